From an optimization exercise on the open Yosys and OpenROAD flow, aimed at small area and a short achievable clock period; shortcuts taken in it are not production practice. RTL that was checked went through simulation tests only; none was proved equivalent to the original. The runs stand in the order in which they began. Some may have run side by side, so a run need not build on the results above it, and the first need not be the original design. Not every run is shown, and edits may drop behaviour that the tests do not exercise. For runs 3, 5, 6, 12, 14, 16 to 19, 22 to 24, 30 and 31, only the layout was checked, not whether the RTL still works.

<file path="config.mk">
export PLATFORM = sky130hd
export DESIGN_NAME = smul_q31
export DESIGN_NICKNAME = smul_q31
export VERILOG_FILES = /design/flow/design.v
export SDC_FILE = /design/flow/constraint.sdc
export NUM_CORES = 4
export LEC_CHECK = 0
export CAP_MARGIN = 20
export CORE_MARGIN = 2
export CORE_UTILIZATION = 45
export SETUP_SLACK_MARGIN = 2.5
export SLEW_MARGIN = 20
</file>
<file path="constraint.sdc">
create_clock -name core_clock -period 8.0 [get_ports {clk}]
set_input_delay 1.6000 -clock core_clock [delete_from_list [all_inputs] [get_ports {clk}]]
set_output_delay 1.6000 -clock core_clock [all_outputs]
set_load 0.01 [all_outputs]
</file>
<file path="design.v">
/*verilator lint_off MULTITOP*/
module num_rpad #(
    parameter int IN_WIDTH  = 32,
    parameter int OUT_WIDTH = 32
) (
    input  logic [ IN_WIDTH-1:0] in,
    output logic [OUT_WIDTH-1:0] out
);
  localparam int EXTEND = OUT_WIDTH - IN_WIDTH;
  assign out = {in, {EXTEND{1'b0}}};
endmodule
module num_sneg #(
    parameter int WIDTH = 32
) (
    input  logic signed [WIDTH-1:0] in,
    output logic signed [WIDTH-1:0] out
);
  assign out = -in;
endmodule
module num_sabs #(
    parameter int WIDTH = 32
) (
    input  logic signed [WIDTH-1:0] in,
    output logic signed [WIDTH-1:0] out
);
  assign out = in[WIDTH-1] ? -in : in;
endmodule
module num_min #(
    parameter int WIDTH = 32
) (
    input  logic [WIDTH-1:0] left,
    input  logic [WIDTH-1:0] right,
    output logic [WIDTH-1:0] out
);
  assign out = (left < right) ? left : right;
endmodule
module num_max #(
    parameter int WIDTH = 32
) (
    input  logic [WIDTH-1:0] left,
    input  logic [WIDTH-1:0] right,
    output logic [WIDTH-1:0] out
);
  assign out = (left > right) ? left : right;
endmodule
module num_smin #(
    parameter int WIDTH = 32
) (
    input  logic signed [WIDTH-1:0] left,
    input  logic signed [WIDTH-1:0] right,
    output logic signed [WIDTH-1:0] out
);
  assign out = (left < right) ? left : right;
endmodule
module num_smax #(
    parameter int WIDTH = 32
) (
    input  logic signed [WIDTH-1:0] left,
    input  logic signed [WIDTH-1:0] right,
    output logic signed [WIDTH-1:0] out
);
  assign out = (left > right) ? left : right;
endmodule
module num_ssignbit #(
    parameter int WIDTH = 32
) (
    input logic signed [WIDTH-1:0] in,
    output logic out
);
  assign out = in[WIDTH-1];
endmodule
module num_sadd #(
    parameter int LEFT_WIDTH = 32,
    parameter int LEFT_LSB = 0,
    parameter int RIGHT_WIDTH = 32,
    parameter int RIGHT_LSB = 0,
    parameter int OUT_WIDTH = 33
) (
    input  logic signed [ LEFT_WIDTH-1:0] left,
    input  logic signed [RIGHT_WIDTH-1:0] right,
    output logic signed [  OUT_WIDTH-1:0] out
);
  logic signed [  LEFT_LSB+LEFT_WIDTH-1:0] left_aligned;
  logic signed [RIGHT_LSB+RIGHT_WIDTH-1:0] right_aligned;
  assign left_aligned = {left, {LEFT_LSB{1'b0}}};
  assign right_aligned = {right, {RIGHT_LSB{1'b0}}};
  assign out = left_aligned + right_aligned;
endmodule
module num_smul #(
    parameter int LEFT_WIDTH = 32,
    parameter int RIGHT_WIDTH = 32,
    parameter int OUT_WIDTH = 64,
    parameter int OUT_LSB = 0
) (
    input  logic signed [ LEFT_WIDTH-1:0] left,
    input  logic signed [RIGHT_WIDTH-1:0] right,
    input  logic                          go,
    input  logic                          reset,
    input  logic                          clk,
    output logic signed [  OUT_WIDTH-1:0] out,
    output logic                          done
);
  logic [1:0] done_buffer;
  assign done = done_buffer[1];
  logic signed [       LEFT_WIDTH-1:0] left_tmp;
  logic signed [      RIGHT_WIDTH-1:0] right_tmp;
  logic signed [OUT_LSB+OUT_WIDTH-1:0] out_tmp;
  assign out = out_tmp[OUT_LSB+OUT_WIDTH-1:OUT_LSB];
  always_ff @(posedge clk) begin
    if (go) begin
      done_buffer[0] <= 1;
      done_buffer[1] <= done_buffer[0];
    end else begin
      done_buffer <= 0;
    end
  end
  always_ff @(posedge clk) begin
    if (!reset && go) begin
      left_tmp  <= left;
      right_tmp <= right;
    end else begin
      left_tmp  <= 0;
      right_tmp <= 0;
    end
  end
  always_ff @(posedge clk) begin
    if (reset) begin
      out_tmp <= 0;
    end else if (go) begin
      out_tmp <= left_tmp * right_tmp;
    end else begin
      out_tmp <= out_tmp;
    end
  end
endmodule
module smul_q31 (
    input  logic        clk,
    input  logic        reset,
    input  logic        go,
    input  logic [31:0] left,
    input  logic [31:0] right,
    output logic [31:0] out,
    output logic        done
);
  num_smul #(
      .LEFT_WIDTH (32),
      .RIGHT_WIDTH(32),
      .OUT_WIDTH  (32),
      .OUT_LSB    (31)
  ) mul (
      .left (left),
      .right(right),
      .go   (go),
      .reset(reset),
      .clk  (clk),
      .out  (out),
      .done (done)
  );
endmodule
</file>
<file path="run.sh">
#!/bin/bash
# synth_recipe.tcl (not shown) runs the flow's synth.tcl, then flattens the netlist and writes it again
# the make line also repeats each setting of config.mk as NAME=value (left out here)
make -C /OpenROAD-flow-scripts/flow DESIGN_CONFIG=/design/flow/config.mk WORK_HOME=/design/flow/orfs CLKGATE_MAP_FILE= SYNTH_SCRIPT=/design/flow/synth_recipe.tcl finish
</file>
==> flow_summary.toml, run 1 <==
[placed_design]
hpwl_um = 85700
routabilityCongestion = 0.8639
post-place-ws_ns = 0.06120
io_buffers = 99

[timing]
slew_viol_final = 0
tns_ns = 0
fmax_mhz = 131.5
worst_pin_slew_ns = 0.6503
period_minus_slack_ns = 7.603
rsz0062_at_grt = "true"
timing.final.ws_setup_ns = 0.3974
hold_violations = 0
finalSetupViolCount = 0
relSlewSlack_pct = 56.57
finClkSkew_ns = 0.02667
fin_crit_sh_pct = 95.03

[clocking]
clock_path_buffers = 2
cts_root_buf = "clkbuf_16"
cts.clk_slew.worst_paths_ns = 0.10
cts_sinks = 98
clock_latency_ns = 0.43
cts.htree.levels = 3
cts_buffers = 9
tritoncts = "yes"

[cells_and_area]
syn2layout_area_growth_pct = 16.86
drive_gt1_share_pct = 14.26
fin_nets = 5528

[grt]
grt_pass1_wl_um = 172300
grtUsageTotal_pct = 26.28
grt_pass1_vias = 30110
antenna_found_initial = 8
grt_max_degree = 51
grt_overflow_total = 0

[setup_path]
worstSetupPathType = "flip-flop to flip-flop"
worstSetupEndpointType = "flip-flop"
cp.required_ns = 8.30
cp.arrival_ns = 7.90
crit_path_top_delay_cell = "fa_1"
cpMostUsedCell = "fa_1"
cp_max_fo = 32
crit_path_max_incr_delay_ns = 0.62
cp-start-kind = "flip-flop"

[floorplanning]
start_util_pct = 45.29
die_h_um = 296.3
ios = 100
core-area_um2 = 84880
fp.dieW_um = 296.3
rows = 107
die_area_um2 = 87790

[routing]
viasPerCell = 5.092
wl_per_cell_um = 20.52
initialDrtViolationCount = 1474
drc = 0
first_pass_iters = 5
routed_wl_um = 110100
antenna_left = 0
vias = 27310

[synthesis]
ys_ff_latch = 98
synthTopCellsByArea = "fa_1 (56%), and2_1 (9.6%), inv_1 (9.5%)"
synth.most_common_cell = "fa_1"
synth_edf_count = 0
synth_area_um2 = 38450
synthCells = 4030
synth_top_area_share_pct = 55.82
synth_area_per_cell_um2 = 9.540
synth_ff_type = "dfxtp_1"
yosysWarnings = 1
async_flop_share_pct = 0
synth_common_cells = "fa_1 (1072), inv_1 (969), and2_1 (590), nand2_1 (513), clkbuf_1 (210)"
seq_area_frac_synth_pct = 5.103
synth_top_area_cell = "fa_1"
synth_cell_types = 68

[min_path]
min_path_type = "flip-flop to flip-flop"

[job]
maxCapViolCount = 0

[outcome]
status = "no timing/DRC/antenna violations"
[critical path, delay by kind of cell, from the launching register on]
| kind | cells | cell delay, ns |
|---|---|---|
| flip-flops | 1 | 0.34 |
| buffers and inverters | 9 | 0.84 |
| AO/OA/AOI/OAI | 4 | 0.58 |
| AND/OR/NAND/NOR | 4 | 1.18 |
| adder cells (fa/ha/maj) | 9 | 4.49 |
[flip-flops by register name (all words and copies together), names as in the netlist]
name	count
mul.done_buffer	2
mul.left_tmp	32
mul.out_tmp	32
mul.right_tmp	32
[path summary, 6_finish.rpt]
path                               start                       endpoint  slack, ns  depth (start not counted)
max          mul.right_tmp[5]$_SDFF_PN0_   mul.out_tmp[60]$_SDFFE_PP0P_       0.40                         26
min           mul.done_buffer[0]$_DFF_P_  mul.done_buffer[1]$_SDFF_PN0_       0.44                          1
max reg2reg  mul.right_tmp[5]$_SDFF_PN0_   mul.out_tmp[60]$_SDFFE_PP0P_       0.40                         26
min reg2reg   mul.done_buffer[0]$_DFF_P_  mul.done_buffer[1]$_SDFF_PN0_       0.44                          1
[kinds of logic (layout without fill, tap and decap cells)]
logic type | Yosys count | in the layout | synth area share [%]
XOR/XNOR | 40 | 40 | 0.9113
AO/OA/AOI/OAI | 181 | 181 | 3.372
flip-flops | 98 | 98 | 5.103
multiplexers | 17 | 17 | 0.4426
other | 0 | 3 | 0
AND/OR/NAND/NOR | 1261 | 1261 | 17.00
adder cells (fa/ha/maj) | 1250 | 1250 | 61.61
buffers and inverters | 1183 | 1369 | 11.55
[layer usage]
layer / routed length (um) / track usage (%)
met5: 12 / 0
met4: 4790 / 10.48
met3: 4020 / 2.637
met2: 58570 / 47.59
met1: 42680 / 32.14
[through the flow]
stage          hold WS (ns)  util [%]  std cells  instance area, um^2
3_5_place_dp         0.4232     49.63       5206                42130
2_1_floorplan        0.4119         -       4030                39660
3_3_place_gp         0.4218     49.63       5206                42130
4_1_cts              0.4434     51.88       5307                44040
5_1_grt              0.4555     52.93       5362                44930
6_report             0.4409     52.93       5363                44930
[cell usage in the layout, fill, tap and decap left out, types with 24 or more instances in the layout]
cell                n
ha_4               28
ha_1              150
fa_1             1014
and2_4             35
buf_12             44
xnor2_1            24
nor2b_1            27
dfxtp_1            47
buf_6              44
inv_1             947
clkdlybuf4s50_1    97
nor2_1             33
nand2_1           499
and2_1            555
a21oi_1            33
a21o_1             24
dfxtp_4            44
fa_2               58
buf_4             174
[final cells by class]
type	count	area, um^2
repair buffers	384	4192
clock inverters	7	71.32
multi-input cells	2749	33220
fillers	7841	39950
well taps	1144	1431
diodes	3	7.507
inverters	969	3645
clock buffers	9	225.2
flip-flops and latches	98	2136
[timing repair]
item	4_1_cts	5_1_grt
gates cloned	10	4
gates resized for setup	194	104
endpoints found under the setup margin	32	32
pin swaps	91	97
hold buffers	0	0
buffers inserted	75	49
endpoints found under the hold margin	0	0
Power of run 1 is not shown: the default activity estimate is doubtful for this run.
==> run 2: changes to the inputs <==
--- a/design.v
+++ b/design.v
@@ -142,18 +142,853 @@
     output logic [31:0] out,
     output logic        done
 );
-  num_smul #(
-      .LEFT_WIDTH (32),
-      .RIGHT_WIDTH(32),
-      .OUT_WIDTH  (32),
-      .OUT_LSB    (31)
-  ) mul (
-      .left (left),
-      .right(right),
-      .go   (go),
-      .reset(reset),
-      .clk  (clk),
-      .out  (out),
-      .done (done)
-  );
+  logic d0, d1;        
+  logic zero;          
+  logic [31:0] p1, p2;  
+  logic pc;            
+  logic [31:0] a1, a2;  
+  logic ac;            
+  wire phase = d0;
+  wire load = d0 & ~d1;
+  assign done = d1;
+  wire [16:0] bs = phase ? right[31:15] : {right[15:0], 1'b0};
+  wire [31:0] psum = p1 + p2 + {31'd0, pc} - 32'd1431633920;
+  wire [46:0] rsum = {{15{psum[31]}}, psum} - 47'd93823560581120;
+  wire [46:0] rrow = phase ? rsum : 47'd0;
+  wire neg0 = bs[2];
+  wire one0 = bs[1] ^ bs[0];
+  wire two0 = (bs[2] & ~bs[1] & ~bs[0]) | (~bs[2] & bs[1] & bs[0]);
+  wire neg1 = bs[4];
+  wire one1 = bs[3] ^ bs[2];
+  wire two1 = (bs[4] & ~bs[3] & ~bs[2]) | (~bs[4] & bs[3] & bs[2]);
+  wire neg2 = bs[6];
+  wire one2 = bs[5] ^ bs[4];
+  wire two2 = (bs[6] & ~bs[5] & ~bs[4]) | (~bs[6] & bs[5] & bs[4]);
+  wire neg3 = bs[8];
+  wire one3 = bs[7] ^ bs[6];
+  wire two3 = (bs[8] & ~bs[7] & ~bs[6]) | (~bs[8] & bs[7] & bs[6]);
+  wire neg4 = bs[10];
+  wire one4 = bs[9] ^ bs[8];
+  wire two4 = (bs[10] & ~bs[9] & ~bs[8]) | (~bs[10] & bs[9] & bs[8]);
+  wire neg5 = bs[12];
+  wire one5 = bs[11] ^ bs[10];
+  wire two5 = (bs[12] & ~bs[11] & ~bs[10]) | (~bs[12] & bs[11] & bs[10]);
+  wire neg6 = bs[14];
+  wire one6 = bs[13] ^ bs[12];
+  wire two6 = (bs[14] & ~bs[13] & ~bs[12]) | (~bs[14] & bs[13] & bs[12]);
+  wire neg7 = bs[16];
+  wire one7 = bs[15] ^ bs[14];
+  wire two7 = (bs[16] & ~bs[15] & ~bs[14]) | (~bs[16] & bs[15] & bs[14]);
+  wire pp0_0 = (one0 & left[0]) ^ neg0;
+  wire pp0_1 = ((one0 & left[1]) | (two0 & left[0])) ^ neg0;
+  wire pp0_2 = ((one0 & left[2]) | (two0 & left[1])) ^ neg0;
+  wire pp0_3 = ((one0 & left[3]) | (two0 & left[2])) ^ neg0;
+  wire pp0_4 = ((one0 & left[4]) | (two0 & left[3])) ^ neg0;
+  wire pp0_5 = ((one0 & left[5]) | (two0 & left[4])) ^ neg0;
+  wire pp0_6 = ((one0 & left[6]) | (two0 & left[5])) ^ neg0;
+  wire pp0_7 = ((one0 & left[7]) | (two0 & left[6])) ^ neg0;
+  wire pp0_8 = ((one0 & left[8]) | (two0 & left[7])) ^ neg0;
+  wire pp0_9 = ((one0 & left[9]) | (two0 & left[8])) ^ neg0;
+  wire pp0_10 = ((one0 & left[10]) | (two0 & left[9])) ^ neg0;
+  wire pp0_11 = ((one0 & left[11]) | (two0 & left[10])) ^ neg0;
+  wire pp0_12 = ((one0 & left[12]) | (two0 & left[11])) ^ neg0;
+  wire pp0_13 = ((one0 & left[13]) | (two0 & left[12])) ^ neg0;
+  wire pp0_14 = ((one0 & left[14]) | (two0 & left[13])) ^ neg0;
+  wire pp0_15 = ((one0 & left[15]) | (two0 & left[14])) ^ neg0;
+  wire pp0_16 = ((one0 & left[16]) | (two0 & left[15])) ^ neg0;
+  wire pp0_17 = ((one0 & left[17]) | (two0 & left[16])) ^ neg0;
+  wire pp0_18 = ((one0 & left[18]) | (two0 & left[17])) ^ neg0;
+  wire pp0_19 = ((one0 & left[19]) | (two0 & left[18])) ^ neg0;
+  wire pp0_20 = ((one0 & left[20]) | (two0 & left[19])) ^ neg0;
+  wire pp0_21 = ((one0 & left[21]) | (two0 & left[20])) ^ neg0;
+  wire pp0_22 = ((one0 & left[22]) | (two0 & left[21])) ^ neg0;
+  wire pp0_23 = ((one0 & left[23]) | (two0 & left[22])) ^ neg0;
+  wire pp0_24 = ((one0 & left[24]) | (two0 & left[23])) ^ neg0;
+  wire pp0_25 = ((one0 & left[25]) | (two0 & left[24])) ^ neg0;
+  wire pp0_26 = ((one0 & left[26]) | (two0 & left[25])) ^ neg0;
+  wire pp0_27 = ((one0 & left[27]) | (two0 & left[26])) ^ neg0;
+  wire pp0_28 = ((one0 & left[28]) | (two0 & left[27])) ^ neg0;
+  wire pp0_29 = ((one0 & left[29]) | (two0 & left[28])) ^ neg0;
+  wire pp0_30 = ((one0 & left[30]) | (two0 & left[29])) ^ neg0;
+  wire pp0_31 = ((one0 & left[31]) | (two0 & left[30])) ^ neg0;
+  wire pp0_32 = ~((((one0 & left[31]) | (two0 & left[31])) ^ neg0));
+  wire pp1_0 = (one1 & left[0]) ^ neg1;
+  wire pp1_1 = ((one1 & left[1]) | (two1 & left[0])) ^ neg1;
+  wire pp1_2 = ((one1 & left[2]) | (two1 & left[1])) ^ neg1;
+  wire pp1_3 = ((one1 & left[3]) | (two1 & left[2])) ^ neg1;
+  wire pp1_4 = ((one1 & left[4]) | (two1 & left[3])) ^ neg1;
+  wire pp1_5 = ((one1 & left[5]) | (two1 & left[4])) ^ neg1;
+  wire pp1_6 = ((one1 & left[6]) | (two1 & left[5])) ^ neg1;
+  wire pp1_7 = ((one1 & left[7]) | (two1 & left[6])) ^ neg1;
+  wire pp1_8 = ((one1 & left[8]) | (two1 & left[7])) ^ neg1;
+  wire pp1_9 = ((one1 & left[9]) | (two1 & left[8])) ^ neg1;
+  wire pp1_10 = ((one1 & left[10]) | (two1 & left[9])) ^ neg1;
+  wire pp1_11 = ((one1 & left[11]) | (two1 & left[10])) ^ neg1;
+  wire pp1_12 = ((one1 & left[12]) | (two1 & left[11])) ^ neg1;
+  wire pp1_13 = ((one1 & left[13]) | (two1 & left[12])) ^ neg1;
+  wire pp1_14 = ((one1 & left[14]) | (two1 & left[13])) ^ neg1;
+  wire pp1_15 = ((one1 & left[15]) | (two1 & left[14])) ^ neg1;
+  wire pp1_16 = ((one1 & left[16]) | (two1 & left[15])) ^ neg1;
+  wire pp1_17 = ((one1 & left[17]) | (two1 & left[16])) ^ neg1;
+  wire pp1_18 = ((one1 & left[18]) | (two1 & left[17])) ^ neg1;
+  wire pp1_19 = ((one1 & left[19]) | (two1 & left[18])) ^ neg1;
+  wire pp1_20 = ((one1 & left[20]) | (two1 & left[19])) ^ neg1;
+  wire pp1_21 = ((one1 & left[21]) | (two1 & left[20])) ^ neg1;
+  wire pp1_22 = ((one1 & left[22]) | (two1 & left[21])) ^ neg1;
+  wire pp1_23 = ((one1 & left[23]) | (two1 & left[22])) ^ neg1;
+  wire pp1_24 = ((one1 & left[24]) | (two1 & left[23])) ^ neg1;
+  wire pp1_25 = ((one1 & left[25]) | (two1 & left[24])) ^ neg1;
+  wire pp1_26 = ((one1 & left[26]) | (two1 & left[25])) ^ neg1;
+  wire pp1_27 = ((one1 & left[27]) | (two1 & left[26])) ^ neg1;
+  wire pp1_28 = ((one1 & left[28]) | (two1 & left[27])) ^ neg1;
+  wire pp1_29 = ((one1 & left[29]) | (two1 & left[28])) ^ neg1;
+  wire pp1_30 = ((one1 & left[30]) | (two1 & left[29])) ^ neg1;
+  wire pp1_31 = ((one1 & left[31]) | (two1 & left[30])) ^ neg1;
+  wire pp1_32 = ~((((one1 & left[31]) | (two1 & left[31])) ^ neg1));
+  wire pp2_0 = (one2 & left[0]) ^ neg2;
+  wire pp2_1 = ((one2 & left[1]) | (two2 & left[0])) ^ neg2;
+  wire pp2_2 = ((one2 & left[2]) | (two2 & left[1])) ^ neg2;
+  wire pp2_3 = ((one2 & left[3]) | (two2 & left[2])) ^ neg2;
+  wire pp2_4 = ((one2 & left[4]) | (two2 & left[3])) ^ neg2;
+  wire pp2_5 = ((one2 & left[5]) | (two2 & left[4])) ^ neg2;
+  wire pp2_6 = ((one2 & left[6]) | (two2 & left[5])) ^ neg2;
+  wire pp2_7 = ((one2 & left[7]) | (two2 & left[6])) ^ neg2;
+  wire pp2_8 = ((one2 & left[8]) | (two2 & left[7])) ^ neg2;
+  wire pp2_9 = ((one2 & left[9]) | (two2 & left[8])) ^ neg2;
+  wire pp2_10 = ((one2 & left[10]) | (two2 & left[9])) ^ neg2;
+  wire pp2_11 = ((one2 & left[11]) | (two2 & left[10])) ^ neg2;
+  wire pp2_12 = ((one2 & left[12]) | (two2 & left[11])) ^ neg2;
+  wire pp2_13 = ((one2 & left[13]) | (two2 & left[12])) ^ neg2;
+  wire pp2_14 = ((one2 & left[14]) | (two2 & left[13])) ^ neg2;
+  wire pp2_15 = ((one2 & left[15]) | (two2 & left[14])) ^ neg2;
+  wire pp2_16 = ((one2 & left[16]) | (two2 & left[15])) ^ neg2;
+  wire pp2_17 = ((one2 & left[17]) | (two2 & left[16])) ^ neg2;
+  wire pp2_18 = ((one2 & left[18]) | (two2 & left[17])) ^ neg2;
+  wire pp2_19 = ((one2 & left[19]) | (two2 & left[18])) ^ neg2;
+  wire pp2_20 = ((one2 & left[20]) | (two2 & left[19])) ^ neg2;
+  wire pp2_21 = ((one2 & left[21]) | (two2 & left[20])) ^ neg2;
+  wire pp2_22 = ((one2 & left[22]) | (two2 & left[21])) ^ neg2;
+  wire pp2_23 = ((one2 & left[23]) | (two2 & left[22])) ^ neg2;
+  wire pp2_24 = ((one2 & left[24]) | (two2 & left[23])) ^ neg2;
+  wire pp2_25 = ((one2 & left[25]) | (two2 & left[24])) ^ neg2;
+  wire pp2_26 = ((one2 & left[26]) | (two2 & left[25])) ^ neg2;
+  wire pp2_27 = ((one2 & left[27]) | (two2 & left[26])) ^ neg2;
+  wire pp2_28 = ((one2 & left[28]) | (two2 & left[27])) ^ neg2;
+  wire pp2_29 = ((one2 & left[29]) | (two2 & left[28])) ^ neg2;
+  wire pp2_30 = ((one2 & left[30]) | (two2 & left[29])) ^ neg2;
+  wire pp2_31 = ((one2 & left[31]) | (two2 & left[30])) ^ neg2;
+  wire pp2_32 = ~((((one2 & left[31]) | (two2 & left[31])) ^ neg2));
+  wire pp3_0 = (one3 & left[0]) ^ neg3;
+  wire pp3_1 = ((one3 & left[1]) | (two3 & left[0])) ^ neg3;
+  wire pp3_2 = ((one3 & left[2]) | (two3 & left[1])) ^ neg3;
+  wire pp3_3 = ((one3 & left[3]) | (two3 & left[2])) ^ neg3;
+  wire pp3_4 = ((one3 & left[4]) | (two3 & left[3])) ^ neg3;
+  wire pp3_5 = ((one3 & left[5]) | (two3 & left[4])) ^ neg3;
+  wire pp3_6 = ((one3 & left[6]) | (two3 & left[5])) ^ neg3;
+  wire pp3_7 = ((one3 & left[7]) | (two3 & left[6])) ^ neg3;
+  wire pp3_8 = ((one3 & left[8]) | (two3 & left[7])) ^ neg3;
+  wire pp3_9 = ((one3 & left[9]) | (two3 & left[8])) ^ neg3;
+  wire pp3_10 = ((one3 & left[10]) | (two3 & left[9])) ^ neg3;
+  wire pp3_11 = ((one3 & left[11]) | (two3 & left[10])) ^ neg3;
+  wire pp3_12 = ((one3 & left[12]) | (two3 & left[11])) ^ neg3;
+  wire pp3_13 = ((one3 & left[13]) | (two3 & left[12])) ^ neg3;
+  wire pp3_14 = ((one3 & left[14]) | (two3 & left[13])) ^ neg3;
+  wire pp3_15 = ((one3 & left[15]) | (two3 & left[14])) ^ neg3;
+  wire pp3_16 = ((one3 & left[16]) | (two3 & left[15])) ^ neg3;
+  wire pp3_17 = ((one3 & left[17]) | (two3 & left[16])) ^ neg3;
+  wire pp3_18 = ((one3 & left[18]) | (two3 & left[17])) ^ neg3;
+  wire pp3_19 = ((one3 & left[19]) | (two3 & left[18])) ^ neg3;
+  wire pp3_20 = ((one3 & left[20]) | (two3 & left[19])) ^ neg3;
+  wire pp3_21 = ((one3 & left[21]) | (two3 & left[20])) ^ neg3;
+  wire pp3_22 = ((one3 & left[22]) | (two3 & left[21])) ^ neg3;
+  wire pp3_23 = ((one3 & left[23]) | (two3 & left[22])) ^ neg3;
+  wire pp3_24 = ((one3 & left[24]) | (two3 & left[23])) ^ neg3;
+  wire pp3_25 = ((one3 & left[25]) | (two3 & left[24])) ^ neg3;
+  wire pp3_26 = ((one3 & left[26]) | (two3 & left[25])) ^ neg3;
+  wire pp3_27 = ((one3 & left[27]) | (two3 & left[26])) ^ neg3;
+  wire pp3_28 = ((one3 & left[28]) | (two3 & left[27])) ^ neg3;
+  wire pp3_29 = ((one3 & left[29]) | (two3 & left[28])) ^ neg3;
+  wire pp3_30 = ((one3 & left[30]) | (two3 & left[29])) ^ neg3;
+  wire pp3_31 = ((one3 & left[31]) | (two3 & left[30])) ^ neg3;
+  wire pp3_32 = ~((((one3 & left[31]) | (two3 & left[31])) ^ neg3));
+  wire pp4_0 = (one4 & left[0]) ^ neg4;
+  wire pp4_1 = ((one4 & left[1]) | (two4 & left[0])) ^ neg4;
+  wire pp4_2 = ((one4 & left[2]) | (two4 & left[1])) ^ neg4;
+  wire pp4_3 = ((one4 & left[3]) | (two4 & left[2])) ^ neg4;
+  wire pp4_4 = ((one4 & left[4]) | (two4 & left[3])) ^ neg4;
+  wire pp4_5 = ((one4 & left[5]) | (two4 & left[4])) ^ neg4;
+  wire pp4_6 = ((one4 & left[6]) | (two4 & left[5])) ^ neg4;
+  wire pp4_7 = ((one4 & left[7]) | (two4 & left[6])) ^ neg4;
+  wire pp4_8 = ((one4 & left[8]) | (two4 & left[7])) ^ neg4;
+  wire pp4_9 = ((one4 & left[9]) | (two4 & left[8])) ^ neg4;
+  wire pp4_10 = ((one4 & left[10]) | (two4 & left[9])) ^ neg4;
+  wire pp4_11 = ((one4 & left[11]) | (two4 & left[10])) ^ neg4;
+  wire pp4_12 = ((one4 & left[12]) | (two4 & left[11])) ^ neg4;
+  wire pp4_13 = ((one4 & left[13]) | (two4 & left[12])) ^ neg4;
+  wire pp4_14 = ((one4 & left[14]) | (two4 & left[13])) ^ neg4;
+  wire pp4_15 = ((one4 & left[15]) | (two4 & left[14])) ^ neg4;
+  wire pp4_16 = ((one4 & left[16]) | (two4 & left[15])) ^ neg4;
+  wire pp4_17 = ((one4 & left[17]) | (two4 & left[16])) ^ neg4;
+  wire pp4_18 = ((one4 & left[18]) | (two4 & left[17])) ^ neg4;
+  wire pp4_19 = ((one4 & left[19]) | (two4 & left[18])) ^ neg4;
+  wire pp4_20 = ((one4 & left[20]) | (two4 & left[19])) ^ neg4;
+  wire pp4_21 = ((one4 & left[21]) | (two4 & left[20])) ^ neg4;
+  wire pp4_22 = ((one4 & left[22]) | (two4 & left[21])) ^ neg4;
+  wire pp4_23 = ((one4 & left[23]) | (two4 & left[22])) ^ neg4;
+  wire pp4_24 = ((one4 & left[24]) | (two4 & left[23])) ^ neg4;
+  wire pp4_25 = ((one4 & left[25]) | (two4 & left[24])) ^ neg4;
+  wire pp4_26 = ((one4 & left[26]) | (two4 & left[25])) ^ neg4;
+  wire pp4_27 = ((one4 & left[27]) | (two4 & left[26])) ^ neg4;
+  wire pp4_28 = ((one4 & left[28]) | (two4 & left[27])) ^ neg4;
+  wire pp4_29 = ((one4 & left[29]) | (two4 & left[28])) ^ neg4;
+  wire pp4_30 = ((one4 & left[30]) | (two4 & left[29])) ^ neg4;
+  wire pp4_31 = ((one4 & left[31]) | (two4 & left[30])) ^ neg4;
+  wire pp4_32 = ~((((one4 & left[31]) | (two4 & left[31])) ^ neg4));
+  wire pp5_0 = (one5 & left[0]) ^ neg5;
+  wire pp5_1 = ((one5 & left[1]) | (two5 & left[0])) ^ neg5;
+  wire pp5_2 = ((one5 & left[2]) | (two5 & left[1])) ^ neg5;
+  wire pp5_3 = ((one5 & left[3]) | (two5 & left[2])) ^ neg5;
+  wire pp5_4 = ((one5 & left[4]) | (two5 & left[3])) ^ neg5;
+  wire pp5_5 = ((one5 & left[5]) | (two5 & left[4])) ^ neg5;
+  wire pp5_6 = ((one5 & left[6]) | (two5 & left[5])) ^ neg5;
+  wire pp5_7 = ((one5 & left[7]) | (two5 & left[6])) ^ neg5;
+  wire pp5_8 = ((one5 & left[8]) | (two5 & left[7])) ^ neg5;
+  wire pp5_9 = ((one5 & left[9]) | (two5 & left[8])) ^ neg5;
+  wire pp5_10 = ((one5 & left[10]) | (two5 & left[9])) ^ neg5;
+  wire pp5_11 = ((one5 & left[11]) | (two5 & left[10])) ^ neg5;
+  wire pp5_12 = ((one5 & left[12]) | (two5 & left[11])) ^ neg5;
+  wire pp5_13 = ((one5 & left[13]) | (two5 & left[12])) ^ neg5;
+  wire pp5_14 = ((one5 & left[14]) | (two5 & left[13])) ^ neg5;
+  wire pp5_15 = ((one5 & left[15]) | (two5 & left[14])) ^ neg5;
+  wire pp5_16 = ((one5 & left[16]) | (two5 & left[15])) ^ neg5;
+  wire pp5_17 = ((one5 & left[17]) | (two5 & left[16])) ^ neg5;
+  wire pp5_18 = ((one5 & left[18]) | (two5 & left[17])) ^ neg5;
+  wire pp5_19 = ((one5 & left[19]) | (two5 & left[18])) ^ neg5;
+  wire pp5_20 = ((one5 & left[20]) | (two5 & left[19])) ^ neg5;
+  wire pp5_21 = ((one5 & left[21]) | (two5 & left[20])) ^ neg5;
+  wire pp5_22 = ((one5 & left[22]) | (two5 & left[21])) ^ neg5;
+  wire pp5_23 = ((one5 & left[23]) | (two5 & left[22])) ^ neg5;
+  wire pp5_24 = ((one5 & left[24]) | (two5 & left[23])) ^ neg5;
+  wire pp5_25 = ((one5 & left[25]) | (two5 & left[24])) ^ neg5;
+  wire pp5_26 = ((one5 & left[26]) | (two5 & left[25])) ^ neg5;
+  wire pp5_27 = ((one5 & left[27]) | (two5 & left[26])) ^ neg5;
+  wire pp5_28 = ((one5 & left[28]) | (two5 & left[27])) ^ neg5;
+  wire pp5_29 = ((one5 & left[29]) | (two5 & left[28])) ^ neg5;
+  wire pp5_30 = ((one5 & left[30]) | (two5 & left[29])) ^ neg5;
+  wire pp5_31 = ((one5 & left[31]) | (two5 & left[30])) ^ neg5;
+  wire pp5_32 = ~((((one5 & left[31]) | (two5 & left[31])) ^ neg5));
+  wire pp6_0 = (one6 & left[0]) ^ neg6;
+  wire pp6_1 = ((one6 & left[1]) | (two6 & left[0])) ^ neg6;
+  wire pp6_2 = ((one6 & left[2]) | (two6 & left[1])) ^ neg6;
+  wire pp6_3 = ((one6 & left[3]) | (two6 & left[2])) ^ neg6;
+  wire pp6_4 = ((one6 & left[4]) | (two6 & left[3])) ^ neg6;
+  wire pp6_5 = ((one6 & left[5]) | (two6 & left[4])) ^ neg6;
+  wire pp6_6 = ((one6 & left[6]) | (two6 & left[5])) ^ neg6;
+  wire pp6_7 = ((one6 & left[7]) | (two6 & left[6])) ^ neg6;
+  wire pp6_8 = ((one6 & left[8]) | (two6 & left[7])) ^ neg6;
+  wire pp6_9 = ((one6 & left[9]) | (two6 & left[8])) ^ neg6;
+  wire pp6_10 = ((one6 & left[10]) | (two6 & left[9])) ^ neg6;
+  wire pp6_11 = ((one6 & left[11]) | (two6 & left[10])) ^ neg6;
+  wire pp6_12 = ((one6 & left[12]) | (two6 & left[11])) ^ neg6;
+  wire pp6_13 = ((one6 & left[13]) | (two6 & left[12])) ^ neg6;
+  wire pp6_14 = ((one6 & left[14]) | (two6 & left[13])) ^ neg6;
+  wire pp6_15 = ((one6 & left[15]) | (two6 & left[14])) ^ neg6;
+  wire pp6_16 = ((one6 & left[16]) | (two6 & left[15])) ^ neg6;
+  wire pp6_17 = ((one6 & left[17]) | (two6 & left[16])) ^ neg6;
+  wire pp6_18 = ((one6 & left[18]) | (two6 & left[17])) ^ neg6;
+  wire pp6_19 = ((one6 & left[19]) | (two6 & left[18])) ^ neg6;
+  wire pp6_20 = ((one6 & left[20]) | (two6 & left[19])) ^ neg6;
+  wire pp6_21 = ((one6 & left[21]) | (two6 & left[20])) ^ neg6;
+  wire pp6_22 = ((one6 & left[22]) | (two6 & left[21])) ^ neg6;
+  wire pp6_23 = ((one6 & left[23]) | (two6 & left[22])) ^ neg6;
+  wire pp6_24 = ((one6 & left[24]) | (two6 & left[23])) ^ neg6;
+  wire pp6_25 = ((one6 & left[25]) | (two6 & left[24])) ^ neg6;
+  wire pp6_26 = ((one6 & left[26]) | (two6 & left[25])) ^ neg6;
+  wire pp6_27 = ((one6 & left[27]) | (two6 & left[26])) ^ neg6;
+  wire pp6_28 = ((one6 & left[28]) | (two6 & left[27])) ^ neg6;
+  wire pp6_29 = ((one6 & left[29]) | (two6 & left[28])) ^ neg6;
+  wire pp6_30 = ((one6 & left[30]) | (two6 & left[29])) ^ neg6;
+  wire pp6_31 = ((one6 & left[31]) | (two6 & left[30])) ^ neg6;
+  wire pp6_32 = ~((((one6 & left[31]) | (two6 & left[31])) ^ neg6));
+  wire pp7_0 = (one7 & left[0]) ^ neg7;
+  wire pp7_1 = ((one7 & left[1]) | (two7 & left[0])) ^ neg7;
+  wire pp7_2 = ((one7 & left[2]) | (two7 & left[1])) ^ neg7;
+  wire pp7_3 = ((one7 & left[3]) | (two7 & left[2])) ^ neg7;
+  wire pp7_4 = ((one7 & left[4]) | (two7 & left[3])) ^ neg7;
+  wire pp7_5 = ((one7 & left[5]) | (two7 & left[4])) ^ neg7;
+  wire pp7_6 = ((one7 & left[6]) | (two7 & left[5])) ^ neg7;
+  wire pp7_7 = ((one7 & left[7]) | (two7 & left[6])) ^ neg7;
+  wire pp7_8 = ((one7 & left[8]) | (two7 & left[7])) ^ neg7;
+  wire pp7_9 = ((one7 & left[9]) | (two7 & left[8])) ^ neg7;
+  wire pp7_10 = ((one7 & left[10]) | (two7 & left[9])) ^ neg7;
+  wire pp7_11 = ((one7 & left[11]) | (two7 & left[10])) ^ neg7;
+  wire pp7_12 = ((one7 & left[12]) | (two7 & left[11])) ^ neg7;
+  wire pp7_13 = ((one7 & left[13]) | (two7 & left[12])) ^ neg7;
+  wire pp7_14 = ((one7 & left[14]) | (two7 & left[13])) ^ neg7;
+  wire pp7_15 = ((one7 & left[15]) | (two7 & left[14])) ^ neg7;
+  wire pp7_16 = ((one7 & left[16]) | (two7 & left[15])) ^ neg7;
+  wire pp7_17 = ((one7 & left[17]) | (two7 & left[16])) ^ neg7;
+  wire pp7_18 = ((one7 & left[18]) | (two7 & left[17])) ^ neg7;
+  wire pp7_19 = ((one7 & left[19]) | (two7 & left[18])) ^ neg7;
+  wire pp7_20 = ((one7 & left[20]) | (two7 & left[19])) ^ neg7;
+  wire pp7_21 = ((one7 & left[21]) | (two7 & left[20])) ^ neg7;
+  wire pp7_22 = ((one7 & left[22]) | (two7 & left[21])) ^ neg7;
+  wire pp7_23 = ((one7 & left[23]) | (two7 & left[22])) ^ neg7;
+  wire pp7_24 = ((one7 & left[24]) | (two7 & left[23])) ^ neg7;
+  wire pp7_25 = ((one7 & left[25]) | (two7 & left[24])) ^ neg7;
+  wire pp7_26 = ((one7 & left[26]) | (two7 & left[25])) ^ neg7;
+  wire pp7_27 = ((one7 & left[27]) | (two7 & left[26])) ^ neg7;
+  wire pp7_28 = ((one7 & left[28]) | (two7 & left[27])) ^ neg7;
+  wire pp7_29 = ((one7 & left[29]) | (two7 & left[28])) ^ neg7;
+  wire pp7_30 = ((one7 & left[30]) | (two7 & left[29])) ^ neg7;
+  wire pp7_31 = ((one7 & left[31]) | (two7 & left[30])) ^ neg7;
+  wire pp7_32 = ~((((one7 & left[31]) | (two7 & left[31])) ^ neg7));
+  wire s1 = rrow[0] ^ neg0;
+  wire c2 = rrow[0] & neg0;
+  wire s3 = rrow[1] ^ c2;
+  wire c4 = rrow[1] & c2;
+  wire s5 = rrow[2] ^ neg1 ^ pp0_2;
+  wire c6 = (rrow[2] & neg1) | (rrow[2] & pp0_2) | (neg1 & pp0_2);
+  wire s7 = pp1_0 ^ c4;
+  wire c8 = pp1_0 & c4;
+  wire s9 = rrow[3] ^ pp0_3 ^ pp1_1;
+  wire c10 = (rrow[3] & pp0_3) | (rrow[3] & pp1_1) | (pp0_3 & pp1_1);
+  wire s11 = c6 ^ c8;
+  wire c12 = c6 & c8;
+  wire s13 = rrow[4] ^ neg2 ^ pp0_4;
+  wire c14 = (rrow[4] & neg2) | (rrow[4] & pp0_4) | (neg2 & pp0_4);
+  wire s15 = pp1_2 ^ pp2_0 ^ c10;
+  wire c16 = (pp1_2 & pp2_0) | (pp1_2 & c10) | (pp2_0 & c10);
+  wire s17 = s13 ^ c12;
+  wire c18 = s13 & c12;
+  wire s19 = rrow[5] ^ pp0_5 ^ pp1_3;
+  wire c20 = (rrow[5] & pp0_5) | (rrow[5] & pp1_3) | (pp0_5 & pp1_3);
+  wire s21 = pp2_1 ^ c14 ^ s19;
+  wire c22 = (pp2_1 & c14) | (pp2_1 & s19) | (c14 & s19);
+  wire s23 = c16 ^ c18;
+  wire c24 = c16 & c18;
+  wire s25 = rrow[6] ^ neg3 ^ pp0_6;
+  wire c26 = (rrow[6] & neg3) | (rrow[6] & pp0_6) | (neg3 & pp0_6);
+  wire s27 = pp1_4 ^ pp2_2 ^ pp3_0;
+  wire c28 = (pp1_4 & pp2_2) | (pp1_4 & pp3_0) | (pp2_2 & pp3_0);
+  wire s29 = c20 ^ s25 ^ s27;
+  wire c30 = (c20 & s25) | (c20 & s27) | (s25 & s27);
+  wire s31 = c22 ^ s29;
+  wire c32 = c22 & s29;
+  wire s33 = rrow[7] ^ pp0_7 ^ pp1_5;
+  wire c34 = (rrow[7] & pp0_7) | (rrow[7] & pp1_5) | (pp0_7 & pp1_5);
+  wire s35 = pp2_3 ^ pp3_1 ^ c26;
+  wire c36 = (pp2_3 & pp3_1) | (pp2_3 & c26) | (pp3_1 & c26);
+  wire s37 = c28 ^ s33 ^ c30;
+  wire c38 = (c28 & s33) | (c28 & c30) | (s33 & c30);
+  wire s39 = s35 ^ c32;
+  wire c40 = s35 & c32;
+  wire s41 = rrow[8] ^ neg4 ^ pp0_8;
+  wire c42 = (rrow[8] & neg4) | (rrow[8] & pp0_8) | (neg4 & pp0_8);
+  wire s43 = pp1_6 ^ pp2_4 ^ pp3_2;
+  wire c44 = (pp1_6 & pp2_4) | (pp1_6 & pp3_2) | (pp2_4 & pp3_2);
+  wire s45 = pp4_0 ^ c34 ^ s41;
+  wire c46 = (pp4_0 & c34) | (pp4_0 & s41) | (c34 & s41);
+  wire s47 = s43 ^ c36 ^ s45;
+  wire c48 = (s43 & c36) | (s43 & s45) | (c36 & s45);
+  wire s49 = c38 ^ s47;
+  wire c50 = c38 & s47;
+  wire s51 = rrow[9] ^ pp0_9 ^ pp1_7;
+  wire c52 = (rrow[9] & pp0_9) | (rrow[9] & pp1_7) | (pp0_9 & pp1_7);
+  wire s53 = pp2_5 ^ pp3_3 ^ pp4_1;
+  wire c54 = (pp2_5 & pp3_3) | (pp2_5 & pp4_1) | (pp3_3 & pp4_1);
+  wire s55 = c42 ^ c44 ^ s51;
+  wire c56 = (c42 & c44) | (c42 & s51) | (c44 & s51);
+  wire s57 = s53 ^ c46 ^ s55;
+  wire c58 = (s53 & c46) | (s53 & s55) | (c46 & s55);
+  wire s59 = c48 ^ s57;
+  wire c60 = c48 & s57;
+  wire s61 = rrow[10] ^ neg5 ^ pp0_10;
+  wire c62 = (rrow[10] & neg5) | (rrow[10] & pp0_10) | (neg5 & pp0_10);
+  wire s63 = pp1_8 ^ pp2_6 ^ pp3_4;
+  wire c64 = (pp1_8 & pp2_6) | (pp1_8 & pp3_4) | (pp2_6 & pp3_4);
+  wire s65 = pp4_2 ^ pp5_0 ^ c52;
+  wire c66 = (pp4_2 & pp5_0) | (pp4_2 & c52) | (pp5_0 & c52);
+  wire s67 = c54 ^ s61 ^ s63;
+  wire c68 = (c54 & s61) | (c54 & s63) | (s61 & s63);
+  wire s69 = c56 ^ s65 ^ s67;
+  wire c70 = (c56 & s65) | (c56 & s67) | (s65 & s67);
+  wire s71 = c58 ^ s69;
+  wire c72 = c58 & s69;
+  wire s73 = rrow[11] ^ pp0_11 ^ pp1_9;
+  wire c74 = (rrow[11] & pp0_11) | (rrow[11] & pp1_9) | (pp0_11 & pp1_9);
+  wire s75 = pp2_7 ^ pp3_5 ^ pp4_3;
+  wire c76 = (pp2_7 & pp3_5) | (pp2_7 & pp4_3) | (pp3_5 & pp4_3);
+  wire s77 = pp5_1 ^ c62 ^ c64;
+  wire c78 = (pp5_1 & c62) | (pp5_1 & c64) | (c62 & c64);
+  wire s79 = s73 ^ s75 ^ c66;
+  wire c80 = (s73 & s75) | (s73 & c66) | (s75 & c66);
+  wire s81 = c68 ^ s77 ^ s79;
+  wire c82 = (c68 & s77) | (c68 & s79) | (s77 & s79);
+  wire s83 = c70 ^ c72;
+  wire c84 = c70 & c72;
+  wire s85 = rrow[12] ^ neg6 ^ pp0_12;
+  wire c86 = (rrow[12] & neg6) | (rrow[12] & pp0_12) | (neg6 & pp0_12);
+  wire s87 = pp1_10 ^ pp2_8 ^ pp3_6;
+  wire c88 = (pp1_10 & pp2_8) | (pp1_10 & pp3_6) | (pp2_8 & pp3_6);
+  wire s89 = pp4_4 ^ pp5_2 ^ pp6_0;
+  wire c90 = (pp4_4 & pp5_2) | (pp4_4 & pp6_0) | (pp5_2 & pp6_0);
+  wire s91 = c74 ^ c76 ^ s85;
+  wire c92 = (c74 & c76) | (c74 & s85) | (c76 & s85);
+  wire s93 = s87 ^ s89 ^ c78;
+  wire c94 = (s87 & s89) | (s87 & c78) | (s89 & c78);
+  wire s95 = s91 ^ c80 ^ s93;
+  wire c96 = (s91 & c80) | (s91 & s93) | (c80 & s93);
+  wire s97 = c82 ^ s95;
+  wire c98 = c82 & s95;
+  wire s99 = rrow[13] ^ pp0_13 ^ pp1_11;
+  wire c100 = (rrow[13] & pp0_13) | (rrow[13] & pp1_11) | (pp0_13 & pp1_11);
+  wire s101 = pp2_9 ^ pp3_7 ^ pp4_5;
+  wire c102 = (pp2_9 & pp3_7) | (pp2_9 & pp4_5) | (pp3_7 & pp4_5);
+  wire s103 = pp5_3 ^ pp6_1 ^ c86;
+  wire c104 = (pp5_3 & pp6_1) | (pp5_3 & c86) | (pp6_1 & c86);
+  wire s105 = c88 ^ c90 ^ s101;
+  wire c106 = (c88 & c90) | (c88 & s101) | (c90 & s101);
+  wire s107 = s99 ^ c92 ^ s103;
+  wire c108 = (s99 & c92) | (s99 & s103) | (c92 & s103);
+  wire s109 = s105 ^ c94 ^ s107;
+  wire c110 = (s105 & c94) | (s105 & s107) | (c94 & s107);
+  wire s111 = c96 ^ s109;
+  wire c112 = c96 & s109;
+  wire s113 = rrow[14] ^ neg7 ^ pp0_14;
+  wire c114 = (rrow[14] & neg7) | (rrow[14] & pp0_14) | (neg7 & pp0_14);
+  wire s115 = pp1_12 ^ pp2_10 ^ pp3_8;
+  wire c116 = (pp1_12 & pp2_10) | (pp1_12 & pp3_8) | (pp2_10 & pp3_8);
+  wire s117 = pp4_6 ^ pp5_4 ^ pp6_2;
+  wire c118 = (pp4_6 & pp5_4) | (pp4_6 & pp6_2) | (pp5_4 & pp6_2);
+  wire s119 = pp7_0 ^ c100 ^ c102;
+  wire c120 = (pp7_0 & c100) | (pp7_0 & c102) | (c100 & c102);
+  wire s121 = s113 ^ s115 ^ s117;
+  wire c122 = (s113 & s115) | (s113 & s117) | (s115 & s117);
+  wire s123 = c104 ^ c106 ^ s119;
+  wire c124 = (c104 & c106) | (c104 & s119) | (c106 & s119);
+  wire s125 = s121 ^ c108 ^ s123;
+  wire c126 = (s121 & c108) | (s121 & s123) | (c108 & s123);
+  wire s127 = c110 ^ s125;
+  wire c128 = c110 & s125;
+  wire s129 = rrow[15] ^ pp0_15 ^ pp1_13;
+  wire c130 = (rrow[15] & pp0_15) | (rrow[15] & pp1_13) | (pp0_15 & pp1_13);
+  wire s131 = pp2_11 ^ pp3_9 ^ pp4_7;
+  wire c132 = (pp2_11 & pp3_9) | (pp2_11 & pp4_7) | (pp3_9 & pp4_7);
+  wire s133 = pp5_5 ^ pp6_3 ^ pp7_1;
+  wire c134 = (pp5_5 & pp6_3) | (pp5_5 & pp7_1) | (pp6_3 & pp7_1);
+  wire s135 = c114 ^ c116 ^ c118;
+  wire c136 = (c114 & c116) | (c114 & c118) | (c116 & c118);
+  wire s137 = s129 ^ s131 ^ s133;
+  wire c138 = (s129 & s131) | (s129 & s133) | (s131 & s133);
+  wire s139 = c120 ^ c122 ^ s135;
+  wire c140 = (c120 & c122) | (c120 & s135) | (c122 & s135);
+  wire s141 = s137 ^ c124 ^ s139;
+  wire c142 = (s137 & c124) | (s137 & s139) | (c124 & s139);
+  wire s143 = c126 ^ s141;
+  wire c144 = c126 & s141;
+  wire s145 = rrow[16] ^ pp0_16 ^ pp1_14;
+  wire c146 = (rrow[16] & pp0_16) | (rrow[16] & pp1_14) | (pp0_16 & pp1_14);
+  wire s147 = pp2_12 ^ pp3_10 ^ pp4_8;
+  wire c148 = (pp2_12 & pp3_10) | (pp2_12 & pp4_8) | (pp3_10 & pp4_8);
+  wire s149 = pp5_6 ^ pp6_4 ^ pp7_2;
+  wire c150 = (pp5_6 & pp6_4) | (pp5_6 & pp7_2) | (pp6_4 & pp7_2);
+  wire s151 = c130 ^ c132 ^ c134;
+  wire c152 = (c130 & c132) | (c130 & c134) | (c132 & c134);
+  wire s153 = s145 ^ s147 ^ s149;
+  wire c154 = (s145 & s147) | (s145 & s149) | (s147 & s149);
+  wire s155 = c136 ^ c138 ^ s151;
+  wire c156 = (c136 & c138) | (c136 & s151) | (c138 & s151);
+  wire s157 = s153 ^ c140 ^ s155;
+  wire c158 = (s153 & c140) | (s153 & s155) | (c140 & s155);
+  wire s159 = c142 ^ s157;
+  wire c160 = c142 & s157;
+  wire s161 = rrow[17] ^ pp0_17 ^ pp1_15;
+  wire c162 = (rrow[17] & pp0_17) | (rrow[17] & pp1_15) | (pp0_17 & pp1_15);
+  wire s163 = pp2_13 ^ pp3_11 ^ pp4_9;
+  wire c164 = (pp2_13 & pp3_11) | (pp2_13 & pp4_9) | (pp3_11 & pp4_9);
+  wire s165 = pp5_7 ^ pp6_5 ^ pp7_3;
+  wire c166 = (pp5_7 & pp6_5) | (pp5_7 & pp7_3) | (pp6_5 & pp7_3);
+  wire s167 = c146 ^ c148 ^ c150;
+  wire c168 = (c146 & c148) | (c146 & c150) | (c148 & c150);
+  wire s169 = s161 ^ s163 ^ s165;
+  wire c170 = (s161 & s163) | (s161 & s165) | (s163 & s165);
+  wire s171 = c152 ^ c154 ^ s167;
+  wire c172 = (c152 & c154) | (c152 & s167) | (c154 & s167);
+  wire s173 = s169 ^ c156 ^ s171;
+  wire c174 = (s169 & c156) | (s169 & s171) | (c156 & s171);
+  wire s175 = c158 ^ s173;
+  wire c176 = c158 & s173;
+  wire s177 = rrow[18] ^ pp0_18 ^ pp1_16;
+  wire c178 = (rrow[18] & pp0_18) | (rrow[18] & pp1_16) | (pp0_18 & pp1_16);
+  wire s179 = pp2_14 ^ pp3_12 ^ pp4_10;
+  wire c180 = (pp2_14 & pp3_12) | (pp2_14 & pp4_10) | (pp3_12 & pp4_10);
+  wire s181 = pp5_8 ^ pp6_6 ^ pp7_4;
+  wire c182 = (pp5_8 & pp6_6) | (pp5_8 & pp7_4) | (pp6_6 & pp7_4);
+  wire s183 = c162 ^ c164 ^ c166;
+  wire c184 = (c162 & c164) | (c162 & c166) | (c164 & c166);
+  wire s185 = s177 ^ s179 ^ s181;
+  wire c186 = (s177 & s179) | (s177 & s181) | (s179 & s181);
+  wire s187 = c168 ^ c170 ^ s183;
+  wire c188 = (c168 & c170) | (c168 & s183) | (c170 & s183);
+  wire s189 = s185 ^ c172 ^ s187;
+  wire c190 = (s185 & c172) | (s185 & s187) | (c172 & s187);
+  wire s191 = c174 ^ s189;
+  wire c192 = c174 & s189;
+  wire s193 = rrow[19] ^ pp0_19 ^ pp1_17;
+  wire c194 = (rrow[19] & pp0_19) | (rrow[19] & pp1_17) | (pp0_19 & pp1_17);
+  wire s195 = pp2_15 ^ pp3_13 ^ pp4_11;
+  wire c196 = (pp2_15 & pp3_13) | (pp2_15 & pp4_11) | (pp3_13 & pp4_11);
+  wire s197 = pp5_9 ^ pp6_7 ^ pp7_5;
+  wire c198 = (pp5_9 & pp6_7) | (pp5_9 & pp7_5) | (pp6_7 & pp7_5);
+  wire s199 = c178 ^ c180 ^ c182;
+  wire c200 = (c178 & c180) | (c178 & c182) | (c180 & c182);
+  wire s201 = s193 ^ s195 ^ s197;
+  wire c202 = (s193 & s195) | (s193 & s197) | (s195 & s197);
+  wire s203 = c184 ^ c186 ^ s199;
+  wire c204 = (c184 & c186) | (c184 & s199) | (c186 & s199);
+  wire s205 = s201 ^ c188 ^ s203;
+  wire c206 = (s201 & c188) | (s201 & s203) | (c188 & s203);
+  wire s207 = c190 ^ s205;
+  wire c208 = c190 & s205;
+  wire s209 = rrow[20] ^ pp0_20 ^ pp1_18;
+  wire c210 = (rrow[20] & pp0_20) | (rrow[20] & pp1_18) | (pp0_20 & pp1_18);
+  wire s211 = pp2_16 ^ pp3_14 ^ pp4_12;
+  wire c212 = (pp2_16 & pp3_14) | (pp2_16 & pp4_12) | (pp3_14 & pp4_12);
+  wire s213 = pp5_10 ^ pp6_8 ^ pp7_6;
+  wire c214 = (pp5_10 & pp6_8) | (pp5_10 & pp7_6) | (pp6_8 & pp7_6);
+  wire s215 = c194 ^ c196 ^ c198;
+  wire c216 = (c194 & c196) | (c194 & c198) | (c196 & c198);
+  wire s217 = s209 ^ s211 ^ s213;
+  wire c218 = (s209 & s211) | (s209 & s213) | (s211 & s213);
+  wire s219 = c200 ^ c202 ^ s215;
+  wire c220 = (c200 & c202) | (c200 & s215) | (c202 & s215);
+  wire s221 = s217 ^ c204 ^ s219;
+  wire c222 = (s217 & c204) | (s217 & s219) | (c204 & s219);
+  wire s223 = c206 ^ s221;
+  wire c224 = c206 & s221;
+  wire s225 = rrow[21] ^ pp0_21 ^ pp1_19;
+  wire c226 = (rrow[21] & pp0_21) | (rrow[21] & pp1_19) | (pp0_21 & pp1_19);
+  wire s227 = pp2_17 ^ pp3_15 ^ pp4_13;
+  wire c228 = (pp2_17 & pp3_15) | (pp2_17 & pp4_13) | (pp3_15 & pp4_13);
+  wire s229 = pp5_11 ^ pp6_9 ^ pp7_7;
+  wire c230 = (pp5_11 & pp6_9) | (pp5_11 & pp7_7) | (pp6_9 & pp7_7);
+  wire s231 = c210 ^ c212 ^ c214;
+  wire c232 = (c210 & c212) | (c210 & c214) | (c212 & c214);
+  wire s233 = s225 ^ s227 ^ s229;
+  wire c234 = (s225 & s227) | (s225 & s229) | (s227 & s229);
+  wire s235 = c216 ^ c218 ^ s231;
+  wire c236 = (c216 & c218) | (c216 & s231) | (c218 & s231);
+  wire s237 = s233 ^ c220 ^ s235;
+  wire c238 = (s233 & c220) | (s233 & s235) | (c220 & s235);
+  wire s239 = c222 ^ s237;
+  wire c240 = c222 & s237;
+  wire s241 = rrow[22] ^ pp0_22 ^ pp1_20;
+  wire c242 = (rrow[22] & pp0_22) | (rrow[22] & pp1_20) | (pp0_22 & pp1_20);
+  wire s243 = pp2_18 ^ pp3_16 ^ pp4_14;
+  wire c244 = (pp2_18 & pp3_16) | (pp2_18 & pp4_14) | (pp3_16 & pp4_14);
+  wire s245 = pp5_12 ^ pp6_10 ^ pp7_8;
+  wire c246 = (pp5_12 & pp6_10) | (pp5_12 & pp7_8) | (pp6_10 & pp7_8);
+  wire s247 = c226 ^ c228 ^ c230;
+  wire c248 = (c226 & c228) | (c226 & c230) | (c228 & c230);
+  wire s249 = s241 ^ s243 ^ s245;
+  wire c250 = (s241 & s243) | (s241 & s245) | (s243 & s245);
+  wire s251 = c232 ^ c234 ^ s247;
+  wire c252 = (c232 & c234) | (c232 & s247) | (c234 & s247);
+  wire s253 = s249 ^ c236 ^ s251;
+  wire c254 = (s249 & c236) | (s249 & s251) | (c236 & s251);
+  wire s255 = c238 ^ s253;
+  wire c256 = c238 & s253;
+  wire s257 = rrow[23] ^ pp0_23 ^ pp1_21;
+  wire c258 = (rrow[23] & pp0_23) | (rrow[23] & pp1_21) | (pp0_23 & pp1_21);
+  wire s259 = pp2_19 ^ pp3_17 ^ pp4_15;
+  wire c260 = (pp2_19 & pp3_17) | (pp2_19 & pp4_15) | (pp3_17 & pp4_15);
+  wire s261 = pp5_13 ^ pp6_11 ^ pp7_9;
+  wire c262 = (pp5_13 & pp6_11) | (pp5_13 & pp7_9) | (pp6_11 & pp7_9);
+  wire s263 = c242 ^ c244 ^ c246;
+  wire c264 = (c242 & c244) | (c242 & c246) | (c244 & c246);
+  wire s265 = s257 ^ s259 ^ s261;
+  wire c266 = (s257 & s259) | (s257 & s261) | (s259 & s261);
+  wire s267 = c248 ^ c250 ^ s263;
+  wire c268 = (c248 & c250) | (c248 & s263) | (c250 & s263);
+  wire s269 = s265 ^ c252 ^ s267;
+  wire c270 = (s265 & c252) | (s265 & s267) | (c252 & s267);
+  wire s271 = c254 ^ s269;
+  wire c272 = c254 & s269;
+  wire s273 = rrow[24] ^ pp0_24 ^ pp1_22;
+  wire c274 = (rrow[24] & pp0_24) | (rrow[24] & pp1_22) | (pp0_24 & pp1_22);
+  wire s275 = pp2_20 ^ pp3_18 ^ pp4_16;
+  wire c276 = (pp2_20 & pp3_18) | (pp2_20 & pp4_16) | (pp3_18 & pp4_16);
+  wire s277 = pp5_14 ^ pp6_12 ^ pp7_10;
+  wire c278 = (pp5_14 & pp6_12) | (pp5_14 & pp7_10) | (pp6_12 & pp7_10);
+  wire s279 = c258 ^ c260 ^ c262;
+  wire c280 = (c258 & c260) | (c258 & c262) | (c260 & c262);
+  wire s281 = s273 ^ s275 ^ s277;
+  wire c282 = (s273 & s275) | (s273 & s277) | (s275 & s277);
+  wire s283 = c264 ^ c266 ^ s279;
+  wire c284 = (c264 & c266) | (c264 & s279) | (c266 & s279);
+  wire s285 = s281 ^ c268 ^ s283;
+  wire c286 = (s281 & c268) | (s281 & s283) | (c268 & s283);
+  wire s287 = c270 ^ s285;
+  wire c288 = c270 & s285;
+  wire s289 = rrow[25] ^ pp0_25 ^ pp1_23;
+  wire c290 = (rrow[25] & pp0_25) | (rrow[25] & pp1_23) | (pp0_25 & pp1_23);
+  wire s291 = pp2_21 ^ pp3_19 ^ pp4_17;
+  wire c292 = (pp2_21 & pp3_19) | (pp2_21 & pp4_17) | (pp3_19 & pp4_17);
+  wire s293 = pp5_15 ^ pp6_13 ^ pp7_11;
+  wire c294 = (pp5_15 & pp6_13) | (pp5_15 & pp7_11) | (pp6_13 & pp7_11);
+  wire s295 = c274 ^ c276 ^ c278;
+  wire c296 = (c274 & c276) | (c274 & c278) | (c276 & c278);
+  wire s297 = s289 ^ s291 ^ s293;
+  wire c298 = (s289 & s291) | (s289 & s293) | (s291 & s293);
+  wire s299 = c280 ^ c282 ^ s295;
+  wire c300 = (c280 & c282) | (c280 & s295) | (c282 & s295);
+  wire s301 = s297 ^ c284 ^ s299;
+  wire c302 = (s297 & c284) | (s297 & s299) | (c284 & s299);
+  wire s303 = c286 ^ s301;
+  wire c304 = c286 & s301;
+  wire s305 = rrow[26] ^ pp0_26 ^ pp1_24;
+  wire c306 = (rrow[26] & pp0_26) | (rrow[26] & pp1_24) | (pp0_26 & pp1_24);
+  wire s307 = pp2_22 ^ pp3_20 ^ pp4_18;
+  wire c308 = (pp2_22 & pp3_20) | (pp2_22 & pp4_18) | (pp3_20 & pp4_18);
+  wire s309 = pp5_16 ^ pp6_14 ^ pp7_12;
+  wire c310 = (pp5_16 & pp6_14) | (pp5_16 & pp7_12) | (pp6_14 & pp7_12);
+  wire s311 = c290 ^ c292 ^ c294;
+  wire c312 = (c290 & c292) | (c290 & c294) | (c292 & c294);
+  wire s313 = s305 ^ s307 ^ s309;
+  wire c314 = (s305 & s307) | (s305 & s309) | (s307 & s309);
+  wire s315 = c296 ^ c298 ^ s311;
+  wire c316 = (c296 & c298) | (c296 & s311) | (c298 & s311);
+  wire s317 = s313 ^ c300 ^ s315;
+  wire c318 = (s313 & c300) | (s313 & s315) | (c300 & s315);
+  wire s319 = c302 ^ s317;
+  wire c320 = c302 & s317;
+  wire s321 = rrow[27] ^ pp0_27 ^ pp1_25;
+  wire c322 = (rrow[27] & pp0_27) | (rrow[27] & pp1_25) | (pp0_27 & pp1_25);
+  wire s323 = pp2_23 ^ pp3_21 ^ pp4_19;
+  wire c324 = (pp2_23 & pp3_21) | (pp2_23 & pp4_19) | (pp3_21 & pp4_19);
+  wire s325 = pp5_17 ^ pp6_15 ^ pp7_13;
+  wire c326 = (pp5_17 & pp6_15) | (pp5_17 & pp7_13) | (pp6_15 & pp7_13);
+  wire s327 = c306 ^ c308 ^ c310;
+  wire c328 = (c306 & c308) | (c306 & c310) | (c308 & c310);
+  wire s329 = s321 ^ s323 ^ s325;
+  wire c330 = (s321 & s323) | (s321 & s325) | (s323 & s325);
+  wire s331 = c312 ^ c314 ^ s327;
+  wire c332 = (c312 & c314) | (c312 & s327) | (c314 & s327);
+  wire s333 = s329 ^ c316 ^ s331;
+  wire c334 = (s329 & c316) | (s329 & s331) | (c316 & s331);
+  wire s335 = c318 ^ s333;
+  wire c336 = c318 & s333;
+  wire s337 = rrow[28] ^ pp0_28 ^ pp1_26;
+  wire c338 = (rrow[28] & pp0_28) | (rrow[28] & pp1_26) | (pp0_28 & pp1_26);
+  wire s339 = pp2_24 ^ pp3_22 ^ pp4_20;
+  wire c340 = (pp2_24 & pp3_22) | (pp2_24 & pp4_20) | (pp3_22 & pp4_20);
+  wire s341 = pp5_18 ^ pp6_16 ^ pp7_14;
+  wire c342 = (pp5_18 & pp6_16) | (pp5_18 & pp7_14) | (pp6_16 & pp7_14);
+  wire s343 = c322 ^ c324 ^ c326;
+  wire c344 = (c322 & c324) | (c322 & c326) | (c324 & c326);
+  wire s345 = s337 ^ s339 ^ s341;
+  wire c346 = (s337 & s339) | (s337 & s341) | (s339 & s341);
+  wire s347 = c328 ^ c330 ^ s343;
+  wire c348 = (c328 & c330) | (c328 & s343) | (c330 & s343);
+  wire s349 = s345 ^ c332 ^ s347;
+  wire c350 = (s345 & c332) | (s345 & s347) | (c332 & s347);
+  wire s351 = c334 ^ s349;
+  wire c352 = c334 & s349;
+  wire s353 = rrow[29] ^ pp0_29 ^ pp1_27;
+  wire c354 = (rrow[29] & pp0_29) | (rrow[29] & pp1_27) | (pp0_29 & pp1_27);
+  wire s355 = pp2_25 ^ pp3_23 ^ pp4_21;
+  wire c356 = (pp2_25 & pp3_23) | (pp2_25 & pp4_21) | (pp3_23 & pp4_21);
+  wire s357 = pp5_19 ^ pp6_17 ^ pp7_15;
+  wire c358 = (pp5_19 & pp6_17) | (pp5_19 & pp7_15) | (pp6_17 & pp7_15);
+  wire s359 = c338 ^ c340 ^ c342;
+  wire c360 = (c338 & c340) | (c338 & c342) | (c340 & c342);
+  wire s361 = s353 ^ s355 ^ s357;
+  wire c362 = (s353 & s355) | (s353 & s357) | (s355 & s357);
+  wire s363 = c344 ^ c346 ^ s359;
+  wire c364 = (c344 & c346) | (c344 & s359) | (c346 & s359);
+  wire s365 = s361 ^ c348 ^ s363;
+  wire c366 = (s361 & c348) | (s361 & s363) | (c348 & s363);
+  wire s367 = c350 ^ s365;
+  wire c368 = c350 & s365;
+  wire s369 = rrow[30] ^ pp0_30 ^ pp1_28;
+  wire c370 = (rrow[30] & pp0_30) | (rrow[30] & pp1_28) | (pp0_30 & pp1_28);
+  wire s371 = pp2_26 ^ pp3_24 ^ pp4_22;
+  wire c372 = (pp2_26 & pp3_24) | (pp2_26 & pp4_22) | (pp3_24 & pp4_22);
+  wire s373 = pp5_20 ^ pp6_18 ^ pp7_16;
+  wire c374 = (pp5_20 & pp6_18) | (pp5_20 & pp7_16) | (pp6_18 & pp7_16);
+  wire s375 = c354 ^ c356 ^ c358;
+  wire c376 = (c354 & c356) | (c354 & c358) | (c356 & c358);
+  wire s377 = s369 ^ s371 ^ s373;
+  wire c378 = (s369 & s371) | (s369 & s373) | (s371 & s373);
+  wire s379 = c360 ^ c362 ^ s375;
+  wire c380 = (c360 & c362) | (c360 & s375) | (c362 & s375);
+  wire s381 = s377 ^ c364 ^ s379;
+  wire c382 = (s377 & c364) | (s377 & s379) | (c364 & s379);
+  wire s383 = c366 ^ s381;
+  wire c384 = c366 & s381;
+  wire s385 = rrow[31] ^ pp0_31 ^ pp1_29;
+  wire c386 = (rrow[31] & pp0_31) | (rrow[31] & pp1_29) | (pp0_31 & pp1_29);
+  wire s387 = pp2_27 ^ pp3_25 ^ pp4_23;
+  wire c388 = (pp2_27 & pp3_25) | (pp2_27 & pp4_23) | (pp3_25 & pp4_23);
+  wire s389 = pp5_21 ^ pp6_19 ^ pp7_17;
+  wire c390 = (pp5_21 & pp6_19) | (pp5_21 & pp7_17) | (pp6_19 & pp7_17);
+  wire s391 = c370 ^ c372 ^ c374;
+  wire c392 = (c370 & c372) | (c370 & c374) | (c372 & c374);
+  wire s393 = s385 ^ s387 ^ s389;
+  wire c394 = (s385 & s387) | (s385 & s389) | (s387 & s389);
+  wire s395 = c376 ^ c378 ^ s391;
+  wire c396 = (c376 & c378) | (c376 & s391) | (c378 & s391);
+  wire s397 = s393 ^ c380 ^ s395;
+  wire c398 = (s393 & c380) | (s393 & s395) | (c380 & s395);
+  wire s399 = c382 ^ s397;
+  wire c400 = c382 & s397;
+  wire s401 = rrow[32] ^ pp0_32 ^ pp1_30;
+  wire c402 = (rrow[32] & pp0_32) | (rrow[32] & pp1_30) | (pp0_32 & pp1_30);
+  wire s403 = pp2_28 ^ pp3_26 ^ pp4_24;
+  wire c404 = (pp2_28 & pp3_26) | (pp2_28 & pp4_24) | (pp3_26 & pp4_24);
+  wire s405 = pp5_22 ^ pp6_20 ^ pp7_18;
+  wire c406 = (pp5_22 & pp6_20) | (pp5_22 & pp7_18) | (pp6_20 & pp7_18);
+  wire s407 = c386 ^ c388 ^ c390;
+  wire c408 = (c386 & c388) | (c386 & c390) | (c388 & c390);
+  wire s409 = s401 ^ s403 ^ s405;
+  wire c410 = (s401 & s403) | (s401 & s405) | (s403 & s405);
+  wire s411 = c392 ^ c394 ^ s407;
+  wire c412 = (c392 & c394) | (c392 & s407) | (c394 & s407);
+  wire s413 = s409 ^ c396 ^ s411;
+  wire c414 = (s409 & c396) | (s409 & s411) | (c396 & s411);
+  wire s415 = c398 ^ s413;
+  wire c416 = c398 & s413;
+  wire s417 = rrow[33] ^ pp1_31 ^ pp2_29;
+  wire c418 = (rrow[33] & pp1_31) | (rrow[33] & pp2_29) | (pp1_31 & pp2_29);
+  wire s419 = pp3_27 ^ pp4_25 ^ pp5_23;
+  wire c420 = (pp3_27 & pp4_25) | (pp3_27 & pp5_23) | (pp4_25 & pp5_23);
+  wire s421 = pp6_21 ^ pp7_19 ^ c402;
+  wire c422 = (pp6_21 & pp7_19) | (pp6_21 & c402) | (pp7_19 & c402);
+  wire s423 = c404 ^ c406 ^ s417;
+  wire c424 = (c404 & c406) | (c404 & s417) | (c406 & s417);
+  wire s425 = s419 ^ c408 ^ c410;
+  wire c426 = (s419 & c408) | (s419 & c410) | (c408 & c410);
+  wire s427 = s421 ^ s423 ^ c412;
+  wire c428 = (s421 & s423) | (s421 & c412) | (s423 & c412);
+  wire s429 = s425 ^ s427 ^ c414;
+  wire c430 = (s425 & s427) | (s425 & c414) | (s427 & c414);
+  wire s431 = rrow[34] ^ pp1_32 ^ pp2_30;
+  wire c432 = (rrow[34] & pp1_32) | (rrow[34] & pp2_30) | (pp1_32 & pp2_30);
+  wire s433 = pp3_28 ^ pp4_26 ^ pp5_24;
+  wire c434 = (pp3_28 & pp4_26) | (pp3_28 & pp5_24) | (pp4_26 & pp5_24);
+  wire s435 = pp6_22 ^ pp7_20 ^ c418;
+  wire c436 = (pp6_22 & pp7_20) | (pp6_22 & c418) | (pp7_20 & c418);
+  wire s437 = c420 ^ s431 ^ s433;
+  wire c438 = (c420 & s431) | (c420 & s433) | (s431 & s433);
+  wire s439 = c422 ^ c424 ^ s435;
+  wire c440 = (c422 & c424) | (c422 & s435) | (c424 & s435);
+  wire s441 = s437 ^ c426 ^ s439;
+  wire c442 = (s437 & c426) | (s437 & s439) | (c426 & s439);
+  wire s443 = c428 ^ s441;
+  wire c444 = c428 & s441;
+  wire s445 = rrow[35] ^ pp2_31 ^ pp3_29;
+  wire c446 = (rrow[35] & pp2_31) | (rrow[35] & pp3_29) | (pp2_31 & pp3_29);
+  wire s447 = pp4_27 ^ pp5_25 ^ pp6_23;
+  wire c448 = (pp4_27 & pp5_25) | (pp4_27 & pp6_23) | (pp5_25 & pp6_23);
+  wire s449 = pp7_21 ^ c432 ^ c434;
+  wire c450 = (pp7_21 & c432) | (pp7_21 & c434) | (c432 & c434);
+  wire s451 = s445 ^ s447 ^ c436;
+  wire c452 = (s445 & s447) | (s445 & c436) | (s447 & c436);
+  wire s453 = c438 ^ s449 ^ c440;
+  wire c454 = (c438 & s449) | (c438 & c440) | (s449 & c440);
+  wire s455 = s451 ^ s453 ^ c442;
+  wire c456 = (s451 & s453) | (s451 & c442) | (s453 & c442);
+  wire s457 = rrow[36] ^ pp2_32 ^ pp3_30;
+  wire c458 = (rrow[36] & pp2_32) | (rrow[36] & pp3_30) | (pp2_32 & pp3_30);
+  wire s459 = pp4_28 ^ pp5_26 ^ pp6_24;
+  wire c460 = (pp4_28 & pp5_26) | (pp4_28 & pp6_24) | (pp5_26 & pp6_24);
+  wire s461 = pp7_22 ^ c446 ^ c448;
+  wire c462 = (pp7_22 & c446) | (pp7_22 & c448) | (c446 & c448);
+  wire s463 = s457 ^ s459 ^ c450;
+  wire c464 = (s457 & s459) | (s457 & c450) | (s459 & c450);
+  wire s465 = s461 ^ c452 ^ s463;
+  wire c466 = (s461 & c452) | (s461 & s463) | (c452 & s463);
+  wire s467 = c454 ^ s465;
+  wire c468 = c454 & s465;
+  wire s469 = rrow[37] ^ pp3_31 ^ pp4_29;
+  wire c470 = (rrow[37] & pp3_31) | (rrow[37] & pp4_29) | (pp3_31 & pp4_29);
+  wire s471 = pp5_27 ^ pp6_25 ^ pp7_23;
+  wire c472 = (pp5_27 & pp6_25) | (pp5_27 & pp7_23) | (pp6_25 & pp7_23);
+  wire s473 = c458 ^ c460 ^ s469;
+  wire c474 = (c458 & c460) | (c458 & s469) | (c460 & s469);
+  wire s475 = s471 ^ c462 ^ s473;
+  wire c476 = (s471 & c462) | (s471 & s473) | (c462 & s473);
+  wire s477 = c464 ^ s475 ^ c466;
+  wire c478 = (c464 & s475) | (c464 & c466) | (s475 & c466);
+  wire s479 = rrow[38] ^ pp3_32 ^ pp4_30;
+  wire c480 = (rrow[38] & pp3_32) | (rrow[38] & pp4_30) | (pp3_32 & pp4_30);
+  wire s481 = pp5_28 ^ pp6_26 ^ pp7_24;
+  wire c482 = (pp5_28 & pp6_26) | (pp5_28 & pp7_24) | (pp6_26 & pp7_24);
+  wire s483 = c470 ^ c472 ^ s479;
+  wire c484 = (c470 & c472) | (c470 & s479) | (c472 & s479);
+  wire s485 = s481 ^ c474 ^ s483;
+  wire c486 = (s481 & c474) | (s481 & s483) | (c474 & s483);
+  wire s487 = c476 ^ s485;
+  wire c488 = c476 & s485;
+  wire s489 = rrow[39] ^ pp4_31 ^ pp5_29;
+  wire c490 = (rrow[39] & pp4_31) | (rrow[39] & pp5_29) | (pp4_31 & pp5_29);
+  wire s491 = pp6_27 ^ pp7_25 ^ c480;
+  wire c492 = (pp6_27 & pp7_25) | (pp6_27 & c480) | (pp7_25 & c480);
+  wire s493 = c482 ^ s489 ^ c484;
+  wire c494 = (c482 & s489) | (c482 & c484) | (s489 & c484);
+  wire s495 = s491 ^ c486 ^ s493;
+  wire c496 = (s491 & c486) | (s491 & s493) | (c486 & s493);
+  wire s497 = rrow[40] ^ pp4_32 ^ pp5_30;
+  wire c498 = (rrow[40] & pp4_32) | (rrow[40] & pp5_30) | (pp4_32 & pp5_30);
+  wire s499 = pp6_28 ^ pp7_26 ^ c490;
+  wire c500 = (pp6_28 & pp7_26) | (pp6_28 & c490) | (pp7_26 & c490);
+  wire s501 = s497 ^ c492 ^ s499;
+  wire c502 = (s497 & c492) | (s497 & s499) | (c492 & s499);
+  wire s503 = c494 ^ s501;
+  wire c504 = c494 & s501;
+  wire s505 = rrow[41] ^ pp5_31 ^ pp6_29;
+  wire c506 = (rrow[41] & pp5_31) | (rrow[41] & pp6_29) | (pp5_31 & pp6_29);
+  wire s507 = pp7_27 ^ c498 ^ s505;
+  wire c508 = (pp7_27 & c498) | (pp7_27 & s505) | (c498 & s505);
+  wire s509 = c500 ^ s507 ^ c502;
+  wire c510 = (c500 & s507) | (c500 & c502) | (s507 & c502);
+  wire s511 = rrow[42] ^ pp5_32 ^ pp6_30;
+  wire c512 = (rrow[42] & pp5_32) | (rrow[42] & pp6_30) | (pp5_32 & pp6_30);
+  wire s513 = pp7_28 ^ c506 ^ s511;
+  wire c514 = (pp7_28 & c506) | (pp7_28 & s511) | (c506 & s511);
+  wire s515 = c508 ^ s513;
+  wire c516 = c508 & s513;
+  wire s517 = rrow[43] ^ pp6_31 ^ pp7_29;
+  wire c518 = (rrow[43] & pp6_31) | (rrow[43] & pp7_29) | (pp6_31 & pp7_29);
+  wire s519 = c512 ^ s517 ^ c514;
+  wire c520 = (c512 & s517) | (c512 & c514) | (s517 & c514);
+  wire s521 = rrow[44] ^ pp6_32 ^ pp7_30;
+  wire c522 = (rrow[44] & pp6_32) | (rrow[44] & pp7_30) | (pp6_32 & pp7_30);
+  wire s523 = c518 ^ s521;
+  wire c524 = c518 & s521;
+  wire s525 = rrow[45] ^ pp7_31 ^ c522;
+  wire c526 = (rrow[45] & pp7_31) | (rrow[45] & c522) | (pp7_31 & c522);
+  wire s527 = rrow[46] ^ pp7_32;
+  wire c528 = rrow[46] & pp7_32;
+  wire [47:0] v1 = {c528, s527, c524, s523, c516, s515, c504, s503, c488, s487, c468, s467, c444, s443, c416, c400, c384, c368, c352, c336, c320, c304, c288, c272, c256, c240, c224, c208, c192, c176, c160, c144, c128, c112, c98, c84, s81, c60, c50, c40, s37, c24, s21, s15, s9, s5, pp0_1, s1};
+  wire [47:0] v2 = {1'b0, c526, s525, c520, s519, c510, s509, c496, s495, c478, s477, c456, s455, c430, s429, s415, s399, s383, s367, s351, s335, s319, s303, s287, s271, s255, s239, s223, s207, s191, s175, s159, s143, s127, s111, s97, s83, s71, s59, s49, s39, s31, s23, s17, s11, s7, s3, pp0_0};
+  wire [16:0] lo16 = {1'b0, v1[15:0]} + {1'b0, v2[15:0]};
+  wire [15:0] lo15 = {1'b0, v1[14:0]} + {1'b0, v2[14:0]};
+  always_ff @(posedge clk) begin
+    d0 <= go;
+    d1 <= go & d0;
+    p1 <= v1[47:16];
+    p2 <= v2[47:16];
+    pc <= lo16[16];
+    if (reset) zero <= 1'b1;
+    else if (load) zero <= 1'b0;
+    if (load) begin
+      a1 <= v1[46:15];
+      a2 <= v2[46:15];
+      ac <= lo15[15];
+    end
+  end
+  wire [31:0] res = a1 + a2 + {31'd0, ac};
+  assign out = zero ? 32'd0 : res;
 endmodule
==> run 2 against run 1 <==
Still clean on timing, DRC and antenna; worst setup slack improved by 2.0 ns; cell count fell by 37%; sequential share of layout area rose by 7.8 points; hold slack improved by 0.30 ns; clock-buffer cell count rose by 8; core utilization rose by 4.6 points; register-to-register slack improved by 2.0 ns; area after synthesis fell by 46%; routed wire length fell by 32%; die area fell by 45%; fmax rose by 35%; clock skew fell by 0.014 ns.
==> flow_summary.toml, run 2 <==
[floorplanning]
rows = 78
core-area_um2 = 45580
fp.dieW_um = 219.4
die_h_um = 219.4
start_util_pct = 45.80
ios = 100
die_area_um2 = 48120

[synthesis]
async_flop_share_pct = 0
yosysWarnings = 1
synthTopCellsByArea = "fa_1 (21%), edfxtp_1 (9.4%), ha_1 (9.0%)"
synth.most_common_cell = "nand2_1"
synth_common_cells = "nand2_1 (372), nor2_1 (286), clkbuf_1 (234), fa_1 (222), inv_1 (214)"
synth_top_area_share_pct = 21.29
synth_edf_count = 65
synth_cell_types = 77
synth_area_per_cell_um2 = 7.748
synth_top_area_cell = "fa_1"
synthCells = 2694
ys_ff_latch = 131
synth_area_um2 = 20870
synth_ff_type = "dfxtp_1"
seq_area_frac_synth_pct = 15.68

[timing]
relSlewSlack_pct = 34.99
tns_ns = 0
worst_pin_slew_ns = 0.9563
slew_viol_final = 0
finalSetupViolCount = 0
finClkSkew_ns = 0.01291
period_minus_slack_ns = 5.643
fin_crit_sh_pct = 70.54
rsz0062_at_grt = "true"
fmax_mhz = 177.2
hold_violations = 0

[cells_and_area]
fin_nets = 3198
reg_top3 = "a1 (32), a2 (32)"
syn2layout_area_growth_pct = 25.55
mostFrequentLayoutCells = "nand2_1 (364), nor2_1 (265), a21oi_1 (190)"
multi_input_area_um2 = 17490
fill_cells = 4086
final_area_um2 = 26210
antenna_cells = 0
regArea_um2 = 3278
final_common_cell = "nand2_1"
drive_gt1_share_pct = 21.25

[setup_path]
reg2regPathDepth = 20
crit_path_max_incr_delay_ns = 0.57
worstSetupPathType = "input port to flip-flop"
cp.required_ns = 8.37
path_delay_family = "adder cells"
cp-start-kind = "input port"
path_cells = "dlygate4sd2_1, mux2_4, clkinv_8, or2_4, nand2_1, a21oi_2, o21ai_1, fa_2, fa_2, inv_2, fa_1, fa_1, ha_4, ha_4, nand4_1, or3_1, o221ai_2, a21o_1, a21o_1"
cp_num_cells = 19
cp_num_buf_inv = 3
crit_path_top_delay_cell = "fa_1"
cp.arrival_ns = 6.02
cp_max_fo = 8
worstSetupEndpointType = "flip-flop"

[routing]
antenna_left = 0
routed_wl_um = 74940
vias = 20520
first_pass_iters = 7
drc = 0
wl_per_cell_um = 22.22
viasPerCell = 6.084
initialDrtViolationCount = 2462

[min_path]
hold_depth = 1
min_path_type = "flip-flop to flip-flop"

[clocking]
cts.htree.levels = 4
tritoncts = "yes"
clock_latency_ns = 0.43
cts_root_buf = "clkbuf_16"
cts.clk_slew.worst_paths_ns = 0.06
cts_buffers = 17
cts_sinks = 131
clock_path_buffers = 2
ctsHoldBuffers = 0

[grt]
grt_max_degree = 55
grt_pass1_wl_um = 114200
grtUsageTotal_pct = 30.74
grt_overflow_total = 0
antenna_found_initial = 0
grt_pass1_vias = 19370

[placed_design]
placed_area_um2 = 22380
routabilityCongestion = 0.9388
hpwl_um = 52990
io_buffers = 99

[outcome]
status = "no timing/DRC/antenna violations"

[job]
maxCapViolCount = 0
## run 2: timing repair
| action | CTS | global route |
|---|---|---|
| gates cloned | 13 | 4 |
| resized for setup | 369 | 181 |
| buffers inserted | 78 | 44 |
| setup endpoints to repair | 115 | 74 |
| pin swaps | 152 | 150 |
## run 2: final cells by class
class,count,area share (%)
sequential,131,12.51
tap,600,2.865
clock inverter,15,0.5109
timing repair inverter,1,0.02865
multi-input combinational,2083,66.74
timing repair buffer,307,12.48
clock buffer,17,1.623
inverter,218,3.242
## run 2: cell families (layout without fill, tap and decap cells)
family,after synthesis,after routing,share of synthesized area (%)
XOR/XNOR,87,87,3.651
multiplexers,27,28,1.373
adder cells (fa/ha/maj),372,372,30.28
AO/OA/AOI/OAI,756,756,23.40
flip-flops,131,131,15.68
buffers and inverters,486,558,8.866
AND/OR/NAND/NOR,835,840,16.74
## run 2: layer usage
| layer | GRT usage (%) | vias to the layer above | wire (um) |
|---|---|---|---|
| met4 | 8.288 | 0 | 2245 |
| li1 | - | 9342 | - |
| met3 | 7.152 | 138 | 8180 |
| met5 | 0 | - | 0 |
| met2 | 47.26 | 1109 | 33160 |
| met1 | 43.27 | 9926 | 31360 |
## run 2: path summary, 6_finish.rpt
check	from	to	slack, ns
min	d0$_DFF_P_	d1$_DFF_P_	0.74
min reg2reg	d0$_DFF_P_	d1$_DFF_P_	0.74
max reg2reg	pc$_DFF_P_	a2[9]$_DFFE_PP_	2.44
max	right[21]	pc$_DFF_P_	2.36
## run 2: metrics by stage
| step | hold WS [ns] | utilization (%) | setup slack [ns] | std cells |
|---|---|---|---|---|
| floorplan | 0.6937 | - | 2.230 | 2694 |
| global placement | 0.7578 | 49.11 | 0.9825 | 3201 |
| detailed placement | 0.7851 | 49.11 | 0.8871 | 3201 |
| CTS | 0.7987 | 55.09 | 2.306 | 3324 |
| global route | 0.7649 | 57.50 | 2.235 | 3372 |
| finish | 0.7361 | 57.50 | 2.357 | 3372 |
Power of run 2 is not shown: the default activity estimate is doubtful for this run.
--- run 3: outline of the changes from run 2 ---
design.v: 994 -> 1092 lines; modules unchanged: 10
  smul_q31: edited, 859 -> 957 lines, shown in part
==> module smul_q31 as of run 3, first 33 of 957 lines <==
module smul_q31 (
    input  logic        clk,
    input  logic        reset,
    input  logic        go,
    input  logic [31:0] left,
    input  logic [31:0] right,
    output logic [31:0] out,
    output logic        done
);
  logic d0, d1;        
  logic zero;          
  logic [31:0] p1, p2;  
  logic pc;            
  logic [31:0] a1, a2;  
  logic ac;            
  wire phase = d0;
  wire load = d0 & ~d1;
  assign done = d1;
  wire [16:0] bs = phase ? right[31:15] : {right[15:0], 1'b0};
  wire [31:0] g1 = phase ? p1 : 32'd0;
  wire [31:0] g2 = phase ? p2 : 32'd0;
  wire gc = phase & pc;
  wire neg0 = bs[2];
  wire one0 = bs[1] ^ bs[0];
  wire two0 = (bs[2] & ~bs[1] & ~bs[0]) | (~bs[2] & bs[1] & bs[0]);
  wire neg1 = bs[4];
  wire one1 = bs[3] ^ bs[2];
  wire two1 = (bs[4] & ~bs[3] & ~bs[2]) | (~bs[4] & bs[3] & bs[2]);
  wire neg2 = bs[6];
  wire one2 = bs[5] ^ bs[4];
  wire two2 = (bs[6] & ~bs[5] & ~bs[4]) | (~bs[6] & bs[5] & bs[4]);
  wire neg3 = bs[8];
  wire one3 = bs[7] ^ bs[6];
==> run 3 against run 2 <==
Flip-flop and latch count unchanged; non-clock buffer count up 24; largest cell class unchanged; clock-buffer cell count up 11; global-route usage up 1.5 points; first-iteration DRC count up 8.8%; clock skew up 0.0043 ns.
==> flow_summary.toml, run 3 <==
[setup_path]
cp-start-kind = "input port"
worstSetupPathType = "input port to flip-flop"
crit_path_top_delay_cell = "fa_2"
path_cells = "clkdlybuf4s50_1, mux2_4, clkinvlp_4, fa_2, fa_1, fa_2, inv_1, fa_1, ha_4, o22ai_1, nor2_2, o221ai_1, o21ai_1, a41o_1, maj3_2"
cp.required_ns = 8.30
cp.arrival_ns = 6.21
worstSetupEndpointType = "flip-flop"
crit_path_max_incr_delay_ns = 0.69
cp_max_fo = 14
critPathLaunch = "right[31]"
reg2reg_from = "d0$_DFF_P_"

[synthesis]
ys_ff_latch = 131
synthCells = 2530
synth_area_per_cell_um2 = 7.711
synthTopCellsByArea = "fa_1 (26%), edfxtp_1 (10%), dfxtp_1 (6.8%)"
seq_area_frac_synth_pct = 16.78
synth_cell_types = 65
synth_common_cells = "nor2_1 (352), nand2_1 (317), inv_1 (265), fa_1 (251), clkbuf_1 (226)"
synth_area_um2 = 19510
synth_top_area_share_pct = 25.76
async_flop_share_pct = 0
yosysWarnings = 1
synth_top_area_cell = "fa_1"
synth.most_common_cell = "nor2_1"
synth_ff_type = "dfxtp_1"
synth_edf_count = 65

[floorplanning]
fp.dieW_um = 212.2
ios = 100
die_h_um = 212.2
die_area_um2 = 45040
rows = 76
start_util_pct = 45.39
core-area_um2 = 42980

[cells_and_area]
reg_top3 = "a1 (32), a2 (32)"
syn2layout_area_growth_pct = 27.17
final_common_cell = "nor2_1"
regArea_um2 = 3277
fin_util_pct = 57.73
multi_input_area_um2 = 15580
mostFrequentLayoutCells = "nor2_1 (336), nand2_1 (308), inv_1 (236)"
fin_nets = 3010
fill_cells = 3827
drive_gt1_share_pct = 22.13

[outcome]
status = "no timing/DRC/antenna violations"

[grt]
grt_overflow_total = 0
grtUsageTotal_pct = 32.22
grt_max_degree = 67
antenna_found_initial = 2
grt_pass1_vias = 17720
grt_pass1_wl_um = 109800

[routing]
wl_per_cell_um = 23.05
routed_wl_um = 74470
first_pass_iters = 7
antenna_left = 0
viasPerCell = 6.075
vias = 19620
initialDrtViolationCount = 2679
drc = 0

[job]
maxCapViolCount = 0

[clocking]
cts.htree.levels = 4
cts_sinks = 131
tritoncts = "yes"
clock_latency_ns = 0.41
cts_buffers = 17
cts_root_buf = "clkbuf_16"
cts.clk_slew.worst_paths_ns = 0.06
clock_path_buffers = 2

[placed_design]
io_buffers = 99
hpwl_um = 51150
routabilityCongestion = 0.9408

[timing]
slew_viol_final = 0
period_minus_slack_ns = 5.911
fmax_mhz = 169.2
worst_pin_slew_ns = 1.011
fin_crit_sh_pct = 73.89
rsz0062_at_grt = "true"
finClkSkew_ns = 0.01725
tns_ns = 0
hold_violations = 0
relSlewSlack_pct = 32.62
finalSetupViolCount = 0

[min_path]
min_path_type = "flip-flop to flip-flop"
hold_start = "zero$_SDFFE_PP1P_"
-- run 3: cell families (layout without fill, tap and decap cells) --
family	after synthesis	after routing	share of synthesized area, %
mux	18	18	1.020
compound gates	686	686	22.60
buf+inv	528	634	10.33
xor+xnor	72	72	3.232
fa+ha+maj	315	315	29.83
simple gates	780	788	16.21
flops	131	131	16.78
other cells	0	1	0
-- run 3: critical path, delay by kind of cell --
kind	cells	cell delay (ns)
adder cells (fa/ha/maj)	6	2.84
AND/OR/NAND/NOR	1	0.06
multiplexers	1	0.29
AO/OA/AOI/OAI	4	0.63
buffers and inverters	3	0.77
-- run 3: what timing repair did --
| action | CTS | global route |
|---|---|---|
| hold buffers | 0 | 0 |
| cloned | 18 | 6 |
| buffers inserted | 99 | 39 |
| endpoints found under the setup margin | 98 | 66 |
| resized for setup | 356 | 203 |
| pin swaps | 98 | 102 |
-- run 3: cell type report --
| type | instances | share of cell area [%] |
|---|---|---|
| multi-input cells | 1879 | 62.80 |
| repair buffers | 331 | 14.51 |
| flip-flops and latches | 131 | 13.21 |
| inverters | 271 | 4.236 |
| well taps | 585 | 2.950 |
| clock buffers | 28 | 2.088 |
| clock inverters | 4 | 0.1967 |
| diodes | 1 | 0.01009 |
-- run 3: final timing paths --
path / to / slack (ns) / cells after the start
max: pc$_DFF_P_ / 2.09 / 15
min: zero$_SDFFE_PP1P_ / 0.83 / 3
max reg2reg: pc$_DFF_P_ / 2.43 / 16
min reg2reg: zero$_SDFFE_PP1P_ / 0.83 / 3
-- run 3: metrics by stage --
stage               hold slack [ns]  cells  cell area (um^2)  worst slack [ns]
floorplan                    0.6610   2530             19790             2.015
global placement             0.8101   3035             21040            0.7639
detailed placement           0.8282   3035             21040            0.6349
CTS                          0.8388   3184             23780             2.079
global route                 0.8933   3230             24810             2.001
finish                       0.8325   3230             24810             2.089
-- run 3: per-layer routing --
layer | global-route usage (%) | share of wire [%]
met5 | 0 | 0.017
met3 | 8.877 | 13
met4 | 9.646 | 4.3
met2 | 47.09 | 42
met1 | 46.41 | 41
Power of run 3 is not shown: the default activity estimate is doubtful for this run.
## Run 4: large edit since run 3, in outline
design.v: 1092 -> 836 lines; modules unchanged: 10
  smul_q31: edited, 957 -> 662 lines, shown in part
  sq_benc: new, 10 lines, not shown
  sq_bpp: new, 10 lines, not shown
  sq_fa: new, 10 lines
  sq_ha: new, 9 lines
==> module smul_q31, changes in run 4, first 12 of 1594 lines <==
@@ -7,951 +7,656 @@
     output logic [31:0] out,
     output logic        done
 );
-  logic d0, d1;        
-  logic zero;          
-  logic [31:0] p1, p2;  
-  logic pc;            
-  logic [31:0] a1, a2;  
-  logic ac;            
-  wire phase = d0;
-  wire load = d0 & ~d1;
==> module sq_fa as of run 4 <==
module sq_fa (
    input  logic a,
    input  logic b,
    input  logic c,
    output logic s,
    output logic co
);
  assign s = a ^ b ^ c;
  assign co = (a & b) | (a & c) | (b & c);
endmodule
==> module sq_ha as of run 4 <==
module sq_ha (
    input  logic a,
    input  logic b,
    output logic s,
    output logic co
);
  assign s = a ^ b;
  assign co = a & b;
endmodule
--- a/config.mk
+++ b/config.mk
@@ -8,5 +8,7 @@
 export CAP_MARGIN = 20
 export CORE_MARGIN = 2
 export CORE_UTILIZATION = 45
-export SETUP_SLACK_MARGIN = 2.5
+export SETUP_SLACK_MARGIN = 4.0
 export SLEW_MARGIN = 20
+export SYNTH_HIERARCHICAL = 1
+export SYNTH_MINIMUM_KEEP_SIZE = 0
==> run 4 against run 3 <==
Core utilization is 6.9 points higher; hold slack worse by 0.20 ns; cell count is 25% lower; sequential share of layout area is 2.4 points higher; global-route usage is 0.066 points lower; routed wire length is 6.7% lower; area after synthesis is 2.6% lower; critical path type unchanged.
==> flow_summary.toml, run 4 <==
[outcome]
status = "no timing/DRC/antenna violations"

[setup_path]
worstSetupPathType = "input port to flip-flop"
cp.required_ns = 8.15
cpMostUsedCell = "fa_2"
cp_max_fo = 5
r2r_end = "a2[27]$_DFFE_PP_"
cp-start-kind = "input port"
cp.arrival_ns = 5.27
worstSetupEndpointType = "flip-flop"
reg2regPathDepth = 13
path_cells = "buf_6, mux2_4, buf_12, xor2_4, buf_12, buf_12, a22oi_2, xnor2_2, fa_2, fa_2, fa_2, fa_1, fa_2"
crit_path_top_delay_cell = "fa_1"
critPathLaunch = "right[2]"
r2r_setup_slack_ns = 3.07
crit_path_max_incr_delay_ns = 0.54
reg2reg_from = "d0$_DFF_P_"

[synthesis]
synthTopCellsByArea = "fa_1 (27%), a22oi_2 (17%), edfxtp_1 (13%)"
yosysWarnings = 7
synth-adder-area-share_pct = 32.89
synth_common_cells = "xnor2_1 (280), a22oi_2 (264), fa_1 (259), dfxtp_1 (86), ha_1 (85)"
synth_mux_area_share_pct = 1.205
synth_edf_count = 83
yosys.area_share.xor_xnor_pct = 13.74
synthCells = 1503
synth_ff_type = "dfxtp_1"
synth_area_per_cell_um2 = 12.64
synth.most_common_cell = "xnor2_1"
async_flop_share_pct = 0
seq_area_frac_synth_pct = 22.18
synth_top_area_cell = "fa_1"
synth_top_family_by_area = "adder cells"
synth_compound_area_share_pct = 23.28
synth_simple_gate_area_share_pct = 5.605
synth_top_area_share_pct = 27.29
ys_ff_latch = 169
synth_area_um2 = 19000
synth_cell_types = 61

[cells_and_area]
syn2layout_area_growth_pct = 42.42
antenna_cells = 0
final_common_cell = "a22oi_2"
drive_gt1_share_pct = 57.17
fin_nets = 2275
fill_cells = 3084
mostFrequentLayoutCells = "a22oi_2 (265), xnor2_1 (173), fa_2 (169)"

[timing]
worst_pin_slew_ns = 1.102
period_minus_slack_ns = 5.122
tns_ns = 0
relSlewSlack_pct = 26.53
rsz0062_at_grt = "true"
finClkSkew_ns = 0.01487
slew_viol_final = 0
fmax_mhz = 195.2
timing.final.ws_setup_ns = 2.878
hold_violations = 0
fin_crit_sh_pct = 64.02
finalSetupViolCount = 0

[clocking]
cts_root_buf = "clkbuf_16"
cts_sinks = 169
cts.clk_slew.worst_paths_ns = 0.07
cts_buffers = 17
ctsHoldBuffers = 0
clock_latency_ns = 0.43
clock_path_buffers = 2
tritoncts = "yes"
cts.htree.levels = 4

[floorplanning]
fp.dieW_um = 209.5
die_h_um = 209.5
rows = 75
start_util_pct = 45.39
ios = 100
die_area_um2 = 43880
core-area_um2 = 41850

[grt]
grt_pass1_wl_um = 103200
grt_pass1_vias = 15400
grtUsageTotal_pct = 32.15
grt_max_degree = 77
antenna_found_initial = 0
grt_overflow_total = 0

[placed_design]
io_buffers = 99
hpwl_um = 41540
routabilityCongestion = 0.8727
post-place-ws_ns = 1.107

[routing]
initialDrtViolationCount = 1286
vias = 14690
viasPerCell = 6.082
routed_wl_um = 69490
wl_per_cell_um = 28.76
drc = 0
antenna_left = 0
first_pass_iters = 6

[min_path]
min_path_type = "flip-flop to flip-flop"
hold_start = "d1$_DFF_P_"
hold_depth = 1
min_to = "a1[38]$_DFFE_PP_"

[job]
maxCapViolCount = 0
-- run 4: worst max-delay path, delay by kind of cell --
kind / cells / cell delay, ns
compound gates: 1 / 0.25
fa+ha+maj: 5 / 2.29
mux: 1 / 0.29
buf+inv: 4 / 0.52
xor+xnor: 2 / 0.32
-- run 4: kinds of logic after synthesis --
logic type	count (synthesis)
buffers and inverters	45
and+or+nand+nor	211
xor gates and xnor gates	298
other	1
AOI/OAI and AO/OA	415
DFF	169
muxes	20
adders and majority gates	344
-- run 4: metrics by stage --
step                instance area [um^2]  cells  util (%)  hold slack, ns
finish                             27060   2416     64.65          0.6336
floorplan                          19960   1512         -          0.8161
global route                       27060   2416     64.65          0.6453
detailed placement                 21760   2154     51.98          0.6255
CTS                                26480   2398     63.26          0.6389
global placement                   21760   2154     51.98          0.6186
-- run 4: layout make-up --
type                            count  area, um^2  area share, %
Sequential cell                   169        4219          15.59
Multi-Input combinational cell   1317       17460          64.54
Clock buffer                       19       452.9          1.674
Clock inverter                     13       117.6         0.4347
Tap cell                          539       674.4          2.493
Inverter                           16       60.06         0.2220
Timing Repair Buffer              343        4070          15.04
-- run 4: Yosys stat by module (local to each module, per instance) --
module / cell area, um^2 / flip-flops and latches
smul_q31: 7511 / 169
sq_benc: 38.79 / 0
sq_bpp: 21.27 / 0
sq_fa: 20.02 / 0
sq_ha: 12.51 / 0
-- run 4: repair_timing --
item | in CTS | in global routing
resized for setup | 706 | 89
setup buffers | 176 | 17
cloned | 36 | 1
pin swaps | 231 | 111
setup endpoints to repair | 198 | 189
-- run 4: worst max path at each step --
stage,slack [ns],depth (start not counted),end
global placement,1.19,12,a2[10]$_DFFE_PP_
finish,2.88,13,a2[15]$_DFFE_PP_
detailed placement,1.11,12,a2[28]$_DFFE_PP_
floorplan,2.25,9,a2[10]$_DFFE_PP_
global route,2.84,13,a2[10]$_DFFE_PP_
CTS,2.93,13,a2[10]$_DFFE_PP_
-- run 4: layer usage --
| layer | up-vias | track usage [%] | part of all wire (%) |
|---|---|---|---|
| li1 | 6223 | - | - |
| met1 | 7430 | 43.76 | 41 |
| met2 | 784 | 48.31 | 43 |
| met3 | 257 | 7.931 | 9.1 |
| met4 | 0 | 15.53 | 6.5 |
| met5 | - | 0 | 0 |
Power of run 4 is not shown: the default activity estimate is doubtful for this run.
==> run 5: too many edits to list; what changed since run 4 <==
design.v: 836 -> 798 lines; modules unchanged: 14
  smul_q31: edited, 662 -> 615 lines, shown in part
  sq_fa1: new, 9 lines
==> module smul_q31, changes in run 5, first 14 of 911 lines <==
@@ -11,16 +11,55 @@
   logic zero;                 
   logic [41:0] p1, p2;       
   logic pl;                   
+  logic pn;                   
   logic [40:0] a1, a2;       
   logic al;                   
+  logic an;                   
   wire phase = d0;            
   wire load = d0 & ~d1;       
   assign done = d1;
   wire [16:0] bs = phase ? right[31:15] : {right[15:0], 1'b0};
-  wire [10:0] plo = {1'b0, p1[9:0]} + {1'b0, p2[9:0]} + {10'd0, pl};
-  wire [31:0] g1 = phase ? p1[41:10] : 32'd0;
==> module sq_fa1 as of run 5 <==
module sq_fa1 (
    input  logic a,
    input  logic b,
    output logic s,
    output logic co
);
  assign s = ~(a ^ b);
  assign co = a | b;
endmodule
--- a/config.mk
+++ b/config.mk
@@ -8,7 +8,7 @@
 export CAP_MARGIN = 20
 export CORE_MARGIN = 2
 export CORE_UTILIZATION = 45
-export SETUP_SLACK_MARGIN = 4.0
+export SETUP_SLACK_MARGIN = 2.5
 export SLEW_MARGIN = 20
 export SYNTH_HIERARCHICAL = 1
 export SYNTH_MINIMUM_KEEP_SIZE = 0
==> run 5 against run 4 <==
Still clean; worst setup slack worse by 1.4 ns; area after synthesis is 9.1% higher; die area is 8.9% higher; first-iteration DRC count is 3.4% lower; via count is 2.8% higher; clock-buffer cell count is 1 lower; sequential share of layout area is 1.4 points higher; non-clock buffer count is 132 lower; largest cell class unchanged.
==> flow_summary.toml, run 5 <==
[synthesis]
synthTopCellsByArea = "fa_1 (22%), a22oi_2 (16%), ha_1 (13%)"
synth_area_um2 = 20720
synth.most_common_cell = "xnor2_1"
yosysWarnings = 7
seq_area_frac_synth_pct = 20.68
async_flop_share_pct = 0
synthCells = 1737
synth_common_cells = "xnor2_1 (284), a22oi_2 (264), fa_1 (227), ha_1 (216), dfxtp_1 (88)"
synth_area_per_cell_um2 = 11.93
synth_cell_types = 67
synth_top_area_share_pct = 21.93
synth_ff_type = "dfxtp_1"
synth_top_area_cell = "fa_1"
ys_ff_latch = 172
synth_edf_count = 84

[job]
maxCapViolCount = 0

[cells_and_area]
largest_register_ffs = 42
fin_nets = 2475
multi_input_area_um2 = 17270
final_common_cell = "xnor2_1"
regArea_um2 = 4288
top_register = "p2"
instances_no_fill = 2578
mostFrequentLayoutCells = "xnor2_1 (280), a22oi_2 (264), ha_1 (202)"
fill_cells = 3890
antenna_cells = 0
fin_util_pct = 55.44
drive_gt1_share_pct = 33.57
syn2layout_area_growth_pct = 21.44

[routing]
antenna_left = 0
first_pass_iters = 5
initialDrtViolationCount = 1242
drc = 0
routed_wl_um = 60440
vias = 15110
viasPerCell = 5.860
wl_per_cell_um = 23.44

[min_path]
min_path_type = "flip-flop to flip-flop"

[placed_design]
post-place-ws_ns = 0.9490
io_buffers = 99
hpwl_um = 44770
dp_cells = 2475
routabilityCongestion = 0.8879

[setup_path]
worstSetupEndpointType = "flip-flop"
cp.required_ns = 8.15
cp_max_fo = 2
worstSetupPathType = "flip-flop to flip-flop"
cp-start-kind = "flip-flop"
cp.arrival_ns = 6.69

[floorplanning]
rows = 78
start_util_pct = 45.65
ios = 100
fp.dieW_um = 218.6
die_h_um = 218.6
core-area_um2 = 45380
die_area_um2 = 47770

[clocking]
ctsHoldBuffers = 0
cts_sinks = 172
cts_root_buf = "clkbuf_16"
clock_path_buffers = 2
cts.htree.levels = 4
tritoncts = "yes"
clock_latency_ns = 0.45
cts_buffers = 17
cts.clk_slew.worst_paths_ns = 0.07

[timing]
fmax_mhz = 153.0
finClkSkew_ns = 0.02547
worst_pin_slew_ns = 1.180
slew_viol_final = 0
timing.final.ws_setup_ns = 1.462
period_minus_slack_ns = 6.538
tns_ns = 0
finalSetupViolCount = 0
hold_violations = 0
fin_crit_sh_pct = 81.72
rsz0062_at_grt = "true"
relSlewSlack_pct = 21.09

[outcome]
status = "no timing/DRC/antenna violations"

[grt]
grt_max_degree = 69
grt_overflow_total = 0
grtUsageTotal_pct = 25.85
grt_pass1_vias = 15420
antenna_found_initial = 2
grt_pass1_wl_um = 92890
## run 5: per-layer routing
layer / vias up / routed length [um] / track usage (%)
li1: 6822 / - / -
met1: 7729 / 29190 / 38.56
met2: 510 / 25990 / 38.53
met3: 47 / 4451 / 5.414
met4: 0 / 814 / 5.125
met5: - / 0 / 0
## run 5: logic make-up (layout without fill, tap and decap cells)
| logic type | Yosys count | after routing | synth area share, % |
|---|---|---|---|
| adders and majority gates | 443 | 443 | 34.98 |
| other | 1 | 15 | 0.01810 |
| AOI/OAI and AO/OA | 473 | 476 | 22.97 |
| DFF | 172 | 172 | 20.68 |
| buffers and inverters | 98 | 320 | 1.926 |
| xor gates and xnor gates | 306 | 308 | 12.94 |
| and+or+nand+nor | 218 | 218 | 5.115 |
| muxes | 26 | 26 | 1.383 |
## run 5: layout make-up
type,instances,area share [%]
multi-input cells,1486,68.65
flip-flops and latches,172,17.04
repair buffers,211,7.937
well taps,600,2.984
clock buffers,18,1.706
inverters,77,1.149
clock inverters,14,0.5321
## run 5: modules after synthesis (local to each module, per instance)
| module | times used | cell area [um^2] | flops+latches | cells |
|---|---|---|---|---|
| sq_bpp | 264 | 21.27 | 0 | 2 |
| sq_ha | 45 | 12.51 | 0 | 1 |
| smul_q31 | 1 | 9518 | 172 | 856 |
| sq_benc | 8 | 38.79 | 0 | 5 |
| sq_fa1 | 9 | 27.53 | 0 | 5 |
| sq_fa | 223 | 20.02 | 0 | 1 |
## run 5: path summary, 6_finish.rpt
check / start / end / slack [ns] / depth (start not counted)
worst max register to register: p2[3]$_DFF_P_ / a2[20]$_DFFE_PP_ / 1.46 / 26
worst min register to register: d1$_DFF_P_ / zero$_SDFFE_PP1P_ / 0.66 / 2
worst max-delay path: p2[3]$_DFF_P_ / a2[20]$_DFFE_PP_ / 1.46 / 26
worst min-delay path: d1$_DFF_P_ / zero$_SDFFE_PP1P_ / 0.66 / 2
## run 5: what timing repair did
action                                  in CTS  in global routing
setup buffers                               40                 24
endpoints found under the setup margin     157                142
resized for setup                          119                 67
gates cloned                                 5                  1
pin swaps                                  104                 58
## run 5: worst max-delay path, cell delays in order, from the launching register on
cell and delay [ns]:
dfxtp_1 0.31, ha_1 0.29, ha_1 0.29, a21o_1 0.18
a21o_1 0.16, a21oi_2 0.13, o21ai_2 0.08, a211o_1 0.26
o211ai_1 0.10, fa_1 0.46, inv_2 0.08, ha_4 0.13
inv_2 0.03, fa_2 0.36, nor2b_4 0.12, o31a_1 0.15
o211ai_1 0.15, a21oi_2 0.29, buf_4 0.18, o31a_1 0.13
buf_4 0.11, nor2_2 0.04, nor3b_4 0.30, fa_2 0.51
fa_2 0.35, fa_2 0.54, fa_2 0.50
## run 5: metrics by stage
stage               hold WS [ns]  cell area [um^2]
floorplan                 0.6636             21210
global placement          0.6368             23180
detailed placement        0.6487             23240
CTS                       0.6699             24610
global route              0.7167             25160
finish                    0.6610             25160
Power of run 5 is left out: the tool's default activity adds up to more than one toggle a clock period on the data nets, which glitch-free logic cannot reach.
==> run 6: changes to the inputs <==
--- a/design.v
+++ b/design.v
@@ -146,7 +146,6 @@
   logic zero;                 
   logic [41:0] p1, p2;       
   logic pl;                   
-  logic pn;                   
   logic [40:0] a1, a2;       
   logic al;                   
   logic an;                   
@@ -154,7 +153,7 @@
   wire load = d0 & ~d1;       
   assign done = d1;
   wire [16:0] bs = phase ? right[31:15] : {right[15:0], 1'b0};
-  wire [11:0] plo = {2'b0, p1[9:0]} + {2'b0, p2[9:0]} + {11'd0, pl} + ({11'd0, pn} << 8);
+  wire [10:0] plo = {1'b0, p1[9:0]} + {1'b0, p2[9:0]} + {10'd0, pl};
   wire [31:0] ph1 = p1[41:10];
   wire [31:0] ph2 = p2[41:10];
   wire [31:0] ks0, kc0;
@@ -191,10 +190,9 @@
   sq_ha k30 (.a(ph1[30]), .b(ph2[30]), .s(ks0[30]), .co(kc0[30]));
   sq_fa1 k31 (.a(ph1[31]), .b(ph2[31]), .s(ks0[31]), .co(kc0[31]));
   wire [46:0] ks = {15'd10922, ks0};
-  wire [46:0] kc = {14'd0, kc0, 1'b0};
-  wire [46:0] rsum = ks + kc + {45'd0, plo[11:10]};
-  wire [46:0] rg = phase ? rsum : 47'd0;
-  wire [46:0] rr = rg;
+  wire [46:0] kc = {14'd0, kc0, plo[10]};
+  wire [46:0] rsum = ks + kc;
+  wire [46:0] rr = phase ? rsum : {32'd0, neg7, 14'd0};
   wire neg0, one0, two0;
   sq_benc e0 (.b(bs[2:0]), .neg(neg0), .one(one0), .two(two0));
   wire neg1, one1, two1;
@@ -735,7 +733,6 @@
     p1 <= v1[47:6];
     p2 <= v2[47:6];
     pl <= c1lo[6];
-    pn <= neg7;
     if (reset) zero <= 1'b1;
     else if (load) zero <= 1'b0;
     if (load) begin
==> run 6 against run 5 <==
Sequential share of layout area is 0.16 points higher; critical path depth stayed put; routed wire length is 4.6% higher; flip-flop and latch count is 1 lower; largest cell class unchanged.
==> flow_summary.toml, run 6 <==
[synthesis]
ys_ff_latch = 171
synth.most_common_cell = "xnor2_1"
synth_ff_type = "dfxtp_1"
synth_area_um2 = 20590
synth_edf_count = 84
seq_area_frac_synth_pct = 20.71
synth_top_area_share_pct = 21.88
synth_area_per_cell_um2 = 11.73
async_flop_share_pct = 0
synth_top_area_cell = "fa_1"
synth_cell_types = 69
synth_common_cells = "xnor2_1 (288), a22oi_2 (264), fa_1 (225), ha_1 (178), dfxtp_1 (87)"
yosysWarnings = 7
synthTopCellsByArea = "fa_1 (22%), a22oi_2 (16%), edfxtp_1 (12%)"
synthCells = 1756

[setup_path]
worstSetupEndpointType = "flip-flop"
cp_num_cells = 26
cp_max_fo = 3
cp.required_ns = 8.17
cp_num_buf_inv = 3
path_delay_family = "adder cells"
reg2regPathDepth = 26
cp-start-kind = "flip-flop"
crit_path_top_delay_cell = "fa_2"
crit_path_max_incr_delay_ns = 0.54
cpMostUsedCell = "fa_2"
cp.arrival_ns = 6.44
worstSetupPathType = "flip-flop to flip-flop"

[grt]
grt_overflow_total = 0
antenna_found_initial = 0
grt_pass1_wl_um = 96390
grtUsageTotal_pct = 26.73
grt_max_degree = 63
grt_pass1_vias = 15710

[floorplanning]
start_util_pct = 45.47
rows = 78
die_h_um = 217.9
core-area_um2 = 45280
die_area_um2 = 47480
ios = 100
fp.dieW_um = 217.9

[cells_and_area]
mostFrequentLayoutCells = "xnor2_1 (285), a22oi_2 (264), ha_1 (174)"
fin_nets = 2445
top_register = "p2"
final_area_um2 = 24810
syn2layout_area_growth_pct = 20.48
largest_register_ffs = 42
drive_gt1_share_pct = 31.24
final_common_cell = "xnor2_1"

[timing]
worst_pin_slew_ns = 1.213
tns_ns = 0
fmax_mhz = 159.3
rsz0062_at_grt = "true"
fin_crit_sh_pct = 78.45
finalSetupViolCount = 0
relSlewSlack_pct = 18.88
finClkSkew_ns = 0.009001
hold_violations = 0
slew_viol_final = 0
period_minus_slack_ns = 6.276

[routing]
wl_per_cell_um = 24.42
initialDrtViolationCount = 1384
first_pass_iters = 5
vias = 15390
antenna_left = 0
routed_wl_um = 63230
viasPerCell = 5.945
drc = 0

[placed_design]
placed_area_um2 = 22860
hpwl_um = 45190
routabilityCongestion = 0.8786
io_buffers = 99

[clocking]
clock_path_buffers = 2
cts_root_buf = "clkbuf_16"
tritoncts = "yes"
cts.clk_slew.worst_paths_ns = 0.07
cts_sinks = 171
cts.htree.levels = 4
cts_buffers = 17
clock_latency_ns = 0.44

[min_path]
hold_depth = 1
min_path_type = "flip-flop to flip-flop"

[outcome]
status = "no timing/DRC/antenna violations"

[job]
maxCapViolCount = 0
[run 6: changes by cell type after synthesis, moves of 5 or more]
| cell | delta |
|---|---|
| a21oi_1 | +10 |
| xor2_1 | +6 |
| clkbuf_1 | +7 |
| a21o_1 | +12 |
| and3_1 | +9 |
| a31oi_1 | +5 |
| nor3b_1 | -5 |
| nor3_1 | +7 |
| inv_1 | -9 |
| ha_1 | -38 |
| nand3_1 | +8 |
[run 6: cell families (layout without fill, tap and decap cells)]
group | after synthesis | count (layout) | share of synthesized area (%)
AO/OA/AOI/OAI | 506 | 510 | 24.35
XOR/XNOR | 316 | 320 | 13.44
adder cells (fa/ha/maj) | 403 | 403 | 32.69
buffers and inverters | 97 | 307 | 1.926
flip-flops | 171 | 171 | 20.71
multiplexers | 23 | 23 | 1.234
other | 1 | 16 | 0.01821
AND/OR/NAND/NOR | 239 | 239 | 5.633
[run 6: layout make-up]
cell class,instances,area (um^2)
diodes,1,2.502
clock buffers,17,425.4
clock inverters,15,166.4
fillers,3879,20480
inverters,68,255.2
multi-input cells,1510,17040
flip-flops and latches,171,4267
well taps,600,750.7
repair buffers,207,1899
[run 6: metal layers]
metal | wire length [um] | global-route usage, %
met1 | 28780 | 39.01
met2 | 28240 | 40.72
met3 | 4504 | 4.379
met4 | 1713 | 7.778
met5 | 0 | 0
[run 6: timing repair]
action | in CTS | in global routing
cloned | 6 | 2
pin swaps | 76 | 85
buffers inserted | 29 | 40
resized for setup | 114 | 82
hold buffers | 0 | 0
endpoints found under the setup margin | 141 | 138
[run 6: path summary, 6_finish.rpt]
check                start               end  slack, ns
max          p1[0]$_DFF_P_  a2[27]$_DFFE_PP_       1.72
min reg2reg     d1$_DFF_P_  a2[40]$_DFFE_PP_       0.79
min             d1$_DFF_P_  a2[40]$_DFFE_PP_       0.79
max reg2reg  p1[0]$_DFF_P_  a2[27]$_DFFE_PP_       1.72
[run 6: Yosys stat by module, one instance, submodules excluded]
module / copies in the design / flops+latches / cells / area (um^2)
sq_ha: 45 / 0 / 1 / 12.51
sq_benc: 8 / 0 / 5 / 38.79
sq_bpp: 264 / 0 / 2 / 21.27
sq_fa: 223 / 0 / 1 / 20.02
sq_fa1: 9 / 0 / 5 / 27.53
smul_q31: 1 / 171 / 875 / 9390
[run 6: metrics by stage]
| stage | utilization, % | hold WS, ns | setup slack [ns] | cells |
|---|---|---|---|---|
| floorplan | - | 0.5862 | 2.313 | 1770 |
| global placement | 50.48 | 0.7955 | 1.483 | 2479 |
| detailed placement | 50.48 | 0.7928 | 1.437 | 2479 |
| CTS | 53.25 | 0.8109 | 1.801 | 2546 |
| global route | 54.78 | 0.8407 | 1.536 | 2588 |
| finish | 54.78 | 0.7852 | 1.724 | 2589 |
Power of run 6 is left out for the same reason.
==> run 7: changes to the inputs <==
==> design.v: back to that of run 4 <==
==> run 7 against run 6 <==
Final area shrank 5.0%; die area shrank 7.6%; non-clock buffer count is the same; register-to-register slack gained 1.3 ns; critical path depth shrank 13.
==> flow_summary.toml, run 7 <==
[grt]
grt_pass1_wl_um = 91500
grt_max_degree = 77
grtUsageTotal_pct = 28.12
grt_pass1_vias = 13970
antenna_found_initial = 0
grt_overflow_total = 0

[floorplanning]
fp.dieW_um = 209.5
core-area_um2 = 41850
die_h_um = 209.5
rows = 75
die_area_um2 = 43880
start_util_pct = 45.39
ios = 100

[clocking]
cts_buffers = 17
ctsHoldBuffers = 0
clock_path_buffers = 2
tritoncts = "yes"
clock_latency_ns = 0.43
cts_root_buf = "clkbuf_16"
cts_sinks = 169
cts.clk_slew.worst_paths_ns = 0.06
cts.htree.levels = 4

[synthesis]
synthTopCellsByArea = "fa_1 (27%), a22oi_2 (17%), edfxtp_1 (13%)"
synth_area_per_cell_um2 = 12.64
synth_common_cells = "xnor2_1 (280), a22oi_2 (264), fa_1 (259), dfxtp_1 (86), ha_1 (85)"
synth_edf_count = 83
seq_area_frac_synth_pct = 22.18
synth_cell_types = 61
synth_top_area_share_pct = 27.29
async_flop_share_pct = 0
synthCells = 1503
yosysWarnings = 7
synth_top_area_cell = "fa_1"
synth_ff_type = "dfxtp_1"
synth.most_common_cell = "xnor2_1"
synth_area_um2 = 19000
ys_ff_latch = 169

[outcome]
status = "no timing/DRC/antenna violations"

[setup_path]
cpMostUsedCell = "fa_1"
crit_path_top_delay_cell = "fa_1"
path_cells = "dlygate4sd2_1, mux2_8, nand2b_4, o22ai_4, buf_12, buf_12, a22oi_2, xnor2_1, fa_1, fa_1, fa_2, fa_1, fa_2"
worstSetupPathType = "input port to flip-flop"
crit_path_max_incr_delay_ns = 0.55
cp.arrival_ns = 5.67
cp_max_fo = 17
cp.required_ns = 8.17
worstSetupEndpointType = "flip-flop"
cp-start-kind = "input port"

[timing]
period_minus_slack_ns = 5.497
tns_ns = 0
fmax_mhz = 181.9
rsz0062_at_grt = "true"
slew_viol_final = 0
relSlewSlack_pct = 21.17
worst_pin_slew_ns = 1.179
fin_crit_sh_pct = 68.72
finalSetupViolCount = 0
hold_violations = 0
finClkSkew_ns = 0.008999

[job]
maxCapViolCount = 0

[routing]
wl_per_cell_um = 26.77
antenna_left = 0
initialDrtViolationCount = 1191
first_pass_iters = 7
routed_wl_um = 61120
drc = 0
viasPerCell = 5.898
vias = 13470

[cells_and_area]
drive_gt1_share_pct = 34.69
syn2layout_area_growth_pct = 24.10
mostFrequentLayoutCells = "a22oi_2 (264), xnor2_1 (248), fa_1 (185)"
final_common_cell = "a22oi_2"
final_area_um2 = 23580
antenna_cells = 0
fill_cells = 3470
fin_nets = 2142
fin_util_pct = 56.33

[placed_design]
hpwl_um = 40690
placed_area_um2 = 21340
routabilityCongestion = 0.8672
io_buffers = 99

[min_path]
min_path_type = "flip-flop to flip-flop"
[run 7: cell count changes in the layout (fill, tap and decap cells not counted), sizes merged, moves of 11 or more]
cell / before / now
a21oi: 63 / 48
a31oi: 15 / 4
and2: 12 / 66
and3: 13 / 2
fa: 225 / 259
ha: 178 / 85
inv: 77 / 19
mux2: 19 / 34
nand3: 19 / 4
nor2: 73 / 50
nor3: 25 / 6
o21a: 16 / 4
o21ai: 32 / 21
[run 7: logic make-up after synthesis]
group | Yosys count | synth area share (%)
muxes | 20 | 1.205
other | 1 | 0.01974
and+or+nand+nor | 211 | 5.605
xor gates and xnor gates | 298 | 13.74
AOI/OAI and AO/OA | 415 | 23.28
buffers and inverters | 45 | 1.080
adders and majority gates | 344 | 32.89
DFF | 169 | 22.18
[run 7: final timing paths]
kind	start	depth (start not counted)	end	slack, ns
hold reg to reg	d1$_DFF_P_	1	a1[40]$_DFFE_PP_	0.64
setup reg to reg	d0$_DFF_P_	9	a2[19]$_DFFE_PP_	3.04
hold / removal	d1$_DFF_P_	1	a1[40]$_DFFE_PP_	0.64
setup / recovery	right[29]	13	a2[21]$_DFFE_PP_	2.50
[run 7: per-layer routing]
| layer | GRT usage (%) | wire length (um) | share of wire, % |
|---|---|---|---|
| met1 | 40.83 | 27240 | 45 |
| met2 | 43.13 | 27020 | 44 |
| met3 | 5.985 | 5021 | 8.2 |
| met4 | 6.872 | 1831 | 3.0 |
| met5 | 0 | 0 | 0 |
[run 7: layout make-up]
| class | instances | area, um^2 | share of cell area, % |
|---|---|---|---|
| Multi-Input combinational cell | 1320 | 15880 | 67.36 |
| Sequential cell | 169 | 4219 | 17.90 |
| Timing Repair Buffer | 207 | 2152 | 9.129 |
| Tap cell | 539 | 674.4 | 2.861 |
| Clock buffer | 21 | 481.7 | 2.043 |
| Clock inverter | 11 | 107.6 | 0.4564 |
| Inverter | 16 | 60.06 | 0.2548 |
[run 7: critical path, delay by kind of cell]
family                     cells  cell delay, ns
AOI/OAI and AO/OA              2            0.27
and+or+nand+nor                1            0.07
muxes                          1            0.36
buffers and inverters          3            0.79
adders and majority gates      5            2.36
xor gates and xnor gates       1            0.20
[run 7: repair_timing]
action                                  in CTS  in global routing
cloned                                      22                  4
pin swaps                                   18                 14
gates resized for setup                     57                 50
buffers inserted                            45                 22
endpoints found under the setup margin     146                 45
[run 7: stage by stage]
| stage | instances | setup slack (ns) | hold WS (ns) |
|---|---|---|---|
| global route | 2283 | 2.479 | 0.6785 |
| floorplan | 1512 | 2.247 | 0.8138 |
| global placement | 2158 | 1.123 | 0.6235 |
| detailed placement | 2158 | 1.022 | 0.6296 |
| CTS | 2257 | 2.491 | 0.6438 |
| finish | 2283 | 2.503 | 0.6406 |
[run 7: Yosys stat by module, one instance, submodules excluded]
module	times used	cell area (um^2)	flops+latches	cells
sq_fa	259	20.02	0	1
sq_benc	8	38.79	0	5
sq_ha	30	12.51	0	1
sq_bpp	264	21.27	0	2
smul_q31	1	7511	169	646
Power of run 7 is not shown: the default activity estimate is doubtful for this run.
## Run 8: large edit since run 7, in outline
design.v: 836 -> 988 lines; modules unchanged: 14
  smul_q31: edited, 662 -> 814 lines, shown in part
==> module smul_q31, changes in run 8, first 27 of 1087 lines <==
@@ -9,18 +9,114 @@
 );
   logic d0, d1;               
   logic zero;                 
-  logic [41:0] p1, p2;       
-  logic pl;                   
-  logic [40:0] a1, a2;       
-  logic al;                   
-  wire phase = d0;            
-  wire load = d0 & ~d1;       
+  logic [41:0] sa, sb;        
+  logic sl;                   
+  wire cyc1 = go & ~d0;       
+  wire cyc2 = d0 & ~d1;       
+  wire hold = ~go | d1;       
+  wire kboth = cyc2 | hold;
   assign done = d1;
-  wire [16:0] bs = phase ? right[31:15] : {right[15:0], 1'b0};
-  wire [10:0] plo = {1'b0, p1[9:0]} + {1'b0, p2[9:0]} + {10'd0, pl};
-  wire [31:0] g1 = phase ? p1[41:10] : 32'd0;
-  wire [31:0] g2 = phase ? p2[41:10] : 32'd0;
-  wire gc = phase & plo[10];
+  wire [16:0] bs = ({17{cyc2}} & right[31:15]) | ({17{cyc1}} & {right[15:0], 1'b0});
+  wire [10:0] qlo = {1'b0, sa[9:0]} + {1'b0, sb[9:0]} + {10'd0, sl};
+  wire [47:0] ea, eb;
+  assign ea[0] = (cyc2 & sa[10]);
+  assign eb[0] = (cyc2 & sb[10]);
==> run 8 against run 7 <==
Still clean on timing, DRC and antenna; global-route usage is 2.6 points higher; flip-flop and latch count shrank 81; non-clock buffer count is 14 higher; via count about the same; sequential share of layout area down 9.5 points; cell count is 4.2% lower; core utilization is 0.41 points lower; clock skew is 0.0042 ns higher; routed wire length shrank 0.41%; critical path depth rose by 1; final area fell by 11%; critical path type unchanged; highest routed layer unchanged.
==> flow_summary.toml, run 8 <==
[outcome]
status = "no timing/DRC/antenna violations"

[synthesis]
ys_ff_latch = 88
synth.most_common_cell = "fa_1"
synth_cell_types = 58
synthTopCellsByArea = "fa_1 (34%), a22oi_2 (19%), xnor2_1 (14%)"
seq_area_frac_synth_pct = 10.22
synth_area_um2 = 17240
yosysWarnings = 7
synth_area_per_cell_um2 = 11.73
synth_simple_gate_area_share_pct = 5.320
synth_top_family_by_area = "adder cells"
synth_ff_type = "dfxtp_1"
synth_common_cells = "fa_1 (290), xnor2_1 (283), a22oi_2 (264), dfxtp_1 (88), ha_1 (75)"
synth-adder-area-share_pct = 39.12
synthCells = 1470
synth_edf_count = 0
async_flop_share_pct = 0
yosys.area_share.xor_xnor_pct = 15.24
synth_top_area_cell = "fa_1"
synth_compound_area_share_pct = 28.47
synth_mux_area_share_pct = 0.06532
synth_top_area_share_pct = 33.68

[clocking]
cts.htree.levels = 3
clock_path_buffers = 2
ctsHoldBuffers = 0
clock_latency_ns = 0.36
cts_root_buf = "clkbuf_16"
cts.clk_slew.worst_paths_ns = 0.07
tritoncts = "yes"
cts_buffers = 9
cts_sinks = 88

[cells_and_area]
drive_gt1_share_pct = 30.39
instances_no_fill = 2186
fin_nets = 2102
mostFrequentLayoutCells = "xnor2_1 (273), fa_1 (265), a22oi_2 (264)"
final_common_cell = "xnor2_1"
final_area_um2 = 21060
syn2layout_area_growth_pct = 22.19
reg_top3 = "sa (42), sb (42)"
antenna_cells = 0

[timing]
relSlewSlack_pct = 21.31
finalSetupViolCount = 0
worst_pin_slew_ns = 1.177
tns_ns = 0
fin_crit_sh_pct = 68.90
rsz0062_at_grt = "true"
finClkSkew_ns = 0.01317
fmax_mhz = 181.4
timing.final.ws_setup_ns = 2.488
slew_viol_final = 0
hold_violations = 0
period_minus_slack_ns = 5.512

[placed_design]
io_buffers = 99
hpwl_um = 43140
dp_cells = 2104
post-place-ws_ns = 0.8199
routabilityCongestion = 0.9038
placed_area_um2 = 19500

[grt]
grtUsageTotal_pct = 30.68
grt_pass1_wl_um = 89770
grt_max_degree = 76
grt_overflow_total = 0
grt_pass1_vias = 13780
antenna_found_initial = 0

[setup_path]
cp.required_ns = 8.23
cp-start-kind = "input port"
r2r_setup_slack_ns = 3.06
cp_max_fo = 19
cp.arrival_ns = 5.74
worstSetupPathType = "input port to flip-flop"
worstSetupEndpointType = "flip-flop"

[min_path]
min_path_type = "flip-flop to flip-flop"

[routing]
antenna_left = 0
first_pass_iters = 5
routed_wl_um = 60870
initialDrtViolationCount = 1196
viasPerCell = 6.165
wl_per_cell_um = 27.84
drc = 0
vias = 13480

[floorplanning]
start_util_pct = 45.77
die_h_um = 199.7
rows = 71
core-area_um2 = 37670
fp.dieW_um = 199.7
die_area_um2 = 39890
ios = 100

[job]
maxCapViolCount = 0
==> run 8: final timing paths <==
| path | from | to | cells past startpoint |
|---|---|---|---|
| setup / recovery | right[19] | sb[26]$_DFF_P_ | 14 |
| hold / removal | d0$_DFF_P_ | d1$_DFF_P_ | 1 |
| setup reg to reg | d0$_DFF_P_ | sb[24]$_DFF_P_ | 8 |
| hold reg to reg | d0$_DFF_P_ | d1$_DFF_P_ | 1 |
==> run 8: area by class of cell <==
| class | count | area, um^2 |
|---|---|---|
| clock buffer | 10 | 229.0 |
| inverter | 19 | 71.32 |
| fill | 3275 | 16600 |
| sequential | 88 | 1763 |
| timing repair buffer | 221 | 2484 |
| clock inverter | 6 | 43.79 |
| tap | 511 | 639.4 |
| multi-input combinational | 1331 | 15830 |
==> run 8: critical path, stage by stage <==
cell	delay, ns
clkdlybuf4s50_1	0.47
a22o_4	0.32
buf_12	0.18
o22ai_4	0.25
buf_12	0.15
buf_12	0.10
buf_16	0.13
a22oi_2	0.08
xnor2_2	0.16
fa_1	0.55
fa_1	0.44
fa_2	0.35
fa_1	0.51
fa_2	0.43
==> run 8: layer usage <==
layer	track usage (%)	part of all wire, %	vias up
li1	-	-	5760
met1	44.06	42	7004
met2	47.25	45	601
met3	5.283	8.6	112
met4	9.630	3.7	0
met5	0	0	-
==> run 8: kinds of logic (layout without fill, tap and decap cells) <==
| kind of cell | Yosys count | count (layout) |
|---|---|---|
| buffers and inverters | 62 | 256 |
| other | 1 | 8 |
| AND/OR/NAND/NOR | 178 | 178 |
| XOR/XNOR | 300 | 301 |
| flip-flops | 88 | 88 |
| AO/OA/AOI/OAI | 475 | 478 |
| multiplexers | 1 | 1 |
| adder cells (fa/ha/maj) | 365 | 365 |
==> run 8: metrics by stage <==
step | hold WS (ns) | util, %
after floorplan | 0.4603 | -
after global placement | 0.5990 | 51.79
after detailed placement | 0.5987 | 51.77
after CTS | 0.6415 | 54.83
after global routing | 0.6544 | 55.92
final | 0.6451 | 55.92
==> run 8: what timing repair did <==
action / CTS / global route
gates resized for setup: 57 / 30
setup endpoints to repair: 82 / 39
pin swaps: 18 / 19
setup buffers: 37 / 15
cloned: 9 / 5
==> run 8: per-module statistics from Yosys, one instance, submodules excluded <==
module	times used	cell area (um^2)	cells inside	flops+latches
sq_fa	290	20.02	1	0
smul_q31	1	5132	582	88
sq_bpp	264	21.27	2	0
sq_ha	30	12.51	1	0
sq_benc	8	38.79	5	0
Power of run 8 is not shown: the default activity estimate is doubtful for this run.
==> run 9: changes to the inputs <==
--- a/config.mk
+++ b/config.mk
@@ -8,7 +8,7 @@
 export CAP_MARGIN = 20
 export CORE_MARGIN = 2
 export CORE_UTILIZATION = 45
-export SETUP_SLACK_MARGIN = 2.5
+export SETUP_SLACK_MARGIN = 3.0
 export SLEW_MARGIN = 20
 export SYNTH_HIERARCHICAL = 1
 export SYNTH_MINIMUM_KEEP_SIZE = 0
==> run 9 against run 8 <==
Still clean on timing, DRC and antenna; cell count up 3.9%; die area unchanged; via count grew 3.5%; clock skew fell by 0.0070 ns; sequential share of layout area is 0.51 points lower; critical path depth rose by 2; register-to-register slack lost 0.05 ns; flip-flop and latch count unchanged; first-iteration DRC count fell by 6.2%; fmax up 3.2%; non-clock buffer count grew 87; critical path type unchanged.
==> flow_summary.toml, run 9 <==
[floorplanning]
fp.dieW_um = 199.7
start_util_pct = 45.77
core-area_um2 = 37670
rows = 71
ios = 100
die_area_um2 = 39890
die_h_um = 199.7

[clocking]
tritoncts = "yes"
cts_root_buf = "clkbuf_16"
ctsHoldBuffers = 0
clock_path_buffers = 2
cts_buffers = 9
clock_latency_ns = 0.36
cts_sinks = 88
cts.htree.levels = 3
cts.clk_slew.worst_paths_ns = 0.07

[synthesis]
synth_cell_types = 58
synth_ff_type = "dfxtp_1"
seq_area_frac_synth_pct = 10.22
synthTopCellsByArea = "fa_1 (34%), a22oi_2 (19%), xnor2_1 (14%)"
async_flop_share_pct = 0
synth_area_per_cell_um2 = 11.73
synthCells = 1470
synth_top_area_share_pct = 33.68
synth_top_area_cell = "fa_1"
ys_ff_latch = 88
synth.most_common_cell = "fa_1"
synth_edf_count = 0
synth_area_um2 = 17240
yosysWarnings = 7
synth_common_cells = "fa_1 (290), xnor2_1 (283), a22oi_2 (264), dfxtp_1 (88), ha_1 (75)"

[setup_path]
cp_num_cells = 16
r2r_end = "sb[19]$_DFF_P_"
cp.arrival_ns = 5.59
crit_path_top_delay_cell = "fa_1"
reg2regPathDepth = 8
worstSetupPathType = "input port to flip-flop"
reg2reg_from = "d0$_DFF_P_"
path_cells = "buf_8, nor2b_4, buf_6, a22o_4, buf_12, xor2_4, buf_12, buf_8, buf_4, a22oi_2, xnor2_2, fa_1, fa_2, fa_2, fa_1, fa_2"
cpMostUsedCell = "fa_2"
cp_max_fo = 6
cp_num_buf_inv = 6
crit_path_max_incr_delay_ns = 0.59
cp.required_ns = 8.24
r2r_setup_slack_ns = 3.01
worstSetupEndpointType = "flip-flop"
path_delay_family = "adder cells"
cp-start-kind = "input port"

[grt]
antenna_found_initial = 2
grt_pass1_vias = 14390
grt_max_degree = 76
grt_pass1_wl_um = 90720
grt_overflow_total = 0
grtUsageTotal_pct = 31.23

[routing]
routed_wl_um = 62340
antenna_left = 0
viasPerCell = 6.141
initialDrtViolationCount = 1122
vias = 13950
wl_per_cell_um = 27.44
first_pass_iters = 5
drc = 0

[timing]
rsz0062_at_grt = "true"
slew_viol_final = 0
period_minus_slack_ns = 5.342
fmax_mhz = 187.2
finClkSkew_ns = 0.006189
tns_ns = 0
worst_pin_slew_ns = 1.181
finalSetupViolCount = 0
relSlewSlack_pct = 21.30
timing.final.ws_setup_ns = 2.658
hold_violations = 0
fin_crit_sh_pct = 66.77

[placed_design]
routabilityCongestion = 0.8993
io_buffers = 99
post-place-ws_ns = 1.190
hpwl_um = 43130

[min_path]
min_path_type = "flip-flop to flip-flop"
min_to = "d1$_DFF_P_"
hold_depth = 1
hold_start = "d0$_DFF_P_"

[cells_and_area]
final_common_cell = "a22oi_2"
fill_cells = 3061
fin_nets = 2187
drive_gt1_share_pct = 42.56
reg_top3 = "sa (42), sb (42)"
syn2layout_area_growth_pct = 30.50
mostFrequentLayoutCells = "a22oi_2 (264), xnor2_1 (236), fa_1 (178)"

[outcome]
status = "no timing/DRC/antenna violations"

[job]
maxCapViolCount = 0
-- run 9: changes by cell type in the layout (fill, tap and decap cells not counted), sizes merged, moves of 2 or more --
cell	before	now
buf	118	211
clkdlybuf4s50	94	66
dlygate4sd2	0	16
dlymetal6s2s	0	6
clkbuf	16	21
o22ai	13	10
bufbuf	3	1
clkinv	4	2
-- run 9: kinds of logic after synthesis --
group	Yosys count	share of synthesized area [%]
AO/OA/AOI/OAI	475	28.47
XOR/XNOR	300	15.24
adder cells (fa/ha/maj)	365	39.12
buffers and inverters	62	1.539
flip-flops	88	10.22
multiplexers	1	0.06532
other	1	0.02175
AND/OR/NAND/NOR	178	5.320
-- run 9: metal layers --
layer / routed length (um) / vias to the layer above / share of wire [%] / GRT usage [%]
met5: 0 / - / 0 / 0
met4: 2801 / 0 / 4.5 / 13.09
met3: 5652 / 139 / 9.1 / 8.405
met2: 27730 / 684 / 44 / 46.69
met1: 26160 / 7205 / 42 / 42.79
li1: - / 5924 / - / -
-- run 9: how the worst max path moves through the flow --
stage,from,endpoint,slack (ns)
detailed placement,go,sb[22]$_DFF_P_,1.19
CTS,go,sb[26]$_DFF_P_,2.70
finish,go,sb[27]$_DFF_P_,2.66
floorplan,go,sb[27]$_DFF_P_,2.25
global placement,go,sb[22]$_DFF_P_,1.27
global route,go,sb[27]$_DFF_P_,2.61
-- run 9: Yosys stat by module, one instance, submodules excluded --
module	copies in the design	cell area, um^2	cells inside
smul_q31	1	5132	582
sq_fa	290	20.02	1
sq_bpp	264	21.27	2
sq_ha	30	12.51	1
sq_benc	8	38.79	5
-- run 9: layout make-up --
type / count / area (um^2) / area share [%]
repair buffers: 308 / 3246 / 14.43
flip-flops and latches: 88 / 1769 / 7.864
well taps: 511 / 639.4 / 2.842
clock buffers: 13 / 260.3 / 1.157
clock inverters: 3 / 40.04 / 0.1780
diodes: 1 / 2.502 / 0.01112
multi-input cells: 1329 / 16470 / 73.20
inverters: 19 / 71.32 / 0.3170
-- run 9: stage by stage --
| stage | cell area (um^2) | util [%] | cells | hold slack [ns] |
|---|---|---|---|---|
| 3_3_place_gp | 19560 | 51.93 | 2106 | 0.5876 |
| 4_1_cts | 21620 | 57.39 | 2229 | 0.6305 |
| 5_1_grt | 22490 | 59.72 | 2271 | 0.6383 |
| 2_1_floorplan | 17660 | - | 1477 | 0.4603 |
| 6_report | 22500 | 59.73 | 2272 | 0.6426 |
| 3_5_place_dp | 19570 | 51.96 | 2107 | 0.5933 |
-- run 9: worst register-to-register path: cells and delay by family (launching register included) --
kind / cells / cell delay (ns)
adder cells (fa/ha/maj): 5 / 2.55
buffers and inverters: 1 / 0.78
AND/OR/NAND/NOR: 1 / 0.67
flip-flops: 1 / 0.52
AO/OA/AOI/OAI: 1 / 0.34
-- run 9: what timing repair did --
action	CTS	global route
gates resized for setup	215	115
setup endpoints to repair	100	79
cloned	6	5
pin swaps	88	108
buffers inserted	100	37
endpoints found under the hold margin	0	0
Power of run 9 is not shown: the default activity estimate is doubtful for this run.
==> run 10: changes to the inputs <==
==> flow/run.sh (new file) <==
#!/bin/bash
# The standard synthesis and layout, except that the input and output
# ports are buffered with buf_2 cells rather than the flow's default choice.
set -euo pipefail
bash standard.sh synth > synth.log 2>&1
export BUFFER_PORTS_ARGS="-buffer_cell sky130_fd_sc_hd__buf_2"
bash standard.sh > layout.log 2>&1
==> standard.sh (new file) <==
#!/bin/bash
# synth_recipe.tcl (not shown) runs the flow's synth.tcl, then flattens the netlist and writes it again
# the make line also repeats each setting of config.mk as NAME=value (left out here)
make -C /OpenROAD-flow-scripts/flow DESIGN_CONFIG=/design/flow/config.mk WORK_HOME=/design/flow/orfs CLKGATE_MAP_FILE= SYNTH_SCRIPT=/design/flow/synth_recipe.tcl "${@:-finish}"
--- a/config.mk
+++ b/config.mk
@@ -8,7 +8,7 @@
 export CAP_MARGIN = 20
 export CORE_MARGIN = 2
 export CORE_UTILIZATION = 45
-export SETUP_SLACK_MARGIN = 3.0
+export SETUP_SLACK_MARGIN = 2.5
 export SLEW_MARGIN = 20
 export SYNTH_HIERARCHICAL = 1
 export SYNTH_MINIMUM_KEEP_SIZE = 0
removed: run.sh
==> run 10 against run 9 <==
Still clean; non-clock buffer count down 142; worst setup slack worse by 0.060 ns; synthesized cell count unchanged; critical path depth unchanged; global-route usage down 1.1 points; clock-buffer cell count down 2; critical endpoint is now sb[14]$_DFF_P_; largest cell class unchanged.
==> flow_summary.toml, run 10 <==
[synthesis]
synthTopCellsByArea = "fa_1 (34%), a22oi_2 (19%), xnor2_1 (14%)"
yosys.area_share.xor_xnor_pct = 15.24
synth.most_common_cell = "fa_1"
synth-adder-area-share_pct = 39.12
yosysWarnings = 7
ys_ff_latch = 88
synth_compound_area_share_pct = 28.47
synth_area_um2 = 17240
synth_top_area_share_pct = 33.68
synth_area_per_cell_um2 = 11.73
synth_simple_gate_area_share_pct = 5.320
synth_top_area_cell = "fa_1"
synth_mux_area_share_pct = 0.06532
synth_ff_type = "dfxtp_1"
synth_top_family_by_area = "adder cells"
async_flop_share_pct = 0
synthCells = 1470
synth_edf_count = 0
seq_area_frac_synth_pct = 10.22
synth_common_cells = "fa_1 (290), xnor2_1 (283), a22oi_2 (264), dfxtp_1 (88), ha_1 (75)"
synth_cell_types = 58

[placed_design]
dp_cells = 2071
hpwl_um = 42840
io_buffers = 99
routabilityCongestion = 0.9272

[floorplanning]
fp.dieW_um = 199.7
ios = 100
die_area_um2 = 39890
core-area_um2 = 37670
die_h_um = 199.7
start_util_pct = 45.77
rows = 71

[cells_and_area]
syn2layout_area_growth_pct = 14.51
final_common_cell = "xnor2_1"
fin_nets = 2049
drive_gt1_share_pct = 33.23
mostFrequentLayoutCells = "xnor2_1 (278), fa_1 (266), a22oi_2 (264)"
fill_cells = 3357
instances_no_fill = 2133
antenna_cells = 0
reg_top3 = "sa (42), sb (42)"

[setup_path]
cp_num_buf_inv = 5
path_cells = "buf_2, nor2b_4, buf_6, a22o_4, buf_16, nand2b_4, o22ai_4, buf_4, clkbuf_16, a22oi_2, xnor2_2, fa_1, fa_1, fa_2, fa_1, fa_2"
worstSetupPathType = "input port to flip-flop"
crit_path_top_delay_cell = "fa_1"
cp_num_cells = 16
cp-start-kind = "input port"
crit_path_max_incr_delay_ns = 0.53
reg2regPathDepth = 13
cpMostUsedCell = "fa_1"
path_delay_family = "adder cells"
reg2reg_from = "d0$_DFF_P_"
cp.arrival_ns = 5.64
r2r_end = "sb[28]$_DFF_P_"
worstSetupEndpointType = "flip-flop"
cp.required_ns = 8.24
r2r_setup_slack_ns = 2.83
cp_max_fo = 18

[grt]
antenna_found_initial = 1
grt_pass1_wl_um = 87750
grt_max_degree = 76
grt_pass1_vias = 13330
grt_overflow_total = 0
grtUsageTotal_pct = 30.16

[clocking]
cts_buffers = 9
cts.htree.levels = 3
ctsHoldBuffers = 0
cts.clk_slew.worst_paths_ns = 0.07
cts_sinks = 88
cts_root_buf = "clkbuf_16"
clock_path_buffers = 2
tritoncts = "yes"
clock_latency_ns = 0.36

[timing]
rsz0062_at_grt = "false"
worst_pin_slew_ns = 0.8828
slew_viol_final = 0
relSlewSlack_pct = 41.15
fin_crit_sh_pct = 67.52
period_minus_slack_ns = 5.402
hold_violations = 0
finClkSkew_ns = 0.01120
tns_ns = 0
fmax_mhz = 185.1
finalSetupViolCount = 0

[min_path]
hold_start = "sa[41]$_DFF_P_"
min_path_type = "flip-flop to flip-flop"
hold_depth = 2
min_to = "sa[41]$_DFF_P_"

[job]
maxCapViolCount = 0

[routing]
wl_per_cell_um = 27.52
initialDrtViolationCount = 1067
routed_wl_um = 58710
antenna_left = 0
drc = 0
vias = 13170
first_pass_iters = 5
viasPerCell = 6.176

[outcome]
status = "no timing/DRC/antenna violations"
## run 10: worst max-delay path by stage
stage / end / startpoint
6_report: sb[14]$_DFF_P_ / go
5_1_grt: sb[19]$_DFF_P_ / go
2_1_floorplan: sb[27]$_DFF_P_ / go
4_1_cts: sb[28]$_DFF_P_ / go
3_5_place_dp: sb[28]$_DFF_P_ / go
3_3_place_gp: sb[28]$_DFF_P_ / go
## run 10: worst register-to-register path: stages (launching register included)
cell     delay [ns]
dfxtp_1        0.58
nor2b_4        0.71
and2_1         0.47
nand2_1        0.16
o22ai_4        0.19
buf_6          0.25
a22oi_2        0.09
xnor2_1        0.22
inv_1          0.10
fa_1           0.50
fa_1           0.41
fa_1           0.43
fa_1           0.53
fa_1           0.41
## run 10: per-module statistics from Yosys (local to each module, per instance)
module,cells inside,area (um^2),flops+latches
smul_q31,582,5132,88
sq_bpp,2,21.27,0
sq_benc,5,38.79,0
sq_ha,1,12.51,0
sq_fa,1,20.02,0
## run 10: repair_timing
| item | in CTS | in global routing |
|---|---|---|
| cloned | 7 | 3 |
| buffers inserted | 23 | 13 |
| resized for setup | 27 | 16 |
| setup endpoints to repair | 72 | 41 |
| pin swaps | 12 | 8 |
## run 10: stage by stage
stage	instance area (um^2)	worst slack, ns	utilization, %	hold WS, ns
final	19740	2.598	52.41	0.6727
after global routing	19740	2.481	52.41	0.6706
after CTS	19500	2.511	51.77	0.6260
after detailed placement	18770	1.242	49.82	0.6152
after global placement	18770	1.313	49.82	0.6034
after floorplan	17620	2.247	-	0.4603
## run 10: area by class of cell
class | count | area (um^2) | area share, %
clock buffer | 11 | 242.7 | 1.230
clock inverter | 5 | 32.53 | 0.1648
inverter | 19 | 71.32 | 0.3613
multi-input combinational | 1333 | 15760 | 79.84
sequential | 88 | 1762 | 8.924
tap | 511 | 639.4 | 3.239
timing repair buffer | 166 | 1232 | 6.243
## run 10: layer usage
metal	vias up	global-route usage (%)	part of all wire (%)
met5	-	0	0
met4	0	10.43	3.3
li1	5656	-	-
met1	6831	42.56	44
met2	601	45.52	44
met3	86	6.937	8.5
## run 10: logic make-up (layout without fill, tap and decap cells)
kind of cell / after synthesis / in the layout
muxes: 1 / 1
and+or+nand+nor: 178 / 178
AOI/OAI and AO/OA: 475 / 480
DFF: 88 / 88
other: 1 / 8
xor gates and xnor gates: 300 / 301
adders and majority gates: 365 / 365
buffers and inverters: 62 / 201
Power of run 10 is not shown: the default activity estimate is doubtful for this run.
==> run 11: changes to the inputs <==
==> run.sh (new file) <==
#!/bin/bash
# synth_recipe.tcl (not shown) runs the flow's synth.tcl, then flattens the netlist and writes it again
# the make line also repeats each setting of config.mk as NAME=value (left out here)
make -C /OpenROAD-flow-scripts/flow DESIGN_CONFIG=/design/flow/config.mk WORK_HOME=/design/flow/orfs CLKGATE_MAP_FILE= SYNTH_SCRIPT=/design/flow/synth_recipe.tcl finish
--- a/config.mk
+++ b/config.mk
@@ -8,7 +8,7 @@
 export CAP_MARGIN = 20
 export CORE_MARGIN = 2
 export CORE_UTILIZATION = 45
-export SETUP_SLACK_MARGIN = 2.5
+export SETUP_SLACK_MARGIN = 2.0
 export SLEW_MARGIN = 20
 export SYNTH_HIERARCHICAL = 1
 export SYNTH_MINIMUM_KEEP_SIZE = 0
removed: flow/run.sh
removed: standard.sh
==> run 11 against run 10 <==
Still clean; first-iteration DRC count increased by 11%; register-to-register slack improved by 0.23 ns; non-clock buffer count up 7; die area did not move; core utilization grew 1.2 points; clock skew up 0.0046 ns; cell count increased by 0.33%; synthesized cell count did not move; routed wire length shrank 1.4%; clock-buffer cell count down 2; fmax down 8.8%; flip-flop and latch count unchanged.
==> flow_summary.toml, run 11 <==
[outcome]
status = "no timing/DRC/antenna violations"

[synthesis]
synth_top_area_share_pct = 33.68
synth_common_cells = "fa_1 (290), xnor2_1 (283), a22oi_2 (264), dfxtp_1 (88), ha_1 (75)"
ys_ff_latch = 88
synth_top_area_cell = "fa_1"
seq_area_frac_synth_pct = 10.22
synthTopCellsByArea = "fa_1 (34%), a22oi_2 (19%), xnor2_1 (14%)"
async_flop_share_pct = 0
synth_area_um2 = 17240
synth_area_per_cell_um2 = 11.73
synthCells = 1470
synth_edf_count = 0
synth_ff_type = "dfxtp_1"
synth.most_common_cell = "fa_1"
yosysWarnings = 7
synth_cell_types = 58

[cells_and_area]
mostFrequentLayoutCells = "fa_1 (290), xnor2_1 (282), a22oi_2 (264)"
antenna_cells = 0
final_area_um2 = 20190
reg_top3 = "sa (42), sb (42)"
drive_gt1_share_pct = 25.54
fin_nets = 2056
instances_no_fill = 2140
syn2layout_area_growth_pct = 17.12
final_common_cell = "fa_1"

[timing]
finClkSkew_ns = 0.01582
worst_pin_slew_ns = 1.160
hold_violations = 0
relSlewSlack_pct = 22.42
timing.hold.ws_ns = 0.6098
slew_viol_final = 0
rsz0062_at_grt = "false"
fmax_mhz = 168.8
tns_ns = 0
finalSetupViolCount = 0
fin_crit_sh_pct = 74.05
period_minus_slack_ns = 5.924

[routing]
antenna_left = 0
viasPerCell = 6.062
drc = 0
wl_per_cell_um = 27.06
initialDrtViolationCount = 1184
routed_wl_um = 57910
first_pass_iters = 5
vias = 12970

[min_path]
min_path_type = "flip-flop to flip-flop"
min_to = "d1$_DFF_P_"
hold_start = "d0$_DFF_P_"
hold_depth = 1

[job]
maxCapViolCount = 0

[placed_design]
routabilityCongestion = 0.9091
placed_area_um2 = 19320
dp_cells = 2090
hpwl_um = 42710
io_buffers = 99

[clocking]
cts_buffers = 9
clock_latency_ns = 0.37
cts_sinks = 88
clock_path_buffers = 2
tritoncts = "yes"
cts.htree.levels = 3
cts.clk_slew.worst_paths_ns = 0.08
cts_root_buf = "clkbuf_16"

[floorplanning]
die_area_um2 = 39890
ios = 100
core-area_um2 = 37670
rows = 71
die_h_um = 199.7
start_util_pct = 45.77
fp.dieW_um = 199.7

[setup_path]
worstSetupEndpointType = "flip-flop"
worstSetupPathType = "input port to flip-flop"
r2r_setup_slack_ns = 3.06
cp-start-kind = "input port"
r2r_end = "sb[18]$_DFF_P_"
cp.required_ns = 8.26
reg2reg_from = "d0$_DFF_P_"
cp_max_fo = 16
reg2regPathDepth = 12
cp.arrival_ns = 6.18

[grt]
grt_overflow_total = 0
antenna_found_initial = 0
grt_pass1_vias = 13380
grtUsageTotal_pct = 30.30
grt_max_degree = 76
grt_pass1_wl_um = 88670
[run 11: cell counts after synthesis]
Identical to the previous run, type by type.
[run 11: cell families after synthesis]
kind of cell             count (synthesis)  share of synthesized area [%]
other                                    1                        0.02175
multiplexers                             1                        0.06532
XOR/XNOR                               300                          15.24
adder cells (fa/ha/maj)                365                          39.12
AND/OR/NAND/NOR                        178                          5.320
AO/OA/AOI/OAI                          475                          28.47
flip-flops                              88                          10.22
buffers and inverters                   62                          1.539
[run 11: per-stage QoR]
step,setup slack [ns],utilization [%]
final,2.076,53.60
after global placement,1.225,51.21
after detailed placement,1.144,51.29
after global routing,2.020,53.60
after CTS,2.004,53.17
after floorplan,2.005,-
[run 11: what timing repair did]
item	CTS	global route
pin swaps	10	5
resized for setup	21	10
buffers inserted	16	12
hold buffers	0	0
setup endpoints to repair	65	54
cloned	6	0
[run 11: worst max-delay path, stage by stage]
cell and delay [ns]:
clkdlybuf4s50_1 0.48, nor2b_1 0.18, buf_6 0.18, a22o_4 0.30
nand2b_2 0.30, o22ai_4 0.26, buf_12 0.20, a22oi_2 0.07
xnor2_1 0.31, fa_1 0.49, fa_1 0.47, fa_1 0.39
fa_1 0.52, fa_1 0.41
[run 11: worst max path at each step]
stage | startpoint | end | slack (ns) | depth (start not counted)
2_1_floorplan | go | sb[27]$_DFF_P_ | 2.00 | 13
3_3_place_gp | go | sb[14]$_DFF_P_ | 1.22 | 14
3_5_place_dp | go | sb[16]$_DFF_P_ | 1.14 | 14
4_1_cts | go | sb[16]$_DFF_P_ | 2.00 | 12
5_1_grt | go | sb[16]$_DFF_P_ | 2.02 | 14
6_report | go | sb[18]$_DFF_P_ | 2.08 | 14
[run 11: final cells by class]
cell class / count / area [um^2]
timing repair buffer: 173 / 1729
tap: 511 / 639.4
fill: 3334 / 17480
sequential: 88 / 1762
inverter: 19 / 71.32
clock inverter: 7 / 87.58
clock buffer: 9 / 225.2
multi-input combinational: 1333 / 15680
[run 11: modules after synthesis, one instance, submodules excluded]
module / area [um^2] / flops+latches / times used
smul_q31: 5132 / 88 / 1
sq_benc: 38.79 / 0 / 8
sq_bpp: 21.27 / 0 / 264
sq_fa: 20.02 / 0 / 290
sq_ha: 12.51 / 0 / 30
[run 11: layer usage]
| layer | track usage, % | part of all wire [%] |
|---|---|---|
| met1 | 44.67 | 46 |
| met2 | 45.79 | 44 |
| met3 | 5.249 | 7.3 |
| met5 | 0 | 0 |
| met4 | 8.340 | 2.9 |
Power of run 11 is not shown: the default activity estimate is doubtful for this run.
==> run 12: changes to the inputs <==
--- a/design.v
+++ b/design.v
@@ -144,7 +144,7 @@
 );
   logic d0, d1;               
   logic zero;                 
-  logic [41:0] sa, sb;        
+  logic [39:0] sa, sb;        
   logic sl;                   
   wire cyc1 = go & ~d0;       
   wire cyc2 = d0 & ~d1;       
@@ -152,152 +152,152 @@
   wire kboth = cyc2 | hold;
   assign done = d1;
   wire [16:0] bs = ({17{cyc2}} & right[31:15]) | ({17{cyc1}} & {right[15:0], 1'b0});
-  wire [10:0] qlo = {1'b0, sa[9:0]} + {1'b0, sb[9:0]} + {10'd0, sl};
+  wire [8:0] qlo = {1'b0, sa[7:0]} + {1'b0, sb[7:0]} + {8'd0, sl};
   wire [47:0] ea, eb;
-  assign ea[0] = (cyc2 & sa[10]);
-  assign eb[0] = (cyc2 & sb[10]);
-  assign ea[1] = (cyc2 & sa[11]);
-  assign eb[1] = (cyc2 & sb[11]);
-  assign ea[2] = (cyc2 & sa[12]);
-  assign eb[2] = (cyc2 & sb[12]);
-  assign ea[3] = (cyc2 & sa[13]);
-  assign eb[3] = (cyc2 & sb[13]);
-  assign ea[4] = (cyc2 & sa[14]);
-  assign eb[4] = (cyc2 & sb[14]);
-  assign ea[5] = (cyc2 & sa[15]);
-  assign eb[5] = (cyc2 & sb[15]);
-  assign ea[6] = (cyc2 & sa[16]) | (hold & sa[0]);
-  assign eb[6] = (cyc2 & sb[16]) | (hold & sb[0]);
-  assign ea[7] = (cyc2 & sa[17]) | (hold & sa[1]);
-  assign eb[7] = (cyc2 & sb[17]) | (hold & sb[1]);
-  assign ea[8] = (cyc2 & sa[18]) | (hold & sa[2]);
-  assign eb[8] = (cyc2 & sb[18]) | (hold & sb[2]);
-  assign ea[9] = (cyc2 & sa[19]) | (hold & sa[3]);
-  assign eb[9] = (cyc2 & sb[19]) | (hold & sb[3]);
-  assign ea[10] = (cyc2 & sa[20]) | (hold & sa[4]);
-  assign eb[10] = (cyc2 & sb[20]) | (hold & sb[4]);
-  assign ea[11] = (cyc2 & sa[21]) | (hold & sa[5]);
-  assign eb[11] = (cyc2 & sb[21]) | (hold & sb[5]);
-  assign ea[12] = (cyc2 & sa[22]) | (hold & sa[6]);
-  assign eb[12] = (cyc2 & sb[22]) | (hold & sb[6]);
-  assign ea[13] = (cyc2 & sa[23]) | (hold & sa[7]);
-  assign eb[13] = (cyc2 & sb[23]) | (hold & sb[7]);
-  assign ea[14] = (cyc2 & sa[24]) | (hold & sa[8]);
-  assign eb[14] = (cyc2 & sb[24]) | (hold & sb[8]);
-  assign ea[15] = (cyc2 & sa[25]) | (hold & sa[9]);
-  assign eb[15] = (cyc2 & sb[25]) | (hold & sb[9]);
-  assign ea[16] = (cyc2 & sa[26]) | (hold & sa[10]);
-  assign eb[16] = (cyc2 & sb[26]) | (hold & sb[10]);
-  assign ea[17] = (cyc2 & sa[27]) | (hold & sa[11]);
-  assign eb[17] = (cyc2 & sb[27]) | (hold & sb[11]);
-  assign ea[18] = (cyc2 & sa[28]) | (hold & sa[12]);
-  assign eb[18] = (cyc2 & sb[28]) | (hold & sb[12]);
-  assign ea[19] = (cyc2 & sa[29]) | (hold & sa[13]);
-  assign eb[19] = (cyc2 & sb[29]) | (hold & sb[13]);
-  assign ea[20] = (cyc2 & sa[30]) | (hold & sa[14]);
-  assign eb[20] = (cyc2 & sb[30]) | (hold & sb[14]);
-  assign ea[21] = (cyc2 & sa[31]) | (hold & sa[15]);
-  assign eb[21] = (cyc2 & sb[31]) | (hold & sb[15]);
-  assign ea[22] = (cyc2 & sa[32]) | (hold & sa[16]);
-  assign eb[22] = (cyc2 & sb[32]) | (hold & sb[16]);
-  assign ea[23] = (cyc2 & sa[33]) | (hold & sa[17]);
-  assign eb[23] = (cyc2 & sb[33]) | (hold & sb[17]);
-  assign ea[24] = (cyc2 & sa[34]) | (hold & sa[18]);
-  assign eb[24] = (cyc2 & sb[34]) | (hold & sb[18]);
-  assign ea[25] = (cyc2 & sa[35]) | (hold & sa[19]);
-  assign eb[25] = (cyc2 & sb[35]) | (hold & sb[19]);
-  assign ea[26] = (cyc2 & sa[36]) | (hold & sa[20]);
-  assign eb[26] = (cyc2 & sb[36]) | (hold & sb[20]);
-  assign ea[27] = (cyc2 & sa[37]) | (hold & sa[21]);
-  assign eb[27] = (cyc2 & sb[37]) | (hold & sb[21]);
-  assign ea[28] = (cyc2 & sa[38]) | (hold & sa[22]);
-  assign eb[28] = (cyc2 & sb[38]) | (hold & sb[22]);
-  assign ea[29] = (cyc2 & sa[39]) | (hold & sa[23]);
-  assign eb[29] = (cyc2 & sb[39]) | (hold & sb[23]);
-  assign ea[30] = (cyc2 & sa[40]) | (hold & sa[24]);
-  assign eb[30] = (cyc2 & sb[40]) | (hold & sb[24]);
-  assign ea[31] = (cyc2 & sa[41]) | (hold & sa[25]);
-  assign eb[31] = (cyc2 & sb[41]) | (hold & sb[25]);
-  assign ea[32] = (hold & sa[26]);
-  assign eb[32] = (hold & sb[26]);
-  assign ea[33] = (hold & sa[27]);
-  assign eb[33] = (hold & sb[27]);
-  assign ea[34] = (hold & sa[28]);
-  assign eb[34] = (hold & sb[28]);
-  assign ea[35] = (hold & sa[29]);
-  assign eb[35] = (hold & sb[29]);
-  assign ea[36] = (hold & sa[30]);
-  assign eb[36] = (hold & sb[30]);
-  assign ea[37] = (hold & sa[31]);
-  assign eb[37] = (hold & sb[31]);
-  assign ea[38] = (hold & sa[32]);
-  assign eb[38] = (hold & sb[32]);
-  assign ea[39] = (hold & sa[33]);
-  assign eb[39] = (hold & sb[33]);
-  assign ea[40] = (hold & sa[34]);
-  assign eb[40] = (hold & sb[34]);
-  assign ea[41] = (hold & sa[35]);
-  assign eb[41] = (hold & sb[35]);
-  assign ea[42] = (hold & sa[36]);
-  assign eb[42] = (hold & sb[36]);
-  assign ea[43] = (hold & sa[37]);
-  assign eb[43] = (hold & sb[37]);
-  assign ea[44] = (hold & sa[38]);
-  assign eb[44] = (hold & sb[38]);
-  assign ea[45] = (hold & sa[39]);
-  assign eb[45] = (hold & sb[39]);
-  assign ea[46] = (hold & sa[40]);
-  assign eb[46] = (hold & sb[40]);
-  assign ea[47] = (hold & sa[41]);
-  assign eb[47] = (hold & sb[41]);
-  wire ec = cyc2 & qlo[10];
+  assign ea[0] = (cyc2 & sa[8]);
+  assign eb[0] = (cyc2 & sb[8]);
+  assign ea[1] = (cyc2 & sa[9]);
+  assign eb[1] = (cyc2 & sb[9]);
+  assign ea[2] = (cyc2 & sa[10]);
+  assign eb[2] = (cyc2 & sb[10]);
+  assign ea[3] = (cyc2 & sa[11]);
+  assign eb[3] = (cyc2 & sb[11]);
+  assign ea[4] = (cyc2 & sa[12]);
+  assign eb[4] = (cyc2 & sb[12]);
+  assign ea[5] = (cyc2 & sa[13]);
+  assign eb[5] = (cyc2 & sb[13]);
+  assign ea[6] = (cyc2 & sa[14]);
+  assign eb[6] = (cyc2 & sb[14]);
+  assign ea[7] = (cyc2 & sa[15]);
+  assign eb[7] = (cyc2 & sb[15]);
+  assign ea[8] = (cyc2 & sa[16]) | (hold & sa[0]);
+  assign eb[8] = (cyc2 & sb[16]) | (hold & sb[0]);
+  assign ea[9] = (cyc2 & sa[17]) | (hold & sa[1]);
+  assign eb[9] = (cyc2 & sb[17]) | (hold & sb[1]);
+  assign ea[10] = (cyc2 & sa[18]) | (hold & sa[2]);
+  assign eb[10] = (cyc2 & sb[18]) | (hold & sb[2]);
+  assign ea[11] = (cyc2 & sa[19]) | (hold & sa[3]);
+  assign eb[11] = (cyc2 & sb[19]) | (hold & sb[3]);
+  assign ea[12] = (cyc2 & sa[20]) | (hold & sa[4]);
+  assign eb[12] = (cyc2 & sb[20]) | (hold & sb[4]);
+  assign ea[13] = (cyc2 & sa[21]) | (hold & sa[5]);
+  assign eb[13] = (cyc2 & sb[21]) | (hold & sb[5]);
+  assign ea[14] = (cyc2 & sa[22]) | (hold & sa[6]);
+  assign eb[14] = (cyc2 & sb[22]) | (hold & sb[6]);
+  assign ea[15] = (cyc2 & sa[23]) | (hold & sa[7]);
+  assign eb[15] = (cyc2 & sb[23]) | (hold & sb[7]);
+  assign ea[16] = (cyc2 & sa[24]) | (hold & sa[8]);
+  assign eb[16] = (cyc2 & sb[24]) | (hold & sb[8]);
+  assign ea[17] = (cyc2 & sa[25]) | (hold & sa[9]);
+  assign eb[17] = (cyc2 & sb[25]) | (hold & sb[9]);
+  assign ea[18] = (cyc2 & sa[26]) | (hold & sa[10]);
+  assign eb[18] = (cyc2 & sb[26]) | (hold & sb[10]);
+  assign ea[19] = (cyc2 & sa[27]) | (hold & sa[11]);
+  assign eb[19] = (cyc2 & sb[27]) | (hold & sb[11]);
+  assign ea[20] = (cyc2 & sa[28]) | (hold & sa[12]);
+  assign eb[20] = (cyc2 & sb[28]) | (hold & sb[12]);
+  assign ea[21] = (cyc2 & sa[29]) | (hold & sa[13]);
+  assign eb[21] = (cyc2 & sb[29]) | (hold & sb[13]);
+  assign ea[22] = (cyc2 & sa[30]) | (hold & sa[14]);
+  assign eb[22] = (cyc2 & sb[30]) | (hold & sb[14]);
+  assign ea[23] = (cyc2 & sa[31]) | (hold & sa[15]);
+  assign eb[23] = (cyc2 & sb[31]) | (hold & sb[15]);
+  assign ea[24] = (cyc2 & sa[32]) | (hold & sa[16]);
+  assign eb[24] = (cyc2 & sb[32]) | (hold & sb[16]);
+  assign ea[25] = (cyc2 & sa[33]) | (hold & sa[17]);
+  assign eb[25] = (cyc2 & sb[33]) | (hold & sb[17]);
+  assign ea[26] = (cyc2 & sa[34]) | (hold & sa[18]);
+  assign eb[26] = (cyc2 & sb[34]) | (hold & sb[18]);
+  assign ea[27] = (cyc2 & sa[35]) | (hold & sa[19]);
+  assign eb[27] = (cyc2 & sb[35]) | (hold & sb[19]);
+  assign ea[28] = (cyc2 & sa[36]) | (hold & sa[20]);
+  assign eb[28] = (cyc2 & sb[36]) | (hold & sb[20]);
+  assign ea[29] = (cyc2 & sa[37]) | (hold & sa[21]);
+  assign eb[29] = (cyc2 & sb[37]) | (hold & sb[21]);
+  assign ea[30] = (cyc2 & sa[38]) | (hold & sa[22]);
+  assign eb[30] = (cyc2 & sb[38]) | (hold & sb[22]);
+  assign ea[31] = (cyc2 & sa[39]) | (hold & sa[23]);
+  assign eb[31] = (cyc2 & sb[39]) | (hold & sb[23]);
+  assign ea[32] = (hold & sa[24]);
+  assign eb[32] = (hold & sb[24]);
+  assign ea[33] = (hold & sa[25]);
+  assign eb[33] = (hold & sb[25]);
+  assign ea[34] = (hold & sa[26]);
+  assign eb[34] = (hold & sb[26]);
+  assign ea[35] = (hold & sa[27]);
+  assign eb[35] = (hold & sb[27]);
+  assign ea[36] = (hold & sa[28]);
+  assign eb[36] = (hold & sb[28]);
+  assign ea[37] = (hold & sa[29]);
+  assign eb[37] = (hold & sb[29]);
+  assign ea[38] = (hold & sa[30]);
+  assign eb[38] = (hold & sb[30]);
+  assign ea[39] = (hold & sa[31]);
+  assign eb[39] = (hold & sb[31]);
+  assign ea[40] = (hold & sa[32]);
+  assign eb[40] = (hold & sb[32]);
+  assign ea[41] = (hold & sa[33]);
+  assign eb[41] = (hold & sb[33]);
+  assign ea[42] = (hold & sa[34]);
+  assign eb[42] = (hold & sb[34]);
+  assign ea[43] = (hold & sa[35]);
+  assign eb[43] = (hold & sb[35]);
+  assign ea[44] = (hold & sa[36]);
+  assign eb[44] = (hold & sb[36]);
+  assign ea[45] = (hold & sa[37]);
+  assign eb[45] = (hold & sb[37]);
+  assign ea[46] = (hold & sa[38]);
+  assign eb[46] = (hold & sb[38]);
+  assign ea[47] = (hold & sa[39]);
+  assign eb[47] = (hold & sb[39]);
+  wire ec = cyc2 & qlo[8];
   wire eh = hold & sl;
-  wire neg0, one0, two0;
-  sq_benc e0 (.b(bs[2:0]), .neg(neg0), .one(one0), .two(two0));
-  wire neg1, one1, two1;
-  sq_benc e1 (.b(bs[4:2]), .neg(neg1), .one(one1), .two(two1));
-  wire neg2, one2, two2;
-  sq_benc e2 (.b(bs[6:4]), .neg(neg2), .one(one2), .two(two2));
-  wire neg3, one3, two3;
-  sq_benc e3 (.b(bs[8:6]), .neg(neg3), .one(one3), .two(two3));
-  wire neg4, one4, two4;
-  sq_benc e4 (.b(bs[10:8]), .neg(neg4), .one(one4), .two(two4));
-  wire neg5, one5, two5;
-  sq_benc e5 (.b(bs[12:10]), .neg(neg5), .one(one5), .two(two5));
-  wire neg6, one6, two6;
-  sq_benc e6 (.b(bs[14:12]), .neg(neg6), .one(one6), .two(two6));
-  wire neg7, one7, two7;
-  sq_benc e7 (.b(bs[16:14]), .neg(neg7), .one(one7), .two(two7));
+  wire [1:0] neg0, one0, two0;
+  sq_benc e0[1:0] (.b(bs[2:0]), .neg(neg0), .one(one0), .two(two0));
+  wire [1:0] neg1, one1, two1;
+  sq_benc e1[1:0] (.b(bs[4:2]), .neg(neg1), .one(one1), .two(two1));
+  wire [1:0] neg2, one2, two2;
+  sq_benc e2[1:0] (.b(bs[6:4]), .neg(neg2), .one(one2), .two(two2));
+  wire [1:0] neg3, one3, two3;
+  sq_benc e3[1:0] (.b(bs[8:6]), .neg(neg3), .one(one3), .two(two3));
+  wire [1:0] neg4, one4, two4;
+  sq_benc e4[1:0] (.b(bs[10:8]), .neg(neg4), .one(one4), .two(two4));
+  wire [1:0] neg5, one5, two5;
+  sq_benc e5[1:0] (.b(bs[12:10]), .neg(neg5), .one(one5), .two(two5));
+  wire [1:0] neg6, one6, two6;
+  sq_benc e6[1:0] (.b(bs[14:12]), .neg(neg6), .one(one6), .two(two6));
+  wire [1:0] neg7, one7, two7;
+  sq_benc e7[1:0] (.b(bs[16:14]), .neg(neg7), .one(one7), .two(two7));
   wire [32:0] pp0, q0;
-  sq_bpp b0[32:0] (.x0({left[31], left}), .x1({left, 1'b0}), .neg(neg0), .one(one0), .two(two0), .p(q0));
+  sq_bpp b0[32:0] (.x0({left[31], left}), .x1({left, 1'b0}), .neg({{17{neg0[1]}}, {16{neg0[0]}}}), .one({{17{one0[1]}}, {16{one0[0]}}}), .two({{17{two0[1]}}, {16{two0[0]}}}), .p(q0));
   assign pp0 = {~q0[32], q0[31:0]};
   wire [32:0] pp1, q1;
-  sq_bpp b1[32:0] (.x0({left[31], left}), .x1({left, 1'b0}), .neg(neg1), .one(one1), .two(two1), .p(q1));
+  sq_bpp b1[32:0] (.x0({left[31], left}), .x1({left, 1'b0}), .neg({{17{neg1[1]}}, {16{neg1[0]}}}), .one({{17{one1[1]}}, {16{one1[0]}}}), .two({{17{two1[1]}}, {16{two1[0]}}}), .p(q1));
   assign pp1 = {~q1[32], q1[31:0]};
   wire [32:0] pp2, q2;
-  sq_bpp b2[32:0] (.x0({left[31], left}), .x1({left, 1'b0}), .neg(neg2), .one(one2), .two(two2), .p(q2));
+  sq_bpp b2[32:0] (.x0({left[31], left}), .x1({left, 1'b0}), .neg({{17{neg2[1]}}, {16{neg2[0]}}}), .one({{17{one2[1]}}, {16{one2[0]}}}), .two({{17{two2[1]}}, {16{two2[0]}}}), .p(q2));
   assign pp2 = {~q2[32], q2[31:0]};
   wire [32:0] pp3, q3;
-  sq_bpp b3[32:0] (.x0({left[31], left}), .x1({left, 1'b0}), .neg(neg3), .one(one3), .two(two3), .p(q3));
+  sq_bpp b3[32:0] (.x0({left[31], left}), .x1({left, 1'b0}), .neg({{17{neg3[1]}}, {16{neg3[0]}}}), .one({{17{one3[1]}}, {16{one3[0]}}}), .two({{17{two3[1]}}, {16{two3[0]}}}), .p(q3));
   assign pp3 = {~q3[32], q3[31:0]};
   wire [32:0] pp4, q4;
-  sq_bpp b4[32:0] (.x0({left[31], left}), .x1({left, 1'b0}), .neg(neg4), .one(one4), .two(two4), .p(q4));
+  sq_bpp b4[32:0] (.x0({left[31], left}), .x1({left, 1'b0}), .neg({{17{neg4[1]}}, {16{neg4[0]}}}), .one({{17{one4[1]}}, {16{one4[0]}}}), .two({{17{two4[1]}}, {16{two4[0]}}}), .p(q4));
   assign pp4 = {~q4[32], q4[31:0]};
   wire [32:0] pp5, q5;
-  sq_bpp b5[32:0] (.x0({left[31], left}), .x1({left, 1'b0}), .neg(neg5), .one(one5), .two(two5), .p(q5));
+  sq_bpp b5[32:0] (.x0({left[31], left}), .x1({left, 1'b0}), .neg({{17{neg5[1]}}, {16{neg5[0]}}}), .one({{17{one5[1]}}, {16{one5[0]}}}), .two({{17{two5[1]}}, {16{two5[0]}}}), .p(q5));
   assign pp5 = {~q5[32], q5[31:0]};
   wire [32:0] pp6, q6;
-  sq_bpp b6[32:0] (.x0({left[31], left}), .x1({left, 1'b0}), .neg(neg6), .one(one6), .two(two6), .p(q6));
+  sq_bpp b6[32:0] (.x0({left[31], left}), .x1({left, 1'b0}), .neg({{17{neg6[1]}}, {16{neg6[0]}}}), .one({{17{one6[1]}}, {16{one6[0]}}}), .two({{17{two6[1]}}, {16{two6[0]}}}), .p(q6));
   assign pp6 = {~q6[32], q6[31:0]};
   wire [32:0] pp7, q7;
-  sq_bpp b7[32:0] (.x0({left[31], left}), .x1({left, 1'b0}), .neg(neg7), .one(one7), .two(two7), .p(q7));
+  sq_bpp b7[32:0] (.x0({left[31], left}), .x1({left, 1'b0}), .neg({{17{neg7[1]}}, {16{neg7[0]}}}), .one({{17{one7[1]}}, {16{one7[0]}}}), .two({{17{two7[1]}}, {16{two7[0]}}}), .p(q7));
   assign pp7 = {~q7[32], q7[31:0]};
   wire s1, c2;
   sq_ha h2 (.a(ea[12]), .b(eb[12]), .s(s1), .co(c2));
   wire s3, c4;
   sq_ha h4 (.a(ea[13]), .b(eb[13]), .s(s3), .co(c4));
   wire s5, c6;
-  sq_fa f6 (.a(ea[14]), .b(eb[14]), .c(neg7), .s(s5), .co(c6));
+  sq_fa f6 (.a(ea[14]), .b(eb[14]), .c(neg7[0]), .s(s5), .co(c6));
   wire s7, c8;
   sq_ha h8 (.a(pp0[14]), .b(pp1[12]), .s(s7), .co(c8));
   wire s9, c10;
@@ -381,19 +381,19 @@
   wire s87, c88;
   sq_ha h88 (.a(kboth), .b(ea[35]), .s(s87), .co(c88));
   wire s89, c90;
-  sq_fa f90 (.a(ea[6]), .b(eb[6]), .c(eh), .s(s89), .co(c90));
+  sq_ha h90 (.a(ea[6]), .b(eb[6]), .s(s89), .co(c90));
   wire s91, c92;
   sq_ha h92 (.a(ea[7]), .b(eb[7]), .s(s91), .co(c92));
   wire s93, c94;
-  sq_fa f94 (.a(ea[8]), .b(eb[8]), .c(neg4), .s(s93), .co(c94));
+  sq_fa f94 (.a(ea[8]), .b(eb[8]), .c(eh), .s(s93), .co(c94));
   wire s95, c96;
-  sq_ha h96 (.a(pp0[8]), .b(pp1[6]), .s(s95), .co(c96));
+  sq_fa f96 (.a(neg4[0]), .b(pp0[8]), .c(pp1[6]), .s(s95), .co(c96));
   wire s97, c98;
   sq_fa f98 (.a(ea[9]), .b(eb[9]), .c(pp0[9]), .s(s97), .co(c98));
   wire s99, c100;
   sq_ha h100 (.a(pp1[7]), .b(pp2[5]), .s(s99), .co(c100));
   wire s101, c102;
-  sq_fa f102 (.a(ea[10]), .b(eb[10]), .c(neg5), .s(s101), .co(c102));
+  sq_fa f102 (.a(ea[10]), .b(eb[10]), .c(neg5[0]), .s(s101), .co(c102));
   wire s103, c104;
   sq_fa f104 (.a(pp0[10]), .b(pp1[8]), .c(pp2[6]), .s(s103), .co(c104));
   wire s105, c106;
@@ -405,7 +405,7 @@
   wire s111, c112;
   sq_ha h112 (.a(pp4[3]), .b(pp5[1]), .s(s111), .co(c112));
   wire s113, c114;
-  sq_fa f114 (.a(s1), .b(neg6), .c(pp0[12]), .s(s113), .co(c114));
+  sq_fa f114 (.a(s1), .b(neg6[0]), .c(pp0[12]), .s(s113), .co(c114));
   wire s115, c116;
   sq_fa f116 (.a(pp1[10]), .b(pp2[8]), .c(pp3[6]), .s(s115), .co(c116));
   wire s117, c118;
@@ -579,7 +579,7 @@
   wire s285, c286;
   sq_ha h286 (.a(ea[3]), .b(eb[3]), .s(s285), .co(c286));
   wire s287, c288;
-  sq_fa f288 (.a(ea[4]), .b(eb[4]), .c(neg2), .s(s287), .co(c288));
+  sq_fa f288 (.a(ea[4]), .b(eb[4]), .c(neg2[0]), .s(s287), .co(c288));
   wire s289, c290;
   sq_ha h290 (.a(pp0[4]), .b(pp1[2]), .s(s289), .co(c290));
   wire s291, c292;
@@ -587,21 +587,21 @@
   wire s293, c294;
   sq_ha h294 (.a(pp1[3]), .b(pp2[1]), .s(s293), .co(c294));
   wire s295, c296;
-  sq_fa f296 (.a(s89), .b(neg3), .c(pp0[6]), .s(s295), .co(c296));
+  sq_fa f296 (.a(s89), .b(neg3[0]), .c(pp0[6]), .s(s295), .co(c296));
   wire s297, c298;
   sq_fa f298 (.a(pp1[4]), .b(pp2[2]), .c(pp3[0]), .s(s297), .co(c298));
   wire s299, c300;
-  sq_fa f300 (.a(s91), .b(c90), .c(pp0[7]), .s(s299), .co(c300));
+  sq_fa f300 (.a(c90), .b(s91), .c(pp0[7]), .s(s299), .co(c300));
   wire s301, c302;
   sq_fa f302 (.a(pp1[5]), .b(pp2[3]), .c(pp3[1]), .s(s301), .co(c302));
   wire s303, c304;
-  sq_fa f304 (.a(c92), .b(pp2[4]), .c(pp3[2]), .s(s303), .co(c304));
+  sq_fa f304 (.a(c92), .b(s93), .c(pp2[4]), .s(s303), .co(c304));
   wire s305, c306;
-  sq_fa f306 (.a(pp4[0]), .b(s93), .c(s95), .s(s305), .co(c306));
+  sq_fa f306 (.a(pp3[2]), .b(pp4[0]), .c(s95), .s(s305), .co(c306));
   wire s307, c308;
-  sq_fa f308 (.a(pp3[3]), .b(pp4[1]), .c(c94), .s(s307), .co(c308));
+  sq_fa f308 (.a(c94), .b(pp3[3]), .c(pp4[1]), .s(s307), .co(c308));
   wire s309, c310;
-  sq_fa f310 (.a(c96), .b(s99), .c(s97), .s(s309), .co(c310));
+  sq_fa f310 (.a(s99), .b(c96), .c(s97), .s(s309), .co(c310));
   wire s311, c312;
   sq_fa f312 (.a(pp5[0]), .b(s101), .c(c100), .s(s311), .co(c312));
   wire s313, c314;
@@ -747,7 +747,7 @@
   wire s453, c454;
   sq_fa f454 (.a(ea[1]), .b(eb[1]), .c(c282), .s(s453), .co(c454));
   wire s455, c456;
-  sq_fa f456 (.a(s283), .b(neg1), .c(pp0[2]), .s(s455), .co(c456));
+  sq_fa f456 (.a(s283), .b(neg1[0]), .c(pp0[2]), .s(s455), .co(c456));
   wire s457, c458;
   sq_fa f458 (.a(c284), .b(s285), .c(pp0[3]), .s(s457), .co(c458));
   wire s459, c460;
@@ -837,7 +837,7 @@
   wire s543, c544;
   sq_fa f544 (.a(ea[46]), .b(eb[46]), .c(c450), .s(s543), .co(c544));
   wire s545, c546;
-  sq_ha h546 (.a(neg0), .b(s451), .s(s545), .co(c546));
+  sq_ha h546 (.a(neg0[0]), .b(s451), .s(s545), .co(c546));
   wire s547, c548;
   sq_fa f548 (.a(c452), .b(s453), .c(pp0[1]), .s(s547), .co(c548));
   wire s549, c550;
@@ -853,7 +853,7 @@
   wire s559, c560;
   sq_fa f560 (.a(s301), .b(c464), .c(s465), .s(s559), .co(c560));
   wire s561, c562;
-  sq_fa f562 (.a(s305), .b(c466), .c(s467), .s(s561), .co(c562));
+  sq_fa f562 (.a(c466), .b(s305), .c(s467), .s(s561), .co(c562));
   wire s563, c564;
   sq_fa f564 (.a(c468), .b(s309), .c(s469), .s(s563), .co(c564));
   wire s565, c566;
@@ -934,18 +934,18 @@
   sq_fa f640 (.a(ea[47]), .b(eb[47]), .c(c544), .s(s639), .co(c640));
   wire [47:0] v1 = {s639, s637, c634, s633, s631, s629, c626, s625, c622, s621, c618, c616, c614, c612, c610, c608, c606, c604, c602, c600, c598, c596, c594, c592, c590, c588, c586, c584, c582, c580, c578, c576, c574, c572, c570, c568, c566, c564, c562, c560, c558, c556, c554, c552, c550, c548, c546, pp0[0]};
   wire [47:0] v2 = {c638, c636, s635, c632, c630, c628, s627, c624, s623, c620, s619, s617, s615, s613, s611, s609, s607, s605, s603, s601, s599, s597, s595, s593, s591, s589, s587, s585, s583, s581, s579, s577, s575, s573, s571, s569, s567, s565, s563, s561, s559, s557, s555, s553, s551, s549, s547, s545};
-  wire [6:0] vlo = {1'b0, v1[5:0]} + {1'b0, v2[5:0]};
+  wire [8:0] vlo = {1'b0, v1[7:0]} + {1'b0, v2[7:0]};
   always_ff @(posedge clk) begin
     d0 <= go;
     d1 <= go & d0;
-    sa <= v1[47:6];
-    sb <= v2[47:6];
-    sl <= vlo[6];
+    sa <= v1[47:8];
+    sb <= v2[47:8];
+    sl <= vlo[8];
     if (reset) zero <= 1'b1;
     else if (cyc2) zero <= 1'b0;
   end
-  wire [40:0] res = sa[40:0] + sb[40:0] + {40'd0, sl};
-  assign out = zero ? 32'd0 : res[40:9];
+  wire [38:0] res = sa[38:0] + sb[38:0] + {38'd0, sl};
+  assign out = zero ? 32'd0 : res[38:7];
 endmodule
 module sq_benc (
     input  logic [2:0] b,
==> flow/run.sh (new file) <==
#!/bin/bash
# The standard synthesis and layout, with two changes to how the layout
# is made:
#  - after synthesis, the Booth selector gates (a22oi) are set to their
#    smallest drive strength (the placement's repair steps resize them again
#    where timing needs it);
#  - the input and output ports are buffered with buf_2 cells rather than
#    the flow's default choice.
set -euo pipefail
bash standard.sh synth > synth.log 2>&1
R=orfs/results/sky130hd/smul_q31/base
cat > downsize.tcl <<TCL
read_db $R/1_synth.odb
set db [ord::get_db]
set m1 [\$db findMaster sky130_fd_sc_hd__a22oi_1]
set n 0
foreach inst [[ord::get_db_block] getInsts] {
  if {[[\$inst getMaster] getName] eq "sky130_fd_sc_hd__a22oi_2"} {
    \$inst swapMaster \$m1
    incr n
  }
}
puts "downsized \$n a22oi_2 to a22oi_1"
write_db $R/1_synth.odb
TCL
openroad -no_init -exit downsize.tcl > downsize.log 2>&1
export BUFFER_PORTS_ARGS="-buffer_cell sky130_fd_sc_hd__buf_2"
bash standard.sh > layout.log 2>&1
==> standard.sh (new file) <==
#!/bin/bash
# synth_recipe.tcl (not shown) runs the flow's synth.tcl, then flattens the netlist and writes it again
# the make line also repeats each setting of config.mk as NAME=value (left out here)
make -C /OpenROAD-flow-scripts/flow DESIGN_CONFIG=/design/flow/config.mk WORK_HOME=/design/flow/orfs CLKGATE_MAP_FILE= SYNTH_SCRIPT=/design/flow/synth_recipe.tcl "${@:-finish}"
--- a/config.mk
+++ b/config.mk
@@ -8,7 +8,7 @@
 export CAP_MARGIN = 20
 export CORE_MARGIN = 2
 export CORE_UTILIZATION = 45
-export SETUP_SLACK_MARGIN = 2.0
+export SETUP_SLACK_MARGIN = 2.5
 export SLEW_MARGIN = 20
 export SYNTH_HIERARCHICAL = 1
 export SYNTH_MINIMUM_KEEP_SIZE = 0
removed: run.sh
==> run 12 against run 11 <==
First-iteration DRC count up 45%; die area down 5.4%; non-clock buffer count up 12; final area down 5.6%; synthesized cell count up 3.5%; area after synthesis down 5.5%; core utilization about the same; fmax up 8.4%; clock skew down 0.0058 ns.
==> flow_summary.toml, run 12 <==
[timing]
worst_pin_slew_ns = 0.8878
slew_viol_final = 0
finalSetupViolCount = 0
fin_crit_sh_pct = 68.30
hold_violations = 0
rsz0062_at_grt = "true"
fmax_mhz = 183.0
tns_ns = 0
finClkSkew_ns = 0.009992
period_minus_slack_ns = 5.464
relSlewSlack_pct = 40.69

[setup_path]
r2r_setup_slack_ns = 2.86
reg2reg_from = "d0$_DFF_P_"
r2r_end = "sb[17]$_DFF_P_"
path_delay_family = "adder cells"
cp_num_buf_inv = 5
cp_max_fo = 13
crit_path_max_incr_delay_ns = 0.58
cp.required_ns = 8.22
path_cells = "buf_2, nor2b_4, buf_8, a22o_4, buf_12, buf_4, xor2_4, buf_12, a22oi_1, xnor2_1, fa_1, fa_2, fa_1, fa_1, fa_1"
worstSetupEndpointType = "flip-flop"
crit_path_top_delay_cell = "fa_1"
cp-start-kind = "input port"
cpMostUsedCell = "fa_1"
reg2regPathDepth = 12
critPathLaunch = "go"
worstSetupPathType = "input port to flip-flop"
cp.arrival_ns = 5.69

[placed_design]
routabilityCongestion = 0.9245
hpwl_um = 41030
io_buffers = 99

[min_path]
min_to = "zero$_SDFFE_PP1P_"
hold_depth = 2
min_path_type = "flip-flop to flip-flop"
hold_start = "zero$_SDFFE_PP1P_"

[outcome]
status = "no timing/DRC/antenna violations"

[routing]
vias = 13590
drc = 0
viasPerCell = 6.341
initialDrtViolationCount = 1718
wl_per_cell_um = 26.48
first_pass_iters = 6
routed_wl_um = 56740
antenna_left = 0

[grt]
grt_overflow_total = 0
antenna_found_initial = 1
grt_pass1_wl_um = 85410
grtUsageTotal_pct = 29.76
grt_max_degree = 76
grt_pass1_vias = 13570

[floorplanning]
die_h_um = 194.3
core-area_um2 = 35570
rows = 69
die_area_um2 = 37740
fp.dieW_um = 194.3
ios = 100
start_util_pct = 45.80

[cells_and_area]
drive_gt1_share_pct = 16.53
syn2layout_area_growth_pct = 17.03
fill_cells = 3246
fin_nets = 2109
fin_util_pct = 53.60
reg_top3 = "sa (40), sb (40)"
antenna_cells = 0
mostFrequentLayoutCells = "fa_1 (288), xnor2_1 (276), a22oi_1 (261)"
final_common_cell = "fa_1"

[clocking]
cts_root_buf = "clkbuf_16"
cts.clk_slew.worst_paths_ns = 0.07
tritoncts = "yes"
cts_buffers = 9
cts.htree.levels = 3
clock_latency_ns = 0.35
clock_path_buffers = 2
ctsHoldBuffers = 0
cts_sinks = 84

[synthesis]
synthCells = 1521
synth_area_per_cell_um2 = 10.71
yosysWarnings = 7
synth_area_um2 = 16290

[job]
maxCapViolCount = 0
-- run 12: changes by cell type in the layout (fill, tap and decap cells not counted), sizes merged, moves of 8 or more --
cell / delta
inv: -8
a21o: -9
clkdlybuf4s50: -98
a21oi: -10
buf: +108
xor2: +10
nand2b: +8
nand2: +11
-- run 12: metal layers --
layer / GRT usage (%) / wire length [um] / vias up / share of wire (%)
met4: 8.081 / 1826 / 0 / 3.2
met2: 47.56 / 26670 / 713 / 47
met3: 3.392 / 4667 / 106 / 8.2
met5: 0 / 0 / - / 0
li1: - / - / 5848 / -
met1: 42.91 / 23570 / 6921 / 42
-- run 12: worst max path at each step --
stage / end / slack, ns / depth (start not counted)
global placement: sb[11]$_DFF_P_ / 1.66 / 13
global route: sb[20]$_DFF_P_ / 2.47 / 14
floorplan: sb[27]$_DFF_P_ / 2.51 / 13
detailed placement: sb[11]$_DFF_P_ / 1.60 / 13
finish: sb[20]$_DFF_P_ / 2.54 / 15
CTS: sb[11]$_DFF_P_ / 2.47 / 15
-- run 12: layout make-up --
type / instances / area, um^2 / area share, %
inverters: 13 / 48.80 / 0.2559
repair buffers: 185 / 1545 / 8.105
multi-input cells: 1384 / 14880 / 78.04
well taps: 461 / 576.8 / 3.025
clock buffers: 10 / 239.0 / 1.253
clock inverters: 6 / 95.09 / 0.4988
flip-flops and latches: 84 / 1682 / 8.820
-- run 12: what timing repair did --
| action | in CTS | in global routing |
|---|---|---|
| setup endpoints to repair | 65 | 60 |
| pin swaps | 15 | 18 |
| gates resized for setup | 44 | 21 |
| cloned | 5 | 2 |
| buffers inserted | 30 | 39 |
-- run 12: metrics by stage --
step                instances  worst slack, ns  instance area (um^2)  hold WS (ns)
floorplan                1528            2.515                 16480        0.4603
CTS                      2102            2.472                 18510        0.4818
global placement         2051            1.664                 17400        0.4594
detailed placement       2051            1.605                 17400        0.4710
finish                   2143            2.536                 19070        0.4784
global route             2143            2.467                 19070        0.5118
-- run 12: tightest hold or removal path, stage by stage, from the launching register on --
cell and delay (ns):
dfxtp_1 0.31, inv_1 0.06, o21bai_1 0.07
Power of run 12 is not shown: the default activity estimate is doubtful for this run.
==> run 13: changes to the inputs <==
==> design.v: back to that of run 8 <==
--- a/flow/run.sh
+++ b/flow/run.sh
@@ -5,7 +5,9 @@
 #    smallest drive strength (the placement's repair steps resize them again
 #    where timing needs it);
 #  - the input and output ports are buffered with buf_2 cells rather than
-#    the flow's default choice.
+#    the flow's default choice;
+#  - after global routing, gates off the critical paths are downsized
+#    (ORFS's RECOVER_POWER step).
 set -euo pipefail
 bash standard.sh synth > synth.log 2>&1
 R=orfs/results/sky130hd/smul_q31/base
@@ -25,4 +27,5 @@
 TCL
 openroad -no_init -exit downsize.tcl > downsize.log 2>&1
 export BUFFER_PORTS_ARGS="-buffer_cell sky130_fd_sc_hd__buf_2"
+export RECOVER_POWER=100
 bash standard.sh > layout.log 2>&1
==> run 13 against run 12 <==
Die area decreased by 2.3%; final area decreased by 3.5%; via count decreased by 0.18%; fmax decreased by 17%; routed wire length increased by 7.1%; critical endpoint is now sb[28]$_DFF_P_; flip-flop and latch count increased by 4; cell count decreased by 3.0%; synthesized cell count decreased by 3.4%; sequential share of layout area increased by 0.76 points; worst setup slack got worse by 1.1 ns; hold slack improved by 0.14 ns; non-clock buffer count decreased by 23; highest routed layer unchanged.
==> flow_summary.toml, run 13 <==
[grt]
met1_usage_pct = 43.93
antenna_found_initial = 0
grt_util_met3_pct = 9.117
grt_busiest_layer = "met2"
grt_pass1_wl_um = 90060
grt_overflow_total = 0
grt_max_degree = 76
grtUsageTotal_pct = 33.69
grt_pass1_vias = 13860
grt_use_met2_pct = 51.46

[cells_and_area]
drive_gt1_share_pct = 13.31
antenna_cells = 0
fill_cells = 3113
mostFrequentLayoutCells = "fa_1 (289), xnor2_1 (283), a22oi_1 (254)"
syn2layout_area_growth_pct = 15.57
final_common_cell = "fa_1"
fin_nets = 2053
reg_top3 = "sa (42), sb (42)"

[outcome]
status = "no timing/DRC/antenna violations"

[synthesis]
synthCells = 1470
synth_area_um2 = 15920
yosysWarnings = 7
synth_area_per_cell_um2 = 10.83

[timing]
fin_crit_sh_pct = 82.65
period_minus_slack_ns = 6.612
worst_pin_slew_ns = 1.078
rsz0062_at_grt = "false"
slew_viol_final = 0
fmax_mhz = 151.2
finClkSkew_ns = 0.01651
hold_violations = 0
finalSetupViolCount = 0
relSlewSlack_pct = 28.11
tns_ns = 0

[floorplanning]
die_h_um = 192.1
rows = 68
start_util_pct = 45.85
core-area_um2 = 34710
die_area_um2 = 36890
ios = 100
fp.dieW_um = 192.1

[routing]
antenna_left = 0
routed_wl_um = 60740
first_pass_iters = 7
drc = 0
initialDrtViolationCount = 1359
vias = 13560
viasPerCell = 6.527
wl_per_cell_um = 29.23

[clocking]
cts.clk_slew.worst_paths_ns = 0.06
tritoncts = "yes"
cts_sinks = 88
cts_root_buf = "clkbuf_16"
cts.htree.levels = 3
cts_buffers = 9
clock_latency_ns = 0.37
clock_path_buffers = 2

[setup_path]
cp.arrival_ns = 6.85
worstSetupEndpointType = "flip-flop"
worstSetupPathType = "input port to flip-flop"
cp-start-kind = "input port"
cp_max_fo = 10
cp.required_ns = 8.24

[placed_design]
routabilityCongestion = 0.9332
hpwl_um = 39670
io_buffers = 99

[job]
maxCapViolCount = 0

[min_path]
min_path_type = "flip-flop to flip-flop"
-- run 13: critical path, cell delays in order --
cell and delay [ns]:
clkbuf_1 0.14, nor2b_1 0.24, clkbuf_1 0.52, a22o_1 0.60, nand2_1 0.30, o22ai_1 0.90, a22oi_1 0.22, xnor2_1 0.19
ha_1 0.32, fa_1 0.48, fa_1 0.39, fa_1 0.51, fa_1 0.41
-- run 13: final timing paths --
check,startpoint,end,slack (ns),cells past startpoint
setup reg to reg,d0$_DFF_P_,sb[28]$_DFF_P_,2.31,11
setup / recovery,go,sb[28]$_DFF_P_,1.39,13
hold reg to reg,d0$_DFF_P_,d1$_DFF_P_,0.61,1
hold / removal,d0$_DFF_P_,d1$_DFF_P_,0.61,1
-- run 13: layout make-up --
| class | count | area [um^2] | area share, % |
|---|---|---|---|
| clock buffers | 12 | 246.5 | 1.340 |
| clock inverters | 1 | 30.03 | 0.1632 |
| inverters | 19 | 71.32 | 0.3877 |
| multi-input cells | 1341 | 14460 | 78.59 |
| flip-flops and latches | 88 | 1762 | 9.576 |
| well taps | 455 | 569.3 | 3.095 |
| repair buffers | 162 | 1260 | 6.849 |
-- run 13: timing repair --
item / in CTS / in global routing
pin swaps: 19 / 6
hold buffers: 0 / 0
cloned: 14 / 2
endpoints found under the setup margin: 69 / 45
setup buffers: 35 / 10
resized for setup: 37 / 12
-- run 13: routing by layer --
| metal | vias up | routed length [um] |
|---|---|---|
| met3 | 202 | 6443 |
| met1 | 6930 | 23520 |
| met4 | 0 | 3560 |
| met2 | 774 | 27220 |
| met5 | - | 0 |
| li1 | 5658 | - |
-- run 13: through the flow --
| stage | util, % | hold slack [ns] | setup slack (ns) | cell area (um^2) | std cells |
|---|---|---|---|---|---|
| floorplan | - | 0.4603 | 2.471 | 16240 | 1477 |
| global placement | 49.64 | 0.5914 | 1.383 | 17230 | 2003 |
| detailed placement | 49.72 | 0.5853 | 1.305 | 17260 | 2004 |
| CTS | 52.97 | 0.5939 | 2.482 | 18390 | 2066 |
| global route | 53.00 | 0.6423 | 1.268 | 18400 | 2078 |
| finish | 53.00 | 0.6140 | 1.388 | 18400 | 2078 |
Power of run 13 is not shown: the default activity estimate is doubtful for this run.
==> run 14: changes to the inputs <==
--- a/design.v
+++ b/design.v
@@ -144,160 +144,161 @@
 );
   logic d0, d1;               
   logic zero;                 
-  logic [41:0] sa, sb;        
+  logic [39:0] sa, sb;        
   logic sl;                   
-  wire cyc1 = go & ~d0;       
+  wire xen = go & ~d1;        
   wire cyc2 = d0 & ~d1;       
   wire hold = ~go | d1;       
   wire kboth = cyc2 | hold;
   assign done = d1;
-  wire [16:0] bs = ({17{cyc2}} & right[31:15]) | ({17{cyc1}} & {right[15:0], 1'b0});
-  wire [10:0] qlo = {1'b0, sa[9:0]} + {1'b0, sb[9:0]} + {10'd0, sl};
+  wire [16:0] bs = cyc2 ? right[31:15] : {right[15:0], 1'b0};
+  wire [31:0] x = left & {32{xen}};
+  wire [8:0] qlo = {1'b0, sa[7:0]} + {1'b0, sb[7:0]} + {8'd0, sl};
   wire [47:0] ea, eb;
-  assign ea[0] = (cyc2 & sa[10]);
-  assign eb[0] = (cyc2 & sb[10]);
-  assign ea[1] = (cyc2 & sa[11]);
-  assign eb[1] = (cyc2 & sb[11]);
-  assign ea[2] = (cyc2 & sa[12]);
-  assign eb[2] = (cyc2 & sb[12]);
-  assign ea[3] = (cyc2 & sa[13]);
-  assign eb[3] = (cyc2 & sb[13]);
-  assign ea[4] = (cyc2 & sa[14]);
-  assign eb[4] = (cyc2 & sb[14]);
-  assign ea[5] = (cyc2 & sa[15]);
-  assign eb[5] = (cyc2 & sb[15]);
-  assign ea[6] = (cyc2 & sa[16]) | (hold & sa[0]);
-  assign eb[6] = (cyc2 & sb[16]) | (hold & sb[0]);
-  assign ea[7] = (cyc2 & sa[17]) | (hold & sa[1]);
-  assign eb[7] = (cyc2 & sb[17]) | (hold & sb[1]);
-  assign ea[8] = (cyc2 & sa[18]) | (hold & sa[2]);
-  assign eb[8] = (cyc2 & sb[18]) | (hold & sb[2]);
-  assign ea[9] = (cyc2 & sa[19]) | (hold & sa[3]);
-  assign eb[9] = (cyc2 & sb[19]) | (hold & sb[3]);
-  assign ea[10] = (cyc2 & sa[20]) | (hold & sa[4]);
-  assign eb[10] = (cyc2 & sb[20]) | (hold & sb[4]);
-  assign ea[11] = (cyc2 & sa[21]) | (hold & sa[5]);
-  assign eb[11] = (cyc2 & sb[21]) | (hold & sb[5]);
-  assign ea[12] = (cyc2 & sa[22]) | (hold & sa[6]);
-  assign eb[12] = (cyc2 & sb[22]) | (hold & sb[6]);
-  assign ea[13] = (cyc2 & sa[23]) | (hold & sa[7]);
-  assign eb[13] = (cyc2 & sb[23]) | (hold & sb[7]);
-  assign ea[14] = (cyc2 & sa[24]) | (hold & sa[8]);
-  assign eb[14] = (cyc2 & sb[24]) | (hold & sb[8]);
-  assign ea[15] = (cyc2 & sa[25]) | (hold & sa[9]);
-  assign eb[15] = (cyc2 & sb[25]) | (hold & sb[9]);
-  assign ea[16] = (cyc2 & sa[26]) | (hold & sa[10]);
-  assign eb[16] = (cyc2 & sb[26]) | (hold & sb[10]);
-  assign ea[17] = (cyc2 & sa[27]) | (hold & sa[11]);
-  assign eb[17] = (cyc2 & sb[27]) | (hold & sb[11]);
-  assign ea[18] = (cyc2 & sa[28]) | (hold & sa[12]);
-  assign eb[18] = (cyc2 & sb[28]) | (hold & sb[12]);
-  assign ea[19] = (cyc2 & sa[29]) | (hold & sa[13]);
-  assign eb[19] = (cyc2 & sb[29]) | (hold & sb[13]);
-  assign ea[20] = (cyc2 & sa[30]) | (hold & sa[14]);
-  assign eb[20] = (cyc2 & sb[30]) | (hold & sb[14]);
-  assign ea[21] = (cyc2 & sa[31]) | (hold & sa[15]);
-  assign eb[21] = (cyc2 & sb[31]) | (hold & sb[15]);
-  assign ea[22] = (cyc2 & sa[32]) | (hold & sa[16]);
-  assign eb[22] = (cyc2 & sb[32]) | (hold & sb[16]);
-  assign ea[23] = (cyc2 & sa[33]) | (hold & sa[17]);
-  assign eb[23] = (cyc2 & sb[33]) | (hold & sb[17]);
-  assign ea[24] = (cyc2 & sa[34]) | (hold & sa[18]);
-  assign eb[24] = (cyc2 & sb[34]) | (hold & sb[18]);
-  assign ea[25] = (cyc2 & sa[35]) | (hold & sa[19]);
-  assign eb[25] = (cyc2 & sb[35]) | (hold & sb[19]);
-  assign ea[26] = (cyc2 & sa[36]) | (hold & sa[20]);
-  assign eb[26] = (cyc2 & sb[36]) | (hold & sb[20]);
-  assign ea[27] = (cyc2 & sa[37]) | (hold & sa[21]);
-  assign eb[27] = (cyc2 & sb[37]) | (hold & sb[21]);
-  assign ea[28] = (cyc2 & sa[38]) | (hold & sa[22]);
-  assign eb[28] = (cyc2 & sb[38]) | (hold & sb[22]);
-  assign ea[29] = (cyc2 & sa[39]) | (hold & sa[23]);
-  assign eb[29] = (cyc2 & sb[39]) | (hold & sb[23]);
-  assign ea[30] = (cyc2 & sa[40]) | (hold & sa[24]);
-  assign eb[30] = (cyc2 & sb[40]) | (hold & sb[24]);
-  assign ea[31] = (cyc2 & sa[41]) | (hold & sa[25]);
-  assign eb[31] = (cyc2 & sb[41]) | (hold & sb[25]);
-  assign ea[32] = (hold & sa[26]);
-  assign eb[32] = (hold & sb[26]);
-  assign ea[33] = (hold & sa[27]);
-  assign eb[33] = (hold & sb[27]);
-  assign ea[34] = (hold & sa[28]);
-  assign eb[34] = (hold & sb[28]);
-  assign ea[35] = (hold & sa[29]);
-  assign eb[35] = (hold & sb[29]);
-  assign ea[36] = (hold & sa[30]);
-  assign eb[36] = (hold & sb[30]);
-  assign ea[37] = (hold & sa[31]);
-  assign eb[37] = (hold & sb[31]);
-  assign ea[38] = (hold & sa[32]);
-  assign eb[38] = (hold & sb[32]);
-  assign ea[39] = (hold & sa[33]);
-  assign eb[39] = (hold & sb[33]);
-  assign ea[40] = (hold & sa[34]);
-  assign eb[40] = (hold & sb[34]);
-  assign ea[41] = (hold & sa[35]);
-  assign eb[41] = (hold & sb[35]);
-  assign ea[42] = (hold & sa[36]);
-  assign eb[42] = (hold & sb[36]);
-  assign ea[43] = (hold & sa[37]);
-  assign eb[43] = (hold & sb[37]);
-  assign ea[44] = (hold & sa[38]);
-  assign eb[44] = (hold & sb[38]);
-  assign ea[45] = (hold & sa[39]);
-  assign eb[45] = (hold & sb[39]);
-  assign ea[46] = (hold & sa[40]);
-  assign eb[46] = (hold & sb[40]);
-  assign ea[47] = (hold & sa[41]);
-  assign eb[47] = (hold & sb[41]);
-  wire ec = cyc2 & qlo[10];
+  assign ea[0] = (cyc2 & sa[8]);
+  assign eb[0] = (cyc2 & sb[8]);
+  assign ea[1] = (cyc2 & sa[9]);
+  assign eb[1] = (cyc2 & sb[9]);
+  assign ea[2] = (cyc2 & sa[10]);
+  assign eb[2] = (cyc2 & sb[10]);
+  assign ea[3] = (cyc2 & sa[11]);
+  assign eb[3] = (cyc2 & sb[11]);
+  assign ea[4] = (cyc2 & sa[12]);
+  assign eb[4] = (cyc2 & sb[12]);
+  assign ea[5] = (cyc2 & sa[13]);
+  assign eb[5] = (cyc2 & sb[13]);
+  assign ea[6] = (cyc2 & sa[14]);
+  assign eb[6] = (cyc2 & sb[14]);
+  assign ea[7] = (cyc2 & sa[15]);
+  assign eb[7] = (cyc2 & sb[15]);
+  assign ea[8] = (cyc2 & sa[16]) | (hold & sa[0]);
+  assign eb[8] = (cyc2 & sb[16]) | (hold & sb[0]);
+  assign ea[9] = (cyc2 & sa[17]) | (hold & sa[1]);
+  assign eb[9] = (cyc2 & sb[17]) | (hold & sb[1]);
+  assign ea[10] = (cyc2 & sa[18]) | (hold & sa[2]);
+  assign eb[10] = (cyc2 & sb[18]) | (hold & sb[2]);
+  assign ea[11] = (cyc2 & sa[19]) | (hold & sa[3]);
+  assign eb[11] = (cyc2 & sb[19]) | (hold & sb[3]);
+  assign ea[12] = (cyc2 & sa[20]) | (hold & sa[4]);
+  assign eb[12] = (cyc2 & sb[20]) | (hold & sb[4]);
+  assign ea[13] = (cyc2 & sa[21]) | (hold & sa[5]);
+  assign eb[13] = (cyc2 & sb[21]) | (hold & sb[5]);
+  assign ea[14] = (cyc2 & sa[22]) | (hold & sa[6]);
+  assign eb[14] = (cyc2 & sb[22]) | (hold & sb[6]);
+  assign ea[15] = (cyc2 & sa[23]) | (hold & sa[7]);
+  assign eb[15] = (cyc2 & sb[23]) | (hold & sb[7]);
+  assign ea[16] = (cyc2 & sa[24]) | (hold & sa[8]);
+  assign eb[16] = (cyc2 & sb[24]) | (hold & sb[8]);
+  assign ea[17] = (cyc2 & sa[25]) | (hold & sa[9]);
+  assign eb[17] = (cyc2 & sb[25]) | (hold & sb[9]);
+  assign ea[18] = (cyc2 & sa[26]) | (hold & sa[10]);
+  assign eb[18] = (cyc2 & sb[26]) | (hold & sb[10]);
+  assign ea[19] = (cyc2 & sa[27]) | (hold & sa[11]);
+  assign eb[19] = (cyc2 & sb[27]) | (hold & sb[11]);
+  assign ea[20] = (cyc2 & sa[28]) | (hold & sa[12]);
+  assign eb[20] = (cyc2 & sb[28]) | (hold & sb[12]);
+  assign ea[21] = (cyc2 & sa[29]) | (hold & sa[13]);
+  assign eb[21] = (cyc2 & sb[29]) | (hold & sb[13]);
+  assign ea[22] = (cyc2 & sa[30]) | (hold & sa[14]);
+  assign eb[22] = (cyc2 & sb[30]) | (hold & sb[14]);
+  assign ea[23] = (cyc2 & sa[31]) | (hold & sa[15]);
+  assign eb[23] = (cyc2 & sb[31]) | (hold & sb[15]);
+  assign ea[24] = (cyc2 & sa[32]) | (hold & sa[16]);
+  assign eb[24] = (cyc2 & sb[32]) | (hold & sb[16]);
+  assign ea[25] = (cyc2 & sa[33]) | (hold & sa[17]);
+  assign eb[25] = (cyc2 & sb[33]) | (hold & sb[17]);
+  assign ea[26] = (cyc2 & sa[34]) | (hold & sa[18]);
+  assign eb[26] = (cyc2 & sb[34]) | (hold & sb[18]);
+  assign ea[27] = (cyc2 & sa[35]) | (hold & sa[19]);
+  assign eb[27] = (cyc2 & sb[35]) | (hold & sb[19]);
+  assign ea[28] = (cyc2 & sa[36]) | (hold & sa[20]);
+  assign eb[28] = (cyc2 & sb[36]) | (hold & sb[20]);
+  assign ea[29] = (cyc2 & sa[37]) | (hold & sa[21]);
+  assign eb[29] = (cyc2 & sb[37]) | (hold & sb[21]);
+  assign ea[30] = (cyc2 & sa[38]) | (hold & sa[22]);
+  assign eb[30] = (cyc2 & sb[38]) | (hold & sb[22]);
+  assign ea[31] = (cyc2 & sa[39]) | (hold & sa[23]);
+  assign eb[31] = (cyc2 & sb[39]) | (hold & sb[23]);
+  assign ea[32] = (hold & sa[24]);
+  assign eb[32] = (hold & sb[24]);
+  assign ea[33] = (hold & sa[25]);
+  assign eb[33] = (hold & sb[25]);
+  assign ea[34] = (hold & sa[26]);
+  assign eb[34] = (hold & sb[26]);
+  assign ea[35] = (hold & sa[27]);
+  assign eb[35] = (hold & sb[27]);
+  assign ea[36] = (hold & sa[28]);
+  assign eb[36] = (hold & sb[28]);
+  assign ea[37] = (hold & sa[29]);
+  assign eb[37] = (hold & sb[29]);
+  assign ea[38] = (hold & sa[30]);
+  assign eb[38] = (hold & sb[30]);
+  assign ea[39] = (hold & sa[31]);
+  assign eb[39] = (hold & sb[31]);
+  assign ea[40] = (hold & sa[32]);
+  assign eb[40] = (hold & sb[32]);
+  assign ea[41] = (hold & sa[33]);
+  assign eb[41] = (hold & sb[33]);
+  assign ea[42] = (hold & sa[34]);
+  assign eb[42] = (hold & sb[34]);
+  assign ea[43] = (hold & sa[35]);
+  assign eb[43] = (hold & sb[35]);
+  assign ea[44] = (hold & sa[36]);
+  assign eb[44] = (hold & sb[36]);
+  assign ea[45] = (hold & sa[37]);
+  assign eb[45] = (hold & sb[37]);
+  assign ea[46] = (hold & sa[38]);
+  assign eb[46] = (hold & sb[38]);
+  assign ea[47] = (hold & sa[39]);
+  assign eb[47] = (hold & sb[39]);
+  wire ec = cyc2 & qlo[8];
   wire eh = hold & sl;
-  wire neg0, one0, two0;
+  wire [0:0] neg0, one0, two0;
   sq_benc e0 (.b(bs[2:0]), .neg(neg0), .one(one0), .two(two0));
-  wire neg1, one1, two1;
+  wire [0:0] neg1, one1, two1;
   sq_benc e1 (.b(bs[4:2]), .neg(neg1), .one(one1), .two(two1));
-  wire neg2, one2, two2;
+  wire [0:0] neg2, one2, two2;
   sq_benc e2 (.b(bs[6:4]), .neg(neg2), .one(one2), .two(two2));
-  wire neg3, one3, two3;
+  wire [0:0] neg3, one3, two3;
   sq_benc e3 (.b(bs[8:6]), .neg(neg3), .one(one3), .two(two3));
-  wire neg4, one4, two4;
+  wire [0:0] neg4, one4, two4;
   sq_benc e4 (.b(bs[10:8]), .neg(neg4), .one(one4), .two(two4));
-  wire neg5, one5, two5;
+  wire [0:0] neg5, one5, two5;
   sq_benc e5 (.b(bs[12:10]), .neg(neg5), .one(one5), .two(two5));
-  wire neg6, one6, two6;
+  wire [0:0] neg6, one6, two6;
   sq_benc e6 (.b(bs[14:12]), .neg(neg6), .one(one6), .two(two6));
-  wire neg7, one7, two7;
+  wire [0:0] neg7, one7, two7;
   sq_benc e7 (.b(bs[16:14]), .neg(neg7), .one(one7), .two(two7));
   wire [32:0] pp0, q0;
-  sq_bpp b0[32:0] (.x0({left[31], left}), .x1({left, 1'b0}), .neg(neg0), .one(one0), .two(two0), .p(q0));
+  sq_bpp b0[32:0] (.x0({x[31], x}), .x1({x, 1'b0}), .neg({{17{neg0[0]}}, {16{neg0[0]}}}), .one({{17{one0[0]}}, {16{one0[0]}}}), .two({{17{two0[0]}}, {16{two0[0]}}}), .p(q0));
   assign pp0 = {~q0[32], q0[31:0]};
   wire [32:0] pp1, q1;
-  sq_bpp b1[32:0] (.x0({left[31], left}), .x1({left, 1'b0}), .neg(neg1), .one(one1), .two(two1), .p(q1));
+  sq_bpp b1[32:0] (.x0({x[31], x}), .x1({x, 1'b0}), .neg({{17{neg1[0]}}, {16{neg1[0]}}}), .one({{17{one1[0]}}, {16{one1[0]}}}), .two({{17{two1[0]}}, {16{two1[0]}}}), .p(q1));
   assign pp1 = {~q1[32], q1[31:0]};
   wire [32:0] pp2, q2;
-  sq_bpp b2[32:0] (.x0({left[31], left}), .x1({left, 1'b0}), .neg(neg2), .one(one2), .two(two2), .p(q2));
+  sq_bpp b2[32:0] (.x0({x[31], x}), .x1({x, 1'b0}), .neg({{17{neg2[0]}}, {16{neg2[0]}}}), .one({{17{one2[0]}}, {16{one2[0]}}}), .two({{17{two2[0]}}, {16{two2[0]}}}), .p(q2));
   assign pp2 = {~q2[32], q2[31:0]};
   wire [32:0] pp3, q3;
-  sq_bpp b3[32:0] (.x0({left[31], left}), .x1({left, 1'b0}), .neg(neg3), .one(one3), .two(two3), .p(q3));
+  sq_bpp b3[32:0] (.x0({x[31], x}), .x1({x, 1'b0}), .neg({{17{neg3[0]}}, {16{neg3[0]}}}), .one({{17{one3[0]}}, {16{one3[0]}}}), .two({{17{two3[0]}}, {16{two3[0]}}}), .p(q3));
   assign pp3 = {~q3[32], q3[31:0]};
   wire [32:0] pp4, q4;
-  sq_bpp b4[32:0] (.x0({left[31], left}), .x1({left, 1'b0}), .neg(neg4), .one(one4), .two(two4), .p(q4));
+  sq_bpp b4[32:0] (.x0({x[31], x}), .x1({x, 1'b0}), .neg({{17{neg4[0]}}, {16{neg4[0]}}}), .one({{17{one4[0]}}, {16{one4[0]}}}), .two({{17{two4[0]}}, {16{two4[0]}}}), .p(q4));
   assign pp4 = {~q4[32], q4[31:0]};
   wire [32:0] pp5, q5;
-  sq_bpp b5[32:0] (.x0({left[31], left}), .x1({left, 1'b0}), .neg(neg5), .one(one5), .two(two5), .p(q5));
+  sq_bpp b5[32:0] (.x0({x[31], x}), .x1({x, 1'b0}), .neg({{17{neg5[0]}}, {16{neg5[0]}}}), .one({{17{one5[0]}}, {16{one5[0]}}}), .two({{17{two5[0]}}, {16{two5[0]}}}), .p(q5));
   assign pp5 = {~q5[32], q5[31:0]};
   wire [32:0] pp6, q6;
-  sq_bpp b6[32:0] (.x0({left[31], left}), .x1({left, 1'b0}), .neg(neg6), .one(one6), .two(two6), .p(q6));
+  sq_bpp b6[32:0] (.x0({x[31], x}), .x1({x, 1'b0}), .neg({{17{neg6[0]}}, {16{neg6[0]}}}), .one({{17{one6[0]}}, {16{one6[0]}}}), .two({{17{two6[0]}}, {16{two6[0]}}}), .p(q6));
   assign pp6 = {~q6[32], q6[31:0]};
   wire [32:0] pp7, q7;
-  sq_bpp b7[32:0] (.x0({left[31], left}), .x1({left, 1'b0}), .neg(neg7), .one(one7), .two(two7), .p(q7));
+  sq_bpp b7[32:0] (.x0({x[31], x}), .x1({x, 1'b0}), .neg({{17{neg7[0]}}, {16{neg7[0]}}}), .one({{17{one7[0]}}, {16{one7[0]}}}), .two({{17{two7[0]}}, {16{two7[0]}}}), .p(q7));
   assign pp7 = {~q7[32], q7[31:0]};
   wire s1, c2;
   sq_ha h2 (.a(ea[12]), .b(eb[12]), .s(s1), .co(c2));
   wire s3, c4;
   sq_ha h4 (.a(ea[13]), .b(eb[13]), .s(s3), .co(c4));
   wire s5, c6;
-  sq_fa f6 (.a(ea[14]), .b(eb[14]), .c(neg7), .s(s5), .co(c6));
+  sq_fa f6 (.a(ea[14]), .b(eb[14]), .c(neg7[0]), .s(s5), .co(c6));
   wire s7, c8;
   sq_ha h8 (.a(pp0[14]), .b(pp1[12]), .s(s7), .co(c8));
   wire s9, c10;
@@ -381,19 +382,19 @@
   wire s87, c88;
   sq_ha h88 (.a(kboth), .b(ea[35]), .s(s87), .co(c88));
   wire s89, c90;
-  sq_fa f90 (.a(ea[6]), .b(eb[6]), .c(eh), .s(s89), .co(c90));
+  sq_ha h90 (.a(ea[6]), .b(eb[6]), .s(s89), .co(c90));
   wire s91, c92;
   sq_ha h92 (.a(ea[7]), .b(eb[7]), .s(s91), .co(c92));
   wire s93, c94;
-  sq_fa f94 (.a(ea[8]), .b(eb[8]), .c(neg4), .s(s93), .co(c94));
+  sq_fa f94 (.a(ea[8]), .b(eb[8]), .c(eh), .s(s93), .co(c94));
   wire s95, c96;
-  sq_ha h96 (.a(pp0[8]), .b(pp1[6]), .s(s95), .co(c96));
+  sq_fa f96 (.a(neg4[0]), .b(pp0[8]), .c(pp1[6]), .s(s95), .co(c96));
   wire s97, c98;
   sq_fa f98 (.a(ea[9]), .b(eb[9]), .c(pp0[9]), .s(s97), .co(c98));
   wire s99, c100;
   sq_ha h100 (.a(pp1[7]), .b(pp2[5]), .s(s99), .co(c100));
   wire s101, c102;
-  sq_fa f102 (.a(ea[10]), .b(eb[10]), .c(neg5), .s(s101), .co(c102));
+  sq_fa f102 (.a(ea[10]), .b(eb[10]), .c(neg5[0]), .s(s101), .co(c102));
   wire s103, c104;
   sq_fa f104 (.a(pp0[10]), .b(pp1[8]), .c(pp2[6]), .s(s103), .co(c104));
   wire s105, c106;
@@ -405,7 +406,7 @@
   wire s111, c112;
   sq_ha h112 (.a(pp4[3]), .b(pp5[1]), .s(s111), .co(c112));
   wire s113, c114;
-  sq_fa f114 (.a(s1), .b(neg6), .c(pp0[12]), .s(s113), .co(c114));
+  sq_fa f114 (.a(s1), .b(neg6[0]), .c(pp0[12]), .s(s113), .co(c114));
   wire s115, c116;
   sq_fa f116 (.a(pp1[10]), .b(pp2[8]), .c(pp3[6]), .s(s115), .co(c116));
   wire s117, c118;
@@ -579,7 +580,7 @@
   wire s285, c286;
   sq_ha h286 (.a(ea[3]), .b(eb[3]), .s(s285), .co(c286));
   wire s287, c288;
-  sq_fa f288 (.a(ea[4]), .b(eb[4]), .c(neg2), .s(s287), .co(c288));
+  sq_fa f288 (.a(ea[4]), .b(eb[4]), .c(neg2[0]), .s(s287), .co(c288));
   wire s289, c290;
   sq_ha h290 (.a(pp0[4]), .b(pp1[2]), .s(s289), .co(c290));
   wire s291, c292;
@@ -587,21 +588,21 @@
   wire s293, c294;
   sq_ha h294 (.a(pp1[3]), .b(pp2[1]), .s(s293), .co(c294));
   wire s295, c296;
-  sq_fa f296 (.a(s89), .b(neg3), .c(pp0[6]), .s(s295), .co(c296));
+  sq_fa f296 (.a(s89), .b(neg3[0]), .c(pp0[6]), .s(s295), .co(c296));
   wire s297, c298;
   sq_fa f298 (.a(pp1[4]), .b(pp2[2]), .c(pp3[0]), .s(s297), .co(c298));
   wire s299, c300;
-  sq_fa f300 (.a(s91), .b(c90), .c(pp0[7]), .s(s299), .co(c300));
+  sq_fa f300 (.a(c90), .b(s91), .c(pp0[7]), .s(s299), .co(c300));
   wire s301, c302;
   sq_fa f302 (.a(pp1[5]), .b(pp2[3]), .c(pp3[1]), .s(s301), .co(c302));
   wire s303, c304;
-  sq_fa f304 (.a(c92), .b(pp2[4]), .c(pp3[2]), .s(s303), .co(c304));
+  sq_fa f304 (.a(c92), .b(s93), .c(pp2[4]), .s(s303), .co(c304));
   wire s305, c306;
-  sq_fa f306 (.a(pp4[0]), .b(s93), .c(s95), .s(s305), .co(c306));
+  sq_fa f306 (.a(pp3[2]), .b(pp4[0]), .c(s95), .s(s305), .co(c306));
   wire s307, c308;
-  sq_fa f308 (.a(pp3[3]), .b(pp4[1]), .c(c94), .s(s307), .co(c308));
+  sq_fa f308 (.a(c94), .b(pp3[3]), .c(pp4[1]), .s(s307), .co(c308));
   wire s309, c310;
-  sq_fa f310 (.a(c96), .b(s99), .c(s97), .s(s309), .co(c310));
+  sq_fa f310 (.a(s99), .b(c96), .c(s97), .s(s309), .co(c310));
   wire s311, c312;
   sq_fa f312 (.a(pp5[0]), .b(s101), .c(c100), .s(s311), .co(c312));
   wire s313, c314;
@@ -747,7 +748,7 @@
   wire s453, c454;
   sq_fa f454 (.a(ea[1]), .b(eb[1]), .c(c282), .s(s453), .co(c454));
   wire s455, c456;
-  sq_fa f456 (.a(s283), .b(neg1), .c(pp0[2]), .s(s455), .co(c456));
+  sq_fa f456 (.a(s283), .b(neg1[0]), .c(pp0[2]), .s(s455), .co(c456));
   wire s457, c458;
   sq_fa f458 (.a(c284), .b(s285), .c(pp0[3]), .s(s457), .co(c458));
   wire s459, c460;
@@ -837,7 +838,7 @@
   wire s543, c544;
   sq_fa f544 (.a(ea[46]), .b(eb[46]), .c(c450), .s(s543), .co(c544));
   wire s545, c546;
-  sq_ha h546 (.a(neg0), .b(s451), .s(s545), .co(c546));
+  sq_ha h546 (.a(neg0[0]), .b(s451), .s(s545), .co(c546));
   wire s547, c548;
   sq_fa f548 (.a(c452), .b(s453), .c(pp0[1]), .s(s547), .co(c548));
   wire s549, c550;
@@ -853,7 +854,7 @@
   wire s559, c560;
   sq_fa f560 (.a(s301), .b(c464), .c(s465), .s(s559), .co(c560));
   wire s561, c562;
-  sq_fa f562 (.a(s305), .b(c466), .c(s467), .s(s561), .co(c562));
+  sq_fa f562 (.a(c466), .b(s305), .c(s467), .s(s561), .co(c562));
   wire s563, c564;
   sq_fa f564 (.a(c468), .b(s309), .c(s469), .s(s563), .co(c564));
   wire s565, c566;
@@ -934,18 +935,18 @@
   sq_fa f640 (.a(ea[47]), .b(eb[47]), .c(c544), .s(s639), .co(c640));
   wire [47:0] v1 = {s639, s637, c634, s633, s631, s629, c626, s625, c622, s621, c618, c616, c614, c612, c610, c608, c606, c604, c602, c600, c598, c596, c594, c592, c590, c588, c586, c584, c582, c580, c578, c576, c574, c572, c570, c568, c566, c564, c562, c560, c558, c556, c554, c552, c550, c548, c546, pp0[0]};
   wire [47:0] v2 = {c638, c636, s635, c632, c630, c628, s627, c624, s623, c620, s619, s617, s615, s613, s611, s609, s607, s605, s603, s601, s599, s597, s595, s593, s591, s589, s587, s585, s583, s581, s579, s577, s575, s573, s571, s569, s567, s565, s563, s561, s559, s557, s555, s553, s551, s549, s547, s545};
-  wire [6:0] vlo = {1'b0, v1[5:0]} + {1'b0, v2[5:0]};
+  wire [8:0] vlo = {1'b0, v1[7:0]} + {1'b0, v2[7:0]};
   always_ff @(posedge clk) begin
     d0 <= go;
     d1 <= go & d0;
-    sa <= v1[47:6];
-    sb <= v2[47:6];
-    sl <= vlo[6];
+    sa <= v1[47:8];
+    sb <= v2[47:8];
+    sl <= vlo[8];
     if (reset) zero <= 1'b1;
     else if (cyc2) zero <= 1'b0;
   end
-  wire [40:0] res = sa[40:0] + sb[40:0] + {40'd0, sl};
-  assign out = zero ? 32'd0 : res[40:9];
+  wire [38:0] res = sa[38:0] + sb[38:0] + {38'd0, sl};
+  assign out = zero ? 32'd0 : res[38:7];
 endmodule
 module sq_benc (
     input  logic [2:0] b,
--- a/flow/run.sh
+++ b/flow/run.sh
@@ -5,9 +5,7 @@
 #    smallest drive strength (the placement's repair steps resize them again
 #    where timing needs it);
 #  - the input and output ports are buffered with buf_2 cells rather than
-#    the flow's default choice;
-#  - after global routing, gates off the critical paths are downsized
-#    (ORFS's RECOVER_POWER step).
+#    the flow's default choice.
 set -euo pipefail
 bash standard.sh synth > synth.log 2>&1
 R=orfs/results/sky130hd/smul_q31/base
@@ -27,5 +25,4 @@
 TCL
 openroad -no_init -exit downsize.tcl > downsize.log 2>&1
 export BUFFER_PORTS_ARGS="-buffer_cell sky130_fd_sc_hd__buf_2"
-export RECOVER_POWER=100
 bash standard.sh > layout.log 2>&1
==> run 14 against run 13 <==
Sequential share of layout area fell by 0.37 points; critical path depth fell by 1; core utilization down 1.7 points; area after synthesis grew 1.9%; register-to-register slack better by 0.54 ns; first-iteration DRC count rose by 0.22%; worst setup slack better by 1.2 ns; largest cell class unchanged; highest routed layer unchanged.
==> flow_summary.toml, run 14 <==
[routing]
initialDrtViolationCount = 1362
first_pass_iters = 6
wl_per_cell_um = 26.95
vias = 13460
antenna_left = 0
routed_wl_um = 56720
drc = 0
viasPerCell = 6.395

[cells_and_area]
regArea_um2 = 1682
fin_util_pct = 51.34
syn2layout_area_growth_pct = 12.59
drive_gt1_share_pct = 14.23
final_common_cell = "fa_1"
fin_nets = 2071
fill_cells = 3312
antenna_cells = 0
multi_input_area_um2 = 14570
reg_top3 = "sa (40), sb (40)"
mostFrequentLayoutCells = "fa_1 (290), xnor2_1 (276), a22oi_1 (264)"

[synthesis]
yosysWarnings = 7
synth_area_per_cell_um2 = 10.72
synth_area_um2 = 16220
synthCells = 1513

[floorplanning]
ios = 100
die_area_um2 = 37580
die_h_um = 193.9
rows = 69
fp.dieW_um = 193.9
start_util_pct = 45.60
core-area_um2 = 35570

[job]
maxCapViolCount = 0

[min_path]
min_path_type = "flip-flop to flip-flop"

[outcome]
status = "no timing/DRC/antenna violations"

[clocking]
cts_buffers = 9
cts_root_buf = "clkbuf_16"
cts.clk_slew.worst_paths_ns = 0.07
cts_sinks = 84
tritoncts = "yes"
clock_path_buffers = 2
cts.htree.levels = 3
clock_latency_ns = 0.36

[grt]
grt_pass1_vias = 13980
grt_overflow_total = 0
grtUsageTotal_pct = 30.03
grt_max_degree = 76
grt_pass1_wl_um = 85950
antenna_found_initial = 1

[timing]
finClkSkew_ns = 0.009759
rsz0062_at_grt = "false"
worst_pin_slew_ns = 1.086
tns_ns = 0
relSlewSlack_pct = 27.61
finalSetupViolCount = 0
hold_violations = 0
fmax_mhz = 186.4
period_minus_slack_ns = 5.365
fin_crit_sh_pct = 67.07
slew_viol_final = 0
timing.hold.ws_ns = 0.5039

[setup_path]
cp-start-kind = "input port"
cpMostUsedCell = "fa_1"
crit_path_top_delay_cell = "fa_1"
path_cells = "buf_2, mux2_2, buf_6, nand2b_1, o22ai_4, buf_4, a22oi_1, xnor2_1, fa_1, fa_1, fa_1, fa_1"
worstSetupPathType = "input port to flip-flop"
path_delay_family = "adder cells"
r2r_setup_slack_ns = 2.85
cp_num_buf_inv = 3
crit_path_max_incr_delay_ns = 0.60
cp.required_ns = 8.21
cp.arrival_ns = 5.57
worstSetupEndpointType = "flip-flop"
cp_max_fo = 37

[placed_design]
io_buffers = 99
routabilityCongestion = 0.9268
hpwl_um = 40880
run 14: repair_timing:
item,4_1_cts,5_1_grt
setup endpoints to repair,71,51
hold endpoints to repair,0,0
cloned,2,2
resized for setup,25,7
hold buffers,0,0
buffers inserted,3,6
pin swaps,2,3
run 14: worst paths after layout:
| check | to | start | cells after the start |
|---|---|---|---|
| max | sa[17]$_DFF_P_ | right[25] | 12 |
| min | d1$_DFF_P_ | d0$_DFF_P_ | 1 |
| max reg2reg | sb[19]$_DFF_P_ | d1$_DFF_P_ | 11 |
| min reg2reg | d1$_DFF_P_ | d0$_DFF_P_ | 1 |
run 14: cell type report:
cell class | instances | area share (%)
sequential | 84 | 9.209
inverter | 14 | 0.3015
clock inverter | 6 | 0.3974
clock buffer | 10 | 1.309
timing repair buffer | 149 | 5.858
multi-input combinational | 1381 | 79.77
tap | 461 | 3.159
run 14: routing by layer:
metal | wire, um | up-vias | GRT usage [%]
met5 | 0 | - | 0
met2 | 25680 | 777 | 45.69
li1 | - | 5725 | -
met1 | 23550 | 6844 | 42.92
met4 | 1786 | 0 | 9.540
met3 | 5707 | 115 | 6.401
run 14: through the flow:
stage	cells	setup slack, ns	area [um^2]
floorplan	1520	2.501	16310
global placement	2069	1.529	17480
detailed placement	2075	1.379	17650
CTS	2096	2.496	18120
global route	2105	2.535	18260
finish	2105	2.635	18260
run 14: worst register-to-register path, stage by stage, from the launching register on:
cell and delay [ns]:
dfxtp_1 0.43, nor2b_4 0.53, mux2_2 0.47, nand2b_1 0.17, o22ai_2 0.85, buf_4 0.38
a22oi_1 0.12, xnor2_1 0.18, fa_1 0.47, fa_1 0.51, fa_1 0.54, fa_1 0.41
Power of run 14 is not shown: the default activity estimate is doubtful for this run.
==> run 15: changes to the inputs <==
==> design.v: back to that of run 8 <==
==> run 15 against run 14 <==
Global-route usage rose by 3.7 points; die area is 1.8% lower; fmax down 1.8%; worst setup slack got worse by 0.097 ns; register-to-register slack improved by 0.08 ns; sequential share of layout area grew 0.28 points; synthesized cell count fell by 2.8%; via count increased by 0.82%; routed wire length rose by 7.2%; hold slack improved by 0.12 ns.
==> flow_summary.toml, run 15 <==
[cells_and_area]
antenna_cells = 0
instances_no_fill = 2078
final_area_um2 = 18560
fin_nets = 2053
syn2layout_area_growth_pct = 16.61
reg_top3 = "sa (42), sb (42)"
drive_gt1_share_pct = 15.83
final_common_cell = "fa_1"
mostFrequentLayoutCells = "fa_1 (289), xnor2_1 (283), a22oi_1 (254)"

[outcome]
status = "no timing/DRC/antenna violations"

[synthesis]
synth_area_per_cell_um2 = 10.83
synth_area_um2 = 15920
synthCells = 1470
yosysWarnings = 7

[placed_design]
io_buffers = 99
hpwl_um = 39670
routabilityCongestion = 0.9332
placed_area_um2 = 17260
post-place-ws_ns = 1.305
dp_cells = 2004

[clocking]
cts_root_buf = "clkbuf_16"
ctsHoldBuffers = 0
cts_sinks = 88
cts.htree.levels = 3
cts.clk_slew.worst_paths_ns = 0.06
tritoncts = "yes"
clock_latency_ns = 0.37
cts_buffers = 9
clock_path_buffers = 2

[timing]
timing.final.ws_setup_ns = 2.538
fin_crit_sh_pct = 68.28
period_minus_slack_ns = 5.462
hold_violations = 0
slew_viol_final = 0
rsz0062_at_grt = "false"
finClkSkew_ns = 0.01603
relSlewSlack_pct = 36.84
worst_pin_slew_ns = 0.9459
finalSetupViolCount = 0
tns_ns = 0
fmax_mhz = 183.1

[setup_path]
setup.worst_path.end = "sb[22]$_DFF_P_"
cp-start-kind = "input port"
worstSetupEndpointType = "flip-flop"
cp.required_ns = 8.23
critPathLaunch = "go"
r2r_setup_slack_ns = 2.93
cp.arrival_ns = 5.70
r2r_end = "sb[22]$_DFF_P_"
worstSetupPathType = "input port to flip-flop"
reg2reg_from = "d0$_DFF_P_"
cp_max_fo = 13
reg2regPathDepth = 8

[routing]
wl_per_cell_um = 29.26
antenna_left = 0
viasPerCell = 6.531
drc = 0
first_pass_iters = 6
initialDrtViolationCount = 1416
vias = 13570
routed_wl_um = 60810

[floorplanning]
start_util_pct = 45.85
ios = 100
rows = 68
core-area_um2 = 34710
die_area_um2 = 36890
die_h_um = 192.1
fp.dieW_um = 192.1

[grt]
antenna_found_initial = 0
grt_max_degree = 76
grt_pass1_wl_um = 90060
grt_pass1_vias = 13860
grtUsageTotal_pct = 33.69
grt_overflow_total = 0

[min_path]
min_path_type = "flip-flop to flip-flop"

[job]
maxCapViolCount = 0
run 15: cell count changes in the layout (fill, tap and decap cells not counted), sizes merged, moves of 5 or more:
cell,change
and2,-37
a22o,+24
mux2,-18
buf,+13
a21oi,+10
a21o,+9
and3,-7
nand4,+7
nor3,-7
xnor2,+7
a41oi,-5
o21a,-5
run 15: worst max-delay path: stages:
cell	delay (ns)
buf_2	0.12
nor2b_2	0.17
buf_4	0.22
a22o_4	0.31
nand2b_1	0.19
o22ai_4	0.20
buf_6	0.20
a22oi_1	0.11
xnor2_1	0.27
fa_1	0.47
fa_1	0.49
fa_1	0.41
fa_1	0.51
fa_1	0.41
run 15: per-stage QoR:
stage	hold WS [ns]	utilization, %
6_report	0.6286	53.47
5_1_grt	0.6516	53.47
4_1_cts	0.5939	52.97
3_5_place_dp	0.5853	49.72
3_3_place_gp	0.5914	49.64
2_1_floorplan	0.4603	-
run 15: timing repair:
item	in CTS	in global routing
setup endpoints to repair	69	45
gates cloned	14	2
resized for setup	37	12
setup buffers	35	10
endpoints found under the hold margin	0	0
pin swaps	19	6
run 15: worst min-delay path by stage:
| stage | cells past startpoint | end | start | slack, ns |
|---|---|---|---|---|
| after floorplan | 1 | d1$_DFF_P_ | d0$_DFF_P_ | 0.46 |
| after global placement | 1 | d1$_DFF_P_ | d0$_DFF_P_ | 0.59 |
| after detailed placement | 1 | d1$_DFF_P_ | d0$_DFF_P_ | 0.59 |
| after CTS | 1 | d1$_DFF_P_ | d0$_DFF_P_ | 0.59 |
| after global routing | 1 | d1$_DFF_P_ | d0$_DFF_P_ | 0.65 |
| final | 1 | d1$_DFF_P_ | d0$_DFF_P_ | 0.63 |
run 15: cell type report:
cell class	instances	area (um^2)
sequential	88	1762
inverter	19	71.32
clock inverter	1	30.03
multi-input combinational	1341	14580
tap	455	569.3
fill	3083	16150
timing repair buffer	162	1305
clock buffer	12	246.5
run 15: metal layers:
metal / global-route usage [%] / vias up / part of all wire [%]
met5: 0 / - / 0
met4: 17.29 / 0 / 5.6
met3: 9.117 / 196 / 10
met2: 51.46 / 798 / 45
met1: 43.93 / 6912 / 39
li1: - / 5665 / -
Power of run 15 is not shown: the default activity estimate is doubtful for this run.
==> run 16: changes to the inputs <==
==> design.v: back to that of run 14 <==
--- a/config.mk
+++ b/config.mk
@@ -8,7 +8,7 @@
 export CAP_MARGIN = 20
 export CORE_MARGIN = 2
 export CORE_UTILIZATION = 45
-export SETUP_SLACK_MARGIN = 2.5
+export SETUP_SLACK_MARGIN = 2.8
 export SLEW_MARGIN = 20
 export SYNTH_HIERARCHICAL = 1
 export SYNTH_MINIMUM_KEEP_SIZE = 0
==> run 16 against run 15 <==
Still clean; worst setup slack improved by 0.29 ns; largest cell class unchanged; fmax increased by 5.6%; flip-flop and latch count decreased by 4.
==> flow_summary.toml, run 16 <==
[outcome]
status = "no timing/DRC/antenna violations"

[routing]
antenna_left = 0
wl_per_cell_um = 27.72
routed_wl_um = 58860
first_pass_iters = 6
dr_wl_met3_um = 6400
viasPerCell = 6.438
routedLengthMet1_um = 24110
initialDrtViolationCount = 1558
drc = 0
top_layer = "met5"
dr_wl_met2_um = 25940
vias = 13670

[grt]
grt_max_degree = 77
grtUsageTotal_pct = 31.25
antenna_found_initial = 2
grt_overflow_total = 0
grt_pass1_vias = 14100
grt_pass1_wl_um = 89040

[floorplanning]
die_area_um2 = 37580
ios = 100
die_h_um = 193.9
core-area_um2 = 35570
rows = 69
start_util_pct = 45.60
fp.dieW_um = 193.9

[synthesis]
synth_area_per_cell_um2 = 10.72
synthCells = 1513
yosysWarnings = 7
synth_area_um2 = 16220

[clocking]
cts_sinks = 84
cts.htree.levels = 3
clock_latency_ns = 0.36
ctsHoldBuffers = 0
cts_buffers = 9
tritoncts = "yes"
cts_root_buf = "clkbuf_16"
clock_path_buffers = 2
cts.clk_slew.worst_paths_ns = 0.07

[setup_path]
cp_num_cells = 10
cpMostUsedCell = "fa_1"
reg2regPathDepth = 12
path_cells = "buf_2, mux2_8, xor2_2, a22oi_1, xnor2_1, ha_1, fa_1, fa_1, fa_1, fa_1"
cp-start-kind = "input port"
path_delay_family = "adder cells"
cp_max_fo = 11
cp.required_ns = 8.24
cp.arrival_ns = 5.41
worstSetupPathType = "input port to flip-flop"
worstSetupEndpointType = "flip-flop"
cp_num_buf_inv = 1
crit_path_max_incr_delay_ns = 0.61
crit_path_top_delay_cell = "xor2_2"

[timing]
fmax_mhz = 193.3
worst_pin_slew_ns = 0.8835
relSlewSlack_pct = 41.01
slew_viol_final = 0
finClkSkew_ns = 0.007197
rsz0062_at_grt = "true"
hold_violations = 0
fin_crit_sh_pct = 64.65
tns_ns = 0
period_minus_slack_ns = 5.172
finalSetupViolCount = 0

[placed_design]
dp_cells = 2072
routabilityCongestion = 0.9076
io_buffers = 99
hpwl_um = 41040

[cells_and_area]
syn2layout_area_growth_pct = 15.34
final_common_cell = "fa_1"
multi_input_area_um2 = 14920
instances_no_fill = 2123
fill_cells = 3266
drive_gt1_share_pct = 17.54
reg_top3 = "sa (40), sb (40)"
mostFrequentLayoutCells = "fa_1 (277), xnor2_1 (274), a22oi_1 (244)"
regArea_um2 = 1683
fin_util_pct = 52.59
fin_nets = 2086

[min_path]
hold_depth = 1
min_path_type = "flip-flop to flip-flop"

[job]
maxCapViolCount = 0
run 16: cell count changes in the layout (fill, tap and decap cells not counted), moves of 12 or more:
| cell | previous run | this run |
|---|---|---|
| and2_1 | 49 | 70 |
| and2_2 | 0 | 12 |
| buf_12 | 18 | 6 |
| fa_1 | 289 | 277 |
| fa_2 | 1 | 13 |
run 16: cell type report:
type,instances,area share [%]
tap,461,3.083
multi-input combinational,1387,79.74
sequential,84,8.996
antenna,3,0.04013
timing repair buffer,158,5.852
clock inverter,7,0.7759
clock buffer,9,1.204
inverter,14,0.3077
run 16: path summary, 6_finish.rpt:
path | slack, ns | endpoint | startpoint
max | 2.83 | sb[11]$_DFF_P_ | right[3]
min | 0.51 | d1$_DFF_P_ | d0$_DFF_P_
max reg2reg | 3.04 | sb[13]$_DFF_P_ | d0$_DFF_P_
min reg2reg | 0.51 | d1$_DFF_P_ | d0$_DFF_P_
run 16: layer usage:
layer	track usage, %	up-vias
li1	-	5764
met1	44.66	6865
met2	46.97	865
met3	6.958	172
met4	10.63	2
met5	0	-
run 16: repair_timing:
action,CTS,global route
gates resized for setup,27,22
pin swaps,7,2
endpoints found under the setup margin,71,46
buffers inserted,18,5
gates cloned,7,2
hold endpoints to repair,0,0
run 16: stage by stage:
stage / hold slack [ns] / setup WS [ns] / cell area [um^2]
floorplan: 0.4403 / 2.688 / 16540
global placement: 0.5038 / 1.858 / 17720
detailed placement: 0.5078 / 1.811 / 17780
CTS: 0.5246 / 2.801 / 18510
global route: 0.5525 / 2.786 / 18700
finish: 0.5131 / 2.828 / 18710
Power of run 16 is not shown: the default activity estimate is doubtful for this run.
==> run 17: changes to the inputs <==
--- a/config.mk
+++ b/config.mk
@@ -8,7 +8,7 @@
 export CAP_MARGIN = 20
 export CORE_MARGIN = 2
 export CORE_UTILIZATION = 45
-export SETUP_SLACK_MARGIN = 2.8
+export SETUP_SLACK_MARGIN = 3.1
 export SLEW_MARGIN = 20
 export SYNTH_HIERARCHICAL = 1
 export SYNTH_MINIMUM_KEEP_SIZE = 0
==> run 17 against run 16 <==
Register-to-register slack improved by 0.08 ns; clock skew up 0.0042 ns; die area stayed put; clock-buffer cell count is 3 higher; synthesized cell count is the same; non-clock buffer count grew 41; via count rose by 3.7%; critical endpoint is now sb[15]$_DFF_P_; routed wire length increased by 9.2%; flip-flop and latch count unchanged.
==> flow_summary.toml, run 17 <==
[clocking]
cts_sinks = 84
tritoncts = "yes"
cts_buffers = 9
cts_root_buf = "clkbuf_16"
cts.clk_slew.worst_paths_ns = 0.07
clock_latency_ns = 0.36
cts.htree.levels = 3
clock_path_buffers = 2

[grt]
grt_pass1_vias = 14560
grt_overflow_total = 0
grt_max_degree = 76
antenna_found_initial = 1
grt_pass1_wl_um = 94340
grtUsageTotal_pct = 33.54

[cells_and_area]
regArea_um2 = 1687
mostFrequentLayoutCells = "xnor2_1 (266), fa_1 (245), a22oi_1 (233)"
antenna_cells = 0
reg_top3 = "sa (40), sb (40)"
syn2layout_area_growth_pct = 21.92
fin_nets = 2131
final_common_cell = "xnor2_1"
fill_cells = 3124
final_area_um2 = 19770
drive_gt1_share_pct = 23.83
multi_input_area_um2 = 15320

[timing]
worst_pin_slew_ns = 0.8647
finClkSkew_ns = 0.01141
rsz0062_at_grt = "true"
period_minus_slack_ns = 5.046
fmax_mhz = 198.2
hold_violations = 0
slew_viol_final = 0
finalSetupViolCount = 0
fin_crit_sh_pct = 63.07
relSlewSlack_pct = 42.36
tns_ns = 0

[setup_path]
cp.required_ns = 8.25
worstSetupPathType = "input port to flip-flop"
cp_num_buf_inv = 3
cp-start-kind = "input port"
path_delay_family = "adder cells"
crit_path_max_incr_delay_ns = 0.61
cp_max_fo = 6
crit_path_top_delay_cell = "fa_1"
cp.arrival_ns = 5.29
path_cells = "buf_6, mux2_8, nand2b_4, o22ai_4, buf_12, buf_8, a22oi_2, xnor2_2, fa_1, fa_2, fa_2, fa_2, fa_1"
cpMostUsedCell = "fa_2"
worstSetupEndpointType = "flip-flop"

[floorplanning]
rows = 69
start_util_pct = 45.60
ios = 100
core-area_um2 = 35570
die_area_um2 = 37580
fp.dieW_um = 193.9
die_h_um = 193.9

[synthesis]
synth_area_per_cell_um2 = 10.72
synthCells = 1513
synth_area_um2 = 16220
yosysWarnings = 7

[routing]
antenna_left = 0
viasPerCell = 6.545
routed_wl_um = 64280
vias = 14170
drc = 0
initialDrtViolationCount = 1475
first_pass_iters = 7
wl_per_cell_um = 29.69

[job]
maxCapViolCount = 0

[placed_design]
io_buffers = 99
routabilityCongestion = 0.9347
hpwl_um = 41210
placed_area_um2 = 17780

[outcome]
status = "no timing/DRC/antenna violations"

[min_path]
min_path_type = "flip-flop to flip-flop"
==> run 17: layout make-up <==
class | count | share of cell area, %
Clock buffer | 12 | 1.196
Clock inverter | 4 | 0.4935
Inverter | 14 | 0.3037
Multi-Input combinational cell | 1391 | 77.49
Sequential cell | 84 | 8.529
Tap cell | 461 | 2.917
Timing Repair Buffer | 199 | 9.074
==> run 17: worst paths after layout <==
| check | start | to | cells after the start | slack, ns |
|---|---|---|---|---|
| max | right[1] | sb[15]$_DFF_P_ | 13 | 2.95 |
| min reg2reg | d0$_DFF_P_ | d1$_DFF_P_ | 1 | 0.64 |
| min | d0$_DFF_P_ | d1$_DFF_P_ | 1 | 0.64 |
| max reg2reg | d0$_DFF_P_ | sb[15]$_DFF_P_ | 13 | 3.12 |
==> run 17: what timing repair did <==
item,in CTS,in global routing
hold buffers,0,0
endpoints found under the setup margin,75,58
cloned,14,5
setup buffers,47,14
pin swaps,23,35
gates resized for setup,94,85
==> run 17: per-stage QoR <==
step / cells / worst slack [ns] / util (%) / hold WS [ns]
floorplan: 1520 / 2.688 / - / 0.4403
finish: 2165 / 2.954 / 55.59 / 0.6445
detailed placement: 2069 / 1.808 / 50.00 / 0.4880
CTS: 2146 / 3.040 / 54.00 / 0.4950
global route: 2165 / 2.927 / 55.59 / 0.6476
global placement: 2068 / 1.838 / 49.92 / 0.4711
==> run 17: worst register-to-register path: cells and delay by family, from the launching register on <==
kind | cells | cell delay, ns
adders and majority gates | 5 | 2.42
DFF | 1 | 0.50
muxes | 1 | 0.51
AOI/OAI and AO/OA | 2 | 0.26
buffers and inverters | 2 | 0.30
and+or+nand+nor | 2 | 0.66
xor gates and xnor gates | 1 | 0.12
==> run 17: per-layer routing <==
| metal | track usage, % | part of all wire, % | vias up |
|---|---|---|---|
| met2 | 49.10 | 43 | 983 |
| met1 | 45.48 | 39 | 7099 |
| li1 | - | - | 5882 |
| met4 | 15.97 | 5.5 | 0 |
| met5 | 0 | 0 | - |
| met3 | 10.16 | 12 | 205 |
Power of run 17 is not shown: the default activity estimate is doubtful for this run.
==> run 18: changes to the inputs <==
--- a/design.v
+++ b/design.v
@@ -253,45 +253,45 @@
   assign eb[47] = (hold & sb[39]);
   wire ec = cyc2 & qlo[8];
   wire eh = hold & sl;
-  wire [0:0] neg0, one0, two0;
-  sq_benc e0 (.b(bs[2:0]), .neg(neg0), .one(one0), .two(two0));
-  wire [0:0] neg1, one1, two1;
-  sq_benc e1 (.b(bs[4:2]), .neg(neg1), .one(one1), .two(two1));
-  wire [0:0] neg2, one2, two2;
-  sq_benc e2 (.b(bs[6:4]), .neg(neg2), .one(one2), .two(two2));
-  wire [0:0] neg3, one3, two3;
-  sq_benc e3 (.b(bs[8:6]), .neg(neg3), .one(one3), .two(two3));
-  wire [0:0] neg4, one4, two4;
-  sq_benc e4 (.b(bs[10:8]), .neg(neg4), .one(one4), .two(two4));
-  wire [0:0] neg5, one5, two5;
-  sq_benc e5 (.b(bs[12:10]), .neg(neg5), .one(one5), .two(two5));
-  wire [0:0] neg6, one6, two6;
-  sq_benc e6 (.b(bs[14:12]), .neg(neg6), .one(one6), .two(two6));
-  wire [0:0] neg7, one7, two7;
-  sq_benc e7 (.b(bs[16:14]), .neg(neg7), .one(one7), .two(two7));
+  wire [1:0] neg0, one0, two0;
+  sq_benc e0[1:0] (.b(bs[2:0]), .neg(neg0), .one(one0), .two(two0));
+  wire [1:0] neg1, one1, two1;
+  sq_benc e1[1:0] (.b(bs[4:2]), .neg(neg1), .one(one1), .two(two1));
+  wire [1:0] neg2, one2, two2;
+  sq_benc e2[1:0] (.b(bs[6:4]), .neg(neg2), .one(one2), .two(two2));
+  wire [1:0] neg3, one3, two3;
+  sq_benc e3[1:0] (.b(bs[8:6]), .neg(neg3), .one(one3), .two(two3));
+  wire [1:0] neg4, one4, two4;
+  sq_benc e4[1:0] (.b(bs[10:8]), .neg(neg4), .one(one4), .two(two4));
+  wire [1:0] neg5, one5, two5;
+  sq_benc e5[1:0] (.b(bs[12:10]), .neg(neg5), .one(one5), .two(two5));
+  wire [1:0] neg6, one6, two6;
+  sq_benc e6[1:0] (.b(bs[14:12]), .neg(neg6), .one(one6), .two(two6));
+  wire [1:0] neg7, one7, two7;
+  sq_benc e7[1:0] (.b(bs[16:14]), .neg(neg7), .one(one7), .two(two7));
   wire [32:0] pp0, q0;
-  sq_bpp b0[32:0] (.x0({x[31], x}), .x1({x, 1'b0}), .neg({{17{neg0[0]}}, {16{neg0[0]}}}), .one({{17{one0[0]}}, {16{one0[0]}}}), .two({{17{two0[0]}}, {16{two0[0]}}}), .p(q0));
+  sq_bpp b0[32:0] (.x0({x[31], x}), .x1({x, 1'b0}), .neg({{17{neg0[1]}}, {16{neg0[0]}}}), .one({{17{one0[1]}}, {16{one0[0]}}}), .two({{17{two0[1]}}, {16{two0[0]}}}), .p(q0));
   assign pp0 = {~q0[32], q0[31:0]};
   wire [32:0] pp1, q1;
-  sq_bpp b1[32:0] (.x0({x[31], x}), .x1({x, 1'b0}), .neg({{17{neg1[0]}}, {16{neg1[0]}}}), .one({{17{one1[0]}}, {16{one1[0]}}}), .two({{17{two1[0]}}, {16{two1[0]}}}), .p(q1));
+  sq_bpp b1[32:0] (.x0({x[31], x}), .x1({x, 1'b0}), .neg({{17{neg1[1]}}, {16{neg1[0]}}}), .one({{17{one1[1]}}, {16{one1[0]}}}), .two({{17{two1[1]}}, {16{two1[0]}}}), .p(q1));
   assign pp1 = {~q1[32], q1[31:0]};
   wire [32:0] pp2, q2;
-  sq_bpp b2[32:0] (.x0({x[31], x}), .x1({x, 1'b0}), .neg({{17{neg2[0]}}, {16{neg2[0]}}}), .one({{17{one2[0]}}, {16{one2[0]}}}), .two({{17{two2[0]}}, {16{two2[0]}}}), .p(q2));
+  sq_bpp b2[32:0] (.x0({x[31], x}), .x1({x, 1'b0}), .neg({{17{neg2[1]}}, {16{neg2[0]}}}), .one({{17{one2[1]}}, {16{one2[0]}}}), .two({{17{two2[1]}}, {16{two2[0]}}}), .p(q2));
   assign pp2 = {~q2[32], q2[31:0]};
   wire [32:0] pp3, q3;
-  sq_bpp b3[32:0] (.x0({x[31], x}), .x1({x, 1'b0}), .neg({{17{neg3[0]}}, {16{neg3[0]}}}), .one({{17{one3[0]}}, {16{one3[0]}}}), .two({{17{two3[0]}}, {16{two3[0]}}}), .p(q3));
+  sq_bpp b3[32:0] (.x0({x[31], x}), .x1({x, 1'b0}), .neg({{17{neg3[1]}}, {16{neg3[0]}}}), .one({{17{one3[1]}}, {16{one3[0]}}}), .two({{17{two3[1]}}, {16{two3[0]}}}), .p(q3));
   assign pp3 = {~q3[32], q3[31:0]};
   wire [32:0] pp4, q4;
-  sq_bpp b4[32:0] (.x0({x[31], x}), .x1({x, 1'b0}), .neg({{17{neg4[0]}}, {16{neg4[0]}}}), .one({{17{one4[0]}}, {16{one4[0]}}}), .two({{17{two4[0]}}, {16{two4[0]}}}), .p(q4));
+  sq_bpp b4[32:0] (.x0({x[31], x}), .x1({x, 1'b0}), .neg({{17{neg4[1]}}, {16{neg4[0]}}}), .one({{17{one4[1]}}, {16{one4[0]}}}), .two({{17{two4[1]}}, {16{two4[0]}}}), .p(q4));
   assign pp4 = {~q4[32], q4[31:0]};
   wire [32:0] pp5, q5;
-  sq_bpp b5[32:0] (.x0({x[31], x}), .x1({x, 1'b0}), .neg({{17{neg5[0]}}, {16{neg5[0]}}}), .one({{17{one5[0]}}, {16{one5[0]}}}), .two({{17{two5[0]}}, {16{two5[0]}}}), .p(q5));
+  sq_bpp b5[32:0] (.x0({x[31], x}), .x1({x, 1'b0}), .neg({{17{neg5[1]}}, {16{neg5[0]}}}), .one({{17{one5[1]}}, {16{one5[0]}}}), .two({{17{two5[1]}}, {16{two5[0]}}}), .p(q5));
   assign pp5 = {~q5[32], q5[31:0]};
   wire [32:0] pp6, q6;
-  sq_bpp b6[32:0] (.x0({x[31], x}), .x1({x, 1'b0}), .neg({{17{neg6[0]}}, {16{neg6[0]}}}), .one({{17{one6[0]}}, {16{one6[0]}}}), .two({{17{two6[0]}}, {16{two6[0]}}}), .p(q6));
+  sq_bpp b6[32:0] (.x0({x[31], x}), .x1({x, 1'b0}), .neg({{17{neg6[1]}}, {16{neg6[0]}}}), .one({{17{one6[1]}}, {16{one6[0]}}}), .two({{17{two6[1]}}, {16{two6[0]}}}), .p(q6));
   assign pp6 = {~q6[32], q6[31:0]};
   wire [32:0] pp7, q7;
-  sq_bpp b7[32:0] (.x0({x[31], x}), .x1({x, 1'b0}), .neg({{17{neg7[0]}}, {16{neg7[0]}}}), .one({{17{one7[0]}}, {16{one7[0]}}}), .two({{17{two7[0]}}, {16{two7[0]}}}), .p(q7));
+  sq_bpp b7[32:0] (.x0({x[31], x}), .x1({x, 1'b0}), .neg({{17{neg7[1]}}, {16{neg7[0]}}}), .one({{17{one7[1]}}, {16{one7[0]}}}), .two({{17{two7[1]}}, {16{two7[0]}}}), .p(q7));
   assign pp7 = {~q7[32], q7[31:0]};
   wire s1, c2;
   sq_ha h2 (.a(ea[12]), .b(eb[12]), .s(s1), .co(c2));
--- a/config.mk
+++ b/config.mk
@@ -8,7 +8,7 @@
 export CAP_MARGIN = 20
 export CORE_MARGIN = 2
 export CORE_UTILIZATION = 45
-export SETUP_SLACK_MARGIN = 3.1
+export SETUP_SLACK_MARGIN = 2.8
 export SLEW_MARGIN = 20
 export SYNTH_HIERARCHICAL = 1
 export SYNTH_MINIMUM_KEEP_SIZE = 0
==> run 18 against run 17 <==
Clock-buffer cell count is 1 lower; routed wire length is 12% lower; final area is 2.9% lower; first-iteration DRC count stayed put; fmax is 2.3% lower; still clean on timing, DRC and antenna; area after synthesis is 1.9% higher; non-clock buffer count is 3 higher; worst setup slack worse by 0.12 ns; die area is 1.9% higher; core utilization is 2.8 points lower; via count is 3.2% lower.
==> flow_summary.toml, run 18 <==
[placed_design]
hpwl_um = 41930
io_buffers = 99
dp_cells = 2095
routabilityCongestion = 0.9248

[grt]
grt_pass1_wl_um = 87020
grt_pass1_vias = 13970
antenna_found_initial = 0
grtUsageTotal_pct = 29.90
grt_overflow_total = 0
grt_max_degree = 76

[floorplanning]
core-area_um2 = 36350
die_h_um = 195.7
ios = 100
fp.dieW_um = 195.7
start_util_pct = 45.48
die_area_um2 = 38280
rows = 70

[routing]
antenna_left = 0
wl_per_cell_um = 25.73
first_pass_iters = 6
viasPerCell = 6.253
routed_wl_um = 56440
drc = 0
vias = 13720
initialDrtViolationCount = 1475

[timing]
finalSetupViolCount = 0
finClkSkew_ns = 0.01295
slew_viol_final = 0
relSlewSlack_pct = 44.43
fmax_mhz = 193.6
worst_pin_slew_ns = 0.8336
period_minus_slack_ns = 5.164
fin_crit_sh_pct = 64.56
rsz0062_at_grt = "true"
timing.hold.ws_ns = 0.4801
tns_ns = 0
hold_violations = 0

[min_path]
min_path_type = "flip-flop to flip-flop"

[setup_path]
worstSetupPathType = "input port to flip-flop"
cp.required_ns = 8.22
path_cells = "buf_2, mux2_4, nand2b_1, o22ai_4, buf_4, a22oi_1, xnor2_2, fa_1, fa_1, fa_1, fa_1, fa_1"
cp_max_fo = 7
crit_path_max_incr_delay_ns = 0.52
cp-start-kind = "input port"
setup.worst_path.end = "sb[22]$_DFF_P_"
r2r_setup_slack_ns = 3.02
reg2regPathDepth = 12
reg2reg_from = "d1$_DFF_P_"
critPathLaunch = "right[2]"
cp.arrival_ns = 5.38
worstSetupEndpointType = "flip-flop"
cpMostUsedCell = "fa_1"
r2r_end = "sb[22]$_DFF_P_"
crit_path_top_delay_cell = "fa_1"

[outcome]
status = "no timing/DRC/antenna violations"

[cells_and_area]
drive_gt1_share_pct = 17.79
reg_top3 = "sa (40), sb (40)"
mostFrequentLayoutCells = "fa_1 (288), xnor2_1 (274), a22oi_1 (264)"
antenna_cells = 0
syn2layout_area_growth_pct = 16.15
fin_nets = 2154
fill_cells = 3233
final_common_cell = "fa_1"
instances_no_fill = 2194

[clocking]
tritoncts = "yes"
cts_root_buf = "clkbuf_16"
clock_latency_ns = 0.35
ctsHoldBuffers = 0
cts.htree.levels = 3
clock_path_buffers = 2
cts.clk_slew.worst_paths_ns = 0.07
cts_buffers = 9
cts_sinks = 84

[synthesis]
synthCells = 1553
yosysWarnings = 7
synth_area_um2 = 16530
synth_area_per_cell_um2 = 10.64

[job]
maxCapViolCount = 0
## run 18: changes by cell type in the layout (fill, tap and decap cells not counted), moves of 6 or more
cell      previous run  this run
buf_2               93        99
buf_12              23        17
nand2_1             33        45
a22oi_2             31         0
fa_1               245       288
xnor2_2             10         2
buf_4               55        77
nand2b_4             6         0
a22oi_1            233       264
and2_2              12         5
xnor2_1            266       274
nand2b_1             5        20
fa_2                45         2
buf_6               16         7
## run 18: worst min-delay path by stage
stage	depth (start not counted)	endpoint	from	slack (ns)
after floorplan	1	d1$_DFF_P_	d0$_DFF_P_	0.44
after global placement	1	d1$_DFF_P_	d0$_DFF_P_	0.47
after detailed placement	1	d1$_DFF_P_	d0$_DFF_P_	0.48
after CTS	1	d1$_DFF_P_	d0$_DFF_P_	0.48
after global routing	1	d1$_DFF_P_	d0$_DFF_P_	0.54
final	1	d1$_DFF_P_	d0$_DFF_P_	0.48
## run 18: metrics by stage
stage	utilization, %	area, um^2	worst slack [ns]
global route	52.82	19200	2.780
detailed placement	48.48	17620	1.602
finish	52.82	19200	2.836
global placement	48.46	17610	1.548
floorplan	-	16620	2.768
CTS	51.54	18730	2.774
## run 18: critical path: cells and delay by family
| kind | cells | cell delay (ns) |
|---|---|---|
| AO/OA/AOI/OAI | 2 | 0.42 |
| multiplexers | 1 | 0.33 |
| XOR/XNOR | 1 | 0.27 |
| AND/OR/NAND/NOR | 1 | 0.20 |
| adder cells (fa/ha/maj) | 5 | 2.28 |
| buffers and inverters | 2 | 0.27 |
## run 18: metal layers
metal	up-vias	wire (um)	GRT usage (%)
met5	-	0	0
li1	5935	-	-
met4	0	2152	10.30
met2	677	25900	47.04
met1	7004	24180	42.96
met3	104	4201	3.559
## run 18: layout make-up
type	count	area, um^2	area share (%)
well taps	468	585.6	3.050
clock inverters	4	57.56	0.2998
clock buffers	11	252.7	1.316
inverters	14	57.56	0.2998
flip-flops and latches	84	1682	8.759
multi-input cells	1411	15040	78.34
repair buffers	202	1523	7.931
## run 18: what timing repair did
item / CTS / global route
gates cloned: 0 / 1
setup endpoints to repair: 70 / 50
gates resized for setup: 60 / 32
buffers inserted: 48 / 35
pin swaps: 14 / 18
Power of run 18 is not shown: the default activity estimate is doubtful for this run.
==> run 19: changes to the inputs <==
==> design.v: back to that of run 14 <==
--- a/config.mk
+++ b/config.mk
@@ -7,7 +7,7 @@
 export LEC_CHECK = 0
 export CAP_MARGIN = 20
 export CORE_MARGIN = 2
-export CORE_UTILIZATION = 45
+export CORE_UTILIZATION = 60
 export SETUP_SLACK_MARGIN = 2.8
 export SLEW_MARGIN = 20
 export SYNTH_HIERARCHICAL = 1
==> run 19 against run 18 <==
Worst setup slack gained 0.015 ns; register-to-register slack lost 0.10 ns; routed wire length is essentially flat; via count grew 1.2%; synthesized cell count shrank 2.6%; fmax grew 0.29%; critical path type unchanged; critical endpoint is now sb[19]$_DFF_P_; highest routed layer unchanged.
==> flow_summary.toml, run 19 <==
[clocking]
clock_path_buffers = 2
cts_sinks = 84
cts.htree.levels = 3
cts_buffers = 9
ctsHoldBuffers = 0
tritoncts = "yes"
clock_latency_ns = 0.36
cts_root_buf = "clkbuf_16"
cts.clk_slew.worst_paths_ns = 0.07

[setup_path]
setup.worst_path.end = "sb[19]$_DFF_P_"
crit_path_top_delay_cell = "fa_1"
cp-start-kind = "input port"
r2r_end = "sb[10]$_DFF_P_"
critPathLaunch = "go"
crit_path_max_incr_delay_ns = 0.50
r2r_setup_slack_ns = 2.92
reg2reg_from = "d0$_DFF_P_"
worstSetupEndpointType = "flip-flop"
cp.arrival_ns = 5.39
path_cells = "buf_2, nor2b_4, buf_4, and2_2, a22oi_1, xnor2_1, fa_1, fa_1, fa_1, fa_1, fa_1"
cp_max_fo = 16
cpMostUsedCell = "fa_1"
reg2regPathDepth = 12
worstSetupPathType = "input port to flip-flop"
cp.required_ns = 8.24

[timing]
worst_pin_slew_ns = 0.8765
period_minus_slack_ns = 5.150
finClkSkew_ns = 0.01136
fmax_mhz = 194.2
timing.hold.ws_ns = 0.6037
slew_viol_final = 0
rsz0062_at_grt = "true"
relSlewSlack_pct = 41.56
hold_violations = 0
fin_crit_sh_pct = 64.37
tns_ns = 0
finalSetupViolCount = 0

[routing]
drc = 0
viasPerCell = 6.949
routed_wl_um = 56470
first_pass_iters = 6
initialDrtViolationCount = 1711
vias = 13880
antenna_left = 0
wl_per_cell_um = 28.28

[grt]
grt_pass1_vias = 14280
grt_overflow_total = 0
grt_pass1_wl_um = 85430
grtUsageTotal_pct = 40.25
antenna_found_initial = 0
grt_max_degree = 76

[cells_and_area]
syn2layout_area_growth_pct = 14.22
mostFrequentLayoutCells = "fa_1 (277), xnor2_1 (276), a22oi_1 (244)"
fill_cells = 2107
regArea_um2 = 1683
drive_gt1_share_pct = 17.41
final_common_cell = "fa_1"
multi_input_area_um2 = 14970
reg_top3 = "sa (40), sb (40)"
fin_nets = 2082

[synthesis]
synth_area_per_cell_um2 = 10.72
synthCells = 1513
synth_area_um2 = 16220
yosysWarnings = 7

[min_path]
min_path_type = "flip-flop to flip-flop"

[floorplanning]
fp.dieW_um = 168.4
start_util_pct = 60.69
ios = 100
core-area_um2 = 26730
die_area_um2 = 28360
rows = 60
die_h_um = 168.4

[outcome]
status = "no timing/DRC/antenna violations"

[placed_design]
hpwl_um = 37900
routabilityCongestion = 0.9341
io_buffers = 99

[job]
maxCapViolCount = 0
[run 19: critical path: cells and delay by family]
kind	cells	cell delay [ns]
buffers and inverters	2	0.36
AND/OR/NAND/NOR	2	0.70
adder cells (fa/ha/maj)	5	2.25
AO/OA/AOI/OAI	1	0.19
XOR/XNOR	1	0.26
[run 19: repair_timing]
action,in CTS,in global routing
hold endpoints to repair,0,0
pin swaps,9,3
endpoints found under the setup margin,70,51
gates cloned,9,4
buffers inserted,17,8
resized for setup,30,20
[run 19: final cells by class]
class,instances,area share (%)
multi-input combinational,1391,80.82
tap,341,2.303
timing repair buffer,150,5.639
antenna,2,0.02701
inverter,14,0.2972
sequential,84,9.084
clock inverter,6,0.6146
clock buffer,9,1.216
[run 19: routing by layer]
layer / vias up / global-route usage [%] / wire, um
met1: 6857 / 53.85 / 21220
met4: 0 / 17.50 / 3025
li1: 5768 / - / -
met2: 1033 / 59.40 / 24190
met5: - / 0 / 0
met3: 220 / 14.22 / 8032
[run 19: how the worst min path moves through the flow]
| stage | from | to | slack, ns | cells past startpoint |
|---|---|---|---|---|
| final | d0$_DFF_P_ | d1$_DFF_P_ | 0.60 | 1 |
| after global routing | d0$_DFF_P_ | d1$_DFF_P_ | 0.60 | 1 |
| after CTS | d0$_DFF_P_ | d1$_DFF_P_ | 0.51 | 1 |
| after detailed placement | d0$_DFF_P_ | d1$_DFF_P_ | 0.49 | 1 |
| after global placement | d0$_DFF_P_ | d1$_DFF_P_ | 0.47 | 1 |
| after floorplan | d0$_DFF_P_ | d1$_DFF_P_ | 0.44 | 1 |
[run 19: stage by stage]
| step | setup WS, ns | instance area, um^2 | utilization, % | instances |
|---|---|---|---|---|
| 2_1_floorplan | 2.688 | 16540 | - | 1520 |
| 3_3_place_gp | 1.719 | 17460 | 65.33 | 1939 |
| 3_5_place_dp | 1.504 | 17550 | 65.68 | 1942 |
| 4_1_cts | 2.806 | 18330 | 68.58 | 1983 |
| 5_1_grt | 2.784 | 18520 | 69.30 | 1995 |
| 6_report | 2.850 | 18530 | 69.32 | 1997 |
Power of run 19 is not shown: the default activity estimate is doubtful for this run.
==> run 20: changes to the inputs <==
--- a/design.v
+++ b/design.v
@@ -143,116 +143,117 @@
     output logic        done
 );
   logic d0, d1;               
-  logic zero;                 
   logic [39:0] sa, sb;        
   logic sl;                   
   wire xen = go & ~d1;        
   wire cyc2 = d0 & ~d1;       
   wire hold = ~go | d1;       
-  wire kboth = cyc2 | hold;
+  wire keep = hold & ~reset;
+  wire add2 = cyc2 & ~reset;  
+  wire kboth = add2 | hold;
   assign done = d1;
   wire [16:0] bs = cyc2 ? right[31:15] : {right[15:0], 1'b0};
   wire [31:0] x = left & {32{xen}};
   wire [8:0] qlo = {1'b0, sa[7:0]} + {1'b0, sb[7:0]} + {8'd0, sl};
   wire [47:0] ea, eb;
-  assign ea[0] = (cyc2 & sa[8]);
-  assign eb[0] = (cyc2 & sb[8]);
-  assign ea[1] = (cyc2 & sa[9]);
-  assign eb[1] = (cyc2 & sb[9]);
-  assign ea[2] = (cyc2 & sa[10]);
-  assign eb[2] = (cyc2 & sb[10]);
-  assign ea[3] = (cyc2 & sa[11]);
-  assign eb[3] = (cyc2 & sb[11]);
-  assign ea[4] = (cyc2 & sa[12]);
-  assign eb[4] = (cyc2 & sb[12]);
-  assign ea[5] = (cyc2 & sa[13]);
-  assign eb[5] = (cyc2 & sb[13]);
-  assign ea[6] = (cyc2 & sa[14]);
-  assign eb[6] = (cyc2 & sb[14]);
-  assign ea[7] = (cyc2 & sa[15]);
-  assign eb[7] = (cyc2 & sb[15]);
-  assign ea[8] = (cyc2 & sa[16]) | (hold & sa[0]);
-  assign eb[8] = (cyc2 & sb[16]) | (hold & sb[0]);
-  assign ea[9] = (cyc2 & sa[17]) | (hold & sa[1]);
-  assign eb[9] = (cyc2 & sb[17]) | (hold & sb[1]);
-  assign ea[10] = (cyc2 & sa[18]) | (hold & sa[2]);
-  assign eb[10] = (cyc2 & sb[18]) | (hold & sb[2]);
-  assign ea[11] = (cyc2 & sa[19]) | (hold & sa[3]);
-  assign eb[11] = (cyc2 & sb[19]) | (hold & sb[3]);
-  assign ea[12] = (cyc2 & sa[20]) | (hold & sa[4]);
-  assign eb[12] = (cyc2 & sb[20]) | (hold & sb[4]);
-  assign ea[13] = (cyc2 & sa[21]) | (hold & sa[5]);
-  assign eb[13] = (cyc2 & sb[21]) | (hold & sb[5]);
-  assign ea[14] = (cyc2 & sa[22]) | (hold & sa[6]);
-  assign eb[14] = (cyc2 & sb[22]) | (hold & sb[6]);
-  assign ea[15] = (cyc2 & sa[23]) | (hold & sa[7]);
-  assign eb[15] = (cyc2 & sb[23]) | (hold & sb[7]);
-  assign ea[16] = (cyc2 & sa[24]) | (hold & sa[8]);
-  assign eb[16] = (cyc2 & sb[24]) | (hold & sb[8]);
-  assign ea[17] = (cyc2 & sa[25]) | (hold & sa[9]);
-  assign eb[17] = (cyc2 & sb[25]) | (hold & sb[9]);
-  assign ea[18] = (cyc2 & sa[26]) | (hold & sa[10]);
-  assign eb[18] = (cyc2 & sb[26]) | (hold & sb[10]);
-  assign ea[19] = (cyc2 & sa[27]) | (hold & sa[11]);
-  assign eb[19] = (cyc2 & sb[27]) | (hold & sb[11]);
-  assign ea[20] = (cyc2 & sa[28]) | (hold & sa[12]);
-  assign eb[20] = (cyc2 & sb[28]) | (hold & sb[12]);
-  assign ea[21] = (cyc2 & sa[29]) | (hold & sa[13]);
-  assign eb[21] = (cyc2 & sb[29]) | (hold & sb[13]);
-  assign ea[22] = (cyc2 & sa[30]) | (hold & sa[14]);
-  assign eb[22] = (cyc2 & sb[30]) | (hold & sb[14]);
-  assign ea[23] = (cyc2 & sa[31]) | (hold & sa[15]);
-  assign eb[23] = (cyc2 & sb[31]) | (hold & sb[15]);
-  assign ea[24] = (cyc2 & sa[32]) | (hold & sa[16]);
-  assign eb[24] = (cyc2 & sb[32]) | (hold & sb[16]);
-  assign ea[25] = (cyc2 & sa[33]) | (hold & sa[17]);
-  assign eb[25] = (cyc2 & sb[33]) | (hold & sb[17]);
-  assign ea[26] = (cyc2 & sa[34]) | (hold & sa[18]);
-  assign eb[26] = (cyc2 & sb[34]) | (hold & sb[18]);
-  assign ea[27] = (cyc2 & sa[35]) | (hold & sa[19]);
-  assign eb[27] = (cyc2 & sb[35]) | (hold & sb[19]);
-  assign ea[28] = (cyc2 & sa[36]) | (hold & sa[20]);
-  assign eb[28] = (cyc2 & sb[36]) | (hold & sb[20]);
-  assign ea[29] = (cyc2 & sa[37]) | (hold & sa[21]);
-  assign eb[29] = (cyc2 & sb[37]) | (hold & sb[21]);
-  assign ea[30] = (cyc2 & sa[38]) | (hold & sa[22]);
-  assign eb[30] = (cyc2 & sb[38]) | (hold & sb[22]);
-  assign ea[31] = (cyc2 & sa[39]) | (hold & sa[23]);
-  assign eb[31] = (cyc2 & sb[39]) | (hold & sb[23]);
-  assign ea[32] = (hold & sa[24]);
-  assign eb[32] = (hold & sb[24]);
-  assign ea[33] = (hold & sa[25]);
-  assign eb[33] = (hold & sb[25]);
-  assign ea[34] = (hold & sa[26]);
-  assign eb[34] = (hold & sb[26]);
-  assign ea[35] = (hold & sa[27]);
-  assign eb[35] = (hold & sb[27]);
-  assign ea[36] = (hold & sa[28]);
-  assign eb[36] = (hold & sb[28]);
-  assign ea[37] = (hold & sa[29]);
-  assign eb[37] = (hold & sb[29]);
-  assign ea[38] = (hold & sa[30]);
-  assign eb[38] = (hold & sb[30]);
-  assign ea[39] = (hold & sa[31]);
-  assign eb[39] = (hold & sb[31]);
-  assign ea[40] = (hold & sa[32]);
-  assign eb[40] = (hold & sb[32]);
-  assign ea[41] = (hold & sa[33]);
-  assign eb[41] = (hold & sb[33]);
-  assign ea[42] = (hold & sa[34]);
-  assign eb[42] = (hold & sb[34]);
-  assign ea[43] = (hold & sa[35]);
-  assign eb[43] = (hold & sb[35]);
-  assign ea[44] = (hold & sa[36]);
-  assign eb[44] = (hold & sb[36]);
-  assign ea[45] = (hold & sa[37]);
-  assign eb[45] = (hold & sb[37]);
-  assign ea[46] = (hold & sa[38]);
-  assign eb[46] = (hold & sb[38]);
-  assign ea[47] = (hold & sa[39]);
-  assign eb[47] = (hold & sb[39]);
-  wire ec = cyc2 & qlo[8];
-  wire eh = hold & sl;
+  assign ea[0] = (add2 & sa[8]);
+  assign eb[0] = (add2 & sb[8]);
+  assign ea[1] = (add2 & sa[9]);
+  assign eb[1] = (add2 & sb[9]);
+  assign ea[2] = (add2 & sa[10]);
+  assign eb[2] = (add2 & sb[10]);
+  assign ea[3] = (add2 & sa[11]);
+  assign eb[3] = (add2 & sb[11]);
+  assign ea[4] = (add2 & sa[12]);
+  assign eb[4] = (add2 & sb[12]);
+  assign ea[5] = (add2 & sa[13]);
+  assign eb[5] = (add2 & sb[13]);
+  assign ea[6] = (add2 & sa[14]);
+  assign eb[6] = (add2 & sb[14]);
+  assign ea[7] = (add2 & sa[15]);
+  assign eb[7] = (add2 & sb[15]);
+  assign ea[8] = (add2 & sa[16]) | (keep & sa[0]);
+  assign eb[8] = (add2 & sb[16]) | (keep & sb[0]);
+  assign ea[9] = (add2 & sa[17]) | (keep & sa[1]);
+  assign eb[9] = (add2 & sb[17]) | (keep & sb[1]);
+  assign ea[10] = (add2 & sa[18]) | (keep & sa[2]);
+  assign eb[10] = (add2 & sb[18]) | (keep & sb[2]);
+  assign ea[11] = (add2 & sa[19]) | (keep & sa[3]);
+  assign eb[11] = (add2 & sb[19]) | (keep & sb[3]);
+  assign ea[12] = (add2 & sa[20]) | (keep & sa[4]);
+  assign eb[12] = (add2 & sb[20]) | (keep & sb[4]);
+  assign ea[13] = (add2 & sa[21]) | (keep & sa[5]);
+  assign eb[13] = (add2 & sb[21]) | (keep & sb[5]);
+  assign ea[14] = (add2 & sa[22]) | (keep & sa[6]);
+  assign eb[14] = (add2 & sb[22]) | (keep & sb[6]);
+  assign ea[15] = (add2 & sa[23]) | (keep & sa[7]);
+  assign eb[15] = (add2 & sb[23]) | (keep & sb[7]);
+  assign ea[16] = (add2 & sa[24]) | (keep & sa[8]);
+  assign eb[16] = (add2 & sb[24]) | (keep & sb[8]);
+  assign ea[17] = (add2 & sa[25]) | (keep & sa[9]);
+  assign eb[17] = (add2 & sb[25]) | (keep & sb[9]);
+  assign ea[18] = (add2 & sa[26]) | (keep & sa[10]);
+  assign eb[18] = (add2 & sb[26]) | (keep & sb[10]);
+  assign ea[19] = (add2 & sa[27]) | (keep & sa[11]);
+  assign eb[19] = (add2 & sb[27]) | (keep & sb[11]);
+  assign ea[20] = (add2 & sa[28]) | (keep & sa[12]);
+  assign eb[20] = (add2 & sb[28]) | (keep & sb[12]);
+  assign ea[21] = (add2 & sa[29]) | (keep & sa[13]);
+  assign eb[21] = (add2 & sb[29]) | (keep & sb[13]);
+  assign ea[22] = (add2 & sa[30]) | (keep & sa[14]);
+  assign eb[22] = (add2 & sb[30]) | (keep & sb[14]);
+  assign ea[23] = (add2 & sa[31]) | (keep & sa[15]);
+  assign eb[23] = (add2 & sb[31]) | (keep & sb[15]);
+  assign ea[24] = (add2 & sa[32]) | (keep & sa[16]);
+  assign eb[24] = (add2 & sb[32]) | (keep & sb[16]);
+  assign ea[25] = (add2 & sa[33]) | (keep & sa[17]);
+  assign eb[25] = (add2 & sb[33]) | (keep & sb[17]);
+  assign ea[26] = (add2 & sa[34]) | (keep & sa[18]);
+  assign eb[26] = (add2 & sb[34]) | (keep & sb[18]);
+  assign ea[27] = (add2 & sa[35]) | (keep & sa[19]);
+  assign eb[27] = (add2 & sb[35]) | (keep & sb[19]);
+  assign ea[28] = (add2 & sa[36]) | (keep & sa[20]);
+  assign eb[28] = (add2 & sb[36]) | (keep & sb[20]);
+  assign ea[29] = (add2 & sa[37]) | (keep & sa[21]);
+  assign eb[29] = (add2 & sb[37]) | (keep & sb[21]);
+  assign ea[30] = (add2 & sa[38]) | (keep & sa[22]);
+  assign eb[30] = (add2 & sb[38]) | (keep & sb[22]);
+  assign ea[31] = (add2 & sa[39]) | (keep & sa[23]);
+  assign eb[31] = (add2 & sb[39]) | (keep & sb[23]);
+  assign ea[32] = (keep & sa[24]);
+  assign eb[32] = (keep & sb[24]);
+  assign ea[33] = (keep & sa[25]);
+  assign eb[33] = (keep & sb[25]);
+  assign ea[34] = (keep & sa[26]);
+  assign eb[34] = (keep & sb[26]);
+  assign ea[35] = (keep & sa[27]);
+  assign eb[35] = (keep & sb[27]);
+  assign ea[36] = (keep & sa[28]);
+  assign eb[36] = (keep & sb[28]);
+  assign ea[37] = (keep & sa[29]);
+  assign eb[37] = (keep & sb[29]);
+  assign ea[38] = (keep & sa[30]);
+  assign eb[38] = (keep & sb[30]);
+  assign ea[39] = (keep & sa[31]);
+  assign eb[39] = (keep & sb[31]);
+  assign ea[40] = (keep & sa[32]);
+  assign eb[40] = (keep & sb[32]);
+  assign ea[41] = (keep & sa[33]);
+  assign eb[41] = (keep & sb[33]);
+  assign ea[42] = (keep & sa[34]);
+  assign eb[42] = (keep & sb[34]);
+  assign ea[43] = (keep & sa[35]);
+  assign eb[43] = (keep & sb[35]);
+  assign ea[44] = (keep & sa[36]);
+  assign eb[44] = (keep & sb[36]);
+  assign ea[45] = (keep & sa[37]);
+  assign eb[45] = (keep & sb[37]);
+  assign ea[46] = (keep & sa[38]);
+  assign eb[46] = (keep & sb[38]);
+  assign ea[47] = (keep & sa[39]);
+  assign eb[47] = (keep & sb[39]);
+  wire ec = add2 & qlo[8];
+  wire eh = keep & sl;
   wire [0:0] neg0, one0, two0;
   sq_benc e0 (.b(bs[2:0]), .neg(neg0), .one(one0), .two(two0));
   wire [0:0] neg1, one1, two1;
@@ -306,11 +307,11 @@
   wire s11, c12;
   sq_ha h12 (.a(pp1[13]), .b(pp2[11]), .s(s11), .co(c12));
   wire s13, c14;
-  sq_fa f14 (.a(cyc2), .b(ea[16]), .c(eb[16]), .s(s13), .co(c14));
+  sq_fa f14 (.a(add2), .b(ea[16]), .c(eb[16]), .s(s13), .co(c14));
   wire s15, c16;
   sq_fa f16 (.a(pp0[16]), .b(pp1[14]), .c(pp2[12]), .s(s15), .co(c16));
   wire s17, c18;
-  sq_fa f18 (.a(cyc2), .b(ea[17]), .c(eb[17]), .s(s17), .co(c18));
+  sq_fa f18 (.a(add2), .b(ea[17]), .c(eb[17]), .s(s17), .co(c18));
   wire s19, c20;
   sq_fa f20 (.a(pp0[17]), .b(pp1[15]), .c(pp2[13]), .s(s19), .co(c20));
   wire s21, c22;
@@ -318,7 +319,7 @@
   wire s23, c24;
   sq_ha h24 (.a(pp1[16]), .b(pp2[14]), .s(s23), .co(c24));
   wire s25, c26;
-  sq_fa f26 (.a(cyc2), .b(ea[19]), .c(eb[19]), .s(s25), .co(c26));
+  sq_fa f26 (.a(add2), .b(ea[19]), .c(eb[19]), .s(s25), .co(c26));
   wire s27, c28;
   sq_fa f28 (.a(pp0[19]), .b(pp1[17]), .c(pp2[15]), .s(s27), .co(c28));
   wire s29, c30;
@@ -326,7 +327,7 @@
   wire s31, c32;
   sq_ha h32 (.a(pp1[18]), .b(pp2[16]), .s(s31), .co(c32));
   wire s33, c34;
-  sq_fa f34 (.a(cyc2), .b(ea[21]), .c(eb[21]), .s(s33), .co(c34));
+  sq_fa f34 (.a(add2), .b(ea[21]), .c(eb[21]), .s(s33), .co(c34));
   wire s35, c36;
   sq_fa f36 (.a(pp0[21]), .b(pp1[19]), .c(pp2[17]), .s(s35), .co(c36));
   wire s37, c38;
@@ -334,7 +335,7 @@
   wire s39, c40;
   sq_ha h40 (.a(pp1[20]), .b(pp2[18]), .s(s39), .co(c40));
   wire s41, c42;
-  sq_fa f42 (.a(cyc2), .b(ea[23]), .c(eb[23]), .s(s41), .co(c42));
+  sq_fa f42 (.a(add2), .b(ea[23]), .c(eb[23]), .s(s41), .co(c42));
   wire s43, c44;
   sq_fa f44 (.a(pp0[23]), .b(pp1[21]), .c(pp2[19]), .s(s43), .co(c44));
   wire s45, c46;
@@ -342,7 +343,7 @@
   wire s47, c48;
   sq_ha h48 (.a(pp1[22]), .b(pp2[20]), .s(s47), .co(c48));
   wire s49, c50;
-  sq_fa f50 (.a(cyc2), .b(ea[25]), .c(eb[25]), .s(s49), .co(c50));
+  sq_fa f50 (.a(add2), .b(ea[25]), .c(eb[25]), .s(s49), .co(c50));
   wire s51, c52;
   sq_fa f52 (.a(pp0[25]), .b(pp1[23]), .c(pp2[21]), .s(s51), .co(c52));
   wire s53, c54;
@@ -350,7 +351,7 @@
   wire s55, c56;
   sq_ha h56 (.a(pp1[24]), .b(pp2[22]), .s(s55), .co(c56));
   wire s57, c58;
-  sq_fa f58 (.a(cyc2), .b(ea[27]), .c(eb[27]), .s(s57), .co(c58));
+  sq_fa f58 (.a(add2), .b(ea[27]), .c(eb[27]), .s(s57), .co(c58));
   wire s59, c60;
   sq_fa f60 (.a(pp0[27]), .b(pp1[25]), .c(pp2[23]), .s(s59), .co(c60));
   wire s61, c62;
@@ -358,7 +359,7 @@
   wire s63, c64;
   sq_ha h64 (.a(pp1[26]), .b(pp2[24]), .s(s63), .co(c64));
   wire s65, c66;
-  sq_fa f66 (.a(cyc2), .b(ea[29]), .c(eb[29]), .s(s65), .co(c66));
+  sq_fa f66 (.a(add2), .b(ea[29]), .c(eb[29]), .s(s65), .co(c66));
   wire s67, c68;
   sq_fa f68 (.a(pp0[29]), .b(pp1[27]), .c(pp2[25]), .s(s67), .co(c68));
   wire s69, c70;
@@ -366,7 +367,7 @@
   wire s71, c72;
   sq_ha h72 (.a(pp1[28]), .b(pp2[26]), .s(s71), .co(c72));
   wire s73, c74;
-  sq_fa f74 (.a(cyc2), .b(ea[31]), .c(eb[31]), .s(s73), .co(c74));
+  sq_fa f74 (.a(add2), .b(ea[31]), .c(eb[31]), .s(s73), .co(c74));
   wire s75, c76;
   sq_fa f76 (.a(pp0[31]), .b(pp1[29]), .c(pp2[27]), .s(s75), .co(c76));
   wire s77, c78;
@@ -942,11 +943,9 @@
     sa <= v1[47:8];
     sb <= v2[47:8];
     sl <= vlo[8];
-    if (reset) zero <= 1'b1;
-    else if (cyc2) zero <= 1'b0;
   end
   wire [38:0] res = sa[38:0] + sb[38:0] + {38'd0, sl};
-  assign out = zero ? 32'd0 : res[38:7];
+  assign out = res[38:7];
 endmodule
 module sq_benc (
     input  logic [2:0] b,
--- a/config.mk
+++ b/config.mk
@@ -7,7 +7,7 @@
 export LEC_CHECK = 0
 export CAP_MARGIN = 20
 export CORE_MARGIN = 2
-export CORE_UTILIZATION = 60
+export CORE_UTILIZATION = 45
 export SETUP_SLACK_MARGIN = 2.8
 export SLEW_MARGIN = 20
 export SYNTH_HIERARCHICAL = 1
==> run 20 against run 19 <==
Still clean; synthesized cell count shrank 4.0%; cell count rose by 3.0%; clock skew barely moved; final area is 1.0% lower; core utilization shrank 16 points; area after synthesis decreased by 2.6%; routed wire length rose by 0.83%; die area grew 29%; hold slack got worse by 0.14 ns; first-iteration DRC count shrank 21%.
==> flow_summary.toml, run 20 <==
[timing]
slew_viol_final = 0
hold_violations = 0
relSlewSlack_pct = 41.96
fmax_mhz = 194.0
tns_ns = 0
finalSetupViolCount = 0
period_minus_slack_ns = 5.155
worst_pin_slew_ns = 0.8706
rsz0062_at_grt = "true"
timing.hold.ws_ns = 0.4675
finClkSkew_ns = 0.01131
fin_crit_sh_pct = 64.44

[setup_path]
worstSetupEndpointType = "flip-flop"
setup.worst_path.end = "sb[21]$_DFF_P_"
reg2reg_from = "d1$_DFF_P_"
worstSetupPathType = "input port to flip-flop"
critPathLaunch = "right[20]"
cp_max_fo = 10
cp.arrival_ns = 5.39
reg2regPathDepth = 12
cp.required_ns = 8.23
cp-start-kind = "input port"
r2r_end = "sb[17]$_DFF_P_"
r2r_setup_slack_ns = 2.90

[floorplanning]
core-area_um2 = 34540
die_area_um2 = 36630
start_util_pct = 45.74
rows = 68
fp.dieW_um = 191.4
ios = 100
die_h_um = 191.4

[clocking]
ctsHoldBuffers = 0
cts_buffers = 9
clock_latency_ns = 0.36
cts.htree.levels = 3
clock_path_buffers = 2
tritoncts = "yes"
cts_sinks = 83
cts_root_buf = "clkbuf_16"
cts.clk_slew.worst_paths_ns = 0.07

[routing]
viasPerCell = 6.384
wl_per_cell_um = 27.68
first_pass_iters = 6
antenna_left = 0
vias = 13130
initialDrtViolationCount = 1347
drc = 0
routed_wl_um = 56930

[cells_and_area]
drive_gt1_share_pct = 17.98
fin_util_pct = 53.08
final_common_cell = "xnor2_1"
mostFrequentLayoutCells = "xnor2_1 (283), fa_1 (278), a22oi_1 (247)"
antenna_cells = 0
syn2layout_area_growth_pct = 16.04
fin_nets = 2029
final_area_um2 = 18340
reg_top3 = "sa (40), sb (40)"
fill_cells = 3173

[placed_design]
io_buffers = 99
hpwl_um = 40290
placed_area_um2 = 17310
routabilityCongestion = 0.9015

[grt]
antenna_found_initial = 1
grt_max_degree = 52
grt_pass1_wl_um = 85590
grt_overflow_total = 0
grtUsageTotal_pct = 31.83
grt_pass1_vias = 13190

[outcome]
status = "no timing/DRC/antenna violations"

[synthesis]
yosysWarnings = 7
synthCells = 1452
synth_area_per_cell_um2 = 10.88
synth_area_um2 = 15800

[min_path]
min_path_type = "flip-flop to flip-flop"

[job]
maxCapViolCount = 0
==> run 20: final cells by class <==
type / count / area, um^2 / area share (%)
flip-flops and latches: 83 / 1662 / 9.062
repair buffers: 156 / 1150 / 6.271
clock inverters: 6 / 88.84 / 0.4845
inverters: 17 / 63.81 / 0.3480
well taps: 455 / 569.3 / 3.105
clock buffers: 10 / 229.0 / 1.249
multi-input cells: 1330 / 14570 / 79.48
==> run 20: what timing repair did <==
item,CTS,global route
buffers inserted,19,8
pin swaps,13,4
setup endpoints to repair,72,41
gates cloned,11,2
gates resized for setup,35,34
==> run 20: how the worst min path moves through the flow <==
stage | from | endpoint | slack, ns | cells past startpoint
finish | d0$_DFF_P_ | d1$_DFF_P_ | 0.47 | 1
global route | d0$_DFF_P_ | d1$_DFF_P_ | 0.48 | 1
CTS | d0$_DFF_P_ | d1$_DFF_P_ | 0.47 | 1
detailed placement | d0$_DFF_P_ | d1$_DFF_P_ | 0.46 | 1
global placement | d0$_DFF_P_ | d1$_DFF_P_ | 0.44 | 1
floorplan | d0$_DFF_P_ | d1$_DFF_P_ | 0.44 | 1
==> run 20: metrics by stage <==
stage | worst slack [ns] | cells
finish | 2.845 | 2057
global route | 2.766 | 2057
CTS | 2.757 | 2047
detailed placement | 1.467 | 2001
global placement | 1.503 | 1998
floorplan | 2.712 | 1459
==> run 20: worst max-delay path: stages <==
cell	delay [ns]
buf_2	0.09
mux2_4	0.34
nand2b_4	0.21
o22ai_2	0.54
a22oi_1	0.17
xnor2_1	0.29
ha_1	0.31
fa_1	0.51
fa_1	0.40
fa_1	0.51
fa_1	0.41
==> run 20: per-layer routing <==
layer  track usage, %  part of all wire [%]  vias to the layer above
met3            8.317                    11                       94
met5                0                     0                        -
li1                 -                     -                     5555
met1            46.21                    42                     6671
met4            9.438                   3.1                        0
met2            46.50                    44                      812
Power of run 20 is not shown: the default activity estimate is doubtful for this run.
==> run 21: changes to the inputs <==
--- a/design.v
+++ b/design.v
@@ -953,7 +953,7 @@
     output logic       one,
     output logic       two
 );
-  assign neg = b[2];
+  assign neg = b[2] & ~(b[1] & b[0]);    
   assign one = b[1] ^ b[0];
   assign two = (b[2] & ~b[1] & ~b[0]) | (~b[2] & b[1] & b[0]);
 endmodule
==> run 21 against run 20 <==
Still clean; cell count rose by 0.97%; fmax shrank 1.3%; register-to-register slack improved by 0.03 ns; synthesized cell count unchanged; flip-flop and latch count unchanged; critical path depth grew 1.
==> flow_summary.toml, run 21 <==
[outcome]
status = "no timing/DRC/antenna violations"

[grt]
antenna_found_initial = 1
grt_pass1_wl_um = 85730
grt_max_degree = 82
grt_util_met3_pct = 8.151
grt_use_met2_pct = 47.28
grt_pass1_vias = 13490
grt_overflow_total = 0
grtUsageTotal_pct = 31.72
grt_busiest_layer = "met2"
met1_usage_pct = 44.93

[routing]
vias = 13270
initialDrtViolationCount = 1315
drc = 0
wl_per_cell_um = 27.59
routed_wl_um = 57300
antenna_left = 0
viasPerCell = 6.390
first_pass_iters = 6

[synthesis]
synth_area_per_cell_um2 = 10.90
yosysWarnings = 7
synthCells = 1452
synth_area_um2 = 15820

[setup_path]
path_cells = "buf_2, nor2b_4, buf_12, buf_4, and2_2, a22oi_1, xnor2_1, fa_1, fa_1, fa_1, fa_1, fa_1"
cpMostUsedCell = "fa_1"
cp.arrival_ns = 5.46
crit_path_top_delay_cell = "fa_1"
worstSetupEndpointType = "flip-flop"
crit_path_max_incr_delay_ns = 0.57
cp.required_ns = 8.24
cp_max_fo = 16
cp-start-kind = "input port"
worstSetupPathType = "input port to flip-flop"

[floorplanning]
start_util_pct = 45.80
die_area_um2 = 36670
die_h_um = 191.5
ios = 100
fp.dieW_um = 191.5
rows = 68
core-area_um2 = 34540

[clocking]
cts_root_buf = "clkbuf_16"
tritoncts = "yes"
cts_sinks = 83
cts.clk_slew.worst_paths_ns = 0.07
cts_buffers = 9
clock_latency_ns = 0.37
clock_path_buffers = 2
cts.htree.levels = 3
ctsHoldBuffers = 0

[timing]
tns_ns = 0
period_minus_slack_ns = 5.223
worst_pin_slew_ns = 0.9633
finalSetupViolCount = 0
slew_viol_final = 0
hold_violations = 0
finClkSkew_ns = 0.01245
rsz0062_at_grt = "true"
fmax_mhz = 191.5
relSlewSlack_pct = 35.78
fin_crit_sh_pct = 65.28

[cells_and_area]
final_common_cell = "xnor2_1"
mostFrequentLayoutCells = "xnor2_1 (279), fa_1 (276), a22oi_1 (264)"
reg_top3 = "sa (40), sb (40)"
syn2layout_area_growth_pct = 15.15
fin_nets = 2053
final_area_um2 = 18220
fill_cells = 3116
drive_gt1_share_pct = 17.80

[placed_design]
placed_area_um2 = 17200
routabilityCongestion = 0.8888
io_buffers = 99
hpwl_um = 39730

[job]
maxCapViolCount = 0

[min_path]
min_path_type = "flip-flop to flip-flop"
[run 21: repair_timing]
| action | in CTS | in global routing |
|---|---|---|
| gates cloned | 8 | 4 |
| resized for setup | 26 | 30 |
| setup buffers | 13 | 23 |
| setup endpoints to repair | 68 | 49 |
| pin swaps | 6 | 6 |
[run 21: path summary, 6_finish.rpt]
kind,endpoint,startpoint,depth (start not counted),slack (ns)
setup / recovery,sb[18]$_DFF_P_,go,12,2.78
hold / removal,d1$_DFF_P_,d0$_DFF_P_,1,0.49
setup reg to reg,sb[18]$_DFF_P_,d1$_DFF_P_,10,2.93
hold reg to reg,d1$_DFF_P_,d0$_DFF_P_,1,0.49
[run 21: cell type report]
class	count	area (um^2)	area share [%]
antenna	4	10.01	0.05494
inverter	17	63.81	0.3503
timing repair buffer	167	1217	6.683
sequential	83	1662	9.121
multi-input combinational	1335	14390	78.97
clock inverter	7	83.83	0.4602
clock buffer	9	225.2	1.236
tap	455	569.3	3.125
[run 21: through the flow]
stage / std cells / util (%) / worst slack (ns) / hold slack (ns)
floorplan: 1459 / - / 2.550 / 0.4360
global placement: 2009 / 49.80 / 1.772 / 0.4445
detailed placement: 2009 / 49.80 / 1.682 / 0.4558
CTS: 2046 / 51.56 / 2.806 / 0.4929
global route: 2073 / 52.71 / 2.694 / 0.5246
finish: 2077 / 52.74 / 2.777 / 0.4917
[run 21: critical path, delay by kind of cell]
kind,cells,cell delay [ns]
buf+inv,3,0.50
xor+xnor,1,0.17
fa+ha+maj,5,2.40
compound gates,1,0.17
simple gates,2,0.59
[run 21: routing by layer]
| metal | routed length [um] | vias to the layer above |
|---|---|---|
| li1 | - | 5617 |
| met1 | 23900 | 6759 |
| met2 | 25320 | 789 |
| met3 | 6349 | 108 |
| met4 | 1722 | 0 |
| met5 | 0 | - |
Power of run 21 is not shown: the default activity estimate is doubtful for this run.
==> run 22: changes to the inputs <==
--- a/design.v
+++ b/design.v
@@ -143,6 +143,7 @@
     output logic        done
 );
   logic d0, d1;               
+  logic hi;                   
   logic [39:0] sa, sb;        
   logic sl;                   
   wire xen = go & ~d1;        
@@ -152,7 +153,7 @@
   wire add2 = cyc2 & ~reset;  
   wire kboth = add2 | hold;
   assign done = d1;
-  wire [16:0] bs = cyc2 ? right[31:15] : {right[15:0], 1'b0};
+  wire [16:0] bs = hi ? right[31:15] : {right[15:0], 1'b0};
   wire [31:0] x = left & {32{xen}};
   wire [8:0] qlo = {1'b0, sa[7:0]} + {1'b0, sb[7:0]} + {8'd0, sl};
   wire [47:0] ea, eb;
@@ -939,6 +940,7 @@
   wire [8:0] vlo = {1'b0, v1[7:0]} + {1'b0, v2[7:0]};
   always_ff @(posedge clk) begin
     d0 <= go;
+    hi <= go & ~d0;
     d1 <= go & d0;
     sa <= v1[47:8];
     sb <= v2[47:8];
--- a/config.mk
+++ b/config.mk
@@ -7,7 +7,8 @@
 export LEC_CHECK = 0
 export CAP_MARGIN = 20
 export CORE_MARGIN = 2
-export CORE_UTILIZATION = 45
+export CORE_UTILIZATION = 60
+export PLACE_DENSITY = 0.75
 export SETUP_SLACK_MARGIN = 2.8
 export SLEW_MARGIN = 20
 export SYNTH_HIERARCHICAL = 1
==> run 22 against run 21 <==
Still clean on timing, DRC and antenna; critical path depth fell by 2; clock skew rose by 0.00070 ns; clock-buffer cell count rose by 4; core utilization rose by 17 points; area after synthesis rose by 1.0%; flip-flop and latch count rose by 1.
==> flow_summary.toml, run 22 <==
[cells_and_area]
syn2layout_area_growth_pct = 13.42
fin_util_pct = 69.37
fill_cells = 2032
multi_input_area_um2 = 14620
regArea_um2 = 1682
reg_top3 = "sa (40), sb (40)"
fin_nets = 2062
final_common_cell = "fa_1"
drive_gt1_share_pct = 16.96
mostFrequentLayoutCells = "fa_1 (280), xnor2_1 (275), a22oi_1 (264)"

[clocking]
cts_buffers = 9
tritoncts = "yes"
ctsHoldBuffers = 0
clock_path_buffers = 2
cts.clk_slew.worst_paths_ns = 0.07
cts.htree.levels = 3
cts_root_buf = "clkbuf_16"
cts_sinks = 84
clock_latency_ns = 0.36

[grt]
met1_usage_pct = 51.50
grt_overflow_total = 0
antenna_found_initial = 3
grt_util_met3_pct = 15.84
grtUsageTotal_pct = 40.03
grt_max_degree = 38
grt_pass1_vias = 14090
grt_busiest_layer = "met2"
grt_pass1_wl_um = 84170
grt_use_met2_pct = 59.88

[floorplanning]
rows = 59
fp.dieW_um = 167.2
die_h_um = 167.2
ios = 100
start_util_pct = 61.16
die_area_um2 = 27960
core-area_um2 = 26130

[setup_path]
worstSetupPathType = "input port to flip-flop"
cp.arrival_ns = 5.41
path_delay_family = "adder cells"
cp-start-kind = "input port"
worstSetupEndpointType = "flip-flop"
cp.required_ns = 8.23
cp_max_fo = 13
cp_num_buf_inv = 2
path_cells = "buf_2, mux2_2, ha_4, nor2b_4, buf_4, xnor2_1, fa_1, fa_1, fa_1, fa_1"
cpMostUsedCell = "fa_1"
crit_path_top_delay_cell = "nor2b_4"
crit_path_max_incr_delay_ns = 0.61

[placed_design]
routabilityCongestion = 1.003
io_buffers = 99
hpwl_um = 37380

[routing]
vias = 13910
drc = 0
routed_wl_um = 56420
initialDrtViolationCount = 1927
first_pass_iters = 19
antenna_left = 0
wl_per_cell_um = 28.71
viasPerCell = 7.078

[timing]
relSlewSlack_pct = 31.67
fin_crit_sh_pct = 64.80
hold_violations = 0
rsz0062_at_grt = "false"
slew_viol_final = 0
fmax_mhz = 192.9
period_minus_slack_ns = 5.184
finalSetupViolCount = 0
finClkSkew_ns = 0.01315
tns_ns = 0
worst_pin_slew_ns = 1.020

[synthesis]
synth_area_per_cell_um2 = 10.86
yosysWarnings = 7
synthCells = 1472
synth_area_um2 = 15980

[min_path]
min_path_type = "flip-flop to flip-flop"

[job]
maxCapViolCount = 0

[outcome]
status = "no timing/DRC/antenna violations"
## run 22: through the flow
| step | setup slack [ns] | instances | instance area [um^2] | hold WS (ns) |
|---|---|---|---|---|
| after floorplan | 2.550 | 1479 | 16200 | 0.4074 |
| after global placement | 2.109 | 1907 | 17190 | 0.5078 |
| after detailed placement | 1.983 | 1907 | 17200 | 0.4911 |
| after CTS | 2.802 | 1941 | 17750 | 0.5273 |
| after global routing | 2.802 | 1962 | 18120 | 0.5640 |
| final | 2.816 | 1965 | 18130 | 0.5486 |
## run 22: area by class of cell
type	instances	share of cell area, %
Sequential cell	84	9.277
Antenna cell	3	0.04141
Tap cell	335	2.312
Multi-Input combinational cell	1359	80.67
Timing Repair Buffer	154	5.819
Inverter	14	0.2899
Clock inverter	3	0.1035
Clock buffer	13	1.491
## run 22: final timing paths
path	start	depth (start not counted)	to	slack [ns]
max	right[27]	10	sb[8]$_DFF_P_	2.82
min	d0$_DFF_P_	1	hi$_DFF_P_	0.55
max reg2reg	hi$_DFF_P_	9	sb[8]$_DFF_P_	3.17
min reg2reg	d0$_DFF_P_	1	hi$_DFF_P_	0.55
## run 22: what timing repair did
action,4_1_cts,5_1_grt
buffers inserted,10,20
pin swaps,4,6
gates cloned,8,1
setup endpoints to repair,59,45
resized for setup,32,37
## run 22: routing by layer
metal	share of wire [%]	vias up
li1	-	5680
met1	35	6856
met2	43	1093
met3	15	277
met4	6.2	2
met5	0.019	-
Power of run 22 is not shown: the default activity estimate is doubtful for this run.
==> run 23: changes to the inputs <==
--- a/design.v
+++ b/design.v
@@ -255,45 +255,45 @@
   assign eb[47] = (keep & sb[39]);
   wire ec = add2 & qlo[8];
   wire eh = keep & sl;
-  wire [0:0] neg0, one0, two0;
-  sq_benc e0 (.b(bs[2:0]), .neg(neg0), .one(one0), .two(two0));
-  wire [0:0] neg1, one1, two1;
-  sq_benc e1 (.b(bs[4:2]), .neg(neg1), .one(one1), .two(two1));
-  wire [0:0] neg2, one2, two2;
-  sq_benc e2 (.b(bs[6:4]), .neg(neg2), .one(one2), .two(two2));
-  wire [0:0] neg3, one3, two3;
-  sq_benc e3 (.b(bs[8:6]), .neg(neg3), .one(one3), .two(two3));
-  wire [0:0] neg4, one4, two4;
-  sq_benc e4 (.b(bs[10:8]), .neg(neg4), .one(one4), .two(two4));
-  wire [0:0] neg5, one5, two5;
-  sq_benc e5 (.b(bs[12:10]), .neg(neg5), .one(one5), .two(two5));
-  wire [0:0] neg6, one6, two6;
-  sq_benc e6 (.b(bs[14:12]), .neg(neg6), .one(one6), .two(two6));
-  wire [0:0] neg7, one7, two7;
-  sq_benc e7 (.b(bs[16:14]), .neg(neg7), .one(one7), .two(two7));
+  wire [1:0] neg0, one0, two0;
+  sq_benc e0[1:0] (.b(bs[2:0]), .neg(neg0), .one(one0), .two(two0));
+  wire [1:0] neg1, one1, two1;
+  sq_benc e1[1:0] (.b(bs[4:2]), .neg(neg1), .one(one1), .two(two1));
+  wire [1:0] neg2, one2, two2;
+  sq_benc e2[1:0] (.b(bs[6:4]), .neg(neg2), .one(one2), .two(two2));
+  wire [1:0] neg3, one3, two3;
+  sq_benc e3[1:0] (.b(bs[8:6]), .neg(neg3), .one(one3), .two(two3));
+  wire [1:0] neg4, one4, two4;
+  sq_benc e4[1:0] (.b(bs[10:8]), .neg(neg4), .one(one4), .two(two4));
+  wire [1:0] neg5, one5, two5;
+  sq_benc e5[1:0] (.b(bs[12:10]), .neg(neg5), .one(one5), .two(two5));
+  wire [1:0] neg6, one6, two6;
+  sq_benc e6[1:0] (.b(bs[14:12]), .neg(neg6), .one(one6), .two(two6));
+  wire [1:0] neg7, one7, two7;
+  sq_benc e7[1:0] (.b(bs[16:14]), .neg(neg7), .one(one7), .two(two7));
   wire [32:0] pp0, q0;
-  sq_bpp b0[32:0] (.x0({x[31], x}), .x1({x, 1'b0}), .neg({{17{neg0[0]}}, {16{neg0[0]}}}), .one({{17{one0[0]}}, {16{one0[0]}}}), .two({{17{two0[0]}}, {16{two0[0]}}}), .p(q0));
+  sq_bpp b0[32:0] (.x0({x[31], x}), .x1({x, 1'b0}), .neg({{17{neg0[1]}}, {16{neg0[0]}}}), .one({{17{one0[1]}}, {16{one0[0]}}}), .two({{17{two0[1]}}, {16{two0[0]}}}), .p(q0));
   assign pp0 = {~q0[32], q0[31:0]};
   wire [32:0] pp1, q1;
-  sq_bpp b1[32:0] (.x0({x[31], x}), .x1({x, 1'b0}), .neg({{17{neg1[0]}}, {16{neg1[0]}}}), .one({{17{one1[0]}}, {16{one1[0]}}}), .two({{17{two1[0]}}, {16{two1[0]}}}), .p(q1));
+  sq_bpp b1[32:0] (.x0({x[31], x}), .x1({x, 1'b0}), .neg({{17{neg1[1]}}, {16{neg1[0]}}}), .one({{17{one1[1]}}, {16{one1[0]}}}), .two({{17{two1[1]}}, {16{two1[0]}}}), .p(q1));
   assign pp1 = {~q1[32], q1[31:0]};
   wire [32:0] pp2, q2;
-  sq_bpp b2[32:0] (.x0({x[31], x}), .x1({x, 1'b0}), .neg({{17{neg2[0]}}, {16{neg2[0]}}}), .one({{17{one2[0]}}, {16{one2[0]}}}), .two({{17{two2[0]}}, {16{two2[0]}}}), .p(q2));
+  sq_bpp b2[32:0] (.x0({x[31], x}), .x1({x, 1'b0}), .neg({{17{neg2[1]}}, {16{neg2[0]}}}), .one({{17{one2[1]}}, {16{one2[0]}}}), .two({{17{two2[1]}}, {16{two2[0]}}}), .p(q2));
   assign pp2 = {~q2[32], q2[31:0]};
   wire [32:0] pp3, q3;
-  sq_bpp b3[32:0] (.x0({x[31], x}), .x1({x, 1'b0}), .neg({{17{neg3[0]}}, {16{neg3[0]}}}), .one({{17{one3[0]}}, {16{one3[0]}}}), .two({{17{two3[0]}}, {16{two3[0]}}}), .p(q3));
+  sq_bpp b3[32:0] (.x0({x[31], x}), .x1({x, 1'b0}), .neg({{17{neg3[1]}}, {16{neg3[0]}}}), .one({{17{one3[1]}}, {16{one3[0]}}}), .two({{17{two3[1]}}, {16{two3[0]}}}), .p(q3));
   assign pp3 = {~q3[32], q3[31:0]};
   wire [32:0] pp4, q4;
-  sq_bpp b4[32:0] (.x0({x[31], x}), .x1({x, 1'b0}), .neg({{17{neg4[0]}}, {16{neg4[0]}}}), .one({{17{one4[0]}}, {16{one4[0]}}}), .two({{17{two4[0]}}, {16{two4[0]}}}), .p(q4));
+  sq_bpp b4[32:0] (.x0({x[31], x}), .x1({x, 1'b0}), .neg({{17{neg4[1]}}, {16{neg4[0]}}}), .one({{17{one4[1]}}, {16{one4[0]}}}), .two({{17{two4[1]}}, {16{two4[0]}}}), .p(q4));
   assign pp4 = {~q4[32], q4[31:0]};
   wire [32:0] pp5, q5;
-  sq_bpp b5[32:0] (.x0({x[31], x}), .x1({x, 1'b0}), .neg({{17{neg5[0]}}, {16{neg5[0]}}}), .one({{17{one5[0]}}, {16{one5[0]}}}), .two({{17{two5[0]}}, {16{two5[0]}}}), .p(q5));
+  sq_bpp b5[32:0] (.x0({x[31], x}), .x1({x, 1'b0}), .neg({{17{neg5[1]}}, {16{neg5[0]}}}), .one({{17{one5[1]}}, {16{one5[0]}}}), .two({{17{two5[1]}}, {16{two5[0]}}}), .p(q5));
   assign pp5 = {~q5[32], q5[31:0]};
   wire [32:0] pp6, q6;
-  sq_bpp b6[32:0] (.x0({x[31], x}), .x1({x, 1'b0}), .neg({{17{neg6[0]}}, {16{neg6[0]}}}), .one({{17{one6[0]}}, {16{one6[0]}}}), .two({{17{two6[0]}}, {16{two6[0]}}}), .p(q6));
+  sq_bpp b6[32:0] (.x0({x[31], x}), .x1({x, 1'b0}), .neg({{17{neg6[1]}}, {16{neg6[0]}}}), .one({{17{one6[1]}}, {16{one6[0]}}}), .two({{17{two6[1]}}, {16{two6[0]}}}), .p(q6));
   assign pp6 = {~q6[32], q6[31:0]};
   wire [32:0] pp7, q7;
-  sq_bpp b7[32:0] (.x0({x[31], x}), .x1({x, 1'b0}), .neg({{17{neg7[0]}}, {16{neg7[0]}}}), .one({{17{one7[0]}}, {16{one7[0]}}}), .two({{17{two7[0]}}, {16{two7[0]}}}), .p(q7));
+  sq_bpp b7[32:0] (.x0({x[31], x}), .x1({x, 1'b0}), .neg({{17{neg7[1]}}, {16{neg7[0]}}}), .one({{17{one7[1]}}, {16{one7[0]}}}), .two({{17{two7[1]}}, {16{two7[0]}}}), .p(q7));
   assign pp7 = {~q7[32], q7[31:0]};
   wire s1, c2;
   sq_ha h2 (.a(ea[12]), .b(eb[12]), .s(s1), .co(c2));
==> run 23 against run 22 <==
Clock-buffer cell count is 2 lower; register-to-register slack worse by 0.16 ns; worst setup slack worse by 0.0092 ns; via count is 0.29% lower; flip-flop and latch count stayed put; critical path depth stayed put; global-route usage is 2.4 points lower; routed wire length is 5.4% lower; synthesized cell count is 2.7% higher; still clean; critical endpoint unchanged; core utilization is 0.83 points lower; highest routed layer is now met4; hold slack worse by 0.090 ns.
==> flow_summary.toml, run 23 <==
[setup_path]
cp.required_ns = 8.23
reg2reg_from = "hi$_DFF_P_"
path_cells = "buf_2, and2_1, ha_2, nor2b_4, xnor2_1, fa_1, fa_1, fa_1, fa_1, fa_1"
worstSetupPathType = "input port to flip-flop"
r2r_end = "sb[8]$_DFF_P_"
cp_max_fo = 17
cpMostUsedCell = "fa_1"
cp-start-kind = "input port"
reg2regPathDepth = 9
crit_path_max_incr_delay_ns = 0.64
cp.arrival_ns = 5.42
r2r_setup_slack_ns = 3.01
worstSetupEndpointType = "flip-flop"
crit_path_top_delay_cell = "nor2b_4"

[timing]
rsz0062_at_grt = "true"
fmax_mhz = 192.6
period_minus_slack_ns = 5.193
finalSetupViolCount = 0
fin_crit_sh_pct = 64.91
finClkSkew_ns = 0.008353
tns_ns = 0
relSlewSlack_pct = 34.90
hold_violations = 0
worst_pin_slew_ns = 0.9751
slew_viol_final = 0

[cells_and_area]
syn2layout_area_growth_pct = 12.60
fill_cells = 2066
reg_top3 = "sa (40), sb (40)"
fin_nets = 2106
final_common_cell = "fa_1"
drive_gt1_share_pct = 16.78
mostFrequentLayoutCells = "fa_1 (290), xnor2_1 (281), a22oi_1 (264)"
antenna_cells = 0

[routing]
initialDrtViolationCount = 1714
vias = 13870
dr_wl_met3_um = 5960
wl_per_cell_um = 26.63
first_pass_iters = 8
routed_wl_um = 53370
drc = 0
top_layer = "met4"
routedLengthMet1_um = 20930
dr_wl_met2_um = 23950
antenna_left = 0
viasPerCell = 6.920

[grt]
grt_pass1_vias = 13720
grt_max_degree = 57
grtUsageTotal_pct = 37.65
antenna_found_initial = 0
grt_overflow_total = 0
grt_pass1_wl_um = 81450

[min_path]
hold_start = "d0$_DFF_P_"
min_path_type = "flip-flop to flip-flop"
hold_depth = 1
min_to = "hi$_DFF_P_"

[clocking]
cts.clk_slew.worst_paths_ns = 0.06
cts_buffers = 9
cts.htree.levels = 3
ctsHoldBuffers = 0
clock_latency_ns = 0.35
clock_path_buffers = 2
cts_sinks = 84
tritoncts = "yes"
cts_root_buf = "clkbuf_16"

[synthesis]
synthCells = 1512
synth_area_um2 = 16310
yosysWarnings = 7
synth_area_per_cell_um2 = 10.79

[placed_design]
routabilityCongestion = 1.007
hpwl_um = 40310
io_buffers = 99

[floorplanning]
fp.dieW_um = 168.9
die_area_um2 = 28520
core-area_um2 = 26800
ios = 100
rows = 60
start_util_pct = 60.87
die_h_um = 168.9

[outcome]
status = "no timing/DRC/antenna violations"

[job]
maxCapViolCount = 0
==> run 23: area by class of cell <==
| type | instances | area, um^2 | area share, % |
|---|---|---|---|
| tap | 341 | 426.7 | 2.323 |
| inverter | 14 | 52.55 | 0.2861 |
| clock buffer | 11 | 242.7 | 1.321 |
| timing repair buffer | 155 | 1074 | 5.844 |
| clock inverter | 5 | 35.03 | 0.1907 |
| multi-input combinational | 1394 | 14860 | 80.88 |
| sequential | 84 | 1682 | 9.155 |
==> run 23: per-layer routing <==
| layer | vias up | global-route usage [%] |
|---|---|---|
| met5 | - | 0 |
| met4 | 0 | 14.32 |
| met3 | 170 | 7.949 |
| met2 | 961 | 58.43 |
| met1 | 6938 | 52.22 |
| li1 | 5798 | - |
==> run 23: worst max path at each step <==
stage	startpoint	to	slack (ns)	cells past startpoint
4_1_cts	right[22]	sb[24]$_DFF_P_	2.81	10
3_5_place_dp	go	sb[16]$_DFF_P_	1.91	11
5_1_grt	right[5]	sb[8]$_DFF_P_	2.76	9
2_1_floorplan	go	sb[9]$_DFF_P_	2.78	11
6_report	right[15]	sb[8]$_DFF_P_	2.81	10
3_3_place_gp	go	sb[16]$_DFF_P_	2.03	11
==> run 23: critical path, delay by kind of cell <==
kind          cells  cell delay (ns)
buf+inv           1             0.10
simple gates      2             0.92
fa+ha+maj         6             2.58
xor+xnor          1             0.20
==> run 23: timing repair <==
| action | 4_1_cts | 5_1_grt |
|---|---|---|
| setup endpoints to repair | 57 | 52 |
| cloned | 2 | 2 |
| pin swaps | 5 | 10 |
| setup buffers | 21 | 26 |
| resized for setup | 27 | 43 |
==> run 23: per-stage QoR <==
stage	setup WS (ns)	cell area, um^2	hold slack, ns	utilization [%]	std cells
after floorplan	2.782	16440	0.4074	-	1519
after global placement	2.026	17310	0.4368	64.60	1937
after detailed placement	1.905	17330	0.4396	64.65	1937
after CTS	2.808	17960	0.4543	67.03	1976
after global routing	2.758	18370	0.4804	68.54	2004
final	2.807	18370	0.4585	68.54	2004
Power of run 23 is not shown: the default activity estimate is doubtful for this run.
==> run 24: changes to the inputs <==
--- a/design.v
+++ b/design.v
@@ -255,46 +255,54 @@
   assign eb[47] = (keep & sb[39]);
   wire ec = add2 & qlo[8];
   wire eh = keep & sl;
-  wire [1:0] neg0, one0, two0;
-  sq_benc e0[1:0] (.b(bs[2:0]), .neg(neg0), .one(one0), .two(two0));
-  wire [1:0] neg1, one1, two1;
-  sq_benc e1[1:0] (.b(bs[4:2]), .neg(neg1), .one(one1), .two(two1));
-  wire [1:0] neg2, one2, two2;
-  sq_benc e2[1:0] (.b(bs[6:4]), .neg(neg2), .one(one2), .two(two2));
-  wire [1:0] neg3, one3, two3;
-  sq_benc e3[1:0] (.b(bs[8:6]), .neg(neg3), .one(one3), .two(two3));
-  wire [1:0] neg4, one4, two4;
-  sq_benc e4[1:0] (.b(bs[10:8]), .neg(neg4), .one(one4), .two(two4));
-  wire [1:0] neg5, one5, two5;
-  sq_benc e5[1:0] (.b(bs[12:10]), .neg(neg5), .one(one5), .two(two5));
-  wire [1:0] neg6, one6, two6;
-  sq_benc e6[1:0] (.b(bs[14:12]), .neg(neg6), .one(one6), .two(two6));
-  wire [1:0] neg7, one7, two7;
-  sq_benc e7[1:0] (.b(bs[16:14]), .neg(neg7), .one(one7), .two(two7));
-  wire [32:0] pp0, q0;
-  sq_bpp b0[32:0] (.x0({x[31], x}), .x1({x, 1'b0}), .neg({{17{neg0[1]}}, {16{neg0[0]}}}), .one({{17{one0[1]}}, {16{one0[0]}}}), .two({{17{two0[1]}}, {16{two0[0]}}}), .p(q0));
-  assign pp0 = {~q0[32], q0[31:0]};
-  wire [32:0] pp1, q1;
-  sq_bpp b1[32:0] (.x0({x[31], x}), .x1({x, 1'b0}), .neg({{17{neg1[1]}}, {16{neg1[0]}}}), .one({{17{one1[1]}}, {16{one1[0]}}}), .two({{17{two1[1]}}, {16{two1[0]}}}), .p(q1));
-  assign pp1 = {~q1[32], q1[31:0]};
-  wire [32:0] pp2, q2;
-  sq_bpp b2[32:0] (.x0({x[31], x}), .x1({x, 1'b0}), .neg({{17{neg2[1]}}, {16{neg2[0]}}}), .one({{17{one2[1]}}, {16{one2[0]}}}), .two({{17{two2[1]}}, {16{two2[0]}}}), .p(q2));
-  assign pp2 = {~q2[32], q2[31:0]};
-  wire [32:0] pp3, q3;
-  sq_bpp b3[32:0] (.x0({x[31], x}), .x1({x, 1'b0}), .neg({{17{neg3[1]}}, {16{neg3[0]}}}), .one({{17{one3[1]}}, {16{one3[0]}}}), .two({{17{two3[1]}}, {16{two3[0]}}}), .p(q3));
-  assign pp3 = {~q3[32], q3[31:0]};
-  wire [32:0] pp4, q4;
-  sq_bpp b4[32:0] (.x0({x[31], x}), .x1({x, 1'b0}), .neg({{17{neg4[1]}}, {16{neg4[0]}}}), .one({{17{one4[1]}}, {16{one4[0]}}}), .two({{17{two4[1]}}, {16{two4[0]}}}), .p(q4));
-  assign pp4 = {~q4[32], q4[31:0]};
-  wire [32:0] pp5, q5;
-  sq_bpp b5[32:0] (.x0({x[31], x}), .x1({x, 1'b0}), .neg({{17{neg5[1]}}, {16{neg5[0]}}}), .one({{17{one5[1]}}, {16{one5[0]}}}), .two({{17{two5[1]}}, {16{two5[0]}}}), .p(q5));
-  assign pp5 = {~q5[32], q5[31:0]};
-  wire [32:0] pp6, q6;
-  sq_bpp b6[32:0] (.x0({x[31], x}), .x1({x, 1'b0}), .neg({{17{neg6[1]}}, {16{neg6[0]}}}), .one({{17{one6[1]}}, {16{one6[0]}}}), .two({{17{two6[1]}}, {16{two6[0]}}}), .p(q6));
-  assign pp6 = {~q6[32], q6[31:0]};
-  wire [32:0] pp7, q7;
-  sq_bpp b7[32:0] (.x0({x[31], x}), .x1({x, 1'b0}), .neg({{17{neg7[1]}}, {16{neg7[0]}}}), .one({{17{one7[1]}}, {16{one7[0]}}}), .two({{17{two7[1]}}, {16{two7[0]}}}), .p(q7));
-  assign pp7 = {~q7[32], q7[31:0]};
+  wire [0:0] neg0, one0, two0;
+  sq_benc e0 (.b(bs[2:0]), .neg(neg0), .one(one0), .two(two0));
+  wire [0:0] neg1, one1, two1;
+  sq_benc e1 (.b(bs[4:2]), .neg(neg1), .one(one1), .two(two1));
+  wire [0:0] neg2, one2, two2;
+  sq_benc e2 (.b(bs[6:4]), .neg(neg2), .one(one2), .two(two2));
+  wire [0:0] neg3, one3, two3;
+  sq_benc e3 (.b(bs[8:6]), .neg(neg3), .one(one3), .two(two3));
+  wire [0:0] neg4, one4, two4;
+  sq_benc e4 (.b(bs[10:8]), .neg(neg4), .one(one4), .two(two4));
+  wire [0:0] neg5, one5, two5;
+  sq_benc e5 (.b(bs[12:10]), .neg(neg5), .one(one5), .two(two5));
+  wire [0:0] neg6, one6, two6;
+  sq_benc e6 (.b(bs[14:12]), .neg(neg6), .one(one6), .two(two6));
+  wire [0:0] neg7, one7, two7;
+  sq_benc e7 (.b(bs[16:14]), .neg(neg7), .one(one7), .two(two7));
+  wire [32:0] pp0;
+  sq_bpp0 bl0 (.x0(x[0]), .neg(neg0[0]), .one(one0[0]), .p(pp0[0]));
+  sq_bpp b0[31:1] (.x0(x[31:1]), .x1(x[30:0]), .neg({{15{neg0[0]}}, {16{neg0[0]}}}), .one({{15{one0[0]}}, {16{one0[0]}}}), .two({{15{two0[0]}}, {16{two0[0]}}}), .p(pp0[31:1]));
+  sq_bpps bs0 (.x31(x[31]), .neg(neg0[0]), .one(one0[0]), .two(two0[0]), .pn(pp0[32]));
+  wire [32:0] pp1;
+  sq_bpp0 bl1 (.x0(x[0]), .neg(neg1[0]), .one(one1[0]), .p(pp1[0]));
+  sq_bpp b1[31:1] (.x0(x[31:1]), .x1(x[30:0]), .neg({{15{neg1[0]}}, {16{neg1[0]}}}), .one({{15{one1[0]}}, {16{one1[0]}}}), .two({{15{two1[0]}}, {16{two1[0]}}}), .p(pp1[31:1]));
+  sq_bpps bs1 (.x31(x[31]), .neg(neg1[0]), .one(one1[0]), .two(two1[0]), .pn(pp1[32]));
+  wire [32:0] pp2;
+  sq_bpp0 bl2 (.x0(x[0]), .neg(neg2[0]), .one(one2[0]), .p(pp2[0]));
+  sq_bpp b2[31:1] (.x0(x[31:1]), .x1(x[30:0]), .neg({{15{neg2[0]}}, {16{neg2[0]}}}), .one({{15{one2[0]}}, {16{one2[0]}}}), .two({{15{two2[0]}}, {16{two2[0]}}}), .p(pp2[31:1]));
+  sq_bpps bs2 (.x31(x[31]), .neg(neg2[0]), .one(one2[0]), .two(two2[0]), .pn(pp2[32]));
+  wire [32:0] pp3;
+  sq_bpp0 bl3 (.x0(x[0]), .neg(neg3[0]), .one(one3[0]), .p(pp3[0]));
+  sq_bpp b3[31:1] (.x0(x[31:1]), .x1(x[30:0]), .neg({{15{neg3[0]}}, {16{neg3[0]}}}), .one({{15{one3[0]}}, {16{one3[0]}}}), .two({{15{two3[0]}}, {16{two3[0]}}}), .p(pp3[31:1]));
+  sq_bpps bs3 (.x31(x[31]), .neg(neg3[0]), .one(one3[0]), .two(two3[0]), .pn(pp3[32]));
+  wire [32:0] pp4;
+  sq_bpp0 bl4 (.x0(x[0]), .neg(neg4[0]), .one(one4[0]), .p(pp4[0]));
+  sq_bpp b4[31:1] (.x0(x[31:1]), .x1(x[30:0]), .neg({{15{neg4[0]}}, {16{neg4[0]}}}), .one({{15{one4[0]}}, {16{one4[0]}}}), .two({{15{two4[0]}}, {16{two4[0]}}}), .p(pp4[31:1]));
+  sq_bpps bs4 (.x31(x[31]), .neg(neg4[0]), .one(one4[0]), .two(two4[0]), .pn(pp4[32]));
+  wire [32:0] pp5;
+  sq_bpp0 bl5 (.x0(x[0]), .neg(neg5[0]), .one(one5[0]), .p(pp5[0]));
+  sq_bpp b5[31:1] (.x0(x[31:1]), .x1(x[30:0]), .neg({{15{neg5[0]}}, {16{neg5[0]}}}), .one({{15{one5[0]}}, {16{one5[0]}}}), .two({{15{two5[0]}}, {16{two5[0]}}}), .p(pp5[31:1]));
+  sq_bpps bs5 (.x31(x[31]), .neg(neg5[0]), .one(one5[0]), .two(two5[0]), .pn(pp5[32]));
+  wire [32:0] pp6;
+  sq_bpp0 bl6 (.x0(x[0]), .neg(neg6[0]), .one(one6[0]), .p(pp6[0]));
+  sq_bpp b6[31:1] (.x0(x[31:1]), .x1(x[30:0]), .neg({{15{neg6[0]}}, {16{neg6[0]}}}), .one({{15{one6[0]}}, {16{one6[0]}}}), .two({{15{two6[0]}}, {16{two6[0]}}}), .p(pp6[31:1]));
+  sq_bpps bs6 (.x31(x[31]), .neg(neg6[0]), .one(one6[0]), .two(two6[0]), .pn(pp6[32]));
+  wire [32:0] pp7;
+  sq_bpp0 bl7 (.x0(x[0]), .neg(neg7[0]), .one(one7[0]), .p(pp7[0]));
+  sq_bpp b7[31:1] (.x0(x[31:1]), .x1(x[30:0]), .neg({{15{neg7[0]}}, {16{neg7[0]}}}), .one({{15{one7[0]}}, {16{one7[0]}}}), .two({{15{two7[0]}}, {16{two7[0]}}}), .p(pp7[31:1]));
+  sq_bpps bs7 (.x31(x[31]), .neg(neg7[0]), .one(one7[0]), .two(two7[0]), .pn(pp7[32]));
   wire s1, c2;
   sq_ha h2 (.a(ea[12]), .b(eb[12]), .s(s1), .co(c2));
   wire s3, c4;
@@ -969,6 +977,23 @@
 );
   assign p = ((one & x0) | (two & x1)) ^ neg;
 endmodule
+module sq_bpp0 (
+    input  logic x0,
+    input  logic neg,
+    input  logic one,
+    output logic p
+);
+  assign p = (one & x0) ^ neg;
+endmodule
+module sq_bpps (
+    input  logic x31,
+    input  logic neg,
+    input  logic one,
+    input  logic two,
+    output logic pn
+);
+  assign pn = ~(((one | two) & x31) ^ neg);
+endmodule
 module sq_fa (
     input  logic a,
     input  logic b,
==> run 24 against run 23 <==
Clock skew is 0.011 ns higher; global-route usage rose by 1.6 points; first-iteration DRC count up 8.9%; critical path type unchanged; hold slack improved by 0.021 ns; still clean; critical path depth is 1 higher.
==> flow_summary.toml, run 24 <==
[outcome]
status = "no timing/DRC/antenna violations"

[floorplanning]
ios = 100
fp.dieW_um = 166.9
die_area_um2 = 27870
rows = 59
core-area_um2 = 26060
start_util_pct = 61.13
die_h_um = 166.9

[timing]
tns_ns = 0
finClkSkew_ns = 0.01912
rsz0062_at_grt = "false"
worst_pin_slew_ns = 1.109
relSlewSlack_pct = 25.74
period_minus_slack_ns = 5.166
hold_violations = 0
fin_crit_sh_pct = 64.57
slew_viol_final = 0
finalSetupViolCount = 0
fmax_mhz = 193.6

[setup_path]
r2r_end = "sb[16]$_DFF_P_"
cpMostUsedCell = "fa_1"
cp-start-kind = "input port"
r2r_setup_slack_ns = 3.18
cp.required_ns = 8.23
crit_path_max_incr_delay_ns = 0.56
cp_max_fo = 23
path_delay_family = "adder cells"
worstSetupPathType = "input port to flip-flop"
reg2reg_from = "hi$_DFF_P_"
cp_num_buf_inv = 2
worstSetupEndpointType = "flip-flop"
reg2regPathDepth = 10
crit_path_top_delay_cell = "fa_1"
path_cells = "buf_2, mux2_2, nand2b_1, o22ai_4, buf_4, a22oi_1, xnor2_1, fa_1, fa_1, fa_1, fa_1"
cp.arrival_ns = 5.40

[cells_and_area]
mostFrequentLayoutCells = "fa_1 (278), xnor2_1 (267), a22oi_1 (248)"
fin_nets = 2057
drive_gt1_share_pct = 18.25
final_common_cell = "fa_1"
reg_top3 = "sa (40), sb (40)"
syn2layout_area_growth_pct = 13.73

[routing]
antenna_left = 0
routed_wl_um = 54650
drc = 0
initialDrtViolationCount = 1866
viasPerCell = 7.024
wl_per_cell_um = 27.90
first_pass_iters = 8
vias = 13760

[placed_design]
routabilityCongestion = 0.9923
io_buffers = 99
hpwl_um = 37670

[grt]
grtUsageTotal_pct = 39.27
antenna_found_initial = 2
grt_pass1_vias = 13990
grt_overflow_total = 0
grt_pass1_wl_um = 83030
grt_max_degree = 34

[min_path]
min_to = "hi$_DFF_P_"
min_path_type = "flip-flop to flip-flop"
hold_depth = 1
hold_start = "d0$_DFF_P_"

[synthesis]
synthCells = 1463
synth_area_um2 = 15930
yosysWarnings = 7
synth_area_per_cell_um2 = 10.89

[clocking]
clock_latency_ns = 0.36
tritoncts = "yes"
clock_path_buffers = 2
cts_root_buf = "clkbuf_16"
cts_sinks = 84
cts_buffers = 9
cts.clk_slew.worst_paths_ns = 0.08
cts.htree.levels = 3

[job]
maxCapViolCount = 0
-- run 24: routing by layer --
layer,vias to the layer above,wire length (um),global-route usage (%)
met5,-,13,0
met1,6776,19870,51.74
met2,1110,23760,58.19
met4,2,2902,17.80
li1,5654,-,-
met3,218,8102,14.33
-- run 24: worst max path at each step --
stage	end	slack, ns	start	cells after the start
after CTS	sb[20]$_DFF_P_	2.80	right[18]	11
after global routing	sb[22]$_DFF_P_	2.81	right[1]	11
after global placement	sb[15]$_DFF_P_	1.72	go	10
after detailed placement	sl$_DFF_P_	1.96	reset	16
after floorplan	sb[10]$_DFF_P_	2.55	right[1]	9
final	sb[16]$_DFF_P_	2.83	right[28]	11
-- run 24: final cells by class --
class,count,area (um^2)
clock inverter,4,48.80
inverter,6,22.52
tap,335,419.2
antenna,2,5.005
clock buffer,12,246.5
fill,1965,7943
timing repair buffer,167,1155
multi-input combinational,1349,14540
sequential,84,1682
-- run 24: through the flow --
step,instances,utilization (%),hold WS (ns),area (um^2),setup WS (ns)
floorplan,1463,-,0.4074,16130,2.551
global placement,1891,65.71,0.4269,17120,1.724
detailed placement,1891,65.73,0.4332,17130,1.955
CTS,1937,68.28,0.4467,17790,2.802
global route,1957,69.50,0.4931,18110,2.807
finish,1959,69.52,0.4793,18120,2.834
-- run 24: what timing repair did --
action | in CTS | in global routing
pin swaps | 6 | 6
gates resized for setup | 30 | 21
endpoints found under the setup margin | 63 | 46
gates cloned | 7 | 0
setup buffers | 23 | 19
hold buffers | 0 | 0
Power of run 24 is not shown: the default activity estimate is doubtful for this run.
==> run 25: changes to the inputs <==
==> design.v: back to that of run 21 <==
--- a/config.mk
+++ b/config.mk
@@ -9,7 +9,7 @@
 export CORE_MARGIN = 2
 export CORE_UTILIZATION = 60
 export PLACE_DENSITY = 0.75
-export SETUP_SLACK_MARGIN = 2.8
+export SETUP_SLACK_MARGIN = 2.95
 export SLEW_MARGIN = 20
 export SYNTH_HIERARCHICAL = 1
 export SYNTH_MINIMUM_KEEP_SIZE = 0
==> run 25 against run 24 <==
Still clean on timing, DRC and antenna; area after synthesis shrank 0.68%; fmax grew 0.92%; routed wire length up 6.3%; via count increased by 2.5%; synthesized cell count shrank 0.75%; register-to-register slack worse by 0.14 ns; core utilization increased by 2.2 points; clock skew is 0.0086 ns lower; first-iteration DRC count rose by 18%; worst setup slack better by 0.047 ns; sequential share of layout area fell by 0.36 points; critical endpoint is now sb[10]$_DFF_P_; largest cell class unchanged.
==> flow_summary.toml, run 25 <==
[routing]
routed_wl_um = 58120
routedLengthMet1_um = 20340
initialDrtViolationCount = 2199
drc = 0
first_pass_iters = 10
vias = 14100
dr_wl_met2_um = 24540
viasPerCell = 7.118
top_layer = "met4"
antenna_left = 0
dr_wl_met3_um = 8872
wl_per_cell_um = 29.34

[floorplanning]
ios = 100
start_util_pct = 60.88
rows = 59
die_h_um = 166.4
core-area_um2 = 25980
die_area_um2 = 27680
fp.dieW_um = 166.4

[grt]
grt_pass1_wl_um = 85080
grtUsageTotal_pct = 40.42
grt_pass1_vias = 14220
grt_max_degree = 41
grt_overflow_total = 0
antenna_found_initial = 4

[clocking]
cts.clk_slew.worst_paths_ns = 0.07
clock_latency_ns = 0.36
cts.htree.levels = 3
cts_sinks = 83
cts_buffers = 9
clock_path_buffers = 2
cts_root_buf = "clkbuf_16"
tritoncts = "yes"

[placed_design]
io_buffers = 99
routabilityCongestion = 0.9696
hpwl_um = 37180

[timing]
hold_violations = 0
worst_pin_slew_ns = 0.7747
fmax_mhz = 195.4
slew_viol_final = 0
tns_ns = 0
finalSetupViolCount = 0
finClkSkew_ns = 0.01054
fin_crit_sh_pct = 63.98
period_minus_slack_ns = 5.119
rsz0062_at_grt = "true"
relSlewSlack_pct = 48.35

[setup_path]
worstSetupEndpointType = "flip-flop"
cp.required_ns = 8.24
reg2regPathDepth = 14
cp-start-kind = "input port"
cp.arrival_ns = 5.36
worstSetupPathType = "input port to flip-flop"
cp_max_fo = 8

[synthesis]
synth_area_um2 = 15820
synthCells = 1452
synth_area_per_cell_um2 = 10.90
yosysWarnings = 7

[min_path]
hold_depth = 1
min_path_type = "flip-flop to flip-flop"

[cells_and_area]
mostFrequentLayoutCells = "xnor2_1 (274), a22oi_1 (263), fa_1 (259)"
final_common_cell = "xnor2_1"
syn2layout_area_growth_pct = 17.76
drive_gt1_share_pct = 20.50
fin_nets = 2074
reg_top3 = "sa (40), sb (40)"

[job]
maxCapViolCount = 0

[outcome]
status = "no timing/DRC/antenna violations"
[run 25: cell type report]
class	count	area [um^2]
Multi-Input combinational cell	1334	14580
Fill cell	1853	7355
Sequential cell	83	1662
Timing Repair Buffer	189	1590
Tap cell	335	419.2
Clock buffer	9	225.2
Clock inverter	7	77.57
Inverter	17	63.81
Antenna cell	7	17.52
[run 25: final timing paths]
check             startpoint        endpoint  slack (ns)
hold / removal    d0$_DFF_P_      d1$_DFF_P_        0.54
setup / recovery   right[20]  sb[10]$_DFF_P_        2.88
setup reg to reg  d1$_DFF_P_  sb[22]$_DFF_P_        3.04
hold reg to reg   d0$_DFF_P_      d1$_DFF_P_        0.54
[run 25: per-stage QoR]
stage	std cells	utilization (%)	hold slack [ns]	instance area (um^2)	setup WS, ns
after floorplan	1459	-	0.4360	16120	2.550
after global placement	1884	65.77	0.4454	17090	1.968
after detailed placement	1884	65.77	0.4582	17090	1.872
after CTS	1942	69.61	0.4980	18090	2.920
after global routing	1975	71.64	0.5428	18620	2.854
final	1981	71.70	0.5395	18630	2.881
[run 25: metal layers]
metal  GRT usage (%)  vias to the layer above
met2           59.38                     1251
met3           14.06                      338
met5               0                        -
met4           22.86                        0
li1                -                     5660
met1           52.30                     6852
[run 25: what timing repair did]
action | CTS | global route
setup buffers | 30 | 30
pin swaps | 16 | 21
gates cloned | 12 | 2
resized for setup | 45 | 55
hold buffers | 0 | 0
endpoints found under the setup margin | 70 | 50
[run 25: worst max-delay path, cell delays in order]
cell,delay [ns]
buf_2,0.11
mux2_4,0.31
nand2b_4,0.17
o22ai_4,0.25
buf_12,0.15
clkbuf_16,0.16
a22oi_1,0.11
xnor2_2,0.19
fa_2,0.56
fa_2,0.48
fa_2,0.36
fa_1,0.51
fa_1,0.40
Power of run 25 is not shown: the default activity estimate is doubtful for this run.
==> run 26: changes to the inputs <==
--- a/config.mk
+++ b/config.mk
@@ -9,7 +9,7 @@
 export CORE_MARGIN = 2
 export CORE_UTILIZATION = 60
 export PLACE_DENSITY = 0.75
-export SETUP_SLACK_MARGIN = 2.95
+export SETUP_SLACK_MARGIN = 2.8
 export SLEW_MARGIN = 20
 export SYNTH_HIERARCHICAL = 1
 export SYNTH_MINIMUM_KEEP_SIZE = 0
==> run 26 against run 25 <==
Critical path depth fell by 3; non-clock buffer count fell by 35; still clean; hold slack got worse by 0.045 ns; largest cell class unchanged.
==> flow_summary.toml, run 26 <==
[outcome]
status = "no timing/DRC/antenna violations"

[floorplanning]
rows = 59
die_area_um2 = 27680
fp.dieW_um = 166.4
start_util_pct = 60.88
ios = 100
core-area_um2 = 25980
die_h_um = 166.4

[routing]
routed_wl_um = 54310
antenna_left = 0
initialDrtViolationCount = 1629
viasPerCell = 6.962
wl_per_cell_um = 28.01
first_pass_iters = 7
vias = 13500
drc = 0

[cells_and_area]
reg_top3 = "sa (40), sb (40)"
mostFrequentLayoutCells = "fa_1 (280), xnor2_1 (279), a22oi_1 (264)"
fin_nets = 2037
drive_gt1_share_pct = 16.54
syn2layout_area_growth_pct = 13.37
final_area_um2 = 17930
final_common_cell = "fa_1"

[timing]
hold_violations = 0
worst_pin_slew_ns = 0.9037
timing.hold.ws_ns = 0.4943
fin_crit_sh_pct = 64.37
finClkSkew_ns = 0.01430
rsz0062_at_grt = "true"
fmax_mhz = 194.2
relSlewSlack_pct = 39.75
finalSetupViolCount = 0
slew_viol_final = 0
period_minus_slack_ns = 5.149
tns_ns = 0

[setup_path]
cp_max_fo = 16
worstSetupEndpointType = "flip-flop"
cp-start-kind = "input port"
r2r_end = "sb[12]$_DFF_P_"
reg2reg_from = "d1$_DFF_P_"
cpMostUsedCell = "fa_1"
cp.required_ns = 8.24
worstSetupPathType = "input port to flip-flop"
reg2regPathDepth = 11
crit_path_max_incr_delay_ns = 0.71
crit_path_top_delay_cell = "o22ai_4"
cp.arrival_ns = 5.39
r2r_setup_slack_ns = 3.10
path_cells = "buf_2, mux2_2, nand2_1, o22ai_4, a22oi_1, xnor2_1, fa_1, fa_1, fa_1, fa_1"

[placed_design]
hpwl_um = 37430
routabilityCongestion = 0.9730
placed_area_um2 = 17040
io_buffers = 99

[grt]
grt_overflow_total = 0
grtUsageTotal_pct = 38.23
antenna_found_initial = 2
grt_pass1_vias = 13740
grt_pass1_wl_um = 80990
grt_max_degree = 82

[clocking]
tritoncts = "yes"
cts.clk_slew.worst_paths_ns = 0.07
cts_buffers = 9
cts.htree.levels = 3
cts_sinks = 83
clock_path_buffers = 2
cts_root_buf = "clkbuf_16"
clock_latency_ns = 0.36

[min_path]
min_to = "d1$_DFF_P_"
min_path_type = "flip-flop to flip-flop"
hold_depth = 1
hold_start = "d0$_DFF_P_"

[synthesis]
synthCells = 1452
yosysWarnings = 7
synth_area_per_cell_um2 = 10.90
synth_area_um2 = 15820

[job]
maxCapViolCount = 0
==> run 26: metal layers <==
| layer | global-route usage [%] | wire length (um) | vias up |
|---|---|---|---|
| met3 | 14.39 | 7898 | 251 |
| met5 | 0 | 9 | - |
| met2 | 57.69 | 23670 | 1093 |
| li1 | - | - | 5564 |
| met4 | 16.79 | 3148 | 2 |
| met1 | 49.44 | 19590 | 6589 |
==> run 26: how the worst max path moves through the flow <==
| stage | start | endpoint | slack, ns | cells after the start |
|---|---|---|---|---|
| global route | right[18] | sb[20]$_DFF_P_ | 2.79 | 12 |
| global placement | right[15] | sb[25]$_DFF_P_ | 2.10 | 13 |
| detailed placement | right[0] | sb[18]$_DFF_P_ | 2.06 | 11 |
| finish | right[9] | sb[12]$_DFF_P_ | 2.85 | 10 |
| floorplan | right[17] | sb[12]$_DFF_P_ | 2.55 | 9 |
| CTS | right[19] | sb[18]$_DFF_P_ | 2.81 | 10 |
==> run 26: critical path: cells and delay by family <==
| kind | cells | cell delay (ns) |
|---|---|---|
| buf+inv | 1 | 0.07 |
| xor+xnor | 1 | 0.20 |
| fa+ha+maj | 4 | 1.93 |
| mux | 1 | 0.34 |
| compound gates | 2 | 0.89 |
| simple gates | 1 | 0.34 |
==> run 26: layout make-up <==
cell class | instances | area (um^2)
tap | 335 | 419.2
sequential | 83 | 1662
antenna | 2 | 5.005
inverter | 17 | 63.81
clock buffer | 9 | 225.2
timing repair buffer | 154 | 1097
fill | 1956 | 8050
clock inverter | 7 | 76.32
multi-input combinational | 1332 | 14390
==> run 26: stage by stage <==
stage               util [%]  cells  setup slack [ns]
floorplan                  -   1459             2.550
global placement       65.49   1883             2.101
detailed placement     65.59   1884             2.063
CTS                    67.66   1913             2.806
global route           69.00   1937             2.788
finish                 69.02   1939             2.851
==> run 26: what timing repair did <==
item | in CTS | in global routing
gates resized for setup | 34 | 23
pin swaps | 3 | 7
setup endpoints to repair | 61 | 53
hold buffers | 0 | 0
gates cloned | 4 | 2
buffers inserted | 9 | 22
Power of run 26 is not shown: the default activity estimate is doubtful for this run.
==> run 27: changes to the inputs <==
--- a/config.mk
+++ b/config.mk
@@ -9,7 +9,7 @@
 export CORE_MARGIN = 2
 export CORE_UTILIZATION = 60
 export PLACE_DENSITY = 0.75
-export SETUP_SLACK_MARGIN = 2.8
+export SETUP_SLACK_MARGIN = 2.7
 export SLEW_MARGIN = 20
 export SYNTH_HIERARCHICAL = 1
 export SYNTH_MINIMUM_KEEP_SIZE = 0
==> run 27 against run 26 <==
Still clean; non-clock buffer count is 18 lower; first-iteration DRC count increased by 7.2%; core utilization decreased by 1.1 points; routed wire length down 1.8%; hold slack better by 0.043 ns; clock-buffer cell count rose by 2; flip-flop and latch count stayed put; register-to-register slack worse by 0.33 ns; area after synthesis unchanged; critical path depth up 1; final area decreased by 1.6%; sequential share of layout area rose by 0.15 points; highest routed layer unchanged.
==> flow_summary.toml, run 27 <==
[setup_path]
path_cells = "buf_2, nor2b_4, buf_4, nor2_4, buf_6, a22o_1, fa_1, fa_1, fa_1, fa_1, fa_1"
cp.required_ns = 8.19
cp_max_fo = 81
cp.arrival_ns = 5.46
crit_path_top_delay_cell = "fa_1"
cpMostUsedCell = "fa_1"
r2r_setup_slack_ns = 2.77
cp-start-kind = "input port"
reg2regPathDepth = 11
worstSetupEndpointType = "flip-flop"
crit_path_max_incr_delay_ns = 0.61
worstSetupPathType = "input port to flip-flop"

[synthesis]
synth_area_um2 = 15820
synthCells = 1452
yosysWarnings = 7
synth_area_per_cell_um2 = 10.90

[routing]
antenna_left = 0
initialDrtViolationCount = 1746
viasPerCell = 7.059
wl_per_cell_um = 27.80
first_pass_iters = 8
routed_wl_um = 53340
drc = 0
vias = 13550

[floorplanning]
die_h_um = 166.4
ios = 100
rows = 59
start_util_pct = 60.88
core-area_um2 = 25980
fp.dieW_um = 166.4
die_area_um2 = 27680

[timing]
rsz0062_at_grt = "false"
finalSetupViolCount = 0
finClkSkew_ns = 0.01549
slew_viol_final = 0
relSlewSlack_pct = 26.27
worst_pin_slew_ns = 1.101
hold_violations = 0
fmax_mhz = 189.8
tns_ns = 0
period_minus_slack_ns = 5.268
fin_crit_sh_pct = 65.85
timing.final.ws_setup_ns = 2.732

[clocking]
cts.htree.levels = 3
clock_latency_ns = 0.37
tritoncts = "yes"
ctsHoldBuffers = 0
cts.clk_slew.worst_paths_ns = 0.07
cts_buffers = 9
cts_root_buf = "clkbuf_16"
clock_path_buffers = 2
cts_sinks = 83

[cells_and_area]
final_common_cell = "fa_1"
drive_gt1_share_pct = 15.34
instances_no_fill = 1919
syn2layout_area_growth_pct = 11.58
fill_cells = 1992
antenna_cells = 0
reg_top3 = "sa (40), sb (40)"
mostFrequentLayoutCells = "fa_1 (285), xnor2_1 (280), a22oi_1 (264)"
fin_nets = 2019

[placed_design]
routabilityCongestion = 0.9416
io_buffers = 99
hpwl_um = 37520
dp_cells = 1887
post-place-ws_ns = 1.765

[grt]
grt_pass1_vias = 14160
grtUsageTotal_pct = 38.60
grt_overflow_total = 0
antenna_found_initial = 3
grt_max_degree = 82
grt_pass1_wl_um = 81720

[min_path]
hold_depth = 1
min_path_type = "flip-flop to flip-flop"

[job]
maxCapViolCount = 0

[outcome]
status = "no timing/DRC/antenna violations"
## run 27: path summary, 6_finish.rpt
kind	from	to
worst max-delay path	go	sa[16]$_DFF_P_
worst min-delay path	d0$_DFF_P_	d1$_DFF_P_
worst min register to register	d0$_DFF_P_	d1$_DFF_P_
worst max register to register	d1$_DFF_P_	sb[10]$_DFF_P_
## run 27: cell type report
class / count / area (um^2) / area share [%]
clock buffers: 11 / 252.7 / 1.432
clock inverters: 5 / 60.06 / 0.3402
inverters: 17 / 63.81 / 0.3615
multi-input cells: 1332 / 14310 / 81.06
flip-flops and latches: 83 / 1662 / 9.413
well taps: 335 / 419.2 / 2.375
repair buffers: 136 / 885.9 / 5.018
## run 27: metrics by stage
| stage | hold WS (ns) | utilization [%] | instance area, um^2 |
|---|---|---|---|
| floorplan | 0.4360 | - | 16010 |
| global placement | 0.4461 | 65.38 | 16990 |
| detailed placement | 0.4579 | 65.60 | 17050 |
| CTS | 0.4741 | 67.60 | 17570 |
| global route | 0.5463 | 67.93 | 17650 |
| finish | 0.5371 | 67.93 | 17650 |
## run 27: routing by layer
metal	track usage, %	vias up	wire (um)
met5	0	-	28
met4	17.39	4	3051
met3	13.49	225	7458
met2	58.43	1067	23190
met1	50.24	6729	19610
li1	-	5522	-
## run 27: critical path: cells and delay by family
kind | cells | cell delay (ns)
adders and majority gates | 5 | 2.52
buffers and inverters | 3 | 0.81
AOI/OAI and AO/OA | 1 | 0.29
and+or+nand+nor | 2 | 0.24
## run 27: timing repair
action / CTS / global route
buffers inserted: 8 / 2
cloned: 4 / 2
setup endpoints to repair: 64 / 53
gates resized for setup: 27 / 15
pin swaps: 3 / 2
Power of run 27 is not shown: the default activity estimate is doubtful for this run.
==> run 28: changes to the inputs <==
--- a/config.mk
+++ b/config.mk
@@ -7,9 +7,9 @@
 export LEC_CHECK = 0
 export CAP_MARGIN = 20
 export CORE_MARGIN = 2
-export CORE_UTILIZATION = 60
-export PLACE_DENSITY = 0.75
-export SETUP_SLACK_MARGIN = 2.7
+export CORE_UTILIZATION = 65
+export PLACE_DENSITY = 0.82
+export SETUP_SLACK_MARGIN = 2.8
 export SLEW_MARGIN = 20
 export SYNTH_HIERARCHICAL = 1
 export SYNTH_MINIMUM_KEEP_SIZE = 0
==> run 28 against run 27 <==
Highest routed layer unchanged; flip-flop and latch count did not move; global-route usage rose by 3.9 points; clock-buffer cell count did not move; critical endpoint is now sb[12]$_DFF_P_; register-to-register slack improved by 0.15 ns; fmax rose by 0.49%; final area rose by 2.8%; first-iteration DRC count rose by 10%; core utilization rose by 7.3 points; still clean on timing, DRC and antenna; hold slack got worse by 0.044 ns; via count rose by 2.9%; non-clock buffer count rose by 32.
==> flow_summary.toml, run 28 <==
[routing]
dr_wl_met2_um = 23540
first_pass_iters = 8
viasPerCell = 7.158
drc = 0
top_layer = "met5"
routed_wl_um = 55720
wl_per_cell_um = 28.60
initialDrtViolationCount = 1921
routedLengthMet1_um = 19070
dr_wl_met3_um = 8987
vias = 13940
antenna_left = 0

[setup_path]
cp_num_buf_inv = 1
worstSetupPathType = "input port to flip-flop"
critPathLaunch = "right[21]"
path_cells = "buf_2, mux2_2, nand2b_4, o22ai_4, a22oi_1, xnor2_1, ha_1, fa_1, fa_1, fa_1, fa_1"
cp.required_ns = 8.23
cp.arrival_ns = 5.48
r2r_setup_slack_ns = 2.92
r2r_end = "sb[12]$_DFF_P_"
path_delay_family = "adder cells"
cp-start-kind = "input port"
crit_path_top_delay_cell = "o22ai_4"
cp_max_fo = 16
cpMostUsedCell = "fa_1"
reg2regPathDepth = 12
crit_path_max_incr_delay_ns = 0.59
worstSetupEndpointType = "flip-flop"
reg2reg_from = "d1$_DFF_P_"

[timing]
tns_ns = 0
fmax_mhz = 190.7
timing.final.ws_setup_ns = 2.757
rsz0062_at_grt = "true"
worst_pin_slew_ns = 0.9627
fin_crit_sh_pct = 65.53
relSlewSlack_pct = 35.53
finClkSkew_ns = 0.009124
hold_violations = 0
slew_viol_final = 0
finalSetupViolCount = 0
period_minus_slack_ns = 5.243

[min_path]
min_to = "d1$_DFF_P_"
hold_start = "d0$_DFF_P_"
hold_depth = 1
min_path_type = "flip-flop to flip-flop"

[floorplanning]
die_area_um2 = 25600
core-area_um2 = 24110
die_h_um = 160.0
fp.dieW_um = 160.0
rows = 57
start_util_pct = 65.63
ios = 100

[grt]
antenna_found_initial = 5
grt_pass1_vias = 13950
grt_pass1_wl_um = 82220
grt_overflow_total = 0
grt_max_degree = 34
grtUsageTotal_pct = 42.55

[placed_design]
routabilityCongestion = 0.9730
hpwl_um = 37480
dp_cells = 1872
io_buffers = 99
placed_area_um2 = 17000
post-place-ws_ns = 1.937

[clocking]
cts_root_buf = "clkbuf_16"
cts_sinks = 83
cts_buffers = 9
cts.htree.levels = 3
clock_path_buffers = 2
clock_latency_ns = 0.36
tritoncts = "yes"
cts.clk_slew.worst_paths_ns = 0.07

[synthesis]
synth_area_per_cell_um2 = 10.90
synthCells = 1452
synth_area_um2 = 15820
yosysWarnings = 7

[cells_and_area]
syn2layout_area_growth_pct = 14.69
fin_nets = 2056
mostFrequentLayoutCells = "fa_1 (280), xnor2_1 (279), a22oi_1 (264)"
fill_cells = 1625
reg_top3 = "sa (40), sb (40)"
drive_gt1_share_pct = 17.64
instances_no_fill = 1948
final_common_cell = "fa_1"
final_area_um2 = 18140

[job]
maxCapViolCount = 0

[outcome]
status = "no timing/DRC/antenna violations"
==> run 28: what timing repair did <==
item,4_1_cts,5_1_grt
setup buffers,20,25
gates cloned,9,2
setup endpoints to repair,62,47
hold buffers,0,0
resized for setup,48,18
pin swaps,6,8
==> run 28: stage by stage <==
step | utilization (%) | hold slack [ns]
6_report | 75.27 | 0.4931
5_1_grt | 75.24 | 0.5185
4_1_cts | 73.69 | 0.4713
3_5_place_dp | 70.53 | 0.4544
3_3_place_gp | 70.53 | 0.4459
2_1_floorplan | - | 0.4360
==> run 28: layout make-up <==
| class | instances | area, um^2 | area share [%] |
|---|---|---|---|
| clock inverters | 5 | 85.08 | 0.4689 |
| flip-flops and latches | 83 | 1662 | 9.157 |
| inverters | 17 | 63.81 | 0.3517 |
| repair buffers | 168 | 1194 | 6.578 |
| multi-input cells | 1337 | 14480 | 79.78 |
| diodes | 3 | 7.507 | 0.04137 |
| well taps | 324 | 405.4 | 2.234 |
| clock buffers | 11 | 252.7 | 1.393 |
==> run 28: worst reg2reg max path: cells and delay by family, from the launching register on <==
family | cells | cell delay, ns
buffers and inverters | 1 | 0.34
AND/OR/NAND/NOR | 2 | 0.51
AO/OA/AOI/OAI | 2 | 0.81
multiplexers | 1 | 0.51
flip-flops | 1 | 0.38
XOR/XNOR | 1 | 0.18
adder cells (fa/ha/maj) | 5 | 2.22
==> run 28: worst max-delay path by stage <==
stage	cells after the start	endpoint
after floorplan	9	sb[12]$_DFF_P_
after global placement	12	sb[12]$_DFF_P_
after detailed placement	12	sb[25]$_DFF_P_
after CTS	11	sb[20]$_DFF_P_
after global routing	12	sb[12]$_DFF_P_
final	11	sb[12]$_DFF_P_
==> run 28: routing by layer <==
metal | GRT usage, % | vias up
li1 | - | 5617
met2 | 63.32 | 1277
met4 | 21.58 | 4
met5 | 0 | -
met1 | 55.21 | 6697
met3 | 15.32 | 349
Power of run 28 is not shown: the default activity estimate is doubtful for this run.
==> run 29: changes to the inputs <==
--- a/design.v
+++ b/design.v
@@ -953,7 +953,7 @@
     output logic       one,
     output logic       two
 );
-  assign neg = b[2] & ~(b[1] & b[0]);    
+  assign neg = b[2];
   assign one = b[1] ^ b[0];
   assign two = (b[2] & ~b[1] & ~b[0]) | (~b[2] & b[1] & b[0]);
 endmodule
--- a/config.mk
+++ b/config.mk
@@ -7,8 +7,8 @@
 export LEC_CHECK = 0
 export CAP_MARGIN = 20
 export CORE_MARGIN = 2
-export CORE_UTILIZATION = 65
-export PLACE_DENSITY = 0.82
+export CORE_UTILIZATION = 60
+export PLACE_DENSITY = 0.75
 export SETUP_SLACK_MARGIN = 2.8
 export SLEW_MARGIN = 20
 export SYNTH_HIERARCHICAL = 1
==> run 29 against run 28 <==
Flip-flop and latch count unchanged; area after synthesis decreased by 0.13%; cell count decreased by 1.2%; fmax increased by 1.9%; critical path depth unchanged; largest cell class unchanged; core utilization decreased by 5.9 points; die area increased by 8.0%; sequential share of layout area increased by 0.058 points; still clean on timing, DRC and antenna.
==> flow_summary.toml, run 29 <==
[outcome]
status = "no timing/DRC/antenna violations"

[cells_and_area]
reg_top3 = "sa (40), sb (40)"
drive_gt1_share_pct = 16.82
fin_nets = 2014
final_common_cell = "xnor2_1"
syn2layout_area_growth_pct = 14.11
mostFrequentLayoutCells = "xnor2_1 (284), fa_1 (278), a22oi_1 (247)"

[routing]
viasPerCell = 7.041
initialDrtViolationCount = 1700
vias = 13550
antenna_left = 0
drc = 0
routed_wl_um = 55690
wl_per_cell_um = 28.93
first_pass_iters = 8

[setup_path]
cp.required_ns = 8.23
r2r_setup_slack_ns = 3.10
cpMostUsedCell = "fa_1"
worstSetupEndpointType = "flip-flop"
crit_path_top_delay_cell = "fa_1"
path_delay_family = "adder cells"
cp_num_buf_inv = 2
cp.arrival_ns = 5.38
cp-start-kind = "input port"
cp_max_fo = 16
crit_path_max_incr_delay_ns = 0.61
worstSetupPathType = "input port to flip-flop"
cp_num_cells = 11
reg2regPathDepth = 12
path_cells = "buf_2, mux2_8, o22ai_4, buf_4, a22oi_1, xnor2_1, fa_1, fa_1, fa_2, fa_1, fa_1"

[clocking]
ctsHoldBuffers = 0
clock_latency_ns = 0.36
cts_root_buf = "clkbuf_16"
clock_path_buffers = 2
tritoncts = "yes"
cts_buffers = 9
cts_sinks = 83
cts.htree.levels = 3
cts.clk_slew.worst_paths_ns = 0.06

[timing]
hold_violations = 0
rsz0062_at_grt = "true"
finalSetupViolCount = 0
period_minus_slack_ns = 5.147
fmax_mhz = 194.3
worst_pin_slew_ns = 0.8530
finClkSkew_ns = 0.003181
tns_ns = 0
fin_crit_sh_pct = 64.34
relSlewSlack_pct = 43.04
slew_viol_final = 0

[grt]
grt_pass1_vias = 13840
grt_overflow_total = 0
grt_max_degree = 74
antenna_found_initial = 1
grt_pass1_wl_um = 83370
grtUsageTotal_pct = 39.70

[placed_design]
hpwl_um = 37490
io_buffers = 99
routabilityCongestion = 1.003

[synthesis]
synthCells = 1452
synth_area_um2 = 15800
yosysWarnings = 7
synth_area_per_cell_um2 = 10.88

[min_path]
hold_depth = 1
min_path_type = "flip-flop to flip-flop"

[job]
maxCapViolCount = 0

[floorplanning]
fp.dieW_um = 166.3
start_util_pct = 60.81
rows = 59
die_h_um = 166.3
die_area_um2 = 27650
ios = 100
core-area_um2 = 25980
==> run 29: cell count changes in the layout (fill, tap and decap cells not counted), sizes merged <==
cell,change
nor2,-3
nor2b,-11
and2,-1
o22ai,-1
ha,-8
clkinvlp,+1
xor2,+9
clkbuf,+2
buf,-24
mux2,+2
==> run 29: repair_timing <==
| item | 4_1_cts | 5_1_grt |
|---|---|---|
| cloned | 4 | 4 |
| setup endpoints to repair | 72 | 53 |
| hold endpoints to repair | 0 | 0 |
| setup buffers | 11 | 5 |
| gates resized for setup | 37 | 26 |
| pin swaps | 9 | 4 |
==> run 29: per-layer routing <==
metal / share of wire (%) / global-route usage (%)
met1: 36 / 52.58
met5: 0.13 / 2.087
met3: 15 / 12.92
met4: 6.1 / 20.35
met2: 43 / 58.52
==> run 29: worst paths after layout <==
kind	from	endpoint
hold reg to reg	d0$_DFF_P_	d1$_DFF_P_
hold / removal	d0$_DFF_P_	d1$_DFF_P_
setup reg to reg	d1$_DFF_P_	sb[29]$_DFF_P_
setup / recovery	right[17]	sb[9]$_DFF_P_
==> run 29: final cells by class <==
cell class / count / area, um^2
multi-input combinational: 1324 / 14460
timing repair buffer: 147 / 1086
inverter: 17 / 63.81
clock buffer: 10 / 239.0
antenna: 3 / 7.507
sequential: 83 / 1662
tap: 335 / 419.2
fill: 1977 / 7955
clock inverter: 6 / 88.84
==> run 29: through the flow <==
stage / instance area (um^2) / utilization, % / instances / setup WS [ns] / hold WS [ns]
finish: 18030 / 69.39 / 1925 / 2.853 / 0.5380
global route: 18020 / 69.37 / 1923 / 2.772 / 0.5368
CTS: 17780 / 68.43 / 1913 / 2.791 / 0.4913
detailed placement: 17190 / 66.15 / 1882 / 1.761 / 0.4508
global placement: 17080 / 65.75 / 1879 / 1.853 / 0.4412
floorplan: 16090 / - / 1459 / 2.712 / 0.4360
Power of run 29 is not shown: the default activity estimate is doubtful for this run.
==> run 30: too many edits to list; what changed since run 29 <==
design.v: 988 -> 863 lines; modules unchanged: 13
  smul_q31: edited, 814 -> 688 lines, shown in part
  sq_benc: edited, 10 -> 11 lines
==> module smul_q31 as of run 30, first 23 of 688 lines <==
module smul_q31 (
    input  logic        clk,
    input  logic        reset,
    input  logic        go,
    input  logic [31:0] left,
    input  logic [31:0] right,
    output logic [31:0] out,
    output logic        done
);
  logic d0, d1;               
  logic hi;                   
  logic [39:0] sa, sb;        
  logic sl;                   
  logic qn;                   
  wire xen = go & ~d1;        
  wire cyc2 = d0 & ~d1;       
  wire hold = ~go | d1;       
  wire keep = hold & ~reset;
  wire add2 = cyc2 & ~reset;  
  assign done = d1;
  wire [16:0] bs = hi ? right[31:15] : {right[15:0], 1'b0};
  wire [31:0] x = left & {32{xen}};
  wire [55:0] rs, rc;
==> module sq_benc as of run 30 <==
module sq_benc (
    input  logic [2:0] b,
    input  logic       en,
    output logic       neg,
    output logic       one,
    output logic       two
);
  assign neg = b[2] & ~(b[1] & b[0]) & en;    
  assign one = b[1] ^ b[0];
  assign two = (b[2] & ~b[1] & ~b[0]) | (~b[2] & b[1] & b[0]);
endmodule
==> run 30 against run 29 <==
Fmax is 1.6% lower; non-clock buffer count is 32 higher; synthesized cell count decreased by 1.4%; critical path depth rose by 3; via count shrank 1.2%; clock skew rose by 0.0099 ns; core utilization rose by 1.8 points; critical path type is now flip-flop to output pin; largest cell class unchanged.
==> flow_summary.toml, run 30 <==
[timing]
worst_pin_slew_ns = 0.8090
relSlewSlack_pct = 46.07
fin_crit_sh_pct = 65.39
finClkSkew_ns = 0.01309
tns_ns = 0
fmax_mhz = 191.2
hold_violations = 0
finalSetupViolCount = 0
rsz0062_at_grt = "true"
period_minus_slack_ns = 5.231
slew_viol_final = 0

[floorplanning]
rows = 58
core-area_um2 = 24960
ios = 100
start_util_pct = 60.47
die_area_um2 = 26440
fp.dieW_um = 162.6
die_h_um = 162.6

[clocking]
cts.clk_slew.worst_paths_ns = 0.07
cts_buffers = 9
ctsHoldBuffers = 0
tritoncts = "yes"
cts_root_buf = "clkbuf_16"
clock_latency_ns = 0.36
cts_sinks = 85
clock_path_buffers = 2
cts.htree.levels = 3

[setup_path]
path_cells = "buf_12, fa_1, ha_4, nand4_1, or3_4, a311oi_2, a211oi_2, buf_4, a21oi_4, a21boi_2, xor2_2, buf_4, inv_2, buf_6"
cp.arrival_ns = 3.63
cp.required_ns = 6.40
r2r_setup_slack_ns = 2.80
cp-start-kind = "flip-flop"
crit_path_max_incr_delay_ns = 0.50
crit_path_top_delay_cell = "fa_1"
r2r_end = "sb[17]$_DFF_P_"
worstSetupPathType = "flip-flop to output pin"
worstSetupEndpointType = "output pin"
reg2regPathDepth = 14
cp_num_buf_inv = 5
cp_max_fo = 6
critPathLaunch = "hi$_DFF_P_"
path_delay_family = "adder cells"
reg2reg_from = "hi$_DFF_P_"
cpMostUsedCell = "buf_4"

[cells_and_area]
drive_gt1_share_pct = 23.51
mostFrequentLayoutCells = "xnor2_1 (283), a22oi_1 (264), fa_1 (214)"
fin_nets = 2015
regArea_um2 = 1712
reg_top3 = "sa (40), sb (40)"
fill_cells = 1814
multi_input_area_um2 = 14010
final_common_cell = "xnor2_1"
syn2layout_area_growth_pct = 17.66
antenna_cells = 0

[min_path]
min_path_type = "flip-flop to flip-flop"
min_to = "hi$_DFF_P_"
hold_depth = 1
hold_start = "d0$_DFF_P_"

[synthesis]
synth_area_um2 = 15100
synth_area_per_cell_um2 = 10.55
synthCells = 1431
yosysWarnings = 7

[routing]
vias = 13390
first_pass_iters = 6
drc = 0
viasPerCell = 6.894
routed_wl_um = 51810
wl_per_cell_um = 26.68
antenna_left = 0
initialDrtViolationCount = 1850

[placed_design]
io_buffers = 99
routabilityCongestion = 0.9277
hpwl_um = 34940

[grt]
grt_overflow_total = 0
grtUsageTotal_pct = 39.46
grt_max_degree = 42
grt_pass1_vias = 13690
grt_pass1_wl_um = 79410
antenna_found_initial = 0

[outcome]
status = "no timing/DRC/antenna violations"

[job]
maxCapViolCount = 0
==> run 30: repair_timing <==
action	CTS	global route
cloned	4	0
buffers inserted	29	23
hold endpoints to repair	0	0
pin swaps	30	55
gates resized for setup	87	91
setup endpoints to repair	84	63
==> run 30: worst max-delay path by stage <==
stage                endpoint  slack, ns  depth (start not counted)
2_1_floorplan  sb[25]$_DFF_P_       2.82                         10
3_3_place_gp   sb[25]$_DFF_P_       1.90                         11
3_5_place_dp   sb[20]$_DFF_P_       1.76                         11
4_1_cts        sb[29]$_DFF_P_       2.80                         18
5_1_grt        sb[22]$_DFF_P_       2.68                         16
6_report              out[31]       2.77                         14
==> run 30: metrics by stage <==
stage / cells / hold WS [ns] / area [um^2] / util (%) / worst slack (ns)
after floorplan: 1438 / 0.4127 / 15190 / - / 2.819
after global placement: 1870 / 0.4384 / 16170 / 64.78 / 1.901
after detailed placement: 1870 / 0.4462 / 16170 / 64.79 / 1.762
after CTS: 1919 / 0.4429 / 17230 / 69.02 / 2.801
after global routing: 1942 / 0.4681 / 17760 / 71.15 / 2.680
final: 1942 / 0.4497 / 17760 / 71.15 / 2.769
==> run 30: cell type report <==
type	count	area share [%]
multi-input cells	1314	78.89
flip-flops and latches	85	9.637
repair buffers	179	6.671
inverters	18	0.5283
clock buffers	9	1.268
well taps	330	2.325
clock inverters	7	0.6833
==> run 30: layer usage <==
| metal | GRT usage [%] | vias up | wire [um] |
|---|---|---|---|
| met5 | 0 | - | 0 |
| met4 | 15.25 | 0 | 1959 |
| met3 | 10.92 | 174 | 6968 |
| met2 | 59.69 | 1039 | 22920 |
| met1 | 54.26 | 6575 | 19960 |
| li1 | - | 5601 | - |
Power of run 30 is not shown: the default activity estimate is doubtful for this run.
==> run 31: changes to the inputs <==
--- a/config.mk
+++ b/config.mk
@@ -9,7 +9,7 @@
 export CORE_MARGIN = 2
 export CORE_UTILIZATION = 60
 export PLACE_DENSITY = 0.75
-export SETUP_SLACK_MARGIN = 2.8
+export SETUP_SLACK_MARGIN = 3.1
 export SLEW_MARGIN = 20
 export SYNTH_HIERARCHICAL = 1
 export SYNTH_MINIMUM_KEEP_SIZE = 0
==> run 31 against run 30 <==
Still clean; first-iteration DRC count is 25% higher; synthesized cell count stayed put; fmax increased by 0.61%; clock-buffer cell count did not move; core utilization is 6.9 points higher; register-to-register slack better by 0.06 ns; sequential share of layout area fell by 0.78 points; worst setup slack improved by 0.031 ns; area after synthesis is the same; final area increased by 9.7%; critical path type unchanged; critical endpoint is now out[21]; highest routed layer unchanged.
==> flow_summary.toml, run 31 <==
[timing]
timing.hold.ws_ns = 0.4522
finalSetupViolCount = 0
finClkSkew_ns = 0.01096
timing.final.ws_setup_ns = 2.800
relSlewSlack_pct = 49.79
period_minus_slack_ns = 5.200
rsz0062_at_grt = "true"
fmax_mhz = 192.3
fin_crit_sh_pct = 65.00
worst_pin_slew_ns = 0.7523
tns_ns = 0
hold_violations = 0
slew_viol_final = 0

[grt]
grt_max_degree = 42
grt_use_met2_pct = 64.66
grt_busiest_layer = "met2"
grt_overflow_total = 0
grt_pass1_vias = 14270
grt_pass1_wl_um = 85510
grt_util_met3_pct = 14.54
grtUsageTotal_pct = 43.19
antenna_found_initial = 0
met1_usage_pct = 56.39

[setup_path]
reg2regPathDepth = 16
worstSetupPathType = "flip-flop to output pin"
reg2reg_from = "sa[13]$_DFF_P_"
cp.arrival_ns = 3.60
cp-start-kind = "flip-flop"
worstSetupEndpointType = "output pin"
cp_max_fo = 6
r2r_setup_slack_ns = 2.86
cp.required_ns = 6.40
r2r_end = "sb[13]$_DFF_P_"

[floorplanning]
fp.dieW_um = 162.6
start_util_pct = 60.47
die_area_um2 = 26440
rows = 58
core-area_um2 = 24960
ios = 100
die_h_um = 162.6

[placed_design]
dp_cells = 1859
post-place-ws_ns = 1.943
routabilityCongestion = 0.9774
hpwl_um = 35380
io_buffers = 99

[cells_and_area]
reg_top3 = "sa (40), sb (40)"
syn2layout_area_growth_pct = 29.12
drive_gt1_share_pct = 36.77
fin_nets = 2090
fill_cells = 1553
mostFrequentLayoutCells = "a22oi_1 (264), xnor2_1 (259), fa_1 (147)"
antenna_cells = 0
final_common_cell = "a22oi_1"
instances_no_fill = 2016

[clocking]
cts_buffers = 9
cts.clk_slew.worst_paths_ns = 0.07
cts.htree.levels = 3
cts_sinks = 85
clock_path_buffers = 2
clock_latency_ns = 0.36
tritoncts = "yes"
ctsHoldBuffers = 0
cts_root_buf = "clkbuf_16"

[synthesis]
synth_area_um2 = 15100
synth_area_per_cell_um2 = 10.55
yosysWarnings = 7
synthCells = 1431

[job]
maxCapViolCount = 0

[routing]
routed_wl_um = 59020
drc = 0
antenna_left = 0
vias = 14290
first_pass_iters = 7
initialDrtViolationCount = 2308
wl_per_cell_um = 29.28
viasPerCell = 7.089

[min_path]
min_path_type = "flip-flop to flip-flop"
hold_start = "d0$_DFF_P_"
hold_depth = 1
min_to = "hi$_DFF_P_"

[outcome]
status = "no timing/DRC/antenna violations"
[run 31: cell types whose count changed in the layout (fill, tap and decap cells not counted), sizes merged]
| cell | previous run | this run |
|---|---|---|
| clkinvlp | 0 | 4 |
| clkinv | 2 | 0 |
| o22ai | 10 | 15 |
| bufbuf | 1 | 0 |
| clkbuf | 10 | 9 |
| buf | 177 | 247 |
| nor2 | 45 | 47 |
| bufinv | 4 | 1 |
[run 31: layout make-up]
| cell class | instances | area, um^2 | share of cell area [%] |
|---|---|---|---|
| Tap cell | 330 | 412.9 | 2.118 |
| Timing Repair Buffer | 247 | 1882 | 9.655 |
| Inverter | 18 | 87.58 | 0.4494 |
| Multi-Input combinational cell | 1321 | 15090 | 77.41 |
| Sequential cell | 85 | 1725 | 8.852 |
| Clock buffer | 9 | 225.2 | 1.155 |
| Clock inverter | 6 | 70.07 | 0.3595 |
[run 31: what timing repair did]
item / in CTS / in global routing
cloned: 10 / 0
endpoints found under the hold margin: 0 / 0
setup buffers: 95 / 37
gates resized for setup: 218 / 150
pin swaps: 78 / 115
setup endpoints to repair: 97 / 78
[run 31: worst max-delay path by stage]
| stage | slack, ns | to | cells past startpoint | startpoint |
|---|---|---|---|---|
| after floorplan | 2.90 | sb[20]$_DFF_P_ | 8 | right[5] |
| after global placement | 1.99 | sb[23]$_DFF_P_ | 14 | hi$_DFF_P_ |
| after detailed placement | 1.94 | sb[9]$_DFF_P_ | 11 | go |
| after CTS | 2.87 | out[31] | 15 | sa[0]$_DFF_P_ |
| after global routing | 2.71 | out[21] | 14 | sb[0]$_DFF_P_ |
| final | 2.80 | out[21] | 14 | qn$_DFF_P_ |
[run 31: through the flow]
| stage | instance area, um^2 | utilization, % |
|---|---|---|
| after global routing | 19490 | 78.08 |
| after detailed placement | 16360 | 65.55 |
| final | 19490 | 78.08 |
| after floorplan | 15480 | - |
| after global placement | 16360 | 65.55 |
| after CTS | 18620 | 74.59 |
[run 31: critical path: stages (launching register included)]
cell	delay, ns
dfxtp_4	0.36
fa_2	0.36
ha_4	0.29
buf_4	0.15
a21oi_4	0.17
nor3_4	0.07
o31ai_4	0.32
nand3b_1	0.23
a31oi_4	0.28
o21a_1	0.22
o41ai_2	0.12
xnor2_1	0.30
buf_4	0.22
inv_2	0.04
buf_6	0.11
[run 31: routing by layer]
metal	part of all wire, %	vias up
met5	0	-
met4	6.2	0
met3	15	272
met2	43	1260
met1	36	6989
li1	-	5771
Power of run 31 is not shown: the default activity estimate is doubtful for this run.
==> run 32: changes to the inputs <==
--- a/design.v
+++ b/design.v
@@ -149,13 +149,14 @@
   logic qn;                   
   wire xen = go & ~d1;        
   wire cyc2 = d0 & ~d1;       
+  wire cyc1 = go & ~d0;       
   wire hold = ~go | d1;       
   wire keep = hold & ~reset;
   wire add2 = cyc2 & ~reset;  
   assign done = d1;
   wire [16:0] bs = hi ? right[31:15] : {right[15:0], 1'b0};
   wire [31:0] x = left & {32{xen}};
-  wire [55:0] rs, rc;
+  wire [40:0] rs, rc;
   sq_ha k0 (.a(sa[0]), .b(sb[0]), .s(rs[0]), .co(rc[1]));
   sq_ha k1 (.a(sa[1]), .b(sb[1]), .s(rs[1]), .co(rc[2]));
   sq_ha k2 (.a(sa[2]), .b(sb[2]), .s(rs[2]), .co(rc[3]));
@@ -180,54 +181,24 @@
   sq_ha k21 (.a(sa[21]), .b(sb[21]), .s(rs[21]), .co(rc[22]));
   sq_ha k22 (.a(sa[22]), .b(sb[22]), .s(rs[22]), .co(rc[23]));
   sq_ha k23 (.a(sa[23]), .b(sb[23]), .s(rs[23]), .co(rc[24]));
-  sq_fa k24 (.a(sa[24]), .b(sb[24]), .c(hi), .s(rs[24]), .co(rc[25]));
-  sq_fa k25 (.a(sa[25]), .b(sb[25]), .c(hi), .s(rs[25]), .co(rc[26]));
+  sq_ha k24 (.a(sa[24]), .b(sb[24]), .s(rs[24]), .co(rc[25]));
+  sq_ha k25 (.a(sa[25]), .b(sb[25]), .s(rs[25]), .co(rc[26]));
   sq_ha k26 (.a(sa[26]), .b(sb[26]), .s(rs[26]), .co(rc[27]));
-  sq_fa k27 (.a(sa[27]), .b(sb[27]), .c(hi), .s(rs[27]), .co(rc[28]));
+  sq_ha k27 (.a(sa[27]), .b(sb[27]), .s(rs[27]), .co(rc[28]));
   sq_ha k28 (.a(sa[28]), .b(sb[28]), .s(rs[28]), .co(rc[29]));
-  sq_fa k29 (.a(sa[29]), .b(sb[29]), .c(hi), .s(rs[29]), .co(rc[30]));
+  sq_ha k29 (.a(sa[29]), .b(sb[29]), .s(rs[29]), .co(rc[30]));
   sq_ha k30 (.a(sa[30]), .b(sb[30]), .s(rs[30]), .co(rc[31]));
-  sq_fa k31 (.a(sa[31]), .b(sb[31]), .c(hi), .s(rs[31]), .co(rc[32]));
+  sq_ha k31 (.a(sa[31]), .b(sb[31]), .s(rs[31]), .co(rc[32]));
   sq_ha k32 (.a(sa[32]), .b(sb[32]), .s(rs[32]), .co(rc[33]));
-  sq_fa k33 (.a(sa[33]), .b(sb[33]), .c(hi), .s(rs[33]), .co(rc[34]));
+  sq_ha k33 (.a(sa[33]), .b(sb[33]), .s(rs[33]), .co(rc[34]));
   sq_ha k34 (.a(sa[34]), .b(sb[34]), .s(rs[34]), .co(rc[35]));
-  sq_fa k35 (.a(sa[35]), .b(sb[35]), .c(hi), .s(rs[35]), .co(rc[36]));
+  sq_ha k35 (.a(sa[35]), .b(sb[35]), .s(rs[35]), .co(rc[36]));
   sq_ha k36 (.a(sa[36]), .b(sb[36]), .s(rs[36]), .co(rc[37]));
-  sq_fa k37 (.a(sa[37]), .b(sb[37]), .c(hi), .s(rs[37]), .co(rc[38]));
+  sq_ha k37 (.a(sa[37]), .b(sb[37]), .s(rs[37]), .co(rc[38]));
   sq_ha k38 (.a(sa[38]), .b(sb[38]), .s(rs[38]), .co(rc[39]));
-  sq_fa k39 (.a(sa[39]), .b(sb[39]), .c(hi), .s(rs[39]), .co(rc[40]));
-  assign rs[40] = 1'b0;
-  assign rc[41] = 1'b0;
-  assign rs[41] = hi;
-  assign rc[42] = 1'b0;
-  assign rs[42] = 1'b0;
-  assign rc[43] = 1'b0;
-  assign rs[43] = hi;
-  assign rc[44] = 1'b0;
-  assign rs[44] = 1'b0;
-  assign rc[45] = 1'b0;
-  assign rs[45] = hi;
-  assign rc[46] = 1'b0;
-  assign rs[46] = 1'b0;
-  assign rc[47] = 1'b0;
-  assign rs[47] = hi;
-  assign rc[48] = 1'b0;
-  assign rs[48] = 1'b0;
-  assign rc[49] = 1'b0;
-  assign rs[49] = hi;
-  assign rc[50] = 1'b0;
-  assign rs[50] = 1'b0;
-  assign rc[51] = 1'b0;
-  assign rs[51] = hi;
-  assign rc[52] = 1'b0;
-  assign rs[52] = 1'b0;
-  assign rc[53] = 1'b0;
-  assign rs[53] = hi;
-  assign rc[54] = 1'b0;
-  assign rs[54] = 1'b0;
-  assign rc[55] = 1'b0;
+  sq_ha k39 (.a(sa[39]), .b(sb[39]), .s(rs[39]), .co(rc[40]));
   assign rc[0] = sl;
-  wire [54:0] r = rs[54:0] + rc[54:0];
+  wire [39:0] r = rs[39:0] + rc[39:0];
   wire [47:0] er;
   assign er[0] = (add2 & r[8]);
   assign er[1] = (add2 & r[9]);
@@ -261,22 +232,22 @@
   assign er[29] = (add2 & r[37]) | (keep & r[21]);
   assign er[30] = (add2 & r[38]) | (keep & r[22]);
   assign er[31] = (add2 & r[39]) | (keep & r[23]);
-  assign er[32] = (add2 & r[40]) | (keep & r[24]);
-  assign er[33] = (add2 & r[41]) | (keep & r[25]);
-  assign er[34] = (add2 & r[42]) | (keep & r[26]);
-  assign er[35] = (add2 & r[43]) | (keep & r[27]);
-  assign er[36] = (add2 & r[44]) | (keep & r[28]);
-  assign er[37] = (add2 & r[45]) | (keep & r[29]);
-  assign er[38] = (add2 & r[46]) | (keep & r[30]);
-  assign er[39] = (add2 & r[47]) | (keep & r[31]);
-  assign er[40] = (add2 & r[48]) | (keep & r[32]);
-  assign er[41] = (add2 & r[49]) | (keep & r[33]);
-  assign er[42] = (add2 & r[50]) | (keep & r[34]);
-  assign er[43] = (add2 & r[51]) | (keep & r[35]);
-  assign er[44] = (add2 & r[52]) | (keep & r[36]);
-  assign er[45] = (add2 & r[53]) | (keep & r[37]);
-  assign er[46] = (add2 & r[54]) | (keep & r[38]);
-  assign er[47] = (keep & r[39]);
+  assign er[32] = (add2 & ~r[39]) | (keep & r[24]) | cyc1;
+  assign er[33] = add2 | (keep & r[25]) | cyc1;
+  assign er[34] = (keep & r[26]);
+  assign er[35] = add2 | (keep & r[27]) | cyc1;
+  assign er[36] = (keep & r[28]);
+  assign er[37] = add2 | (keep & r[29]) | cyc1;
+  assign er[38] = (keep & r[30]);
+  assign er[39] = add2 | (keep & r[31]) | cyc1;
+  assign er[40] = (keep & r[32]);
+  assign er[41] = add2 | (keep & r[33]) | cyc1;
+  assign er[42] = (keep & r[34]);
+  assign er[43] = add2 | (keep & r[35]) | cyc1;
+  assign er[44] = (keep & r[36]);
+  assign er[45] = add2 | (keep & r[37]) | cyc1;
+  assign er[46] = (keep & r[38]);
+  assign er[47] = (keep & r[39]) | cyc1;
   wire [0:0] neg0, one0, two0;
   sq_benc e0 (.b(bs[2:0]), .en(xen), .neg(neg0), .one(one0), .two(two0));
   wire [0:0] neg1, one1, two1;
--- a/config.mk
+++ b/config.mk
@@ -9,7 +9,7 @@
 export CORE_MARGIN = 2
 export CORE_UTILIZATION = 60
 export PLACE_DENSITY = 0.75
-export SETUP_SLACK_MARGIN = 3.1
+export SETUP_SLACK_MARGIN = 3.0
 export SLEW_MARGIN = 20
 export SYNTH_HIERARCHICAL = 1
 export SYNTH_MINIMUM_KEEP_SIZE = 0
==> run 32 against run 31 <==
Still clean on timing, DRC and antenna; sequential share of layout area increased by 0.56 points; synthesized cell count decreased by 1.7%; routed wire length decreased by 9.4%; die area decreased by 2.1%; final area decreased by 6.8%; critical path depth increased by 4.
==> flow_summary.toml, run 32 <==
[cells_and_area]
mostFrequentLayoutCells = "xnor2_1 (264), a22oi_1 (264), fa_1 (150)"
antenna_cells = 0
multi_input_area_um2 = 14250
fin_nets = 2007
fill_cells = 1600
drive_gt1_share_pct = 29.53
syn2layout_area_growth_pct = 23.00
regArea_um2 = 1709
reg_top3 = "sa (40), sb (40)"

[timing]
tns_ns = 0
finalSetupViolCount = 0
period_minus_slack_ns = 5.224
relSlewSlack_pct = 40.55
worst_pin_slew_ns = 0.8918
hold_violations = 0
finClkSkew_ns = 0.009989
fin_crit_sh_pct = 65.30
slew_viol_final = 0
rsz0062_at_grt = "true"
fmax_mhz = 191.4

[setup_path]
r2r_setup_slack_ns = 2.78
reg2regPathDepth = 18
cp_max_fo = 2
cp-start-kind = "flip-flop"
cp.required_ns = 8.31
r2r_end = "sb[23]$_DFF_P_"
reg2reg_from = "sb[0]$_DFF_P_"
worstSetupPathType = "flip-flop to flip-flop"
worstSetupEndpointType = "flip-flop"
cp.arrival_ns = 5.53

[routing]
vias = 13590
drc = 0
antenna_left = 0
viasPerCell = 7.043
first_pass_iters = 7
wl_per_cell_um = 27.72
routed_wl_um = 53470
initialDrtViolationCount = 1869

[clocking]
cts_root_buf = "clkbuf_16"
cts_sinks = 85
tritoncts = "yes"
cts.htree.levels = 3
cts.clk_slew.worst_paths_ns = 0.07
ctsHoldBuffers = 0
clock_latency_ns = 0.36
clock_path_buffers = 2
cts_buffers = 9

[min_path]
min_path_type = "flip-flop to flip-flop"
hold_depth = 1
hold_start = "d0$_DFF_P_"
min_to = "d1$_DFF_P_"

[floorplanning]
ios = 100
start_util_pct = 60.91
fp.dieW_um = 160.9
core-area_um2 = 24250
die_area_um2 = 25890
die_h_um = 160.9
rows = 57

[grt]
grt_pass1_wl_um = 79920
antenna_found_initial = 2
grt_max_degree = 42
grt_pass1_vias = 13670
grtUsageTotal_pct = 40.59
grt_overflow_total = 0

[outcome]
status = "no timing/DRC/antenna violations"

[placed_design]
io_buffers = 99
hpwl_um = 33890
routabilityCongestion = 0.9731

[synthesis]
synth_area_per_cell_um2 = 10.51
synth_area_um2 = 14770
yosysWarnings = 7
synthCells = 1406

[job]
maxCapViolCount = 0
## run 32: cell count changes in the layout (fill, tap and decap cells not counted), moves of 10 or more
cell     before  now
fa_2         87   75
buf_6        14   26
buf_4       125   66
ha_1         68   98
ha_4         31   12
xnor2_2      24   14
## run 32: how the worst max path moves through the flow
stage / startpoint / endpoint / slack [ns] / depth (start not counted)
after floorplan: right[28] / sb[19]$_DFF_P_ / 2.89 / 9
after global placement: go / sb[26]$_DFF_P_ / 2.07 / 11
after detailed placement: go / sb[23]$_DFF_P_ / 1.93 / 11
after CTS: sa[0]$_DFF_P_ / sb[25]$_DFF_P_ / 2.81 / 16
after global routing: sa[6]$_DFF_P_ / sb[25]$_DFF_P_ / 2.68 / 16
final: sb[0]$_DFF_P_ / sb[23]$_DFF_P_ / 2.78 / 18
## run 32: final cells by class
class	instances	area share, %
Multi-Input combinational cell	1293	78.42
Sequential cell	85	9.408
Timing Repair Buffer	194	7.893
Tap cell	324	2.231
Clock buffer	9	1.240
Inverter	17	0.4959
Clock inverter	7	0.3099
## run 32: through the flow
| stage | worst slack, ns | util [%] | std cells | cell area [um^2] | hold slack, ns |
|---|---|---|---|---|---|
| final | 2.776 | 74.92 | 1929 | 18170 | 0.5423 |
| after global routing | 2.679 | 74.92 | 1929 | 18170 | 0.5559 |
| after CTS | 2.812 | 71.19 | 1899 | 17260 | 0.5165 |
| after detailed placement | 1.934 | 65.62 | 1833 | 15910 | 0.4983 |
| after global placement | 2.071 | 65.62 | 1833 | 15910 | 0.4882 |
| after floorplan | 2.889 | - | 1413 | 14970 | 0.4706 |
## run 32: critical path, stage by stage (launching register included)
cell and delay [ns]:
dfxtp_2 0.33, ha_4 0.24, ha_4 0.16, fa_2 0.36
a21o_1 0.20, a311o_1 0.38, a31oi_4 0.24, a21oi_4 0.11
a211oi_2 0.18, buf_4 0.17, o31ai_4 0.07, a221oi_2 0.35
xor2_2 0.19, buf_4 0.16, o21ai_4 0.08, fa_2 0.43
fa_2 0.56, fa_2 0.45, fa_2 0.52
## run 32: what timing repair did
item / CTS / global route
setup endpoints to repair: 87 / 81
gates cloned: 4 / 0
resized for setup: 153 / 140
buffers inserted: 46 / 30
pin swaps: 77 / 89
hold endpoints to repair: 0 / 0
## run 32: routing by layer
layer | vias up | track usage, % | share of wire [%] | wire length, um
met1 | 6605 | 54.04 | 36 | 19380
met4 | 4 | 16.88 | 5.1 | 2709
li1 | 5548 | - | - | -
met5 | - | 0 | 0.049 | 26
met3 | 269 | 14.28 | 15 | 7889
met2 | 1160 | 60.55 | 44 | 23470
Power of run 32 is not shown: the default activity estimate is doubtful for this run.
==> run 33: changes to the inputs <==
--- a/config.mk
+++ b/config.mk
@@ -9,7 +9,7 @@
 export CORE_MARGIN = 2
 export CORE_UTILIZATION = 60
 export PLACE_DENSITY = 0.75
-export SETUP_SLACK_MARGIN = 3.0
+export SETUP_SLACK_MARGIN = 2.8
 export SLEW_MARGIN = 20
 export SYNTH_HIERARCHICAL = 1
 export SYNTH_MINIMUM_KEEP_SIZE = 0
==> run 33 against run 32 <==
Still clean; worst setup slack worse by 0.13 ns; sequential share of layout area up 0.49 points; clock skew rose by 0.0024 ns; hold slack got worse by 0.021 ns; die area stayed put; fmax down 2.4%; clock-buffer cell count is 1 higher; flip-flop and latch count unchanged; via count is 4.1% lower; cell count is 1.3% lower; synthesized cell count unchanged; highest routed layer is now met4.
==> flow_summary.toml, run 33 <==
[outcome]
status = "no timing/DRC/antenna violations"

[timing]
finClkSkew_ns = 0.01235
fin_crit_sh_pct = 66.88
hold_violations = 0
finalSetupViolCount = 0
fmax_mhz = 186.9
relSlewSlack_pct = 26.67
rsz0062_at_grt = "true"
slew_viol_final = 0
tns_ns = 0
timing.hold.ws_ns = 0.5209
period_minus_slack_ns = 5.350
timing.final.ws_setup_ns = 2.650
worst_pin_slew_ns = 1.099

[setup_path]
reg2reg_from = "sb[0]$_DFF_P_"
cp.arrival_ns = 5.64
path_delay_family = "adder cells"
cp.required_ns = 8.29
crit_path_max_incr_delay_ns = 0.55
r2r_end = "sb[21]$_DFF_P_"
crit_path_top_delay_cell = "fa_2"
worstSetupPathType = "flip-flop to flip-flop"
reg2regPathDepth = 17
cp_max_fo = 3
r2r_setup_slack_ns = 2.65
cp_num_buf_inv = 1
cp-start-kind = "flip-flop"
worstSetupEndpointType = "flip-flop"
path_cells = "ha_4, ha_4, fa_2, a21o_1, a311o_1, a31oi_4, buf_6, nand2_4, a221o_1, a31o_4, a21oi_4, xnor2_4, a22o_4, fa_2, fa_2, fa_2, fa_2"
cpMostUsedCell = "fa_2"

[synthesis]
synthCells = 1406
yosysWarnings = 7
synth_area_um2 = 14770
synth_area_per_cell_um2 = 10.51

[placed_design]
hpwl_um = 34580
routabilityCongestion = 0.9379
post-place-ws_ns = 2.054
io_buffers = 99

[job]
maxCapViolCount = 0

[cells_and_area]
drive_gt1_share_pct = 21.71
reg_top3 = "sa (40), sb (40)"
multi_input_area_um2 = 13630
fin_nets = 1984
antenna_cells = 0
mostFrequentLayoutCells = "xnor2_1 (273), a22oi_1 (264), fa_1 (196)"
fill_cells = 1796
syn2layout_area_growth_pct = 16.58
final_common_cell = "xnor2_1"
fin_util_pct = 71.01
regArea_um2 = 1704

[floorplanning]
rows = 57
fp.dieW_um = 160.9
die_area_um2 = 25890
ios = 100
start_util_pct = 60.91
die_h_um = 160.9
core-area_um2 = 24250

[clocking]
tritoncts = "yes"
cts_buffers = 9
cts_sinks = 85
ctsHoldBuffers = 0
cts_root_buf = "clkbuf_16"
cts.htree.levels = 3
clock_path_buffers = 2
clock_latency_ns = 0.35
cts.clk_slew.worst_paths_ns = 0.07

[routing]
initialDrtViolationCount = 1827
vias = 13030
antenna_left = 0
routed_wl_um = 50190
first_pass_iters = 7
viasPerCell = 6.845
wl_per_cell_um = 26.36
drc = 0

[grt]
antenna_found_initial = 0
grt_overflow_total = 0
grtUsageTotal_pct = 38.37
grt_max_degree = 42
grt_pass1_vias = 13000
grt_pass1_wl_um = 76520

[min_path]
hold_start = "d0$_DFF_P_"
min_to = "d1$_DFF_P_"
min_path_type = "flip-flop to flip-flop"
hold_depth = 1
==> run 33: changes by cell type in the layout (fill, tap and decap cells not counted), sizes merged <==
cell      change
buf          -22
inv           -4
o22ai         -3
nor2          +2
clkbuf        +1
clkinvlp      +1
==> run 33: area by class of cell <==
class	count	share of cell area (%)
Clock buffer	10	1.330
Clock inverter	4	0.2979
Inverter	17	0.3851
Multi-Input combinational cell	1292	79.18
Sequential cell	85	9.897
Tap cell	324	2.354
Timing Repair Buffer	172	6.554
==> run 33: metal layers <==
metal  up-vias  global-route usage [%]  routed length [um]
li1       5485                       -                   -
met1      6319                   54.55               19420
met2      1066                   56.50               21750
met3       162                   11.36                7298
met4         0                   12.42                1716
met5         -                       0                   0
==> run 33: worst max-delay path by stage <==
stage	startpoint	endpoint	slack [ns]	depth (start not counted)
final	sb[0]$_DFF_P_	sb[21]$_DFF_P_	2.65	17
after global routing	sb[0]$_DFF_P_	sb[21]$_DFF_P_	2.54	17
after CTS	sa[0]$_DFF_P_	sb[13]$_DFF_P_	2.77	15
after detailed placement	go	sb[5]$_DFF_P_	2.05	12
after global placement	right[19]	sb[9]$_DFF_P_	2.10	9
after floorplan	right[16]	sb[25]$_DFF_P_	2.82	10
==> run 33: repair_timing <==
action                     4_1_cts  5_1_grt
setup buffers                   13       33
gates cloned                     3        0
gates resized for setup         45      102
pin swaps                       21       60
setup endpoints to repair       70       63
==> run 33: stage by stage <==
| step | cells | cell area, um^2 |
|---|---|---|
| 2_1_floorplan | 1413 | 14860 |
| 3_3_place_gp | 1841 | 15880 |
| 3_5_place_dp | 1841 | 15880 |
| 4_1_cts | 1871 | 16530 |
| 5_1_grt | 1904 | 17220 |
| 6_report | 1904 | 17220 |
Power of run 33 is not shown: the default activity estimate is doubtful for this run.
==> run 34: changes to the inputs <==
--- a/design.v
+++ b/design.v
@@ -198,7 +198,249 @@
   sq_ha k38 (.a(sa[38]), .b(sb[38]), .s(rs[38]), .co(rc[39]));
   sq_ha k39 (.a(sa[39]), .b(sb[39]), .s(rs[39]), .co(rc[40]));
   assign rc[0] = sl;
-  wire [39:0] r = rs[39:0] + rc[39:0];
+  wire [39:0] r;
+  wire [39:0] ag, ap;
+  sq_ha pg[39:0] (.a(rs[39:0]), .b(rc[39:0]), .s(ap), .co(ag));
+  wire sg0_1;
+  sq_g u0_1 (.gh(ag[1]), .ph(ap[1]), .gl(ag[0]), .g(sg0_1));
+  wire sg0_3, sp0_3;
+  sq_gp u0_3 (.gh(ag[3]), .ph(ap[3]), .gl(ag[2]), .pl(ap[2]), .g(sg0_3), .p(sp0_3));
+  wire sg0_5, sp0_5;
+  sq_gp u0_5 (.gh(ag[5]), .ph(ap[5]), .gl(ag[4]), .pl(ap[4]), .g(sg0_5), .p(sp0_5));
+  wire sg0_7, sp0_7;
+  sq_gp u0_7 (.gh(ag[7]), .ph(ap[7]), .gl(ag[6]), .pl(ap[6]), .g(sg0_7), .p(sp0_7));
+  wire sg0_9, sp0_9;
+  sq_gp u0_9 (.gh(ag[9]), .ph(ap[9]), .gl(ag[8]), .pl(ap[8]), .g(sg0_9), .p(sp0_9));
+  wire sg0_11, sp0_11;
+  sq_gp u0_11 (.gh(ag[11]), .ph(ap[11]), .gl(ag[10]), .pl(ap[10]), .g(sg0_11), .p(sp0_11));
+  wire sg0_13, sp0_13;
+  sq_gp u0_13 (.gh(ag[13]), .ph(ap[13]), .gl(ag[12]), .pl(ap[12]), .g(sg0_13), .p(sp0_13));
+  wire sg0_15, sp0_15;
+  sq_gp u0_15 (.gh(ag[15]), .ph(ap[15]), .gl(ag[14]), .pl(ap[14]), .g(sg0_15), .p(sp0_15));
+  wire sg0_17, sp0_17;
+  sq_gp u0_17 (.gh(ag[17]), .ph(ap[17]), .gl(ag[16]), .pl(ap[16]), .g(sg0_17), .p(sp0_17));
+  wire sg0_19, sp0_19;
+  sq_gp u0_19 (.gh(ag[19]), .ph(ap[19]), .gl(ag[18]), .pl(ap[18]), .g(sg0_19), .p(sp0_19));
+  wire sg0_21, sp0_21;
+  sq_gp u0_21 (.gh(ag[21]), .ph(ap[21]), .gl(ag[20]), .pl(ap[20]), .g(sg0_21), .p(sp0_21));
+  wire sg0_23, sp0_23;
+  sq_gp u0_23 (.gh(ag[23]), .ph(ap[23]), .gl(ag[22]), .pl(ap[22]), .g(sg0_23), .p(sp0_23));
+  wire sg0_25, sp0_25;
+  sq_gp u0_25 (.gh(ag[25]), .ph(ap[25]), .gl(ag[24]), .pl(ap[24]), .g(sg0_25), .p(sp0_25));
+  wire sg0_27, sp0_27;
+  sq_gp u0_27 (.gh(ag[27]), .ph(ap[27]), .gl(ag[26]), .pl(ap[26]), .g(sg0_27), .p(sp0_27));
+  wire sg0_29, sp0_29;
+  sq_gp u0_29 (.gh(ag[29]), .ph(ap[29]), .gl(ag[28]), .pl(ap[28]), .g(sg0_29), .p(sp0_29));
+  wire sg0_31, sp0_31;
+  sq_gp u0_31 (.gh(ag[31]), .ph(ap[31]), .gl(ag[30]), .pl(ap[30]), .g(sg0_31), .p(sp0_31));
+  wire sg0_33, sp0_33;
+  sq_gp u0_33 (.gh(ag[33]), .ph(ap[33]), .gl(ag[32]), .pl(ap[32]), .g(sg0_33), .p(sp0_33));
+  wire sg0_35, sp0_35;
+  sq_gp u0_35 (.gh(ag[35]), .ph(ap[35]), .gl(ag[34]), .pl(ap[34]), .g(sg0_35), .p(sp0_35));
+  wire sg0_37, sp0_37;
+  sq_gp u0_37 (.gh(ag[37]), .ph(ap[37]), .gl(ag[36]), .pl(ap[36]), .g(sg0_37), .p(sp0_37));
+  wire sg0_39, sp0_39;
+  sq_gp u0_39 (.gh(ag[39]), .ph(ap[39]), .gl(ag[38]), .pl(ap[38]), .g(sg0_39), .p(sp0_39));
+  wire sg1_2;
+  sq_g u1_2 (.gh(ag[2]), .ph(ap[2]), .gl(sg0_1), .g(sg1_2));
+  wire sg1_3;
+  sq_g u1_3 (.gh(sg0_3), .ph(sp0_3), .gl(sg0_1), .g(sg1_3));
+  wire sg1_6, sp1_6;
+  sq_gp u1_6 (.gh(ag[6]), .ph(ap[6]), .gl(sg0_5), .pl(sp0_5), .g(sg1_6), .p(sp1_6));
+  wire sg1_7, sp1_7;
+  sq_gp u1_7 (.gh(sg0_7), .ph(sp0_7), .gl(sg0_5), .pl(sp0_5), .g(sg1_7), .p(sp1_7));
+  wire sg1_10, sp1_10;
+  sq_gp u1_10 (.gh(ag[10]), .ph(ap[10]), .gl(sg0_9), .pl(sp0_9), .g(sg1_10), .p(sp1_10));
+  wire sg1_11, sp1_11;
+  sq_gp u1_11 (.gh(sg0_11), .ph(sp0_11), .gl(sg0_9), .pl(sp0_9), .g(sg1_11), .p(sp1_11));
+  wire sg1_14, sp1_14;
+  sq_gp u1_14 (.gh(ag[14]), .ph(ap[14]), .gl(sg0_13), .pl(sp0_13), .g(sg1_14), .p(sp1_14));
+  wire sg1_15, sp1_15;
+  sq_gp u1_15 (.gh(sg0_15), .ph(sp0_15), .gl(sg0_13), .pl(sp0_13), .g(sg1_15), .p(sp1_15));
+  wire sg1_18, sp1_18;
+  sq_gp u1_18 (.gh(ag[18]), .ph(ap[18]), .gl(sg0_17), .pl(sp0_17), .g(sg1_18), .p(sp1_18));
+  wire sg1_19, sp1_19;
+  sq_gp u1_19 (.gh(sg0_19), .ph(sp0_19), .gl(sg0_17), .pl(sp0_17), .g(sg1_19), .p(sp1_19));
+  wire sg1_22, sp1_22;
+  sq_gp u1_22 (.gh(ag[22]), .ph(ap[22]), .gl(sg0_21), .pl(sp0_21), .g(sg1_22), .p(sp1_22));
+  wire sg1_23, sp1_23;
+  sq_gp u1_23 (.gh(sg0_23), .ph(sp0_23), .gl(sg0_21), .pl(sp0_21), .g(sg1_23), .p(sp1_23));
+  wire sg1_26, sp1_26;
+  sq_gp u1_26 (.gh(ag[26]), .ph(ap[26]), .gl(sg0_25), .pl(sp0_25), .g(sg1_26), .p(sp1_26));
+  wire sg1_27, sp1_27;
+  sq_gp u1_27 (.gh(sg0_27), .ph(sp0_27), .gl(sg0_25), .pl(sp0_25), .g(sg1_27), .p(sp1_27));
+  wire sg1_30, sp1_30;
+  sq_gp u1_30 (.gh(ag[30]), .ph(ap[30]), .gl(sg0_29), .pl(sp0_29), .g(sg1_30), .p(sp1_30));
+  wire sg1_31, sp1_31;
+  sq_gp u1_31 (.gh(sg0_31), .ph(sp0_31), .gl(sg0_29), .pl(sp0_29), .g(sg1_31), .p(sp1_31));
+  wire sg1_34, sp1_34;
+  sq_gp u1_34 (.gh(ag[34]), .ph(ap[34]), .gl(sg0_33), .pl(sp0_33), .g(sg1_34), .p(sp1_34));
+  wire sg1_35, sp1_35;
+  sq_gp u1_35 (.gh(sg0_35), .ph(sp0_35), .gl(sg0_33), .pl(sp0_33), .g(sg1_35), .p(sp1_35));
+  wire sg1_38, sp1_38;
+  sq_gp u1_38 (.gh(ag[38]), .ph(ap[38]), .gl(sg0_37), .pl(sp0_37), .g(sg1_38), .p(sp1_38));
+  wire sg1_39, sp1_39;
+  sq_gp u1_39 (.gh(sg0_39), .ph(sp0_39), .gl(sg0_37), .pl(sp0_37), .g(sg1_39), .p(sp1_39));
+  wire sg2_4;
+  sq_g u2_4 (.gh(ag[4]), .ph(ap[4]), .gl(sg1_3), .g(sg2_4));
+  wire sg2_5;
+  sq_g u2_5 (.gh(sg0_5), .ph(sp0_5), .gl(sg1_3), .g(sg2_5));
+  wire sg2_6;
+  sq_g u2_6 (.gh(sg1_6), .ph(sp1_6), .gl(sg1_3), .g(sg2_6));
+  wire sg2_7;
+  sq_g u2_7 (.gh(sg1_7), .ph(sp1_7), .gl(sg1_3), .g(sg2_7));
+  wire sg2_12, sp2_12;
+  sq_gp u2_12 (.gh(ag[12]), .ph(ap[12]), .gl(sg1_11), .pl(sp1_11), .g(sg2_12), .p(sp2_12));
+  wire sg2_13, sp2_13;
+  sq_gp u2_13 (.gh(sg0_13), .ph(sp0_13), .gl(sg1_11), .pl(sp1_11), .g(sg2_13), .p(sp2_13));
+  wire sg2_14, sp2_14;
+  sq_gp u2_14 (.gh(sg1_14), .ph(sp1_14), .gl(sg1_11), .pl(sp1_11), .g(sg2_14), .p(sp2_14));
+  wire sg2_15, sp2_15;
+  sq_gp u2_15 (.gh(sg1_15), .ph(sp1_15), .gl(sg1_11), .pl(sp1_11), .g(sg2_15), .p(sp2_15));
+  wire sg2_20, sp2_20;
+  sq_gp u2_20 (.gh(ag[20]), .ph(ap[20]), .gl(sg1_19), .pl(sp1_19), .g(sg2_20), .p(sp2_20));
+  wire sg2_21, sp2_21;
+  sq_gp u2_21 (.gh(sg0_21), .ph(sp0_21), .gl(sg1_19), .pl(sp1_19), .g(sg2_21), .p(sp2_21));
+  wire sg2_22, sp2_22;
+  sq_gp u2_22 (.gh(sg1_22), .ph(sp1_22), .gl(sg1_19), .pl(sp1_19), .g(sg2_22), .p(sp2_22));
+  wire sg2_23, sp2_23;
+  sq_gp u2_23 (.gh(sg1_23), .ph(sp1_23), .gl(sg1_19), .pl(sp1_19), .g(sg2_23), .p(sp2_23));
+  wire sg2_28, sp2_28;
+  sq_gp u2_28 (.gh(ag[28]), .ph(ap[28]), .gl(sg1_27), .pl(sp1_27), .g(sg2_28), .p(sp2_28));
+  wire sg2_29, sp2_29;
+  sq_gp u2_29 (.gh(sg0_29), .ph(sp0_29), .gl(sg1_27), .pl(sp1_27), .g(sg2_29), .p(sp2_29));
+  wire sg2_30, sp2_30;
+  sq_gp u2_30 (.gh(sg1_30), .ph(sp1_30), .gl(sg1_27), .pl(sp1_27), .g(sg2_30), .p(sp2_30));
+  wire sg2_31, sp2_31;
+  sq_gp u2_31 (.gh(sg1_31), .ph(sp1_31), .gl(sg1_27), .pl(sp1_27), .g(sg2_31), .p(sp2_31));
+  wire sg2_36, sp2_36;
+  sq_gp u2_36 (.gh(ag[36]), .ph(ap[36]), .gl(sg1_35), .pl(sp1_35), .g(sg2_36), .p(sp2_36));
+  wire sg2_37, sp2_37;
+  sq_gp u2_37 (.gh(sg0_37), .ph(sp0_37), .gl(sg1_35), .pl(sp1_35), .g(sg2_37), .p(sp2_37));
+  wire sg2_38, sp2_38;
+  sq_gp u2_38 (.gh(sg1_38), .ph(sp1_38), .gl(sg1_35), .pl(sp1_35), .g(sg2_38), .p(sp2_38));
+  wire sg2_39, sp2_39;
+  sq_gp u2_39 (.gh(sg1_39), .ph(sp1_39), .gl(sg1_35), .pl(sp1_35), .g(sg2_39), .p(sp2_39));
+  wire sg3_8;
+  sq_g u3_8 (.gh(ag[8]), .ph(ap[8]), .gl(sg2_7), .g(sg3_8));
+  wire sg3_9;
+  sq_g u3_9 (.gh(sg0_9), .ph(sp0_9), .gl(sg2_7), .g(sg3_9));
+  wire sg3_10;
+  sq_g u3_10 (.gh(sg1_10), .ph(sp1_10), .gl(sg2_7), .g(sg3_10));
+  wire sg3_11;
+  sq_g u3_11 (.gh(sg1_11), .ph(sp1_11), .gl(sg2_7), .g(sg3_11));
+  wire sg3_12;
+  sq_g u3_12 (.gh(sg2_12), .ph(sp2_12), .gl(sg2_7), .g(sg3_12));
+  wire sg3_13;
+  sq_g u3_13 (.gh(sg2_13), .ph(sp2_13), .gl(sg2_7), .g(sg3_13));
+  wire sg3_14;
+  sq_g u3_14 (.gh(sg2_14), .ph(sp2_14), .gl(sg2_7), .g(sg3_14));
+  wire sg3_15;
+  sq_g u3_15 (.gh(sg2_15), .ph(sp2_15), .gl(sg2_7), .g(sg3_15));
+  wire sg3_24, sp3_24;
+  sq_gp u3_24 (.gh(ag[24]), .ph(ap[24]), .gl(sg2_23), .pl(sp2_23), .g(sg3_24), .p(sp3_24));
+  wire sg3_25, sp3_25;
+  sq_gp u3_25 (.gh(sg0_25), .ph(sp0_25), .gl(sg2_23), .pl(sp2_23), .g(sg3_25), .p(sp3_25));
+  wire sg3_26, sp3_26;
+  sq_gp u3_26 (.gh(sg1_26), .ph(sp1_26), .gl(sg2_23), .pl(sp2_23), .g(sg3_26), .p(sp3_26));
+  wire sg3_27, sp3_27;
+  sq_gp u3_27 (.gh(sg1_27), .ph(sp1_27), .gl(sg2_23), .pl(sp2_23), .g(sg3_27), .p(sp3_27));
+  wire sg3_28, sp3_28;
+  sq_gp u3_28 (.gh(sg2_28), .ph(sp2_28), .gl(sg2_23), .pl(sp2_23), .g(sg3_28), .p(sp3_28));
+  wire sg3_29, sp3_29;
+  sq_gp u3_29 (.gh(sg2_29), .ph(sp2_29), .gl(sg2_23), .pl(sp2_23), .g(sg3_29), .p(sp3_29));
+  wire sg3_30, sp3_30;
+  sq_gp u3_30 (.gh(sg2_30), .ph(sp2_30), .gl(sg2_23), .pl(sp2_23), .g(sg3_30), .p(sp3_30));
+  wire sg3_31, sp3_31;
+  sq_gp u3_31 (.gh(sg2_31), .ph(sp2_31), .gl(sg2_23), .pl(sp2_23), .g(sg3_31), .p(sp3_31));
+  wire sg4_16;
+  sq_g u4_16 (.gh(ag[16]), .ph(ap[16]), .gl(sg3_15), .g(sg4_16));
+  wire sg4_17;
+  sq_g u4_17 (.gh(sg0_17), .ph(sp0_17), .gl(sg3_15), .g(sg4_17));
+  wire sg4_18;
+  sq_g u4_18 (.gh(sg1_18), .ph(sp1_18), .gl(sg3_15), .g(sg4_18));
+  wire sg4_19;
+  sq_g u4_19 (.gh(sg1_19), .ph(sp1_19), .gl(sg3_15), .g(sg4_19));
+  wire sg4_20;
+  sq_g u4_20 (.gh(sg2_20), .ph(sp2_20), .gl(sg3_15), .g(sg4_20));
+  wire sg4_21;
+  sq_g u4_21 (.gh(sg2_21), .ph(sp2_21), .gl(sg3_15), .g(sg4_21));
+  wire sg4_22;
+  sq_g u4_22 (.gh(sg2_22), .ph(sp2_22), .gl(sg3_15), .g(sg4_22));
+  wire sg4_23;
+  sq_g u4_23 (.gh(sg2_23), .ph(sp2_23), .gl(sg3_15), .g(sg4_23));
+  wire sg4_24;
+  sq_g u4_24 (.gh(sg3_24), .ph(sp3_24), .gl(sg3_15), .g(sg4_24));
+  wire sg4_25;
+  sq_g u4_25 (.gh(sg3_25), .ph(sp3_25), .gl(sg3_15), .g(sg4_25));
+  wire sg4_26;
+  sq_g u4_26 (.gh(sg3_26), .ph(sp3_26), .gl(sg3_15), .g(sg4_26));
+  wire sg4_27;
+  sq_g u4_27 (.gh(sg3_27), .ph(sp3_27), .gl(sg3_15), .g(sg4_27));
+  wire sg4_28;
+  sq_g u4_28 (.gh(sg3_28), .ph(sp3_28), .gl(sg3_15), .g(sg4_28));
+  wire sg4_29;
+  sq_g u4_29 (.gh(sg3_29), .ph(sp3_29), .gl(sg3_15), .g(sg4_29));
+  wire sg4_30;
+  sq_g u4_30 (.gh(sg3_30), .ph(sp3_30), .gl(sg3_15), .g(sg4_30));
+  wire sg4_31;
+  sq_g u4_31 (.gh(sg3_31), .ph(sp3_31), .gl(sg3_15), .g(sg4_31));
+  wire sg5_32;
+  sq_g u5_32 (.gh(ag[32]), .ph(ap[32]), .gl(sg4_31), .g(sg5_32));
+  wire sg5_33;
+  sq_g u5_33 (.gh(sg0_33), .ph(sp0_33), .gl(sg4_31), .g(sg5_33));
+  wire sg5_34;
+  sq_g u5_34 (.gh(sg1_34), .ph(sp1_34), .gl(sg4_31), .g(sg5_34));
+  wire sg5_35;
+  sq_g u5_35 (.gh(sg1_35), .ph(sp1_35), .gl(sg4_31), .g(sg5_35));
+  wire sg5_36;
+  sq_g u5_36 (.gh(sg2_36), .ph(sp2_36), .gl(sg4_31), .g(sg5_36));
+  wire sg5_37;
+  sq_g u5_37 (.gh(sg2_37), .ph(sp2_37), .gl(sg4_31), .g(sg5_37));
+  wire sg5_38;
+  sq_g u5_38 (.gh(sg2_38), .ph(sp2_38), .gl(sg4_31), .g(sg5_38));
+  wire sg5_39;
+  sq_g u5_39 (.gh(sg2_39), .ph(sp2_39), .gl(sg4_31), .g(sg5_39));
+  assign r[0] = ap[0];
+  assign r[1] = ap[1] ^ ag[0];
+  assign r[2] = ap[2] ^ sg0_1;
+  assign r[3] = ap[3] ^ sg1_2;
+  assign r[4] = ap[4] ^ sg1_3;
+  assign r[5] = ap[5] ^ sg2_4;
+  assign r[6] = ap[6] ^ sg2_5;
+  assign r[7] = ap[7] ^ sg2_6;
+  assign r[8] = ap[8] ^ sg2_7;
+  assign r[9] = ap[9] ^ sg3_8;
+  assign r[10] = ap[10] ^ sg3_9;
+  assign r[11] = ap[11] ^ sg3_10;
+  assign r[12] = ap[12] ^ sg3_11;
+  assign r[13] = ap[13] ^ sg3_12;
+  assign r[14] = ap[14] ^ sg3_13;
+  assign r[15] = ap[15] ^ sg3_14;
+  assign r[16] = ap[16] ^ sg3_15;
+  assign r[17] = ap[17] ^ sg4_16;
+  assign r[18] = ap[18] ^ sg4_17;
+  assign r[19] = ap[19] ^ sg4_18;
+  assign r[20] = ap[20] ^ sg4_19;
+  assign r[21] = ap[21] ^ sg4_20;
+  assign r[22] = ap[22] ^ sg4_21;
+  assign r[23] = ap[23] ^ sg4_22;
+  assign r[24] = ap[24] ^ sg4_23;
+  assign r[25] = ap[25] ^ sg4_24;
+  assign r[26] = ap[26] ^ sg4_25;
+  assign r[27] = ap[27] ^ sg4_26;
+  assign r[28] = ap[28] ^ sg4_27;
+  assign r[29] = ap[29] ^ sg4_28;
+  assign r[30] = ap[30] ^ sg4_29;
+  assign r[31] = ap[31] ^ sg4_30;
+  assign r[32] = ap[32] ^ sg4_31;
+  assign r[33] = ap[33] ^ sg5_32;
+  assign r[34] = ap[34] ^ sg5_33;
+  assign r[35] = ap[35] ^ sg5_34;
+  assign r[36] = ap[36] ^ sg5_35;
+  assign r[37] = ap[37] ^ sg5_36;
+  assign r[38] = ap[38] ^ sg5_37;
+  assign r[39] = ap[39] ^ sg5_38;
   wire [47:0] er;
   assign er[0] = (add2 & r[8]);
   assign er[1] = (add2 & r[9]);
@@ -813,6 +1055,25 @@
 );
   assign p = ((one & x0) | (two & x1)) ^ neg;
 endmodule
+module sq_g (
+    input  logic gh,
+    input  logic ph,
+    input  logic gl,
+    output logic g
+);
+  assign g = gh | (ph & gl);
+endmodule
+module sq_gp (
+    input  logic gh,
+    input  logic ph,
+    input  logic gl,
+    input  logic pl,
+    output logic g,
+    output logic p
+);
+  assign g = gh | (ph & gl);
+  assign p = ph & pl;
+endmodule
 module sq_fa (
     input  logic a,
     input  logic b,
==> run 34 against run 33 <==
Still clean on timing, DRC and antenna; area after synthesis is 0.75% lower; hold slack worse by 0.0071 ns; fmax is 2.4% higher; worst setup slack better by 0.12 ns; first-iteration DRC count is 11% lower; routed wire length is 3.6% lower; clock skew is 0.0024 ns higher; final area is 3.4% lower; critical path depth is 7 lower; core utilization is 2.2 points lower; register-to-register slack better by 0.28 ns; largest cell class unchanged.
==> flow_summary.toml, run 34 <==
[outcome]
status = "no timing/DRC/antenna violations"

[floorplanning]
start_util_pct = 60.64
ios = 100
die_area_um2 = 25700
core-area_um2 = 24180
rows = 57
die_h_um = 160.3
fp.dieW_um = 160.3

[setup_path]
setup.worst_path.end = "sa[17]$_DFF_P_"
critPathLaunch = "right[17]"
r2r_end = "sb[17]$_DFF_P_"
reg2regPathDepth = 13
worstSetupPathType = "input port to flip-flop"
cp.required_ns = 8.20
cp.arrival_ns = 5.43
reg2reg_from = "sa[6]$_DFF_P_"
cp_max_fo = 18
r2r_setup_slack_ns = 2.93
cp-start-kind = "input port"
worstSetupEndpointType = "flip-flop"

[synthesis]
synth_area_um2 = 14660
synth_area_per_cell_um2 = 10.82
yosysWarnings = 7
synthCells = 1355

[clocking]
clock_latency_ns = 0.37
cts_sinks = 85
cts_buffers = 9
tritoncts = "yes"
clock_path_buffers = 2
cts.clk_slew.worst_paths_ns = 0.07
cts.htree.levels = 3
cts_root_buf = "clkbuf_16"

[routing]
dr_wl_met3_um = 7391
top_layer = "met5"
wl_per_cell_um = 26.35
routed_wl_um = 48380
routedLengthMet1_um = 18060
viasPerCell = 6.855
vias = 12590
antenna_left = 0
drc = 0
first_pass_iters = 10
dr_wl_met2_um = 19850
initialDrtViolationCount = 1623

[cells_and_area]
final_common_cell = "xnor2_1"
fin_nets = 1914
drive_gt1_share_pct = 18.25
reg_top3 = "sa (40), sb (40)"
antenna_cells = 0
fill_cells = 1861
multi_input_area_um2 = 13270
regArea_um2 = 1702
syn2layout_area_growth_pct = 13.50
mostFrequentLayoutCells = "xnor2_1 (278), a22oi_1 (264), fa_1 (224)"

[placed_design]
routabilityCongestion = 1.006
io_buffers = 99
hpwl_um = 32400

[grt]
grtUsageTotal_pct = 37.59
antenna_found_initial = 0
grt_max_degree = 42
grt_overflow_total = 0
grt_pass1_wl_um = 73440
grt_pass1_vias = 13050

[timing]
slew_viol_final = 0
fmax_mhz = 191.3
finClkSkew_ns = 0.01470
tns_ns = 0
period_minus_slack_ns = 5.227
relSlewSlack_pct = 47.65
finalSetupViolCount = 0
rsz0062_at_grt = "true"
fin_crit_sh_pct = 65.33
worst_pin_slew_ns = 0.7823
hold_violations = 0

[min_path]
min_path_type = "flip-flop to flip-flop"

[job]
maxCapViolCount = 0
run 34: metal layers:
layer	vias to the layer above	global-route usage (%)
li1	5194	-
met1	6063	49.32
met2	1084	53.70
met3	242	13.51
met4	2	22.11
met5	-	0
run 34: critical path, cell delays in order:
cell and delay, ns:
buf_2 0.09, mux2_2 0.39, ha_2 0.62, buf_4 0.34
a22oi_1 0.14, xnor2_1 0.27, fa_1 0.51, fa_1 0.48
fa_1 0.46, fa_1 0.51
run 34: layout make-up:
| cell class | instances | area share, % |
|---|---|---|
| multi-input combinational | 1240 | 79.75 |
| clock buffer | 9 | 1.353 |
| sequential | 85 | 10.23 |
| inverter | 31 | 0.7143 |
| tap | 324 | 2.436 |
| timing repair buffer | 140 | 5.121 |
| clock inverter | 7 | 0.3985 |
run 34: stage by stage:
step                      std cells  cell area (um^2)  setup slack [ns]  hold WS (ns)  utilization [%]
final                          1836             16640             2.773        0.5139            68.82
after global placement         1799             15760             2.156        0.4774            65.19
after global routing           1836             16640             2.763        0.5483            68.82
after CTS                      1832             16420             2.776        0.5127            67.92
after detailed placement       1799             15760             2.039        0.4966            65.19
after floorplan                1362             14750             2.804        0.4543                -
run 34: worst min-delay path by stage:
| stage | startpoint | depth (start not counted) | endpoint | slack [ns] |
|---|---|---|---|---|
| after floorplan | d0$_DFF_P_ | 1 | d1$_DFF_P_ | 0.45 |
| after global placement | d0$_DFF_P_ | 1 | d1$_DFF_P_ | 0.48 |
| after detailed placement | d0$_DFF_P_ | 1 | d1$_DFF_P_ | 0.50 |
| after CTS | d0$_DFF_P_ | 1 | d1$_DFF_P_ | 0.51 |
| after global routing | d0$_DFF_P_ | 1 | d1$_DFF_P_ | 0.55 |
| final | d0$_DFF_P_ | 1 | d1$_DFF_P_ | 0.51 |
run 34: repair_timing:
item,in CTS,in global routing
pin swaps,9,6
hold buffers,0,0
gates resized for setup,56,33
setup buffers,12,2
setup endpoints to repair,77,68
cloned,5,2
Power of run 34 is not shown: the default activity estimate is doubtful for this run.
==> run 35: changes to the inputs <==
--- a/design.v
+++ b/design.v
@@ -1041,7 +1041,7 @@
     output logic       one,
     output logic       two
 );
-  assign neg = b[2] & ~(b[1] & b[0]) & en;    
+  assign neg = b[2] & en;
   assign one = b[1] ^ b[0];
   assign two = (b[2] & ~b[1] & ~b[0]) | (~b[2] & b[1] & b[0]);
 endmodule
==> run 35 against run 34 <==
Clock skew about the same; sequential share of layout area up 0.15 points; highest routed layer is now met4; flip-flop and latch count unchanged; global-route usage down 1.4 points.
==> flow_summary.toml, run 35 <==
[placed_design]
io_buffers = 99
post-place-ws_ns = 2.024
placed_area_um2 = 15720
hpwl_um = 31870
routabilityCongestion = 0.9951

[timing]
fmax_mhz = 195.9
finalSetupViolCount = 0
finClkSkew_ns = 0.01520
worst_pin_slew_ns = 0.8290
slew_viol_final = 0
period_minus_slack_ns = 5.104
relSlewSlack_pct = 44.73
fin_crit_sh_pct = 63.80
tns_ns = 0
rsz0062_at_grt = "true"
timing.final.ws_setup_ns = 2.896
hold_violations = 0

[min_path]
min_path_type = "flip-flop to flip-flop"

[clocking]
tritoncts = "yes"
cts_root_buf = "clkbuf_16"
clock_path_buffers = 2
cts.htree.levels = 3
clock_latency_ns = 0.37
cts_sinks = 85
ctsHoldBuffers = 0
cts.clk_slew.worst_paths_ns = 0.07
cts_buffers = 9

[cells_and_area]
syn2layout_area_growth_pct = 12.19
mostFrequentLayoutCells = "xnor2_1 (279), a22oi_1 (264), fa_1 (224)"
final_area_um2 = 16400
drive_gt1_share_pct = 17.34
reg_top3 = "sa (40), sb (40)"
fill_cells = 1933
fin_nets = 1882
final_common_cell = "xnor2_1"

[grt]
grtUsageTotal_pct = 36.24
grt_max_degree = 42
grt_overflow_total = 0
grt_pass1_wl_um = 71150
grt_pass1_vias = 12530
antenna_found_initial = 2

[floorplanning]
die_h_um = 160.1
die_area_um2 = 25630
rows = 57
start_util_pct = 60.65
core-area_um2 = 24110
fp.dieW_um = 160.1
ios = 100

[routing]
wl_per_cell_um = 25.19
initialDrtViolationCount = 1600
antenna_left = 0
drc = 0
vias = 12010
routed_wl_um = 45670
first_pass_iters = 8
viasPerCell = 6.622

[synthesis]
synth_area_um2 = 14620
synth_area_per_cell_um2 = 10.85
yosysWarnings = 7
synthCells = 1347

[setup_path]
cp_max_fo = 9
cp.required_ns = 8.24
cpMostUsedCell = "fa_1"
worstSetupPathType = "flip-flop to flip-flop"
cp-start-kind = "flip-flop"
crit_path_max_incr_delay_ns = 0.60
cp.arrival_ns = 5.35
path_cells = "fa_1, ha_4, and2_1, and2_1, a21o_4, a21o_4, a21o_1, xnor2_1, o22ai_2, fa_1, fa_1, fa_1, fa_1"
worstSetupEndpointType = "flip-flop"
crit_path_top_delay_cell = "xnor2_1"

[job]
maxCapViolCount = 0

[outcome]
status = "no timing/DRC/antenna violations"
## run 35: worst paths after layout
path,startpoint,to,slack [ns],depth (start not counted)
setup / recovery,sa[6]$_DFF_P_,sb[13]$_DFF_P_,2.90,13
setup reg to reg,sa[6]$_DFF_P_,sb[13]$_DFF_P_,2.90,13
hold / removal,d0$_DFF_P_,d1$_DFF_P_,0.51,1
hold reg to reg,d0$_DFF_P_,d1$_DFF_P_,0.51,1
## run 35: layout make-up
class,instances,area (um^2),share of cell area (%)
multi-input cells,1225,13130,80.04
flip-flops and latches,85,1702,10.37
repair buffers,131,755.7,4.608
well taps,324,405.4,2.472
clock buffers,9,225.2,1.373
inverters,31,121.4,0.7399
clock inverters,7,62.56,0.3814
diodes,1,2.502,0.01526
## run 35: worst max-delay path: cells and delay by family, from the launching register on
family | cells | cell delay (ns)
flip-flops | 1 | 0.32
AND/OR/NAND/NOR | 2 | 0.31
adder cells (fa/ha/maj) | 6 | 2.82
XOR/XNOR | 1 | 0.60
AO/OA/AOI/OAI | 4 | 0.93
## run 35: through the flow
step           cells  utilization (%)  hold WS, ns
6_report        1813            68.04       0.5100
5_1_grt         1812            68.03       0.5258
4_1_cts         1808            67.25       0.5000
3_5_place_dp    1789            65.23       0.4838
3_3_place_gp    1789            65.23       0.4742
2_1_floorplan   1354                -       0.4543
## run 35: routing by layer
layer	wire [um]	track usage, %	up-vias
met5	0	0	-
met4	2175	16.13	0
met3	5846	9.091	131
met2	19780	54.58	883
met1	17870	49.77	5876
li1	-	-	5116
## run 35: what timing repair did
action,4_1_cts,5_1_grt
pin swaps,2,6
endpoints found under the setup margin,81,62
gates resized for setup,50,27
buffers inserted,3,3
Power of run 35 is not shown: the default activity estimate is doubtful for this run.

afterwards: timing with drivers on the ports:
How much do the figures lean on ideal ports? The routed layouts below were timed once more, with nothing changed but the port constraints. Step 1, drivers: a clkbuf_16 drives clk and a buf_2 each remaining input, both assumed. Step 2 moves the port delays by t, midway between the first and last clock arrival at a register: inputs arrive t later, outputs are due t later. That takes back most of the time a late clock gives input paths. a / b / c = no drivers / after step 1 / after step 2; a / b = the first two.
| run | t, ns | setup slack, ns | hold slack, ns | pins driven straight from the clock port |
|---|---|---|---|---|
| run 1 | 0.488 | 0.397 / 0.397 / 0.397 | 0.441 / 0.441 / 0.441 | 1 |
| run 2 | 0.467 | 2.357 / 2.377 / 1.910 | 0.736 / 0.736 / 0.736 | 1 |
| run 3 | 0.453 | 2.089 / 2.109 / 1.656 | 0.833 / 0.833 / 0.833 | 1 |
| run 4 | 0.478 | 2.878 / 2.894 / 2.416 | 0.634 / 0.634 / 0.634 | 1 |
| run 5 | 0.506 | 1.462 / 1.462 / 1.462 | 0.661 / 0.661 / 0.661 | 1 |
| run 6 | 0.482 | 1.724 / 1.724 / 1.702 | 0.785 / 0.785 / 0.785 | 1 |
| run 7 | 0.483 | 2.503 / 2.539 / 2.055 | 0.641 / 0.641 / 0.641 | 1 |
| run 8 | 0.398 | 2.488 / 2.510 / 2.113 | 0.645 / 0.645 / 0.645 | 1 |
| run 9 | 0.410 | 2.658 / 2.655 / 2.245 | 0.643 / 0.643 / 0.643 | 1 |
| run 10 | 0.408 | 2.598 / 2.601 / 2.193 | 0.673 / 0.673 / 0.673 | 1 |
| run 11 | 0.410 | 2.076 / 2.079 / 1.669 | 0.610 / 0.610 / 0.610 | 1 |
| run 12 | 0.384 | 2.536 / 2.556 / 2.172 | 0.478 / 0.478 / 0.478 | 1 |
| run 13 | 0.413 | 1.388 / 1.419 / 1.006 | 0.614 / 0.614 / 0.614 | 1 |
| run 14 | 0.400 | 2.635 / 2.643 / 2.243 | 0.504 / 0.504 / 0.504 | 1 |
| run 15 | 0.413 | 2.538 / 2.572 / 2.159 | 0.629 / 0.629 / 0.629 | 1 |
| run 16 | 0.407 | 2.828 / 2.851 / 2.443 | 0.513 / 0.513 / 0.513 | 1 |
| run 17 | 0.401 | 2.954 / 2.968 / 2.567 | 0.644 / 0.644 / 0.644 | 1 |
| run 18 | 0.387 | 2.836 / 2.859 / 2.472 | 0.480 / 0.480 / 0.480 | 1 |
| run 19 | 0.409 | 2.850 / 2.883 / 2.474 | 0.604 / 0.604 / 0.604 | 1 |
| run 20 | 0.405 | 2.845 / 2.868 / 2.463 | 0.467 / 0.467 / 0.467 | 1 |
| run 21 | 0.407 | 2.777 / 2.797 / 2.390 | 0.492 / 0.492 / 0.492 | 1 |
| run 22 | 0.394 | 2.816 / 2.838 / 2.444 | 0.549 / 0.549 / 0.549 | 1 |
| run 23 | 0.384 | 2.807 / 2.824 / 2.440 | 0.458 / 0.458 / 0.458 | 1 |
| run 24 | 0.399 | 2.834 / 2.862 / 2.462 | 0.479 / 0.479 / 0.479 | 1 |
| run 25 | 0.400 | 2.881 / 2.902 / 2.503 | 0.540 / 0.540 / 0.540 | 1 |
| run 26 | 0.395 | 2.851 / 2.863 / 2.468 | 0.494 / 0.494 / 0.494 | 1 |
| run 27 | 0.403 | 2.732 / 2.759 / 2.355 | 0.537 / 0.537 / 0.537 | 1 |
| run 28 | 0.408 | 2.757 / 2.779 / 2.371 | 0.493 / 0.493 / 0.493 | 1 |
| run 29 | 0.401 | 2.853 / 2.880 / 2.480 | 0.538 / 0.538 / 0.538 | 1 |
| run 30 | 0.395 | 2.769 / 2.723 / 2.554 | 0.450 / 0.450 / 0.450 | 1 |
| run 31 | 0.401 | 2.800 / 2.754 / 2.648 | 0.452 / 0.452 / 0.452 | 1 |
| run 32 | 0.406 | 2.776 / 2.729 / 2.483 | 0.542 / 0.542 / 0.542 | 1 |
| run 33 | 0.388 | 2.650 / 2.618 / 2.351 | 0.521 / 0.521 / 0.521 | 1 |
| run 34 | 0.406 | 2.773 / 2.795 / 2.389 | 0.514 / 0.514 / 0.514 | 1 |
| run 35 | 0.419 | 2.896 / 2.896 / 2.531 | 0.510 / 0.510 / 0.510 | 1 |
After both steps setup and hold are still met in every run listed. For run 4, which loses most, drivers alone change the setup slack by +0.016 ns; drivers and shift together by -0.462 ns.
